Context: an optimization exercise on an open-source flow, tuned for small area, a short achievable clock period and few clock cycles per item. The choices shown serve that exercise and are no tape-out recipe.
At most, simulation tests tie the RTL to the original design; equivalence was not proved.
Runs are listed by start time; runs that overlapped did not see each other's results, and the first one shown may already differ from the original design.
Some runs may be left out. An edit can pass the tests and still lose a function that they never use.
The RTL of runs 2, 3, 6, 10, 16 and 19 was laid out without a check of its function.
The clock cells of runs 7 to 43 come from the design's own scripts or RTL, not from TritonCTS.
The clock input has no modelled driver; a real chip could not lean on it and would need a root buffer or a full tree.
Power is estimated from default activity; no workload was simulated.

==> design.v <==
    module CLA_8(
        input  wire        Cin,
        input  wire [7:0]  A,
        input  wire [7:0]  B,
        output wire [8:0]  result
    );
        reg [7:0] G, P, S;
        reg [8:0] C;  
        integer i;
        assign result = {C[8], S};
        always @(*) begin
            C[1] = G[0] | (P[0] & C[0]);
            C[2] = G[1] | (P[1] & G[0]) | (P[1] & P[0] & C[0]);
            C[3] = G[2] | (P[2] & G[1]) | (P[2] & P[1] & G[0]) | (P[2] & P[1] & P[0] & C[0]);
            C[4] = G[3] | (P[3] & G[2]) | (P[3] & P[2] & G[1]) | (P[3] & P[2] & P[1] & G[0]) | (P[3] & P[2] & P[1] & P[0] & C[0]);
            C[5] = G[4] | (P[4] & G[3]) | (P[4] & P[3] & G[2]) | (P[4] & P[3] & P[2] & G[1]) | (P[4] & P[3] & P[2] & P[1] & G[0]) | (P[4] & P[3] & P[2] & P[1] & P[0] & C[0]);
            C[6] = G[5] | (P[5] & G[4]) | (P[5] & P[4] & G[3]) | (P[5] & P[4] & P[3] & G[2]) | (P[5] & P[4] & P[3] & P[2] & G[1]) | (P[5] & P[4] & P[3] & P[2] & P[1] & G[0]) | (P[5] & P[4] & P[3] & P[2] & P[1] & P[0] & C[0]);
            C[7] = G[6] | (P[6] & G[5]) | (P[6] & P[5] & G[4]) | (P[6] & P[5] & P[4] & G[3]) | (P[6] & P[5] & P[4] & P[3] & G[2]) | (P[6] & P[5] & P[4] & P[3] & P[2] & G[1]) | (P[6] & P[5] & P[4] & P[3] & P[2] & P[1] & G[0]) | (P[6] & P[5] & P[4] & P[3] & P[2] & P[1] & P[0] & C[0]);
            C[8] = G[7] | (P[7] & G[6]) | (P[7] & P[6] & G[5]) | (P[7] & P[6] & P[5] & G[4]) | (P[7] & P[6] & P[5] & P[4] & G[3]) | (P[7] & P[6] & P[5] & P[4] & P[3] & G[2]) | (P[7] & P[6] & P[5] & P[4] & P[3] & P[2] & G[1]) | (P[7] & P[6] & P[5] & P[4] & P[3] & P[2] & P[1] & G[0]) | (P[7] & P[6] & P[5] & P[4] & P[3] & P[2] & P[1] & P[0] & C[0]);
        end
        always @(*)begin
            C[0] = Cin;
        end
        always @(*) begin
            for (i = 0; i < 8; i = i + 1) begin
                G[i] = A[i] & B[i];
                P[i] = A[i] ^ B[i];
            end
        end
        always @(*) begin
            for (i = 0; i < 8; i = i + 1)begin
                S[i] = P[i] ^ C[i];
            end
        end
    endmodule
module LOD_64 #(
    parameter pDATA_WIDTH    = 64,
    parameter pCOUNTER_WIDTH = 12
)(
    input [(pDATA_WIDTH-1)   :0] A,
    output[(pCOUNTER_WIDTH-1):0] position
);
localparam pSECOND_WIDTH  = pDATA_WIDTH  /2;    
localparam pTHIRD_WIDTH   = pSECOND_WIDTH/2;    
localparam pFOURTH_WIDTH  = pTHIRD_WIDTH /2;    
localparam pFIFTH_WIDTH   = pFOURTH_WIDTH/2;    
localparam pSIXTH_WIDTH   = pFIFTH_WIDTH/2 ;    
wire [5:0]                  data_chk;
wire [(pSECOND_WIDTH-1):0]  part_1;
wire [(pTHIRD_WIDTH-1):0]   part_2;
wire [(pFOURTH_WIDTH-1):0]  part_3;
wire [(pFIFTH_WIDTH-1):0]   part_4;
wire [(pSIXTH_WIDTH-1):0]   part_5;
assign data_chk[5] = |A     [(pDATA_WIDTH-1):pSECOND_WIDTH];   
assign data_chk[4] = |part_1[(pSECOND_WIDTH-1): pTHIRD_WIDTH];
assign data_chk[3] = |part_2[(pTHIRD_WIDTH-1) : pFOURTH_WIDTH];
assign data_chk[2] = |part_3[(pFOURTH_WIDTH-1): pFIFTH_WIDTH ];
assign data_chk[1] = |part_4[(pFIFTH_WIDTH-1) : pSIXTH_WIDTH ];
assign data_chk[0] = |part_5[(pSIXTH_WIDTH-1) ];
assign	part_1	 = (data_chk[5]) ?      A[(pDATA_WIDTH-1):pSECOND_WIDTH]    :      A[(pSECOND_WIDTH-1):0]; 
assign	part_2 	 = (data_chk[4]) ? part_1[(pSECOND_WIDTH-1):pTHIRD_WIDTH]   : part_1[(pTHIRD_WIDTH-1):0];		
assign	part_3 	 = (data_chk[3]) ? part_2[(pTHIRD_WIDTH-1) :pFOURTH_WIDTH]  : part_2[(pFOURTH_WIDTH-1):0];		
assign	part_4 	 = (data_chk[2]) ? part_3[(pFOURTH_WIDTH-1):pFIFTH_WIDTH]   : part_3[(pFIFTH_WIDTH-1 ):0];		
assign  part_5   = (data_chk[1]) ? part_4[(pFIFTH_WIDTH-1 ):pSIXTH_WIDTH]   : part_4[(pSIXTH_WIDTH-1):0];		
assign 	position = (|A) ? {{(pCOUNTER_WIDTH-6){1'b0}}, ~data_chk} : {{(pCOUNTER_WIDTH-8){1'b0}} , 8'd64} ;
endmodule
    module add_11_overflow (
        input [10:0] in_A,
        input [10:0] in_B,
        output[11:0] result
    );
    wire[15:0]      result_expand;
    wire[15:0]      in_A_expand;
    wire[15:0]      in_B_expand;
    wire[7:0]       part_A[0:1];
    wire[7:0]       part_B[0:1];
    wire[8:0]       result_predict_zero[0:1];
    wire[8:0]       result_predict_one [0:1];
    wire            logic_one;
    wire            logic_zero;
    wire[8:0]       r[0:1];            
    assign logic_one   = 1'b1;
    assign logic_zero  = 1'b0;
    assign in_A_expand = {5'd0 ,in_A};
    assign in_B_expand = {5'd0 ,in_B};
    genvar i;
    generate
        for(i=0 ; i<2 ; i=i+1)begin : GEN_PART
            assign part_A[i] = in_A_expand[(8*i+7):(8*i)] ;
            assign part_B[i] = in_B_expand[(8*i+7):(8*i)] ;
        end
    endgenerate
        CLA_8 CLA8_zero(
            .Cin(logic_zero),
            .A( part_A[0] ),
            .B( part_B[0] ),
            .result(result_predict_zero[0])
        );
    genvar j;
    generate
        for(j=1 ; j<2 ; j=j+1)begin : GEN_CLA8
            CLA_8 CLA8_0(
                    .Cin(logic_zero),
                    .A( part_A[j] ),
                    .B( part_B[j] ),
                    .result(result_predict_zero[j])
            );
            CLA_8 CLA8_1(
                    .Cin(logic_one),
                    .A( part_A[j] ),
                    .B( part_B[j] ),
                    .result(result_predict_one[j])
            );
        end
    endgenerate
    assign r[0] = result_predict_zero[0];
    genvar k ;
    generate 
        for(k=1 ; k<2 ; k=k+1)begin : GEN_result
            assign r[k] = (r[k-1][8])? result_predict_one[k] : result_predict_zero[k];
        end
    endgenerate
    assign result_expand    = { r[1][7:0]  , r[0][7:0]  };
    assign result           = result_expand[11:0];
    endmodule
    module add_53_overflow (
        input [52:0] in_A,
        input [52:0] in_B,
        output[53:0] result
    );
    wire[55:0]     result_expand;
    wire[55:0]     in_A_expand;
    wire[55:0]     in_B_expand;
    wire[7:0]       part_A[0:6];
    wire[7:0]       part_B[0:6];
    wire[8:0]       result_predict_zero[0:6];
    wire[8:0]       result_predict_one [0:6];
    wire            logic_one;
    wire            logic_zero;
    wire[8:0]       r[0:6];            
    assign logic_one   = 1'b1;
    assign logic_zero  = 1'b0;
    assign in_A_expand = {3'd0 ,in_A};
    assign in_B_expand = {3'd0 ,in_B};
    genvar i;
    generate
        for(i=0 ; i<7 ; i=i+1)begin : GEN_PART
            assign part_A[i] = in_A_expand[(8*i+7):(8*i)] ;
            assign part_B[i] = in_B_expand[(8*i+7):(8*i)] ;
        end
    endgenerate
        CLA_8 CLA8_zero(
            .Cin(logic_zero),
            .A( part_A[0] ),
            .B( part_B[0] ),
            .result(result_predict_zero[0])
        );
    genvar j;
    generate
        for(j=1 ; j<7 ; j=j+1)begin : GEN_CLA8
            CLA_8 CLA8_0(
                    .Cin(logic_zero),
                    .A( part_A[j] ),
                    .B( part_B[j] ),
                    .result(result_predict_zero[j])
            );
            CLA_8 CLA8_1(
                    .Cin(logic_one),
                    .A( part_A[j] ),
                    .B( part_B[j] ),
                    .result(result_predict_one[j])
            );
        end
    endgenerate
    assign r[0] = result_predict_zero[0];
    genvar k ;
    generate 
        for(k=1 ; k<7 ; k=k+1)begin : GEN_result
            assign r[k] = (r[k-1][8])? result_predict_one[k] : result_predict_zero[k];
        end
    endgenerate
    assign result_expand    = { r[6][7:0], r[5][7:0]  , r[4][7:0]  , r[3][7:0]  , r[2][7:0], r[1][7:0]  , r[0][7:0]  };
    assign result           = result_expand[53:0];
    endmodule
    module add_58 (
        input [57:0] in_A,
        input [57:0] in_B,
        output[57:0] result
    );
    wire[63:0]     result_expand;
    wire[63:0]     in_A_expand;
    wire[63:0]     in_B_expand;
    wire[7:0]       part_A[0:7];
    wire[7:0]       part_B[0:7];
    wire[8:0]       result_predict_zero[0:7];
    wire[8:0]       result_predict_one [0:7];
    wire            logic_one;
    wire            logic_zero;
    wire[8:0]       r[0:7];            
    assign logic_one   = 1'b1;
    assign logic_zero  = 1'b0;
    assign in_A_expand = {6'd0 ,in_A};
    assign in_B_expand = {6'd0 ,in_B};
    genvar i;
    generate
        for(i=0 ; i<8 ; i=i+1)begin : GEN_PART
            assign part_A[i] = in_A_expand[(8*i+7):(8*i)] ;
            assign part_B[i] = in_B_expand[(8*i+7):(8*i)] ;
        end
    endgenerate
        CLA_8 CLA8_zero(
            .Cin(logic_zero),
            .A( part_A[0] ),
            .B( part_B[0] ),
            .result(result_predict_zero[0])
        );
    genvar j;
    generate
        for(j=1 ; j<8 ; j=j+1)begin : GEN_CLA8
            CLA_8 CLA8_0(
                    .Cin(logic_zero),
                    .A( part_A[j] ),
                    .B( part_B[j] ),
                    .result(result_predict_zero[j])
            );
            CLA_8 CLA8_1(
                    .Cin(logic_one),
                    .A( part_A[j] ),
                    .B( part_B[j] ),
                    .result(result_predict_one[j])
            );
        end
    endgenerate
    assign r[0] = result_predict_zero[0];
    genvar k ;
    generate 
        for(k=1 ; k<8 ; k=k+1)begin : GEN_result
            assign r[k] = (r[k-1][8])? result_predict_one[k] : result_predict_zero[k];
        end
    endgenerate
    assign result_expand    = {r[7][7:0] ,  r[6][7:0], r[5][7:0]  , r[4][7:0]  , r[3][7:0]  , r[2][7:0], r[1][7:0]  , r[0][7:0]  };
    assign result           = result_expand[57:0];
    endmodule
    module sub_12 (
        input [11:0] in_A,
        input [11:0] in_B,
        output[11:0] result
    );
    wire[11:0]      in_B_inv     ;
    wire[15:0]      result_expand;
    wire[15:0]      in_A_expand;
    wire[15:0]      in_B_expand;
    wire[7:0]       part_A[0:1];
    wire[7:0]       part_B[0:1];
    wire[8:0]       result_predict_zero[0:1];
    wire[8:0]       result_predict_one [0:1];
    wire            logic_one;
    wire            logic_zero;
    wire[8:0]       r[0:1];            
    assign in_B_inv    = ~in_B ;
    assign logic_one   = 1'b1;
    assign logic_zero  = 1'b0;
    assign in_A_expand = {4'd0 ,in_A};
    assign in_B_expand = {4'd0 ,in_B_inv};
    genvar i;
    generate
        for(i=0 ; i<2 ; i=i+1)begin : GEN_PART
            assign part_A[i] = in_A_expand[(8*i+7):(8*i)] ;
            assign part_B[i] = in_B_expand[(8*i+7):(8*i)] ;
        end
    endgenerate
        CLA_8 CLA8_zero(
            .Cin(logic_one),
            .A( part_A[0] ),
            .B( part_B[0] ),
            .result(result_predict_zero[0])
        );
    genvar j;
    generate
        for(j=1 ; j<2 ; j=j+1)begin : GEN_CLA8
            CLA_8 CLA8_0(
                    .Cin(logic_zero),
                    .A( part_A[j] ),
                    .B( part_B[j] ),
                    .result(result_predict_zero[j])
            );
            CLA_8 CLA8_1(
                    .Cin(logic_one),
                    .A( part_A[j] ),
                    .B( part_B[j] ),
                    .result(result_predict_one[j])
            );
        end
    endgenerate
    assign r[0] = result_predict_zero[0];
    genvar k ;
    generate 
        for(k=1 ; k<2 ; k=k+1)begin : GEN_result
            assign r[k] = (r[k-1][8])? result_predict_one[k] : result_predict_zero[k];
        end
    endgenerate
    assign result_expand    = { r[1][7:0]  , r[0][7:0]  };
    assign result           = result_expand[11:0];
    endmodule
    module sub_58 (
        input [57:0] in_A,
        input [57:0] in_B,
        output[57:0] result
    );
    wire[57:0]      in_B_inv ;
    wire[63:0]      result_expand;
    wire[63:0]      in_A_expand;
    wire[63:0]      in_B_expand;
    wire[7:0]       part_A[0:7];
    wire[7:0]       part_B[0:7];
    wire[8:0]       result_predict_zero[0:7];
    wire[8:0]       result_predict_one [0:7];
    wire            logic_one;
    wire            logic_zero;
    wire[8:0]       r[0:7];            
    assign in_B_inv    = ~in_B ;
    assign logic_one   = 1'b1;
    assign logic_zero  = 1'b0;
    assign in_A_expand = {6'd0 ,in_A};
    assign in_B_expand = {6'd0 ,in_B_inv};
    genvar i;
    generate
        for(i=0 ; i<8 ; i=i+1)begin : GEN_PART
            assign part_A[i] = in_A_expand[(8*i+7):(8*i)] ;
            assign part_B[i] = in_B_expand[(8*i+7):(8*i)] ;
        end
    endgenerate
        CLA_8 CLA8_zero(
            .Cin(logic_one),
            .A( part_A[0] ),
            .B( part_B[0] ),
            .result(result_predict_zero[0])
        );
    genvar j;
    generate
        for(j=1 ; j<8 ; j=j+1)begin : GEN_CLA8
            CLA_8 CLA8_0(
                    .Cin(logic_zero),
                    .A( part_A[j] ),
                    .B( part_B[j] ),
                    .result(result_predict_zero[j])
            );
            CLA_8 CLA8_1(
                    .Cin(logic_one),
                    .A( part_A[j] ),
                    .B( part_B[j] ),
                    .result(result_predict_one[j])
            );
        end
    endgenerate
    assign r[0] = result_predict_zero[0];
    genvar k ;
    generate 
        for(k=1 ; k<8 ; k=k+1)begin : GEN_result
            assign r[k] = (r[k-1][8])? result_predict_one[k] : result_predict_zero[k];
        end
    endgenerate
    assign result_expand    = {r[7][7:0] ,  r[6][7:0], r[5][7:0]  , r[4][7:0]  , r[3][7:0]  , r[2][7:0], r[1][7:0]  , r[0][7:0]  };
    assign result           = result_expand[57:0];
    endmodule
module fp_add#(
    parameter pDATA_WIDTH = 64,
    parameter pEXP_WIDTH  = 11, 
    parameter pFRAC_WIDTH = 52
)
(
    in_A,
    in_B,
    clk,
    rst_n,
    in_valid,
    result,
    out_valid
);
input  [(pDATA_WIDTH-1):0]          in_A ;
input  [(pDATA_WIDTH-1):0]          in_B ;
input                               clk  ;
input                               rst_n ;
input                               in_valid ;
output [(pDATA_WIDTH-1):0]          result;
output                              out_valid ;   
localparam pLOD_WIDTH   = 64;
localparam postive   = 0;
localparam negative  = 1;
localparam posA_posB = 2'b00;
localparam negA_negB = 2'b11;
localparam negA_posB = 2'b10;
localparam posA_negB = 2'b01;
localparam ADD       = 1;
localparam SUB       = 0;
localparam A_ADD_B   = 2'b00;
localparam A_SUB_B   = 2'b01;
localparam B_SUB_A   = 2'b10;
wire[(pFRAC_WIDTH)  :0]             frac_a        ;
wire[(pFRAC_WIDTH)  :0]             frac_b        ;
wire[(pEXP_WIDTH-1) :0]             exp_a         ;
wire[(pEXP_WIDTH-1) :0]             exp_b         ;
wire[(pEXP_WIDTH)   :0]             exp_A         ;
wire[(pEXP_WIDTH)   :0]             exp_B         ;
wire[(pEXP_WIDTH)   :0]             exp_diff_ab   ;
wire[(pEXP_WIDTH)   :0]             exp_diff_ba   ;
wire[(pEXP_WIDTH-1) :0]             pip1_exp_nxt  ;
wire[(pEXP_WIDTH-1) :0]             pip1_shift_nxt;
wire                                exp_compare   ;
wire                                sign_a;
wire                                sign_b;
wire                                hid_a ;
wire                                hid_b ;
wire                                inf_a ; 
wire                                inf_b ;
wire                                NaN   ;
wire                                mantissa_nonzero_a;
wire                                mantissa_nonzero_b;
reg [(pEXP_WIDTH-1) :0]             pip1_exp    ;     
reg [(pEXP_WIDTH-1) :0]             pip1_shift  ;
reg [(pFRAC_WIDTH)  :0]             pip1_frac_a ;     
reg [(pFRAC_WIDTH)  :0]             pip1_frac_b ;
reg                                 pip1_sign_a ;     
reg                                 pip1_sign_b ;    
reg                                 pip1_inf_a ;
reg                                 pip1_inf_b ;
reg                                 pip1_NaN   ;
reg                                 pip1_exp_compare ;
reg                                 pip1_v; 
wire [(pFRAC_WIDTH*2+1) :0]         frac_a_shifted ;
wire [(pFRAC_WIDTH*2+1) :0]         frac_a_expand  ;
wire [(pFRAC_WIDTH*2+1) :0]         frac_b_shifted ;
wire [(pFRAC_WIDTH*2+1) :0]         frac_b_expand  ;
wire [(pFRAC_WIDTH*2+1) :0]         operand_1    ;
wire [(pFRAC_WIDTH*2+1) :0]         operand_2    ;
wire                                inf          ;
wire [1:0]                          sign_ab      ;
reg  [1:0]                          op           ;
reg                                 pip2_op_nxt  ;
reg                                 sign_predict ;
wire                                operand_1_sticky ;
wire                                operand_2_sticky ;
reg  [(pFRAC_WIDTH)   :0]           pip2_operand_1 ; 
reg  [(pFRAC_WIDTH)   :0]           pip2_operand_2 ;  
reg  [(pEXP_WIDTH-1)  :0]           pip2_exp  ;
reg                                 pip2_NaN  ;       
reg                                 pip2_inf  ;   
reg                                 pip2_sign ;      
reg                                 pip2_op   ;       
reg                                 pip2_sticky1   ;
reg                                 pip2_round1    ;
reg                                 pip2_guard1    ;
reg                                 pip2_sticky2   ;
reg                                 pip2_round2    ;
reg                                 pip2_guard2    ;
reg                                 pip2_v         ;
wire [(pFRAC_WIDTH+5) :0]           operand1 ;
wire [(pFRAC_WIDTH+5) :0]           operand2 ;
wire [(pFRAC_WIDTH+5) :0]           adder_op1 ;
wire [(pFRAC_WIDTH+5) :0]           adder_op2 ;
wire [(pFRAC_WIDTH+5) :0]           op1_add_op2 ;
wire [(pFRAC_WIDTH+5) :0]           op1_sub_op2 ;
wire [(pFRAC_WIDTH+5) :0]           adder_out   ; 
wire [(pFRAC_WIDTH+5) :0]           frac_result ;
wire [(pFRAC_WIDTH+5) :0]           logic_one ;
wire [(pFRAC_WIDTH+5) :0]           op1_sub_op2_abs ;
wire [(pFRAC_WIDTH+5) :0]           op1_sub_op2_inv ;
wire                                sign_result ;
reg  [(pEXP_WIDTH-1)  :0]           pip3_exp  ;
reg  [(pFRAC_WIDTH+4) :0]           pip3_frac ;
reg                                 pip3_NaN  ;
reg                                 pip3_inf  ;
reg                                 pip3_sign ;
reg                                 pip3_v    ;
wire [(pEXP_WIDTH)    :0]           exp_add1 ;
wire [(pEXP_WIDTH)    :0]           exp_add2 ;
wire [(pEXP_WIDTH)    :0]           exp_normal_0 ;
wire [(pFRAC_WIDTH)   :0]           frac     ;
wire [(pFRAC_WIDTH+1) :0]           frac_add ;
wire [(pFRAC_WIDTH+1) :0]           frac_rounded ;
wire [(pEXP_WIDTH-1)  :0]           logic_two ;
wire                                guard_bit  ;
wire                                round_bit  ;
wire                                sticky_bit ;
wire                                lsb        ;
reg                                 pip4_NaN  ;
reg                                 pip4_inf  ;
reg                                 pip4_sign ;
reg  [(pEXP_WIDTH)    :0]           pip4_exp  ;
reg  [(pFRAC_WIDTH)   :0]           pip4_frac ;
reg                                 pip4_v    ;
wire [(pLOD_WIDTH-1):0]             frac_expand  ;
wire [(pEXP_WIDTH  ):0]             shift        ;
wire [(pEXP_WIDTH  ):0]             shift_amount ;
wire [(pEXP_WIDTH  ):0]             exp_normal_1 ;
wire [(pFRAC_WIDTH ):0]             frac_shifted ;
wire [(pEXP_WIDTH-1) :0]            exp_final    ;
reg  [(pFRAC_WIDTH-1):0]            frac_final   ;
reg  [(pEXP_WIDTH-1) :0]            pip5_exp  ;
reg  [(pFRAC_WIDTH-1):0]            pip5_frac ;
reg                                 pip5_sign ;
reg                                 pip5_v    ;
assign NaN    = (in_A[pDATA_WIDTH-1] != in_B[pDATA_WIDTH-1])? ((inf_a & inf_b) | ( ((inf_a & mantissa_nonzero_a) | (inf_b & mantissa_nonzero_b)) )) : ((inf_a & mantissa_nonzero_a) | (inf_b & mantissa_nonzero_b));
assign sign_a = in_A[pDATA_WIDTH-1];
assign sign_b = in_B[pDATA_WIDTH-1];
assign exp_a  = in_A[(pDATA_WIDTH-2) : pFRAC_WIDTH]; 
assign exp_b  = in_B[(pDATA_WIDTH-2) : pFRAC_WIDTH];
assign hid_a  = |exp_a;
assign hid_b  = |exp_b;
assign inf_a  = &(exp_a);
assign inf_b  = &(exp_b);
assign frac_a = (hid_a)?  {hid_a , in_A[(pFRAC_WIDTH-1) : 0] } : {in_A[(pFRAC_WIDTH-1) : 0] , 1'b0};      
assign frac_b = (hid_b)?  {hid_b , in_B[(pFRAC_WIDTH-1) : 0] } : {in_B[(pFRAC_WIDTH-1) : 0] , 1'b0};      
assign mantissa_nonzero_a  = (| (in_A[(pFRAC_WIDTH-1):0]));
assign mantissa_nonzero_b  = (| (in_B[(pFRAC_WIDTH-1):0]));
localparam a_bigger = 1'b1;
localparam b_bigger = 1'b0;
assign exp_A = { 1'b0 , exp_a } ;
assign exp_B = { 1'b0 , exp_b } ; 
sub_12 sub_12_00( .in_A( exp_A ) , .in_B( exp_B ) , .result( exp_diff_ab ));
sub_12 sub_12_01( .in_A( exp_B ) , .in_B( exp_A ) , .result( exp_diff_ba ));
assign pip1_shift_nxt  = ( exp_diff_ba[pEXP_WIDTH] )?   exp_diff_ab[(pEXP_WIDTH-1):0] : exp_diff_ba[(pEXP_WIDTH-1):0] ;
assign pip1_exp_nxt    = ( exp_diff_ba[pEXP_WIDTH] )?   exp_a                         : exp_b    ;
assign exp_compare     = ( exp_diff_ba[pEXP_WIDTH] )?   a_bigger                      : b_bigger ;
always @(posedge clk or negedge rst_n) begin
    if(!rst_n)begin
        pip1_NaN         <= 1'b0 ;
        pip1_inf_a       <= 1'b0 ;
        pip1_inf_b       <= 1'b0 ;
        pip1_sign_a      <= 1'b0 ;
        pip1_sign_b      <= 1'b0 ;
        pip1_frac_a      <= {(pFRAC_WIDTH+1){1'b0}} ;
        pip1_frac_b      <= {(pFRAC_WIDTH+1){1'b0}} ;
        pip1_exp         <= {(pEXP_WIDTH){1'b0}} ;
        pip1_shift       <= {(pEXP_WIDTH){1'b0}} ;
        pip1_exp_compare <= 1'b0 ;
        pip1_v           <= 1'b0;
    end else begin
        pip1_NaN         <= NaN    ;
        pip1_inf_a       <= inf_a  ;
        pip1_inf_b       <= inf_b  ; 
        pip1_sign_a      <= sign_a ;
        pip1_sign_b      <= sign_b ;
        pip1_frac_a      <= frac_a ;
        pip1_frac_b      <= frac_b ;
        pip1_exp         <= pip1_exp_nxt  ;
        pip1_shift       <= pip1_shift_nxt;
        pip1_exp_compare <= exp_compare ;
        pip1_v           <= in_valid;
    end
end
assign sign_ab          = {pip1_sign_a , pip1_sign_b};
assign frac_a_expand    = {pip1_frac_a , {(pFRAC_WIDTH+1){1'b0}}};
assign frac_b_expand    = {pip1_frac_b , {(pFRAC_WIDTH+1){1'b0}}};
assign frac_a_shifted   = (pip1_exp_compare == b_bigger)?  (frac_a_expand >> pip1_shift) : frac_a_expand ; 
assign frac_b_shifted   = (pip1_exp_compare == a_bigger)?  (frac_b_expand >> pip1_shift) : frac_b_expand ;
assign operand_1        = (op == B_SUB_A)?  frac_b_shifted : frac_a_shifted ;
assign operand_2        = (op == B_SUB_A)?  frac_a_shifted : frac_b_shifted ;
assign operand_1_sticky = |(operand_1[(pFRAC_WIDTH-2) : 0]);
assign operand_2_sticky = |(operand_2[(pFRAC_WIDTH-2) : 0]);
assign inf              = pip1_inf_a | pip1_inf_b ;
always @(*) begin
    case(sign_ab)
        posA_posB : op =  A_ADD_B ;
        negA_negB : op =  A_ADD_B ;
        negA_posB : op =  B_SUB_A ;
        posA_negB : op =  A_SUB_B ;
    endcase
end
always @(*) begin
    case(sign_ab)
        posA_posB : sign_predict =  postive ;
        negA_negB : sign_predict =  negative ;
        negA_posB : sign_predict =  (pip1_inf_a)? negative : postive ;
        posA_negB : sign_predict =  (pip1_inf_b)? negative : postive ;
    endcase
end
always @(*) begin
    case(sign_ab)
        posA_posB : pip2_op_nxt =  ADD ;
        negA_negB : pip2_op_nxt =  ADD ;
        negA_posB : pip2_op_nxt =  SUB ;
        posA_negB : pip2_op_nxt =  SUB ;
    endcase
end
always @(posedge clk or negedge rst_n) begin
    if(!rst_n)begin
        pip2_NaN         <= 1'b0 ;
        pip2_inf         <= 1'b0 ;
        pip2_sign        <= 1'b0 ;
        pip2_op          <= 1'b0 ;
        pip2_operand_1   <= {(pFRAC_WIDTH+1){1'b0}} ;
        pip2_operand_2   <= {(pFRAC_WIDTH+1){1'b0}} ;
        pip2_exp         <= {(pEXP_WIDTH){1'b0}} ;
        pip2_guard1      <= 1'b0 ;
        pip2_round1      <= 1'b0 ;
        pip2_sticky1     <= 1'b0 ;
        pip2_guard2      <= 1'b0 ;
        pip2_round2      <= 1'b0 ;
        pip2_sticky2     <= 1'b0 ;
        pip2_v           <= 1'b0 ;
    end else begin
        pip2_NaN         <= pip1_NaN  ;
        pip2_inf         <= inf  ;
        pip2_sign        <= sign_predict ;
        pip2_op          <= pip2_op_nxt  ;
        pip2_operand_1   <= operand_1[(pFRAC_WIDTH*2+1):(pFRAC_WIDTH+1)] ;
        pip2_operand_2   <= operand_2[(pFRAC_WIDTH*2+1):(pFRAC_WIDTH+1)] ;
        pip2_guard1      <= operand_1[pFRAC_WIDTH]   ;
        pip2_round1      <= operand_1[pFRAC_WIDTH-1] ;
        pip2_sticky1     <= operand_1_sticky         ;
        pip2_guard2      <= operand_2[pFRAC_WIDTH]   ;
        pip2_round2      <= operand_2[pFRAC_WIDTH-1] ;
        pip2_sticky2     <= operand_2_sticky         ;
        pip2_exp         <= pip1_exp  ;
        pip2_v           <= pip1_v;
    end
end
assign logic_one       = {{(pFRAC_WIDTH+5){1'b0}} , 1'b1}   ;
assign operand1        = { 2'b00 , pip2_operand_1 , pip2_guard1 , pip2_round1 , pip2_sticky1};
assign operand2        = { 2'b00 , pip2_operand_2 , pip2_guard2 , pip2_round2 , pip2_sticky2};
assign op1_sub_op2_inv = ~op1_sub_op2 ;
assign frac_result     = (pip2_op == ADD)?   op1_add_op2 : ((op1_sub_op2[pFRAC_WIDTH+5])?  op1_sub_op2_abs : op1_sub_op2) ;
assign sign_result     = (pip2_inf )?        pip2_sign   : ((pip2_op == ADD)?   pip2_sign   : ( pip2_sign ^ op1_sub_op2[pFRAC_WIDTH+5] ));
assign adder_op1        = (pip2_op == ADD)?  operand1 : op1_sub_op2_inv ;
assign adder_op2        = (pip2_op == ADD)?  operand2 : logic_one   ;
assign op1_add_op2      = adder_out ;
assign op1_sub_op2_abs  = adder_out ;
add_58 add_58_00 (.in_A( adder_op1       ), .in_B( adder_op2  ), .result( adder_out       ));
sub_58 sub_58_00 (.in_A( operand1        ), .in_B( operand2   ), .result( op1_sub_op2     ));
always @(posedge clk or negedge rst_n) begin
    if(!rst_n)begin
        pip3_NaN         <= 1'b0 ;
        pip3_inf         <= 1'b0 ;
        pip3_sign        <= 1'b0 ;
        pip3_exp         <= {(pEXP_WIDTH){1'b0}} ;
        pip3_frac        <= {(pFRAC_WIDTH+5){1'b0}};
        pip3_v           <= 1'b0 ;
    end else begin
        pip3_NaN         <= pip2_NaN  ;
        pip3_inf         <= pip2_inf  ;
        pip3_sign        <= sign_result ;
        pip3_exp         <= pip2_exp  ;
        pip3_frac        <= frac_result[(pFRAC_WIDTH+4):0] ;
        pip3_v           <= pip2_v;
    end
end
assign logic_two    = { {(pEXP_WIDTH-2){1'b0}}  , 2'b10 } ;
assign exp_normal_0 = ( pip3_frac[pFRAC_WIDTH+4] )? ((frac_rounded[pFRAC_WIDTH+1])?  exp_add2 : exp_add1 ) : ((frac_rounded[pFRAC_WIDTH+1])? exp_add1 : ({1'b0 , pip3_exp }));
assign lsb          = ( pip3_frac[pFRAC_WIDTH+4] )? pip3_frac[4]      : pip3_frac[3] ;
assign guard_bit    = ( pip3_frac[pFRAC_WIDTH+4] )? pip3_frac[3]      : pip3_frac[2] ;
assign round_bit    = ( pip3_frac[pFRAC_WIDTH+4] )? pip3_frac[2]      : pip3_frac[1] ;
assign sticky_bit   = ( pip3_frac[pFRAC_WIDTH+4] )? |(pip3_frac[1:0]) : pip3_frac[0] ;
assign frac         = ( pip3_frac[pFRAC_WIDTH+4] )? pip3_frac[(pFRAC_WIDTH+4):4] : pip3_frac[(pFRAC_WIDTH+3):3];
assign frac_rounded = ( guard_bit && (round_bit | lsb | sticky_bit) )?  frac_add : {1'b0 , frac} ;
add_11_overflow add_11_00( .in_A( pip3_exp ) , .in_B( logic_one[(pEXP_WIDTH-1):0] ) , .result( exp_add1  ));
add_11_overflow add_11_01( .in_A( pip3_exp ) , .in_B( logic_two[(pEXP_WIDTH-1):0] ) , .result( exp_add2  ));
add_53_overflow add_53_02( .in_A( frac )     , .in_B( logic_one[(pFRAC_WIDTH):0]  ) , .result( frac_add ));
always @(posedge clk or negedge rst_n) begin
    if(!rst_n)begin
        pip4_NaN         <= 1'b0 ;
        pip4_inf         <= 1'b0 ;
        pip4_sign        <= 1'b0 ;
        pip4_exp         <= {(pEXP_WIDTH+1){1'b0}} ;
        pip4_frac        <= {(pFRAC_WIDTH+1){1'b0}};
        pip4_v           <= 1'b0 ;
    end else begin
        pip4_NaN         <= pip3_NaN  ;
        pip4_inf         <= pip3_inf  ;
        pip4_sign        <= pip3_sign ;
        pip4_exp         <= exp_normal_0  ;
        pip4_frac        <= (frac_rounded[pFRAC_WIDTH+1])? frac_rounded[(pFRAC_WIDTH+1):1] : frac_rounded [pFRAC_WIDTH:0] ;
        pip4_v           <= pip3_v;
    end
end
localparam EXP_MAX      = 11'd2047 ;
localparam EXP_MIN      = 11'd0    ;
localparam FRAC_ZERO    = 52'd0    ;
localparam FRAC_ONE     = 52'd1    ;
assign frac_expand   = {pip4_frac , {(pLOD_WIDTH-pFRAC_WIDTH-1){1'b0}}};
assign frac_shifted  =  pip4_frac << shift_amount;
assign shift_amount  = (shift > pip4_exp)?      pip4_exp : shift ;
assign exp_normal_1  = ((shift > pip4_exp)||(~(|pip4_frac)))?  {(pEXP_WIDTH+1){1'b0}} : (pip4_exp - shift);  
assign exp_final     = (pip4_inf || pip4_NaN)?  EXP_MAX :(( exp_normal_1[pEXP_WIDTH] )?  EXP_MAX  : exp_normal_1[(pEXP_WIDTH-1) : 0]) ;
always @(*) begin
    if(pip4_NaN)begin
        frac_final = FRAC_ONE ;
    end else if ( pip4_inf )begin
        frac_final = FRAC_ZERO ;
    end else if ( exp_normal_1[pEXP_WIDTH] )begin
        frac_final = FRAC_ZERO ;
    end else if ( &(exp_normal_1[(pEXP_WIDTH-1):0])  )begin
        frac_final = FRAC_ZERO ;
    end else if ( |(exp_normal_1[(pEXP_WIDTH)  :0]) )begin
        frac_final = frac_shifted[(pFRAC_WIDTH-1) :0];
    end else begin
        frac_final = frac_shifted[(pFRAC_WIDTH)   :1];
    end
end            
LOD_64 LOD_02  ( .A(frac_expand) , .position(shift));
wire sign_final ;
always @(posedge clk or negedge rst_n) begin
    if(!rst_n)begin
        pip5_sign        <= 1'b0 ;
        pip5_exp         <= {(pEXP_WIDTH){1'b0}} ;
        pip5_frac        <= {(pFRAC_WIDTH){1'b0}};
        pip5_v           <= 1'b0 ;
    end else begin
        pip5_sign        <= (pip4_NaN)? 1'b0 : pip4_sign  ;
        pip5_exp         <= exp_final  ;
        pip5_frac        <= frac_final ;
        pip5_v           <= pip4_v     ;
    end
end
assign sign_final = ((~(| pip5_exp)) && (~(| pip5_frac)))?  1'b0  : pip5_sign ;
assign out_valid  = pip5_v ;
assign result     = { sign_final , pip5_exp , pip5_frac};
endmodule
==> run.sh <==
#!/bin/bash
# synth_recipe.tcl (not shown) runs the flow's synth.tcl, then flattens the netlist and writes it again
# the make line also repeats each setting of config.mk as NAME=value (left out here)
make -C /OpenROAD-flow-scripts/flow DESIGN_CONFIG=/design/flow/config.mk WORK_HOME=/design/flow/orfs CLKGATE_MAP_FILE= SYNTH_SCRIPT=/design/flow/synth_recipe.tcl finish
==> config.mk <==
export PLATFORM = sky130hd
export DESIGN_NAME = fp_add
export DESIGN_NICKNAME = fp_add
export VERILOG_FILES = /design/flow/design.v
export SDC_FILE = /design/flow/constraint.sdc
export NUM_CORES = 8
export LEC_CHECK = 0
export CAP_MARGIN = 20
export CORE_MARGIN = 2
export CORE_UTILIZATION = 40
export SLEW_MARGIN = 20
==> constraint.sdc <==
create_clock -name core_clock -period 10.0 [get_ports {clk}]
set_input_delay 2.0000 -clock core_clock [delete_from_list [all_inputs] [get_ports {clk}]]
set_output_delay 2.0000 -clock core_clock [all_outputs]
set_load 0.01 [all_outputs]
==> results of run 1 <==
[critical path, cell delays in order (launching register included)]
cell and delay [ns]:
dfrtp_1 0.44, nor4_1 0.45, nand4_1 0.33, o41ai_1 0.54, nand3_1 0.35, nand2_1 0.22, o31a_1 0.16, o21ai_1 0.11
a211oi_4 0.30, ha_1 0.24, inv_1 0.06, fa_1 0.39, a21o_1 0.19, a21oi_1 0.22, o21ba_2 0.17, o21ai_1 0.18
nor3_2 0.20, buf_4 0.25, nor2_1 0.12, a32oi_4 0.23, buf_4 0.60, mux2i_1 0.34, mux2i_1 0.14, mux2i_1 0.49
mux2i_1 0.21, a221oi_1 0.58, o22ai_1 0.16
[state kept, by name, summed over array words and instances (netlist names), 11 cells and up]
register and flops:
pip3_frac 57, pip1_frac_b 53, pip1_exp 11, pip4_exp 12
pip1_frac_a 53, pip2_exp 11, pip3_exp 11, pip2_operand_2 53
pip4_frac 53, pip1_shift 11, pip2_operand_1 53, pip5_exp 11
pip5_frac 52
[metal layers]
metal / wire length (um) / track usage / part of all wire / vias up
met1: 59000 / 0.363 / 0.44 / 16300
met4: 6280 / 0.115 / 0.047 / 0
met5: 0 / 0 / 0 / -
met3: 7650 / 0.0346 / 0.057 / 241
met2: 60500 / 0.418 / 0.45 / 1181
li1: - / - / - / 16000
[final timing paths]
path,slack (ns),depth (start not counted),end,start
worst max-delay path,2.16,26,pip5_frac[34]$_DFF_PN0_,pip4_frac[7]$_DFF_PN0_
worst min-delay path,0.34,0,pip3_exp[1]$_DFF_PN0_,pip2_exp[1]$_DFF_PN0_
worst max register to register,2.16,26,pip5_frac[34]$_DFF_PN0_,pip4_frac[7]$_DFF_PN0_
worst min register to register,0.34,0,pip3_exp[1]$_DFF_PN0_,pip2_exp[1]$_DFF_PN0_
max in group asynchronous,6.54,3,pip3_frac[56]$_DFF_PN0_,rst_n
min in group asynchronous,1.36,1,pip5_frac[12]$_DFF_PN0_,rst_n
[through the flow]
step                      setup WS, ns   util
after floorplan                   3.73      -
after global placement            2.52  0.433
after detailed placement          2.47  0.433
after CTS                         2.46  0.453
after global routing              1.86  0.453
final                             2.16  0.453
[power by group]
group	switching [W]	total (W)	internal, W
clock network	0.000863	0.00208	0.00122
registers	0.000644	0.00304	0.00240
logic	0.00399	0.00669	0.00270
total	0.00550	0.0118	0.00632
[logic make-up after synthesis]
family,Yosys count,share of synthesized area
DFF,469,0.303
and+or+nand+nor,1442,0.174
muxes,672,0.213
adders and majority gates,174,0.0570
xor gates and xnor gates,164,0.0371
AOI/OAI and AO/OA,1008,0.169
buffers and inverters,445,0.0463
[synth_stat cells (8+ instances only)]
| cell type | count |
|---|---|
| inv_1 | 168 |
| buf_1 | 57 |
| o211ai_1 | 21 |
| xor2_1 | 53 |
| o22ai_1 | 34 |
| dfrtp_1 | 469 |
| o21bai_1 | 18 |
| buf_2 | 21 |
| a21boi_0 | 10 |
| o2bb2ai_1 | 25 |
| mux2_2 | 218 |
| nor3_1 | 135 |
| nand2_1 | 497 |
| a22o_1 | 24 |
| a21o_1 | 56 |
| nor2b_1 | 32 |
| nor4b_1 | 8 |
| or2_2 | 20 |
| nand3_1 | 85 |
| o21a_1 | 33 |
| a211oi_1 | 35 |
| nor4_1 | 61 |
| a21oi_1 | 305 |
| mux4_2 | 97 |
| a31oi_1 | 27 |
| buf_4 | 15 |
| a221oi_1 | 13 |
| ha_1 | 170 |
| o31ai_1 | 12 |
| clkbuf_1 | 174 |
| o221ai_1 | 10 |
| or3_1 | 23 |
| o22a_1 | 9 |
| nand4_1 | 46 |
| a22oi_1 | 57 |
| nand2b_1 | 27 |
| xnor2_1 | 111 |
| nor2_1 | 362 |
| and3_1 | 22 |
| o21ai_0 | 210 |
| and2_1 | 84 |
| mux2i_1 | 354 |
[cell type report]
cell class	count	area share
antenna	1	0.0000574
clock buffer	68	0.0340
clock inverter	32	0.00907
inverter	173	0.0149
multi-input combinational	3460	0.579
sequential	469	0.270
tap	1276	0.0366
timing repair buffer	258	0.0560
==> results.txt, run 1 <==
* Full die area at 99200 um^2
* FF+latch area at 11800 um^2
* Nets at 4721
* Sequential element share of the synthesized area at 0.303
* Worst Max-Slew Pin Slew at 1.05 ns
* Synth Cell Area at 38700 um^2
* Slew HR at 0.291
* Hpwl dp at 105000 um
* # Max-Cap Violations at 0
* Period minus WS final at 7.84 ns
* Most frequent cells in the layout: 497 x nand2_1, 461 x dfrtp_1, 361 x nor2_1, 354 x mux2i_1, 304 x a21oi_1
* Initial Utilization at 0.402
* Footprint of the multi-input gates at 25300 um^2
* Non-filler instance count after layout at 5737
* CTS Sinks at 469
* Final hold violations at 0
* Worst IR Drop VDD at 0.000150 V
* Via/cell ratio at 5.87
* Largest net degree at the start of global routing at 158
* DP Cell Count at 5636
* FP Rows at 114
* Top post-synthesis cells by area: dfrtp_1 30%, mux2i_1 9.2%, mux2_2 6.3%
* Fraction of registers with async set/reset at 1.00
* Number of flops mapped to enable cells by yosys at 0
* Cts repair resizes at 0
* Final Setup Violations at 0
* Clock transition at path regs at 0.07 ns
* Post-DRT Antenna Nets at 0
* Ys Warns at 7
* Max Clock Freq at 128 MHz
* Core area at 96300 um^2
* Yosys top cell area share at 0.303
* GRT Resource Usage Total at 0.265
* Layout cells sized above 1 at 0.125
* Die H at 315 um
* Vias post-DR at 33700
* CTS max path bufs at 3
* Total Power at 0.0118 W
* Cts bufs inserted at 54
* Global-route wire length before repair at 202000 um
* Largest area contributor in the netlist: dfrtp_1
* RSZ-0062 raised after global routing: false
* Fillers at 9397
* CTS tree: yes
* Area added between synthesis and finish at 12.7%
* Crit start category: register
* Most common cell after layout, fill and taps aside: nand2_1
* Arr. time, crit path at 8.36 ns
* DR iter-0 viols at 3159
* First-pass DRT Iterations at 8
* Hold_buf cts at 0
* Synth Area per Inst at 8.85 um^2
* Pwr Density at 271 nW/um^2
* Die X-Extent at 315 um
* Worst-path maximum fanout at 46
* P_leak at 18.6 nW
* HP Class: register to register
* Syn nets at 4679
* I/O Buffers at 195
* Number of global-route vias before repair at 32400
* Skew-Pair Late Insertion Delay at 0.66 ns
* Gpl congestion at 1.03
* Initial antenna violation count at 0
* WS Path Type: register to register
* Dominant synthesized flop cell: dfrtp_1
* Final instance area at 43600 um^2
* Grt ovf at 0
* Final Cycle Share at 0.784
* I/O Pins at 196
* H-tree levels at 2
* Syn Inst Count at 4374
* Avg WL per Cell at 23.3 um
* Placed Instance Area at 41700 um^2
* #FFs+latches synth at 469
* Status: finished clean
* Max-slew violations at 0
* CP endpoint kind: register
* Post-synthesis cell type count at 101
* Post-CTS setup buffer count at 0
* Critical Path RT at 10.52 ns
* Routed WL at 133000 um
* Clock skew at 0.0240 ns
* Root buf cell: clkbuf_16
* Hold_ws at 0.342 ns
* Sum Neg Setup Slack at 0 ns
* Drt drc at 0
Testbench counts, summed over its fixed seeds: cycles 80,040, items 80,000.
==> inputs of run 2 (changes only) <==
==> design.v (replaced) <==
module fp_add (
    input  [63:0] in_A,
    input  [63:0] in_B,
    input         clk,
    input         rst_n,
    input         in_valid,
    output [63:0] result,
    output        out_valid
);
reg v0, v1, v2, v3, v4;
always @(posedge clk or negedge rst_n) begin
    if (!rst_n) begin
        v0 <= 1'b0; v1 <= 1'b0; v2 <= 1'b0; v3 <= 1'b0; v4 <= 1'b0;
    end else begin
        v0 <= in_valid; v1 <= v0; v2 <= v1; v3 <= v2; v4 <= v3;
    end
end
assign out_valid = v4;
reg [63:0] a0, b0;
always @(posedge clk) begin
    a0 <= in_A;
    b0 <= in_B;
end
wire        sA = a0[63], sB = b0[63];
wire [10:0] eA = a0[62:52], eB = b0[62:52];
wire [51:0] mA = a0[51:0],  mB = b0[51:0];
wire        hA = |eA, hB = |eB;
wire [52:0] fA = hA ? {1'b1, mA} : {mA, 1'b0};
wire [52:0] fB = hB ? {1'b1, mB} : {mB, 1'b0};
wire        infA = &eA, infB = &eB;
wire        nanA = infA & (|mA), nanB = infB & (|mB);
wire        nan1_n = nanA | nanB | (infA & infB & (sA ^ sB));
wire        inf1_n = infA | infB;
wire        a_big = a0[62:0] > b0[62:0];
wire [11:0] dAB = {1'b0, eA} - {1'b0, eB};
wire [11:0] dBA = {1'b0, eB} - {1'b0, eA};
wire [10:0] s   = dAB[11] ? dBA[10:0] : dAB[10:0];    
wire [10:0] eBig = a_big ? eA : eB;
wire [52:0] fBig = a_big ? fA : fB;
wire [52:0] fSm  = a_big ? fB : fA;
wire        sgn  = a_big ? sA : sB;
wire        s_big = |s[10:6];
wire [54:0] w0 = {fSm, 2'b00};
wire [54:0] w1 = s[0] ? {1'b0,  w0[54:1]}  : w0;
wire [54:0] w2 = s[1] ? {2'b0,  w1[54:2]}  : w1;
wire [54:0] w3 = s[2] ? {4'b0,  w2[54:4]}  : w2;
wire [54:0] w4 = s[3] ? {8'b0,  w3[54:8]}  : w3;
wire [54:0] w5 = s[4] ? {16'b0, w4[54:16]} : w4;
wire [54:0] w6 = s[5] ? {32'b0, w5[54:32]} : w5;
wire [54:0] ysh = s_big ? 55'd0 : w6;
reg  [52:0] band;
integer k;
always @(*) begin
    for (k = 0; k < 53; k = k + 1)
        band[k] = ({1'b0, s} >= k + 3) && ({1'b0, s} <= k + 53);
end
wire        stk = |(fSm & band);
reg  [52:0] X1;
reg  [54:0] Y1;
reg         st1;
reg  [10:0] E1;
reg         sgn1, sub1, inf1, nan1;
always @(posedge clk) begin
    X1   <= fBig;
    Y1   <= ysh;
    st1  <= stk;
    E1   <= eBig;
    sgn1 <= sgn;
    sub1 <= sA ^ sB;
    inf1 <= inf1_n;
    nan1 <= nan1_n;
end
wire [55:0] opX = {X1, 3'b000};
wire [55:0] opY = {Y1, st1};
wire [56:0] F   = sub1 ? ({1'b0, opX} - {1'b0, opY}) : ({1'b0, opX} + {1'b0, opY});
reg  [56:0] F2;
reg  [10:0] E2;
reg         sgn2, inf2, nan2;
always @(posedge clk) begin
    F2   <= F;
    E2   <= E1;
    sgn2 <= sgn1;
    inf2 <= inf1;
    nan2 <= nan1;
end
wire        hi   = F2[56];
wire [52:0] frac = hi ? F2[56:4] : F2[55:3];
wire        gb   = hi ? F2[3] : F2[2];
wire        rb   = hi ? F2[2] : F2[1];
wire        sb   = hi ? (F2[1] | F2[0]) : F2[0];
wire        rnd  = gb & (rb | frac[0] | sb);
wire [53:0] fr   = {1'b0, frac} + {53'd0, rnd};
wire [11:0] exp0 = {1'b0, E2} + {11'd0, hi} + {11'd0, fr[53]};
wire [52:0] f4   = {fr[53] | fr[52], fr[51:0]};
reg  [52:0] f3;
reg  [11:0] x3;
reg         sgn3, inf3, nan3;
always @(posedge clk) begin
    f3   <= f4;
    x3   <= exp0;
    sgn3 <= sgn2;
    inf3 <= inf2;
    nan3 <= nan2;
end
reg  [53:0] mark;
always @(*) begin
    for (k = 0; k < 54; k = k + 1)
        mark[k] = (x3 == 53 - k);
end
wire [63:0] lz_in = {({1'b0, f3} | mark), 10'h3ff};
wire [31:0] l1v; wire [31:0] l1c;
wire [15:0] l2v; wire [31:0] l2c;
wire [7:0]  l3v; wire [23:0] l3c;
wire [3:0]  l4v; wire [15:0] l4c;
wire [1:0]  l5v; wire [9:0]  l5c;
wire [5:0]  t;
genvar g;
generate
    for (g = 0; g < 32; g = g + 1) begin : L1
        assign l1v[g] = lz_in[2*g+1] | lz_in[2*g];
        assign l1c[g] = ~lz_in[2*g+1];
    end
    for (g = 0; g < 16; g = g + 1) begin : L2
        assign l2v[g] = l1v[2*g+1] | l1v[2*g];
        assign l2c[2*g+1:2*g] = l1v[2*g+1] ? {1'b0, l1c[2*g+1]} : {1'b1, l1c[2*g]};
    end
    for (g = 0; g < 8; g = g + 1) begin : L3
        assign l3v[g] = l2v[2*g+1] | l2v[2*g];
        assign l3c[3*g+2:3*g] = l2v[2*g+1] ? {1'b0, l2c[4*g+3:4*g+2]} : {1'b1, l2c[4*g+1:4*g]};
    end
    for (g = 0; g < 4; g = g + 1) begin : L4
        assign l4v[g] = l3v[2*g+1] | l3v[2*g];
        assign l4c[4*g+3:4*g] = l3v[2*g+1] ? {1'b0, l3c[6*g+5:6*g+3]} : {1'b1, l3c[6*g+2:6*g]};
    end
    for (g = 0; g < 2; g = g + 1) begin : L5
        assign l5v[g] = l4v[2*g+1] | l4v[2*g];
        assign l5c[5*g+4:5*g] = l4v[2*g+1] ? {1'b0, l4c[8*g+7:8*g+4]} : {1'b1, l4c[8*g+3:8*g]};
    end
endgenerate
assign t = l5v[1] ? {1'b0, l5c[9:5]} : {1'b1, l5c[4:0]};
wire [53:0] p0 = {1'b0, f3};
wire [53:0] p1 = t[5] ? {p0[21:0], 32'd0} : p0;
wire [53:0] p2 = t[4] ? {p1[37:0], 16'd0} : p1;
wire [53:0] p3 = t[3] ? {p2[45:0], 8'd0}  : p2;
wire [53:0] p4 = t[2] ? {p3[49:0], 4'd0}  : p3;
wire [53:0] p5 = t[1] ? {p4[51:0], 2'd0}  : p4;
wire [53:0] p6 = t[0] ? {p5[52:0], 1'd0}  : p5;
wire        normal = p6[53];
wire [11:0] exp1   = normal ? (x3 + 12'd1 - {6'd0, t}) : 12'd0;
wire        ovf    = exp1[11] | (&exp1[10:0]);
wire [51:0] fout   = p6[52:1];
wire        zero   = ~normal & ~(|fout);
reg  [63:0] res;
always @(posedge clk) begin
    if (nan3)
        res <= {1'b0, 11'h7ff, 52'd1};
    else if (inf3 | ovf)
        res <= {sgn3, 11'h7ff, 52'd0};
    else
        res <= {sgn3 & ~zero, exp1[10:0], fout};
end
assign result = res;
endmodule
==> run 2 against run 1 <==
Compared with the run above: critical path type unchanged; largest cell class unchanged; power down 33%; still clean on timing, DRC and antenna; clock power decreased by 6%; largest power group unchanged; sequential share of layout area fell by 2.3 points; highest routed layer is now met5; clock-buffer cell count shrank 5; first-iteration DRC count down 1.5%; critical path depth grew 3.
==> results.txt, run 2 <==
* Status: finished clean
* Slew HR at 0.159 (-0.132)
* R2R Setup Slk at 2.28 ns (+0.12 ns)
* Top post-synthesis cells by area: dfxtp_1 28%, mux2i_1 9.0%, ha_1 7.7%
* Avg WL per Cell at 24.3 um (+4.5%)
* RSZ-0062 raised after global routing: false
* Non-filler instance count after layout at 5312 (-7.4%)
* CP max-delay cell: or4_1
* CP top delay family: simple AND/OR/NAND/NOR gates
* Cts repair resizes at 0 (unchanged)
* Final Cycle Share at 0.772 (-0.0119)
* Post-DRT Antenna Nets at 0 (unchanged)
* Post-synthesis cell type count at 92 (-8.9%)
* CTS max path bufs at 3 (unchanged)
* Clock transition at path regs at 0.06 ns (about the same)
* Hpwl dp at 102000 um (-2.8%)
* Final hold violations at 0 (unchanged)
* Die X-Extent at 291 um (-7.5%)
* Fillers at 8168 (-13%)
* Final Setup Violations at 0 (unchanged)
* Nets at 4538 (-3.9%)
* Syn Inst Count at 4157 (-5.0%)
* Crit start category: register
* Hold_buf cts at 0 (unchanged)
* Full die area at 84900 um^2 (-14%)
* Largest net degree at the start of global routing at 104 (-34%)
* Die H at 291 um (-7.5%)
* CTS Sinks at 460 (-1.9%)
* Worst-path maximum fanout at 31 (-33%)
* Ys Warns at 1 (-6)
* Pwr Density at 210 nW/um^2 (-22%)
* M2 GR Usage at 0.473 (+0.0554)
* HP Class: register to register
* Initial antenna violation count at 5 (+5)
* Vias post-DR at 32200 (-4.3%)
* # Max-Cap Violations at 0 (unchanged)
* Total Power at 0.00789 W (-33%)
* Syn nets at 4496 (-3.9%)
* Number of global-route vias before repair at 30300 (-6.5%)
* Initial Utilization at 0.403 (+0.00158)
* Cts bufs inserted at 52 (-3.7%)
* Yosys top cell area share at 0.276 (-0.0275)
* P_leak at 15.4 nW (-17%)
* Root buf cell: clkbuf_16
* Worst Path Buf+Inv at 5 (+2)
* Worst Max-Slew Pin Slew at 1.25 ns (+0.197 ns)
* Grt met3 use at 0.0402 (+0.00564)
* H-tree levels at 2 (unchanged)
* Skew-Pair Late Insertion Delay at 0.62 ns (-0.04 ns)
* Grt ovf at 0 (unchanged)
* Synth Cell Area at 33000 um^2 (-15%)
* First-pass DRT Iterations at 6 (-2)
* Synth Area per Inst at 7.94 um^2 (-10%)
* Largest regs: a0: 64 flops, b0: 64 flops, res: 64 flops
* I/O Pins at 196 (unchanged)
* Layout cells sized above 1 at 0.0667 (-0.0579)
* WS Path Type: register to register
* Met1 Use GR at 0.378 (+0.0153)
* Sum Neg Setup Slack at 0 ns (unchanged)
* Via/cell ratio at 6.07 (+3.3%)
* CP endpoint kind: register
* Core area at 81800 um^2 (-15%)
* Routed WL at 129000 um (-3.3%)
* Dominant synthesized flop cell: dfxtp_1
* Max-slew violations at 0 (unchanged)
* Gpl congestion at 1.02 (-0.43%)
* GRT Resource Usage Total at 0.292 (+0.0271)
* Count leader, synth: dfxtp_1
* Clock skew at 0.0220 ns (-0.00201 ns)
* Arr. time, crit path at 8.23 ns (-0.13 ns)
* Post-CTS setup buffer count at 0 (unchanged)
* FP Rows at 105 (-7.9%)
* Critical Path RT at 10.51 ns (about the same)
* I/O Buffers at 195 (unchanged)
* Period minus WS final at 7.72 ns (-0.119 ns)
* Most common cell after layout, fill and taps aside: dfxtp_1
* CTS tree: yes
* Worst stage delay on the critical path at 0.57 ns (-0.03 ns)
* Number of flops mapped to enable cells by yosys at 0 (unchanged)
* Synth top cells by count: 455 x dfxtp_1, 419 x nor2_1, 372 x nand2_1
* #FFs+latches synth at 460 (-1.9%)
* Largest area contributor in the netlist: dfxtp_1
* Area added between synthesis and finish at 13.6%
* DR iter-0 viols at 3112 (-1.5%)
* Max Clock Freq at 130 MHz (+1.5%)
* Fraction of registers with async set/reset at 0.0109 (-0.989)
* Drt drc at 0 (unchanged)
* Sequential element share of the synthesized area at 0.280 (-0.0237)
* DP Cell Count at 5215 (-7.5%)
* Worst IR Drop VDD at 0.000126 V (-16%)
* Most frequent cells in the layout: 453 x dfxtp_1, 417 x nor2_1, 371 x nand2_1, 355 x a21oi_1, 297 x mux2i_1
* Global-route wire length before repair at 191000 um (-5.3%)
* Busiest grt layer: met2
run 2: routing by layer:
metal	up-vias	wire length, um
li1	15200	-
met1	15400	54600
met2	1389	58600
met3	319	8720
met4	2	7140
met5	-	11
run 2: cell type report:
type                       instances  area, um^2  area share
multi-input combinational       3211       22000       0.586
antenna                            2        5.00    0.000133
clock buffer                      63        1430      0.0382
sequential                       460        9240       0.246
inverter                         225         847      0.0226
clock inverter                    32         325     0.00867
tap                             1070        1340      0.0357
timing repair buffer             249        2360      0.0628
run 2: per-stage QoR:
stage / util / setup WS [ns] / area [um^2] / hold slack [ns]
finish: 0.458 / 2.28 / 37500 / 0.327
global placement: 0.437 / 2.46 / 35700 / 0.312
CTS: 0.458 / 2.32 / 37500 / 0.326
detailed placement: 0.437 / 2.35 / 35700 / 0.313
floorplan: - / 3.19 / 33000 / 0.310
global route: 0.458 / 1.67 / 37500 / 0.328
run 2: path summary, 6_finish.rpt:
path | startpoint | endpoint | cells past startpoint
max | x3[6]$_DFF_P_ | res[13]$_SDFF_PP0_ | 29
min | E1[7]$_DFF_P_ | E2[7]$_DFF_P_ | 0
max reg2reg | x3[6]$_DFF_P_ | res[13]$_SDFF_PP0_ | 29
min reg2reg | E1[7]$_DFF_P_ | E2[7]$_DFF_P_ | 0
max in group asynchronous | rst_n | v2$_DFF_PN0_ | 1
min in group asynchronous | rst_n | v0$_DFF_PN0_ | 1
run 2: kinds of logic (layout without fill, tap and decap cells):
kind of cell    count (synthesis)  count (layout)  synth area share
other cells                     0               2                 0
fa+ha+maj                     208             208            0.0800
simple gates                 1302            1302             0.185
mux                           378             378             0.127
compound gates               1169            1169             0.229
flops                         460             460             0.280
xor+xnor                      154             154            0.0408
buf+inv                       486             569            0.0590
run 2: power breakdown:
group / total (W) / internal [W] / leakage (nW) / switching [W]
combinational: 0.00334 / 0.00128 / 10.7 / 0.00205
clock: 0.00195 / 0.00113 / 0.860 / 0.000816
sequential: 0.00261 / 0.00218 / 3.87 / 0.000425
==> inputs of run 3 (changes only) <==
--- a/config.mk
+++ b/config.mk
@@ -7,2 +7,3 @@
 export LEC_CHECK = 0
+export ABC_CLOCK_PERIOD_IN_PS = 3000
 export CAP_MARGIN = 20
@@ -10,2 +11,3 @@
 export CORE_UTILIZATION = 40
+export SETUP_SLACK_MARGIN = 5
 export SLEW_MARGIN = 20
==> run 3 against run 2 <==
Compared with the run above: power increased by 5.4%; synthesized cell count did not move; critical path type unchanged; critical path depth fell by 1; routed wire length increased by 2.8%; clock skew is 0.0039 ns lower; core utilization grew 3.1 points; register-to-register slack improved by 1.8 ns; non-clock buffer count up 99; final area rose by 6.8%; worst setup slack better by 1.8 ns; critical endpoint is now res[12]$_SDFF_PP0_.
==> results.txt, run 3 <==
* Worst Max-Slew Pin Slew at 1.00 ns (-0.247 ns)
* Final instance area at 40100 um^2 (+6.8%)
* Area added between synthesis and finish at 21.3%
* Final Worst Setup Slack at 4.08 ns (+1.80 ns)
* Synth top cells by count: 455 x dfxtp_1, 419 x nor2_1, 372 x nand2_1
* Syn nets at 4496 (unchanged)
* Die H at 291 um (unchanged)
* GRT Resource Usage Total at 0.296 (+0.00383)
* Sequential element share of the synthesized area at 0.280 (unchanged)
* Non-filler instance count after layout at 5420 (+2.0%)
* Yosys top cell area share at 0.276 (unchanged)
* Final Cycle Share at 0.592 (-0.180)
* Via/cell ratio at 6.10 (+0.51%)
* Synth Cell Area at 33000 um^2 (unchanged)
* Final hold violations at 0 (unchanged)
* Status: finished clean
* #FFs+latches synth at 460 (unchanged)
* HP Class: register to register
* Pre-CTS WS at 2.52 ns (+0.169 ns)
* Most common cell after layout, fill and taps aside: dfxtp_1
* CTS tree: yes
* CP max-delay cell: or4_4
* FP Rows at 105 (unchanged)
* CTS Sinks at 460 (unchanged)
* Grt ovf at 0 (unchanged)
* Most frequent cells in the layout: 438 x dfxtp_1, 388 x nor2_1, 362 x nand2_1, 342 x a21oi_1, 275 x mux2i_1
* Cts bufs inserted at 51 (-1.9%)
* Gpl congestion at 1.04 (+1.5%)
* R2R Setup Slk at 4.08 ns (+1.80 ns)
* Final Setup Violations at 0 (unchanged)
* Syn Inst Count at 4157 (unchanged)
* Initial Utilization at 0.403 (unchanged)
* Max-slew violations at 0 (unchanged)
* Core area at 81800 um^2 (unchanged)
* Routed WL at 133000 um (+2.8%)
* Hold_ws at 0.326 ns (-0.000224 ns)
* Full die area at 84900 um^2 (unchanged)
* Drt drc at 0 (unchanged)
* Worst-path maximum fanout at 8 (-74%)
* Combinational share of power at 0.452 (+0.029)
* Period minus WS final at 5.92 ns (-1.80 ns)
* Post-synthesis cell type count at 92 (unchanged)
* Fraction of registers with async set/reset at 0.0109 (unchanged)
* Slew HR at 0.315 (+0.155)
* Number of flops mapped to enable cells by yosys at 0 (unchanged)
* Ys Warns at 1 (unchanged)
* Clk pwr share at 0.236 (-0.011)
* RSZ-0062 raised after global routing: true
* Largest area contributor in the netlist: dfxtp_1
* Switching Share at 0.417 (about the same)
* Clock transition at path regs at 0.06 ns (about the same)
* CTS max path bufs at 3 (unchanged)
* Worst IR Drop VDD at 0.000142 V (+13%)
* Max Clock Freq at 169 MHz (+30%)
* # Max-Cap Violations at 0 (unchanged)
* Synth Area per Inst at 7.94 um^2 (unchanged)
* DR iter-0 viols at 3446 (+11%)
* Dominant synthesized flop cell: dfxtp_1
* Sum Neg Setup Slack at 0 ns (unchanged)
* Layout cells sized above 1 at 0.138 (+0.0715)
* Skew-Pair Late Insertion Delay at 0.62 ns (about the same)
* Fillers at 7952 (-2.6%)
* I/O Pins at 196 (unchanged)
* Pint at 0.00485 W (+5.3%)
* Arr. time, crit path at 6.39 ns (-1.84 ns)
* Critical Path RT at 10.47 ns (-0.04 ns)
* DP Cell Count at 5214 (-0.019%)
* Post-DRT Antenna Nets at 0 (unchanged)
* Global-route wire length before repair at 194000 um (+1.6%)
* Crit start category: register
* Root buf cell: clkbuf_16
* Avg WL per Cell at 24.5 um (+0.79%)
* Placed Instance Area at 36000 um^2 (+0.64%)
* Hold Crit Depth at 0 (unchanged)
* Hpwl dp at 99300 um (-3.0%)
* Largest regs: a0: 64 flops, b0: 64 flops, res: 64 flops
* Top post-synthesis cells by area: dfxtp_1 28%, mux2i_1 9.0%, ha_1 7.7%
* WS Path Type: register to register
* H-tree levels at 2 (unchanged)
* Nets at 4647 (+2.4%)
* Pwr Density at 208 nW/um^2 (-1.3%)
* Vias post-DR at 33100 (+2.5%)
* Clock skew at 0.0180 ns (-0.00390 ns)
* Switching power total at 0.00347 W (+5.5%)
* Die X-Extent at 291 um (unchanged)
* Worst stage delay on the critical path at 0.55 ns (-0.02 ns)
* Worst r2r path cells at 28 (-3.4%)
* I/O Buffers at 195 (unchanged)
* Number of global-route vias before repair at 30900 (+1.9%)
* Sequential Power Share at 0.312 (-0.019)
* Largest net degree at the start of global routing at 74 (-29%)
* First-pass DRT Iterations at 6 (unchanged)
* Count leader, synth: dfxtp_1
* CP endpoint kind: register
* Initial antenna violation count at 4 (-1)
* P_leak at 16.3 nW (+5.5%)
[run 3: logic make-up after synthesis]
group	share of synthesized area
simple gates	0.185
fa+ha+maj	0.0800
mux	0.127
compound gates	0.229
flops	0.280
xor+xnor	0.0408
buf+inv	0.0590
[run 3: layout make-up]
cell class	count	area, um^2	area share
Timing Repair inverter	4	32.5	0.000812
Timing Repair Buffer	348	3470	0.0865
Multi-Input combinational cell	3218	23300	0.581
Clock buffer	68	1440	0.0359
Inverter	225	902	0.0225
Clock inverter	25	317	0.00790
Antenna cell	2	5.00	0.000125
Tap cell	1070	1340	0.0334
Sequential cell	460	9270	0.231
[run 3: power by group through the flow]
stage               Sequential (W)  Combinational [W]  Clock [W]
floorplan                  0.00247            0.00216          0
global placement           0.00261            0.00330          0
detailed placement         0.00261            0.00328          0
CTS                        0.00258            0.00351    0.00201
global route               0.00263            0.00396    0.00208
finish                     0.00260            0.00376    0.00196
[run 3: routing by layer]
layer	vias up	wire [um]	GRT usage
li1	15400	-	-
met1	15600	54600	0.379
met2	1636	59800	0.479
met3	400	10400	0.0458
met4	2	7930	0.153
met5	-	13	0
[run 3: what timing repair did]
| action | 4_1_cts | 5_1_grt |
|---|---|---|
| setup buffers | 63 | 29 |
| pin swaps | 57 | 40 |
| endpoints found under the setup margin | 136 | 122 |
| hold buffers | 0 | 0 |
| gates cloned | 13 | 6 |
| gates resized for setup | 197 | 121 |
[run 3: critical path, delay by kind of cell (launching register included)]
family	cells	cell delay, ns
compound gates	11	2.06
simple gates	6	1.78
buf+inv	6	0.64
xor+xnor	1	0.09
flops	1	0.34
fa+ha+maj	4	0.82
[run 3: path summary, 6_finish.rpt]
kind / startpoint / end
max in group asynchronous: rst_n / v4$_DFF_PN0_
min in group asynchronous: rst_n / v3$_DFF_PN0_
hold reg to reg: E1[1]$_DFF_P_ / E2[1]$_DFF_P_
hold / removal: E1[1]$_DFF_P_ / E2[1]$_DFF_P_
setup / recovery: x3[6]$_DFF_P_ / res[12]$_SDFF_PP0_
setup reg to reg: x3[6]$_DFF_P_ / res[12]$_SDFF_PP0_
[run 3: per-stage QoR]
step	util	power, W
after floorplan	-	0.00462
after global placement	0.440	0.00590
after detailed placement	0.440	0.00589
after CTS	0.479	0.00811
after global routing	0.489	0.00867
final	0.490	0.00832
==> inputs of run 4 (changes only) <==
==> design.v (replaced) <==
module fp_add (
    input  [63:0] in_A,
    input  [63:0] in_B,
    input         clk,
    input         rst_n,
    input         in_valid,
    output [63:0] result,
    output        out_valid
);
integer k;
reg [6:0] v;
always @(posedge clk or negedge rst_n) begin
    if (!rst_n) v <= 7'd0;
    else        v <= {v[5:0], in_valid};
end
assign out_valid = v[6];
wire hA_i = |in_A[62:52], hB_i = |in_B[62:52];
reg [63:0] a0, b0;
reg        hA, hB;
always @(posedge clk) begin
    a0 <= {in_A[63:53], in_A[52] | ~hA_i, in_A[51:0]};
    b0 <= {in_B[63:53], in_B[52] | ~hB_i, in_B[51:0]};
    hA <= hA_i;
    hB <= hB_i;
end
wire        sA = a0[63], sB = b0[63];
wire [10:0] eA = a0[62:52], eB = b0[62:52];
wire [51:0] mA = a0[51:0],  mB = b0[51:0];
wire [52:0] fA = {hA, mA};
wire [52:0] fB = {hB, mB};
wire        infA = &eA, infB = &eB;
wire        nanA = infA & (|mA), nanB = infB & (|mB);
wire [11:0] dAB  = {1'b0, eA} - {1'b0, eB};
wire [11:0] dBA  = {1'b0, eB} - {1'b0, eA};
wire        a_ge = ~dAB[11];                        
wire [6:0]  s7   = a_ge ? dAB[6:0] : dBA[6:0];    
wire        o64  = a_ge ? (|dAB[10:6]) : (|dBA[10:6]);
wire        o128 = a_ge ? (|dAB[10:7]) : (|dBA[10:7]);
wire        sub  = sA ^ sB;
reg  [52:0] fBig1, fSm1;
reg  [6:0]  sc1;
reg         o64_1, o128_1;
reg  [10:0] E1;
reg         sgn1, sub1, inf1, nan1;
always @(posedge clk) begin
    fBig1 <= a_ge ? fA : fB;
    fSm1  <= a_ge ? (fB ^ {53{sub}}) : (fA ^ {53{sub}});
    sc1   <= s7;
    o64_1 <= o64;
    o128_1 <= o128;
    E1    <= a_ge ? eA : eB;
    sgn1  <= a_ge ? sA : sB;
    sub1  <= sub;
    inf1  <= infA | infB;
    nan1  <= nanA | nanB | (infA & infB & (sA ^ sB));
end
wire [54:0] w0 = o64_1 ? {55{sub1}} : {fSm1, {2{sub1}}};
wire [54:0] w1 = sc1[5] ? {{32{sub1}}, w0[54:32]} : w0;
wire [54:0] w2 = sc1[4] ? {{16{sub1}}, w1[54:16]} : w1;
wire [54:0] w3 = sc1[3] ? {{8{sub1}},  w2[54:8]}  : w2;
wire [54:0] w4 = sc1[2] ? {{4{sub1}},  w3[54:4]}  : w3;
wire [54:0] w5 = sc1[1] ? {{2{sub1}},  w4[54:2]}  : w4;
wire [54:0] w6 = sc1[0] ? {sub1,       w5[54:1]}  : w5;
reg  [52:0] band;
always @(*) begin
    for (k = 0; k < 53; k = k + 1)
        band[k] = (sc1 >= k + 3) && ({1'b0, sc1} <= k + 53);
end
reg  [52:0] X2;
reg  [54:0] Y2;
reg         st2;
reg  [10:0] E2;
reg         sgn2, sub2, inf2, nan2;
always @(posedge clk) begin
    X2   <= fBig1;
    Y2   <= w6;
    st2  <= ~o128_1 & (|((fSm1 ^ {53{sub1}}) & band));
    E2   <= E1;
    sgn2 <= sgn1;
    sub2 <= sub1;
    inf2 <= inf1;
    nan2 <= nan1;
end
wire [55:0] opX = {X2, 3'b000};
wire [55:0] opY = {Y2, st2 ^ sub2};    
wire [56:0] F   = {1'b0, opX} + {sub2, opY} + {56'd0, sub2};
reg  [56:0] F3;
reg  [10:0] E3;
reg         sgn3, sub3, inf3, nan3;
always @(posedge clk) begin
    F3   <= F;
    E3   <= E2;
    sgn3 <= sgn2;
    sub3 <= sub2;
    inf3 <= inf2;
    nan3 <= nan2;
end
wire        neg  = sub3 & F3[56];
wire        hi   = ~sub3 & F3[56];
wire [52:0] frac = neg ? ~F3[55:3] : hi ? F3[56:4] : F3[55:3];
wire        gb   = hi ? F3[3] : F3[2];
wire        rb   = hi ? F3[2] : F3[1];
wire        sb   = hi ? (F3[1] | F3[0]) : F3[0];
wire        rnd  = neg | (gb & (rb | frac[0] | sb));
wire [53:0] fr   = {1'b0, frac} + {53'd0, rnd};
wire        ones = neg ? ~(|F3[55:3]) : hi ? (&F3[56:4]) : (&F3[55:3]);
wire        fr53 = rnd & ones;
wire [11:0] E3p0 = {1'b0, E3};
wire [11:0] E3p1 = {1'b0, E3} + 12'd1;
wire [11:0] E3p2 = {1'b0, E3} + 12'd2;
wire [11:0] exp0 = (hi & fr53) ? E3p2 : (hi | fr53) ? E3p1 : E3p0;
reg  [52:0] f4;
reg  [11:0] x4;
reg         sgn4, inf4, nan4;
always @(posedge clk) begin
    f4   <= {fr53 | fr[52], fr[51:0]};
    x4   <= exp0;
    sgn4 <= sgn3 ^ neg;
    inf4 <= inf3;
    nan4 <= nan3;
end
reg  [53:0] mark;
always @(*) begin
    for (k = 0; k < 54; k = k + 1)
        mark[k] = (x4 == 53 - k);
end
wire [63:0] lz_in = {({1'b0, f4} | mark), 10'h3ff};
wire [31:0] l1v; wire [31:0] l1c;
wire [15:0] l2v; wire [31:0] l2c;
wire [7:0]  l3v; wire [23:0] l3c;
wire [3:0]  l4v; wire [15:0] l4c;
wire [1:0]  l5v; wire [9:0]  l5c;
wire [5:0]  t;
genvar g;
generate
    for (g = 0; g < 32; g = g + 1) begin : L1
        assign l1v[g] = lz_in[2*g+1] | lz_in[2*g];
        assign l1c[g] = ~lz_in[2*g+1];
    end
    for (g = 0; g < 16; g = g + 1) begin : L2
        assign l2v[g] = l1v[2*g+1] | l1v[2*g];
        assign l2c[2*g+1:2*g] = l1v[2*g+1] ? {1'b0, l1c[2*g+1]} : {1'b1, l1c[2*g]};
    end
    for (g = 0; g < 8; g = g + 1) begin : L3
        assign l3v[g] = l2v[2*g+1] | l2v[2*g];
        assign l3c[3*g+2:3*g] = l2v[2*g+1] ? {1'b0, l2c[4*g+3:4*g+2]} : {1'b1, l2c[4*g+1:4*g]};
    end
    for (g = 0; g < 4; g = g + 1) begin : L4
        assign l4v[g] = l3v[2*g+1] | l3v[2*g];
        assign l4c[4*g+3:4*g] = l3v[2*g+1] ? {1'b0, l3c[6*g+5:6*g+3]} : {1'b1, l3c[6*g+2:6*g]};
    end
    for (g = 0; g < 2; g = g + 1) begin : L5
        assign l5v[g] = l4v[2*g+1] | l4v[2*g];
        assign l5c[5*g+4:5*g] = l4v[2*g+1] ? {1'b0, l4c[8*g+7:8*g+4]} : {1'b1, l4c[8*g+3:8*g]};
    end
endgenerate
assign t = l5v[1] ? {1'b0, l5c[9:5]} : {1'b1, l5c[4:0]};
wire ovf  = ((x4 == 12'd2047) & f4[52]) |
            ((x4 == 12'd2048) & (|f4[52:51])) |
            ((x4 == 12'd2049) & (|f4[52:50]));
wire zero = ~(|f4);
wire [11:0] x4p1   = x4 + 12'd1;
reg  [53:0] p5;
reg  [5:0]  t5;
reg  [11:0] x5;           
reg         sgn5, big5, nan5;
always @(posedge clk) begin
    p5   <= t[5] ? {f4[21:0], 32'd0} : {1'b0, f4};
    t5   <= t;
    x5   <= x4p1;
    sgn5 <= sgn4 & ~nan4 & (inf4 | ~zero);
    big5 <= inf4 | ovf;
    nan5 <= nan4;
end
wire [53:0] p6 = t5[4] ? {p5[37:0], 16'd0} : p5;
wire [53:0] p7 = t5[3] ? {p6[45:0], 8'd0}  : p6;
wire [53:0] p8 = t5[2] ? {p7[49:0], 4'd0}  : p7;
wire [53:0] p9 = t5[1] ? {p8[51:0], 2'd0}  : p8;
wire [53:0] pa = t5[0] ? {p9[52:0], 1'd0}  : p9;
wire        normal = pa[53];
wire [11:0] e1     = x5 - {6'd0, t5};
reg  [63:0] res;
always @(posedge clk) begin
    if (nan5)
        res <= {1'b0, 11'h7ff, 52'd1};
    else if (big5)
        res <= {sgn5, 11'h7ff, 52'd0};
    else
        res <= {sgn5, normal ? e1[10:0] : 11'd0, pa[52:1]};
end
assign result = res;
endmodule
--- a/config.mk
+++ b/config.mk
@@ -7,3 +7,2 @@
 export LEC_CHECK = 0
-export ABC_CLOCK_PERIOD_IN_PS = 3000
 export CAP_MARGIN = 20
==> run 4 against run 3 <==
Compared with the run above: power is 54% higher; largest cell class unchanged; clock power rose by 47%; combinational power up 41%; clock-buffer cell count is 27 higher; still clean; register-to-register slack improved by 1.2 ns.
==> results.txt, run 4 <==
* Sequential element share of the synthesized area at 0.393 (+0.113)
* Nets at 4233 (-8.9%)
* Number of global-route vias before repair at 27600 (-11%)
* Cts repair resizes at 0 (-100%)
* Final Cycle Share at 0.475 (-0.117)
* Final Setup Violations at 0 (unchanged)
* Synth Area per Inst at 8.57 um^2 (+7.8%)
* Synth Cell Area at 34200 um^2 (+3.6%)
* Slew HR at 0.300 (-0.0146)
* Sum Neg Setup Slack at 0 ns (unchanged)
* Gpl congestion at 0.977 (-6.1%)
* Vias post-DR at 28800 (-13%)
* Hpwl dp at 82100 um (-17%)
* Via/cell ratio at 5.53 (-9.4%)
* Largest area contributor in the netlist: dfxtp_1
* Skew-Pair Late Insertion Delay at 0.64 ns (+0.02 ns)
* Arr. time, crit path at 5.26 ns (-1.13 ns)
* Syn Inst Count at 3992 (-4.0%)
* H-tree levels at 3 (+1)
* Grt ovf at 0 (unchanged)
* Post-synthesis cell type count at 97 (+5.4%)
* Area added between synthesis and finish at 15.1%
* P_leak at 16.0 nW (-1.8%)
* Most common cell after layout, fill and taps aside: dfxtp_1
* Cts bufs inserted at 75 (+47%)
* #FFs+latches synth at 669 (+45%)
* Status: finished clean
* Largest net degree at the start of global routing at 103 (+39%)
* Period minus WS final at 4.75 ns (-1.17 ns)
* Worst Max-Slew Pin Slew at 1.05 ns (+0.0439 ns)
* CTS tree: yes
* Final instance area at 39300 um^2 (-1.8%)
* Ys Warns at 1 (unchanged)
* Pwr Density at 326 nW/um^2 (+57%)
* # Max-Cap Violations at 0 (unchanged)
* RSZ-0062 raised after global routing: false
* Synth top cells by count: 662 x dfxtp_1, 423 x nand2_1, 341 x nor2_1
* Worst-path maximum fanout at 95 (+87)
* Full die area at 87800 um^2 (+3.5%)
* I/O Pins at 196 (unchanged)
* Count leader, synth: dfxtp_1
* Clock skew at 0.0283 ns (+0.0102 ns)
* Post-CTS setup buffer count at 0 (-100%)
* Clock transition at path regs at 0.06 ns (about the same)
* CTS Sinks at 669 (+45%)
* CP endpoint kind: register
* Placed Instance Area at 36700 um^2 (+2.1%)
* FF+latch area at 13400 um^2 (+45%)
* Yosys top cell area share at 0.388 (+0.112)
* Max-slew violations at 0 (unchanged)
* Max Clock Freq at 211 MHz (+25%)
* Largest regs: a0: 64 flops, b0: 64 flops, res: 64 flops
* CTS max path bufs at 3 (unchanged)
* HP Class: register to register
* Core area at 84900 um^2 (+3.7%)
* Avg WL per Cell at 20.7 um (-15%)
* WS Path Type: register to register
* Most frequent cells in the layout: 650 x dfxtp_1, 423 x nand2_1, 341 x nor2_1, 340 x a21oi_1, 265 x mux2i_1
* Die X-Extent at 296 um (+1.7%)
* I/O Buffers at 195 (unchanged)
* Footprint of the multi-input gates at 19300 um^2 (-17%)
* Crit start category: register
* Syn nets at 4216 (-6.2%)
* Final hold violations at 0 (unchanged)
* Top post-synthesis cells by area: dfxtp_1 39%, mux2i_1 7.8%, a21oi_1 5.0%
* First-pass DRT Iterations at 6 (unchanged)
* Critical Path RT at 10.51 ns (+0.04 ns)
* Initial Utilization at 0.403 (-0.000538)
* Layout cells sized above 1 at 0.0848 (-0.0534)
* FP Rows at 107 (+1.9%)
* Dominant synthesized flop cell: dfxtp_1
* Diodes inserted at 0 (-2)
* DR iter-0 viols at 2250 (-35%)
* Util after Layout at 0.464 (-0.0259)
* Drt drc at 0 (unchanged)
* Root buf cell: clkbuf_16
* Number of flops mapped to enable cells by yosys at 0 (unchanged)
* Post-DRT Antenna Nets at 0 (unchanged)
* Initial antenna violation count at 1 (-3)
* Fraction of registers with async set/reset at 0.0105 (-0.000406)
* Worst IR Drop VDD at 0.000154 V (+8.4%)
* Global-route wire length before repair at 163000 um (-16%)
* Hold_buf cts at 0 (unchanged)
* Die H at 296 um (+1.7%)
* Fillers at 8365 (+5.2%)
* GRT Resource Usage Total at 0.240 (-0.0553)
* Routed WL at 108000 um (-19%)
==> run 4: changes by cell type in the layout (fill, tap and decap cells not counted), sizes merged, moves of 31 or more <==
| cell | before | now |
|---|---|---|
| dfxtp | 455 | 662 |
| inv | 235 | 116 |
| buf | 146 | 29 |
| ha | 203 | 90 |
| nor2 | 420 | 341 |
| mux2 | 53 | 108 |
| nand2 | 372 | 423 |
| xnor2 | 104 | 149 |
| mux2i | 297 | 265 |
| a31oi | 75 | 44 |
==> run 4: layout make-up <==
| type | count | area share |
|---|---|---|
| multi-input cells | 2931 | 0.489 |
| flip-flops and latches | 669 | 0.342 |
| repair buffers | 224 | 0.0551 |
| clock buffers | 95 | 0.0522 |
| well taps | 1144 | 0.0364 |
| clock inverters | 40 | 0.0147 |
| inverters | 108 | 0.0103 |
==> run 4: worst max-delay path: stages, from the launching register on <==
cell and delay, ns:
dfxtp_4 0.64, buf_4 0.74, nand2b_1 0.29, o21ai_0 0.10, a211o_1 0.34, nand2_1 0.09
ha_1 0.18, inv_1 0.08, a2111oi_4 0.40, nand4_2 0.51, nor4_4 0.57, nand2b_1 0.15
or3_1 0.34, xor2_1 0.14
==> run 4: logic make-up (layout without fill, tap and decap cells) <==
kind of cell,after synthesis,count (layout),share of synthesized area
compound gates,982,982,0.176
xor+xnor,227,227,0.0581
fa+ha+maj,93,93,0.0347
buf+inv,392,467,0.0451
flops,669,669,0.393
mux,381,381,0.118
simple gates,1248,1248,0.175
==> run 4: layer usage <==
metal  wire, um  global-route usage  up-vias
met4       6310               0.132        0
met1      45100               0.295    13400
met2      51000               0.405      985
met3       5460              0.0342      275
met5          0                   0        -
li1           -                   -    14100
==> run 4: power by group <==
part	internal (W)	switching, W	leakage (nW)
Sequential	0.00350	0.00112	5.66
Clock	0.00174	0.00115	1.27
Combinational	0.00229	0.00300	9.05
==> run 4: path summary, 6_finish.rpt <==
| check | start | to | slack, ns | cells after the start |
|---|---|---|---|---|
| hold reg to reg | fBig1[5]$_DFF_P_ | X2[5]$_DFF_P_ | 0.33 | 0 |
| setup / recovery | sub3$_DFF_P_ | f4[51]$_DFF_P_ | 5.25 | 13 |
| hold / removal | fBig1[5]$_DFF_P_ | X2[5]$_DFF_P_ | 0.33 | 0 |
| min in group asynchronous | rst_n | v[6]$_DFF_PN0_ | 1.64 | 1 |
| setup reg to reg | sub3$_DFF_P_ | f4[51]$_DFF_P_ | 5.25 | 13 |
| max in group asynchronous | rst_n | v[1]$_DFF_PN0_ | 8.14 | 1 |
==> run 4: stage by stage <==
| stage | instances | setup WS, ns | power, W | hold slack (ns) |
|---|---|---|---|---|
| 2_1_floorplan | 3992 | 5.59 | 0.00806 | 0.310 |
| 3_3_place_gp | 5076 | 5.52 | 0.00988 | 0.310 |
| 3_5_place_dp | 5076 | 5.40 | 0.00988 | 0.312 |
| 4_1_cts | 5211 | 5.38 | 0.0128 | 0.326 |
| 5_1_grt | 5211 | 5.00 | 0.0136 | 0.328 |
| 6_report | 5211 | 5.25 | 0.0128 | 0.326 |
Testbench counts for the RTL of run 4, summed over its fixed seeds: cycles 80,056, items 80,000.
==> inputs of run 5 (changes only) <==
==> flow/run.sh (new file) <==
#!/bin/bash
set -euo pipefail
bash standard.sh synth > synth.log 2>&1
for step in floorplan place cts grt route finish; do
  bash standard.sh SETUP_SLACK_MARGIN=7 $step > $step.log 2>&1
done
==> standard.sh (new file) <==
#!/bin/bash
# synth_recipe.tcl (not shown) runs the flow's synth.tcl, then flattens the netlist and writes it again
# the make line also repeats each setting of config.mk as NAME=value (left out here)
make -C /OpenROAD-flow-scripts/flow DESIGN_CONFIG=/design/flow/config.mk WORK_HOME=/design/flow/orfs CLKGATE_MAP_FILE= SYNTH_SCRIPT=/design/flow/synth_recipe.tcl "${@:-finish}"
--- a/config.mk
+++ b/config.mk
@@ -9,4 +9,3 @@
 export CORE_MARGIN = 2
-export CORE_UTILIZATION = 40
-export SETUP_SLACK_MARGIN = 5
+export CORE_UTILIZATION = 55
 export SLEW_MARGIN = 20
removed: run.sh
==> run 5 against run 4 <==
Compared with the run above: combinational power up 12%; sequential share of layout area fell by 0.81 points; sequential power grew 1%; power grew 3.7%; largest cell class unchanged; sequential cell count unchanged; worst setup slack improved by 1.6 ns; critical endpoint is now f4[52]$_DFF_P_; critical path type unchanged.
==> results.txt, run 5 <==
* Status: finished clean
* Arr. time, crit path at 3.65 ns (-1.61 ns)
* Switching power total at 0.00570 W (+7.9%)
* Gpl congestion at 1.00 (+2.5%)
* Post-synthesis cell type count at 97 (unchanged)
* Hold Crit Depth at 0 (unchanged)
* HP Class: register to register
* Largest regs: a0: 64 flops, b0: 64 flops, res: 64 flops
* Final hold violations at 0 (unchanged)
* Drt drc at 0 (unchanged)
* Post-DRT Antenna Nets at 0 (unchanged)
* CTS Sinks at 669 (unchanged)
* I/O Buffers at 195 (unchanged)
* DP Cell Count at 4767 (-6.1%)
* Largest net degree at the start of global routing at 78 (-24%)
* Via/cell ratio at 6.21 (+12%)
* Synth Cell Area at 34200 um^2 (unchanged)
* Number of global-route vias before repair at 29700 (+7.7%)
* Clock transition at path regs at 0.07 ns (about the same)
* Synth top cells by count: 662 x dfxtp_1, 423 x nand2_1, 341 x nor2_1
* Fraction of registers with async set/reset at 0.0105 (unchanged)
* Most common cell after layout, fill and taps aside: dfxtp_1
* RSZ-0062 raised after global routing: true
* Nets at 4326 (+2.2%)
* Worst Max-Slew Pin Slew at 0.969 ns (-0.0763 ns)
* Crit-path cells: buf_6 -> buf_4 -> nor2_1 -> a21oi_1 -> mux2_2 -> ha_4 -> inv_4 -> a221oi_4 -> nand4_4 -> nor4b_4 -> and4_4 -> nand4_1 -> xnor2_1 -> nand2_1
* Final Worst Setup Slack at 6.88 ns (+1.62 ns)
* Largest area contributor in the netlist: dfxtp_1
* WS Path Type: register to register
* Combinational share of power at 0.447 (+0.034)
* GRT Resource Usage Total at 0.345 (+0.105)
* Yosys top cell area share at 0.388 (unchanged)
* Final Cycle Share at 0.312 (-0.162)
* Clk pwr share at 0.200 (-0.026)
* Full die area at 64200 um^2 (-27%)
* Switching Share at 0.429 (+0.0166)
* Syn nets at 4216 (unchanged)
* Worst r2r path cells at 14 (+1)
* Hpwl dp at 83100 um (+1.1%)
* Worst IR Drop VDD at 0.000159 V (+3.0%)
* Non-filler instance count after layout at 4996 (-4.1%)
* Count leader, synth: dfxtp_1
* First-pass DRT Iterations at 8 (+2)
* Synth Area per Inst at 8.57 um^2 (unchanged)
* Top post-synthesis cells by area: dfxtp_1 39%, mux2i_1 7.8%, a21oi_1 5.0%
* Pwr Density at 328 nW/um^2 (+0.75%)
* Slew HR at 0.348 (+0.0475)
* # Max-Cap Violations at 0 (unchanged)
* FP Rows at 91 (-15%)
* Final Setup Violations at 0 (unchanged)
* Routed WL at 116000 um (+7.4%)
* Total Power at 0.0133 W (+3.7%)
* Sequential element share of the synthesized area at 0.393 (unchanged)
* H-tree levels at 3 (unchanged)
* Pre-CTS WS at 5.82 ns (+0.427 ns)
* Sum Neg Setup Slack at 0 ns (unchanged)
* Crit start category: register
* CTS tree: yes
* Core area at 61600 um^2 (-27%)
* Skew-Pair Late Insertion Delay at 0.64 ns (about the same)
* I/O Pins at 196 (unchanged)
* Root buf cell: clkbuf_16
* Critical Path RT at 10.53 ns (+0.02 ns)
* #FFs+latches synth at 669 (unchanged)
* Initial antenna violation count at 2 (+1)
* Vias post-DR at 31100 (+7.8%)
* Area added between synthesis and finish at 18.4%
* Number of flops mapped to enable cells by yosys at 0 (unchanged)
* Avg WL per Cell at 23.2 um (+12%)
* Sequential Power Share at 0.353 (-0.008)
* Ys Warns at 1 (unchanged)
* P_leak at 16.8 nW (+5.1%)
* DR iter-0 viols at 3176 (+41%)
* Cts bufs inserted at 70 (-6.7%)
* CP max-delay cell: dfxtp_4
* CTS max path bufs at 3 (unchanged)
* Syn Inst Count at 3992 (unchanged)
* Worst stage delay on the critical path at 0.41 ns (-0.33 ns)
* Layout cells sized above 1 at 0.154 (+0.0696)
* Period minus WS final at 3.12 ns (-1.62 ns)
* Pint at 0.00759 W (+0.78%)
* Global-route wire length before repair at 173000 um (+5.8%)
* CP endpoint kind: register
* Most frequent cells in the layout: 606 x dfxtp_1, 415 x nand2_1, 333 x a21oi_1, 331 x nor2_1, 265 x mux2i_1
* Max-slew violations at 0 (unchanged)
* Initial Utilization at 0.555 (+0.152)
* Worst-path maximum fanout at 6 (-94%)
* Dominant synthesized flop cell: dfxtp_1
* Max Clock Freq at 320 MHz (+52%)
* Grt ovf at 0 (unchanged)
* Die H at 253 um (-15%)
* Clock skew at 0.0263 ns (-0.00193 ns)
* Die X-Extent at 253 um (-15%)
## run 5: cell types whose count changed in the layout (fill, tap and decap cells not counted), sizes merged, moves of 5 or more
cell and delta:
inv -7, bufinv -6, clkinv +9, clkdlybuf4s50 -65, clkbuf +5, buf +147
bufbuf +5
## run 5: per-layer routing
metal | part of all wire | vias up | track usage
met4 | 0.056 | 0 | 0.176
met2 | 0.47 | 1645 | 0.581
met1 | 0.40 | 14700 | 0.429
li1 | - | 14300 | -
met3 | 0.075 | 378 | 0.0523
met5 | 0 | - | 0
## run 5: logic make-up (layout without fill, tap and decap cells)
kind of cell / Yosys count / count (layout) / synth area share
AO/OA/AOI/OAI: 982 / 982 / 0.176
multiplexers: 381 / 381 / 0.118
buffers and inverters: 392 / 556 / 0.0451
other: 0 / 1 / 0
flip-flops: 669 / 669 / 0.393
XOR/XNOR: 227 / 227 / 0.0581
AND/OR/NAND/NOR: 1248 / 1250 / 0.175
adder cells (fa/ha/maj): 93 / 93 / 0.0347
## run 5: power by group through the flow
| stage | registers (W) | clock network (W) | logic [W] |
|---|---|---|---|
| floorplan | 0.00396 | 0 | 0.00414 |
| global placement | 0.00466 | 0 | 0.00521 |
| detailed placement | 0.00467 | 0 | 0.00528 |
| CTS | 0.00460 | 0.00268 | 0.00557 |
| global route | 0.00472 | 0.00279 | 0.00643 |
| finish | 0.00469 | 0.00265 | 0.00594 |
## run 5: stage by stage
| step | hold WS [ns] | util | instance area (um^2) |
|---|---|---|---|
| floorplan | 0.310 | - | 34400 |
| global placement | 0.310 | 0.591 | 36400 |
| detailed placement | 0.312 | 0.591 | 36400 |
| CTS | 0.322 | 0.642 | 39600 |
| global route | 0.327 | 0.657 | 40500 |
| finish | 0.320 | 0.658 | 40500 |
## run 5: what timing repair did
action | 4_1_cts | 5_1_grt
setup endpoints to repair | 357 | 274
gates resized for setup | 406 | 124
hold buffers | 0 | 0
pin swaps | 25 | 33
setup buffers | 41 | 46
cloned | 6 | 7
## run 5: critical path: cells and delay by family, from the launching register on
kind	cells	cell delay (ns)
AND/OR/NAND/NOR	6	1.14
AO/OA/AOI/OAI	2	0.57
flip-flops	1	0.41
buffers and inverters	3	0.29
multiplexers	1	0.25
XOR/XNOR	1	0.23
adder cells (fa/ha/maj)	1	0.15
## run 5: worst paths after layout
path	startpoint	end	slack (ns)
max	sub3$_DFF_P_	f4[52]$_DFF_P_	6.88
min	E1[0]$_DFF_P_	E2[0]$_DFF_P_	0.32
max reg2reg	sub3$_DFF_P_	f4[52]$_DFF_P_	6.88
min reg2reg	E1[0]$_DFF_P_	E2[0]$_DFF_P_	0.32
max in group asynchronous	rst_n	v[2]$_DFF_PN0_	8.14
min in group asynchronous	rst_n	v[5]$_DFF_PN0_	1.64
## run 5: cell type report
type	instances	area [um^2]
fill	4978	21100
multi-input combinational	2933	19900
sequential	669	13500
timing repair buffer	319	3250
clock buffer	92	1960
tap	837	1050
inverter	108	438
clock inverter	36	417
timing repair inverter	1	5.00
antenna	1	2.50
==> inputs of run 6 (changes only) <==
--- a/design.v
+++ b/design.v
@@ -63,7 +63,8 @@
 wire [54:0] w6 = sc1[0] ? {sub1,       w5[54:1]}  : w5;
-reg  [52:0] band;
+reg  [106:0] ge;
 always @(*) begin
-    for (k = 0; k < 53; k = k + 1)
-        band[k] = (sc1 >= k + 3) && ({1'b0, sc1} <= k + 53);
-end
+    for (k = 0; k < 107; k = k + 1)
+        ge[k] = (sc1 >= k);
+end
+wire [52:0] band = ge[55:3] & ~ge[106:54];
 reg  [52:0] X2;
@@ -97,12 +98,30 @@
 end
-wire        neg  = sub3 & F3[56];
-wire        hi   = ~sub3 & F3[56];
-wire [52:0] frac = neg ? ~F3[55:3] : hi ? F3[56:4] : F3[55:3];
-wire        gb   = hi ? F3[3] : F3[2];
-wire        rb   = hi ? F3[2] : F3[1];
-wire        sb   = hi ? (F3[1] | F3[0]) : F3[0];
-wire        rnd  = neg | (gb & (rb | frac[0] | sb));
-wire [53:0] fr   = {1'b0, frac} + {53'd0, rnd};
-wire        ones = neg ? ~(|F3[55:3]) : hi ? (&F3[56:4]) : (&F3[55:3]);
-wire        fr53 = rnd & ones;
+wire        neg    = sub3 & F3[56];
+wire        hi     = ~sub3 & F3[56];
+wire        rnd_hi = F3[3] & (F3[2] | F3[4] | F3[1] | F3[0]);
+wire        rnd_lo = F3[2] & (F3[1] | F3[3] | F3[0]);
+wire [53:0] xr     = F3[56:3] ^ {54{neg}};
+wire        inc0   = neg | (~hi & rnd_lo);
+wire        inc1   = hi & rnd_hi;
+wire        cin1   = inc1 | (inc0 & xr[0]);      
+wire [52:0] pfx [0:6];
+assign pfx[0] = xr[53:1];
+genvar l, j;
+generate
+    for (l = 0; l < 6; l = l + 1) begin : PAL
+        for (j = 0; j < 53; j = j + 1) begin : PAB
+            if ((j >> l) & 1) begin : C
+                assign pfx[l+1][j] = pfx[l][j] & pfx[l][((j >> l) << l) - 1];
+            end else begin : N
+                assign pfx[l+1][j] = pfx[l][j];
+            end
+        end
+    end
+endgenerate
+wire [54:0] R    = {cin1 & pfx[6][52],
+                    xr[53:2] ^ ({52{cin1}} & pfx[6][51:0]),
+                    xr[1] ^ cin1,
+                    xr[0] ^ inc0};
+wire [52:0] frac = hi ? R[53:1] : R[52:0];
+wire        fr53 = hi ? R[54] : R[53];           
 wire [11:0] E3p0 = {1'b0, E3};
@@ -115,3 +134,3 @@
 always @(posedge clk) begin
-    f4   <= {fr53 | fr[52], fr[51:0]};
+    f4   <= {fr53 | frac[52], frac[51:0]};
     x4   <= exp0;
==> run 6 against run 5 <==
Compared with the run above: final area grew 0.17%; area after synthesis shrank 3.4%; critical path depth shrank 1; via count shrank 4.0%; sequential cell count is the same; core utilization grew 2.7 points; largest power group unchanged; global-route usage shrank 0.34 points; clock power grew 3%; die area shrank 3.3%; worst hold slack lost 0.010 ns.
==> results.txt, run 6 <==
* Status: finished clean
* M2 GR Usage at 0.563 (-0.0184)
* Ys Warns at 1 (unchanged)
* Synth Area per Inst at 8.86 um^2 (+3.5%)
* Initial Utilization at 0.558 (+0.00265)
* Sum Neg Setup Slack at 0 ns (unchanged)
* Pwr Density at 309 nW/um^2 (-5.8%)
* Vias post-DR at 29800 (-4.0%)
* #FFs+latches synth at 669 (unchanged)
* Slew HR at 0.336 (-0.0113)
* Full die area at 62100 um^2 (-3.3%)
* Fillers at 4590 (-7.8%)
* P_leak at 16.4 nW (-2.5%)
* Grt met3 use at 0.0618 (+0.00943)
* Die H at 249 um (-1.7%)
* Crit start category: register
* Hold Crit Depth at 0 (unchanged)
* Number of flops mapped to enable cells by yosys at 0 (unchanged)
* Worst r2r path cells at 13 (-1)
* GRT Resource Usage Total at 0.342 (-0.00344)
* Routed WL at 114000 um (-2.1%)
* DR iter-0 viols at 2767 (-13%)
* Worst Max-Slew Pin Slew at 0.989 ns (+0.0198 ns)
* CP endpoint kind: register
* Count leader, synth: dfxtp_1
* Final Worst Setup Slack at 6.79 ns (-0.0834 ns)
* Dominant synthesized flop cell: dfxtp_1
* Max Clock Freq at 312 MHz (-2.6%)
* R2R Setup Slk at 6.79 ns (-0.08 ns)
* Final hold violations at 0 (unchanged)
* Util after Layout at 0.685 (+0.0273)
* Arr. time, crit path at 3.70 ns (+0.05 ns)
* Via/cell ratio at 6.31 (+1.5%)
* I/O Buffers at 195 (unchanged)
* FF+latch area at 13500 um^2 (about the same)
* Avg WL per Cell at 24.0 um (+3.4%)
* I/O Pins at 196 (unchanged)
* Cts bufs inserted at 69 (-1.4%)
* Hold_ws at 0.310 ns (-0.0100 ns)
* Yosys top cell area share at 0.401 (+0.0135)
* Met1 Use GR at 0.432 (+0.00298)
* Initial antenna violation count at 10 (+8)
* Number of global-route vias before repair at 28300 (-4.7%)
* Fraction of registers with async set/reset at 0.0105 (unchanged)
* # Max-Cap Violations at 0 (unchanged)
* Busiest grt layer: met2
* Core area at 59200 um^2 (-3.8%)
* Most common cell after layout, fill and taps aside: dfxtp_1
* Worst IR Drop VDD at 0.000189 V (+19%)
* Clock transition at path regs at 0.06 ns (about the same)
* Nets at 4121 (-4.7%)
* Hpwl dp at 78700 um (-5.3%)
* CTS tree: yes
* WS Path Type: register to register
* HP Class: register to register
* H-tree levels at 3 (unchanged)
* Footprint of the multi-input gates at 19500 um^2 (-2.0%)
* Worst Hold End: inf3$_DFF_P_
* Max-slew violations at 0 (unchanged)
* Period minus WS final at 3.21 ns (+0.0834 ns)
* Layout cells sized above 1 at 0.191 (+0.0369)
* Hold path startpoint: inf2$_DFF_P_
* Top post-synthesis cells by area: dfxtp_1 40%, mux2i_1 6.9%, a21oi_1 4.5%
* CTS max path bufs at 3 (unchanged)
* Pre-CTS WS at 5.10 ns (-0.721 ns)
* Synth top cells by count: 662 x dfxtp_1, 377 x nor2_1, 295 x a21oi_1
* Worst R2R Start: sub3$_DFF_P_
* Most frequent cells in the layout: 608 x dfxtp_1, 359 x nor2_1, 278 x a21oi_1, 262 x nand2_1, 225 x mux2i_1
* Final Setup Violations at 0 (unchanged)
* Grt ovf at 0 (unchanged)
* Largest area contributor in the netlist: dfxtp_1
* Sequential element share of the synthesized area at 0.406 (+0.0137)
* Non-filler instance count after layout at 4728 (-5.4%)
* Skew-Pair Late Insertion Delay at 0.63 ns (about the same)
* Area added between synthesis and finish at 22.8%
* Post-synthesis cell type count at 92 (-5.2%)
* Syn nets at 3952 (-6.3%)
* Gpl congestion at 1.03 (+3.0%)
* First-pass DRT Iterations at 6 (-2)
* FP Rows at 89 (-2.2%)
* Global-route wire length before repair at 166000 um (-3.7%)
* RSZ-0062 raised after global routing: true
* Final Cycle Share at 0.321 (+0.00834)
* Root buf cell: clkbuf_16
* Clock skew at 0.0317 ns (+0.00538 ns)
* Largest net degree at the start of global routing at 85 (+9.0%)
* Worst-path maximum fanout at 20 (+14)
* Post-DRT Antenna Nets at 0 (unchanged)
* Syn Inst Count at 3728 (-6.6%)
* Largest regs: a0: 64 flops, b0: 64 flops, res: 64 flops
* Die X-Extent at 249 um (-1.7%)
* Synth Cell Area at 33000 um^2 (-3.4%)
* DP Cell Count at 4478 (-6.1%)
* Worst r2r dst: f4[41]$_DFF_P_
* Drt drc at 0 (unchanged)
* CTS Sinks at 669 (unchanged)
* Critical Path RT at 10.49 ns (-0.04 ns)
run 6: per-layer routing:
layer  wire length [um]  share of wire  up-vias
li1                   -              -    13700
met1              45300           0.40    14200
met2              52800           0.47     1481
met3               9240          0.081      415
met4               6190          0.055        4
met5                 27        0.00024        -
run 6: worst max-delay path, cell delays in order (launching register included):
cell and delay [ns]:
dfxtp_4 0.37, buf_12 0.15, and2_4 0.22, buf_8 0.19
nor3_1 0.49, o2111ai_4 0.24, nor4_4 0.29, buf_4 0.20
buf_8 0.13, buf_12 0.10, nand2_8 0.06, and3_4 0.22
a2111oi_4 0.33, a21oi_1 0.08
run 6: cell families (layout without fill, tap and decap cells):
| family | after synthesis | count (layout) | synth area share |
|---|---|---|---|
| simple gates | 1036 | 1036 | 0.145 |
| flops | 669 | 669 | 0.406 |
| xor+xnor | 218 | 218 | 0.0578 |
| mux | 375 | 375 | 0.126 |
| fa+ha+maj | 95 | 95 | 0.0365 |
| other cells | 0 | 4 | 0 |
| buf+inv | 354 | 577 | 0.0414 |
| compound gates | 981 | 981 | 0.187 |
run 6: metrics by stage:
stage                     cell area (um^2)  power, W
after CTS                            39100    0.0121
final                                40600    0.0125
after global placement               35300   0.00897
after detailed placement             35300   0.00903
after floorplan                      33100   0.00744
after global routing                 40600    0.0131
run 6: layout make-up:
class	instances	area share
clock inverter	33	0.0112
multi-input combinational	2705	0.480
antenna	4	0.000247
timing repair buffer	355	0.0932
tap	773	0.0238
inverter	97	0.00934
clock buffer	92	0.0489
sequential	669	0.333
run 6: where the power goes:
group          switching, W  internal, W
Clock               0.00109      0.00164
Sequential         0.000965      0.00349
Combinational       0.00299      0.00237
run 6: worst max path at each step:
stage,slack (ns),startpoint,depth (start not counted),to
2_1_floorplan,6.97,sub3$_DFF_P_,15,f4[16]$_DFF_P_
3_3_place_gp,5.28,F3[56]$_DFF_P_,11,x4[9]$_DFF_P_
3_5_place_dp,5.10,F3[56]$_DFF_P_,11,x4[9]$_DFF_P_
4_1_cts,6.86,v[6]$_DFF_PN0_,1,out_valid
5_1_grt,6.62,sub3$_DFF_P_,13,f4[47]$_DFF_P_
6_report,6.79,sub3$_DFF_P_,13,f4[41]$_DFF_P_
run 6: repair_timing:
action	4_1_cts	5_1_grt
setup endpoints to repair	325	259
gates resized for setup	473	202
setup buffers	42	61
pin swaps	32	66
hold buffers	0	0
cloned	13	5
==> inputs of run 7 (changes only) <==
--- a/design.v
+++ b/design.v
@@ -63,8 +63,7 @@
 wire [54:0] w6 = sc1[0] ? {sub1,       w5[54:1]}  : w5;
-reg  [106:0] ge;
+reg  [52:0] band;
 always @(*) begin
-    for (k = 0; k < 107; k = k + 1)
-        ge[k] = (sc1 >= k);
+    for (k = 0; k < 53; k = k + 1)
+        band[k] = (sc1 >= k + 3) && ({1'b0, sc1} <= k + 53);
 end
-wire [52:0] band = ge[55:3] & ~ge[106:54];
 reg  [52:0] X2;
@@ -98,30 +97,12 @@
 end
-wire        neg    = sub3 & F3[56];
-wire        hi     = ~sub3 & F3[56];
-wire        rnd_hi = F3[3] & (F3[2] | F3[4] | F3[1] | F3[0]);
-wire        rnd_lo = F3[2] & (F3[1] | F3[3] | F3[0]);
-wire [53:0] xr     = F3[56:3] ^ {54{neg}};
-wire        inc0   = neg | (~hi & rnd_lo);
-wire        inc1   = hi & rnd_hi;
-wire        cin1   = inc1 | (inc0 & xr[0]);      
-wire [52:0] pfx [0:6];
-assign pfx[0] = xr[53:1];
-genvar l, j;
-generate
-    for (l = 0; l < 6; l = l + 1) begin : PAL
-        for (j = 0; j < 53; j = j + 1) begin : PAB
-            if ((j >> l) & 1) begin : C
-                assign pfx[l+1][j] = pfx[l][j] & pfx[l][((j >> l) << l) - 1];
-            end else begin : N
-                assign pfx[l+1][j] = pfx[l][j];
-            end
-        end
-    end
-endgenerate
-wire [54:0] R    = {cin1 & pfx[6][52],
-                    xr[53:2] ^ ({52{cin1}} & pfx[6][51:0]),
-                    xr[1] ^ cin1,
-                    xr[0] ^ inc0};
-wire [52:0] frac = hi ? R[53:1] : R[52:0];
-wire        fr53 = hi ? R[54] : R[53];           
+wire        neg  = sub3 & F3[56];
+wire        hi   = ~sub3 & F3[56];
+wire [52:0] frac = neg ? ~F3[55:3] : hi ? F3[56:4] : F3[55:3];
+wire        gb   = hi ? F3[3] : F3[2];
+wire        rb   = hi ? F3[2] : F3[1];
+wire        sb   = hi ? (F3[1] | F3[0]) : F3[0];
+wire        rnd  = neg | (gb & (rb | frac[0] | sb));
+wire [53:0] fr   = {1'b0, frac} + {53'd0, rnd};
+wire        ones = neg ? ~(|F3[55:3]) : hi ? (&F3[56:4]) : (&F3[55:3]);
+wire        fr53 = rnd & ones;
 wire [11:0] E3p0 = {1'b0, E3};
@@ -134,3 +115,3 @@
 always @(posedge clk) begin
-    f4   <= {fr53 | frac[52], frac[51:0]};
+    f4   <= {fr53 | fr[52], fr[51:0]};
     x4   <= exp0;
==> flow/run.sh (replaced) <==
#!/bin/bash
set -euo pipefail
TREE=$PWD/flow/cts_tree.tcl
PORTS="BUFFER_PORTS_ARGS=-inputs -outputs -buffer_cell sky130_fd_sc_hd__buf_1"
bash standard.sh synth > synth.log 2>&1
bash standard.sh SETUP_SLACK_MARGIN=7 floorplan > floorplan.log 2>&1
bash standard.sh SETUP_SLACK_MARGIN=7 "$PORTS" place > place.log 2>&1
bash standard.sh SETUP_SLACK_MARGIN=7 PRE_CTS_TCL=$TREE cts > cts.log 2>&1
for step in grt route finish; do
  bash standard.sh SETUP_SLACK_MARGIN=7 $step > $step.log 2>&1
done
==> flow/cts_tree.tcl (new file) <==
# Sourced by ORFS's cts.tcl (PRE_CTS_TCL) in place of TritonCTS: builds a
# two-level clock tree. Root buffers on the clock port each drive a group
# of leaf buffers; each leaf buffer sits at the centre of a k-means cluster
# of flip-flops and drives them. All flip-flops see the same two buffer
# stages; the tree only shortens the clock's insertion delay.
proc my_clock_tree { {nleaf 20} {nroot 4} {bufname sky130_fd_sc_hd__clkbuf_16} } {
  set db [ord::get_db]
  set block [ord::get_db_block]
  set master [$db findMaster $bufname]
  set clk_net [$block findNet clk]
  set sinks {}
  foreach it [$clk_net getITerms] {
    set inst [$it getInst]
    set bb [$inst getBBox]
    lappend sinks [list $it [expr {([$bb xMin] + [$bb xMax]) / 2.0}] [expr {([$bb yMin] + [$bb yMax]) / 2.0}]]
  }
  set n [llength $sinks]
  # k-means: seed with sinks spread by sorted order
  set sorted [lsort -real -index 1 $sinks]
  set cx {}; set cy {}
  for {set k 0} {$k < $nleaf} {incr k} {
    set s [lindex $sorted [expr {int(($k + 0.5) * $n / $nleaf)}]]
    lappend cx [lindex $s 1]; lappend cy [lindex $s 2]
  }
  for {set iter 0} {$iter < 30} {incr iter} {
    set sx [lrepeat $nleaf 0.0]; set sy [lrepeat $nleaf 0.0]; set cnt [lrepeat $nleaf 0]
    set assign {}
    foreach s $sinks {
      set x [lindex $s 1]; set y [lindex $s 2]
      set best 0; set bd 1e30
      for {set k 0} {$k < $nleaf} {incr k} {
        set d [expr {abs($x - [lindex $cx $k]) + abs($y - [lindex $cy $k])}]
        if {$d < $bd} { set bd $d; set best $k }
      }
      lappend assign $best
      lset sx $best [expr {[lindex $sx $best] + $x}]
      lset sy $best [expr {[lindex $sy $best] + $y}]
      lset cnt $best [expr {[lindex $cnt $best] + 1}]
    }
    for {set k 0} {$k < $nleaf} {incr k} {
      if {[lindex $cnt $k] > 0} {
        lset cx $k [expr {[lindex $sx $k] / [lindex $cnt $k]}]
        lset cy $k [expr {[lindex $sy $k] / [lindex $cnt $k]}]
      }
    }
  }
  # roots: k-means of leaf centres into nroot groups
  set leaves {}
  for {set k 0} {$k < $nleaf} {incr k} { lappend leaves [list $k [lindex $cx $k] [lindex $cy $k]] }
  set lsorted [lsort -real -index 1 $leaves]
  set rx {}; set ry {}
  for {set r 0} {$r < $nroot} {incr r} {
    set s [lindex $lsorted [expr {int(($r + 0.5) * $nleaf / $nroot)}]]
    lappend rx [lindex $s 1]; lappend ry [lindex $s 2]
  }
  set rassign [lrepeat $nleaf 0]
  for {set iter 0} {$iter < 20} {incr iter} {
    set sx [lrepeat $nroot 0.0]; set sy [lrepeat $nroot 0.0]; set cnt [lrepeat $nroot 0]
    for {set k 0} {$k < $nleaf} {incr k} {
      set x [lindex $cx $k]; set y [lindex $cy $k]
      set best 0; set bd 1e30
      for {set r 0} {$r < $nroot} {incr r} {
        set d [expr {abs($x - [lindex $rx $r]) + abs($y - [lindex $ry $r])}]
        if {$d < $bd} { set bd $d; set best $r }
      }
      lset rassign $k $best
      lset sx $best [expr {[lindex $sx $best] + $x}]
      lset sy $best [expr {[lindex $sy $best] + $y}]
      lset cnt $best [expr {[lindex $cnt $best] + 1}]
    }
    for {set r 0} {$r < $nroot} {incr r} {
      if {[lindex $cnt $r] > 0} {
        lset rx $r [expr {[lindex $sx $r] / [lindex $cnt $r]}]
        lset ry $r [expr {[lindex $sy $r] / [lindex $cnt $r]}]
      }
    }
  }
  set w [$master getWidth]; set h [$master getHeight]
  # root buffers
  set rnets {}
  for {set r 0} {$r < $nroot} {incr r} {
    set inst [odb::dbInst_create $block $master "clkroot_$r"]
    set net [odb::dbNet_create $block "clkroot_net_$r"]
    $net setSigType CLOCK
    [$inst findITerm A] connect $clk_net
    [$inst findITerm X] connect $net
    $inst setLocation [expr {int([lindex $rx $r] - $w / 2)}] [expr {int([lindex $ry $r] - $h / 2)}]
    $inst setPlacementStatus PLACED
    lappend rnets $net
  }
  # leaf buffers
  set lnets {}
  for {set k 0} {$k < $nleaf} {incr k} {
    set inst [odb::dbInst_create $block $master "clkleaf_$k"]
    set net [odb::dbNet_create $block "clkleaf_net_$k"]
    $net setSigType CLOCK
    [$inst findITerm A] connect [lindex $rnets [lindex $rassign $k]]
    [$inst findITerm X] connect $net
    $inst setLocation [expr {int([lindex $cx $k] - $w / 2)}] [expr {int([lindex $cy $k] - $h / 2)}]
    $inst setPlacementStatus PLACED
    lappend lnets $net
  }
  set i 0
  foreach s $sinks {
    set it [lindex $s 0]
    $it disconnect
    $it connect [lindex $lnets [lindex $assign $i]]
    incr i
  }
  $clk_net setSigType CLOCK
  puts "my_clock_tree: $n sinks, $nleaf leaves, $nroot roots"
}

rename clock_tree_synthesis tritoncts_clock_tree_synthesis
proc clock_tree_synthesis { args } {
  my_clock_tree 40 4
}
==> run 7 against run 6 <==
Compared with the run above: worst setup slack lost 0.0030 ns; maximum frequency is essentially flat; still clean on timing, DRC and antenna; power shrank 3.8%; critical path type unchanged.
==> results.txt, run 7 <==
* Arr. time, crit path at 3.53 ns (-0.17 ns)
* Worst-path maximum fanout at 35 (+75%)
* Number of global-route vias before repair at 28200 (-0.45%)
* I/O Pins at 196 (unchanged)
* P_leak at 15.5 nW (-5.6%)
* Most common cell after layout, fill and taps aside: dfxtp_1
* Yosys top cell area share at 0.388 (-0.0135)
* GRT Resource Usage Total at 0.331 (-0.0112)
* Clock skew at 0.136 ns (+0.104 ns)
* Die H at 253 um (+1.7%)
* Area added between synthesis and finish at 11.4%
* First-pass DRT Iterations at 10 (+4)
* Util after Layout at 0.618 (-0.0664)
* CP max-delay cell: dfxtp_4
* HP Class: register to register
* Synth Area per Inst at 8.57 um^2 (-3.4%)
* Grt ovf at 0 (unchanged)
* #FFs+latches synth at 669 (unchanged)
* Hold_ws at 0.207 ns (-0.103 ns)
* Drt drc at 0 (unchanged)
* Worst stage delay on the critical path at 0.42 ns (-0.07 ns)
* Die X-Extent at 253 um (+1.7%)
* Period minus WS final at 3.21 ns (+0.00300 ns)
* Skew-Pair Late Insertion Delay at 0.46 ns (-0.17 ns)
* Synth top cells by count: 662 x dfxtp_1, 423 x nand2_1, 341 x nor2_1
* Routed WL at 112000 um (-1.3%)
* Non-filler instance count after layout at 4891 (+3.4%)
* Top post-synthesis cells by area: dfxtp_1 39%, mux2i_1 7.8%, a21oi_1 5.0%
* Worst Max-Slew Pin Slew at 0.905 ns (-0.0844 ns)
* Count leader, synth: dfxtp_1
* Cell mode on critical path: buf_4
* Sequential element share of the synthesized area at 0.393 (-0.0137)
* Largest area contributor in the netlist: dfxtp_1
* Largest regs: a0: 64 flops, b0: 64 flops, res: 64 flops
* Avg WL per Cell at 22.9 um (-4.6%)
* WS Path Type: register to register
* Core area at 61600 um^2 (+4.0%)
* Via/cell ratio at 6.21 (-1.5%)
* Sum Neg Setup Slack at 0 ns (unchanged)
* Syn nets at 4216 (+6.7%)
* DR iter-0 viols at 3638 (+31%)
* Full die area at 64200 um^2 (+3.4%)
* Crit-path cells: buf_4 -> buf_4 -> buf_8 -> buf_16 -> o21ai_2 -> a221oi_4 -> nand4_4 -> nor4b_4 -> buf_4 -> nand4b_4 -> or3b_4 -> nor3_4 -> xnor2_1
* DP Cell Count at 4765 (+6.4%)
* Final Cycle Share at 0.321 (about the same)
* Post-DRT Antenna Nets at 0 (unchanged)
* Fraction of registers with async set/reset at 0.0105 (unchanged)
* CP endpoint kind: register
* Pwr Density at 317 nW/um^2 (+2.4%)
* Synth Cell Area at 34200 um^2 (+3.5%)
* Hold_buf cts at 0 (unchanged)
* RSZ-0062 raised after global routing: true
* Most frequent cells in the layout: 634 x dfxtp_1, 414 x nand2_1, 330 x nor2_1, 330 x a21oi_1, 265 x mux2i_1
* Hpwl dp at 81600 um (+3.8%)
* Gpl congestion at 1.05 (+1.6%)
* Global-route wire length before repair at 167000 um (+0.21%)
* Nets at 4280 (+3.9%)
* Initial Utilization at 0.555 (-0.00265)
* FP Rows at 91 (+2.2%)
* Dominant synthesized flop cell: dfxtp_1
* Ys Warns at 1 (unchanged)
* Worst IR Drop VDD at 0.000186 V (-1.8%)
* Slew HR at 0.397 (+0.0604)
* Largest net degree at the start of global routing at 80 (-5.9%)
* Critical Path RT at 10.32 ns (-0.17 ns)
* Diodes inserted at 0 (-4)
* Post-synthesis cell type count at 97 (+5.4%)
* Initial antenna violation count at 4 (-6)
* Number of flops mapped to enable cells by yosys at 0 (unchanged)
* Syn Inst Count at 3992 (+7.1%)
* Layout cells sized above 1 at 0.115 (-0.0766)
* Max-slew violations at 0 (unchanged)
* Final hold violations at 0 (unchanged)
* Clock transition at path regs at 0.10 ns (+0.04 ns)
* # Max-Cap Violations at 0 (unchanged)
* Max Clock Freq at 312 MHz (about the same)
* I/O Buffers at 195 (unchanged)
* Status: finished clean
* Vias post-DR at 30400 (+1.9%)
* Crit start category: register
* Final Setup Violations at 0 (unchanged)
* Total Power at 0.0121 W (-3.8%)
-- run 7: cell count changes after synthesis, sizes merged, moves of 18 or more --
cell and delta:
a21oi +46, nand4 +21, a211oi -20, mux2 -18
mux2i +37, buf +35, nor2 -36, nand2 +147
nand3 +24
-- run 7: path summary, 6_finish.rpt --
check,from,to,slack [ns],depth (start not counted)
worst max register to register,F3[56]$_DFF_P_,f4[50]$_DFF_P_,6.79,13
worst min-delay path,E1[7]$_DFF_P_,E2[7]$_DFF_P_,0.21,0
worst min register to register,E1[7]$_DFF_P_,E2[7]$_DFF_P_,0.21,0
worst max-delay path,F3[56]$_DFF_P_,f4[50]$_DFF_P_,6.79,13
min in group asynchronous,rst_n,v[0]$_DFF_PN0_,1.42,1
max in group asynchronous,rst_n,v[5]$_DFF_PN0_,8.26,1
-- run 7: critical path, delay by kind of cell, from the launching register on --
family / cells / cell delay, ns
AO/OA/AOI/OAI: 2 / 0.46
XOR/XNOR: 1 / 0.14
AND/OR/NAND/NOR: 5 / 0.99
buffers and inverters: 5 / 1.11
flip-flops: 1 / 0.42
-- run 7: final cells by class --
cell class                      instances  area (um^2)
Buffer                                 44         1100
Multi-Input combinational cell       2931        19900
Fill cell                            5399        23500
Timing Repair inverter                  2         13.8
Timing Repair Buffer                  300         2120
Inverter                              108          445
Tap cell                              837         1050
Sequential cell                       669        13500
-- run 7: what timing repair did --
action / CTS / global route
gates cloned: 9 / 5
endpoints found under the setup margin: 280 / 155
buffers inserted: 44 / 24
pin swaps: 19 / 37
gates resized for setup: 106 / 128
-- run 7: metrics by stage --
stage	setup slack [ns]	area, um^2
after floorplan	6.34	34400
after global placement	5.48	35100
after detailed placement	5.38	35100
after CTS	6.81	37300
after global routing	6.69	38100
final	6.79	38100
-- run 7: kinds of logic (layout without fill, tap and decap cells) --
| kind of cell | Yosys count | after routing | synth area share |
|---|---|---|---|
| buffers and inverters | 392 | 454 | 0.0451 |
| adders and majority gates | 93 | 93 | 0.0347 |
| muxes | 381 | 381 | 0.118 |
| and+or+nand+nor | 1248 | 1248 | 0.175 |
| AOI/OAI and AO/OA | 982 | 982 | 0.176 |
| xor gates and xnor gates | 227 | 227 | 0.0581 |
| DFF | 669 | 669 | 0.393 |
-- run 7: metal layers --
| layer | track usage | wire, um | up-vias |
|---|---|---|---|
| met1 | 0.443 | 46500 | 14300 |
| li1 | - | - | 14200 |
| met3 | 0.0435 | 8950 | 369 |
| met5 | 0 | 0 | - |
| met2 | 0.529 | 49900 | 1551 |
| met4 | 0.154 | 6730 | 0 |
-- run 7: power by group --
part           total, W  internal [W]  switching, W
Sequential      0.00471       0.00351       0.00120
Clock           0.00158      0.000775      0.000802
Combinational   0.00578       0.00245       0.00333
Testbench counts for the RTL of run 7, summed over its fixed seeds: cycles 80,056, items 80,000.
==> inputs of run 8 (changes only) <==
--- a/design.v
+++ b/design.v
@@ -89,4 +89,7 @@
 reg         sgn3, sub3, inf3, nan3;
+reg         neg3, hi3;     
 always @(posedge clk) begin
     F3   <= F;
+    neg3 <= sub2 & F[56];
+    hi3  <= ~sub2 & F[56];
     E3   <= E2;
@@ -97,4 +100,4 @@
 end
-wire        neg  = sub3 & F3[56];
-wire        hi   = ~sub3 & F3[56];
+wire        neg  = neg3;
+wire        hi   = hi3;
 wire [52:0] frac = neg ? ~F3[55:3] : hi ? F3[56:4] : F3[55:3];
--- a/flow/run.sh
+++ b/flow/run.sh
@@ -4,3 +4,3 @@
 PORTS="BUFFER_PORTS_ARGS=-inputs -outputs -buffer_cell sky130_fd_sc_hd__buf_1"
-bash standard.sh synth > synth.log 2>&1
+MY_ABC_SCRIPT=$PWD/flow/map.abc bash standard.sh SYNTH_SCRIPT=$PWD/flow/my_synth.tcl synth > synth.log 2>&1
 bash standard.sh SETUP_SLACK_MARGIN=7 floorplan > floorplan.log 2>&1
==> flow/map.abc (new file) <==
strash
dch
map -D 2500
topo
stime -c
buffer -c
upsize -c -D 2500
dnsize -c -D 2500
==> flow/my_synth.tcl (new file) <==
# synth_recipe.tcl (the standard synthesis script) with one change: the
# final ABC technology mapping uses flow/map.abc, a delay-targeted mapping
# (map -D 2500) with buffering and sizing, instead of ORFS's abc_speed
# script. Registers, their names and cell types are untouched: ABC maps only
# the logic between them.
proc synth {args} { yosys synth -nofsm -noshare {*}$args }
proc abc {args} {
  set i [lsearch -exact $args -script]
  if {$i >= 0} { lset args [expr {$i + 1}] $::env(MY_ABC_SCRIPT) }
  yosys abc {*}$args
}
source $::env(SCRIPTS_DIR)/synth.tcl
# left out here: clear keep_hierarchy, flatten, clean up, hide names made inside functions, write 1_2_yosys.v
==> run 8 against run 7 <==
Compared with the run above: sequential cell count up 1; clock skew down 0.042 ns; via count up 0.47%; final cell count up 9.3%; critical path depth up 9; routed wire length down 6.3%; synthesized cell count up 10%; first-iteration DRC count down 24%; sequential power down about 10%; maximum frequency down 8.9%; die area down 4.1%; core utilization up 1.1 points.
==> results.txt, run 8 <==
* Fillers at 5414 (+0.28%)
* Sequential Power Share at 0.370 (-0.020)
* DR iter-0 viols at 2770 (-24%)
* Hpwl dp at 79500 um (-2.7%)
* Final Setup Violations at 0 (unchanged)
* Sequential element share of the synthesized area at 0.410 (+0.0177)
* Worst Path Buf+Inv at 8 (+3)
* Final hold violations at 0 (unchanged)
* Yosys top cell area share at 0.405 (+0.0175)
* Arr. time, crit path at 3.83 ns (+0.30 ns)
* Count leader, synth: nand2_1
* Initial Utilization at 0.556 (+0.00114)
* Worst Max-Slew Pin Slew at 0.911 ns (+0.00574 ns)
* Drt drc at 0 (unchanged)
* Clock skew at 0.0936 ns (-0.0424 ns)
* Hold_ws at 0.316 ns (+0.110 ns)
* DP Cell Count at 5189 (+8.9%)
* Ys Warns at 1 (unchanged)
* Number of flops mapped to enable cells by yosys at 0 (unchanged)
* Footprint of the multi-input gates at 17300 um^2 (-13%)
* Diodes inserted at 0 (unchanged)
* Core area at 58900 um^2 (-4.4%)
* Layout cells sized above 1 at 0.0793 (-0.0354)
* Status: finished clean
* Full die area at 61600 um^2 (-4.1%)
* First-pass DRT Iterations at 8 (-2)
* Final Cycle Share at 0.352 (+0.0313)
* Crit-path cells: buf_12 -> clkinvlp_4 -> buf_4 -> buf_12 -> nor2_1 -> o31ai_4 -> ha_4 -> ha_4 -> inv_4 -> nor2_4 -> nand2_4 -> nor3_4 -> nand3_2 -> nor2_4 -> inv_2 -> nor2_4 -> nand4_1 -> buf_6 -> nor4_4 -> buf_4 -> nand2_2 -> xor2_1
* HP Class: register to register
* Via/cell ratio at 5.71 (-8.1%)
* GRT Resource Usage Total at 0.322 (-0.00841)
* Gpl congestion at 1.01 (-3.7%)
* Number of global-route vias before repair at 27700 (-2.0%)
* Worst IR Drop VDD at 0.000211 V (+14%)
* Top post-synthesis cells by area: dfxtp_1 41%, o21ai_0 9.8%, nand2_1 9.3%
* Switching Share at 0.458 (+0.0166)
* Most common cell after layout, fill and taps aside: nand2_1
* Non-filler instance count after layout at 5348 (+9.3%)
* Largest net degree at the start of global routing at 73 (-8.8%)
* Grt ovf at 0 (unchanged)
* Post-DRT Antenna Nets at 0 (unchanged)
* Clk pwr share at 0.137 (+0.006)
* Slew HR at 0.393 (-0.00383)
* Post-synthesis cell type count at 59 (-39%)
* Period minus WS final at 3.52 ns (+0.313 ns)
* Switching power total at 0.00525 W (-1.5%)
* Sum Neg Setup Slack at 0 ns (unchanged)
* I/O Pins at 196 (unchanged)
* Synth top cells by count: 808 x nand2_1, 663 x dfxtp_1, 644 x o21ai_0
* Die H at 248 um (-2.1%)
* WS Path Type: register to register
* CP top delay family: simple AND/OR/NAND/NOR gates
* Max-slew violations at 0 (unchanged)
* Critical Path RT at 10.31 ns (about the same)
* Most frequent cells in the layout: 801 x nand2_1, 647 x dfxtp_1, 623 x o21ai_0, 480 x inv_1, 296 x nor2_1
* #FFs+latches synth at 670 (+0.15%)
* I/O Buffers at 195 (unchanged)
* Crit start category: register
* Max Clock Freq at 284 MHz (-8.9%)
* Syn nets at 4625 (+9.7%)
* Vias post-DR at 30500 (+0.47%)
* # Max-Cap Violations at 0 (unchanged)
* CP endpoint kind: register
* P_leak at 15.9 nW (+3.1%)
* Fraction of registers with async set/reset at 0.0104 (-0.0000156)
* Avg WL per Cell at 19.6 um (-14%)
* Area added between synthesis and finish at 13.1%
* Largest regs: a0: 64 flops, b0: 64 flops, res: 64 flops
* Worst stage delay on the critical path at 0.35 ns (-0.07 ns)
* Pint at 0.00621 W (-7.8%)
* Routed WL at 105000 um (-6.3%)
* Skew-Pair Late Insertion Delay at 0.43 ns (-0.03 ns)
* Global-route wire length before repair at 155000 um (-6.8%)
* Syn Inst Count at 4399 (+10%)
* Largest area contributor in the netlist: dfxtp_1
* Dominant synthesized flop cell: dfxtp_1
* Initial antenna violation count at 1 (-3)
* FF+latch area at 13500 um^2 (about the same)
* RSZ-0062 raised after global routing: true
* Hold_buf cts at 0 (unchanged)
* Cell mode on critical path: nor2_4
* Die X-Extent at 248 um (-2.1%)
* Nets at 4803 (+12%)
* Clock transition at path regs at 0.09 ns (about the same)
* CP max-delay cell: dfxtp_2
* Synth Cell Area at 32800 um^2 (-4.2%)
* Combinational share of power at 0.492 (+0.013)
* Worst-path maximum fanout at 10 (-71%)
* Synth Area per Inst at 7.45 um^2 (-13%)
* Pwr Density at 309 nW/um^2 (-2.4%)
* FP Rows at 89 (-2.2%)
## run 8: area by class of cell
| cell class | count | area share |
|---|---|---|
| multi-input combinational | 3017 | 0.467 |
| inverter | 502 | 0.0524 |
| timing repair buffer | 339 | 0.0611 |
| timing repair inverter | 3 | 0.000608 |
| tap | 773 | 0.0261 |
| buffer | 44 | 0.0297 |
| sequential | 670 | 0.363 |
## run 8: layer usage
metal,track usage,wire [um],vias up
met2,0.563,50000,1255
met4,0.135,5890,0
met5,0,0,-
met3,0.0300,6150,308
met1,0.407,43000,14000
li1,-,-,15000
## run 8: logic make-up (layout without fill, tap and decap cells)
group,count (synthesis),after routing,share of synthesized area
xor+xnor,242,242,0.0647
mux,62,62,0.0190
compound gates,1151,1152,0.196
buf+inv,714,888,0.0830
fa+ha+maj,95,95,0.0370
simple gates,1465,1466,0.190
flops,670,670,0.410
## run 8: worst paths after layout
check,slack (ns),endpoint,from,cells past startpoint
max,6.48,f4[40]$_DFF_P_,hi3$_DFF_P_,22
min,0.32,X2[46]$_DFF_P_,fBig1[46]$_DFF_P_,0
max reg2reg,6.48,f4[40]$_DFF_P_,hi3$_DFF_P_,22
min reg2reg,0.32,X2[46]$_DFF_P_,fBig1[46]$_DFF_P_,0
max in group asynchronous,8.25,v[0]$_DFF_PN0_,rst_n,1
min in group asynchronous,1.47,v[1]$_DFF_PN0_,rst_n,1
## run 8: what timing repair did
action	CTS	global route
gates cloned	10	5
setup endpoints to repair	280	248
pin swaps	28	36
gates resized for setup	111	141
setup buffers	56	44
## run 8: per-stage QoR
step                power [W]  setup slack (ns)  area (um^2)   util
floorplan             0.00769              6.63        32900      -
global placement      0.00938              5.65        34000  0.577
detailed placement    0.00938              5.57        34000  0.577
CTS                    0.0109              6.67        36200  0.614
global route           0.0122              6.27        37100  0.629
finish                 0.0115              6.48        37100  0.629
## run 8: power by group through the flow
| stage | logic [W] | clock network [W] | registers [W] |
|---|---|---|---|
| 6_report | 0.00564 | 0.00157 | 0.00424 |
| 4_1_cts | 0.00533 | 0.00129 | 0.00428 |
| 2_1_floorplan | 0.00373 | 0 | 0.00395 |
| 3_5_place_dp | 0.00513 | 0 | 0.00426 |
| 3_3_place_gp | 0.00512 | 0 | 0.00425 |
| 5_1_grt | 0.00626 | 0.00169 | 0.00430 |
Testbench counts for the RTL of run 8, summed over its fixed seeds: cycles 80,056, items 80,000.
==> inputs of run 9 (changes only) <==
--- a/flow/run.sh
+++ b/flow/run.sh
@@ -4,3 +4,3 @@
 PORTS="BUFFER_PORTS_ARGS=-inputs -outputs -buffer_cell sky130_fd_sc_hd__buf_1"
-MY_ABC_SCRIPT=$PWD/flow/map.abc bash standard.sh SYNTH_SCRIPT=$PWD/flow/my_synth.tcl synth > synth.log 2>&1
+bash standard.sh synth > synth.log 2>&1
 bash standard.sh SETUP_SLACK_MARGIN=7 floorplan > floorplan.log 2>&1
removed: flow/map.abc
removed: flow/my_synth.tcl
==> run 9 against run 8 <==
Compared with the run above: first-iteration DRC count is 11% higher; critical path depth is 14 lower; sequential share of layout area is 0.36 points lower; combinational power is 4.6% lower; final area is 1.1% higher; global-route usage is 1.5 points higher; die area is 3.9% higher; worst hold slack worse by 0.028 ns; sequential power is 6.6% higher; highest routed layer is now met5; routed wire length is 8.0% higher; clock power hardly changed; clock skew is 0.00086 ns higher.
==> results.txt, run 9 <==
* Status: finished clean
* Post-synthesis cell type count at 94 (+59%)
* RSZ-0062 raised after global routing: true
* Area added between synthesis and finish at 9.99%
* First-pass DRT Iterations at 6 (-2)
* Initial antenna violation count at 5 (+4)
* Hold_ws at 0.288 ns (-0.0282 ns)
* Critical Path RT at 10.30 ns (about the same)
* Number of global-route vias before repair at 28300 (+2.3%)
* Crit start category: register
* Routed WL at 113000 um (+8.0%)
* Ys Warns at 1 (unchanged)
* Synth Cell Area at 34100 um^2 (+3.9%)
* Switching power total at 0.00497 W (-5.3%)
* Max Clock Freq at 333 MHz (+17%)
* FP Rows at 91 (+2.2%)
* Worst stage delay on the critical path at 0.57 ns (+0.22 ns)
* Via/cell ratio at 6.37 (+12%)
* Dominant synthesized flop cell: dfxtp_1
* Number of flops mapped to enable cells by yosys at 0 (unchanged)
* HP Class: register to register
* Core area at 61500 um^2 (+4.4%)
* I/O Buffers at 195 (unchanged)
* Die H at 253 um (+1.9%)
* Syn Inst Count at 3806 (-13%)
* Clk pwr share at 0.137 (about the same)
* Combinational share of power at 0.469 (-0.023)
* GRT Resource Usage Total at 0.337 (+0.0147)
* #FFs+latches synth at 670 (unchanged)
* Largest net degree at the start of global routing at 71 (-2.7%)
* Initial Utilization at 0.554 (-0.00241)
* Avg WL per Cell at 24.3 um (+24%)
* Clock transition at path regs at 0.11 ns (+0.02 ns)
* Most common cell after layout, fill and taps aside: dfxtp_1
* Final Setup Violations at 0 (unchanged)
* Worst-path maximum fanout at 13 (+3)
* Util after Layout at 0.609 (-0.0200)
* Arr. time, crit path at 3.31 ns (-0.52 ns)
* Hpwl dp at 84900 um (+6.9%)
* Sequential element share of the synthesized area at 0.395 (-0.0155)
* Sequential Power Share at 0.394 (+0.024)
* Gpl congestion at 1.01 (+0.44%)
* Final hold violations at 0 (unchanged)
* Fraction of registers with async set/reset at 0.0104 (unchanged)
* Period minus WS final at 3.01 ns (-0.517 ns)
* Full die area at 63900 um^2 (+3.9%)
* FF+latch area at 13500 um^2 (about the same)
* Grt ovf at 0 (unchanged)
* Layout cells sized above 1 at 0.113 (+0.0341)
* Syn nets at 4032 (-13%)
* Top post-synthesis cells by area: dfxtp_1 39%, mux2i_1 8.0%, mux2_2 4.7%
* R2R Setup Slk at 6.99 ns (+0.52 ns)
* Vias post-DR at 29700 (-2.8%)
* Largest area contributor in the netlist: dfxtp_1
* Pwr Density at 307 nW/um^2 (-0.85%)
* Worst IR Drop VDD at 0.000168 V (-20%)
* Max-slew violations at 0 (unchanged)
* CP endpoint kind: register
* Synth top cells by count: 663 x dfxtp_1, 311 x nor2_1, 281 x nand2_1
* Global-route wire length before repair at 169000 um (+8.7%)
* Fillers at 5342 (-1.3%)
* Footprint of the multi-input gates at 19700 um^2 (+14%)
* # Max-Cap Violations at 0 (unchanged)
* Post-DRT Antenna Nets at 0 (unchanged)
* Slew HR at 0.354 (-0.0389)
* Switching Share at 0.433 (-0.0253)
* Largest regs: a0: 64 flops, b0: 64 flops, res: 64 flops
* CP max-delay cell: dfxtp_1
* Pint at 0.00651 W (+4.9%)
* Final Cycle Share at 0.301 (-0.0517)
* Sum Neg Setup Slack at 0 ns (unchanged)
* Clock skew at 0.0945 ns (+0.000858 ns)
* P_leak at 14.9 nW (-6.4%)
* Worst Max-Slew Pin Slew at 0.969 ns (+0.0584 ns)
* Skew-Pair Late Insertion Delay at 0.42 ns (about the same)
* I/O Pins at 196 (unchanged)
* Synth Area per Inst at 8.95 um^2 (+20%)
* Die X-Extent at 253 um (+1.9%)
* Count leader, synth: dfxtp_1
* WS Path Type: register to register
* Yosys top cell area share at 0.390 (-0.0153)
* Crit-path cells: nand4_1 -> nor4_1 -> o211ai_1 -> o31ai_4 -> buf_4 -> nand3_1 -> a211oi_1 -> xor2_1
* Drt drc at 0 (unchanged)
* DR iter-0 viols at 3080 (+11%)
* Most frequent cells in the layout: 645 x dfxtp_1, 299 x nor2_1, 280 x nand2_1, 270 x mux2i_1, 258 x a21oi_1
* Nets at 4098 (-15%)
run 9: final timing paths:
| path | startpoint | end | depth (start not counted) |
|---|---|---|---|
| worst max-delay path | F3[32]$_DFF_P_ | x4[8]$_DFF_P_ | 8 |
| worst min register to register | sgn1$_DFF_P_ | sgn2$_DFF_P_ | 0 |
| max in group asynchronous | rst_n | v[2]$_DFF_PN0_ | 1 |
| worst min-delay path | sgn1$_DFF_P_ | sgn2$_DFF_P_ | 0 |
| worst max register to register | F3[32]$_DFF_P_ | x4[8]$_DFF_P_ | 8 |
| min in group asynchronous | rst_n | v[3]$_DFF_PN0_ | 1 |
run 9: per-stage QoR:
step	worst slack, ns	power [W]	std cells	cell area [um^2]
4_1_cts	6.90	0.0109	4624	36700
2_1_floorplan	6.61	0.00784	3806	34200
3_5_place_dp	6.13	0.00949	4564	35100
6_report	6.99	0.0115	4662	37500
5_1_grt	6.88	0.0121	4660	37500
3_3_place_gp	6.27	0.00941	4564	35100
run 9: worst max-delay path, delay by kind of cell, from the launching register on:
family | cells | cell delay, ns
AOI/OAI and AO/OA | 3 | 1.02
xor gates and xnor gates | 1 | 0.22
buffers and inverters | 1 | 0.25
DFF | 1 | 0.57
and+or+nand+nor | 3 | 0.81
run 9: per-layer routing:
| metal | part of all wire | track usage |
|---|---|---|
| met1 | 0.40 | 0.432 |
| met2 | 0.46 | 0.554 |
| met3 | 0.074 | 0.0413 |
| met4 | 0.064 | 0.181 |
| met5 | 0.000088 | 0 |
run 9: timing repair:
item	4_1_cts	5_1_grt
hold buffers	0	0
setup buffers	12	31
pin swaps	5	18
endpoints found under the hold margin	0	0
setup endpoints to repair	257	224
gates cloned	4	5
resized for setup	79	79
run 9: cells by family after synthesis:
family,Yosys count,share of synthesized area
AO/OA/AOI/OAI,930,0.174
XOR/XNOR,205,0.0527
adder cells (fa/ha/maj),96,0.0359
buffers and inverters,376,0.0435
flip-flops,670,0.395
multiplexers,438,0.143
AND/OR/NAND/NOR,1091,0.156
run 9: power groups by stage:
| stage | combinational [W] | clock, W | sequential, W |
|---|---|---|---|
| floorplan | 0.00388 | 0 | 0.00396 |
| global placement | 0.00491 | 0 | 0.00450 |
| detailed placement | 0.00497 | 0 | 0.00451 |
| CTS | 0.00512 | 0.00129 | 0.00452 |
| global route | 0.00585 | 0.00170 | 0.00455 |
| finish | 0.00538 | 0.00158 | 0.00452 |
run 9: final cells by class:
| cell class | instances | area share |
|---|---|---|
| inverters | 118 | 0.0127 |
| multi-input cells | 2761 | 0.526 |
| well taps | 790 | 0.0264 |
| diodes | 2 | 0.000134 |
| plain buffers | 44 | 0.0294 |
| flip-flops and latches | 670 | 0.360 |
| repair buffers | 277 | 0.0457 |
==> inputs of run 10 (changes only) <==
--- a/design.v
+++ b/design.v
@@ -46,3 +46,3 @@
     fBig1 <= a_ge ? fA : fB;
-    fSm1  <= a_ge ? (fB ^ {53{sub}}) : (fA ^ {53{sub}});
+    fSm1  <= a_ge ? fB : fA;
     sc1   <= s7;
@@ -56,14 +56,15 @@
 end
-wire [54:0] w0 = o64_1 ? {55{sub1}} : {fSm1, {2{sub1}}};
-wire [54:0] w1 = sc1[5] ? {{32{sub1}}, w0[54:32]} : w0;
-wire [54:0] w2 = sc1[4] ? {{16{sub1}}, w1[54:16]} : w1;
-wire [54:0] w3 = sc1[3] ? {{8{sub1}},  w2[54:8]}  : w2;
-wire [54:0] w4 = sc1[2] ? {{4{sub1}},  w3[54:4]}  : w3;
-wire [54:0] w5 = sc1[1] ? {{2{sub1}},  w4[54:2]}  : w4;
-wire [54:0] w6 = sc1[0] ? {sub1,       w5[54:1]}  : w5;
-reg  [52:0] band;
+wire [54:0] w0 = o64_1 ? 55'd0 : {fSm1, 2'b00};
+wire [54:0] w1 = sc1[5] ? {32'd0, w0[54:32]} : w0;
+wire [54:0] w2 = sc1[4] ? {16'd0, w1[54:16]} : w1;
+wire [54:0] w3 = sc1[3] ? {8'd0,  w2[54:8]}  : w2;
+wire [54:0] w4 = sc1[2] ? {4'd0,  w3[54:4]}  : w3;
+wire [54:0] w5 = sc1[1] ? {2'd0,  w4[54:2]}  : w4;
+wire [54:0] w6 = sc1[0] ? {1'd0,  w5[54:1]}  : w5;
+reg  [106:0] ge;
 always @(*) begin
-    for (k = 0; k < 53; k = k + 1)
-        band[k] = (sc1 >= k + 3) && ({1'b0, sc1} <= k + 53);
+    for (k = 0; k < 107; k = k + 1)
+        ge[k] = (sc1 >= k);
 end
+wire [52:0] band = ge[55:3] & ~ge[106:54];
 reg  [52:0] X2;
@@ -76,3 +77,3 @@
     Y2   <= w6;
-    st2  <= ~o128_1 & (|((fSm1 ^ {53{sub1}}) & band));
+    st2  <= ~o128_1 & (|(fSm1 & band));
     E2   <= E1;
@@ -84,4 +85,4 @@
 wire [55:0] opX = {X2, 3'b000};
-wire [55:0] opY = {Y2, st2 ^ sub2};    
-wire [56:0] F   = {1'b0, opX} + {sub2, opY} + {56'd0, sub2};
+wire [55:0] opY = {Y2, st2};
+wire [56:0] F   = {1'b0, opX} + ({1'b0, opY} ^ {57{sub2}}) + {56'd0, sub2};
 reg  [56:0] F3;
==> run 10 against run 9 <==
Compared with the run above: die area shrank 2.4%; routed wire length grew 0.29%; critical path type unchanged; global-route usage grew 0.15 points; power shrank 4.1%; sequential power shrank 2%; worst setup slack lost 0.35 ns; clock skew grew 0.064 ns; maximum frequency shrank 10%; sequential cell count is the same; final cell count grew 4.0%.
==> results.txt, run 10 <==
* Status: finished clean
* I/O Pins at 196 (unchanged)
* Pwr Density at 289 nW/um^2 (-5.6%)
* Vias post-DR at 30300 (+2.0%)
* RSZ-0062 raised after global routing: true
* Skew-Pair Late Insertion Delay at 0.47 ns (+0.05 ns)
* Max Clock Freq at 298 MHz (-10%)
* Worst IR Drop VDD at 0.000206 V (+22%)
* Slew HR at 0.281 (-0.0729)
* Footprint of the multi-input gates at 19700 um^2 (about the same)
* Post-synthesis cell type count at 115 (+22%)
* P_leak at 15.6 nW (+4.6%)
* Post-DRT Antenna Nets at 0 (unchanged)
* Number of flops mapped to enable cells by yosys at 0 (unchanged)
* Hold_ws at 0.247 ns (-0.0409 ns)
* Crit start category: register
* Via/cell ratio at 6.25 (-1.9%)
* Final Setup Violations at 0 (unchanged)
* Number of global-route vias before repair at 28100 (-0.74%)
* Clock transition at path regs at 0.10 ns (about the same)
* Sequential element share of the synthesized area at 0.405 (+0.00983)
* HP Class: register to register
* Final Cycle Share at 0.335 (+0.0346)
* Drt drc at 0 (unchanged)
* Largest regs: a0: 64 flops, b0: 64 flops, res: 64 flops
* Sum Neg Setup Slack at 0 ns (unchanged)
* Routed WL at 114000 um (+0.29%)
* WS Path Type: register to register
* Ys Warns at 1 (unchanged)
* Util after Layout at 0.634 (+0.0245)
* Max-slew violations at 0 (unchanged)
* Most frequent cells in the layout: 647 x dfxtp_1, 600 x nand2_1, 342 x nor2_1, 239 x mux2i_1, 225 x a21oi_1
* DR iter-0 viols at 2888 (-6.2%)
* FP Rows at 90 (-1.1%)
* FF+latch area at 13500 um^2 (about the same)
* Final Worst Setup Slack at 6.65 ns (-0.346 ns)
* Total Power at 0.0110 W (-4.1%)
* CP endpoint kind: register
* Avg WL per Cell at 23.5 um (-3.5%)
* Full die area at 62400 um^2 (-2.4%)
* Critical Path RT at 10.29 ns (about the same)
* Synth Area per Inst at 8.44 um^2 (-5.7%)
* Final hold violations at 0 (unchanged)
* Fraction of registers with async set/reset at 0.0104 (unchanged)
* Hold_buf cts at 0 (unchanged)
* Grt ovf at 0 (unchanged)
* Most common cell after layout, fill and taps aside: dfxtp_1
* GRT Resource Usage Total at 0.338 (+0.00152)
* #FFs+latches synth at 670 (unchanged)
* Diodes inserted at 0 (-2)
* Worst Max-Slew Pin Slew at 1.08 ns (+0.108 ns)
* Syn Inst Count at 3936 (+3.4%)
* Count leader, synth: dfxtp_1
* First-pass DRT Iterations at 6 (unchanged)
* Yosys top cell area share at 0.399 (+0.00970)
* Top post-synthesis cells by area: dfxtp_1 40%, mux2i_1 7.2%, nand2_1 6.9%
* Worst-path maximum fanout at 7 (-6)
* Largest net degree at the start of global routing at 108 (+52%)
* Global-route wire length before repair at 166000 um (-1.6%)
* Area added between synthesis and finish at 14.5%
* Initial Utilization at 0.554 (about the same)
* Clock skew at 0.159 ns (+0.0641 ns)
* Fillers at 4998 (-6.4%)
* # Max-Cap Violations at 0 (unchanged)
* Initial antenna violation count at 8 (+3)
* Hpwl dp at 82400 um (-3.0%)
* Dominant synthesized flop cell: dfxtp_1
* Arr. time, crit path at 3.65 ns (+0.34 ns)
* Die H at 250 um (-1.2%)
* Synth Cell Area at 33200 um^2 (-2.4%)
* Pre-CTS WS at 5.90 ns (-0.229 ns)
* Die X-Extent at 250 um (-1.2%)
* Gpl congestion at 1.00 (-0.90%)
* I/O Buffers at 195 (unchanged)
* Core area at 60000 um^2 (-2.4%)
* Nets at 4293 (+4.8%)
* Layout cells sized above 1 at 0.127 (+0.0135)
* Largest area contributor in the netlist: dfxtp_1
* Syn nets at 4162 (+3.2%)
* Synth top cells by count: 663 x dfxtp_1, 609 x nand2_1, 360 x nor2_1
* Period minus WS final at 3.35 ns (+0.346 ns)
run 10: cells by family (layout without fill, tap and decap cells):
| group | Yosys count | in the layout | synth area share |
|---|---|---|---|
| adder cells (fa/ha/maj) | 97 | 97 | 0.0371 |
| buffers and inverters | 342 | 470 | 0.0427 |
| flip-flops | 670 | 670 | 0.405 |
| AO/OA/AOI/OAI | 885 | 886 | 0.171 |
| XOR/XNOR | 188 | 188 | 0.0496 |
| AND/OR/NAND/NOR | 1467 | 1467 | 0.205 |
| multiplexers | 287 | 287 | 0.0904 |
run 10: metrics by stage:
step | cells | area, um^2
final | 4847 | 38000
after detailed placement | 4675 | 34100
after CTS | 4779 | 36600
after floorplan | 3936 | 33400
after global placement | 4675 | 34100
after global routing | 4847 | 38000
run 10: repair_timing:
action                                  CTS  global route
endpoints found under the setup margin  273           127
resized for setup                       171           168
buffers inserted                         50            64
pin swaps                                34            84
cloned                                   10             3
run 10: cell type report:
cell class              count  share of cell area
well taps                 782              0.0257
multi-input cells        2925               0.518
repair inverters            1            0.000132
repair buffers            350              0.0649
inverters                  75             0.00816
flip-flops and latches    670               0.355
plain buffers              44              0.0289
run 10: worst max-delay path, cell delays in order (launching register included):
cell and delay, ns:
dfxtp_4 0.49, buf_12 0.19, xor2_1 0.31, ha_4 0.29
a21oi_2 0.18, nand2_1 0.11, o311ai_2 0.27, o211ai_1 0.19
a221oi_2 0.36, a31oi_2 0.20, a31o_4 0.28, ha_4 0.26
inv_2 0.03
run 10: report_power, final:
part	internal [W]	total (W)	switching, W
combinational	0.00210	0.00501	0.00291
clock	0.000775	0.00158	0.000800
sequential	0.00340	0.00443	0.00102
run 10: worst paths after layout:
kind | cells after the start | slack [ns] | endpoint | from
setup / recovery | 12 | 6.65 | F3[56]$_DFF_P_ | sub2$_DFF_P_
hold / removal | 0 | 0.25 | X2[48]$_DFF_P_ | fBig1[48]$_DFF_P_
setup reg to reg | 12 | 6.65 | F3[56]$_DFF_P_ | sub2$_DFF_P_
hold reg to reg | 0 | 0.25 | X2[48]$_DFF_P_ | fBig1[48]$_DFF_P_
max in group asynchronous | 1 | 8.26 | v[6]$_DFF_PN0_ | rst_n
min in group asynchronous | 1 | 1.45 | v[4]$_DFF_PN0_ | rst_n
run 10: per-layer routing:
layer	GRT usage	wire length (um)	vias to the layer above
met2	0.570	53300	1447
li1	-	-	14000
met1	0.443	46500	14500
met5	0	27	-
met4	0.128	5650	4
met3	0.0426	8250	322
==> inputs of run 11 (changes only) <==
--- a/design.v
+++ b/design.v
@@ -46,3 +46,3 @@
     fBig1 <= a_ge ? fA : fB;
-    fSm1  <= a_ge ? fB : fA;
+    fSm1  <= a_ge ? (fB ^ {53{sub}}) : (fA ^ {53{sub}});
     sc1   <= s7;
@@ -56,15 +56,14 @@
 end
-wire [54:0] w0 = o64_1 ? 55'd0 : {fSm1, 2'b00};
-wire [54:0] w1 = sc1[5] ? {32'd0, w0[54:32]} : w0;
-wire [54:0] w2 = sc1[4] ? {16'd0, w1[54:16]} : w1;
-wire [54:0] w3 = sc1[3] ? {8'd0,  w2[54:8]}  : w2;
-wire [54:0] w4 = sc1[2] ? {4'd0,  w3[54:4]}  : w3;
-wire [54:0] w5 = sc1[1] ? {2'd0,  w4[54:2]}  : w4;
-wire [54:0] w6 = sc1[0] ? {1'd0,  w5[54:1]}  : w5;
-reg  [106:0] ge;
+wire [54:0] w0 = o64_1 ? {55{sub1}} : {fSm1, {2{sub1}}};
+wire [54:0] w1 = sc1[5] ? {{32{sub1}}, w0[54:32]} : w0;
+wire [54:0] w2 = sc1[4] ? {{16{sub1}}, w1[54:16]} : w1;
+wire [54:0] w3 = sc1[3] ? {{8{sub1}},  w2[54:8]}  : w2;
+wire [54:0] w4 = sc1[2] ? {{4{sub1}},  w3[54:4]}  : w3;
+wire [54:0] w5 = sc1[1] ? {{2{sub1}},  w4[54:2]}  : w4;
+wire [54:0] w6 = sc1[0] ? {sub1,       w5[54:1]}  : w5;
+reg  [52:0] band;
 always @(*) begin
-    for (k = 0; k < 107; k = k + 1)
-        ge[k] = (sc1 >= k);
+    for (k = 0; k < 53; k = k + 1)
+        band[k] = (sc1 >= k + 3) && ({1'b0, sc1} <= k + 53);
 end
-wire [52:0] band = ge[55:3] & ~ge[106:54];
 reg  [52:0] X2;
@@ -77,3 +76,3 @@
     Y2   <= w6;
-    st2  <= ~o128_1 & (|(fSm1 & band));
+    st2  <= ~o128_1 & (|((fSm1 ^ {53{sub1}}) & band));
     E2   <= E1;
@@ -85,4 +84,4 @@
 wire [55:0] opX = {X2, 3'b000};
-wire [55:0] opY = {Y2, st2};
-wire [56:0] F   = {1'b0, opX} + ({1'b0, opY} ^ {57{sub2}}) + {56'd0, sub2};
+wire [55:0] opY = {Y2, st2 ^ sub2};    
+wire [56:0] F   = {1'b0, opX} + {sub2, opY} + {56'd0, sub2};
 reg  [56:0] F3;
==> flow/run.sh (replaced) <==
#!/bin/bash
set -euo pipefail
TREE=$PWD/flow/cts_tree.tcl
PORTS="BUFFER_PORTS_ARGS=-inputs -outputs -buffer_cell sky130_fd_sc_hd__buf_1"
bash standard.sh synth > synth.log 2>&1
bash standard.sh SETUP_SLACK_MARGIN=7.2 floorplan > floorplan.log 2>&1
bash standard.sh SETUP_SLACK_MARGIN=7.2 "$PORTS" place > place.log 2>&1
bash standard.sh SETUP_SLACK_MARGIN=7.2 PRE_CTS_TCL=$TREE cts > cts.log 2>&1
for step in grt route finish; do
  bash standard.sh SETUP_SLACK_MARGIN=7.2 $step > $step.log 2>&1
done
==> run 11 against run 10 <==
Compared with the run above: die area is 2.4% higher; sequential cell count stayed put; via count is 0.53% higher; clock skew is 0.0036 ns higher; first-iteration DRC count is 24% higher; synthesized cell count is 3.3% lower; area after synthesis is 2.5% higher; highest routed layer unchanged.
==> results.txt, run 11 <==
* Status: finished clean
* CP max-delay cell: dfxtp_4
* Syn nets at 4032 (-3.1%)
* DP Cell Count at 4566 (-2.3%)
* Worst Max-Slew Pin Slew at 1.02 ns (-0.0615 ns)
* Fraction of the mapped netlist area in compound gates at 0.174 (+0.00323)
* R2R Setup Slk at 7.05 ns (+0.40 ns)
* Final Cycle Share at 0.295 (-0.0401)
* Total Power at 0.0121 W (+10%)
* Post-synthesis mux area share at 0.143 (+0.0524)
* Top post-synthesis cells by area: dfxtp_1 39%, mux2i_1 8.0%, mux2_2 4.7%
* Gpl congestion at 1.01 (about the same)
* WS Path Type: register to register
* Post-Synth XOR/XNOR Area at 0.0527 (+0.00317)
* Critical Path RT at 10.30 ns (about the same)
* Yosys top cell area share at 0.390 (-0.00970)
* I/O Pins at 196 (unchanged)
* P_leak at 15.7 nW (+0.71%)
* Worst IR Drop VDD at 0.000252 V (+23%)
* Hold_buf cts at 0 (unchanged)
* Largest family of logic cells by synthesized area: compound AO/OA/AOI/OAI gates
* RSZ-0062 raised after global routing: true
* Initial antenna violation count at 2 (-6)
* Synth Area in Adders at 0.0359 (-0.00123)
* Most frequent cells in the layout: 592 x dfxtp_1, 294 x nor2_1, 271 x nand2_1, 258 x mux2i_1, 256 x a21oi_1
* Dominant synthesized flop cell: dfxtp_1
* Syn Inst Count at 3806 (-3.3%)
* Count leader, synth: dfxtp_1
* Number of global-route vias before repair at 28400 (+1.1%)
* Ys Warns at 1 (unchanged)
* Nets at 4152 (-3.3%)
* Sequential element share of the synthesized area at 0.395 (-0.00983)
* CP endpoint kind: register
* #FFs+latches synth at 670 (unchanged)
* Global-route wire length before repair at 173000 um (+4.1%)
* Area added between synthesis and finish at 15.3%
* Worst-path maximum fanout at 8 (+1)
* Most common cell after layout, fill and taps aside: dfxtp_1
* # Max-Cap Violations at 0 (unchanged)
* Via/cell ratio at 6.46 (+3.3%)
* Initial Utilization at 0.554 (about the same)
* Largest regs: a0: 64 flops, b0: 64 flops, res: 64 flops
* Pre-CTS WS at 6.00 ns (+0.0988 ns)
* Number of flops mapped to enable cells by yosys at 0 (unchanged)
* Post-synthesis cell type count at 94 (-18%)
* Max Clock Freq at 339 MHz (+14%)
* Layout cells sized above 1 at 0.179 (+0.0517)
* DR iter-0 viols at 3585 (+24%)
* Max-slew violations at 0 (unchanged)
* Hpwl dp at 85100 um (+3.3%)
* Core area at 61500 um^2 (+2.4%)
* Vias post-DR at 30400 (+0.53%)
* Skew-Pair Late Insertion Delay at 0.49 ns (+0.02 ns)
* CP top delay family: simple AND/OR/NAND/NOR gates
* Full die area at 63900 um^2 (+2.4%)
* Largest area contributor in the netlist: dfxtp_1
* Sum Neg Setup Slack at 0 ns (unchanged)
* Worst stage delay on the critical path at 0.54 ns (+0.05 ns)
* Avg WL per Cell at 25.3 um (+8.0%)
* HP Class: register to register
* Footprint of the multi-input gates at 20300 um^2 (+3.3%)
* Slew HR at 0.323 (+0.0418)
* First-pass DRT Iterations at 10 (+4)
* I/O Buffers at 195 (unchanged)
* Synth top cells by count: 663 x dfxtp_1, 311 x nor2_1, 281 x nand2_1
* Die H at 253 um (+1.2%)
* Largest net degree at the start of global routing at 69 (-36%)
* FP Rows at 91 (+1.1%)
* Period minus WS final at 2.95 ns (-0.401 ns)
* Final Setup Violations at 0 (unchanged)
* Grt ovf at 0 (unchanged)
* Crit-path cells: clkbuf_16 -> a211oi_2 -> a21oi_2 -> ha_4 -> o211ai_1 -> nor4_4 -> nand2_2 -> or4_4 -> buf_12 -> nor3b_4 -> xor2_1
* FF+latch area at 13600 um^2 (+0.53%)
* Crit start category: register
* GRT Resource Usage Total at 0.347 (+0.00847)
* Arr. time, crit path at 3.25 ns (-0.40 ns)
* Fraction of registers with async set/reset at 0.0104 (unchanged)
* Clock transition at path regs at 0.11 ns (about the same)
* Pwr Density at 308 nW/um^2 (+6.5%)
* Util after Layout at 0.639 (+0.00502)
* Simple-gate share of the synthesized area at 0.156 (-0.0486)
* Clock skew at 0.162 ns (+0.00356 ns)
* Final hold violations at 0 (unchanged)
* Drt drc at 0 (unchanged)
* Non-filler instance count after layout at 4715 (-2.7%)
* Fillers at 5080 (+1.6%)
* Synth Cell Area at 34100 um^2 (+2.5%)
* Worst Path Buf+Inv at 2 (unchanged)
* Final Worst Setup Slack at 7.05 ns (+0.401 ns)
* Die X-Extent at 253 um (+1.2%)
* Post-DRT Antenna Nets at 0 (unchanged)
* Routed WL at 119000 um (+5.0%)
* Synth Area per Inst at 8.95 um^2 (+6.0%)
run 11: cell count changes after synthesis, moves of 17 or more:
cell and delta:
mux2_2 +102, mux4_2 +19, nor2_1 -49, xor2_1 -44
xnor2_1 +61, inv_1 +38, a21oi_1 +17, o21ai_0 +23
nor3_1 +19, mux2i_1 +33, nand2_1 -328, buf_2 -22
run 11: final timing paths:
path,start,to,cells after the start
max,hi3$_DFF_P_,f4[47]$_DFF_P_,11
min,fBig1[37]$_DFF_P_,X2[37]$_DFF_P_,0
max reg2reg,hi3$_DFF_P_,f4[47]$_DFF_P_,11
min reg2reg,fBig1[37]$_DFF_P_,X2[37]$_DFF_P_,0
max in group asynchronous,rst_n,v[4]$_DFF_PN0_,1
min in group asynchronous,rst_n,v[1]$_DFF_PN0_,1
run 11: routing by layer:
metal | wire [um] | vias to the layer above | GRT usage
met5 | 18 | - | 0
met4 | 6820 | 2 | 0.154
met3 | 8490 | 368 | 0.0328
met2 | 56100 | 1623 | 0.578
met1 | 48000 | 14600 | 0.457
li1 | - | 13800 | -
run 11: power breakdown:
part / switching (W) / internal [W]
Sequential: 0.00111 / 0.00350
Combinational: 0.00332 / 0.00261
Clock: 0.000804 / 0.000774
run 11: logic make-up (layout without fill, tap and decap cells):
| logic type | count (synthesis) | in the layout |
|---|---|---|
| xor+xnor | 205 | 205 |
| other cells | 0 | 1 |
| simple gates | 1091 | 1092 |
| fa+ha+maj | 96 | 96 |
| flops | 670 | 670 |
| buf+inv | 376 | 493 |
| mux | 438 | 438 |
| compound gates | 930 | 930 |
run 11: repair_timing:
| action | 4_1_cts | 5_1_grt |
|---|---|---|
| gates resized for setup | 166 | 387 |
| pin swaps | 34 | 64 |
| buffers inserted | 38 | 45 |
| cloned | 12 | 9 |
| setup endpoints to repair | 286 | 280 |
run 11: final cells by class:
type                       count  area share
sequential                   670       0.345
timing repair buffer         331      0.0710
antenna                        1   0.0000637
tap                          790      0.0252
multi-input combinational   2761       0.518
inverter                     118      0.0124
buffer                        44      0.0280
run 11: stage by stage:
step	hold WS [ns]	instance area, um^2
3_5_place_dp	0.312	35100
5_1_grt	0.279	39300
6_report	0.306	39300
4_1_cts	0.312	37600
2_1_floorplan	0.310	34200
3_3_place_gp	0.311	35100
Testbench counts for the RTL of run 11, summed over its fixed seeds: cycles 80,056, items 80,000.
==> inputs of run 12 (changes only) <==
==> flow/run.sh (replaced) <==
#!/bin/bash
set -euo pipefail
TREE=$PWD/flow/cts_tree.tcl
PORTS="BUFFER_PORTS_ARGS=-inputs -outputs -buffer_cell sky130_fd_sc_hd__buf_1"
bash standard.sh synth > synth.log 2>&1
bash standard.sh SETUP_SLACK_MARGIN=6.8 floorplan > floorplan.log 2>&1
bash standard.sh SETUP_SLACK_MARGIN=6.8 "$PORTS" place > place.log 2>&1
bash standard.sh SETUP_SLACK_MARGIN=6.8 PRE_CTS_TCL=$TREE cts > cts.log 2>&1
for step in grt route finish; do
  bash standard.sh SETUP_SLACK_MARGIN=6.8 $step > $step.log 2>&1
done
==> run 12 against run 11 <==
Compared with the run above: clock skew shrank 0.082 ns; largest power group unchanged; critical path type unchanged; register-to-register slack got worse by 0.36 ns; clock power about the same; highest routed layer unchanged; final cell count fell by 1.7%.
==> results.txt, run 12 <==
* Cell mode on critical path: buf_4
* Synth top cells by count: 663 x dfxtp_1, 311 x nor2_1, 281 x nand2_1
* Die X-Extent at 253 um (unchanged)
* Hpwl dp at 84700 um (-0.42%)
* Die H at 253 um (unchanged)
* Pre-CTS WS at 5.76 ns (-0.242 ns)
* Crit start category: register
* Routed WL at 112000 um (-6.3%)
* Clk pwr share at 0.140 (+0.010)
* Most common cell after layout, fill and taps aside: dfxtp_1
* Most frequent cells in the layout: 650 x dfxtp_1, 303 x nor2_1, 280 x nand2_1, 272 x mux2i_1, 263 x a21oi_1
* Top post-synthesis cells by area: dfxtp_1 39%, mux2i_1 8.0%, mux2_2 4.7%
* Arr. time, crit path at 3.50 ns (+0.25 ns)
* P_leak at 14.7 nW (-6.5%)
* Core area at 61500 um^2 (unchanged)
* I/O Buffers at 195 (unchanged)
* Fraction of registers with async set/reset at 0.0104 (unchanged)
* Sequential Power Share at 0.399 (+0.019)
* Synth Area per Inst at 8.95 um^2 (unchanged)
* Global-route wire length before repair at 166000 um (-3.6%)
* Crit-path cells: buf_4 -> buf_4 -> nor3_1 -> nand2_1 -> a21oi_1 -> o22ai_1 -> a32oi_1 -> nand4_1 -> a211oi_1 -> a41oi_1
* Slew HR at 0.304 (-0.0193)
* Dominant synthesized flop cell: dfxtp_1
* First-pass DRT Iterations at 8 (-2)
* Period minus WS final at 3.31 ns (+0.356 ns)
* Via/cell ratio at 6.30 (-2.4%)
* R2R Setup Slk at 6.69 ns (-0.36 ns)
* Hold Crit Depth at 0 (unchanged)
* Worst stage delay on the critical path at 0.88 ns (+0.34 ns)
* Max Clock Freq at 302 MHz (-11%)
* Switching Share at 0.433 (+0.00183)
* Skew-Pair Late Insertion Delay at 0.43 ns (-0.06 ns)
* Gpl congestion at 0.979 (-2.6%)
* FP Rows at 91 (unchanged)
* Worst Max-Slew Pin Slew at 1.04 ns (+0.0210 ns)
* Worst r2r dst: st2$_DFF_P_
* Yosys top cell area share at 0.390 (unchanged)
* Largest net degree at the start of global routing at 71 (+2.9%)
* Full die area at 63900 um^2 (unchanged)
* Fillers at 5318 (+4.7%)
* Number of global-route vias before repair at 27600 (-2.9%)
* Switching power total at 0.00489 W (-6.4%)
* HP Class: register to register
* I/O Pins at 196 (unchanged)
* Max-slew violations at 0 (unchanged)
* RSZ-0062 raised after global routing: true
* # Max-Cap Violations at 0 (unchanged)
* CP endpoint kind: register
* Sequential element share of the synthesized area at 0.395 (unchanged)
* Sum Neg Setup Slack at 0 ns (unchanged)
* Layout cells sized above 1 at 0.0970 (-0.0817)
* Post-synthesis cell type count at 94 (unchanged)
* Status: finished clean
* Worst Hold End: E2[2]$_DFF_P_
* Syn Inst Count at 3806 (unchanged)
* Post-DRT Antenna Nets at 0 (unchanged)
* Worst IR Drop VDD at 0.000189 V (-25%)
* Final Cycle Share at 0.331 (+0.0356)
* Final hold violations at 0 (unchanged)
* Hold_buf cts at 0 (unchanged)
* Critical Path RT at 10.20 ns (-0.10 ns)
* Pwr Density at 306 nW/um^2 (-0.63%)
* WS Path Type: register to register
* Worst-path maximum fanout at 35 (+27)
* Clock skew at 0.0800 ns (-0.0821 ns)
* Clock transition at path regs at 0.11 ns (about the same)
* Hold path startpoint: E1[2]$_DFF_P_
* Number of flops mapped to enable cells by yosys at 0 (unchanged)
* Initial antenna violation count at 7 (+5)
* Area added between synthesis and finish at 8.17%
* Syn nets at 4032 (unchanged)
* Initial Utilization at 0.554 (unchanged)
* Combinational share of power at 0.461 (-0.028)
* Worst r2r path cells at 10 (-1)
* Diodes inserted at 0 (-1)
* Drt drc at 0 (unchanged)
* Largest area contributor in the netlist: dfxtp_1
* Worst R2R Start: sc1[2]$_DFF_P_
* #FFs+latches synth at 670 (unchanged)
* Pint at 0.00640 W (-7.1%)
* DR iter-0 viols at 2774 (-23%)
* Largest regs: a0: 64 flops, b0: 64 flops, res: 64 flops
* Final Setup Violations at 0 (unchanged)
* GRT Resource Usage Total at 0.334 (-0.0130)
* Ys Warns at 1 (unchanged)
* Grt ovf at 0 (unchanged)
* CP max-delay cell: nor3_1
* Vias post-DR at 29200 (-4.1%)
* Nets at 4074 (-1.9%)
* Avg WL per Cell at 24.1 um (-4.7%)
* Hold_ws at 0.303 ns (-0.00297 ns)
* Final Worst Setup Slack at 6.69 ns (-0.356 ns)
* Synth Cell Area at 34100 um^2 (unchanged)
* Count leader, synth: dfxtp_1
==> run 12: cell types whose count changed in the layout (fill, tap and decap cells not counted), moves of 11 or more <==
cell and delta:
buf_1 +65, buf_12 -11, buf_2 -32, buf_4 -46
buf_6 -33, dfxtp_1 +58, dfxtp_2 -52, ha_1 +25
ha_4 -17, mux2i_1 +14, mux2i_2 -13
==> run 12: worst max-delay path by stage <==
stage                              start             end  slack [ns]
after floorplan              hi3$_DFF_P_  f4[51]$_DFF_P_        6.61
after global placement    sc1[4]$_DFF_P_     st2$_DFF_P_        5.81
after detailed placement  sc1[4]$_DFF_P_     st2$_DFF_P_        5.76
after global routing      sc1[4]$_DFF_P_  Y2[45]$_DFF_P_        6.75
after CTS                 sc1[3]$_DFF_P_     st2$_DFF_P_        6.71
final                     sc1[2]$_DFF_P_     st2$_DFF_P_        6.69
==> run 12: through the flow <==
stage          cells  area, um^2  power (W)   util
6_report        4636       36800     0.0113  0.599
2_1_floorplan   3806       34200    0.00784      -
4_1_cts         4616       36400     0.0109  0.592
3_5_place_dp    4564       35000    0.00948  0.570
5_1_grt         4636       36800     0.0119  0.599
3_3_place_gp    4564       35000    0.00942  0.570
==> run 12: layer usage <==
| layer | routed length (um) | up-vias | global-route usage |
|---|---|---|---|
| li1 | - | 13600 | - |
| met1 | 46600 | 14000 | 0.445 |
| met2 | 52800 | 1281 | 0.560 |
| met3 | 7480 | 256 | 0.0309 |
| met4 | 5010 | 2 | 0.129 |
| met5 | 13 | - | 0 |
==> run 12: kinds of logic (layout without fill, tap and decap cells) <==
group / Yosys count / after routing / synth area share
DFF: 670 / 670 / 0.395
adders and majority gates: 96 / 96 / 0.0359
buffers and inverters: 376 / 414 / 0.0435
xor gates and xnor gates: 205 / 205 / 0.0527
AOI/OAI and AO/OA: 930 / 930 / 0.174
muxes: 438 / 438 / 0.143
and+or+nand+nor: 1091 / 1093 / 0.156
==> run 12: cell type report <==
| class | instances | area (um^2) | area share |
|---|---|---|---|
| Multi-Input combinational cell | 2762 | 19400 | 0.528 |
| Sequential cell | 670 | 13500 | 0.366 |
| Tap cell | 790 | 988 | 0.0268 |
| Timing Repair Buffer | 252 | 1360 | 0.0370 |
| Buffer | 44 | 1100 | 0.0299 |
| Inverter | 118 | 467 | 0.0127 |
==> run 12: power by group through the flow <==
stage	Clock (W)	Sequential, W	Combinational (W)
after detailed placement	0	0.00453	0.00495
after CTS	0.00129	0.00453	0.00504
after global routing	0.00171	0.00454	0.00566
final	0.00158	0.00450	0.00520
after floorplan	0	0.00396	0.00388
after global placement	0	0.00453	0.00489
==> run 12: critical path, delay by kind of cell (launching register included) <==
kind                   cells  cell delay, ns
AND/OR/NAND/NOR            3            1.23
buffers and inverters      2            0.51
flip-flops                 1            0.31
AO/OA/AOI/OAI              5            1.03
==> run 12: repair_timing <==
| action | 4_1_cts | 5_1_grt |
|---|---|---|
| resized for setup | 34 | 60 |
| cloned | 2 | 2 |
| pin swaps | 1 | 6 |
| endpoints found under the setup margin | 195 | 170 |
| buffers inserted | 6 | 18 |
| endpoints found under the hold margin | 0 | 0 |
==> inputs of run 13 (changes only) <==
==> flow/run.sh (replaced) <==
#!/bin/bash
set -euo pipefail
TREE=$PWD/flow/cts_tree.tcl
PORTS="BUFFER_PORTS_ARGS=-inputs -outputs -buffer_cell sky130_fd_sc_hd__buf_1"
bash standard.sh synth > synth.log 2>&1
bash standard.sh SETUP_SLACK_MARGIN=7 floorplan > floorplan.log 2>&1
bash standard.sh SETUP_SLACK_MARGIN=7 "$PORTS" place > place.log 2>&1
bash standard.sh SETUP_SLACK_MARGIN=7 PRE_CTS_TCL=$TREE cts > cts.log 2>&1
for step in grt route finish; do
  bash standard.sh SETUP_SLACK_MARGIN=7 $step > $step.log 2>&1
done
--- a/config.mk
+++ b/config.mk
@@ -9,3 +9,3 @@
 export CORE_MARGIN = 2
-export CORE_UTILIZATION = 55
+export CORE_UTILIZATION = 65
 export SLEW_MARGIN = 20
==> run 13 against run 12 <==
Compared with the run above: largest cell class unchanged; die area is 15% lower; critical path depth down 3; maximum frequency rose by 8.1%; clock power about the same; register-to-register slack improved by 0.25 ns; combinational power grew 7.3%.
==> results.txt, run 13 <==
* Placed Instance Area at 34900 um^2 (-0.42%)
* Critical Path RT at 10.39 ns (+0.19 ns)
* Most common cell after layout, fill and taps aside: dfxtp_1
* FP Rows at 83 (-8.8%)
* Arr. time, crit path at 3.45 ns (-0.05 ns)
* RSZ-0062 raised after global routing: true
* Worst r2r dst: t5[0]$_DFF_P_
* CP endpoint kind: register
* First-pass DRT Iterations at 8 (unchanged)
* Max Clock Freq at 327 MHz (+8.1%)
* Period minus WS final at 3.06 ns (-0.248 ns)
* Area added between synthesis and finish at 9.91%
* P_leak at 14.9 nW (+1.5%)
* Final instance area at 37400 um^2 (+1.6%)
* Slew HR at 0.341 (+0.0375)
* Worst IR Drop VDD at 0.000208 V (+10%)
* Full die area at 54200 um^2 (-15%)
* Synth Area per Inst at 8.95 um^2 (unchanged)
* Final hold violations at 0 (unchanged)
* Number of global-route vias before repair at 29100 (+5.5%)
* Hold Crit Depth at 0 (unchanged)
* Post-synthesis cell type count at 94 (unchanged)
* Gpl congestion at 1.07 (+8.9%)
* Top post-synthesis cells by area: dfxtp_1 39%, mux2i_1 8.0%, mux2_2 4.7%
* Hold_ws at 0.299 ns (-0.00463 ns)
* Drt drc at 0 (unchanged)
* Count leader, synth: dfxtp_1
* Fraction of registers with async set/reset at 0.0104 (unchanged)
* Post-DRT Antenna Nets at 0 (unchanged)
* Largest net degree at the start of global routing at 69 (-2.8%)
* Initial antenna violation count at 7 (unchanged)
* Largest regs: a0: 64 flops, b0: 64 flops, res: 64 flops
* Total Power at 0.0117 W (+3.5%)
* Yosys top cell area share at 0.390 (unchanged)
* R2R Setup Slk at 6.94 ns (+0.25 ns)
* Global-route wire length before repair at 170000 um (+1.9%)
* Most frequent cells in the layout: 643 x dfxtp_1, 299 x nor2_1, 279 x nand2_1, 264 x mux2i_1, 257 x a21oi_1
* Worst-path maximum fanout at 13 (-63%)
* Syn nets at 4032 (unchanged)
* Core area at 51500 um^2 (-16%)
* Worst R2R Start: x4[3]$_DFF_P_
* I/O Pins at 196 (unchanged)
* Skew-Pair Late Insertion Delay at 0.47 ns (+0.04 ns)
* Sum Neg Setup Slack at 0 ns (unchanged)
* Worst Hold End: p5[31]$_SDFF_PP0_
* I/O Buffers at 195 (unchanged)
* Syn Inst Count at 3806 (unchanged)
* Max-slew violations at 0 (unchanged)
* Via/cell ratio at 6.81 (+8.1%)
* Crit start category: register
* Clock transition at path regs at 0.10 ns (about the same)
* Clock skew at 0.125 ns (+0.0449 ns)
* GRT Resource Usage Total at 0.400 (+0.0658)
* Ys Warns at 1 (unchanged)
* Die X-Extent at 233 um (-7.9%)
* Final Cycle Share at 0.306 (-0.0248)
* Layout cells sized above 1 at 0.119 (+0.0216)
* Nets at 4098 (+0.59%)
* Grt ovf at 0 (unchanged)
* Synth Cell Area at 34100 um^2 (unchanged)
* Routed WL at 117000 um (+4.1%)
* Status: finished clean
* DR iter-0 viols at 3707 (+34%)
* Worst Max-Slew Pin Slew at 0.988 ns (-0.0483 ns)
* # Max-Cap Violations at 0 (unchanged)
* WS Path Type: register to register
* Hpwl dp at 82900 um (-2.2%)
* Synth top cells by count: 663 x dfxtp_1, 311 x nor2_1, 281 x nand2_1
* Initial Utilization at 0.661 (+0.107)
* Fillers at 3561 (-33%)
* Diodes inserted at 0 (unchanged)
* Final Setup Violations at 0 (unchanged)
* Vias post-DR at 31000 (+6.1%)
* HP Class: register to register
* Dominant synthesized flop cell: dfxtp_1
* Worst r2r path cells at 7 (-3)
* Avg WL per Cell at 25.6 um (+6.1%)
* Die H at 233 um (-7.9%)
* Sequential element share of the synthesized area at 0.395 (unchanged)
* Number of flops mapped to enable cells by yosys at 0 (unchanged)
* #FFs+latches synth at 670 (unchanged)
* Hold path startpoint: f4[31]$_DFF_P_
* Largest area contributor in the netlist: dfxtp_1
* Pwr Density at 312 nW/um^2 (+1.9%)
## run 13: changes by cell type in the layout (fill, tap and decap cells not counted), moves of 7 or more
cell,change
dfxtp_1,-7
mux2i_1,-8
mux2i_2,+7
ha_1,-11
ha_2,+9
## run 13: cells by family after synthesis
| group | share of synthesized area |
|---|---|
| and+or+nand+nor | 0.156 |
| AOI/OAI and AO/OA | 0.174 |
| DFF | 0.395 |
| muxes | 0.143 |
| buffers and inverters | 0.0435 |
| xor gates and xnor gates | 0.0527 |
| adders and majority gates | 0.0359 |
## run 13: worst max-delay path: stages (launching register included)
cell and delay [ns]:
dfxtp_1 0.51, nor2_1 0.56, nand2_1 0.16, nor4_1 0.57, a211oi_1 0.19, a2111oi_1 0.60, o22ai_1 0.18, a211oi_1 0.24
## run 13: layout make-up
type,instances,area [um^2],area share
Buffer,44,1100,0.0294
Inverter,118,472,0.0126
Multi-Input combinational cell,2762,19700,0.527
Sequential cell,670,13500,0.360
Tap cell,680,851,0.0227
Timing Repair Buffer,276,1810,0.0482
## run 13: per-stage QoR
stage	util	std cells	worst slack, ns
floorplan	-	3806	6.61
global placement	0.678	4450	6.15
detailed placement	0.678	4450	5.96
CTS	0.711	4510	6.87
global route	0.727	4550	6.88
finish	0.727	4550	6.94
## run 13: power by group
group / total [W] / leakage, nW / switching [W] / internal [W]
Sequential: 0.00452 / 5.67 / 0.00104 / 0.00348
Clock: 0.00159 / 0.542 / 0.000812 / 0.000777
Combinational: 0.00558 / 8.69 / 0.00330 / 0.00228
## run 13: how the worst max path moves through the flow
| stage | startpoint | endpoint | slack [ns] | cells after the start |
|---|---|---|---|---|
| 6_report | x4[3]$_DFF_P_ | t5[0]$_DFF_P_ | 6.94 | 7 |
| 2_1_floorplan | hi3$_DFF_P_ | f4[51]$_DFF_P_ | 6.61 | 18 |
| 3_3_place_gp | sc1[4]$_DFF_P_ | st2$_DFF_P_ | 6.15 | 8 |
| 3_5_place_dp | hi3$_DFF_P_ | f4[46]$_DFF_P_ | 5.96 | 12 |
| 5_1_grt | a0[53]$_DFF_P_ | fSm1[24]$_DFF_P_ | 6.88 | 11 |
| 4_1_cts | hi3$_DFF_P_ | f4[46]$_DFF_P_ | 6.87 | 12 |
## run 13: metal layers
metal / vias up / routed length, um / global-route usage / share of wire
met5: - / 57 / 0 / 0.00049
met4: 8 / 8550 / 0.211 / 0.073
met3: 560 / 11400 / 0.0602 / 0.098
met2: 2177 / 53100 / 0.663 / 0.46
met1: 14500 / 43400 / 0.503 / 0.37
li1: 13700 / - / - / -
## run 13: repair_timing
item	in CTS	in global routing
cloned	5	11
endpoints found under the setup margin	266	240
buffers inserted	11	29
pin swaps	7	19
endpoints found under the hold margin	0	0
hold buffers	0	0
resized for setup	88	99
==> inputs of run 14 (changes only) <==
--- a/config.mk
+++ b/config.mk
@@ -9,3 +9,3 @@
 export CORE_MARGIN = 2
-export CORE_UTILIZATION = 65
+export CORE_UTILIZATION = 60
 export SLEW_MARGIN = 20
==> run 14 against run 13 <==
Compared with the run above: still clean on timing, DRC and antenna; sequential cell count is the same; routed wire length shrank 5.7%; final cell count grew 1.7%; critical path depth grew 6; worst setup slack gained 0.090 ns; die area grew 8.2%; worst hold slack gained 0.012 ns; highest routed layer unchanged.
==> results.txt, run 14 <==
* Largest area contributor in the netlist: dfxtp_1
* Layout cells sized above 1 at 0.118 (-0.00109)
* Core area at 56300 um^2 (+9.3%)
* Post-Synth XOR/XNOR Area at 0.0527 (unchanged)
* Final Worst Setup Slack at 7.03 ns (+0.0896 ns)
* Worst R2R Start: hi3$_DFF_P_
* Hold Crit Depth at 0 (unchanged)
* Drt drc at 0 (unchanged)
* HP Class: register to register
* Count leader, synth: dfxtp_1
* Full die area at 58700 um^2 (+8.2%)
* DP Cell Count at 4528 (+1.8%)
* Worst IR Drop VDD at 0.000241 V (+16%)
* Critical path origin: hi3$_DFF_P_
* FP Rows at 87 (+4.8%)
* Critical Path RT at 10.32 ns (-0.07 ns)
* Pre-CTS WS at 5.86 ns (-0.0949 ns)
* Routed WL at 110000 um (-5.7%)
* Final hold violations at 0 (unchanged)
* Syn Inst Count at 3806 (unchanged)
* Clock skew at 0.0870 ns (-0.0379 ns)
* Worst Hold End: X2[36]$_DFF_P_
* R2R Setup Slk at 7.03 ns (+0.09 ns)
* Max-slew violations at 0 (unchanged)
* Non-filler instance count after layout at 4629 (+1.7%)
* Arr. time, crit path at 3.29 ns (-0.16 ns)
* WS Path Type: register to register
* Area added between synthesis and finish at 10.3%
* Largest net degree at the start of global routing at 71 (+2.9%)
* Grt ovf at 0 (unchanged)
* Initial Utilization at 0.605 (-0.0560)
* Largest regs: a0: 64 flops, b0: 64 flops, res: 64 flops
* Fillers at 4499 (+26%)
* Dominant synthesized flop cell: dfxtp_1
* Pwr Density at 307 nW/um^2 (-1.7%)
* Synth Area in Adders at 0.0359 (unchanged)
* Nets at 4100 (+0.049%)
* CP endpoint kind: register
* RSZ-0062 raised after global routing: true
* Global-route wire length before repair at 164000 um (-3.3%)
* Via/cell ratio at 6.48 (-4.9%)
* Crit start category: register
* First-pass DRT Iterations at 8 (unchanged)
* Die H at 242 um (+4.0%)
* Hold_ws at 0.311 ns (+0.0120 ns)
* Most common cell after layout, fill and taps aside: dfxtp_1
* Worst-path maximum fanout at 19 (+6)
* Fraction of registers with async set/reset at 0.0104 (unchanged)
* I/O Pins at 196 (unchanged)
* #FFs+latches synth at 670 (unchanged)
* Skew-Pair Late Insertion Delay at 0.44 ns (-0.03 ns)
* Slew HR at 0.349 (+0.00776)
* I/O Buffers at 195 (unchanged)
* Post-DRT Antenna Nets at 0 (unchanged)
* Avg WL per Cell at 23.8 um (-7.3%)
* Worst r2r path cells at 13 (+6)
* Die X-Extent at 242 um (+4.0%)
* GRT Resource Usage Total at 0.350 (-0.0497)
* Post-synthesis cell type count at 94 (unchanged)
* Most frequent cells in the layout: 644 x dfxtp_1, 296 x nor2_1, 278 x nand2_1, 270 x mux2i_1, 262 x a21oi_1
* Status: finished clean
* Clock transition at path regs at 0.08 ns (-0.02 ns)
* Sum Neg Setup Slack at 0 ns (unchanged)
* Yosys top cell area share at 0.390 (unchanged)
* Max Clock Freq at 337 MHz (+3.0%)
* Final Cycle Share at 0.297 (-0.00896)
* Synth Cell Area at 34100 um^2 (unchanged)
* Hold_buf cts at 0 (unchanged)
* Worst r2r dst: f4[47]$_DFF_P_
* Largest family of logic cells by synthesized area: compound AO/OA/AOI/OAI gates
* Final Setup Violations at 0 (unchanged)
* Post-synthesis mux area share at 0.143 (unchanged)
* Hpwl dp at 81200 um (-2.1%)
* Initial antenna violation count at 4 (-3)
* # Max-Cap Violations at 0 (unchanged)
* Simple-gate share of the synthesized area at 0.156 (unchanged)
* Synth Area per Inst at 8.95 um^2 (unchanged)
* Total Power at 0.0115 W (-1.4%)
* Top post-synthesis cells by area: dfxtp_1 39%, mux2i_1 8.0%, mux2_2 4.7%
* Fraction of the mapped netlist area in compound gates at 0.174 (unchanged)
* Sequential element share of the synthesized area at 0.395 (unchanged)
* P_leak at 14.9 nW (about the same)
* Syn nets at 4032 (unchanged)
* DR iter-0 viols at 2952 (-20%)
* Vias post-DR at 30000 (-3.3%)
* Ys Warns at 1 (unchanged)
* Hold path startpoint: fBig1[36]$_DFF_P_
* Number of flops mapped to enable cells by yosys at 0 (unchanged)
* Gpl congestion at 1.06 (-0.31%)
* Synth top cells by count: 663 x dfxtp_1, 311 x nor2_1, 281 x nand2_1
* Period minus WS final at 2.97 ns (-0.0896 ns)
* Worst Max-Slew Pin Slew at 0.977 ns (-0.0116 ns)
* Number of global-route vias before repair at 27800 (-4.5%)
-- run 14: cell types whose count changed in the layout (fill, tap and decap cells not counted), moves of 3 or more --
cell     previous run  this run
buf_6               9         5
mux2i_2             8         0
nor2_1            299       296
buf_4              43        54
a21oi_1           257       262
ha_4                2         5
buf_8               6         2
mux2i_1           264       270
a21oi_2             8         3
buf_12              6         9
-- run 14: power by group --
group / total [W] / switching, W / internal (W)
Sequential: 0.00452 / 0.00104 / 0.00348
Combinational: 0.00543 / 0.00316 / 0.00227
Clock: 0.00157 / 0.000794 / 0.000777
Total: 0.0115 / 0.00499 / 0.00653
-- run 14: area by class of cell --
| cell class | instances | area (um^2) | share of cell area |
|---|---|---|---|
| inverter | 118 | 488 | 0.0130 |
| timing repair buffer | 279 | 1780 | 0.0473 |
| multi-input combinational | 2761 | 19800 | 0.526 |
| sequential | 670 | 13500 | 0.359 |
| tap | 756 | 946 | 0.0252 |
| antenna | 1 | 2.50 | 0.0000666 |
| buffer | 44 | 1100 | 0.0293 |
-- run 14: through the flow --
stage | utilization | instance area (um^2)
2_1_floorplan | - | 34200
3_3_place_gp | 0.622 | 35000
3_5_place_dp | 0.622 | 35000
4_1_cts | 0.652 | 36700
5_1_grt | 0.667 | 37500
6_report | 0.667 | 37500
-- run 14: how the worst max path moves through the flow --
| stage | end | slack, ns | cells after the start |
|---|---|---|---|
| 2_1_floorplan | f4[51]$_DFF_P_ | 6.61 | 18 |
| 3_3_place_gp | f4[21]$_DFF_P_ | 5.95 | 9 |
| 3_5_place_dp | f4[46]$_DFF_P_ | 5.86 | 11 |
| 4_1_cts | f4[46]$_DFF_P_ | 6.93 | 12 |
| 5_1_grt | f4[49]$_DFF_P_ | 6.97 | 13 |
| 6_report | f4[47]$_DFF_P_ | 7.03 | 13 |
-- run 14: cells by family after synthesis --
logic type / after synthesis
xor gates and xnor gates: 205
buffers and inverters: 376
AOI/OAI and AO/OA: 930
adders and majority gates: 96
DFF: 670
and+or+nand+nor: 1091
muxes: 438
-- run 14: worst max-delay path: stages, from the launching register on --
cell,delay [ns]
dfxtp_4,0.41
buf_16,0.20
nor2_2,0.13
o22ai_2,0.10
nand2_1,0.10
ha_2,0.21
o211ai_1,0.11
buf_4,0.19
nor4_4,0.30
nand2_2,0.10
or4_4,0.54
buf_4,0.18
nor3b_2,0.19
xor2_1,0.15
-- run 14: repair_timing --
action,4_1_cts,5_1_grt
resized for setup,86,105
setup endpoints to repair,265,223
setup buffers,9,36
pin swaps,4,31
gates cloned,5,6
-- run 14: layer usage --
metal | global-route usage | up-vias | routed length, um
met5 | 0 | - | 13
met4 | 0.178 | 2 | 7240
met3 | 0.0413 | 422 | 8730
met2 | 0.570 | 1676 | 50000
met1 | 0.459 | 14200 | 44000
li1 | - | 13700 | -
==> inputs of run 15 (changes only) <==
==> flow/cts_tree.tcl (replaced) <==
# Sourced by ORFS's cts.tcl (PRE_CTS_TCL) in place of TritonCTS: builds a
# two-level clock tree. Four root buffers on the clock port each drive a
# group of leaf buffers; each leaf buffer sits at the centre of a cluster of
# flip-flops (k-means, then no cluster above 20 flip-flops) and drives them.
# All flip-flops see the same two buffer stages; the tree only shortens the
# clock's insertion delay.
proc kmeans_assign { pts cx cy } {
  set assign {}
  set nk [llength $cx]
  foreach p $pts {
    set x [lindex $p 1]; set y [lindex $p 2]
    set best 0; set bd 1e30
    for {set k 0} {$k < $nk} {incr k} {
      set d [expr {abs($x - [lindex $cx $k]) + abs($y - [lindex $cy $k])}]
      if {$d < $bd} { set bd $d; set best $k }
    }
    lappend assign $best
  }
  return $assign
}
proc my_clock_tree { nleaf nroot cap small } {
  set db [ord::get_db]
  set block [ord::get_db_block]
  set m16 [$db findMaster sky130_fd_sc_hd__clkbuf_16]
  set m8 [$db findMaster sky130_fd_sc_hd__clkbuf_8]
  set clk_net [$block findNet clk]
  set sinks {}
  foreach it [$clk_net getITerms] {
    set bb [[$it getInst] getBBox]
    lappend sinks [list $it [expr {([$bb xMin] + [$bb xMax]) / 2.0}] [expr {([$bb yMin] + [$bb yMax]) / 2.0}]]
  }
  set n [llength $sinks]
  set sorted [lsort -real -index 1 $sinks]
  set cx {}; set cy {}
  for {set k 0} {$k < $nleaf} {incr k} {
    set s [lindex $sorted [expr {int(($k + 0.5) * $n / $nleaf)}]]
    lappend cx [lindex $s 1]; lappend cy [lindex $s 2]
  }
  for {set iter 0} {$iter < 40} {incr iter} {
    set assign [kmeans_assign $sinks $cx $cy]
    set sx [lrepeat $nleaf 0.0]; set sy [lrepeat $nleaf 0.0]; set cnt [lrepeat $nleaf 0]
    foreach s $sinks a $assign {
      lset sx $a [expr {[lindex $sx $a] + [lindex $s 1]}]
      lset sy $a [expr {[lindex $sy $a] + [lindex $s 2]}]
      lset cnt $a [expr {[lindex $cnt $a] + 1}]
    }
    for {set k 0} {$k < $nleaf} {incr k} {
      if {[lindex $cnt $k] > 0} {
        lset cx $k [expr {[lindex $sx $k] / [lindex $cnt $k]}]
        lset cy $k [expr {[lindex $sy $k] / [lindex $cnt $k]}]
      }
    }
  }
  # capacity: move the farthest members of an over-full cluster to the
  # nearest cluster with room
  set assign [kmeans_assign $sinks $cx $cy]
  set cnt [lrepeat $nleaf 0]
  foreach a $assign { lset cnt $a [expr {[lindex $cnt $a] + 1}] }
  for {set k 0} {$k < $nleaf} {incr k} {
    if {[lindex $cnt $k] <= $cap} { continue }
    set mem {}
    set i 0
    foreach s $sinks a $assign {
      if {$a == $k} {
        lappend mem [list $i [expr {abs([lindex $s 1] - [lindex $cx $k]) + abs([lindex $s 2] - [lindex $cy $k])}]]
      }
      incr i
    }
    set mem [lsort -real -decreasing -index 1 $mem]
    foreach m $mem {
      if {[lindex $cnt $k] <= $cap} { break }
      set i [lindex $m 0]
      set s [lindex $sinks $i]
      set best -1; set bd 1e30
      for {set j 0} {$j < $nleaf} {incr j} {
        if {$j == $k || [lindex $cnt $j] >= $cap} { continue }
        set d [expr {abs([lindex $s 1] - [lindex $cx $j]) + abs([lindex $s 2] - [lindex $cy $j])}]
        if {$d < $bd} { set bd $d; set best $j }
      }
      if {$best < 0} { break }
      lset assign $i $best
      lset cnt $k [expr {[lindex $cnt $k] - 1}]
      lset cnt $best [expr {[lindex $cnt $best] + 1}]
    }
  }
  # leaf centres from the final members
  set sx [lrepeat $nleaf 0.0]; set sy [lrepeat $nleaf 0.0]
  foreach s $sinks a $assign {
    lset sx $a [expr {[lindex $sx $a] + [lindex $s 1]}]
    lset sy $a [expr {[lindex $sy $a] + [lindex $s 2]}]
  }
  for {set k 0} {$k < $nleaf} {incr k} {
    if {[lindex $cnt $k] > 0} {
      lset cx $k [expr {[lindex $sx $k] / [lindex $cnt $k]}]
      lset cy $k [expr {[lindex $sy $k] / [lindex $cnt $k]}]
    }
  }
  # roots: k-means of the leaf centres
  set leaves {}
  for {set k 0} {$k < $nleaf} {incr k} { lappend leaves [list $k [lindex $cx $k] [lindex $cy $k]] }
  set lsorted [lsort -real -index 1 $leaves]
  set rx {}; set ry {}
  for {set r 0} {$r < $nroot} {incr r} {
    set s [lindex $lsorted [expr {int(($r + 0.5) * $nleaf / $nroot)}]]
    lappend rx [lindex $s 1]; lappend ry [lindex $s 2]
  }
  for {set iter 0} {$iter < 20} {incr iter} {
    set rassign [kmeans_assign $leaves $rx $ry]
    set sx [lrepeat $nroot 0.0]; set sy [lrepeat $nroot 0.0]; set rc [lrepeat $nroot 0]
    foreach l $leaves a $rassign {
      lset sx $a [expr {[lindex $sx $a] + [lindex $l 1]}]
      lset sy $a [expr {[lindex $sy $a] + [lindex $l 2]}]
      lset rc $a [expr {[lindex $rc $a] + 1}]
    }
    for {set r 0} {$r < $nroot} {incr r} {
      if {[lindex $rc $r] > 0} {
        lset rx $r [expr {[lindex $sx $r] / [lindex $rc $r]}]
        lset ry $r [expr {[lindex $sy $r] / [lindex $rc $r]}]
      }
    }
  }
  set rassign [kmeans_assign $leaves $rx $ry]
  set rnets {}
  for {set r 0} {$r < $nroot} {incr r} {
    set inst [odb::dbInst_create $block $m16 "clkroot_$r"]
    set net [odb::dbNet_create $block "clkroot_net_$r"]
    $net setSigType CLOCK
    [$inst findITerm A] connect $clk_net
    [$inst findITerm X] connect $net
    $inst setLocation [expr {int([lindex $rx $r] - [$m16 getWidth] / 2)}] [expr {int([lindex $ry $r] - [$m16 getHeight] / 2)}]
    $inst setPlacementStatus PLACED
    lappend rnets $net
  }
  set lnets {}
  for {set k 0} {$k < $nleaf} {incr k} {
    set m [expr {[lindex $cnt $k] <= $small ? $m8 : $m16}]
    set inst [odb::dbInst_create $block $m "clkleaf_$k"]
    set net [odb::dbNet_create $block "clkleaf_net_$k"]
    $net setSigType CLOCK
    [$inst findITerm A] connect [lindex $rnets [lindex $rassign $k]]
    [$inst findITerm X] connect $net
    $inst setLocation [expr {int([lindex $cx $k] - [$m getWidth] / 2)}] [expr {int([lindex $cy $k] - [$m getHeight] / 2)}]
    $inst setPlacementStatus PLACED
    lappend lnets $net
  }
  foreach s $sinks a $assign {
    set it [lindex $s 0]
    $it disconnect
    $it connect [lindex $lnets $a]
  }
  $clk_net setSigType CLOCK
  puts "my_clock_tree: $n sinks, $nleaf leaves (sizes [lsort -integer $cnt]), $nroot roots"
}

rename clock_tree_synthesis tritoncts_clock_tree_synthesis
proc clock_tree_synthesis { args } {
  my_clock_tree 40 4 20 0
}
==> run 15 against run 14 <==
Compared with the run above: still clean; worst setup slack worse by 0.064 ns; maximum frequency down 2.1%; routed wire length up 1.5%; worst hold slack worse by 0.059 ns; synthesized cell count unchanged; final area up 0.32%; power up 0.75%; core utilization up 0.21 points; final cell count up 0.19%; area after synthesis unchanged; critical endpoint unchanged; combinational power about the same.
==> results.txt, run 15 <==
* Post-synthesis cell type count at 94 (unchanged)
* Critical Path RT at 10.34 ns (+0.02 ns)
* Top post-synthesis cells by area: dfxtp_1 39%, mux2i_1 8.0%, mux2_2 4.7%
* Routed WL at 112000 um (+1.5%)
* Arr. time, crit path at 3.37 ns (+0.08 ns)
* Sum Neg Setup Slack at 0 ns (unchanged)
* Post-DRT Antenna Nets at 0 (unchanged)
* Max Clock Freq at 330 MHz (-2.1%)
* Number of global-route vias before repair at 27900 (+0.36%)
* Worst IR Drop VDD at 0.000283 V (+17%)
* Count leader, synth: dfxtp_1
* CP endpoint kind: register
* # Max-Cap Violations at 0 (unchanged)
* #FFs+latches synth at 670 (unchanged)
* WS Path Type: register to register
* FP Rows at 87 (unchanged)
* Synth Cell Area at 34100 um^2 (unchanged)
* Synth Area per Inst at 8.95 um^2 (unchanged)
* Placed Instance Area at 35000 um^2 (unchanged)
* Vias post-DR at 30000 (+0.14%)
* Hold path startpoint: fBig1[3]$_DFF_P_
* Hpwl dp at 81200 um (unchanged)
* R2R Setup Slk at 6.97 ns (-0.06 ns)
* RSZ-0062 raised after global routing: true
* Slew HR at 0.347 (-0.00215)
* Period minus WS final at 3.03 ns (+0.0638 ns)
* First-pass DRT Iterations at 6 (-2)
* Syn nets at 4032 (unchanged)
* Final instance area at 37700 um^2 (+0.32%)
* Skew-Pair Late Insertion Delay at 0.45 ns (about the same)
* Initial Utilization at 0.605 (unchanged)
* Gpl congestion at 1.06 (unchanged)
* Die X-Extent at 242 um (unchanged)
* Drt drc at 0 (unchanged)
* Largest net degree at the start of global routing at 71 (unchanged)
* Grt ovf at 0 (unchanged)
* Clock transition at path regs at 0.10 ns (+0.02 ns)
* Synth top cells by count: 663 x dfxtp_1, 311 x nor2_1, 281 x nand2_1
* Status: finished clean
* HP Class: register to register
* Largest regs: a0: 64 flops, b0: 64 flops, res: 64 flops
* Largest area contributor in the netlist: dfxtp_1
* Most frequent cells in the layout: 639 x dfxtp_1, 296 x nor2_1, 276 x nand2_1, 267 x mux2i_1, 262 x a21oi_1
* Util after Layout at 0.669 (+0.00213)
* Core area at 56300 um^2 (unchanged)
* Avg WL per Cell at 24.1 um (+1.3%)
* Final hold violations at 0 (unchanged)
* Yosys top cell area share at 0.390 (unchanged)
* Worst R2R Start: hi3$_DFF_P_
* P_leak at 15.0 nW (+0.34%)
* Ys Warns at 1 (unchanged)
* Fraction of registers with async set/reset at 0.0104 (unchanged)
* Global-route wire length before repair at 166000 um (+1.1%)
* Sequential element share of the synthesized area at 0.395 (unchanged)
* Pwr Density at 308 nW/um^2 (+0.43%)
* Most common cell after layout, fill and taps aside: dfxtp_1
* Final Setup Violations at 0 (unchanged)
* Dominant synthesized flop cell: dfxtp_1
* GRT Resource Usage Total at 0.355 (+0.00558)
* Hold_buf cts at 0 (unchanged)
* Final Cycle Share at 0.303 (+0.00638)
* Full die area at 58700 um^2 (unchanged)
* Initial antenna violation count at 3 (-1)
* Number of flops mapped to enable cells by yosys at 0 (unchanged)
* Nets at 4108 (+0.20%)
* Critical path origin: hi3$_DFF_P_
* I/O Pins at 196 (unchanged)
* Worst Max-Slew Pin Slew at 0.972 ns (-0.00426 ns)
* Clock skew at 0.125 ns (+0.0381 ns)
* Die H at 242 um (unchanged)
* Area added between synthesis and finish at 10.6%
* Layout cells sized above 1 at 0.121 (+0.00337)
* Worst-path maximum fanout at 10 (-9)
* Via/cell ratio at 6.47 (about the same)
* I/O Buffers at 195 (unchanged)
* Max-slew violations at 0 (unchanged)
* Crit start category: register
* DR iter-0 viols at 2927 (-0.85%)
* Syn Inst Count at 3806 (unchanged)
-- run 15: area by class of cell --
cell class	count	area (um^2)
plain buffers	44	1100
fillers	4494	18600
inverters	118	482
flip-flops and latches	670	13500
diodes	2	5.00
well taps	756	946
multi-input cells	2761	19800
repair buffers	287	1860
-- run 15: layer usage --
metal  up-vias  global-route usage  part of all wire  wire length, um
li1      13700                   -                 -                -
met1     14200               0.462              0.40            44500
met2      1664               0.585              0.46            51300
met3       390              0.0403             0.079             8860
met4         2               0.183             0.062             6910
met5         -                   0           0.00012               13
-- run 15: kinds of logic (layout without fill, tap and decap cells) --
logic type                 count (synthesis)  in the layout  synth area share
muxes                                    438            438             0.143
adders and majority gates                 96             96            0.0359
xor gates and xnor gates                 205            205            0.0527
buffers and inverters                    376            449            0.0435
DFF                                      670            670             0.395
other                                      0              2                 0
AOI/OAI and AO/OA                        930            930             0.174
and+or+nand+nor                         1091           1092             0.156
-- run 15: critical path, stage by stage (launching register included) --
cell,delay [ns]
dfxtp_4,0.42
buf_16,0.17
buf_8,0.17
mux2i_1,0.10
o22ai_2,0.26
o211ai_1,0.14
buf_4,0.19
nor4_4,0.35
nand2_2,0.10
or4_4,0.54
buf_4,0.18
nor3b_2,0.19
xor2_1,0.15
-- run 15: path summary, 6_finish.rpt --
check | cells past startpoint | end
setup / recovery | 12 | f4[47]$_DFF_P_
hold / removal | 0 | X2[3]$_DFF_P_
setup reg to reg | 12 | f4[47]$_DFF_P_
hold reg to reg | 0 | X2[3]$_DFF_P_
max in group asynchronous | 1 | v[2]$_DFF_PN0_
min in group asynchronous | 1 | v[0]$_DFF_PN0_
-- run 15: repair_timing --
action,CTS,global route
gates cloned,5,5
gates resized for setup,86,120
pin swaps,4,28
setup endpoints to repair,265,219
buffers inserted,9,45
-- run 15: per-stage QoR --
step,hold slack (ns),setup slack [ns],cells,total power (W)
after floorplan,0.310,6.61,3806,0.00784
after global placement,0.311,5.95,4528,0.00935
after detailed placement,0.312,5.86,4528,0.00944
after CTS,0.312,6.93,4586,0.0109
after global routing,0.241,6.93,4637,0.0122
final,0.251,6.97,4638,0.0116
-- run 15: power by group --
part / switching [W] / total (W) / internal [W]
registers: 0.00105 / 0.00453 / 0.00348
logic: 0.00316 / 0.00544 / 0.00228
clock network: 0.000859 / 0.00164 / 0.000778
total: 0.00506 / 0.0116 / 0.00654
==> inputs of run 16 (changes only) <==
--- a/design.v
+++ b/design.v
@@ -46,3 +46,3 @@
     fBig1 <= a_ge ? fA : fB;
-    fSm1  <= a_ge ? (fB ^ {53{sub}}) : (fA ^ {53{sub}});
+    fSm1  <= a_ge ? fB : fA;
     sc1   <= s7;
@@ -56,3 +56,3 @@
 end
-wire [54:0] w0 = o64_1 ? {55{sub1}} : {fSm1, {2{sub1}}};
+wire [54:0] w0 = o64_1 ? {55{sub1}} : ({fSm1, 2'b00} ^ {55{sub1}});
 wire [54:0] w1 = sc1[5] ? {{32{sub1}}, w0[54:32]} : w0;
@@ -76,3 +76,3 @@
     Y2   <= w6;
-    st2  <= ~o128_1 & (|((fSm1 ^ {53{sub1}}) & band));
+    st2  <= ~o128_1 & (|(fSm1 & band));
     E2   <= E1;
==> run 16 against run 15 <==
Compared with the run above: highest routed layer is now met4; critical endpoint is now F3[56]$_DFF_P_; register-to-register slack barely moved; first-iteration DRC count decreased by 4.9%; largest cell class unchanged; worst setup slack better by 0.0082 ns; clock power about the same; synthesized cell count is 2.2% lower; sequential share of layout area shrank 0.056 points; maximum frequency increased by 0.27%; area after synthesis is essentially flat; sequential power decreased by 3%; critical path depth rose by 1; worst hold slack lost 0.021 ns; global-route usage down 1.0 points.
==> results.txt, run 16 <==
* Dominant synthesized flop cell: dfxtp_1
* Post-synthesis mux area share at 0.157 (+0.0138)
* Max-slew violations at 0 (unchanged)
* Area added between synthesis and finish at 10.9%
* Switching Share at 0.431 (-0.00574)
* Synth top cells by count: 663 x dfxtp_1, 320 x nor2_1, 279 x mux2i_1
* Die H at 242 um (about the same)
* Syn Inst Count at 3721 (-2.2%)
* Skew-Pair Late Insertion Delay at 0.52 ns (+0.07 ns)
* I/O Pins at 196 (unchanged)
* DP Cell Count at 4439 (-2.0%)
* WS Path Type: register to register
* Total Power at 0.0116 W (+0.12%)
* Clock transition at path regs at 0.10 ns (about the same)
* Pre-CTS WS at 6.00 ns (+0.136 ns)
* Layout cells sized above 1 at 0.149 (+0.0278)
* Via/cell ratio at 6.37 (-1.5%)
* Simple-gate share of the synthesized area at 0.155 (-0.00125)
* Final instance area at 37700 um^2 (+0.19%)
* Worst IR Drop VDD at 0.000230 V (-19%)
* Largest net degree at the start of global routing at 68 (-4.2%)
* Pwr Density at 308 nW/um^2 (about the same)
* Gpl congestion at 1.06 (+0.11%)
* Largest area contributor in the netlist: dfxtp_1
* Yosys top cell area share at 0.390 (about the same)
* Final hold violations at 0 (unchanged)
* Hpwl dp at 78700 um (-3.0%)
* Sum Neg Setup Slack at 0 ns (unchanged)
* Max Clock Freq at 331 MHz (+0.27%)
* # Max-Cap Violations at 0 (unchanged)
* RSZ-0062 raised after global routing: true
* Core area at 56300 um^2 (unchanged)
* Worst-path maximum fanout at 4 (-6)
* Period minus WS final at 3.02 ns (-0.00817 ns)
* Syn nets at 3947 (-2.1%)
* Fraction of registers with async set/reset at 0.0104 (unchanged)
* Final Worst Setup Slack at 6.98 ns (+0.00817 ns)
* Worst Max-Slew Pin Slew at 1.10 ns (+0.125 ns)
* Status: finished clean
* First-pass DRT Iterations at 6 (unchanged)
* Final Cycle Share at 0.302 (-0.000817)
* Synth Cell Area at 34000 um^2 (about the same)
* P_leak at 14.9 nW (-0.28%)
* Count leader, synth: dfxtp_1
* Avg WL per Cell at 24.0 um (about the same)
* Global-route wire length before repair at 161000 um (-3.1%)
* Clk pwr share at 0.141 (about the same)
* CP endpoint kind: register
* Sequential Power Share at 0.379 (-0.012)
* GRT Resource Usage Total at 0.345 (-0.0100)
* Synth Area in Adders at 0.0356 (-0.000261)
* Vias post-DR at 29000 (-3.3%)
* Placed Instance Area at 34900 um^2 (-0.39%)
* Pint at 0.00662 W (+1.1%)
* Number of global-route vias before repair at 27600 (-0.94%)
* Arr. time, crit path at 3.27 ns (-0.10 ns)
* Clock skew at 0.209 ns (+0.0836 ns)
* Full die area at 58600 um^2 (about the same)
* Post-synthesis cell type count at 112 (+19%)
* Critical Path RT at 10.25 ns (-0.09 ns)
* Post-DRT Antenna Nets at 0 (unchanged)
* Nets at 4027 (-2.0%)
* Slew HR at 0.262 (-0.0851)
* Sequential element share of the synthesized area at 0.395 (about the same)
* #FFs+latches synth at 670 (unchanged)
* DR iter-0 viols at 2783 (-4.9%)
* Non-filler instance count after layout at 4556 (-1.8%)
* Combinational share of power at 0.479 (+0.011)
* Top post-synthesis cells by area: dfxtp_1 39%, mux2i_1 8.2%, mux2_2 6.6%
* Switching power total at 0.00500 W (-1.2%)
* Routed WL at 110000 um (-1.8%)
* Largest regs: a0: 64 flops, b0: 64 flops, res: 64 flops
* Grt ovf at 0 (unchanged)
* Synth Area per Inst at 9.14 um^2 (+2.2%)
* I/O Buffers at 195 (unchanged)
* Number of flops mapped to enable cells by yosys at 0 (unchanged)
* Initial antenna violation count at 6 (+3)
* Initial Utilization at 0.605 (about the same)
* Fraction of the mapped netlist area in compound gates at 0.167 (-0.00771)
* Most common cell after layout, fill and taps aside: dfxtp_1
* Die X-Extent at 242 um (about the same)
* Most frequent cells in the layout: 640 x dfxtp_1, 310 x nor2_1, 278 x mux2i_1, 263 x nand2_1, 216 x a21oi_1
* Largest family of logic cells by synthesized area: compound AO/OA/AOI/OAI gates
* FP Rows at 87 (unchanged)
* Post-Synth XOR/XNOR Area at 0.0492 (-0.00356)
* Ys Warns at 1 (unchanged)
* Crit start category: register
* Drt drc at 0 (unchanged)
* HP Class: register to register
* Final Setup Violations at 0 (unchanged)
[run 16: worst paths after layout]
check                             startpoint              to  slack (ns)  cells after the start
max reg2reg                     sub2$_DFF_P_  F3[56]$_DFF_P_        6.98                     13
max                             sub2$_DFF_P_  F3[56]$_DFF_P_        6.98                     13
min reg2reg                fBig1[25]$_DFF_P_  X2[25]$_DFF_P_        0.23                      0
min                        fBig1[25]$_DFF_P_  X2[25]$_DFF_P_        0.23                      0
min in group asynchronous              rst_n  v[0]$_DFF_PN0_        1.37                      1
max in group asynchronous              rst_n  v[4]$_DFF_PN0_        8.39                      1
[run 16: cell type report]
cell class | instances | area [um^2]
multi-input cells | 2712 | 19900
fillers | 4624 | 18500
flip-flops and latches | 670 | 13500
repair buffers | 293 | 1920
plain buffers | 44 | 1100
well taps | 756 | 946
inverters | 78 | 320
repair inverters | 2 | 12.5
diodes | 1 | 2.50
[run 16: power groups by stage]
stage	logic [W]	clock network (W)	registers, W
detailed placement	0.00493	0	0.00441
global placement	0.00486	0	0.00439
global route	0.00601	0.00175	0.00445
floorplan	0.00392	0	0.00391
finish	0.00557	0.00164	0.00441
CTS	0.00513	0.00129	0.00441
[run 16: cells by family after synthesis]
| kind of cell | Yosys count |
|---|---|
| DFF | 670 |
| xor gates and xnor gates | 191 |
| buffers and inverters | 339 |
| and+or+nand+nor | 1062 |
| adders and majority gates | 95 |
| AOI/OAI and AO/OA | 872 |
| muxes | 492 |
[run 16: layer usage]
| layer | GRT usage | part of all wire | wire [um] | up-vias |
|---|---|---|---|---|
| li1 | - | - | - | 13500 |
| met1 | 0.414 | 0.38 | 42000 | 13700 |
| met5 | 0 | 0 | 0 | - |
| met4 | 0.212 | 0.078 | 8530 | 0 |
| met3 | 0.0305 | 0.061 | 6690 | 412 |
| met2 | 0.602 | 0.48 | 52300 | 1419 |
[run 16: repair_timing]
item,in CTS,in global routing
cloned,4,8
resized for setup,81,155
pin swaps,10,38
hold buffers,0,0
setup endpoints to repair,221,213
buffers inserted,19,41
[run 16: through the flow]
step	util	hold slack [ns]
floorplan	-	0.310
global placement	0.620	0.311
detailed placement	0.620	0.312
CTS	0.650	0.312
global route	0.671	0.207
finish	0.671	0.230
[run 16: worst max-delay path, stage by stage, from the launching register on]
cell	delay, ns
dfxtp_4	0.38
ha_4	0.18
ha_4	0.17
a31oi_4	0.17
a221oi_2	0.08
buf_4	0.17
a41o_4	0.24
o311ai_4	0.37
a41o_1	0.25
o21a_1	0.15
o21ai_2	0.09
a21o_1	0.18
ha_1	0.27
inv_1	0.03
==> inputs of run 17 (changes only) <==
--- a/design.v
+++ b/design.v
@@ -46,3 +46,3 @@
     fBig1 <= a_ge ? fA : fB;
-    fSm1  <= a_ge ? fB : fA;
+    fSm1  <= a_ge ? (fB ^ {53{sub}}) : (fA ^ {53{sub}});
     sc1   <= s7;
@@ -56,3 +56,3 @@
 end
-wire [54:0] w0 = o64_1 ? {55{sub1}} : ({fSm1, 2'b00} ^ {55{sub1}});
+wire [54:0] w0 = o64_1 ? {55{sub1}} : {fSm1, {2{sub1}}};
 wire [54:0] w1 = sc1[5] ? {{32{sub1}}, w0[54:32]} : w0;
@@ -76,3 +76,3 @@
     Y2   <= w6;
-    st2  <= ~o128_1 & (|(fSm1 & band));
+    st2  <= ~o128_1 & (|((fSm1 ^ {53{sub1}}) & band));
     E2   <= E1;
==> flow/run.sh (replaced) <==
#!/bin/bash
set -euo pipefail
TREE=$PWD/flow/cts_tree.tcl
PORTS="BUFFER_PORTS_ARGS=-inputs -outputs -buffer_cell sky130_fd_sc_hd__buf_1"
bash standard.sh synth > synth.log 2>&1
bash standard.sh SETUP_SLACK_MARGIN=7.1 floorplan > floorplan.log 2>&1
bash standard.sh SETUP_SLACK_MARGIN=7.1 "$PORTS" place > place.log 2>&1
bash standard.sh SETUP_SLACK_MARGIN=7.1 PRE_CTS_TCL=$TREE cts > cts.log 2>&1
for step in grt route finish; do
  bash standard.sh SETUP_SLACK_MARGIN=7.1 $step > $step.log 2>&1
done
==> flow/cts_tree.tcl: back to that of run 7 <==
==> run 17 against run 16 <==
Compared with the run above: clock skew is 0.13 ns lower; final area is 0.99% higher; combinational power hardly changed; area after synthesis hardly changed; largest power group unchanged.
==> results.txt, run 17 <==
* Final Worst Setup Slack at 7.10 ns (+0.123 ns)
* Routed WL at 115000 um (+5.0%)
* RSZ-0062 raised after global routing: true
* Sum Neg Setup Slack at 0 ns (unchanged)
* Final Cycle Share at 0.290 (-0.0123)
* Max-slew violations at 0 (unchanged)
* I/O Buffers at 195 (unchanged)
* Final hold violations at 0 (unchanged)
* Most common cell after layout, fill and taps aside: dfxtp_1
* Non-filler instance count after layout at 4641 (+1.9%)
* DP Cell Count at 4529 (+2.0%)
* Largest regs: a0: 64 flops, b0: 64 flops, res: 64 flops
* CP max-delay cell: dfxtp_1
* Yosys top cell area share at 0.390 (about the same)
* Full die area at 58700 um^2 (about the same)
* Pwr Density at 307 nW/um^2 (-0.23%)
* Crit start category: register
* HP Class: register to register
* Largest area contributor in the netlist: dfxtp_1
* Syn nets at 4032 (+2.2%)
* Clock transition at path regs at 0.08 ns (-0.02 ns)
* Drt drc at 0 (unchanged)
* Sequential element share of the synthesized area at 0.395 (about the same)
* Die X-Extent at 242 um (about the same)
* Max Clock Freq at 345 MHz (+4.2%)
* Clock skew at 0.0807 ns (-0.128 ns)
* Worst-path maximum fanout at 1 (-3)
* Critical Path RT at 8.00 ns (-2.25 ns)
* Worst stage delay on the critical path at 0.35 ns (-0.03 ns)
* FP Rows at 87 (unchanged)
* #FFs+latches synth at 670 (unchanged)
* # Max-Cap Violations at 0 (unchanged)
* Post-synthesis cell type count at 94 (-16%)
* Via/cell ratio at 6.54 (+2.6%)
* Fraction of registers with async set/reset at 0.0104 (unchanged)
* Layout cells sized above 1 at 0.138 (-0.0107)
* Area added between synthesis and finish at 11.9%
* Avg WL per Cell at 24.8 um (+3.1%)
* GRT Resource Usage Total at 0.363 (+0.0177)
* Skew-Pair Late Insertion Delay at 0.41 ns (-0.11 ns)
* Worst Max-Slew Pin Slew at 0.980 ns (-0.117 ns)
* I/O Pins at 196 (unchanged)
* Core area at 56300 um^2 (unchanged)
* Status: finished clean
* Initial Utilization at 0.605 (about the same)
* Hold_ws at 0.311 ns (+0.0808 ns)
* Number of global-route vias before repair at 28600 (+3.4%)
* Largest net degree at the start of global routing at 71 (+4.4%)
* WS Path Type: register to output pin
* Synth Cell Area at 34100 um^2 (about the same)
* Final Setup Violations at 0 (unchanged)
* Syn Inst Count at 3806 (+2.3%)
* Worst Path Buf+Inv at 1 (-1)
* P_leak at 15.1 nW (+1.4%)
* Initial antenna violation count at 3 (-3)
* Gpl congestion at 1.02 (-4.3%)
* Post-DRT Antenna Nets at 0 (unchanged)
* Number of flops mapped to enable cells by yosys at 0 (unchanged)
* Synth Area per Inst at 8.95 um^2 (-2.1%)
* Final instance area at 38100 um^2 (+0.99%)
* Placed Instance Area at 35000 um^2 (+0.41%)
* Ys Warns at 1 (unchanged)
* Synth top cells by count: 663 x dfxtp_1, 311 x nor2_1, 281 x nand2_1
* Nets at 4112 (+2.1%)
* CP top delay family: flip-flops
* First-pass DRT Iterations at 7 (+1)
* Count leader, synth: dfxtp_1
* Grt ovf at 0 (unchanged)
* DR iter-0 viols at 3036 (+9.1%)
* CP endpoint kind: output pin
* Pre-CTS WS at 5.87 ns (-0.123 ns)
* Slew HR at 0.347 (+0.0850)
* Top post-synthesis cells by area: dfxtp_1 39%, mux2i_1 8.0%, mux2_2 4.7%
* Arr. time, crit path at 0.90 ns (-2.37 ns)
* Worst IR Drop VDD at 0.000213 V (-7.2%)
* Die H at 242 um (about the same)
* Crit-path cells: clkbuf_2
* Dominant synthesized flop cell: dfxtp_1
* Hpwl dp at 82900 um (+5.3%)
* Most frequent cells in the layout: 633 x dfxtp_1, 297 x nor2_1, 275 x nand2_1, 259 x a21oi_1, 259 x mux2i_1
* Period minus WS final at 2.90 ns (-0.123 ns)
* Global-route wire length before repair at 169000 um (+5.0%)
* Vias post-DR at 30400 (+4.5%)
-- run 17: changes by cell type after synthesis, sizes merged, moves of 19 or more --
cell    change
mux2       -59
buf        -48
clkbuf     +45
inv        +38
a21oi      +31
nor2b      +30
xnor2      +28
o21ai      +25
and3       -19
-- run 17: timing repair --
action | in CTS | in global routing
resized for setup | 122 | 165
hold buffers | 0 | 0
pin swaps | 14 | 30
setup endpoints to repair | 274 | 228
gates cloned | 10 | 5
buffers inserted | 21 | 31
-- run 17: path summary, 6_finish.rpt --
path | from | to | slack [ns] | depth (start not counted)
max | res[52]$_SDFF_PP1_ | result[52] | 7.10 | 1
min | E1[4]$_DFF_P_ | E2[4]$_DFF_P_ | 0.31 | 0
max reg2reg | X2[4]$_DFF_P_ | F3[56]$_DFF_P_ | 7.12 | 10
min reg2reg | E1[4]$_DFF_P_ | E2[4]$_DFF_P_ | 0.31 | 0
max in group asynchronous | rst_n | v[1]$_DFF_PN0_ | 8.32 | 1
min in group asynchronous | rst_n | v[2]$_DFF_PN0_ | 1.44 | 1
-- run 17: where the power goes --
group / total, W / internal (W) / switching, W
Combinational: 0.00556 / 0.00236 / 0.00320
Sequential: 0.00456 / 0.00349 / 0.00107
Clock: 0.00158 / 0.000776 / 0.000807
Total: 0.0117 / 0.00663 / 0.00508
-- run 17: kinds of logic after synthesis --
group | synth area share
and+or+nand+nor | 0.156
AOI/OAI and AO/OA | 0.174
DFF | 0.395
muxes | 0.143
buffers and inverters | 0.0435
xor gates and xnor gates | 0.0527
adders and majority gates | 0.0359
-- run 17: layout make-up --
class / count / area [um^2]
antenna: 1 / 2.50
buffer: 44 / 1100
fill: 4361 / 18200
inverter: 118 / 470
multi-input combinational: 2761 / 20000
sequential: 670 / 13500
tap: 756 / 946
timing repair buffer: 291 / 2060
-- run 17: layer usage --
| layer | GRT usage | part of all wire |
|---|---|---|
| met5 | 0 | 0 |
| met2 | 0.597 | 0.46 |
| met1 | 0.462 | 0.39 |
| met4 | 0.196 | 0.066 |
| met3 | 0.0521 | 0.081 |
-- run 17: through the flow --
stage	total power, W	utilization
final	0.0117	0.677
after global routing	0.0123	0.677
after CTS	0.0110	0.659
after detailed placement	0.00947	0.622
after global placement	0.00937	0.622
after floorplan	0.00784	-
Testbench counts for the RTL of run 17, summed over its fixed seeds: cycles 80,056, items 80,000.
==> inputs of run 18 (changes only) <==
--- a/config.mk
+++ b/config.mk
@@ -10,2 +10,3 @@
 export CORE_UTILIZATION = 60
+export PLACE_DENSITY = 0.7
 export SLEW_MARGIN = 20
==> run 18 against run 17 <==
Compared with the run above: worst hold slack got worse by 0.078 ns; clock power about the same; still clean; final cell count increased by 0.71%; register-to-register slack worse by 0.04 ns; critical path depth unchanged; critical endpoint is now out_valid.
==> results.txt, run 18 <==
* CP max-delay cell: dfrtp_1
* Synth Area in Adders at 0.0359 (unchanged)
* Sequential Power Share at 0.387 (-0.003)
* Worst r2r path cells at 12 (+2)
* Final Worst Setup Slack at 7.07 ns (-0.0266 ns)
* Busiest grt layer: met2
* Fraction of the mapped netlist area in compound gates at 0.174 (unchanged)
* Initial antenna violation count at 1 (-2)
* I/O Pins at 196 (unchanged)
* Post-Synth XOR/XNOR Area at 0.0527 (unchanged)
* Hpwl dp at 83800 um (+1.1%)
* # Max-Cap Violations at 0 (unchanged)
* Full die area at 58700 um^2 (unchanged)
* Synth Area per Inst at 8.95 um^2 (unchanged)
* WS Path Type: register to output pin
* Diodes inserted at 0 (-1)
* Met1 Use GR at 0.471 (+0.00885)
* Synth Cell Area at 34100 um^2 (unchanged)
* Fraction of registers with async set/reset at 0.0104 (unchanged)
* Period minus WS final at 2.93 ns (+0.0266 ns)
* Die X-Extent at 242 um (unchanged)
* HP Class: register to register
* Area added between synthesis and finish at 12.8%
* GRT Resource Usage Total at 0.368 (+0.00453)
* Sequential element share of the synthesized area at 0.395 (unchanged)
* Worst-path maximum fanout at 1 (unchanged)
* Total Power at 0.0118 W (+0.52%)
* Post-synthesis mux area share at 0.143 (unchanged)
* DP Cell Count at 4532 (+0.066%)
* Dominant synthesized flop cell: dfxtp_1
* Switching Share at 0.435 (+0.00158)
* Pre-CTS WS at 5.95 ns (+0.0757 ns)
* Drt drc at 0 (unchanged)
* Die H at 242 um (unchanged)
* Synth top cells by count: 663 x dfxtp_1, 311 x nor2_1, 281 x nand2_1
* Gpl congestion at 1.02 (+0.31%)
* Largest area contributor in the netlist: dfxtp_1
* Arr. time, crit path at 0.93 ns (+0.03 ns)
* Post-synthesis cell type count at 94 (unchanged)
* Critical path origin: v[6]$_DFF_PN0_
* Worst r2r dst: f4[51]$_DFF_P_
* Clock skew at 0.130 ns (+0.0492 ns)
* Switching power total at 0.00513 W (+0.88%)
* Worst Path Buf+Inv at 1 (unchanged)
* Non-filler instance count after layout at 4674 (+0.71%)
* P_leak at 15.3 nW (+1.4%)
* Skew-Pair Late Insertion Delay at 0.46 ns (+0.05 ns)
* RSZ-0062 raised after global routing: true
* I/O Buffers at 195 (unchanged)
* Layout cells sized above 1 at 0.148 (+0.00978)
* Pwr Density at 306 nW/um^2 (-0.31%)
* R2R Setup Slk at 7.08 ns (-0.04 ns)
* Nets at 4146 (+0.83%)
* Critical Path RT at 8.00 ns (about the same)
* Syn nets at 4032 (unchanged)
* Via/cell ratio at 6.53 (-0.15%)
* Simple-gate share of the synthesized area at 0.156 (unchanged)
* Clock transition at path regs at 0.09 ns (about the same)
* Core area at 56300 um^2 (unchanged)
* Ys Warns at 1 (unchanged)
* Slew HR at 0.344 (-0.00273)
* Syn Inst Count at 3806 (unchanged)
* Final Cycle Share at 0.293 (+0.00266)
* Pint at 0.00664 W (+0.24%)
* Vias post-DR at 30500 (+0.56%)
* DR iter-0 viols at 3150 (+3.8%)
* Worst IR Drop VDD at 0.000240 V (+13%)
* Count leader, synth: dfxtp_1
* Yosys top cell area share at 0.390 (unchanged)
* Hold Crit Depth at 0 (unchanged)
* Avg WL per Cell at 25.0 um (+1.0%)
* Max Clock Freq at 341 MHz (-0.91%)
* Hold path startpoint: fBig1[24]$_DFF_P_
* Max-slew violations at 0 (unchanged)
* Grt met3 use at 0.0489 (-0.00321)
* Largest regs: a0: 64 flops, b0: 64 flops, res: 64 flops
* Crit-path cells: clkbuf_2
* Final Setup Violations at 0 (unchanged)
* Util after Layout at 0.683 (+0.00563)
* Worst Hold End: X2[24]$_DFF_P_
* Crit start category: register
* Hold_buf cts at 0 (unchanged)
* First-pass DRT Iterations at 6 (-1)
* Grt ovf at 0 (unchanged)
* CP endpoint kind: output pin
* Worst stage delay on the critical path at 0.36 ns (about the same)
* Most common cell after layout, fill and taps aside: dfxtp_1
* FP Rows at 87 (unchanged)
* Initial Utilization at 0.605 (unchanged)
* Final hold violations at 0 (unchanged)
* Number of global-route vias before repair at 29000 (+1.6%)
* Status: finished clean
* Post-DRT Antenna Nets at 0 (unchanged)
* Largest net degree at the start of global routing at 67 (-5.6%)
* Worst Max-Slew Pin Slew at 0.984 ns (+0.00409 ns)
* Largest family of logic cells by synthesized area: compound AO/OA/AOI/OAI gates
* Worst R2R Start: hi3$_DFF_P_
* Top post-synthesis cells by area: dfxtp_1 39%, mux2i_1 8.0%, mux2_2 4.7%
* Global-route wire length before repair at 171000 um (+1.3%)
* M2 GR Usage at 0.607 (+0.00972)
* Sum Neg Setup Slack at 0 ns (unchanged)
* Clk pwr share at 0.135 (about the same)
* #FFs+latches synth at 670 (unchanged)
* Number of flops mapped to enable cells by yosys at 0 (unchanged)
* Routed WL at 117000 um (+1.8%)
* CP top delay family: flip-flops
* Most frequent cells in the layout: 627 x dfxtp_1, 299 x nor2_1, 276 x nand2_1, 260 x mux2i_1, 256 x a21oi_1
* Combinational share of power at 0.478 (+0.003)
==> run 18: worst max path at each step <==
stage	to	slack [ns]	cells after the start
6_report	out_valid	7.07	1
5_1_grt	t5[0]$_DFF_P_	6.95	8
4_1_cts	F3[56]$_DFF_P_	7.05	10
3_5_place_dp	t5[1]$_DFF_P_	5.95	12
3_3_place_gp	t5[1]$_DFF_P_	6.10	12
2_1_floorplan	f4[51]$_DFF_P_	6.61	18
==> run 18: area by class of cell <==
cell class | count | area (um^2)
well taps | 756 | 946
inverters | 118 | 468
plain buffers | 44 | 1100
flip-flops and latches | 670 | 13500
multi-input cells | 2762 | 20000
repair buffers | 324 | 2360
fillers | 4230 | 17800
==> run 18: what timing repair did <==
item | in CTS | in global routing
setup endpoints to repair | 281 | 237
endpoints found under the hold margin | 0 | 0
resized for setup | 136 | 167
pin swaps | 17 | 33
gates cloned | 9 | 6
setup buffers | 30 | 53
==> run 18: cells by family (layout without fill, tap and decap cells) <==
| family | count (synthesis) | in the layout |
|---|---|---|
| AO/OA/AOI/OAI | 930 | 930 |
| XOR/XNOR | 205 | 205 |
| adder cells (fa/ha/maj) | 96 | 96 |
| buffers and inverters | 376 | 486 |
| flip-flops | 670 | 670 |
| multiplexers | 438 | 438 |
| AND/OR/NAND/NOR | 1091 | 1093 |
==> run 18: power by group through the flow <==
stage	registers, W	clock network, W	logic (W)
floorplan	0.00396	0	0.00388
global placement	0.00449	0	0.00483
detailed placement	0.00451	0	0.00494
CTS	0.00452	0.00129	0.00519
global route	0.00456	0.00170	0.00605
finish	0.00455	0.00159	0.00563
==> run 18: layer usage <==
layer  vias up  routed length, um
li1      13800                  -
met1     14500              46000
met2      1809              54300
met3       388               9680
met4         0               7050
met5         -                  0
==> run 18: stage by stage <==
stage | hold slack (ns) | cell area, um^2
final | 0.233 | 38400
after global routing | 0.219 | 38400
after CTS | 0.312 | 37200
after detailed placement | 0.312 | 35000
after global placement | 0.312 | 35000
after floorplan | 0.310 | 34200
==> inputs of run 19 (changes only) <==
--- a/design.v
+++ b/design.v
@@ -107,3 +107,17 @@
 wire        rnd  = neg | (gb & (rb | frac[0] | sb));
-wire [53:0] fr   = {1'b0, frac} + {53'd0, rnd};
+wire [52:0] pfx [0:6];
+assign pfx[0] = frac;
+genvar pl, pj;
+generate
+    for (pl = 0; pl < 6; pl = pl + 1) begin : PAL
+        for (pj = 0; pj < 53; pj = pj + 1) begin : PAB
+            if ((pj >> pl) & 1) begin : C
+                assign pfx[pl+1][pj] = pfx[pl][pj] & pfx[pl][((pj >> pl) << pl) - 1];
+            end else begin : N
+                assign pfx[pl+1][pj] = pfx[pl][pj];
+            end
+        end
+    end
+endgenerate
+wire [53:0] fr   = {rnd & pfx[6][52], frac ^ {{52{rnd}} & pfx[6][51:0], rnd}};
 wire        ones = neg ? ~(|F3[55:3]) : hi ? (&F3[56:4]) : (&F3[55:3]);
--- a/flow/run.sh
+++ b/flow/run.sh
@@ -4,3 +4,3 @@
 PORTS="BUFFER_PORTS_ARGS=-inputs -outputs -buffer_cell sky130_fd_sc_hd__buf_1"
-bash standard.sh synth > synth.log 2>&1
+MY_ABC_SCRIPT=$PWD/flow/map.abc bash standard.sh SYNTH_SCRIPT=$PWD/flow/my_synth.tcl synth > synth.log 2>&1
 bash standard.sh SETUP_SLACK_MARGIN=7.1 floorplan > floorplan.log 2>&1
==> flow/map.abc (new file) <==
strash
dch
map -D 2100
topo
stime -c
buffer -c
upsize -c -D 2100
dnsize -c -D 2100
==> flow/my_synth.tcl (new file) <==
# synth_recipe.tcl (the standard synthesis script) with one change: the
# final ABC technology mapping uses flow/map.abc, a delay-targeted mapping
# (map -D 2100) with buffering and sizing, instead of ORFS's abc_speed
# script. Registers, their names and cell types are untouched: ABC maps only
# the logic between them.
proc synth {args} { yosys synth -nofsm -noshare {*}$args }
proc abc {args} {
  set i [lsearch -exact $args -script]
  if {$i >= 0} { lset args [expr {$i + 1}] $::env(MY_ABC_SCRIPT) }
  yosys abc {*}$args
}
source $::env(SCRIPTS_DIR)/synth.tcl
# left out here: clear keep_hierarchy, flatten, clean up, hide names made inside functions, write 1_2_yosys.v
--- a/config.mk
+++ b/config.mk
@@ -10,3 +10,2 @@
 export CORE_UTILIZATION = 60
-export PLACE_DENSITY = 0.7
 export SLEW_MARGIN = 20
==> run 19 against run 18 <==
Compared with the run above: still clean; combinational power up 6.0%; power barely moved; area after synthesis fell by 3.4%; critical path depth is 19 higher.
==> results.txt, run 19 <==
* Status: finished clean
* Most common cell after layout, fill and taps aside: nand2_1
* Post-DRT Antenna Nets at 0 (unchanged)
* FP Rows at 85 (-2.3%)
* Worst Path Buf+Inv at 3 (+2)
* Avg WL per Cell at 20.3 um (-19%)
* Non-filler instance count after layout at 5304 (+13%)
* Simple-gate share of the synthesized area at 0.201 (+0.0446)
* Initial antenna violation count at 1 (unchanged)
* Dominant synthesized flop cell: dfxtp_1
* Initial Utilization at 0.609 (+0.00377)
* FF+latch area at 13500 um^2 (about the same)
* Final hold violations at 0 (unchanged)
* Die H at 238 um (-1.7%)
* Most frequent cells in the layout: 828 x nand2_1, 639 x dfxtp_1, 584 x o21ai_0, 451 x inv_1, 323 x nor2_1
* Placed Instance Area at 33800 um^2 (-3.4%)
* Number of global-route vias before repair at 29600 (+1.9%)
* Max-slew violations at 0 (unchanged)
* HP Class: register to register
* WP depth at 20 (+19)
* Pint at 0.00641 W (-3.5%)
* R2R Setup Slk at 6.87 ns (-0.21 ns)
* Arr. time, crit path at 3.38 ns (+2.45 ns)
* Final Cycle Share at 0.313 (+0.0197)
* RSZ-0062 raised after global routing: true
* Worst stage delay on the critical path at 0.38 ns (+0.02 ns)
* Switching Share at 0.456 (+0.0202)
* Sequential Power Share at 0.361 (-0.026)
* Skew-Pair Late Insertion Delay at 0.48 ns (+0.02 ns)
* P_leak at 16.0 nW (+4.3%)
* Synth Area per Inst at 7.41 um^2 (-17%)
* Cell mode on critical path: nor2_4
* Count leader, synth: nand2_1
* Period minus WS final at 3.13 ns (+0.197 ns)
* Number of flops mapped to enable cells by yosys at 0 (unchanged)
* Critical Path RT at 10.26 ns (+2.26 ns)
* Fraction of the mapped netlist area in compound gates at 0.197 (+0.0233)
* CP max-delay cell: dfxtp_4
* Fillers at 4532 (+7.1%)
* CP endpoint: f4[47]$_DFF_P_
* Drt drc at 0 (unchanged)
* Synth top cells by count: 832 x nand2_1, 663 x dfxtp_1, 605 x o21ai_0
* Clock skew at 0.160 ns (+0.0304 ns)
* Die X-Extent at 238 um (-1.7%)
* Crit start category: register
* # Max-Cap Violations at 0 (unchanged)
* Hpwl dp at 78500 um (-6.4%)
* Via/cell ratio at 5.99 (-8.3%)
* Pwr Density at 315 nW/um^2 (+3.0%)
* Largest area contributor in the netlist: dfxtp_1
* Clk pwr share at 0.133 (-0.002)
* CP endpoint kind: register
* Global-route wire length before repair at 160000 um (-6.1%)
* DR iter-0 viols at 3364 (+6.8%)
* Critical path origin: hi3$_DFF_P_
* Largest net degree at the start of global routing at 120 (+79%)
* I/O Pins at 196 (unchanged)
* Hold_buf cts at 0 (unchanged)
* Grt ovf at 0 (unchanged)
* Switching power total at 0.00537 W (+4.7%)
* Clock transition at path regs at 0.09 ns (about the same)
* Crit-path cells: buf_4 -> bufbuf_16 -> nand2_1 -> o211ai_1 -> o21ai_2 -> nand3_2 -> nor2_4 -> nand4_4 -> nor2_8 -> nand2_4 -> nor2_4 -> inv_2 -> nor3_4 -> nand2_4 -> nor2_4 -> nand3_2 -> nor2_4 -> nand2_2 -> nor2_4 -> xnor2_1
* WS Path Type: register to register
* #FFs+latches synth at 670 (unchanged)
* Largest family of logic cells by synthesized area: simple AND/OR/NAND/NOR gates
* Area added between synthesis and finish at 13.5%
* Total Power at 0.0118 W (about the same)
* Nets at 4834 (+17%)
* Top post-synthesis cells by area: dfxtp_1 40%, nand2_1 9.5%, o21ai_0 9.2%
* Worst r2r path cells at 20 (+8)
* Hold Crit Depth at 0 (unchanged)
* Worst r2r dst: f4[47]$_DFF_P_
* Routed WL at 108000 um (-8.1%)
* Gpl congestion at 1.06 (+3.9%)
* Sequential element share of the synthesized area at 0.409 (+0.0139)
* CP top delay family: simple AND/OR/NAND/NOR gates
* Fraction of registers with async set/reset at 0.0104 (unchanged)
* Yosys top cell area share at 0.403 (+0.0137)
* First-pass DRT Iterations at 7 (+1)
* Syn Inst Count at 4437 (+17%)
* Worst IR Drop VDD at 0.000212 V (-12%)
* Worst R2R Start: hi3$_DFF_P_
* Largest regs: a0: 64 flops, b0: 64 flops, res: 64 flops
* Post-synthesis cell type count at 69 (-27%)
* Slew HR at 0.337 (-0.00697)
* Core area at 54000 um^2 (-4.0%)
* Worst-path maximum fanout at 25 (+24)
* Worst Max-Slew Pin Slew at 0.987 ns (+0.00286 ns)
* Post-Synth XOR/XNOR Area at 0.0578 (+0.00505)
* Combinational share of power at 0.507 (+0.029)
* I/O Buffers at 195 (unchanged)
* Max Clock Freq at 320 MHz (-6.3%)
* Synth Cell Area at 32900 um^2 (-3.4%)
* Syn nets at 4662 (+16%)
* Synth Area in Adders at 0.0364 (+0.000578)
* Sum Neg Setup Slack at 0 ns (unchanged)
* Layout cells sized above 1 at 0.0920 (-0.0557)
* Full die area at 56700 um^2 (-3.3%)
* Footprint of the multi-input gates at 17500 um^2 (-13%)
* GRT Resource Usage Total at 0.358 (-0.0100)
* Final Setup Violations at 0 (unchanged)
* Vias post-DR at 31700 (+4.0%)
* Final instance area at 37300 um^2 (-2.8%)
* Ys Warns at 1 (unchanged)
* Post-synthesis mux area share at 0.0158 (-0.127)
* DP Cell Count at 5147 (+14%)
-- run 19: power groups by stage --
| stage | sequential [W] | combinational [W] | clock (W) |
|---|---|---|---|
| after floorplan | 0.00397 | 0.00377 | 0 |
| final | 0.00425 | 0.00597 | 0.00156 |
| after CTS | 0.00427 | 0.00548 | 0.00129 |
| after detailed placement | 0.00426 | 0.00509 | 0 |
| after global placement | 0.00424 | 0.00506 | 0 |
| after global routing | 0.00430 | 0.00655 | 0.00168 |
-- run 19: per-stage QoR --
step                       util  hold WS, ns  setup slack, ns
after floorplan               -        0.310             7.11
after global placement    0.627        0.310             5.76
after detailed placement  0.627        0.312             5.77
after CTS                 0.669        0.312             6.99
after global routing      0.691        0.329             6.66
final                     0.691        0.322             6.87
-- run 19: area by class of cell --
cell class                 count  area share
antenna                        1   0.0000670
buffer                        44      0.0295
sequential                   670       0.362
inverter                     483      0.0498
tap                          696      0.0233
timing repair buffer         336      0.0660
timing repair inverter         2    0.000335
multi-input combinational   3072       0.469
-- run 19: kinds of logic (layout without fill, tap and decap cells) --
logic type | Yosys count | after routing
multiplexers | 52 | 52
XOR/XNOR | 217 | 217
AND/OR/NAND/NOR | 1552 | 1553
AO/OA/AOI/OAI | 1156 | 1156
flip-flops | 670 | 670
other | 0 | 1
adder cells (fa/ha/maj) | 94 | 94
buffers and inverters | 696 | 865
-- run 19: how the worst min path moves through the flow --
stage                      to  slack [ns]         startpoint
2_1_floorplan   E2[0]$_DFF_P_        0.31      E1[0]$_DFF_P_
3_3_place_gp   X2[13]$_DFF_P_        0.31  fBig1[13]$_DFF_P_
3_5_place_dp   X2[16]$_DFF_P_        0.31  fBig1[16]$_DFF_P_
4_1_cts         X2[1]$_DFF_P_        0.31   fBig1[1]$_DFF_P_
5_1_grt        X2[31]$_DFF_P_        0.33  fBig1[31]$_DFF_P_
6_report       X2[31]$_DFF_P_        0.32  fBig1[31]$_DFF_P_
-- run 19: worst reg2reg max path, stage by stage, from the launching register on --
cell and delay (ns):
dfxtp_4 0.38, buf_4 0.17, bufbuf_16 0.30, nand2_1 0.09
o211ai_1 0.12, o21ai_2 0.11, nand3_2 0.16, nor2_4 0.14
nand4_4 0.12, nor2_8 0.17, nand2_4 0.07, nor2_4 0.11
inv_2 0.06, nor3_4 0.17, nand2_4 0.11, nor2_4 0.14
nand3_2 0.10, nor2_4 0.17, nand2_2 0.09, nor2_4 0.10
xnor2_1 0.06
-- run 19: metal layers --
| metal | GRT usage | vias up | part of all wire |
|---|---|---|---|
| li1 | - | 15100 | - |
| met5 | 0 | - | 0 |
| met2 | 0.620 | 1489 | 0.48 |
| met1 | 0.417 | 14700 | 0.37 |
| met3 | 0.0415 | 461 | 0.066 |
| met4 | 0.239 | 0 | 0.080 |
-- run 19: timing repair --
item	CTS	global route
endpoints found under the hold margin	0	0
buffers inserted	47	48
endpoints found under the setup margin	297	246
cloned	13	4
pin swaps	25	54
gates resized for setup	121	216
==> inputs of run 20 (changes only) <==
--- a/design.v
+++ b/design.v
@@ -32,4 +32,31 @@
 wire        nanA = infA & (|mA), nanB = infB & (|mB);
-wire [11:0] dAB  = {1'b0, eA} - {1'b0, eB};
-wire [11:0] dBA  = {1'b0, eB} - {1'b0, eA};
+wire [11:0] dAB, dBA;
+genvar sg, sl, si;
+generate
+    for (sg = 0; sg < 2; sg = sg + 1) begin : SUBS
+        wire [10:0] u = sg ? eB : eA;
+        wire [10:0] w = sg ? ~eA : ~eB;
+        wire [11:0] sG [0:4];
+        wire [11:0] sP [0:4];
+        assign sG[0] = {u & w, 1'b1};
+        assign sP[0] = {u ^ w, 1'b0};
+        for (sl = 0; sl < 4; sl = sl + 1) begin : LV
+            for (si = 0; si < 12; si = si + 1) begin : B
+                if (si >= (1 << sl)) begin : C
+                    assign sG[sl+1][si] = sG[sl][si] | (sP[sl][si] & sG[sl][si - (1 << sl)]);
+                    assign sP[sl+1][si] = sP[sl][si] & sP[sl][si - (1 << sl)];
+                end else begin : N
+                    assign sG[sl+1][si] = sG[sl][si];
+                    assign sP[sl+1][si] = sP[sl][si];
+                end
+            end
+        end
+        wire [11:0] r = {~sG[4][11], sP[0][11:1] ^ sG[4][10:0]};
+        if (sg == 0) begin : AB
+            assign dAB = r;
+        end else begin : BA
+            assign dBA = r;
+        end
+    end
+endgenerate
 wire        a_ge = ~dAB[11];                        
@@ -85,3 +112,23 @@
 wire [55:0] opY = {Y2, st2 ^ sub2};    
-wire [56:0] F   = {1'b0, opX} + {sub2, opY} + {56'd0, sub2};
+wire [56:0] ag = {opX & opY, sub2};
+wire [56:0] ap = {opX ^ opY, 1'b0};
+wire [56:0] aG [0:6];
+wire [56:0] aP [0:6];
+assign aG[0] = ag;
+assign aP[0] = ap;
+genvar al, ai;
+generate
+    for (al = 0; al < 6; al = al + 1) begin : ADL
+        for (ai = 0; ai < 57; ai = ai + 1) begin : ADB
+            if ((ai >> al) & 1) begin : C
+                assign aG[al+1][ai] = aG[al][ai] | (aP[al][ai] & aG[al][((ai >> al) << al) - 1]);
+                assign aP[al+1][ai] = aP[al][ai] & aP[al][((ai >> al) << al) - 1];
+            end else begin : N
+                assign aG[al+1][ai] = aG[al][ai];
+                assign aP[al+1][ai] = aP[al][ai];
+            end
+        end
+    end
+endgenerate
+wire [56:0] F   = {sub2 ^ aG[6][56], ap[56:1] ^ aG[6][55:0]};
 reg  [56:0] F3;
==> run 20 against run 19 <==
Compared with the run above: power down 6.9%; clock skew down 0.070 ns; critical path depth down 19; register-to-register slack better by 0.21 ns; critical path type is now register to output pin; sequential cell count unchanged; routed wire length down 11%.
==> results.txt, run 20 <==
* Status: finished clean
* Synth top cells by count: 771 x nand2_1, 663 x dfxtp_1, 556 x o21ai_0
* Final instance area at 35500 um^2 (-5.0%)
* Hold_buf cts at 0 (unchanged)
* Critical Path RT at 8.00 ns (-2.26 ns)
* Post-synthesis cell type count at 63 (-8.7%)
* Drt drc at 0 (unchanged)
* Nets at 4534 (-6.2%)
* Via/cell ratio at 5.72 (-4.4%)
* Largest regs: a0: 64 flops, b0: 64 flops, res: 64 flops
* Syn nets at 4393 (-5.8%)
* Crit-path cells: clkbuf_2
* Worst IR Drop VDD at 0.000212 V (+0.11%)
* I/O Buffers at 195 (unchanged)
* Number of flops mapped to enable cells by yosys at 0 (unchanged)
* Die X-Extent at 233 um (-2.0%)
* Largest net degree at the start of global routing at 145 (+21%)
* # Max-Cap Violations at 0 (unchanged)
* Clock transition at path regs at 0.12 ns (+0.03 ns)
* Top post-synthesis cells by area: dfxtp_1 42%, nand2_1 9.2%, o21ai_0 8.8%
* DP Cell Count at 4876 (-5.3%)
* Largest area contributor in the netlist: dfxtp_1
* Switching power total at 0.00478 W (-11%)
* Hold Crit Depth at 0 (unchanged)
* Initial antenna violation count at 1 (unchanged)
* CP top delay family: flip-flops
* Synth Area per Inst at 7.58 um^2 (+2.3%)
* P_leak at 15.4 nW (-3.5%)
* Yosys top cell area share at 0.420 (+0.0168)
* GRT Resource Usage Total at 0.331 (-0.0270)
* Area added between synthesis and finish at 12.4%
* Skew-Pair Late Insertion Delay at 0.45 ns (-0.03 ns)
* Final Setup Violations at 0 (unchanged)
* Util after Layout at 0.678 (-0.0132)
* Fillers at 4559 (+0.60%)
* Clk pwr share at 0.143 (+0.010)
* Arr. time, crit path at 0.95 ns (-2.43 ns)
* Combinational share of power at 0.476 (-0.031)
* Footprint of the multi-input gates at 16200 um^2 (-7.6%)
* Max-slew violations at 0 (unchanged)
* Core area at 52300 um^2 (-3.1%)
* Vias post-DR at 28600 (-10%)
* I/O Pins at 196 (unchanged)
* Most common cell after layout, fill and taps aside: nand2_1
* Max Clock Freq at 339 MHz (+5.8%)
* Count leader, synth: nand2_1
* Worst Max-Slew Pin Slew at 0.965 ns (-0.0219 ns)
* Synth Cell Area at 31600 um^2 (-4.0%)
* Grt ovf at 0 (unchanged)
* Gpl congestion at 1.05 (-1.5%)
* Number of global-route vias before repair at 26200 (-12%)
* FF+latch area at 13500 um^2 (about the same)
* Sequential Power Share at 0.381 (+0.020)
* #FFs+latches synth at 670 (unchanged)
* WS Path Type: register to output pin
* Final hold violations at 0 (unchanged)
* Initial Utilization at 0.603 (-0.00550)
* DR iter-0 viols at 2847 (-15%)
* Worst-path maximum fanout at 1 (-96%)
* Ys Warns at 1 (unchanged)
* RSZ-0062 raised after global routing: true
* Worst r2r dst: F3[56]$_DFF_P_
* Syn Inst Count at 4164 (-6.2%)
* Non-filler instance count after layout at 4992 (-5.9%)
* Worst R2R Start: X2[21]$_DFF_P_
* Worst stage delay on the critical path at 0.37 ns (about the same)
* FP Rows at 84 (-1.2%)
* CP max-delay cell: dfrtp_1
* R2R Setup Slk at 7.08 ns (+0.21 ns)
* Period minus WS final at 2.95 ns (-0.172 ns)
* Sequential element share of the synthesized area at 0.426 (+0.0170)
* CP endpoint kind: output pin
* Routed WL at 95300 um (-11%)
* Global-route wire length before repair at 142000 um (-12%)
* Final Cycle Share at 0.295 (-0.0172)
* Fraction of registers with async set/reset at 0.0104 (unchanged)
* Most frequent cells in the layout: 762 x nand2_1, 635 x dfxtp_1, 547 x o21ai_0, 429 x inv_1, 282 x nor2_1
* Slew HR at 0.356 (+0.0190)
* Worst Hold End: X2[49]$_DFF_P_
* First-pass DRT Iterations at 7 (unchanged)
* Pwr Density at 309 nW/um^2 (-2.0%)
* Switching Share at 0.436 (-0.0195)
* Placed Instance Area at 32600 um^2 (-3.7%)
* Worst r2r path cells at 20 (unchanged)
* Avg WL per Cell at 19.1 um (-5.9%)
* Full die area at 54500 um^2 (-3.9%)
* Crit start category: register
* Dominant synthesized flop cell: dfxtp_1
* Hold path startpoint: fBig1[49]$_DFF_P_
* Die H at 233 um (-2.0%)
* Post-DRT Antenna Nets at 0 (unchanged)
* Sum Neg Setup Slack at 0 ns (unchanged)
* Clock skew at 0.0902 ns (-0.0701 ns)
* Pint at 0.00618 W (-3.5%)
* HP Class: register to register
* Hpwl dp at 70000 um (-11%)
* Layout cells sized above 1 at 0.0927 (+0.000692)
* Worst Path Buf+Inv at 1 (-2)
run 20: power by group through the flow:
stage | Combinational (W) | Sequential, W | Clock (W)
floorplan | 0.00343 | 0.00396 | 0
global placement | 0.00461 | 0.00417 | 0
detailed placement | 0.00463 | 0.00418 | 0
CTS | 0.00482 | 0.00419 | 0.00129
global route | 0.00582 | 0.00424 | 0.00169
finish | 0.00522 | 0.00418 | 0.00157
run 20: area by class of cell:
| type | instances | area share |
|---|---|---|
| flip-flops and latches | 670 | 0.380 |
| repair inverters | 3 | 0.000458 |
| diodes | 1 | 0.0000705 |
| well taps | 688 | 0.0243 |
| plain buffers | 44 | 0.0310 |
| repair buffers | 293 | 0.0565 |
| inverters | 465 | 0.0512 |
| multi-input cells | 2828 | 0.456 |
run 20: kinds of logic (layout without fill, tap and decap cells):
family                   count (synthesis)  in the layout  synth area share
AO/OA/AOI/OAI                         1083           1083             0.192
XOR/XNOR                               211            211            0.0585
adder cells (fa/ha/maj)                 98             98            0.0405
buffers and inverters                  671            805            0.0823
flip-flops                             670            670             0.426
multiplexers                            53             53            0.0168
other                                    0              1                 0
AND/OR/NAND/NOR                       1378           1383             0.184
run 20: worst max-delay path by stage:
stage                        start          endpoint  cells past startpoint
floorplan           X2[21]$_DFF_P_    F3[32]$_DFF_P_                     16
global placement    a0[53]$_DFF_P_  fSm1[48]$_DFF_P_                      9
detailed placement  a0[53]$_DFF_P_  fSm1[48]$_DFF_P_                      9
CTS                 Y2[23]$_DFF_P_    F3[56]$_DFF_P_                     20
global route        X2[21]$_DFF_P_    F3[56]$_DFF_P_                     20
finish              v[6]$_DFF_PN0_         out_valid                      1
run 20: what timing repair did:
action / CTS / global route
buffers inserted: 25 / 27
endpoints found under the setup margin: 291 / 304
gates resized for setup: 77 / 280
gates cloned: 10 / 9
pin swaps: 8 / 45
run 20: metal layers:
metal	GRT usage	vias to the layer above	wire [um]
met5	0	-	0
met4	0.175	0	6210
met3	0.0376	316	5590
met2	0.569	1102	45400
met1	0.406	13100	38100
li1	-	14100	-
run 20: through the flow:
stage / setup WS [ns] / hold WS [ns] / power, W
finish: 7.05 / 0.297 / 0.0110
global route: 6.87 / 0.303 / 0.0118
CTS: 7.05 / 0.312 / 0.0103
detailed placement: 6.24 / 0.312 / 0.00881
global placement: 6.31 / 0.311 / 0.00878
floorplan: 7.25 / 0.310 / 0.00739
Testbench counts for the RTL of run 20, summed over its fixed seeds: cycles 80,056, items 80,000.
==> inputs of run 21 (changes only) <==
==> flow/map.abc (replaced) <==
strash
dch
map -D 2300
topo
stime -c
buffer -c
upsize -c -D 2300
dnsize -c -D 2300
--- a/flow/my_synth.tcl
+++ b/flow/my_synth.tcl
@@ -2,3 +2,3 @@
 # final ABC technology mapping uses flow/map.abc, a delay-targeted mapping
-# (map -D 2100) with buffering and sizing, instead of ORFS's abc_speed
+# (map -D 2300) with buffering and sizing, instead of ORFS's abc_speed
 # script. Registers, their names and cell types are untouched: ABC maps only
==> run 21 against run 20 <==
Compared with the run above: synthesized cell count about the same; critical endpoint is now f4[52]$_DFF_P_; critical path type is now register to register; worst setup slack improved by 0.042 ns; largest cell class unchanged; maximum frequency grew 1.5%; global-route usage up 0.11 points; first-iteration DRC count fell by 1.0%; final area rose by 0.74%; worst hold slack better by 0.0037 ns; clock skew is 0.031 ns lower.
==> results.txt, run 21 <==
* Status: finished clean
* # Max-Cap Violations at 0 (unchanged)
* Final hold violations at 0 (unchanged)
* Full die area at 54400 um^2 (-0.15%)
* Synth top cells by count: 766 x nand2_1, 663 x dfxtp_1, 573 x o21ai_0
* Layout cells sized above 1 at 0.0965 (+0.00380)
* Worst-path maximum fanout at 21 (+20)
* Largest net degree at the start of global routing at 82 (-43%)
* Hpwl dp at 70400 um (+0.52%)
* Avg WL per Cell at 18.9 um (-0.78%)
* Post-synthesis mux area share at 0.0171 (+0.000344)
* Synth Area per Inst at 7.57 um^2 (-0.23%)
* Core area at 52200 um^2 (-0.20%)
* Worst IR Drop VDD at 0.000176 V (-17%)
* Clock transition at path regs at 0.10 ns (-0.02 ns)
* FF+latch area at 13500 um^2 (unchanged)
* Max Clock Freq at 344 MHz (+1.5%)
* Most common cell after layout, fill and taps aside: nand2_1
* Number of global-route vias before repair at 26300 (+0.47%)
* Gpl congestion at 1.04 (-0.47%)
* Final Cycle Share at 0.291 (-0.00423)
* Top post-synthesis cells by area: dfxtp_1 42%, nand2_1 9.1%, o21ai_0 9.1%
* Arr. time, crit path at 3.26 ns (+2.31 ns)
* I/O Buffers at 195 (unchanged)
* DP Cell Count at 4878 (+0.041%)
* Vias post-DR at 28800 (+0.83%)
* Final Setup Violations at 0 (unchanged)
* Area added between synthesis and finish at 13.4%
* Critical path origin: neg3$_DFF_P_
* Synth Area in Adders at 0.0406 (+0.0000643)
* Initial antenna violation count at 4 (+3)
* Hold path startpoint: fBig1[41]$_DFF_P_
* Post-DRT Antenna Nets at 0 (unchanged)
* Clock skew at 0.0590 ns (-0.0312 ns)
* Pwr Density at 306 nW/um^2 (-1.1%)
* Sum Neg Setup Slack at 0 ns (unchanged)
* WS Path Type: register to register
* Worst R2R Start: neg3$_DFF_P_
* Skew-Pair Late Insertion Delay at 0.40 ns (-0.05 ns)
* Slew HR at 0.365 (+0.00901)
* Dominant synthesized flop cell: dfxtp_1
* Simple-gate share of the synthesized area at 0.184 (-0.000382)
* Ys Warns at 1 (unchanged)
* #FFs+latches synth at 670 (unchanged)
* Fillers at 4334 (-4.9%)
* Largest area contributor in the netlist: dfxtp_1
* Total Power at 0.0109 W (-0.41%)
* Max-slew violations at 0 (unchanged)
* HP Class: register to register
* Die X-Extent at 233 um (about the same)
* P_leak at 15.5 nW (+0.54%)
* Critical Path RT at 10.35 ns (+2.35 ns)
* I/O Pins at 196 (unchanged)
* Fraction of the mapped netlist area in compound gates at 0.192 (+0.000265)
* CP endpoint kind: register
* Footprint of the multi-input gates at 16200 um^2 (+0.12%)
* Post-Synth XOR/XNOR Area at 0.0575 (-0.00102)
* Worst r2r path cells at 19 (-5.0%)
* Nets at 4572 (+0.84%)
* Fraction of registers with async set/reset at 0.0104 (unchanged)
* Hold_buf cts at 0 (unchanged)
* Routed WL at 95200 um (about the same)
* Count leader, synth: nand2_1
* GRT Resource Usage Total at 0.332 (+0.00110)
* Syn Inst Count at 4167 (+0.072%)
* Global-route wire length before repair at 142000 um (about the same)
* Period minus WS final at 2.91 ns (-0.0423 ns)
* Via/cell ratio at 5.73 (about the same)
* Die H at 233 um (about the same)
* Drt drc at 0 (unchanged)
* Worst Max-Slew Pin Slew at 0.953 ns (-0.0125 ns)
* Largest regs: a0: 64 flops, b0: 64 flops, res: 64 flops
* Largest family of logic cells by synthesized area: compound AO/OA/AOI/OAI gates
* Initial Utilization at 0.604 (about the same)
* Post-synthesis cell type count at 63 (unchanged)
* Number of flops mapped to enable cells by yosys at 0 (unchanged)
* Syn nets at 4396 (+0.068%)
* Grt ovf at 0 (unchanged)
* Hold Crit Depth at 0 (unchanged)
* FP Rows at 84 (unchanged)
* RSZ-0062 raised after global routing: true
* Synth Cell Area at 31500 um^2 (-0.16%)
* Non-filler instance count after layout at 5030 (+0.76%)
* Most frequent cells in the layout: 759 x nand2_1, 643 x dfxtp_1, 556 x o21ai_0, 436 x inv_1, 275 x nor2_1
* First-pass DRT Iterations at 8 (+1)
* Hold_ws at 0.301 ns (+0.00366 ns)
* Crit start category: register
* DR iter-0 viols at 2818 (-1.0%)
* Yosys top cell area share at 0.421 (+0.000667)
* Sequential element share of the synthesized area at 0.426 (+0.000676)
[run 21: cell types whose count changed after synthesis, moves of 5 or more]
cell / change
nor2_1: +16
o21ai_0: +17
nor2_2: -6
nand2_1: -5
inv_1: +10
inv_2: -6
o21ai_1: -21
[run 21: repair_timing]
item | in CTS | in global routing
hold endpoints to repair | 0 | 0
setup endpoints to repair | 249 | 252
gates resized for setup | 108 | 210
pin swaps | 23 | 39
setup buffers | 42 | 51
gates cloned | 10 | 4
[run 21: worst paths after layout]
path,end,slack (ns)
max,f4[52]$_DFF_P_,7.09
max reg2reg,f4[52]$_DFF_P_,7.09
min in group asynchronous,v[0]$_DFF_PN0_,1.48
min reg2reg,X2[41]$_DFF_P_,0.30
min,X2[41]$_DFF_P_,0.30
max in group asynchronous,v[5]$_DFF_PN0_,8.23
[run 21: area by class of cell]
cell class / instances / area share
multi-input cells: 2825 / 0.454
plain buffers: 44 / 0.0308
flip-flops and latches: 670 / 0.377
repair buffers: 331 / 0.0625
repair inverters: 3 / 0.000665
inverters: 468 / 0.0510
diodes: 1 / 0.0000700
well taps: 688 / 0.0241
[run 21: logic make-up (layout without fill, tap and decap cells)]
logic type | after synthesis | after routing
buf+inv | 674 | 846
compound gates | 1081 | 1081
fa+ha+maj | 98 | 98
other cells | 0 | 1
flops | 670 | 670
mux | 54 | 54
xor+xnor | 207 | 207
simple gates | 1383 | 1385
[run 21: critical path: stages, from the launching register on]
cell and delay, ns:
dfxtp_4 0.41, clkinv_8 0.11, buf_16 0.18, o21ai_4 0.18, nand2_2 0.09, inv_2 0.05
nand3_1 0.08, nand3b_1 0.23, nor3_2 0.24, nand3_2 0.12, nor2_4 0.14, inv_2 0.08
nor2_4 0.15, nand2_4 0.08, nor2_4 0.13, and3_4 0.20, nand2_4 0.06, nor3_4 0.16
nand2_1 0.08, o211ai_1 0.08
[run 21: per-stage QoR]
stage                     cell area, um^2  utilization  setup slack [ns]
after floorplan                     31500            -              7.25
after global placement              32600        0.624              6.06
after detailed placement            32600        0.624              6.00
after CTS                           34600        0.662              7.02
after global routing                35700        0.684              6.87
final                               35700        0.684              7.09
[run 21: report_power, final]
part | internal, W | switching (W) | leakage, nW
Clock | 0.000777 | 0.000786 | 0.542
Combinational | 0.00185 | 0.00334 | 9.31
Sequential | 0.00353 | 0.000645 | 5.67
Total | 0.00615 | 0.00477 | 15.5
[run 21: per-layer routing]
layer  GRT usage  vias to the layer above  wire, um
met5           0                        -        15
met4       0.202                        2      6600
met3      0.0396                      336      5630
met2       0.565                     1141     45200
met1       0.401                    13200     37800
li1            -                    14200         -
==> inputs of run 22 (changes only) <==
==> flow/map.abc (replaced) <==
strash
dch
map -D 1900
topo
stime -c
buffer -c
upsize -c -D 1900
dnsize -c -D 1900
--- a/flow/my_synth.tcl
+++ b/flow/my_synth.tcl
@@ -2,3 +2,3 @@
 # final ABC technology mapping uses flow/map.abc, a delay-targeted mapping
-# (map -D 2300) with buffering and sizing, instead of ORFS's abc_speed
+# (map -D 1900) with buffering and sizing, instead of ORFS's abc_speed
 # script. Registers, their names and cell types are untouched: ABC maps only
==> run 22 against run 21 <==
Compared with the run above: die area rose by 0.16%; worst setup slack improved by 0.016 ns; sequential power barely moved; first-iteration DRC count fell by 9.7%; maximum frequency rose by 0.56%; power rose by 0.36%; critical path depth fell by 18; synthesized cell count barely moved; sequential share of layout area rose by 0.20 points; final area fell by 0.52%; final cell count fell by 0.58%; worst hold slack improved by 0.0062 ns; critical endpoint is now result[61]; largest cell class unchanged; largest power group unchanged.
==> results.txt, run 22 <==
* Final Cycle Share at 0.289 (-0.00163)
* Arr. time, crit path at 0.89 ns (-2.37 ns)
* Pre-CTS WS at 6.06 ns (+0.0674 ns)
* Count leader, synth: nand2_1
* #FFs+latches synth at 670 (unchanged)
* Crit start category: register
* Ys Warns at 1 (unchanged)
* GRT Resource Usage Total at 0.330 (-0.00148)
* Period minus WS final at 2.89 ns (-0.0163 ns)
* Most frequent cells in the layout: 766 x nand2_1, 641 x dfxtp_1, 555 x o21ai_0, 419 x inv_1, 280 x nor2_1
* Pwr Density at 308 nW/um^2 (+0.89%)
* Full die area at 54500 um^2 (+0.16%)
* Largest net degree at the start of global routing at 66 (-20%)
* Grt ovf at 0 (unchanged)
* Status: finished clean
* Worst r2r dst: F3[56]$_DFF_P_
* Synth Area per Inst at 7.59 um^2 (+0.26%)
* Worst Path Buf+Inv at 1 (-3)
* Area added between synthesis and finish at 12.6%
* Clock transition at path regs at 0.11 ns (about the same)
* Post-synthesis cell type count at 62 (-1.6%)
* Initial antenna violation count at 1 (-3)
* Worst R2R Start: X2[13]$_DFF_P_
* Sum Neg Setup Slack at 0 ns (unchanged)
* Core area at 52300 um^2 (+0.20%)
* Vias post-DR at 28600 (-0.66%)
* HP Class: register to register
* Global-route wire length before repair at 141000 um (-0.16%)
* Drt drc at 0 (unchanged)
* I/O Pins at 196 (unchanged)
* Hpwl dp at 69700 um (-0.93%)
* Top post-synthesis cells by area: dfxtp_1 42%, nand2_1 9.2%, o21ai_0 9.0%
* Die X-Extent at 233 um (about the same)
* Clock skew at 0.0973 ns (+0.0383 ns)
* CP max-delay cell: dfxtp_1
* Skew-Pair Late Insertion Delay at 0.43 ns (+0.03 ns)
* Critical Path RT at 8.00 ns (-2.35 ns)
* R2R Setup Slk at 7.15 ns (+0.06 ns)
* Hold path startpoint: fBig1[21]$_DFF_P_
* Routed WL at 95800 um (+0.56%)
* Worst Max-Slew Pin Slew at 0.997 ns (+0.0440 ns)
* Synth top cells by count: 777 x nand2_1, 663 x dfxtp_1, 566 x o21ai_0
* Synth Cell Area at 31600 um^2 (+0.16%)
* Final Setup Violations at 0 (unchanged)
* Via/cell ratio at 5.72 (about the same)
* P_leak at 15.3 nW (-1.1%)
* First-pass DRT Iterations at 6 (-2)
* Final Worst Setup Slack at 7.11 ns (+0.0163 ns)
* Post-DRT Antenna Nets at 0 (unchanged)
* Avg WL per Cell at 19.1 um (+1.1%)
* Fraction of registers with async set/reset at 0.0104 (unchanged)
* WS Path Type: register to output pin
* Worst stage delay on the critical path at 0.33 ns (-0.08 ns)
* Dominant synthesized flop cell: dfxtp_1
* Die H at 233 um (about the same)
* Worst IR Drop VDD at 0.000174 V (-0.86%)
* Max-slew violations at 0 (unchanged)
* Initial Utilization at 0.603 (about the same)
* Syn Inst Count at 4163 (-0.096%)
* Largest regs: a0: 64 flops, b0: 64 flops, res: 64 flops
* Slew HR at 0.331 (-0.0345)
* Max Clock Freq at 345 MHz (+0.56%)
* Diodes inserted at 0 (-1)
* # Max-Cap Violations at 0 (unchanged)
* CP top delay family: flip-flops
* Final hold violations at 0 (unchanged)
* Layout cells sized above 1 at 0.0872 (-0.00934)
* DR iter-0 viols at 2546 (-9.7%)
* Crit-path cells: buf_2
* Worst r2r path cells at 20 (+1)
* Nets at 4544 (-0.61%)
* Yosys top cell area share at 0.420 (-0.000684)
* Number of global-route vias before repair at 26300 (+0.0038%)
* Largest area contributor in the netlist: dfxtp_1
* Gpl congestion at 1.03 (-0.71%)
* Most common cell after layout, fill and taps aside: nand2_1
* Syn nets at 4392 (-0.091%)
* I/O Buffers at 195 (unchanged)
* Worst-path maximum fanout at 1 (-95%)
* FP Rows at 84 (unchanged)
* CP endpoint kind: output pin
* RSZ-0062 raised after global routing: true
* Sequential element share of the synthesized area at 0.426 (-0.000693)
* Number of flops mapped to enable cells by yosys at 0 (unchanged)
* Worst Hold End: X2[21]$_DFF_P_
* Hold Crit Depth at 0 (unchanged)
run 22: cell types whose count changed after synthesis, sizes merged, moves of 2 or more:
cell and delta:
nand2 +9, o211ai +3, nor2 -12, or2 +2
a21oi -6, clkbuf -6, inv -11, o21ai +5
nand3 +6, xor2 +3, nand4 +2, xnor2 +2
buf +7
run 22: final cells by class:
cell class                 instances  area, um^2
fill                            4536       16800
multi-input combinational       2830       16200
sequential                       670       13500
timing repair buffer             307        2070
inverter                         458        1790
buffer                            44        1100
tap                              688         861
timing repair inverter             4        26.3
run 22: worst max-delay path by stage:
stage | startpoint | endpoint | slack [ns] | cells past startpoint
global placement | sc1[4]$_DFF_P_ | st2$_DFF_P_ | 6.18 | 12
floorplan | a0[53]$_DFF_P_ | fSm1[52]$_DFF_P_ | 7.44 | 11
finish | res[61]$_SDFF_PP1_ | result[61] | 7.11 | 1
global route | X2[20]$_DFF_P_ | neg3$_DFF_P_ | 6.96 | 22
detailed placement | a0[53]$_DFF_P_ | fSm1[51]$_DFF_P_ | 6.06 | 10
CTS | a0[53]$_DFF_P_ | o64_1$_DFF_P_ | 7.11 | 11
run 22: per-layer routing:
| metal | wire (um) | up-vias | track usage |
|---|---|---|---|
| met5 | 0 | - | 0 |
| met4 | 6720 | 0 | 0.189 |
| met3 | 5820 | 340 | 0.0374 |
| met2 | 45500 | 1119 | 0.572 |
| met1 | 37700 | 13000 | 0.397 |
| li1 | - | 14100 | - |
run 22: repair_timing:
| item | 4_1_cts | 5_1_grt |
|---|---|---|
| pin swaps | 3 | 40 |
| gates resized for setup | 64 | 231 |
| hold buffers | 0 | 0 |
| endpoints found under the setup margin | 274 | 289 |
| gates cloned | 10 | 9 |
| setup buffers | 20 | 44 |
run 22: cells by family after synthesis:
kind of cell | after synthesis | share of synthesized area
multiplexers | 53 | 0.0168
XOR/XNOR | 212 | 0.0588
flip-flops | 670 | 0.426
adder cells (fa/ha/maj) | 98 | 0.0405
buffers and inverters | 665 | 0.0815
AO/OA/AOI/OAI | 1078 | 0.191
AND/OR/NAND/NOR | 1387 | 0.185
run 22: where the power goes:
part           internal [W]  switching [W]
clock              0.000776       0.000790
combinational       0.00187        0.00334
sequential          0.00353       0.000663
total               0.00617        0.00479
run 22: stage by stage:
stage	hold slack [ns]	total power [W]	instances	util	instance area (um^2)
finish	0.307	0.0110	5001	0.679	35600
global route	0.313	0.0118	5001	0.679	35600
CTS	0.312	0.0103	4948	0.655	34300
detailed placement	0.312	0.00881	4874	0.623	32600
global placement	0.310	0.00876	4874	0.623	32600
floorplan	0.310	0.00739	4163	-	31600
==> inputs of run 23 (changes only) <==
==> flow/run.sh (replaced) <==
#!/bin/bash
set -euo pipefail
TREE=$PWD/flow/cts_tree.tcl
PORTS="BUFFER_PORTS_ARGS=-inputs -outputs -buffer_cell sky130_fd_sc_hd__buf_1"
MY_ABC_SCRIPT=$PWD/flow/map.abc bash standard.sh SYNTH_SCRIPT=$PWD/flow/my_synth.tcl synth > synth.log 2>&1
bash standard.sh SETUP_SLACK_MARGIN=7.25 floorplan > floorplan.log 2>&1
bash standard.sh SETUP_SLACK_MARGIN=7.25 "$PORTS" place > place.log 2>&1
bash standard.sh SETUP_SLACK_MARGIN=7.25 PRE_CTS_TCL=$TREE cts > cts.log 2>&1
for step in grt route finish; do
  bash standard.sh SETUP_SLACK_MARGIN=7.25 $step > $step.log 2>&1
done
==> run 23 against run 22 <==
Compared with the run above: synthesized cell count did not move; register-to-register slack improved by 0.05 ns; routed wire length rose by 3.1%; maximum frequency barely moved; sequential power rose by 1%; combinational power rose by 6.7%; sequential cell count did not move; first-iteration DRC count rose by 12%; area after synthesis did not move; via count rose by 2.1%; critical path depth did not move; core utilization rose by 2.4 points; largest cell class unchanged.
==> results.txt, run 23 <==
* CP endpoint kind: output pin
* CP max-delay cell: dfxtp_1
* Status: finished clean
* Pre-CTS WS at 6.06 ns (unchanged)
* Hpwl dp at 69700 um (unchanged)
* Layout cells sized above 1 at 0.133 (+0.0459)
* Hold_buf cts at 0 (unchanged)
* Worst Path Buf+Inv at 1 (unchanged)
* Most frequent cells in the layout: 765 x nand2_1, 604 x dfxtp_1, 540 x o21ai_0, 403 x inv_1, 266 x nor2_1
* Vias post-DR at 29200 (+2.1%)
* #FFs+latches synth at 670 (unchanged)
* Initial antenna violation count at 2 (+1)
* DR iter-0 viols at 2844 (+12%)
* Drt drc at 0 (unchanged)
* Synth Cell Area at 31600 um^2 (unchanged)
* Max Clock Freq at 346 MHz (about the same)
* Number of global-route vias before repair at 26700 (+1.6%)
* Initial Utilization at 0.603 (unchanged)
* Crit-path cells: buf_2
* Count leader, synth: nand2_1
* Final Setup Violations at 0 (unchanged)
* Hold_ws at 0.315 ns (+0.00805 ns)
* R2R Setup Slk at 7.20 ns (+0.05 ns)
* Sequential element share of the synthesized area at 0.426 (unchanged)
* Crit start category: register
* Avg WL per Cell at 19.6 um (+2.1%)
* Nets at 4589 (+0.99%)
* WS Path Type: register to output pin
* I/O Pins at 196 (unchanged)
* Max-slew violations at 0 (unchanged)
* Hold Crit Depth at 0 (unchanged)
* Worst r2r dst: neg3$_DFF_P_
* Sum Neg Setup Slack at 0 ns (unchanged)
* CP top delay family: flip-flops
* Diodes inserted at 0 (unchanged)
* Global-route wire length before repair at 144000 um (+1.5%)
* First-pass DRT Iterations at 8 (+2)
* Skew-Pair Late Insertion Delay at 0.43 ns (about the same)
* Yosys top cell area share at 0.420 (unchanged)
* Die X-Extent at 233 um (unchanged)
* Clock transition at path regs at 0.11 ns (about the same)
* Syn Inst Count at 4163 (unchanged)
* Gpl congestion at 1.03 (unchanged)
* Worst-path maximum fanout at 1 (unchanged)
* Arr. time, crit path at 0.89 ns (about the same)
* Synth Area per Inst at 7.59 um^2 (unchanged)
* Largest area contributor in the netlist: dfxtp_1
* Via/cell ratio at 5.79 (+1.2%)
* Total Power at 0.0114 W (+3.6%)
* Post-DRT Antenna Nets at 0 (unchanged)
* Most common cell after layout, fill and taps aside: nand2_1
* I/O Buffers at 195 (unchanged)
* Placed Instance Area at 32600 um^2 (unchanged)
* HP Class: register to register
* RSZ-0062 raised after global routing: true
* Die H at 233 um (unchanged)
* Worst R2R Start: X2[21]$_DFF_P_
* Syn nets at 4392 (unchanged)
* Grt ovf at 0 (unchanged)
* Number of flops mapped to enable cells by yosys at 0 (unchanged)
* Final hold violations at 0 (unchanged)
* Hold path startpoint: fBig1[21]$_DFF_P_
* Clock skew at 0.103 ns (+0.00547 ns)
* Fraction of registers with async set/reset at 0.0104 (unchanged)
* Largest net degree at the start of global routing at 66 (unchanged)
* Dominant synthesized flop cell: dfxtp_1
* Ys Warns at 1 (unchanged)
* Slew HR at 0.336 (+0.00558)
* Period minus WS final at 2.89 ns (-0.00206 ns)
* Worst IR Drop VDD at 0.000203 V (+17%)
* Largest regs: a0: 64 flops, b0: 64 flops, res: 64 flops
* Critical Path RT at 8.00 ns (about the same)
* GRT Resource Usage Total at 0.335 (+0.00517)
* P_leak at 15.9 nW (+3.5%)
* Final Worst Setup Slack at 7.11 ns (+0.00206 ns)
* Final Cycle Share at 0.289 (about the same)
* Area added between synthesis and finish at 16.5%
* Routed WL at 98700 um (+3.1%)
* FP Rows at 84 (unchanged)
* Worst Hold End: X2[21]$_DFF_P_
* Worst Max-Slew Pin Slew at 0.988 ns (-0.00831 ns)
* WP depth at 1 (unchanged)
* Full die area at 54500 um^2 (unchanged)
* Synth top cells by count: 777 x nand2_1, 663 x dfxtp_1, 566 x o21ai_0
* Core area at 52300 um^2 (unchanged)
* Top post-synthesis cells by area: dfxtp_1 42%, nand2_1 9.2%, o21ai_0 9.0%
* Pwr Density at 308 nW/um^2 (about the same)
* Worst r2r path cells at 22 (+10%)
* Final instance area at 36800 um^2 (+3.5%)
* Post-synthesis cell type count at 62 (unchanged)
* # Max-Cap Violations at 0 (unchanged)
* Worst stage delay on the critical path at 0.32 ns (about the same)
-- run 23: changes by cell type in the layout (fill, tap and decap cells not counted), sizes merged --
| cell | delta |
|---|---|
| clkbuf | +9 |
| inv | -2 |
| clkinvlp | +2 |
| buf | +34 |
| nand3 | +1 |
| bufinv | +1 |
-- run 23: per-stage QoR --
step | instances | utilization
global route | 5046 | 0.703
detailed placement | 4874 | 0.623
finish | 5046 | 0.703
global placement | 4874 | 0.623
CTS | 4968 | 0.664
floorplan | 4163 | -
-- run 23: how the worst max path moves through the flow --
stage | start | to
6_report | res[56]$_SDFF_PP1_ | result[56]
5_1_grt | X2[21]$_DFF_P_ | neg3$_DFF_P_
4_1_cts | a0[59]$_DFF_P_ | fSm1[22]$_DFF_P_
3_5_place_dp | a0[53]$_DFF_P_ | fSm1[51]$_DFF_P_
3_3_place_gp | sc1[4]$_DFF_P_ | st2$_DFF_P_
2_1_floorplan | a0[53]$_DFF_P_ | fSm1[52]$_DFF_P_
-- run 23: final cells by class --
class,instances,area [um^2]
tap,688,861
inverter,458,1800
buffer,44,1100
timing repair buffer,350,2910
timing repair inverter,5,31.3
sequential,670,13500
multi-input combinational,2831,16500
fill,4303,15500
-- run 23: where the power goes --
group | total (W) | switching [W] | internal [W]
clock network | 0.00157 | 0.000791 | 0.000777
registers | 0.00423 | 0.000688 | 0.00354
logic | 0.00555 | 0.00346 | 0.00210
-- run 23: routing by layer --
| metal | GRT usage | vias up | share of wire |
|---|---|---|---|
| met4 | 0.202 | 2 | 0.075 |
| met1 | 0.397 | 13400 | 0.38 |
| met5 | 0 | - | 0.00011 |
| met2 | 0.580 | 1259 | 0.47 |
| met3 | 0.0447 | 400 | 0.066 |
| li1 | - | 14200 | - |
-- run 23: what timing repair did --
item                                    CTS  global route
endpoints found under the setup margin  333           353
gates cloned                             13            17
pin swaps                                24            55
gates resized for setup                 130           449
buffers inserted                         37            61
-- run 23: cell families after synthesis --
family / count (synthesis) / share of synthesized area
muxes: 53 / 0.0168
and+or+nand+nor: 1387 / 0.185
AOI/OAI and AO/OA: 1078 / 0.191
DFF: 670 / 0.426
buffers and inverters: 665 / 0.0815
adders and majority gates: 98 / 0.0405
xor gates and xnor gates: 212 / 0.0588
==> inputs of run 24 (changes only) <==
==> flow/run.sh (replaced) <==
#!/bin/bash
set -euo pipefail
TREE=$PWD/flow/cts_tree.tcl
PORTS="BUFFER_PORTS_ARGS=-inputs -outputs -buffer_cell sky130_fd_sc_hd__buf_1"
MY_ABC_SCRIPT=$PWD/flow/map.abc bash standard.sh SYNTH_SCRIPT=$PWD/flow/my_synth.tcl synth > synth.log 2>&1
bash standard.sh SETUP_SLACK_MARGIN=7.1 SKIP_GATE_CLONING=1 floorplan > floorplan.log 2>&1
bash standard.sh SETUP_SLACK_MARGIN=7.1 SKIP_GATE_CLONING=1 "$PORTS" place > place.log 2>&1
bash standard.sh SETUP_SLACK_MARGIN=7.1 SKIP_GATE_CLONING=1 PRE_CTS_TCL=$TREE cts > cts.log 2>&1
for step in grt route finish; do
  bash standard.sh SETUP_SLACK_MARGIN=7.1 SKIP_GATE_CLONING=1 $step > $step.log 2>&1
done
==> run 24 against run 23 <==
Compared with the run above: register-to-register slack got worse by 0.04 ns; sequential share of layout area is 1.2 points higher; final cell count shrank 0.91%; maximum frequency shrank 0.70%; largest power group unchanged; highest routed layer is now met4.
==> results.txt, run 24 <==
* Status: finished clean
* Fillers at 4512 (+4.9%)
* Crit start category: register
* DR iter-0 viols at 2662 (-6.4%)
* Global-route wire length before repair at 141000 um (-2.1%)
* Initial Utilization at 0.603 (unchanged)
* Critical path origin: res[55]$_SDFF_PP1_
* Layout cells sized above 1 at 0.0893 (-0.0438)
* Top post-synthesis cells by area: dfxtp_1 42%, nand2_1 9.2%, o21ai_0 9.0%
* Area added between synthesis and finish at 12.4%
* Critical Path RT at 8.00 ns (about the same)
* Pwr Density at 309 nW/um^2 (about the same)
* Skew-Pair Late Insertion Delay at 0.43 ns (about the same)
* Largest area contributor in the netlist: dfxtp_1
* Max-slew violations at 0 (unchanged)
* R2R Setup Slk at 7.16 ns (-0.04 ns)
* CP endpoint: result[55]
* Sequential element share of the synthesized area at 0.426 (unchanged)
* Crit-path cells: clkbuf_2
* Vias post-DR at 28500 (-2.5%)
* Clock transition at path regs at 0.11 ns (about the same)
* Clock skew at 0.0988 ns (-0.00403 ns)
* # Max-Cap Violations at 0 (unchanged)
* Util after Layout at 0.678 (-0.0249)
* Worst IR Drop VDD at 0.000207 V (+1.9%)
* Dominant synthesized flop cell: dfxtp_1
* Avg WL per Cell at 19.0 um (-3.0%)
* Via/cell ratio at 5.70 (-1.6%)
* CP max-delay cell: dfxtp_1
* Number of global-route vias before repair at 26300 (-1.7%)
* Worst Max-Slew Pin Slew at 1.01 ns (+0.0248 ns)
* Worst stage delay on the critical path at 0.35 ns (+0.03 ns)
* Hold_buf cts at 0 (unchanged)
* Total Power at 0.0110 W (-3.5%)
* Hpwl dp at 69700 um (unchanged)
* Most frequent cells in the layout: 766 x nand2_1, 646 x dfxtp_1, 550 x o21ai_0, 418 x inv_1, 277 x nor2_1
* Arr. time, crit path at 0.91 ns (+0.02 ns)
* Largest net degree at the start of global routing at 65 (-1.5%)
* Core area at 52300 um^2 (unchanged)
* Final Setup Violations at 0 (unchanged)
* FP Rows at 84 (unchanged)
* Number of flops mapped to enable cells by yosys at 0 (unchanged)
* I/O Pins at 196 (unchanged)
* Syn Inst Count at 4163 (unchanged)
* Worst R2R Start: sc1[4]$_DFF_P_
* WS Path Type: register to output pin
* Grt ovf at 0 (unchanged)
* Die H at 233 um (unchanged)
* Drt drc at 0 (unchanged)
* CP top delay family: flip-flops
* Max Clock Freq at 343 MHz (-0.70%)
* Hold path startpoint: fBig1[21]$_DFF_P_
* Worst r2r path cells at 13 (-41%)
* Gpl congestion at 1.03 (unchanged)
* Sum Neg Setup Slack at 0 ns (unchanged)
* Synth Cell Area at 31600 um^2 (unchanged)
* Final Cycle Share at 0.291 (+0.00203)
* Routed WL at 94800 um (-3.9%)
* HP Class: register to register
* Synth top cells by count: 777 x nand2_1, 663 x dfxtp_1, 566 x o21ai_0
* Fraction of registers with async set/reset at 0.0104 (unchanged)
* Largest regs: a0: 64 flops, b0: 64 flops, res: 64 flops
* Hold_ws at 0.312 ns (-0.00315 ns)
* Worst r2r dst: st2$_DFF_P_
* #FFs+latches synth at 670 (unchanged)
* First-pass DRT Iterations at 8 (unchanged)
* Ys Warns at 1 (unchanged)
* Post-DRT Antenna Nets at 0 (unchanged)
* Worst Path Buf+Inv at 1 (unchanged)
* Yosys top cell area share at 0.420 (unchanged)
* GRT Resource Usage Total at 0.328 (-0.00731)
* Count leader, synth: nand2_1
* CP endpoint kind: output pin
* Slew HR at 0.319 (-0.0167)
* Full die area at 54500 um^2 (unchanged)
* P_leak at 15.3 nW (-3.6%)
* Synth Area per Inst at 7.59 um^2 (unchanged)
* Final hold violations at 0 (unchanged)
* Most common cell after layout, fill and taps aside: nand2_1
* Nets at 4543 (-1.0%)
* Initial antenna violation count at 1 (-1)
* I/O Buffers at 195 (unchanged)
* Post-synthesis cell type count at 62 (unchanged)
* RSZ-0062 raised after global routing: true
* Syn nets at 4392 (unchanged)
* Die X-Extent at 233 um (unchanged)
* Worst-path maximum fanout at 1 (unchanged)
* WP depth at 1 (unchanged)
* Period minus WS final at 2.91 ns (+0.0203 ns)
* Diodes inserted at 0 (unchanged)
run 24: cell count changes in the layout (fill, tap and decap cells not counted), moves of 15 or more:
cell     change
buf_1       +50
dfxtp_2     -37
inv_1       +15
buf_4       -26
buf_6       -17
dfxtp_1     +42
buf_2       -27
run 24: stage by stage:
| step | area (um^2) | setup WS, ns | instances |
|---|---|---|---|
| global placement | 32600 | 6.18 | 4874 |
| global route | 35500 | 6.96 | 5000 |
| CTS | 34200 | 7.10 | 4948 |
| floorplan | 31600 | 7.44 | 4163 |
| detailed placement | 32600 | 6.06 | 4874 |
| finish | 35500 | 7.09 | 5000 |
run 24: repair_timing:
item	4_1_cts	5_1_grt
resized for setup	64	232
pin swaps	3	40
setup buffers	30	52
setup endpoints to repair	274	266
run 24: layer usage:
metal	global-route usage	vias to the layer above	wire length (um)
met3	0.0371	327	5760
met1	0.394	13000	37400
met5	0	-	0
met4	0.183	0	6270
li1	-	14100	-
met2	0.571	1092	45400
run 24: kinds of logic after synthesis:
kind of cell               count (synthesis)  share of synthesized area
adders and majority gates                 98                     0.0405
xor gates and xnor gates                 212                     0.0588
AOI/OAI and AO/OA                       1078                      0.191
muxes                                     53                     0.0168
DFF                                      670                      0.426
and+or+nand+nor                         1387                      0.185
buffers and inverters                    665                     0.0815
run 24: how the worst min path moves through the flow:
stage / endpoint / depth (start not counted)
global route: X2[21]$_DFF_P_ / 0
CTS: X2[16]$_DFF_P_ / 0
global placement: X2[12]$_DFF_P_ / 0
detailed placement: X2[16]$_DFF_P_ / 0
floorplan: E2[0]$_DFF_P_ / 0
finish: X2[21]$_DFF_P_ / 0
run 24: area by class of cell:
class / instances / area [um^2] / share of cell area
tap: 688 / 861 / 0.0243
buffer: 44 / 1100 / 0.0310
multi-input combinational: 2828 / 16200 / 0.457
inverter: 458 / 1770 / 0.0499
timing repair buffer: 312 / 2040 / 0.0575
sequential: 670 / 13500 / 0.380
run 24: power by group:
part | switching (W) | leakage, nW | internal, W
logic | 0.00335 | 9.10 | 0.00186
clock network | 0.000788 | 0.542 | 0.000776
registers | 0.000661 | 5.67 | 0.00353
total | 0.00479 | 15.3 | 0.00616
==> inputs of run 25 (changes only) <==
==> flow/run.sh (replaced) <==
#!/bin/bash
set -euo pipefail
TREE=$PWD/flow/cts_tree.tcl
PORTS="BUFFER_PORTS_ARGS=-inputs -outputs -buffer_cell sky130_fd_sc_hd__buf_1"
MY_ABC_SCRIPT=$PWD/flow/map.abc bash standard.sh SYNTH_SCRIPT=$PWD/flow/my_synth.tcl synth > synth.log 2>&1
bash standard.sh SETUP_SLACK_MARGIN=7.1 floorplan > floorplan.log 2>&1
bash standard.sh SETUP_SLACK_MARGIN=7.1 "$PORTS" place > place.log 2>&1
bash standard.sh SETUP_SLACK_MARGIN=7.1 PRE_CTS_TCL=$TREE POST_CTS_TCL=$PWD/flow/post_cts.tcl cts > cts.log 2>&1
for step in grt route finish; do
  bash standard.sh SETUP_SLACK_MARGIN=7.1 $step > $step.log 2>&1
done
==> flow/area_recovery.tcl (new file) <==
# Area recovery: give each cell the smallest drive strength of its kind
# that keeps the worst setup slack at or above a target and keeps the
# slew and capacitance limits with margin (register and clock-buffer types
# are kept; only the drive strength changes).
proc dn_ok { target smin cmin } {
  if {[worst_slack -max] < $target} { return 0 }
  if {[sta::max_slew_check_slack_limit] < $smin} { return 0 }
  if {[sta::max_capacitance_check_slack_limit] < $cmin} { return 0 }
  return 1
}
proc downsize_pass { target smin cmin } {
  set n 0
  foreach inst [get_cells *] {
    set lc [get_lib_cells -of_objects $inst]
    if {$lc eq ""} { continue }
    if {[catch {set name [get_name $lc]}]} { continue }
    if {![regexp {^(sky130_fd_sc_hd__[a-z0-9]+)_([0-9]+)$} $name -> base drv]} { continue }
    if {[string match "*clkbuf*" $base] || [string match "*clkinv*" $base] || [string match "*lpflow*" $base]} { continue }
    foreach d {0 1 2 3 4 6 8 12} {
      if {$d >= $drv} { break }
      set cand [get_lib_cells -quiet ${base}_$d]
      if {$cand eq ""} { continue }
      replace_cell $inst $cand
      if {[dn_ok $target $smin $cmin]} { incr n; break }
      replace_cell $inst $lc
    }
  }
  return $n
}
proc area_recovery { margin } {
  set wns [worst_slack -max]
  set target [expr {$wns < $margin ? $wns : $margin}]
  set s0 [sta::max_slew_check_slack_limit]
  set c0 [sta::max_capacitance_check_slack_limit]
  set smin [expr {$s0 < 0.2 ? $s0 : 0.2}]
  set cmin [expr {$c0 < 0.2 ? $c0 : 0.2}]
  set a0 [rsz::design_area]
  set total 0
  for {set pass 0} {$pass < 3} {incr pass} {
    set n [downsize_pass $target $smin $cmin]
    incr total $n
    if {$n == 0} { break }
  }
  puts [format "area_recovery: target slack %.3f (slew %.3f cap %.3f), %d cells downsized, area %.1f -> %.1f um2, worst slack %.3f" $target $smin $cmin $total [expr {$a0 * 1e12}] [expr {[rsz::design_area] * 1e12}] [worst_slack -max]]
}
==> flow/post_cts.tcl (new file) <==
# POST_CTS_TCL: area recovery after CTS's timing repair (flow/area_recovery.tcl),
# keeping the worst setup slack at the repair's target, then re-legalise.
source [file dirname [info script]]/area_recovery.tcl
estimate_parasitics -placement
area_recovery $::env(SETUP_SLACK_MARGIN)
detailed_placement
==> run 25 against run 24 <==
Compared with the run above: highest routed layer unchanged; via count is 1.3% higher; first-iteration DRC count is 2.0% lower; sequential share of layout area down 0.067 points; core utilization increased by 0.18 points; clock skew up 0.0018 ns; still clean; critical endpoint is now f4[52]$_DFF_P_; area after synthesis unchanged.
==> results.txt, run 25 <==
* Status: finished clean
* Via/cell ratio at 5.75 (+0.91%)
* #FFs+latches synth at 670 (unchanged)
* Final Worst Setup Slack at 7.08 ns (-0.00726 ns)
* RSZ-0062 raised after global routing: true
* Syn nets at 4392 (unchanged)
* Largest area contributor in the netlist: dfxtp_1
* Combinational share of power at 0.475 (about the same)
* Core area at 52300 um^2 (unchanged)
* Worst-path maximum fanout at 7 (+6)
* Largest net degree at the start of global routing at 66 (+1.5%)
* Drt drc at 0 (unchanged)
* Ys Warns at 1 (unchanged)
* Synth top cells by count: 777 x nand2_1, 663 x dfxtp_1, 566 x o21ai_0
* Diodes inserted at 0 (unchanged)
* Synth Cell Area at 31600 um^2 (unchanged)
* Slew HR at 0.321 (+0.00205)
* Syn Inst Count at 4163 (unchanged)
* Pwr Density at 308 nW/um^2 (-0.19%)
* Worst r2r path cells at 20 (+7)
* Yosys top cell area share at 0.420 (unchanged)
* Placed Instance Area at 32600 um^2 (unchanged)
* Sum Neg Setup Slack at 0 ns (unchanged)
* HP Class: register to register
* CP endpoint: f4[52]$_DFF_P_
* Hpwl dp at 69700 um (unchanged)
* Non-filler instance count after layout at 5018 (+0.36%)
* DR iter-0 viols at 2609 (-2.0%)
* Die X-Extent at 233 um (unchanged)
* Routed WL at 96400 um (+1.6%)
* Worst IR Drop VDD at 0.000177 V (-15%)
* Clk pwr share at 0.143 (about the same)
* Sequential element share of the synthesized area at 0.426 (unchanged)
* First-pass DRT Iterations at 7 (-1)
* Count leader, synth: nand2_1
* Final hold violations at 0 (unchanged)
* Pint at 0.00616 W (about the same)
* Top post-synthesis cells by area: dfxtp_1 42%, nand2_1 9.2%, o21ai_0 9.0%
* Post-DRT Antenna Nets at 0 (unchanged)
* R2R Setup Slk at 7.08 ns (-0.08 ns)
* I/O Buffers at 195 (unchanged)
* Number of flops mapped to enable cells by yosys at 0 (unchanged)
* Synth Area in Adders at 0.0405 (unchanged)
* Avg WL per Cell at 19.2 um (+1.3%)
* Max-slew violations at 0 (unchanged)
* Initial antenna violation count at 1 (unchanged)
* GRT Resource Usage Total at 0.330 (+0.00223)
* Crit start category: register
* P_leak at 15.4 nW (+0.27%)
* Largest family of logic cells by synthesized area: compound AO/OA/AOI/OAI gates
* Die H at 233 um (unchanged)
* Worst R2R Start: neg3$_DFF_P_
* Most common cell after layout, fill and taps aside: nand2_1
* WS Path Type: register to register
* Simple-gate share of the synthesized area at 0.185 (unchanged)
* Vias post-DR at 28900 (+1.3%)
* Clock skew at 0.101 ns (+0.00182 ns)
* Sequential Power Share at 0.382 (about the same)
* Nets at 4561 (+0.40%)
* DP Cell Count at 4874 (unchanged)
* Post-Synth XOR/XNOR Area at 0.0588 (unchanged)
* FP Rows at 84 (unchanged)
* Post-synthesis mux area share at 0.0168 (unchanged)
* Switching Share at 0.438 (about the same)
* Fraction of registers with async set/reset at 0.0104 (unchanged)
* Grt ovf at 0 (unchanged)
* Final Setup Violations at 0 (unchanged)
* Post-synthesis cell type count at 62 (unchanged)
* Pre-CTS WS at 6.06 ns (unchanged)
* I/O Pins at 196 (unchanged)
* Final instance area at 35600 um^2 (+0.26%)
* Full die area at 54500 um^2 (unchanged)
* Layout cells sized above 1 at 0.0829 (-0.00638)
* # Max-Cap Violations at 0 (unchanged)
* CP endpoint kind: register
* Max Clock Freq at 342 MHz (-0.25%)
* Fraction of the mapped netlist area in compound gates at 0.191 (unchanged)
* Area added between synthesis and finish at 12.7%
* Final Cycle Share at 0.292 (+0.000726)
* Period minus WS final at 2.92 ns (+0.00726 ns)
* Arr. time, crit path at 3.26 ns (+2.35 ns)
* Gpl congestion at 1.03 (unchanged)
* Most frequent cells in the layout: 766 x nand2_1, 639 x dfxtp_1, 568 x o21ai_0, 424 x inv_1, 283 x nor2_1
* Critical path origin: neg3$_DFF_P_
* Worst r2r dst: f4[52]$_DFF_P_
* Switching power total at 0.00480 W (+0.16%)
* Synth Area per Inst at 7.59 um^2 (unchanged)
* Number of global-route vias before repair at 26300 (+0.34%)
* Dominant synthesized flop cell: dfxtp_1
* Global-route wire length before repair at 141000 um (+0.58%)
* Initial Utilization at 0.603 (unchanged)
* Clock transition at path regs at 0.09 ns (-0.02 ns)
* Largest regs: a0: 64 flops, b0: 64 flops, res: 64 flops
* Critical Path RT at 10.34 ns (+2.34 ns)
* Skew-Pair Late Insertion Delay at 0.43 ns (about the same)
* Worst Max-Slew Pin Slew at 1.01 ns (-0.00306 ns)
==> run 25: per-layer routing <==
layer,part of all wire,up-vias,global-route usage
li1,-,14100,-
met1,0.39,13200,0.397
met2,0.47,1182,0.573
met3,0.062,374,0.0375
met4,0.072,0,0.189
met5,0,-,0
==> run 25: how the worst min path moves through the flow <==
stage	slack [ns]	cells after the start	start	to
after floorplan	0.31	0	E1[0]$_DFF_P_	E2[0]$_DFF_P_
after global placement	0.31	0	fBig1[12]$_DFF_P_	X2[12]$_DFF_P_
after detailed placement	0.31	0	fBig1[16]$_DFF_P_	X2[16]$_DFF_P_
after global routing	0.31	0	fBig1[21]$_DFF_P_	X2[21]$_DFF_P_
final	0.31	0	fBig1[14]$_DFF_P_	X2[14]$_DFF_P_
==> run 25: kinds of logic after synthesis <==
family,Yosys count
AO/OA/AOI/OAI,1078
buffers and inverters,665
adder cells (fa/ha/maj),98
AND/OR/NAND/NOR,1387
XOR/XNOR,212
flip-flops,670
multiplexers,53
==> run 25: final cells by class <==
cell class	count	area [um^2]
well taps	688	861
repair inverters	4	26.3
multi-input cells	2830	16200
plain buffers	44	1100
fillers	4524	16800
repair buffers	324	2140
inverters	458	1770
flip-flops and latches	670	13500
==> run 25: per-stage QoR <==
step | hold slack [ns] | power [W] | util
2_1_floorplan | 0.310 | 0.00739 | -
3_3_place_gp | 0.310 | 0.00876 | 0.623
3_5_place_dp | 0.312 | 0.00881 | 0.623
5_1_grt | 0.312 | 0.0118 | 0.680
6_report | 0.308 | 0.0110 | 0.680
==> run 25: power groups by stage <==
stage	Sequential, W	Clock, W	Combinational [W]
after global placement	0.00418	0	0.00458
after global routing	0.00424	0.00168	0.00583
after floorplan	0.00396	0	0.00343
after detailed placement	0.00419	0	0.00462
final	0.00419	0.00156	0.00521
==> run 25: critical path, cell delays in order (launching register included) <==
cell        delay [ns]
dfxtp_2           0.34
buf_6             0.15
clkinvlp_4        0.15
buf_12            0.17
buf_12            0.14
o21ai_4           0.15
nand2_1           0.08
nor2_2            0.12
nand2_1           0.08
nor3_2            0.12
inv_1             0.08
nor3_2            0.18
nand3_2           0.11
nor2_4            0.18
inv_4             0.09
nor2_4            0.12
nand2_2           0.07
or2_4             0.25
nor2_4            0.11
nand2_1           0.06
o211ai_1          0.08
==> inputs of run 26 (changes only) <==
--- a/flow/run.sh
+++ b/flow/run.sh
@@ -8,3 +8,4 @@
 bash standard.sh SETUP_SLACK_MARGIN=7.1 PRE_CTS_TCL=$TREE POST_CTS_TCL=$PWD/flow/post_cts.tcl cts > cts.log 2>&1
-for step in grt route finish; do
+bash standard.sh SETUP_SLACK_MARGIN=7.1 POST_GLOBAL_ROUTE_TCL=$PWD/flow/post_grt.tcl grt > grt.log 2>&1
+for step in route finish; do
   bash standard.sh SETUP_SLACK_MARGIN=7.1 $step > $step.log 2>&1
==> flow/post_grt.tcl (new file) <==
# POST_GLOBAL_ROUTE_TCL: area recovery after global routing's timing repair
# (flow/area_recovery.tcl), with global-routing parasitics.
source [file dirname [info script]]/area_recovery.tcl
estimate_parasitics -global_routing
area_recovery $::env(SETUP_SLACK_MARGIN)
==> run 26 against run 25 <==
Compared with the run above: still clean; clock power about the same; core utilization decreased by 2.7 points; routed wire length about the same; critical path depth decreased by 3; die area unchanged; global-route usage unchanged; final cell count unchanged; sequential share of layout area increased by 1.4 points; critical path type unchanged; largest cell class unchanged; highest routed layer unchanged.
==> results.txt, run 26 <==
* Status: finished clean
* Die X-Extent at 233 um (unchanged)
* # Max-Cap Violations at 0 (unchanged)
* Via/cell ratio at 5.75 (about the same)
* HP Class: register to register
* Yosys top cell area share at 0.420 (unchanged)
* Hpwl dp at 69700 um (unchanged)
* Synth Cell Area at 31600 um^2 (unchanged)
* Diodes inserted at 0 (unchanged)
* Count leader, synth: nand2_1
* Worst R2R Start: x4[10]$_DFF_P_
* Post-synthesis cell type count at 62 (unchanged)
* GRT Resource Usage Total at 0.330 (unchanged)
* Max-slew violations at 0 (unchanged)
* Largest regs: a0: 64 flops, b0: 64 flops, res: 64 flops
* Area added between synthesis and finish at 8.24%
* Critical path origin: x4[10]$_DFF_P_
* Max Clock Freq at 262 MHz (-23%)
* Non-filler instance count after layout at 5018 (unchanged)
* Fillers at 4806 (+6.2%)
* Post-DRT Antenna Nets at 0 (unchanged)
* Critical Path RT at 10.28 ns (-0.06 ns)
* Crit start category: register
* First-pass DRT Iterations at 8 (+1)
* Switching power total at 0.00465 W (-3.2%)
* Full die area at 54500 um^2 (unchanged)
* #FFs+latches synth at 670 (unchanged)
* Ys Warns at 1 (unchanged)
* I/O Pins at 196 (unchanged)
* Hold path startpoint: fBig1[14]$_DFF_P_
* Number of global-route vias before repair at 26300 (unchanged)
* Switching Share at 0.439 (+0.00142)
* Worst stage delay on the critical path at 0.62 ns (+0.28 ns)
* Cell mode on critical path: inv_1
* DR iter-0 viols at 2533 (-2.9%)
* Clock transition at path regs at 0.11 ns (+0.02 ns)
* Most common cell after layout, fill and taps aside: nand2_1
* Sequential element share of the synthesized area at 0.426 (unchanged)
* Skew-Pair Late Insertion Delay at 0.43 ns (about the same)
* Sum Neg Setup Slack at 0 ns (unchanged)
* Nets at 4561 (unchanged)
* Sequential Power Share at 0.393 (+0.011)
* Total Power at 0.0106 W (-3.6%)
* Most frequent cells in the layout: 777 x nand2_1, 663 x dfxtp_1, 603 x o21ai_0, 443 x inv_1, 314 x nor2_1
* Final hold violations at 0 (unchanged)
* Initial antenna violation count at 1 (unchanged)
* Syn nets at 4392 (unchanged)
* Synth top cells by count: 777 x nand2_1, 663 x dfxtp_1, 566 x o21ai_0
* Layout cells sized above 1 at 0.0279 (-0.0550)
* Slew HR at 0.350 (+0.0282)
* Pwr Density at 309 nW/um^2 (+0.39%)
* CP endpoint kind: register
* Footprint of the multi-input gates at 15500 um^2 (-4.6%)
* I/O Buffers at 195 (unchanged)
* Largest net degree at the start of global routing at 66 (unchanged)
* Final Cycle Share at 0.381 (+0.0894)
* Combinational share of power at 0.459 (-0.016)
* Routed WL at 96500 um (about the same)
* Top post-synthesis cells by area: dfxtp_1 42%, nand2_1 9.2%, o21ai_0 9.0%
* Pint at 0.00593 W (-3.8%)
* Crit-path cells: nor4_1 -> inv_1 -> nor4_1 -> a21boi_0 -> inv_1 -> nor2_1 -> nand3_1 -> nor2_1 -> clkinv_1 -> nor3_1 -> nand2_1 -> inv_1 -> nand3_1 -> buf_2 -> inv_2 -> nand2_1 -> o21ai_0
* FP Rows at 84 (unchanged)
* Hold_ws at 0.314 ns (+0.00605 ns)
* Clk pwr share at 0.148 (+0.005)
* Die H at 233 um (unchanged)
* Avg WL per Cell at 19.2 um (about the same)
* Period minus WS final at 3.81 ns (+0.894 ns)
* Grt ovf at 0 (unchanged)
* Gpl congestion at 1.03 (unchanged)
* Number of flops mapped to enable cells by yosys at 0 (unchanged)
* P_leak at 14.8 nW (-3.4%)
* Fraction of registers with async set/reset at 0.0104 (unchanged)
* Worst-path maximum fanout at 13 (+6)
* Global-route wire length before repair at 141000 um (unchanged)
* Drt drc at 0 (unchanged)
* Largest area contributor in the netlist: dfxtp_1
* Clock skew at 0.101 ns (+0.000212 ns)
* Dominant synthesized flop cell: dfxtp_1
* Initial Utilization at 0.603 (unchanged)
* Worst IR Drop VDD at 0.000176 V (-0.36%)
* Worst Max-Slew Pin Slew at 0.976 ns (-0.0345 ns)
* Final Setup Violations at 0 (unchanged)
* Arr. time, crit path at 4.10 ns (+0.84 ns)
* FF+latch area at 13400 um^2 (-0.32%)
* Core area at 52300 um^2 (unchanged)
* R2R Setup Slk at 6.19 ns (-0.89 ns)
* DP Cell Count at 4874 (unchanged)
* Vias post-DR at 28900 (+0.014%)
* WS Path Type: register to register
* Syn Inst Count at 4163 (unchanged)
* Synth Area per Inst at 7.59 um^2 (unchanged)
* CP max-delay cell: nor4_1
run 26: cell count changes in the layout (fill, tap and decap cells not counted), moves of 14 or more:
cell     before  now
buf_1       193  272
buf_4        58   15
o21ai_0     568  603
nor2_1      283  314
dfxtp_1     639  663
buf_6        23    3
o21ai_1      22    2
dfxtp_2      19    0
inv_1       424  443
nor2_4       19    0
a21oi_1     229  243
run 26: final cells by class:
type,instances,area share
buffer,44,0.0322
inverter,458,0.0513
multi-input combinational,2830,0.452
sequential,670,0.393
tap,688,0.0252
timing repair buffer,324,0.0453
timing repair inverter,4,0.000622
run 26: per-stage QoR:
stage | cell area, um^2 | utilization | setup WS (ns)
after floorplan | 31600 | - | 7.44
after global placement | 32600 | 0.623 | 6.18
after detailed placement | 32600 | 0.623 | 6.06
final | 34200 | 0.653 | 6.19
run 26: worst max-delay path, delay by kind of cell, from the launching register on:
kind | cells | cell delay [ns]
buffers and inverters | 6 | 1.21
AND/OR/NAND/NOR | 9 | 1.77
AO/OA/AOI/OAI | 2 | 0.30
flip-flops | 1 | 0.35
run 26: power groups by stage:
stage                     logic, W  clock network (W)  registers (W)
after detailed placement   0.00462                  0        0.00419
after global placement     0.00458                  0        0.00418
after floorplan            0.00343                  0        0.00396
final                      0.00486            0.00157        0.00415
run 26: cells by family after synthesis:
kind of cell	share of synthesized area
xor gates and xnor gates	0.0588
DFF	0.426
muxes	0.0168
buffers and inverters	0.0815
adders and majority gates	0.0405
and+or+nand+nor	0.185
AOI/OAI and AO/OA	0.191
run 26: final timing paths:
kind | end | cells after the start
worst max-delay path | t5[1]$_DFF_P_ | 17
worst min-delay path | X2[14]$_DFF_P_ | 0
worst max register to register | t5[1]$_DFF_P_ | 17
worst min register to register | X2[14]$_DFF_P_ | 0
max in group asynchronous | v[2]$_DFF_PN0_ | 1
min in group asynchronous | v[5]$_DFF_PN0_ | 1
run 26: per-layer routing:
metal | vias up | share of wire | global-route usage
li1 | 14100 | - | -
met1 | 13200 | 0.39 | 0.397
met2 | 1200 | 0.47 | 0.573
met3 | 383 | 0.063 | 0.0375
met4 | 0 | 0.074 | 0.189
met5 | - | 0 | 0
==> inputs of run 27 (changes only) <==
--- a/flow/run.sh
+++ b/flow/run.sh
@@ -7,3 +7,3 @@
 bash standard.sh SETUP_SLACK_MARGIN=7.1 "$PORTS" place > place.log 2>&1
-bash standard.sh SETUP_SLACK_MARGIN=7.1 PRE_CTS_TCL=$TREE POST_CTS_TCL=$PWD/flow/post_cts.tcl cts > cts.log 2>&1
+bash standard.sh SETUP_SLACK_MARGIN=7.1 PRE_CTS_TCL=$TREE cts > cts.log 2>&1
 bash standard.sh SETUP_SLACK_MARGIN=7.1 POST_GLOBAL_ROUTE_TCL=$PWD/flow/post_grt.tcl grt > grt.log 2>&1
==> flow/area_recovery.tcl (replaced) <==
# Area recovery: give each cell the smallest drive strength of its kind
# that keeps the worst setup slack at or above a target plus a guard, keeps
# the slew and capacitance limits with margin, and keeps the cell's own
# output transition below a bound (register and clock-buffer types are
# kept; only the drive strength changes).
proc dn_out_slew { inst } {
  set s 0
  foreach pin [get_pins -of_objects $inst -filter "direction==output"] {
    foreach p {slew_max_rise slew_max_fall} {
      set v [get_property $pin $p]
      if {$v > $s} { set s $v }
    }
  }
  return $s
}
proc dn_ok { inst target smin cmin smax } {
  if {[worst_slack -max] < $target} { return 0 }
  if {[dn_out_slew $inst] > $smax} { return 0 }
  if {[sta::max_slew_check_slack_limit] < $smin} { return 0 }
  if {[sta::max_capacitance_check_slack_limit] < $cmin} { return 0 }
  return 1
}
proc downsize_pass { target smin cmin smax } {
  set n 0
  foreach inst [get_cells *] {
    set lc [get_lib_cells -of_objects $inst]
    if {$lc eq ""} { continue }
    if {[catch {set name [get_name $lc]}]} { continue }
    if {![regexp {^(sky130_fd_sc_hd__[a-z0-9]+)_([0-9]+)$} $name -> base drv]} { continue }
    if {[string match "*clkbuf*" $base] || [string match "*clkinv*" $base] || [string match "*lpflow*" $base]} { continue }
    foreach d {0 1 2 3 4 6 8 12} {
      if {$d >= $drv} { break }
      set cand [get_lib_cells -quiet ${base}_$d]
      if {$cand eq ""} { continue }
      replace_cell $inst $cand
      if {[dn_ok $inst $target $smin $cmin $smax]} { incr n; break }
      replace_cell $inst $lc
    }
  }
  return $n
}
proc area_recovery { margin guard smax } {
  set wns [worst_slack -max]
  set target [expr {($wns < $margin ? $wns : $margin) + $guard}]
  set s0 [sta::max_slew_check_slack_limit]
  set c0 [sta::max_capacitance_check_slack_limit]
  set smin [expr {$s0 < 0.2 ? $s0 : 0.2}]
  set cmin [expr {$c0 < 0.2 ? $c0 : 0.2}]
  set a0 [rsz::design_area]
  set total 0
  for {set pass 0} {$pass < 3} {incr pass} {
    set n [downsize_pass $target $smin $cmin $smax]
    incr total $n
    if {$n == 0} { break }
  }
  puts [format "area_recovery: target slack %.3f (slew %.3f cap %.3f out %.2f), %d cells downsized, area %.1f -> %.1f um2, worst slack %.3f" $target $smin $cmin $smax $total [expr {$a0 * 1e12}] [expr {[rsz::design_area] * 1e12}] [worst_slack -max]]
}
==> flow/post_grt.tcl (replaced) <==
# POST_GLOBAL_ROUTE_TCL: area recovery after global routing's timing repair
# (flow/area_recovery.tcl), with global-routing parasitics: keep the worst
# setup slack 0.08 ns above the repair's result and every downsized cell's
# output transition under 0.3 ns.
source [file dirname [info script]]/area_recovery.tcl
estimate_parasitics -global_routing
area_recovery $::env(SETUP_SLACK_MARGIN) 0.08 0.3
removed: flow/post_cts.tcl
==> run 27 against run 26 <==
Compared with the run above: final cell count decreased by 0.34%; worst hold slack improved by 0.0012 ns; register-to-register slack improved by 0.22 ns; combinational power increased by 0.8%; via count decreased by 1.0%; global-route usage about the same; final area increased by 0.61%; worst setup slack improved by 0.22 ns; maximum frequency increased by 6.1%; first-iteration DRC count increased by 3.6%; largest power group unchanged.
==> results.txt, run 27 <==
* Status: finished clean
* Drt drc at 0 (unchanged)
* Cts repair resizes at 64
* Largest net degree at the start of global routing at 66 (unchanged)
* Number of global-route vias before repair at 26300 (-0.17%)
* Syn nets at 4392 (unchanged)
* Clock transition at path regs at 0.08 ns (-0.03 ns)
* R2R Setup Slk at 6.41 ns (+0.22 ns)
* Post-synthesis cell type count at 62 (unchanged)
* Fillers at 4780 (-0.54%)
* Max Clock Freq at 278 MHz (+6.1%)
* Final hold violations at 0 (unchanged)
* FF+latch area at 13500 um^2 (about the same)
* Ys Warns at 1 (unchanged)
* Hold Crit Depth at 0 (unchanged)
* Arr. time, crit path at 3.94 ns (-0.16 ns)
* WS Path Type: register to register
* Sum Neg Setup Slack at 0 ns (unchanged)
* Pre-CTS WS at 6.06 ns (unchanged)
* #FFs+latches synth at 670 (unchanged)
* Vias post-DR at 28600 (-1.0%)
* Via/cell ratio at 5.71 (-0.67%)
* Most common cell after layout, fill and taps aside: nand2_1
* Max-slew violations at 0 (unchanged)
* Area added between synthesis and finish at 8.91%
* I/O Buffers at 195 (unchanged)
* Yosys top cell area share at 0.420 (unchanged)
* Global-route wire length before repair at 141000 um (about the same)
* Initial antenna violation count at 1 (unchanged)
* Dominant synthesized flop cell: dfxtp_1
* Worst r2r dst: f4[52]$_DFF_P_
* Worst r2r path cells at 19 (+2)
* Synth top cells by count: 777 x nand2_1, 663 x dfxtp_1, 566 x o21ai_0
* DR iter-0 viols at 2625 (+3.6%)
* Gpl congestion at 1.03 (unchanged)
* Nets at 4544 (-0.37%)
* Grt ovf at 0 (unchanged)
* P_leak at 14.9 nW (+0.23%)
* # Max-Cap Violations at 0 (unchanged)
* Period minus WS final at 3.59 ns (-0.220 ns)
* CP endpoint kind: register
* First-pass DRT Iterations at 6 (-2)
* Non-filler instance count after layout at 5001 (-0.34%)
* Syn Inst Count at 4163 (unchanged)
* Worst IR Drop VDD at 0.000173 V (-1.6%)
* Final Cycle Share at 0.359 (-0.0220)
* Footprint of the multi-input gates at 15600 um^2 (+1.2%)
* Sequential element share of the synthesized area at 0.426 (unchanged)
* FP Rows at 84 (unchanged)
* Crit start category: register
* Fraction of registers with async set/reset at 0.0104 (unchanged)
* Synth Cell Area at 31600 um^2 (unchanged)
* Synth Area per Inst at 7.59 um^2 (unchanged)
* Full die area at 54500 um^2 (unchanged)
* Largest area contributor in the netlist: dfxtp_1
* Final Setup Violations at 0 (unchanged)
* Hold_ws at 0.315 ns (+0.00121 ns)
* Clock skew at 0.0990 ns (-0.00182 ns)
* Number of flops mapped to enable cells by yosys at 0 (unchanged)
* Worst R2R Start: neg3$_DFF_P_
* Hpwl dp at 69700 um (unchanged)
* Die X-Extent at 233 um (unchanged)
* Hold path startpoint: fBig1[9]$_DFF_P_
* Top post-synthesis cells by area: dfxtp_1 42%, nand2_1 9.2%, o21ai_0 9.0%
* I/O Pins at 196 (unchanged)
* Post-CTS setup buffer count at 20
* HP Class: register to register
* DP Cell Count at 4874 (unchanged)
* Most frequent cells in the layout: 776 x nand2_1, 660 x dfxtp_1, 581 x o21ai_0, 440 x inv_1, 304 x nor2_1
* Skew-Pair Late Insertion Delay at 0.43 ns (about the same)
* Hold_buf cts at 0
* Critical Path RT at 10.34 ns (+0.06 ns)
* Post-DRT Antenna Nets at 0 (unchanged)
* Core area at 52300 um^2 (unchanged)
* Slew HR at 0.344 (-0.00541)
* Avg WL per Cell at 19.1 um (-0.55%)
* Largest regs: a0: 64 flops, b0: 64 flops, res: 64 flops
* Pwr Density at 309 nW/um^2 (-0.16%)
* Worst-path maximum fanout at 25 (+12)
* Worst Hold End: X2[9]$_DFF_P_
* Die H at 233 um (unchanged)
* Diodes inserted at 0 (unchanged)
* Count leader, synth: nand2_1
* Worst Max-Slew Pin Slew at 0.984 ns (+0.00812 ns)
* Final Worst Setup Slack at 6.41 ns (+0.220 ns)
* Util after Layout at 0.657 (+0.00402)
* Initial Utilization at 0.603 (unchanged)
* Layout cells sized above 1 at 0.0373 (+0.00938)
* GRT Resource Usage Total at 0.330 (about the same)
* Routed WL at 95600 um (-0.89%)
-- run 27: per-stage QoR --
stage | area (um^2) | total power [W]
global placement | 32600 | 0.00876
floorplan | 31600 | 0.00739
finish | 34400 | 0.0106
detailed placement | 32600 | 0.00881
CTS | 34300 | 0.0103
-- run 27: worst max-delay path by stage --
stage              startpoint               end  slack, ns  cells past startpoint
2_1_floorplan  a0[53]$_DFF_P_  fSm1[52]$_DFF_P_       7.44                     11
3_3_place_gp   sc1[4]$_DFF_P_       st2$_DFF_P_       6.18                     12
3_5_place_dp   a0[53]$_DFF_P_  fSm1[51]$_DFF_P_       6.06                     10
4_1_cts        a0[53]$_DFF_P_     o64_1$_DFF_P_       7.11                     11
6_report         neg3$_DFF_P_    f4[52]$_DFF_P_       6.41                     19
-- run 27: kinds of logic (layout without fill, tap and decap cells) --
group / after synthesis / after routing / synth area share
AOI/OAI and AO/OA: 1078 / 1078 / 0.191
muxes: 53 / 53 / 0.0168
xor gates and xnor gates: 212 / 212 / 0.0588
buffers and inverters: 665 / 813 / 0.0815
and+or+nand+nor: 1387 / 1389 / 0.185
adders and majority gates: 98 / 98 / 0.0405
DFF: 670 / 670 / 0.426
-- run 27: area by class of cell --
type	count	area share
repair buffers	307	0.0451
repair inverters	4	0.000618
plain buffers	44	0.0320
well taps	688	0.0250
multi-input cells	2830	0.455
flip-flops and latches	670	0.391
inverters	458	0.0515
-- run 27: routing by layer --
layer,GRT usage,up-vias,wire [um]
met4,0.189,0,6810
met5,0,-,0
met2,0.572,1114,45400
met1,0.397,13000,37400
li1,-,14100,-
met3,0.0374,351,6050
-- run 27: power by group --
group,total (W),internal (W),switching (W)
Sequential,0.00416,0.00352,0.000638
Combinational,0.00490,0.00166,0.00324
Clock,0.00157,0.000777,0.000791
-- run 27: critical path, cell delays in order (launching register included) --
cell and delay (ns):
dfxtp_1 0.38, buf_2 0.28, clkinv_8 0.13, buf_4 0.25, o21ai_0 0.32, nand2_1 0.09, nor2_1 0.17, nand2_1 0.08
nor3_1 0.16, inv_1 0.08, nor3_1 0.18, nand3_1 0.10, nor2_1 0.27, inv_1 0.20, nor2_2 0.18, nand2_1 0.10
or2_0 0.25, nor2_1 0.16, nand2_1 0.07, o211ai_1 0.08
==> inputs of run 28 (changes only) <==
==> flow/area_recovery.tcl (replaced) <==
# Area recovery after timing repair: give each cell (register and
# clock-buffer types kept, only the drive strength changes) the smallest
# drive strength of its kind that keeps the worst setup slack at or above
# a target, keeps the slew and capacitance limits with margin, and keeps
# the cell's own output transition under a bound. Parasitics are
# re-estimated after every swap, since a swapped cell's nets lose theirs.
proc ar_out_slew { inst } {
  set s 0
  foreach pin [get_pins -of_objects $inst -filter "direction==output"] {
    foreach p {slew_max_rise slew_max_fall} {
      set v [get_property $pin $p]
      if {$v > $s} { set s $v }
    }
  }
  return $s
}
proc ar_out_slack { inst } {
  set s 1e9
  foreach pin [get_pins -of_objects $inst -filter "direction==output"] {
    set v [get_property $pin slack_max]
    if {$v < $s} { set s $v }
  }
  return $s
}
proc ar_ok { inst target smin cmin smax } {
  estimate_parasitics $::ar_mode
  if {[worst_slack -max] < $target} { return 0 }
  if {[ar_out_slew $inst] > $smax} { return 0 }
  if {[sta::max_slew_check_slack_limit] < $smin} { return 0 }
  if {[sta::max_capacitance_check_slack_limit] < $cmin} { return 0 }
  return 1
}
proc ar_pass { target smin cmin smax } {
  set n 0
  foreach inst [get_cells *] {
    set lc [get_lib_cells -of_objects $inst]
    if {$lc eq ""} { continue }
    if {[catch {set name [get_name $lc]}]} { continue }
    if {![regexp {^(sky130_fd_sc_hd__[a-z0-9]+)_([0-9]+)$} $name -> base drv]} { continue }
    if {[string match "*clkbuf*" $base] || [string match "*clkinv*" $base] || [string match "*lpflow*" $base]} { continue }
    if {[ar_out_slack $inst] < $target + 0.02} { continue }
    # smaller drive strengths of the same cell, largest first
    set cands {}
    foreach d {12 8 6 4 3 2 1 0} {
      if {$d >= $drv} { continue }
      set c [get_lib_cells -quiet ${base}_$d]
      if {$c ne ""} { lappend cands $c }
    }
    set best $lc
    foreach c $cands {
      replace_cell $inst $c
      if {[ar_ok $inst $target $smin $cmin $smax]} { set best $c } else { break }
    }
    if {$best ne $lc} { incr n }
    replace_cell $inst $best
  }
  estimate_parasitics $::ar_mode
  return $n
}
proc area_recovery { mode margin guard smax } {
  set ::ar_mode $mode
  estimate_parasitics $mode
  set wns [worst_slack -max]
  set target [expr {($wns < $margin ? $wns : $margin) + $guard}]
  set s0 [sta::max_slew_check_slack_limit]
  set c0 [sta::max_capacitance_check_slack_limit]
  set smin [expr {$s0 < 0.2 ? $s0 : 0.2}]
  set cmin [expr {$c0 < 0.2 ? $c0 : 0.2}]
  set a0 [rsz::design_area]
  set total 0
  for {set pass 0} {$pass < 2} {incr pass} {
    set n [ar_pass $target $smin $cmin $smax]
    incr total $n
    if {$n == 0} { break }
  }
  puts [format "area_recovery: target slack %.3f (slew %.3f cap %.3f out %.2f), %d cells downsized, area %.1f -> %.1f um2, worst slack %.3f" $target $smin $cmin $smax $total [expr {$a0 * 1e12}] [expr {[rsz::design_area] * 1e12}] [worst_slack -max]]
}
==> flow/post_grt.tcl (replaced) <==
# POST_GLOBAL_ROUTE_TCL: area recovery after global routing's timing repair
# (flow/area_recovery.tcl), with global-routing parasitics: the worst setup
# slack may not drop below what the repair reached (or its target), and no
# downsized cell's output transition may exceed 0.5 ns.
source [file dirname [info script]]/area_recovery.tcl
area_recovery -global_routing $::env(SETUP_SLACK_MARGIN) 0.0 0.5
==> run 28 against run 27 <==
Compared with the run above: clock power barely moved; final cell count did not move; final area rose by 1.2%; routed wire length rose by 0.12%; critical path depth fell by 18; die area did not move; global-route usage did not move.
==> results.txt, run 28 <==
* Status: finished clean
* Pint at 0.00601 W (+0.87%)
* Syn nets at 4392 (unchanged)
* Top post-synthesis cells by area: dfxtp_1 42%, nand2_1 9.2%, o21ai_0 9.0%
* Clk pwr share at 0.146 (-0.002)
* Skew-Pair Late Insertion Delay at 0.43 ns (about the same)
* Fraction of registers with async set/reset at 0.0104 (unchanged)
* Initial Utilization at 0.603 (unchanged)
* Diodes inserted at 0 (unchanged)
* Ys Warns at 1 (unchanged)
* Synth Area per Inst at 7.59 um^2 (unchanged)
* Post-synthesis cell type count at 62 (unchanged)
* Area added between synthesis and finish at 10.2%
* Layout cells sized above 1 at 0.0536 (+0.0162)
* Gpl congestion at 1.03 (unchanged)
* Die X-Extent at 233 um (unchanged)
* Count leader, synth: nand2_1
* Pwr Density at 308 nW/um^2 (-0.25%)
* Hold Crit Depth at 0 (unchanged)
* Avg WL per Cell at 19.1 um (+0.12%)
* Final instance area at 34800 um^2 (+1.2%)
* Number of global-route vias before repair at 26300 (unchanged)
* Worst IR Drop VDD at 0.000173 V (about the same)
* Placed Instance Area at 32600 um^2 (unchanged)
* Worst stage delay on the critical path at 0.33 ns (-0.05 ns)
* Slew HR at 0.338 (-0.00579)
* Synth Cell Area at 31600 um^2 (unchanged)
* Yosys top cell area share at 0.420 (unchanged)
* Final hold violations at 0 (unchanged)
* Drt drc at 0 (unchanged)
* Largest area contributor in the netlist: dfxtp_1
* Crit-path cells: buf_1
* Crit start category: register
* Synth top cells by count: 777 x nand2_1, 663 x dfxtp_1, 566 x o21ai_0
* WS Path Type: register to output pin
* Busiest grt layer: met2
* Hold_ws at 0.310 ns (-0.00526 ns)
* GRT Resource Usage Total at 0.330 (unchanged)
* FP Rows at 84 (unchanged)
* Arr. time, crit path at 0.94 ns (-3.00 ns)
* Clock transition at path regs at 0.11 ns (+0.03 ns)
* Pre-CTS WS at 6.06 ns (unchanged)
* CP top delay family: flip-flops
* Cts repair resizes at 64 (unchanged)
* Largest regs: a0: 64 flops, b0: 64 flops, res: 64 flops
* Initial antenna violation count at 1 (unchanged)
* Final Cycle Share at 0.294 (-0.0649)
* Combinational share of power at 0.466 (+0.005)
* Most frequent cells in the layout: 770 x nand2_1, 651 x dfxtp_1, 582 x o21ai_0, 431 x inv_1, 291 x nor2_1
* Max-slew violations at 0 (unchanged)
* Hold_buf cts at 0 (unchanged)
* Post-DRT Antenna Nets at 0 (unchanged)
* Dominant synthesized flop cell: dfxtp_1
* FF+latch area at 13500 um^2 (+0.12%)
* Post-CTS setup buffer count at 20 (unchanged)
* Grt ovf at 0 (unchanged)
* Final Setup Violations at 0 (unchanged)
* Hpwl dp at 69700 um (unchanged)
* Die H at 233 um (unchanged)
* Max Clock Freq at 340 MHz (+22%)
* Worst Max-Slew Pin Slew at 0.992 ns (+0.00869 ns)
* Nets at 4544 (unchanged)
* Util after Layout at 0.665 (+0.00767)
* Switching Share at 0.439 (about the same)
* Sum Neg Setup Slack at 0 ns (unchanged)
* # Max-Cap Violations at 0 (unchanged)
* Worst Path Buf+Inv at 1 (-4)
* Via/cell ratio at 5.73 (+0.32%)
* Full die area at 54500 um^2 (unchanged)
* Syn Inst Count at 4163 (unchanged)
* Switching power total at 0.00471 W (+0.96%)
* Fillers at 4702 (-1.6%)
* CP max-delay cell: dfxtp_1
* First-pass DRT Iterations at 6 (unchanged)
* Final Worst Setup Slack at 7.06 ns (+0.649 ns)
* Core area at 52300 um^2 (unchanged)
* Grt met3 use at 0.0374 (unchanged)
* Sequential element share of the synthesized area at 0.426 (unchanged)
* Footprint of the multi-input gates at 15900 um^2 (+1.7%)
* Global-route wire length before repair at 141000 um (unchanged)
* P_leak at 15.0 nW (+0.74%)
* Most common cell after layout, fill and taps aside: nand2_1
* Period minus WS final at 2.94 ns (-0.649 ns)
* Routed WL at 95700 um (+0.12%)
* Clock skew at 0.0986 ns (-0.000310 ns)
* HP Class: register to register
* Critical Path RT at 8.00 ns (-2.34 ns)
* Largest net degree at the start of global routing at 66 (unchanged)
* I/O Buffers at 195 (unchanged)
* WP depth at 1 (-18)
* Worst-path maximum fanout at 1 (-96%)
* #FFs+latches synth at 670 (unchanged)
* Sequential Power Share at 0.389 (-0.003)
* M2 GR Usage at 0.572 (unchanged)
* CP endpoint kind: output pin
* Met1 Use GR at 0.397 (unchanged)
* Vias post-DR at 28700 (+0.32%)
* Worst r2r path cells at 14 (-5)
* DR iter-0 viols at 2463 (-6.2%)
* I/O Pins at 196 (unchanged)
* Number of flops mapped to enable cells by yosys at 0 (unchanged)
## run 28: area by class of cell
class | count | area share
plain buffers | 44 | 0.0316
inverters | 458 | 0.0512
multi-input cells | 2830 | 0.457
flip-flops and latches | 670 | 0.387
well taps | 688 | 0.0247
repair buffers | 307 | 0.0475
repair inverters | 4 | 0.000683
## run 28: final timing paths
| path | start | endpoint | slack (ns) |
|---|---|---|---|
| hold reg to reg | fBig1[21]$_DFF_P_ | X2[21]$_DFF_P_ | 0.31 |
| setup / recovery | res[60]$_SDFF_PP1_ | result[60] | 7.06 |
| max in group asynchronous | rst_n | v[2]$_DFF_PN0_ | 8.16 |
| min in group asynchronous | rst_n | v[5]$_DFF_PN0_ | 1.52 |
| hold / removal | fBig1[21]$_DFF_P_ | X2[21]$_DFF_P_ | 0.31 |
| setup reg to reg | sc1[4]$_DFF_P_ | st2$_DFF_P_ | 7.07 |
## run 28: metrics by stage
step | std cells | power, W
2_1_floorplan | 4163 | 0.00739
3_3_place_gp | 4874 | 0.00876
3_5_place_dp | 4874 | 0.00881
4_1_cts | 4948 | 0.0103
6_report | 5001 | 0.0107
## run 28: kinds of logic (layout without fill, tap and decap cells)
family,after synthesis,count (layout),share of synthesized area
AO/OA/AOI/OAI,1078,1078,0.191
AND/OR/NAND/NOR,1387,1389,0.185
adder cells (fa/ha/maj),98,98,0.0405
multiplexers,53,53,0.0168
flip-flops,670,670,0.426
buffers and inverters,665,813,0.0815
XOR/XNOR,212,212,0.0588
## run 28: power by group through the flow
stage / registers [W] / clock network, W / logic (W)
after floorplan: 0.00396 / 0 / 0.00343
after global placement: 0.00418 / 0 / 0.00458
after detailed placement: 0.00419 / 0 / 0.00462
after CTS: 0.00420 / 0.00129 / 0.00478
final: 0.00417 / 0.00156 / 0.00499
## run 28: routing by layer
| layer | wire [um] | vias to the layer above |
|---|---|---|
| met3 | 5830 | 356 |
| li1 | - | 14100 |
| met5 | 0 | - |
| met2 | 45300 | 1143 |
| met1 | 37700 | 13100 |
| met4 | 6800 | 0 |
==> inputs of run 29 (changes only) <==
--- a/flow/area_recovery.tcl
+++ b/flow/area_recovery.tcl
@@ -2,4 +2,5 @@
 # clock-buffer types kept, only the drive strength changes) the smallest
-# drive strength of its kind that keeps the worst setup slack at or above
-# a target, keeps the slew and capacitance limits with margin, and keeps
+# drive strength of its kind that keeps the worst setup slack where it was
+# (or at the repair's target), keeps every path through the cell a guard
+# above that, keeps the slew and capacitance limits with margin, and keeps
 # the cell's own output transition under a bound. Parasitics are
@@ -24,5 +25,6 @@
 }
-proc ar_ok { inst target smin cmin smax } {
+proc ar_ok { inst floor target smin cmin smax } {
   estimate_parasitics $::ar_mode
-  if {[worst_slack -max] < $target} { return 0 }
+  if {[worst_slack -max] < $floor} { return 0 }
+  if {[ar_out_slack $inst] < $target} { return 0 }
   if {[ar_out_slew $inst] > $smax} { return 0 }
@@ -32,3 +34,3 @@
 }
-proc ar_pass { target smin cmin smax } {
+proc ar_pass { floor target smin cmin smax } {
   set n 0
@@ -51,3 +53,3 @@
       replace_cell $inst $c
-      if {[ar_ok $inst $target $smin $cmin $smax]} { set best $c } else { break }
+      if {[ar_ok $inst $floor $target $smin $cmin $smax]} { set best $c } else { break }
     }
@@ -63,3 +65,4 @@
   set wns [worst_slack -max]
-  set target [expr {($wns < $margin ? $wns : $margin) + $guard}]
+  set floor [expr {$wns < $margin ? $wns : $margin}]
+  set target [expr {$floor + $guard}]
   set s0 [sta::max_slew_check_slack_limit]
@@ -71,3 +74,3 @@
   for {set pass 0} {$pass < 2} {incr pass} {
-    set n [ar_pass $target $smin $cmin $smax]
+    set n [ar_pass $floor $target $smin $cmin $smax]
     incr total $n
==> flow/post_grt.tcl (replaced) <==
# POST_GLOBAL_ROUTE_TCL: area recovery after global routing's timing repair
# (flow/area_recovery.tcl), with global-routing parasitics: the worst setup
# slack may not drop below what the repair reached (or its target), every
# path through a downsized cell keeps 0.05 ns above that, and no downsized
# cell's output transition may exceed 0.5 ns.
source [file dirname [info script]]/area_recovery.tcl
area_recovery -global_routing $::env(SETUP_SLACK_MARGIN) 0.05 0.5
==> run 29 against run 28 <==
Compared with the run above: still clean; clock power about the same; sequential power about the same; power increased by 0.34%; die area unchanged; final cell count unchanged; core utilization increased by 0.19 points; routed wire length about the same; via count decreased by 0.15%; largest power group unchanged.
==> results.txt, run 29 <==
* CP endpoint kind: output pin
* Ys Warns at 1 (unchanged)
* Crit start category: register
* Full die area at 54500 um^2 (unchanged)
* Sequential Power Share at 0.388 (about the same)
* Synth top cells by count: 777 x nand2_1, 663 x dfxtp_1, 566 x o21ai_0
* Worst r2r dst: st2$_DFF_P_
* Largest family of logic cells by synthesized area: compound AO/OA/AOI/OAI gates
* Via/cell ratio at 5.72 (-0.15%)
* Sum Neg Setup Slack at 0 ns (unchanged)
* # Max-Cap Violations at 0 (unchanged)
* Layout cells sized above 1 at 0.0591 (+0.00556)
* Worst Max-Slew Pin Slew at 0.978 ns (-0.0145 ns)
* Gpl congestion at 1.03 (unchanged)
* Largest area contributor in the netlist: dfxtp_1
* Worst IR Drop VDD at 0.000173 V (-0.10%)
* Fraction of registers with async set/reset at 0.0104 (unchanged)
* Max Clock Freq at 341 MHz (+0.35%)
* HP Class: register to register
* DR iter-0 viols at 2421 (-1.7%)
* Post-CTS setup buffer count at 20 (unchanged)
* Post-Synth XOR/XNOR Area at 0.0588 (unchanged)
* Final Setup Violations at 0 (unchanged)
* Core area at 52300 um^2 (unchanged)
* Post-DRT Antenna Nets at 0 (unchanged)
* Util after Layout at 0.667 (+0.00191)
* Drt drc at 0 (unchanged)
* Vias post-DR at 28600 (-0.15%)
* Area added between synthesis and finish at 10.5%
* Hpwl dp at 69700 um (unchanged)
* Pre-CTS WS at 6.06 ns (unchanged)
* Synth Area per Inst at 7.59 um^2 (unchanged)
* Hold_ws at 0.306 ns (-0.00399 ns)
* Most frequent cells in the layout: 771 x nand2_1, 648 x dfxtp_1, 580 x o21ai_0, 430 x inv_1, 288 x nor2_1
* Worst r2r path cells at 13 (-1)
* Synth Area in Adders at 0.0405 (unchanged)
* Crit-path cells: buf_1
* Post-synthesis mux area share at 0.0168 (unchanged)
* Die H at 233 um (unchanged)
* WP depth at 1 (unchanged)
* Number of global-route vias before repair at 26300 (unchanged)
* CP max-delay cell: dfxtp_1
* Dominant synthesized flop cell: dfxtp_1
* Synth Cell Area at 31600 um^2 (unchanged)
* Switching power total at 0.00473 W (+0.38%)
* Simple-gate share of the synthesized area at 0.185 (unchanged)
* I/O Buffers at 195 (unchanged)
* Placed Instance Area at 32600 um^2 (unchanged)
* Worst R2R Start: sc1[2]$_DFF_P_
* P_leak at 15.0 nW (+0.22%)
* Switching Share at 0.439 (about the same)
* I/O Pins at 196 (unchanged)
* FF+latch area at 13500 um^2 (about the same)
* CP top delay family: flip-flops
* Fillers at 4682 (-0.43%)
* Initial Utilization at 0.603 (unchanged)
* Slew HR at 0.348 (+0.00967)
* Critical path origin: res[61]$_SDFF_PP1_
* Clk pwr share at 0.146 (about the same)
* Status: finished clean
* Footprint of the multi-input gates at 16000 um^2 (+0.43%)
* Pint at 0.00603 W (+0.30%)
* Most common cell after layout, fill and taps aside: nand2_1
* Number of flops mapped to enable cells by yosys at 0 (unchanged)
* Clock skew at 0.0986 ns (-0.0000347 ns)
* Arr. time, crit path at 0.93 ns (about the same)
* Count leader, synth: nand2_1
* Final hold violations at 0 (unchanged)
* Hold_buf cts at 0 (unchanged)
* Worst-path maximum fanout at 1 (unchanged)
* Clock transition at path regs at 0.11 ns (about the same)
* Final instance area at 34900 um^2 (+0.29%)
* Global-route wire length before repair at 141000 um (unchanged)
* Skew-Pair Late Insertion Delay at 0.43 ns (about the same)
* Largest regs: a0: 64 flops, b0: 64 flops, res: 64 flops
* Combinational share of power at 0.467 (about the same)
* Syn Inst Count at 4163 (unchanged)
* Routed WL at 95700 um (about the same)
* R2R Setup Slk at 7.11 ns (+0.04 ns)
* Top post-synthesis cells by area: dfxtp_1 42%, nand2_1 9.2%, o21ai_0 9.0%
* WS Path Type: register to output pin
* Pwr Density at 308 nW/um^2 (about the same)
* Avg WL per Cell at 19.1 um (about the same)
* Initial antenna violation count at 1 (unchanged)
* Grt ovf at 0 (unchanged)
* Nets at 4544 (unchanged)
* Worst stage delay on the critical path at 0.33 ns (about the same)
* GRT Resource Usage Total at 0.330 (unchanged)
* Max-slew violations at 0 (unchanged)
* Yosys top cell area share at 0.420 (unchanged)
* Critical Path RT at 8.00 ns (about the same)
* CP endpoint: result[61]
* Period minus WS final at 2.93 ns (-0.0103 ns)
* Post-synthesis cell type count at 62 (unchanged)
* Diodes inserted at 0 (unchanged)
* Final Worst Setup Slack at 7.07 ns (+0.0103 ns)
* FP Rows at 84 (unchanged)
* Fraction of the mapped netlist area in compound gates at 0.191 (unchanged)
* Die X-Extent at 233 um (unchanged)
* Cts repair resizes at 64 (unchanged)
* First-pass DRT Iterations at 10 (+4)
* Sequential element share of the synthesized area at 0.426 (unchanged)
* Worst Path Buf+Inv at 1 (unchanged)
* Largest net degree at the start of global routing at 66 (unchanged)
* Final Cycle Share at 0.293 (-0.00103)
* Syn nets at 4392 (unchanged)
* #FFs+latches synth at 670 (unchanged)
## run 29: cell counts after synthesis
No cell type changed its count.
## run 29: cell type report
class,count,share of cell area
Buffer,44,0.0316
Inverter,458,0.0511
Multi-Input combinational cell,2830,0.458
Sequential cell,670,0.386
Tap cell,688,0.0247
Timing Repair Buffer,307,0.0479
Timing Repair inverter,4,0.000753
## run 29: cells by family after synthesis
group                    Yosys count
AND/OR/NAND/NOR                 1387
AO/OA/AOI/OAI                   1078
flip-flops                       670
buffers and inverters            665
XOR/XNOR                         212
adder cells (fa/ha/maj)           98
multiplexers                      53
## run 29: worst min path at each step
| stage | cells past startpoint | slack, ns | end | from |
|---|---|---|---|---|
| final | 0 | 0.31 | X2[21]$_DFF_P_ | fBig1[21]$_DFF_P_ |
| after global placement | 0 | 0.31 | X2[12]$_DFF_P_ | fBig1[12]$_DFF_P_ |
| after floorplan | 0 | 0.31 | E2[0]$_DFF_P_ | E1[0]$_DFF_P_ |
| after CTS | 0 | 0.31 | X2[16]$_DFF_P_ | fBig1[16]$_DFF_P_ |
| after detailed placement | 0 | 0.31 | X2[16]$_DFF_P_ | fBig1[16]$_DFF_P_ |
## run 29: metrics by stage
stage	power, W	cells
2_1_floorplan	0.00739	4163
3_3_place_gp	0.00876	4874
3_5_place_dp	0.00881	4874
4_1_cts	0.0103	4948
6_report	0.0108	5001
## run 29: per-layer routing
| metal | vias up | wire (um) | GRT usage |
|---|---|---|---|
| met5 | - | 0 | 0 |
| met4 | 0 | 6630 | 0.189 |
| met3 | 347 | 5960 | 0.0374 |
| met2 | 1126 | 45600 | 0.572 |
| met1 | 13000 | 37500 | 0.397 |
| li1 | 14100 | - | - |
## run 29: power groups by stage
stage | registers [W] | clock network [W] | logic, W
after floorplan | 0.00396 | 0 | 0.00343
after global placement | 0.00418 | 0 | 0.00458
after detailed placement | 0.00419 | 0 | 0.00462
after CTS | 0.00420 | 0.00129 | 0.00478
final | 0.00417 | 0.00157 | 0.00502
==> inputs of run 30 (changes only) <==
--- a/flow/run.sh
+++ b/flow/run.sh
@@ -8,4 +8,3 @@
 bash standard.sh SETUP_SLACK_MARGIN=7.1 PRE_CTS_TCL=$TREE cts > cts.log 2>&1
-bash standard.sh SETUP_SLACK_MARGIN=7.1 POST_GLOBAL_ROUTE_TCL=$PWD/flow/post_grt.tcl grt > grt.log 2>&1
-for step in route finish; do
+for step in grt route finish; do
   bash standard.sh SETUP_SLACK_MARGIN=7.1 $step > $step.log 2>&1
--- a/config.mk
+++ b/config.mk
@@ -9,3 +9,3 @@
 export CORE_MARGIN = 2
-export CORE_UTILIZATION = 60
+export CORE_UTILIZATION = 58
 export SLEW_MARGIN = 20
removed: flow/area_recovery.tcl
removed: flow/post_grt.tcl
==> run 30 against run 29 <==
Compared with the run above: still clean; combinational power up 4%; sequential share of layout area down 0.58 points; routed wire length barely moved; worst hold slack lost 0.023 ns; final cell count shrank 0.12%; via count down 0.62%; area after synthesis unchanged; critical endpoint is now out_valid; synthesized cell count is the same.
==> results.txt, run 30 <==
* Fraction of registers with async set/reset at 0.0104 (unchanged)
* Skew-Pair Late Insertion Delay at 0.45 ns (+0.02 ns)
* Synth Cell Area at 31600 um^2 (unchanged)
* Gpl congestion at 1.01 (-2.5%)
* Switching power total at 0.00480 W (+1.5%)
* Via/cell ratio at 5.69 (-0.50%)
* Crit start category: register
* DR iter-0 viols at 3004 (+24%)
* Critical Path RT at 8.00 ns (about the same)
* Top post-synthesis cells by area: dfxtp_1 42%, nand2_1 9.2%, o21ai_0 9.0%
* Count leader, synth: nand2_1
* Worst-path maximum fanout at 1 (unchanged)
* Post-DRT Antenna Nets at 0 (unchanged)
* #FFs+latches synth at 670 (unchanged)
* Die H at 237 um (+1.7%)
* Ys Warns at 1 (unchanged)
* Combinational share of power at 0.475 (+0.008)
* DP Cell Count at 4878 (+0.082%)
* Pwr Density at 309 nW/um^2 (+0.22%)
* Worst Max-Slew Pin Slew at 0.972 ns (-0.00574 ns)
* First-pass DRT Iterations at 6 (-4)
* Full die area at 56300 um^2 (+3.4%)
* Yosys top cell area share at 0.420 (unchanged)
* Switching Share at 0.437 (-0.00221)
* Hold_ws at 0.283 ns (-0.0229 ns)
* Number of flops mapped to enable cells by yosys at 0 (unchanged)
* Non-filler instance count after layout at 4995 (-0.12%)
* FP Rows at 85 (+1.2%)
* Status: finished clean
* Vias post-DR at 28400 (-0.62%)
* Core area at 53800 um^2 (+2.8%)
* Layout cells sized above 1 at 0.0944 (+0.0353)
* Slew HR at 0.351 (+0.00311)
* Worst Path Buf+Inv at 1 (unchanged)
* Initial antenna violation count at 1 (unchanged)
* Largest area contributor in the netlist: dfxtp_1
* Nets at 4530 (-0.31%)
* Final Setup Violations at 0 (unchanged)
* Util after Layout at 0.660 (-0.00671)
* Die X-Extent at 237 um (+1.7%)
* Worst R2R Start: sc1[4]$_DFF_P_
* Synth Area per Inst at 7.59 um^2 (unchanged)
* GRT Resource Usage Total at 0.322 (-0.00806)
* Dominant synthesized flop cell: dfxtp_1
* Sequential element share of the synthesized area at 0.426 (unchanged)
* Most common cell after layout, fill and taps aside: nand2_1
* Grt ovf at 0 (unchanged)
* I/O Pins at 196 (unchanged)
* Pint at 0.00617 W (+2.4%)
* I/O Buffers at 195 (unchanged)
* RSZ-0062 raised after global routing: true
* Clk pwr share at 0.143 (-0.003)
* HP Class: register to register
* Clock skew at 0.106 ns (+0.00741 ns)
* WS Path Type: register to output pin
* Drt drc at 0 (unchanged)
* Sequential Power Share at 0.382 (-0.006)
* Final hold violations at 0 (unchanged)
* Post-synthesis cell type count at 62 (unchanged)
* Global-route wire length before repair at 144000 um (+1.6%)
* Synth top cells by count: 777 x nand2_1, 663 x dfxtp_1, 566 x o21ai_0
* Final Cycle Share at 0.295 (+0.00105)
* CP endpoint kind: output pin
* Avg WL per Cell at 19.2 um (+0.14%)
* Diodes inserted at 0 (unchanged)
* Number of global-route vias before repair at 26200 (-0.55%)
* Syn nets at 4392 (unchanged)
* CP max-delay cell: dfrtp_1
* Worst IR Drop VDD at 0.000189 V (+9.2%)
* Period minus WS final at 2.95 ns (+0.0105 ns)
* Hold_buf cts at 0 (unchanged)
* Arr. time, crit path at 0.95 ns (+0.02 ns)
* # Max-Cap Violations at 0 (unchanged)
* Placed Instance Area at 32600 um^2 (about the same)
* Hpwl dp at 70900 um (+1.7%)
* Critical path origin: v[6]$_DFF_PN0_
* Final instance area at 35500 um^2 (+1.8%)
* Hold path startpoint: fBig1[29]$_DFF_P_
* Max-slew violations at 0 (unchanged)
* Area added between synthesis and finish at 12.5%
* Initial Utilization at 0.587 (-0.0165)
* Crit-path cells: clkbuf_2
* P_leak at 15.3 nW (+2.2%)
* Worst stage delay on the critical path at 0.37 ns (+0.04 ns)
* Syn Inst Count at 4163 (unchanged)
* Routed WL at 95800 um (about the same)
* Most frequent cells in the layout: 767 x nand2_1, 624 x dfxtp_1, 558 x o21ai_0, 425 x inv_1, 279 x nor2_1
* Largest regs: a0: 64 flops, b0: 64 flops, res: 64 flops
* CP top delay family: flip-flops
* Clock transition at path regs at 0.08 ns (-0.03 ns)
* Sum Neg Setup Slack at 0 ns (unchanged)
* Largest net degree at the start of global routing at 114 (+73%)
* Max Clock Freq at 340 MHz (-0.36%)
==> run 30: final timing paths <==
| path | endpoint | depth (start not counted) | slack, ns |
|---|---|---|---|
| worst max-delay path | out_valid | 1 | 7.05 |
| worst min-delay path | X2[29]$_DFF_P_ | 0 | 0.28 |
| worst max register to register | st2$_DFF_P_ | 11 | 7.22 |
| worst min register to register | X2[29]$_DFF_P_ | 0 | 0.28 |
| max in group asynchronous | v[6]$_DFF_PN0_ | 1 | 8.34 |
| min in group asynchronous | v[4]$_DFF_PN0_ | 1 | 1.41 |
==> run 30: metal layers <==
layer,share of wire,global-route usage,up-vias
met5,0,0,-
met3,0.057,0.0369,278
met1,0.40,0.393,13100
met2,0.48,0.565,1019
met4,0.060,0.159,0
li1,-,-,14100
==> run 30: worst register-to-register path: stages (launching register included) <==
cell       delay, ns
dfxtp_1         0.30
clkbuf_8        0.24
nor2_1          0.44
inv_1           0.38
a21oi_2         0.36
inv_1           0.13
a21oi_1         0.15
a2111oi_0       0.08
nor4_1          0.39
nand3_1         0.15
nor2_1          0.11
nor2_1          0.04
==> run 30: power by group through the flow <==
stage	registers, W	clock network, W	logic, W
after global routing	0.00425	0.00169	0.00582
after detailed placement	0.00419	0	0.00464
after floorplan	0.00396	0	0.00343
after global placement	0.00418	0	0.00461
final	0.00419	0.00157	0.00522
after CTS	0.00420	0.00129	0.00480
==> run 30: repair_timing <==
item,4_1_cts,5_1_grt
buffers inserted,16,38
pin swaps,3,31
setup endpoints to repair,290,293
gates resized for setup,74,273
cloned,9,10
==> run 30: metrics by stage <==
step | total power [W] | setup slack, ns
4_1_cts | 0.0103 | 7.09
3_5_place_dp | 0.00883 | 6.12
6_report | 0.0110 | 7.05
3_3_place_gp | 0.00879 | 6.15
5_1_grt | 0.0118 | 7.02
2_1_floorplan | 0.00739 | 7.44
==> run 30: cell families (layout without fill, tap and decap cells) <==
group | Yosys count | after routing | share of synthesized area
xor gates and xnor gates | 212 | 212 | 0.0588
DFF | 670 | 670 | 0.426
muxes | 53 | 53 | 0.0168
AOI/OAI and AO/OA | 1078 | 1078 | 0.191
and+or+nand+nor | 1387 | 1389 | 0.185
buffers and inverters | 665 | 799 | 0.0815
adders and majority gates | 98 | 98 | 0.0405
==> run 30: area by class of cell <==
type,count,area [um^2]
buffer,44,1100
fill,4777,18300
inverter,458,1790
multi-input combinational,2830,16200
sequential,670,13500
tap,696,871
timing repair buffer,291,1990
timing repair inverter,6,36.3
==> inputs of run 31 (changes only) <==
--- a/config.mk
+++ b/config.mk
@@ -9,3 +9,3 @@
 export CORE_MARGIN = 2
-export CORE_UTILIZATION = 58
+export CORE_UTILIZATION = 63
 export SLEW_MARGIN = 20
==> run 31 against run 30 <==
Compared with the run above: still clean; maximum frequency rose by 1.9%; power decreased by 0.73%; clock power is essentially flat; sequential power hardly changed; critical path type unchanged; largest cell class unchanged; largest power group unchanged.
==> results.txt, run 31 <==
* Status: finished clean
* Fraction of registers with async set/reset at 0.0104 (unchanged)
* Number of flops mapped to enable cells by yosys at 0 (unchanged)
* Pwr Density at 309 nW/um^2 (about the same)
* Slew HR at 0.278 (-0.0732)
* Avg WL per Cell at 18.8 um (-1.7%)
* Number of global-route vias before repair at 26300 (+0.51%)
* Footprint of the multi-input gates at 16100 um^2 (-0.83%)
* Pint at 0.00613 W (-0.67%)
* Skew-Pair Late Insertion Delay at 0.42 ns (-0.03 ns)
* Crit-path cells: clkbuf_2
* Pre-CTS WS at 6.04 ns (-0.0867 ns)
* Area added between synthesis and finish at 11.6%
* Full die area at 51900 um^2 (-7.8%)
* Global-route wire length before repair at 141000 um (-1.6%)
* First-pass DRT Iterations at 7 (+1)
* Initial Utilization at 0.633 (+0.0465)
* Via/cell ratio at 5.78 (+1.5%)
* Period minus WS final at 2.89 ns (-0.0559 ns)
* Post-DRT Antenna Nets at 0 (unchanged)
* Max-slew violations at 0 (unchanged)
* Diodes inserted at 0 (unchanged)
* Final hold violations at 0 (unchanged)
* Largest area contributor in the netlist: dfxtp_1
* Nets at 4528 (-0.044%)
* Top post-synthesis cells by area: dfxtp_1 42%, nand2_1 9.2%, o21ai_0 9.0%
* Layout cells sized above 1 at 0.0861 (-0.00833)
* Final Setup Violations at 0 (unchanged)
* Sequential Power Share at 0.385 (+0.003)
* CP endpoint kind: output pin
* CP top delay family: flip-flops
* Die H at 228 um (-4.0%)
* Core area at 49900 um^2 (-7.3%)
* Initial antenna violation count at 2 (+1)
* Fillers at 4144 (-13%)
* Combinational share of power at 0.471 (-0.004)
* Sequential element share of the synthesized area at 0.426 (unchanged)
* Clock transition at path regs at 0.07 ns (about the same)
* Yosys top cell area share at 0.420 (unchanged)
* Hold_buf cts at 0 (unchanged)
* Max Clock Freq at 346 MHz (+1.9%)
* Crit start category: register
* I/O Pins at 196 (unchanged)
* Vias post-DR at 28700 (+1.0%)
* CP max-delay cell: dfrtp_1
* Largest regs: a0: 64 flops, b0: 64 flops, res: 64 flops
* GRT Resource Usage Total at 0.337 (+0.0145)
* Syn nets at 4392 (unchanged)
* HP Class: register to register
* #FFs+latches synth at 670 (unchanged)
* Switching Share at 0.437 (about the same)
* I/O Buffers at 195 (unchanged)
* DP Cell Count at 4854 (-0.49%)
* Worst Max-Slew Pin Slew at 1.07 ns (+0.101 ns)
* Sum Neg Setup Slack at 0 ns (unchanged)
* RSZ-0062 raised after global routing: true
* Most frequent cells in the layout: 768 x nand2_1, 641 x dfxtp_1, 554 x o21ai_0, 421 x inv_1, 276 x nor2_1
* Switching power total at 0.00476 W (-0.81%)
* Hpwl dp at 69000 um (-2.7%)
* FF+latch area at 13500 um^2 (-0.12%)
* Gpl congestion at 1.05 (+3.8%)
* Worst-path maximum fanout at 1 (unchanged)
* Worst IR Drop VDD at 0.000210 V (+11%)
* Critical Path RT at 8.00 ns (about the same)
* Clk pwr share at 0.144 (about the same)
* Routed WL at 93600 um (-2.2%)
* Grt ovf at 0 (unchanged)
* DR iter-0 viols at 2507 (-17%)
* Synth Area per Inst at 7.59 um^2 (unchanged)
* Die X-Extent at 228 um (-4.0%)
* Worst stage delay on the critical path at 0.36 ns (about the same)
* Arr. time, crit path at 0.89 ns (-0.06 ns)
* Most common cell after layout, fill and taps aside: nand2_1
* Dominant synthesized flop cell: dfxtp_1
* Final Cycle Share at 0.289 (-0.00559)
* Count leader, synth: nand2_1
* Non-filler instance count after layout at 4969 (-0.52%)
* Final Worst Setup Slack at 7.11 ns (+0.0559 ns)
* # Max-Cap Violations at 0 (unchanged)
* Ys Warns at 1 (unchanged)
* P_leak at 15.3 nW (-0.50%)
* Synth top cells by count: 777 x nand2_1, 663 x dfxtp_1, 566 x o21ai_0
* Worst Path Buf+Inv at 1 (unchanged)
* Synth Cell Area at 31600 um^2 (unchanged)
* WS Path Type: register to output pin
* Drt drc at 0 (unchanged)
* Syn Inst Count at 4163 (unchanged)
* Post-synthesis cell type count at 62 (unchanged)
* Clock skew at 0.104 ns (-0.00239 ns)
* Largest net degree at the start of global routing at 132 (+16%)
* FP Rows at 82 (-3.5%)
-- run 31: metrics by stage --
stage | hold WS [ns] | instance area (um^2) | utilization | power [W]
after detailed placement | 0.312 | 32600 | 0.653 | 0.00879
after floorplan | 0.310 | 31600 | - | 0.00739
final | 0.280 | 35300 | 0.707 | 0.0109
after global placement | 0.310 | 32600 | 0.653 | 0.00874
after global routing | 0.290 | 35300 | 0.707 | 0.0116
after CTS | 0.312 | 34200 | 0.686 | 0.0103
-- run 31: path summary, 6_finish.rpt --
check / end / slack (ns) / cells past startpoint / start
max: out_valid / 7.11 / 1 / v[6]$_DFF_PN0_
min: X2[45]$_DFF_P_ / 0.28 / 0 / fBig1[45]$_DFF_P_
max reg2reg: F3[56]$_DFF_P_ / 7.17 / 20 / X2[13]$_DFF_P_
min reg2reg: X2[45]$_DFF_P_ / 0.28 / 0 / fBig1[45]$_DFF_P_
max in group asynchronous: v[6]$_DFF_PN0_ / 8.26 / 1 / rst_n
min in group asynchronous: v[0]$_DFF_PN0_ / 1.47 / 1 / rst_n
-- run 31: area by class of cell --
class | count | share of cell area
inverters | 458 | 0.0508
plain buffers | 44 | 0.0312
repair inverters | 5 | 0.000958
flip-flops and latches | 670 | 0.383
repair buffers | 291 | 0.0540
multi-input cells | 2829 | 0.456
well taps | 672 | 0.0239
-- run 31: kinds of logic after synthesis --
group / share of synthesized area
flip-flops: 0.426
multiplexers: 0.0168
adder cells (fa/ha/maj): 0.0405
buffers and inverters: 0.0815
XOR/XNOR: 0.0588
AO/OA/AOI/OAI: 0.191
AND/OR/NAND/NOR: 0.185
-- run 31: power groups by stage --
stage | clock (W) | combinational (W) | sequential (W)
global placement | 0 | 0.00453 | 0.00420
finish | 0.00157 | 0.00513 | 0.00420
detailed placement | 0 | 0.00458 | 0.00421
global route | 0.00169 | 0.00571 | 0.00425
floorplan | 0 | 0.00343 | 0.00396
CTS | 0.00129 | 0.00474 | 0.00423
-- run 31: routing by layer --
layer,vias up,track usage,share of wire
met2,1164,0.586,0.48
met5,-,0,0.00014
met1,13200,0.412,0.39
met3,318,0.0408,0.067
li1,14100,-,-
met4,2,0.169,0.061
-- run 31: timing repair --
| action | CTS | global route |
|---|---|---|
| gates cloned | 8 | 7 |
| resized for setup | 76 | 212 |
| pin swaps | 5 | 27 |
| endpoints found under the setup margin | 287 | 297 |
| buffers inserted | 17 | 39 |
==> inputs of run 32 (changes only) <==
--- a/config.mk
+++ b/config.mk
@@ -9,3 +9,3 @@
 export CORE_MARGIN = 2
-export CORE_UTILIZATION = 63
+export CORE_UTILIZATION = 66
 export SLEW_MARGIN = 20
==> run 32 against run 31 <==
Compared with the run above: sequential share of layout area shrank 0.18 points; global-route usage rose by 3.3 points; critical path depth is 17 higher; core utilization increased by 3.9 points; critical path type is now register to register; largest cell class unchanged; largest power group unchanged.
==> results.txt, run 32 <==
* Nets at 4542 (+0.31%)
* Switching Share at 0.442 (+0.00519)
* Slew HR at 0.335 (+0.0571)
* Synth Cell Area at 31600 um^2 (unchanged)
* Global-route wire length before repair at 146000 um (+3.4%)
* CP top delay family: compound AO/OA/AOI/OAI gates
* Sequential element share of the synthesized area at 0.426 (unchanged)
* Gpl congestion at 1.07 (+2.0%)
* Worst Max-Slew Pin Slew at 0.997 ns (-0.0757 ns)
* Critical Path RT at 10.29 ns (+2.29 ns)
* Switching power total at 0.00488 W (+2.5%)
* Util after Layout at 0.746 (+0.0394)
* #FFs+latches synth at 670 (unchanged)
* Skew-Pair Late Insertion Delay at 0.43 ns (about the same)
* Number of flops mapped to enable cells by yosys at 0 (unchanged)
* Routed WL at 98600 um (+5.3%)
* Dominant synthesized flop cell: dfxtp_1
* Count leader, synth: nand2_1
* Worst r2r path cells at 18 (-10%)
* Worst-path maximum fanout at 5 (+4)
* Hold_buf cts at 0 (unchanged)
* Total Power at 0.0110 W (+1.3%)
* Syn nets at 4392 (unchanged)
* Clock transition at path regs at 0.09 ns (+0.02 ns)
* Worst Path Buf+Inv at 6 (+5)
* Most frequent cells in the layout: 766 x nand2_1, 642 x dfxtp_1, 549 x o21ai_0, 419 x inv_1, 276 x nor2_1
* First-pass DRT Iterations at 7 (unchanged)
* Largest area contributor in the netlist: dfxtp_1
* Sequential Power Share at 0.381 (-0.004)
* GRT Resource Usage Total at 0.369 (+0.0327)
* Crit-path cells: ha_2 -> a21oi_4 -> nor3_2 -> a211oi_2 -> inv_1 -> nand2_2 -> a21oi_2 -> nor2_1 -> inv_2 -> a21oi_2 -> o21ai_1 -> nor2_2 -> buf_6 -> clkinvlp_4 -> buf_6 -> buf_6 -> a311oi_2 -> xor2_1
* Die H at 223 um (-2.3%)
* Post-synthesis cell type count at 62 (unchanged)
* I/O Pins at 196 (unchanged)
* Avg WL per Cell at 20.0 um (+6.2%)
* CP endpoint kind: register
* DR iter-0 viols at 3245 (+29%)
* Status: finished clean
* DP Cell Count at 4799 (-1.1%)
* Period minus WS final at 2.98 ns (+0.0958 ns)
* # Max-Cap Violations at 0 (unchanged)
* Pwr Density at 312 nW/um^2 (+0.89%)
* Initial antenna violation count at 2 (unchanged)
* Worst IR Drop VDD at 0.000235 V (+12%)
* Grt ovf at 0 (unchanged)
* Most common cell after layout, fill and taps aside: nand2_1
* Hold Crit Depth at 0 (unchanged)
* Hpwl dp at 69600 um (+0.88%)
* Cell mode on critical path: buf_6
* Synth top cells by count: 777 x nand2_1, 663 x dfxtp_1, 566 x o21ai_0
* Final hold violations at 0 (unchanged)
* Synth Area per Inst at 7.59 um^2 (unchanged)
* Arr. time, crit path at 3.27 ns (+2.38 ns)
* Vias post-DR at 29700 (+3.2%)
* Ys Warns at 1 (unchanged)
* Max Clock Freq at 335 MHz (-3.2%)
* Pint at 0.00616 W (+0.41%)
* Via/cell ratio at 6.02 (+4.1%)
* Final Setup Violations at 0 (unchanged)
* I/O Buffers at 195 (unchanged)
* Final instance area at 35400 um^2 (+0.45%)
* Worst stage delay on the critical path at 0.36 ns (about the same)
* Fraction of registers with async set/reset at 0.0104 (unchanged)
* Number of global-route vias before repair at 27300 (+4.0%)
* WP depth at 18 (+17)
* Final Cycle Share at 0.298 (+0.00958)
* Yosys top cell area share at 0.420 (unchanged)
* Clk pwr share at 0.143 (about the same)
* Combinational share of power at 0.477 (+0.006)
* Full die area at 49600 um^2 (-4.5%)
* Drt drc at 0 (unchanged)
* CP max-delay cell: dfxtp_1
* WS Path Type: register to register
* Area added between synthesis and finish at 12.1%
* Diodes inserted at 0 (unchanged)
* Clock skew at 0.0740 ns (-0.0296 ns)
* Max-slew violations at 0 (unchanged)
* Largest regs: a0: 64 flops, b0: 64 flops, res: 64 flops
* Initial Utilization at 0.666 (+0.0323)
* Placed Instance Area at 32500 um^2 (-0.17%)
* RSZ-0062 raised after global routing: true
* Post-DRT Antenna Nets at 0 (unchanged)
* Die X-Extent at 223 um (-2.3%)
* HP Class: register to register
* P_leak at 15.3 nW (about the same)
* Non-filler instance count after layout at 4926 (-0.87%)
* Core area at 47400 um^2 (-4.8%)
* Largest net degree at the start of global routing at 81 (-39%)
* FP Rows at 80 (-2.4%)
* Syn Inst Count at 4163 (unchanged)
* Layout cells sized above 1 at 0.0879 (+0.00181)
* Top post-synthesis cells by area: dfxtp_1 42%, nand2_1 9.2%, o21ai_0 9.0%
* Sum Neg Setup Slack at 0 ns (unchanged)
* Crit start category: register
[run 32: cell types whose count changed in the layout (fill, tap and decap cells not counted), sizes merged]
cell	change
buf	+34
nand3	+2
clkinv	+2
clkbuf	-21
clkinvlp	-4
inv	+1
[run 32: final timing paths]
path / startpoint / to / slack [ns]
setup reg to reg: X2[12]$_DFF_P_ / F3[48]$_DFF_P_ / 7.02
max in group asynchronous: rst_n / v[0]$_DFF_PN0_ / 8.20
hold reg to reg: E1[5]$_DFF_P_ / E2[5]$_DFF_P_ / 0.32
setup / recovery: X2[12]$_DFF_P_ / F3[48]$_DFF_P_ / 7.02
hold / removal: E1[5]$_DFF_P_ / E2[5]$_DFF_P_ / 0.32
min in group asynchronous: rst_n / v[6]$_DFF_PN0_ / 1.49
[run 32: cell type report]
type / instances / area [um^2]
multi-input cells: 2831 / 16200
flip-flops and latches: 670 / 13500
fillers: 3554 / 12000
repair buffers: 304 / 2020
inverters: 458 / 1780
plain buffers: 44 / 1100
well taps: 615 / 769
repair inverters: 4 / 27.5
[run 32: per-stage QoR]
| step | hold WS (ns) | setup WS [ns] |
|---|---|---|
| global placement | 0.311 | 6.19 |
| detailed placement | 0.312 | 6.04 |
| global route | 0.315 | 6.94 |
| floorplan | 0.310 | 7.44 |
| CTS | 0.312 | 7.10 |
| finish | 0.315 | 7.02 |
[run 32: cell families after synthesis]
| group | count (synthesis) | share of synthesized area |
|---|---|---|
| fa+ha+maj | 98 | 0.0405 |
| buf+inv | 665 | 0.0815 |
| flops | 670 | 0.426 |
| simple gates | 1387 | 0.185 |
| compound gates | 1078 | 0.191 |
| mux | 53 | 0.0168 |
| xor+xnor | 212 | 0.0588 |
[run 32: what timing repair did]
action                     in CTS  in global routing
gates resized for setup        80                203
gates cloned                    9                 11
setup endpoints to repair     240                263
pin swaps                       6                 35
buffers inserted               21                 42
[run 32: power groups by stage]
| stage | combinational [W] | clock [W] | sequential (W) |
|---|---|---|---|
| CTS | 0.00479 | 0.00129 | 0.00420 |
| global route | 0.00583 | 0.00167 | 0.00425 |
| finish | 0.00526 | 0.00157 | 0.00420 |
| global placement | 0.00453 | 0 | 0.00417 |
| detailed placement | 0.00459 | 0 | 0.00419 |
| floorplan | 0.00343 | 0 | 0.00396 |
[run 32: routing by layer]
layer,up-vias,GRT usage,routed length [um]
li1,14100,-,-
met1,13600,0.437,36800
met2,1500,0.653,47700
met3,408,0.0365,6780
met4,0,0.215,7370
met5,-,0,0
==> inputs of run 33 (changes only) <==
--- a/flow/cts_tree.tcl
+++ b/flow/cts_tree.tcl
@@ -4,7 +4,11 @@
 # of flip-flops and drives them. All flip-flops see the same two buffer
-# stages; the tree only shortens the clock's insertion delay.
-proc my_clock_tree { {nleaf 20} {nroot 4} {bufname sky130_fd_sc_hd__clkbuf_16} } {
+# stages; the tree only shortens the clock's insertion delay. The roots are
+# buf_16; a leaf is buf_8, or buf_12 when it drives more than 20
+# flip-flops (plain buffers: faster than the clkbuf cells at these loads).
+proc my_clock_tree { {nleaf 20} {nroot 4} } {
   set db [ord::get_db]
   set block [ord::get_db_block]
-  set master [$db findMaster $bufname]
+  set master [$db findMaster sky130_fd_sc_hd__buf_16]
+  set m8 [$db findMaster sky130_fd_sc_hd__buf_8]
+  set m12 [$db findMaster sky130_fd_sc_hd__buf_12]
   set clk_net [$block findNet clk]
@@ -91,5 +95,8 @@
   # leaf buffers
+  set lcnt [lrepeat $nleaf 0]
+  foreach a $assign { lset lcnt $a [expr {[lindex $lcnt $a] + 1}] }
   set lnets {}
   for {set k 0} {$k < $nleaf} {incr k} {
-    set inst [odb::dbInst_create $block $master "clkleaf_$k"]
+    set lm [expr {[lindex $lcnt $k] > 20 ? $m12 : $m8}]
+    set inst [odb::dbInst_create $block $lm "clkleaf_$k"]
     set net [odb::dbNet_create $block "clkleaf_net_$k"]
@@ -98,3 +105,3 @@
     [$inst findITerm X] connect $net
-    $inst setLocation [expr {int([lindex $cx $k] - $w / 2)}] [expr {int([lindex $cy $k] - $h / 2)}]
+    $inst setLocation [expr {int([lindex $cx $k] - [$lm getWidth] / 2)}] [expr {int([lindex $cy $k] - [$lm getHeight] / 2)}]
     $inst setPlacementStatus PLACED
--- a/config.mk
+++ b/config.mk
@@ -9,3 +9,3 @@
 export CORE_MARGIN = 2
-export CORE_UTILIZATION = 66
+export CORE_UTILIZATION = 63
 export SLEW_MARGIN = 20
==> run 33 against run 32 <==
Compared with the run above: still clean on timing, DRC and antenna; global-route usage is 3.4 points lower; routed wire length is 5.6% lower; worst setup slack better by 0.11 ns; maximum frequency is 3.9% higher; clock skew is 0.018 ns higher; sequential share of layout area is 0.77 points higher; power is 3.9% lower; die area is 4.7% higher; final area is 2.0% lower; sequential cell count stayed put; worst hold slack worse by 0.018 ns; critical path depth is 17 lower; critical endpoint is now result[45].
==> results.txt, run 33 <==
* Max-slew violations at 0 (unchanged)
* P_leak at 14.9 nW (-2.2%)
* I/O Buffers at 195 (unchanged)
* Critical Path RT at 8.00 ns (-2.29 ns)
* Synth Area in Adders at 0.0405 (unchanged)
* Initial Utilization at 0.633 (-0.0323)
* Non-filler instance count after layout at 4960 (+0.69%)
* Hold_ws at 0.297 ns (-0.0184 ns)
* Skew-Pair Late Insertion Delay at 0.39 ns (-0.04 ns)
* Number of global-route vias before repair at 26200 (-4.2%)
* Final Cycle Share at 0.287 (-0.0112)
* Initial antenna violation count at 2 (unchanged)
* Arr. time, crit path at 0.87 ns (-2.40 ns)
* Largest net degree at the start of global routing at 132 (+63%)
* Worst r2r dst: F3[56]$_DFF_P_
* Count leader, synth: nand2_1
* Status: finished clean
* Hold Crit Depth at 0 (unchanged)
* Clock skew at 0.0918 ns (+0.0178 ns)
* Hpwl dp at 69000 um (-0.87%)
* Synth top cells by count: 777 x nand2_1, 663 x dfxtp_1, 566 x o21ai_0
* Worst IR Drop VDD at 0.000211 V (-10%)
* Nets at 4519 (-0.51%)
* Yosys top cell area share at 0.420 (unchanged)
* I/O Pins at 196 (unchanged)
* #FFs+latches synth at 670 (unchanged)
* Crit-path cells: buf_1
* Global-route wire length before repair at 141000 um (-3.8%)
* CP top delay family: flip-flops
* Sequential element share of the synthesized area at 0.426 (unchanged)
* Worst Max-Slew Pin Slew at 1.09 ns (+0.0925 ns)
* R2R Setup Slk at 7.13 ns (+0.11 ns)
* Fillers at 4218 (+19%)
* Largest regs: a0: 64 flops, b0: 64 flops, res: 64 flops
* Largest family of logic cells by synthesized area: compound AO/OA/AOI/OAI gates
* Ys Warns at 1 (unchanged)
* Vias post-DR at 28600 (-3.4%)
* Final hold violations at 0 (unchanged)
* Most frequent cells in the layout: 767 x nand2_1, 643 x dfxtp_1, 558 x o21ai_0, 422 x inv_1, 280 x nor2_1
* Top post-synthesis cells by area: dfxtp_1 42%, nand2_1 9.2%, o21ai_0 9.0%
* Via/cell ratio at 5.78 (-4.1%)
* Worst Hold End: X2[45]$_DFF_P_
* Synth Area per Inst at 7.59 um^2 (unchanged)
* HP Class: register to register
* Grt ovf at 0 (unchanged)
* WS Path Type: register to output pin
* RSZ-0062 raised after global routing: true
* Layout cells sized above 1 at 0.0730 (-0.0149)
* Die H at 228 um (+2.3%)
* Worst-path maximum fanout at 1 (-4)
* Core area at 49900 um^2 (+5.1%)
* Worst Path Buf+Inv at 1 (-5)
* Full die area at 51900 um^2 (+4.7%)
* Clock transition at path regs at 0.10 ns (about the same)
* Post-Synth XOR/XNOR Area at 0.0588 (unchanged)
* Simple-gate share of the synthesized area at 0.185 (unchanged)
* Hold_buf cts at 0 (unchanged)
* Period minus WS final at 2.87 ns (-0.112 ns)
* CP endpoint kind: output pin
* # Max-Cap Violations at 0 (unchanged)
* CP max-delay cell: dfxtp_1
* Worst stage delay on the critical path at 0.35 ns (about the same)
* Synth Cell Area at 31600 um^2 (unchanged)
* Post-DRT Antenna Nets at 0 (unchanged)
* First-pass DRT Iterations at 6 (-1)
* Slew HR at 0.267 (-0.0684)
* Avg WL per Cell at 18.8 um (-6.2%)
* Diodes inserted at 0 (unchanged)
* Most common cell after layout, fill and taps aside: nand2_1
* Fraction of registers with async set/reset at 0.0104 (unchanged)
* Dominant synthesized flop cell: dfxtp_1
* Sum Neg Setup Slack at 0 ns (unchanged)
* GRT Resource Usage Total at 0.335 (-0.0342)
* Drt drc at 0 (unchanged)
* Final Setup Violations at 0 (unchanged)
* Die X-Extent at 228 um (+2.3%)
* Area added between synthesis and finish at 9.92%
* Worst r2r path cells at 20 (+2)
* Post-synthesis mux area share at 0.0168 (unchanged)
* Routed WL at 93100 um (-5.6%)
* Fraction of the mapped netlist area in compound gates at 0.191 (unchanged)
* Number of flops mapped to enable cells by yosys at 0 (unchanged)
* Pwr Density at 306 nW/um^2 (-1.9%)
* Largest area contributor in the netlist: dfxtp_1
* Hold path startpoint: fBig1[45]$_DFF_P_
* Gpl congestion at 1.05 (-1.9%)
* Crit start category: register
* Max Clock Freq at 348 MHz (+3.9%)
* FP Rows at 82 (+2.5%)
* Worst R2R Start: X2[13]$_DFF_P_
* Syn Inst Count at 4163 (unchanged)
* Syn nets at 4392 (unchanged)
* DP Cell Count at 4854 (+1.1%)
* DR iter-0 viols at 2509 (-23%)
* Post-synthesis cell type count at 62 (unchanged)
[run 33: cell types whose count changed in the layout (fill, tap and decap cells not counted), sizes merged]
cell	before	now
buf	282	313
clkbuf	65	12
clkinv	5	4
clkinvlp	10	11
inv	447	448
nand3	109	107
[run 33: worst max path at each step]
stage / startpoint / endpoint / slack (ns) / cells past startpoint
6_report: res[45]$_SDFF_PP0_ / result[45] / 7.13 / 1
5_1_grt: a0[58]$_DFF_P_ / o64_1$_DFF_P_ / 7.00 / 14
4_1_cts: hi3$_DFF_P_ / f4[52]$_DFF_P_ / 7.11 / 17
3_5_place_dp: a0[53]$_DFF_P_ / fSm1[34]$_DFF_P_ / 6.04 / 10
3_3_place_gp: sc1[4]$_DFF_P_ / st2$_DFF_P_ / 6.06 / 12
2_1_floorplan: a0[53]$_DFF_P_ / fSm1[52]$_DFF_P_ / 7.44 / 11
[run 33: cells by family after synthesis]
kind of cell               Yosys count
and+or+nand+nor                   1387
AOI/OAI and AO/OA                 1078
DFF                                670
buffers and inverters              665
xor gates and xnor gates           212
adders and majority gates           98
muxes                               53
[run 33: power by group]
| part | switching [W] | leakage [nW] | internal [W] |
|---|---|---|---|
| registers | 0.000666 | 5.67 | 0.00353 |
| clock network | 0.000792 | 0.363 | 0.000560 |
| logic | 0.00328 | 8.91 | 0.00179 |
[run 33: layout make-up]
class,instances,area (um^2),area share
Buffer,44,751,0.0216
Inverter,458,1780,0.0511
Multi-Input combinational cell,2829,16000,0.462
Sequential cell,670,13500,0.389
Tap cell,672,841,0.0242
Timing Repair Buffer,282,1790,0.0516
Timing Repair inverter,5,33.8,0.000973
[run 33: repair_timing]
action | CTS | global route
setup endpoints to repair | 287 | 255
gates resized for setup | 74 | 152
pin swaps | 4 | 30
gates cloned | 7 | 7
buffers inserted | 15 | 33
[run 33: per-layer routing]
metal,wire (um),vias up,GRT usage
li1,-,14100,-
met1,36700,13100,0.411
met2,44200,1198,0.582
met3,6130,325,0.0404
met4,6010,2,0.171
met5,13,-,0
[run 33: metrics by stage]
step	utilization	area, um^2	total power [W]	worst slack [ns]
2_1_floorplan	-	31600	0.00739	7.44
3_3_place_gp	0.653	32600	0.00874	6.06
3_5_place_dp	0.653	32600	0.00879	6.04
4_1_cts	0.678	33800	0.0100	7.11
5_1_grt	0.696	34700	0.0114	7.00
6_report	0.696	34700	0.0106	7.13
==> inputs of run 34 (changes only) <==
==> flow/run.sh (replaced) <==
#!/bin/bash
set -euo pipefail
TREE=$PWD/flow/cts_tree.tcl
PORTS="BUFFER_PORTS_ARGS=-inputs -outputs -buffer_cell sky130_fd_sc_hd__buf_1"
MY_ABC_SCRIPT=$PWD/flow/map.abc bash standard.sh SYNTH_SCRIPT=$PWD/flow/my_synth.tcl synth > synth.log 2>&1
bash standard.sh SETUP_SLACK_MARGIN=7.15 floorplan > floorplan.log 2>&1
bash standard.sh SETUP_SLACK_MARGIN=7.15 "$PORTS" place > place.log 2>&1
bash standard.sh SETUP_SLACK_MARGIN=7.15 PRE_CTS_TCL=$TREE cts > cts.log 2>&1
for step in grt route finish; do
  bash standard.sh SETUP_SLACK_MARGIN=7.15 $step > $step.log 2>&1
done
--- a/flow/cts_tree.tcl
+++ b/flow/cts_tree.tcl
@@ -1,8 +1 @@
-# Sourced by ORFS's cts.tcl (PRE_CTS_TCL) in place of TritonCTS: builds a
-# two-level clock tree. Root buffers on the clock port each drive a group
-# of leaf buffers; each leaf buffer sits at the centre of a k-means cluster
-# of flip-flops and drives them. All flip-flops see the same two buffer
-# stages; the tree only shortens the clock's insertion delay. The roots are
-# buf_16; a leaf is buf_8, or buf_12 when it drives more than 20
-# flip-flops (plain buffers: faster than the clkbuf cells at these loads).
 proc my_clock_tree { {nleaf 20} {nroot 4} } {
@@ -117,2 +110,29 @@
   $clk_net setSigType CLOCK
+  set_propagated_clock [all_clocks]
+  # leaf sizing for the flip-flop clock transition
+  set order [list sky130_fd_sc_hd__buf_8 sky130_fd_sc_hd__buf_12 sky130_fd_sc_hd__buf_16]
+  for {set pass 0} {$pass < 3} {incr pass} {
+    estimate_parasitics -placement
+    set changed 0
+    for {set k 0} {$k < $nleaf} {incr k} {
+      set inst [$block findInst "clkleaf_$k"]
+      set worst 0
+      foreach it [[lindex $lnets $k] getITerms] {
+        if {[$it getIoType] eq "INPUT"} {
+          set pin [get_pins [[$it getInst] getName]/[[$it getMTerm] getName]]
+          foreach p {slew_max_rise slew_max_fall} {
+            set v [get_property $pin $p]
+            if {$v > $worst} { set worst $v }
+          }
+        }
+      }
+      set cur [[$inst getMaster] getName]
+      set i [lsearch -exact $order $cur]
+      if {$worst > 0.090 && $i >= 0 && $i < 2} {
+        $inst swapMaster [$db findMaster [lindex $order [expr {$i + 1}]]]
+        set changed 1
+      }
+    }
+    if {!$changed} { break }
+  }
   puts "my_clock_tree: $n sinks, $nleaf leaves, $nroot roots"
@@ -122,3 +142,3 @@
 proc clock_tree_synthesis { args } {
-  my_clock_tree 40 4
+  my_clock_tree 48 4
 }
==> run 34 against run 33 <==
Compared with the run above: still clean on timing, DRC and antenna; sequential power about the same; register-to-register slack better by 0.07 ns; clock power up 9%; critical path depth unchanged; first-iteration DRC count up 8.2%; via count up 0.62%; core utilization up 1.1 points; final area up 1.6%; sequential share of layout area down 0.61 points; routed wire length up 1.0%; maximum frequency up 1.2%; critical endpoint is now out_valid; largest cell class unchanged.
==> results.txt, run 34 <==
* Worst-path maximum fanout at 1 (unchanged)
* M2 GR Usage at 0.586 (+0.00419)
* Yosys top cell area share at 0.420 (unchanged)
* Die X-Extent at 228 um (unchanged)
* Synth Area per Inst at 7.59 um^2 (unchanged)
* Nets at 4547 (+0.62%)
* Full die area at 51900 um^2 (unchanged)
* Busiest grt layer: met2
* Most common cell after layout, fill and taps aside: nand2_1
* Switching power total at 0.00479 W (+1.2%)
* Combinational share of power at 0.476 (about the same)
* Final instance area at 35300 um^2 (+1.6%)
* Gpl congestion at 1.05 (unchanged)
* Worst Path Buf+Inv at 1 (unchanged)
* Sequential element share of the synthesized area at 0.426 (unchanged)
* Syn Inst Count at 4163 (unchanged)
* Number of global-route vias before repair at 26400 (+1.0%)
* Met1 Use GR at 0.413 (+0.00197)
* I/O Pins at 196 (unchanged)
* Fraction of the mapped netlist area in compound gates at 0.191 (unchanged)
* FF+latch area at 13500 um^2 (about the same)
* First-pass DRT Iterations at 7 (+1)
* Largest family of logic cells by synthesized area: compound AO/OA/AOI/OAI gates
* Synth top cells by count: 777 x nand2_1, 663 x dfxtp_1, 566 x o21ai_0
* Layout cells sized above 1 at 0.0945 (+0.0215)
* # Max-Cap Violations at 0 (unchanged)
* Critical Path RT at 8.00 ns (about the same)
* Dominant synthesized flop cell: dfxtp_1
* Routed WL at 94100 um (+1.0%)
* FP Rows at 82 (unchanged)
* Sequential Power Share at 0.388 (-0.007)
* Area added between synthesis and finish at 11.7%
* Grt ovf at 0 (unchanged)
* Drt drc at 0 (unchanged)
* Global-route wire length before repair at 142000 um (+0.86%)
* Arr. time, crit path at 0.84 ns (-0.03 ns)
* Top post-synthesis cells by area: dfxtp_1 42%, nand2_1 9.2%, o21ai_0 9.0%
* Switching Share at 0.442 (-0.00392)
* Placed Instance Area at 32600 um^2 (unchanged)
* I/O Buffers at 195 (unchanged)
* Largest area contributor in the netlist: dfxtp_1
* Worst stage delay on the critical path at 0.36 ns (about the same)
* Count leader, synth: nand2_1
* Period minus WS final at 2.84 ns (-0.0328 ns)
* Max Clock Freq at 352 MHz (+1.2%)
* DR iter-0 viols at 2715 (+8.2%)
* Ys Warns at 1 (unchanged)
* Vias post-DR at 28800 (+0.62%)
* Post-synthesis cell type count at 62 (unchanged)
* CP max-delay cell: dfrtp_1
* Final Cycle Share at 0.284 (-0.00328)
* Initial Utilization at 0.633 (unchanged)
* Crit-path cells: clkbuf_2
* Max-slew violations at 0 (unchanged)
* Diodes inserted at 0 (unchanged)
* Clock skew at 0.0799 ns (-0.0119 ns)
* P_leak at 15.2 nW (+1.8%)
* Grt met3 use at 0.0424 (+0.00200)
* HP Class: register to register
* Most frequent cells in the layout: 765 x nand2_1, 639 x dfxtp_1, 551 x o21ai_0, 415 x inv_1, 273 x nor2_1
* Fillers at 4111 (-2.5%)
* Skew-Pair Late Insertion Delay at 0.39 ns (about the same)
* Fraction of registers with async set/reset at 0.0104 (unchanged)
* Simple-gate share of the synthesized area at 0.185 (unchanged)
* WS Path Type: register to output pin
* RSZ-0062 raised after global routing: true
* Largest regs: a0: 64 flops, b0: 64 flops, res: 64 flops
* Synth Cell Area at 31600 um^2 (unchanged)
* Final hold violations at 0 (unchanged)
* Crit start category: register
* Via/cell ratio at 5.78 (about the same)
* Final Setup Violations at 0 (unchanged)
* Hpwl dp at 69000 um (unchanged)
* Footprint of the multi-input gates at 16200 um^2 (+0.98%)
* Clock transition at path regs at 0.08 ns (-0.02 ns)
* CP endpoint kind: output pin
* Largest net degree at the start of global routing at 67 (-49%)
* Post-DRT Antenna Nets at 0 (unchanged)
* Status: finished clean
* Post-Synth XOR/XNOR Area at 0.0588 (unchanged)
* CP top delay family: flip-flops
* Die H at 228 um (unchanged)
* Worst IR Drop VDD at 0.000200 V (-5.1%)
* Post-synthesis mux area share at 0.0168 (unchanged)
* Slew HR at 0.259 (-0.00794)
* Total Power at 0.0108 W (+2.1%)
* Synth Area in Adders at 0.0405 (unchanged)
* Sum Neg Setup Slack at 0 ns (unchanged)
* GRT Resource Usage Total at 0.338 (+0.00306)
* Number of flops mapped to enable cells by yosys at 0 (unchanged)
* #FFs+latches synth at 670 (unchanged)
* Pint at 0.00604 W (+2.8%)
* Clk pwr share at 0.136 (+0.009)
* Pwr Density at 307 nW/um^2 (+0.47%)
* Worst Max-Slew Pin Slew at 1.10 ns (+0.0118 ns)
* Syn nets at 4392 (unchanged)
* Initial antenna violation count at 2 (unchanged)
* Avg WL per Cell at 18.9 um (+0.45%)
* Core area at 49900 um^2 (unchanged)
==> run 34: kinds of logic after synthesis <==
group	after synthesis
xor+xnor	212
compound gates	1078
flops	670
simple gates	1387
mux	53
buf+inv	665
fa+ha+maj	98
==> run 34: what timing repair did <==
| item | in CTS | in global routing |
|---|---|---|
| hold buffers | 0 | 0 |
| cloned | 10 | 7 |
| endpoints found under the hold margin | 0 | 0 |
| pin swaps | 10 | 28 |
| setup endpoints to repair | 304 | 251 |
| setup buffers | 22 | 43 |
| gates resized for setup | 103 | 205 |
==> run 34: worst paths after layout <==
path | startpoint | end | slack [ns] | depth (start not counted)
min in group asynchronous | rst_n | v[3]$_DFF_PN0_ | 1.51 | 1
worst min-delay path | fBig1[34]$_DFF_P_ | X2[34]$_DFF_P_ | 0.30 | 0
max in group asynchronous | rst_n | v[0]$_DFF_PN0_ | 8.19 | 1
worst max-delay path | v[6]$_DFF_PN0_ | out_valid | 7.16 | 1
worst max register to register | a0[52]$_DFF_P_ | o64_1$_DFF_P_ | 7.20 | 13
worst min register to register | fBig1[34]$_DFF_P_ | X2[34]$_DFF_P_ | 0.30 | 0
==> run 34: power groups by stage <==
stage | combinational, W | sequential, W | clock [W]
after global routing | 0.00575 | 0.00425 | 0.00160
after floorplan | 0.00343 | 0.00396 | 0
after detailed placement | 0.00458 | 0.00421 | 0
final | 0.00516 | 0.00420 | 0.00147
after global placement | 0.00453 | 0.00420 | 0
after CTS | 0.00478 | 0.00416 | 0.00150
==> run 34: per-layer routing <==
layer,wire (um),up-vias
met5,13,-
met4,5900,2
met3,6310,307
met2,44500,1231
met1,37300,13200
li1,-,14100
==> run 34: area by class of cell <==
class,instances,share of cell area
buffer,52,0.0253
inverter,458,0.0510
multi-input combinational,2830,0.459
sequential,670,0.383
tap,672,0.0238
timing repair buffer,301,0.0575
timing repair inverter,5,0.000887
==> run 34: per-stage QoR <==
step / util / std cells / setup WS [ns] / hold slack (ns)
after floorplan: - / 4163 / 7.44 / 0.310
after global placement: 0.653 / 4854 / 6.06 / 0.310
after detailed placement: 0.653 / 4854 / 6.04 / 0.312
after CTS: 0.684 / 4938 / 7.15 / 0.301
after global routing: 0.707 / 4988 / 7.05 / 0.319
final: 0.707 / 4988 / 7.16 / 0.304
==> inputs of run 35 (changes only) <==
--- a/flow/cts_tree.tcl
+++ b/flow/cts_tree.tcl
@@ -1 +1,8 @@
+# Sourced by ORFS's cts.tcl (PRE_CTS_TCL) in place of TritonCTS: builds a
+# two-level clock tree. Root buffers on the clock port each drive a group
+# of leaf buffers; each leaf buffer sits at the centre of a k-means cluster
+# of flip-flops and drives them. All flip-flops see the same two buffer
+# stages; the tree only shortens the clock's insertion delay. The roots are
+# buf_16; a leaf is buf_8, or buf_12 when it drives more than 20
+# flip-flops (plain buffers: faster than the clkbuf cells at these loads).
 proc my_clock_tree { {nleaf 20} {nroot 4} } {
@@ -110,29 +117,2 @@
   $clk_net setSigType CLOCK
-  set_propagated_clock [all_clocks]
-  # leaf sizing for the flip-flop clock transition
-  set order [list sky130_fd_sc_hd__buf_8 sky130_fd_sc_hd__buf_12 sky130_fd_sc_hd__buf_16]
-  for {set pass 0} {$pass < 3} {incr pass} {
-    estimate_parasitics -placement
-    set changed 0
-    for {set k 0} {$k < $nleaf} {incr k} {
-      set inst [$block findInst "clkleaf_$k"]
-      set worst 0
-      foreach it [[lindex $lnets $k] getITerms] {
-        if {[$it getIoType] eq "INPUT"} {
-          set pin [get_pins [[$it getInst] getName]/[[$it getMTerm] getName]]
-          foreach p {slew_max_rise slew_max_fall} {
-            set v [get_property $pin $p]
-            if {$v > $worst} { set worst $v }
-          }
-        }
-      }
-      set cur [[$inst getMaster] getName]
-      set i [lsearch -exact $order $cur]
-      if {$worst > 0.090 && $i >= 0 && $i < 2} {
-        $inst swapMaster [$db findMaster [lindex $order [expr {$i + 1}]]]
-        set changed 1
-      }
-    }
-    if {!$changed} { break }
-  }
   puts "my_clock_tree: $n sinks, $nleaf leaves, $nroot roots"
@@ -142,3 +122,3 @@
 proc clock_tree_synthesis { args } {
-  my_clock_tree 48 4
+  my_clock_tree 40 4
 }
==> run 35 against run 34 <==
Compared with the run above: final area decreased by 0.49%; via count decreased by 0.31%; maximum frequency decreased by 0.22%; still clean on timing, DRC and antenna; sequential cell count unchanged; worst setup slack got worse by 0.0064 ns; highest routed layer unchanged; critical path type unchanged; worst hold slack got worse by 0.011 ns; critical endpoint unchanged; register-to-register slack about the same; core utilization decreased by 0.35 points; synthesized cell count unchanged; clock power decreased by 8%.
==> results.txt, run 35 <==
* I/O Buffers at 195 (unchanged)
* Final Cycle Share at 0.285 (+0.000640)
* Number of flops mapped to enable cells by yosys at 0 (unchanged)
* GRT Resource Usage Total at 0.337 (-0.00157)
* Sum Neg Setup Slack at 0 ns (unchanged)
* Hpwl dp at 69000 um (unchanged)
* Arr. time, crit path at 0.85 ns (about the same)
* Worst r2r path cells at 20 (+7)
* CP endpoint kind: output pin
* Pwr Density at 305 nW/um^2 (-0.74%)
* Number of global-route vias before repair at 26300 (-0.71%)
* Period minus WS final at 2.85 ns (+0.00640 ns)
* Largest net degree at the start of global routing at 132 (+97%)
* Nets at 4531 (-0.35%)
* Initial antenna violation count at 2 (unchanged)
* P_leak at 15.1 nW (-0.34%)
* Worst R2R Start: X2[13]$_DFF_P_
* Layout cells sized above 1 at 0.0972 (+0.00268)
* Diodes inserted at 0 (unchanged)
* Sequential element share of the synthesized area at 0.426 (unchanged)
* Total Power at 0.0107 W (-1.2%)
* Worst Max-Slew Pin Slew at 1.13 ns (+0.0327 ns)
* R2R Setup Slk at 7.20 ns (about the same)
* Clock skew at 0.0882 ns (+0.00826 ns)
* Post-Synth XOR/XNOR Area at 0.0588 (unchanged)
* Area added between synthesis and finish at 11.1%
* Synth Cell Area at 31600 um^2 (unchanged)
* Largest area contributor in the netlist: dfxtp_1
* Die X-Extent at 228 um (unchanged)
* Core area at 49900 um^2 (unchanged)
* Max Clock Freq at 351 MHz (-0.22%)
* Worst r2r dst: F3[56]$_DFF_P_
* I/O Pins at 196 (unchanged)
* Skew-Pair Late Insertion Delay at 0.38 ns (about the same)
* DR top layer: met5
* Initial Utilization at 0.633 (unchanged)
* Critical path origin: v[6]$_DFF_PN0_
* Largest regs: a0: 64 flops, b0: 64 flops, res: 64 flops
* Largest family of logic cells by synthesized area: compound AO/OA/AOI/OAI gates
* Post-synthesis cell type count at 62 (unchanged)
* Most frequent cells in the layout: 764 x nand2_1, 623 x dfxtp_1, 552 x o21ai_0, 414 x inv_1, 271 x nor2_1
* Simple-gate share of the synthesized area at 0.185 (unchanged)
* Most common cell after layout, fill and taps aside: nand2_1
* # Max-Cap Violations at 0 (unchanged)
* CP endpoint: out_valid
* Syn nets at 4392 (unchanged)
* Gpl congestion at 1.05 (unchanged)
* #FFs+latches synth at 670 (unchanged)
* Fraction of the mapped netlist area in compound gates at 0.191 (unchanged)
* Max-slew violations at 0 (unchanged)
* Count leader, synth: nand2_1
* Via/cell ratio at 5.78 (about the same)
* Worst Path Buf+Inv at 1 (unchanged)
* Top post-synthesis cells by area: dfxtp_1 42%, nand2_1 9.2%, o21ai_0 9.0%
* Synth Area in Adders at 0.0405 (unchanged)
* Ys Warns at 1 (unchanged)
* Synth top cells by count: 777 x nand2_1, 663 x dfxtp_1, 566 x o21ai_0
* Critical Path RT at 8.00 ns (about the same)
* Full die area at 51900 um^2 (unchanged)
* Avg WL per Cell at 18.9 um (+0.12%)
* Worst-path maximum fanout at 1 (unchanged)
* Dominant synthesized flop cell: dfxtp_1
* Synth Area per Inst at 7.59 um^2 (unchanged)
* Die H at 228 um (unchanged)
* Met1 WL at 36800 um (-1.4%)
* WS Path Type: register to output pin
* Final Setup Violations at 0 (unchanged)
* Util after Layout at 0.704 (-0.00346)
* Vias post-DR at 28700 (-0.31%)
* HP Class: register to register
* CP max-delay cell: dfrtp_1
* Fraction of registers with async set/reset at 0.0104 (unchanged)
* Crit start category: register
* FP Rows at 82 (unchanged)
* WL met3 at 6370 um (+1.0%)
* WP depth at 1 (unchanged)
* Final hold violations at 0 (unchanged)
* Post-DRT Antenna Nets at 0 (unchanged)
* Drt drc at 0 (unchanged)
* Hold_buf cts at 0 (unchanged)
* Clock transition at path regs at 0.10 ns (+0.02 ns)
* RSZ-0062 raised after global routing: true
* DR iter-0 viols at 2633 (-3.0%)
* Slew HR at 0.237 (-0.0220)
* Worst stage delay on the critical path at 0.37 ns (about the same)
* Grt ovf at 0 (unchanged)
* Status: finished clean
* Met2 Routed Length at 44700 um (+0.39%)
* Hold Crit Depth at 0 (unchanged)
* CP top delay family: flip-flops
* First-pass DRT Iterations at 6 (-1)
* Yosys top cell area share at 0.420 (unchanged)
* Post-synthesis mux area share at 0.0168 (unchanged)
* Crit-path cells: clkbuf_2
* Syn Inst Count at 4163 (unchanged)
* Routed WL at 93900 um (-0.20%)
* Global-route wire length before repair at 141000 um (-0.42%)
* Worst IR Drop VDD at 0.000211 V (+5.2%)
-- run 35: logic make-up (layout without fill, tap and decap cells) --
group | after synthesis | in the layout
simple gates | 1387 | 1388
compound gates | 1078 | 1078
flops | 670 | 670
buf+inv | 665 | 801
xor+xnor | 212 | 212
fa+ha+maj | 98 | 98
mux | 53 | 53
-- run 35: final cells by class --
type / instances / area [um^2]
Buffer: 44 / 751
Tap cell: 672 / 841
Timing Repair Buffer: 294 / 1990
Timing Repair inverter: 5 / 33.8
Multi-Input combinational cell: 2829 / 16200
Fill cell: 4164 / 14800
Inverter: 458 / 1790
Sequential cell: 670 / 13500
-- run 35: per-stage QoR --
step	setup WS, ns	cell area [um^2]	std cells	hold WS (ns)
finish	7.15	35100	4972	0.293
floorplan	7.44	31600	4163	0.310
global route	7.04	35100	4972	0.310
global placement	6.06	32600	4854	0.310
CTS	7.16	33900	4925	0.312
detailed placement	6.04	32600	4854	0.312
-- run 35: worst min path at each step --
stage,from,end
floorplan,E1[0]$_DFF_P_,E2[0]$_DFF_P_
global placement,E2[1]$_DFF_P_,E3[1]$_DFF_P_
detailed placement,E1[5]$_DFF_P_,E2[5]$_DFF_P_
CTS,fBig1[13]$_DFF_P_,X2[13]$_DFF_P_
global route,fBig1[45]$_DFF_P_,X2[45]$_DFF_P_
finish,fBig1[45]$_DFF_P_,X2[45]$_DFF_P_
-- run 35: what timing repair did --
item	in CTS	in global routing
endpoints found under the setup margin	295	314
pin swaps	7	34
gates resized for setup	86	265
cloned	8	8
buffers inserted	19	39
-- run 35: metal layers --
layer  vias up  global-route usage
met1     13100               0.412
met4         2               0.172
met2      1209               0.585
li1      14100                   -
met5         -                   0
met3       310              0.0404
-- run 35: power breakdown --
group	leakage (nW)	switching (W)	internal [W]	total, W
clock	0.363	0.000791	0.000560	0.00135
combinational	9.11	0.00330	0.00184	0.00514
sequential	5.67	0.000674	0.00354	0.00421
==> inputs of run 36 (changes only) <==
==> flow/run.sh (replaced) <==
#!/bin/bash
set -euo pipefail
TREE=$PWD/flow/cts_tree.tcl
PORTS="BUFFER_PORTS_ARGS=-inputs -outputs -buffer_cell sky130_fd_sc_hd__buf_1"
MY_ABC_SCRIPT=$PWD/flow/map.abc bash standard.sh SYNTH_SCRIPT=$PWD/flow/my_synth.tcl synth > synth.log 2>&1
bash standard.sh SETUP_SLACK_MARGIN=7.2 floorplan > floorplan.log 2>&1
bash standard.sh SETUP_SLACK_MARGIN=7.2 "$PORTS" place > place.log 2>&1
bash standard.sh SETUP_SLACK_MARGIN=7.2 PRE_CTS_TCL=$TREE cts > cts.log 2>&1
for step in grt route finish; do
  bash standard.sh SETUP_SLACK_MARGIN=7.2 $step > $step.log 2>&1
done
==> run 36 against run 35 <==
Compared with the run above: power is 2.4% higher; final area increased by 1.9%; synthesized cell count unchanged; global-route usage is 0.22 points higher; sequential cell count unchanged; sequential power barely moved; highest routed layer unchanged; maximum frequency down 0.10%; critical endpoint unchanged; clock skew is 0.0047 ns higher; first-iteration DRC count up 1.8%.
==> results.txt, run 36 <==
* Status: finished clean
* FP Rows at 82 (unchanged)
* Worst IR Drop VDD at 0.000211 V (about the same)
* Fraction of registers with async set/reset at 0.0104 (unchanged)
* Sum Neg Setup Slack at 0 ns (unchanged)
* WS Path Type: register to output pin
* Number of flops mapped to enable cells by yosys at 0 (unchanged)
* Largest net degree at the start of global routing at 132 (unchanged)
* Routed WL at 95900 um (+2.2%)
* Largest area contributor in the netlist: dfxtp_1
* Initial Utilization at 0.633 (unchanged)
* Gpl congestion at 1.05 (unchanged)
* DR iter-0 viols at 2681 (+1.8%)
* Most common cell after layout, fill and taps aside: nand2_1
* Met2 Routed Length at 45600 um (+2.0%)
* Via/cell ratio at 5.82 (+0.68%)
* Worst Max-Slew Pin Slew at 1.09 ns (-0.0493 ns)
* DP Cell Count at 4854 (unchanged)
* Final Cycle Share at 0.285 (+0.000296)
* Post-DRT Antenna Nets at 0 (unchanged)
* Count leader, synth: nand2_1
* Sequential Power Share at 0.388 (-0.005)
* Full die area at 51900 um^2 (unchanged)
* Sequential element share of the synthesized area at 0.426 (unchanged)
* HP Class: register to register
* Synth top cells by count: 777 x nand2_1, 663 x dfxtp_1, 566 x o21ai_0
* Nets at 4553 (+0.49%)
* Vias post-DR at 29100 (+1.1%)
* Top post-synthesis cells by area: dfxtp_1 42%, nand2_1 9.2%, o21ai_0 9.0%
* GRT Resource Usage Total at 0.339 (+0.00218)
* First-pass DRT Iterations at 8 (+2)
* Grt ovf at 0 (unchanged)
* Critical Path RT at 8.00 ns (about the same)
* Synth Area per Inst at 7.59 um^2 (unchanged)
* CP max-delay cell: dfrtp_1
* Clock skew at 0.0929 ns (+0.00470 ns)
* Most frequent cells in the layout: 763 x nand2_1, 604 x dfxtp_1, 550 x o21ai_0, 414 x inv_1, 267 x nor2_1
* Ys Warns at 1 (unchanged)
* Fillers at 4031 (-3.2%)
* Post-synthesis cell type count at 62 (unchanged)
* Met1 WL at 37300 um (+1.3%)
* RSZ-0062 raised after global routing: true
* Final Setup Violations at 0 (unchanged)
* Die H at 228 um (unchanged)
* Core area at 49900 um^2 (unchanged)
* P_leak at 15.4 nW (+1.9%)
* Combinational share of power at 0.489 (+0.009)
* DR top layer: met5
* Clock transition at path regs at 0.10 ns (about the same)
* Yosys top cell area share at 0.420 (unchanged)
* Final hold violations at 0 (unchanged)
* Worst-path maximum fanout at 1 (unchanged)
* Switching power total at 0.00486 W (+2.0%)
* Number of global-route vias before repair at 26400 (+0.58%)
* Largest regs: a0: 64 flops, b0: 64 flops, res: 64 flops
* Max-slew violations at 0 (unchanged)
* Hpwl dp at 69000 um (unchanged)
* # Max-Cap Violations at 0 (unchanged)
* Non-filler instance count after layout at 4994 (+0.44%)
* WL met3 at 6670 um (+4.7%)
* Clk pwr share at 0.124 (-0.002)
* Worst stage delay on the critical path at 0.37 ns (about the same)
* Syn nets at 4392 (unchanged)
* CP top delay family: flip-flops
* I/O Buffers at 195 (unchanged)
* Pwr Density at 306 nW/um^2 (+0.42%)
* Footprint of the multi-input gates at 16300 um^2 (+0.97%)
* Crit start category: register
* Layout cells sized above 1 at 0.115 (+0.0182)
* Arr. time, crit path at 0.85 ns (about the same)
* Die X-Extent at 228 um (unchanged)
* Drt drc at 0 (unchanged)
* I/O Pins at 196 (unchanged)
* Period minus WS final at 2.85 ns (+0.00296 ns)
* Skew-Pair Late Insertion Delay at 0.39 ns (about the same)
* Slew HR at 0.270 (+0.0332)
* Diodes inserted at 0 (unchanged)
* Hold_buf cts at 0 (unchanged)
* Avg WL per Cell at 19.2 um (+1.8%)
* Max Clock Freq at 351 MHz (-0.10%)
* #FFs+latches synth at 670 (unchanged)
* Area added between synthesis and finish at 13.3%
* FF+latch area at 13600 um^2 (+0.23%)
* Dominant synthesized flop cell: dfxtp_1
* Global-route wire length before repair at 142000 um (+0.63%)
* Worst Path Buf+Inv at 1 (unchanged)
* Switching Share at 0.443 (-0.00156)
* Pint at 0.00610 W (+2.6%)
* Synth Cell Area at 31600 um^2 (unchanged)
* Initial antenna violation count at 2 (unchanged)
* Syn Inst Count at 4163 (unchanged)
* Crit-path cells: clkbuf_2
* CP endpoint kind: output pin
[run 36: path summary, 6_finish.rpt]
kind,endpoint,slack (ns),from,cells past startpoint
max,out_valid,7.15,v[6]$_DFF_PN0_,1
min reg2reg,X2[45]$_DFF_P_,0.30,fBig1[45]$_DFF_P_,0
min in group asynchronous,v[4]$_DFF_PN0_,1.51,rst_n,1
min,X2[45]$_DFF_P_,0.30,fBig1[45]$_DFF_P_,0
max reg2reg,F3[56]$_DFF_P_,7.23,X2[13]$_DFF_P_,20
max in group asynchronous,v[6]$_DFF_PN0_,8.23,rst_n,1
[run 36: layout make-up]
cell class,instances,share of cell area
plain buffers,44,0.0210
inverters,458,0.0502
multi-input cells,2829,0.456
flip-flops and latches,670,0.379
well taps,672,0.0235
repair buffers,316,0.0692
repair inverters,5,0.000944
[run 36: worst reg2reg max path, stage by stage (launching register included)]
cell and delay [ns]:
dfxtp_4 0.37, ha_4 0.25, a21oi_2 0.14, nor3_1 0.07, a211oi_2 0.17, inv_1 0.10, nand2_1 0.07, a21oi_1 0.06
nor2_1 0.08, inv_1 0.07, a21oi_1 0.12, o21ai_1 0.09, nor2_1 0.12, buf_6 0.15, clkinvlp_4 0.16, nand2_2 0.11
nand2_2 0.06, nand4_1 0.09, nand2_2 0.10, ha_4 0.27, inv_2 0.02
[run 36: stage by stage]
stage | hold WS (ns) | cell area [um^2] | power [W] | util | setup WS, ns
detailed placement | 0.312 | 32600 | 0.00879 | 0.653 | 6.04
finish | 0.296 | 35800 | 0.0110 | 0.717 | 7.15
global placement | 0.310 | 32600 | 0.00874 | 0.653 | 6.06
CTS | 0.312 | 34100 | 0.0101 | 0.684 | 7.20
global route | 0.312 | 35800 | 0.0117 | 0.717 | 7.08
floorplan | 0.310 | 31600 | 0.00739 | - | 7.44
[run 36: logic make-up (layout without fill, tap and decap cells)]
kind of cell	Yosys count	count (layout)	share of synthesized area
xor gates and xnor gates	212	212	0.0588
buffers and inverters	665	823	0.0815
AOI/OAI and AO/OA	1078	1078	0.191
muxes	53	53	0.0168
adders and majority gates	98	98	0.0405
DFF	670	670	0.426
and+or+nand+nor	1387	1388	0.185
[run 36: power groups by stage]
| stage | clock network (W) | registers (W) | logic [W] |
|---|---|---|---|
| 2_1_floorplan | 0 | 0.00396 | 0.00343 |
| 3_3_place_gp | 0 | 0.00420 | 0.00453 |
| 3_5_place_dp | 0 | 0.00421 | 0.00458 |
| 4_1_cts | 0.00108 | 0.00422 | 0.00479 |
| 5_1_grt | 0.00147 | 0.00430 | 0.00594 |
| 6_report | 0.00135 | 0.00424 | 0.00535 |
[run 36: repair_timing]
action / in CTS / in global routing
gates cloned: 10 / 12
pin swaps: 15 / 53
endpoints found under the setup margin: 308 / 330
setup buffers: 26 / 48
gates resized for setup: 109 / 385
[run 36: layer usage]
metal  up-vias  global-route usage
met1     13300               0.413
met3       348              0.0414
met5         -                   0
met4         2               0.175
li1      14100                   -
met2      1304               0.589
==> inputs of run 37 (changes only) <==
==> flow/run.sh (replaced) <==
#!/bin/bash
set -euo pipefail
TREE=$PWD/flow/cts_tree.tcl
PORTS="BUFFER_PORTS_ARGS=-inputs -outputs -buffer_cell sky130_fd_sc_hd__buf_1"
MY_ABC_SCRIPT=$PWD/flow/map.abc bash standard.sh SYNTH_SCRIPT=$PWD/flow/my_synth.tcl synth > synth.log 2>&1
bash standard.sh SETUP_SLACK_MARGIN=7.25 floorplan > floorplan.log 2>&1
bash standard.sh SETUP_SLACK_MARGIN=7.25 "$PORTS" place > place.log 2>&1
bash standard.sh SETUP_SLACK_MARGIN=7.25 PRE_CTS_TCL=$TREE cts > cts.log 2>&1
for step in grt route finish; do
  bash standard.sh SETUP_SLACK_MARGIN=7.25 $step > $step.log 2>&1
done
==> run 37 against run 36 <==
Compared with the run above: clock skew shrank 0.0015 ns; clock power is essentially flat; maximum frequency is essentially flat; synthesized cell count is the same; worst setup slack is essentially flat; first-iteration DRC count grew 3.5%; core utilization grew 0.56 points; worst hold slack lost 0.0093 ns; critical endpoint unchanged; routed wire length grew 1.7%; still clean; critical path type unchanged.
==> results.txt, run 37 <==
* FP Rows at 82 (unchanged)
* Hold path startpoint: fBig1[45]$_DFF_P_
* Syn nets at 4392 (unchanged)
* Final Cycle Share at 0.285 (about the same)
* Core area at 49900 um^2 (unchanged)
* Critical Path RT at 8.00 ns (about the same)
* Clock transition at path regs at 0.10 ns (about the same)
* Pre-CTS WS at 6.04 ns (unchanged)
* Combinational share of power at 0.493 (+0.004)
* Number of global-route vias before repair at 26400 (+0.14%)
* Worst IR Drop VDD at 0.000210 V (-0.51%)
* Switching Share at 0.444 (+0.00107)
* Worst Hold End: X2[45]$_DFF_P_
* Skew-Pair Late Insertion Delay at 0.39 ns (about the same)
* DR iter-0 viols at 2774 (+3.5%)
* Period minus WS final at 2.85 ns (-0.000470 ns)
* Count leader, synth: nand2_1
* Worst-path maximum fanout at 1 (unchanged)
* Status: finished clean
* Arr. time, crit path at 0.85 ns (about the same)
* WL met3 at 7180 um (+7.6%)
* # Max-Cap Violations at 0 (unchanged)
* Largest net degree at the start of global routing at 132 (unchanged)
* Die H at 228 um (unchanged)
* Hpwl dp at 69000 um (unchanged)
* Worst r2r path cells at 17 (-15%)
* Synth top cells by count: 777 x nand2_1, 663 x dfxtp_1, 566 x o21ai_0
* Number of flops mapped to enable cells by yosys at 0 (unchanged)
* Worst R2R Start: X2[29]$_DFF_P_
* Fillers at 3999 (-0.79%)
* Largest regs: a0: 64 flops, b0: 64 flops, res: 64 flops
* Pwr Density at 307 nW/um^2 (+0.19%)
* Post-synthesis cell type count at 62 (unchanged)
* Synth Cell Area at 31600 um^2 (unchanged)
* Hold Crit Depth at 0 (unchanged)
* Diodes inserted at 0 (unchanged)
* Drt drc at 0 (unchanged)
* Worst r2r dst: F3[56]$_DFF_P_
* Worst Path Buf+Inv at 1 (unchanged)
* Ys Warns at 1 (unchanged)
* Hold_buf cts at 0 (unchanged)
* Initial Utilization at 0.633 (unchanged)
* P_leak at 15.5 nW (+0.58%)
* Routed WL at 97600 um (+1.7%)
* Syn Inst Count at 4163 (unchanged)
* GRT Resource Usage Total at 0.341 (+0.00222)
* Final instance area at 36100 um^2 (+0.78%)
* Crit start category: register
* Fraction of registers with async set/reset at 0.0104 (unchanged)
* Gpl congestion at 1.05 (unchanged)
* #FFs+latches synth at 670 (unchanged)
* Layout cells sized above 1 at 0.122 (+0.00695)
* Area added between synthesis and finish at 14.2%
* Via/cell ratio at 5.86 (+0.76%)
* Avg WL per Cell at 19.5 um (+1.6%)
* Synth Area per Inst at 7.59 um^2 (unchanged)
* Nets at 4561 (+0.18%)
* Full die area at 51900 um^2 (unchanged)
* Met2 Routed Length at 46200 um (+1.3%)
* Max Clock Freq at 351 MHz (about the same)
* WS Path Type: register to output pin
* Initial antenna violation count at 1 (-1)
* Post-DRT Antenna Nets at 0 (unchanged)
* DR top layer: met4
* Util after Layout at 0.723 (+0.00557)
* Global-route wire length before repair at 143000 um (+0.60%)
* HP Class: register to register
* Vias post-DR at 29300 (+0.92%)
* I/O Buffers at 195 (unchanged)
* Worst Max-Slew Pin Slew at 1.06 ns (-0.0244 ns)
* RSZ-0062 raised after global routing: true
* Clock skew at 0.0914 ns (-0.00152 ns)
* Sequential Power Share at 0.384 (-0.004)
* Sum Neg Setup Slack at 0 ns (unchanged)
* R2R Setup Slk at 7.21 ns (-0.02 ns)
* Final Setup Violations at 0 (unchanged)
* Met1 WL at 37500 um (+0.69%)
* Crit-path cells: clkbuf_2
* Dominant synthesized flop cell: dfxtp_1
* Die X-Extent at 228 um (unchanged)
* CP max-delay cell: dfrtp_1
* Clk pwr share at 0.122 (-0.002)
* Largest area contributor in the netlist: dfxtp_1
* Top post-synthesis cells by area: dfxtp_1 42%, nand2_1 9.2%, o21ai_0 9.0%
* First-pass DRT Iterations at 6 (-2)
* Placed Instance Area at 32600 um^2 (unchanged)
* Slew HR at 0.286 (+0.0164)
* Yosys top cell area share at 0.420 (unchanged)
* Max-slew violations at 0 (unchanged)
* Worst stage delay on the critical path at 0.37 ns (about the same)
* Sequential element share of the synthesized area at 0.426 (unchanged)
* Grt ovf at 0 (unchanged)
* Most frequent cells in the layout: 763 x nand2_1, 602 x dfxtp_1, 545 x o21ai_0, 411 x inv_1, 265 x nor2_1
* Final Worst Setup Slack at 7.15 ns (+0.000470 ns)
* Final hold violations at 0 (unchanged)
* CP endpoint kind: output pin
* Switching power total at 0.00492 W (+1.2%)
* Pint at 0.00614 W (+0.78%)
* Most common cell after layout, fill and taps aside: nand2_1
* CP top delay family: flip-flops
* I/O Pins at 196 (unchanged)
==> run 37: area by class of cell <==
class / count / area (um^2) / share of cell area
Inverter: 458 / 1800 / 0.0500
Tap cell: 672 / 841 / 0.0233
Buffer: 44 / 751 / 0.0208
Timing Repair inverter: 5 / 33.8 / 0.000937
Sequential cell: 670 / 13600 / 0.376
Multi-Input combinational cell: 2829 / 16500 / 0.457
Timing Repair Buffer: 324 / 2610 / 0.0725
==> run 37: per-layer routing <==
metal  track usage  up-vias
met3        0.0400      384
li1              -    14100
met4         0.171        0
met5             0        -
met1         0.417    13400
met2         0.596     1424
==> run 37: repair_timing <==
action,CTS,global route
cloned,10,15
resized for setup,146,402
setup buffers,32,47
setup endpoints to repair,323,345
pin swaps,22,60
==> run 37: metrics by stage <==
stage	total power [W]	hold slack [ns]	instances
6_report	0.0111	0.287	5002
5_1_grt	0.0118	0.310	5002
4_1_cts	0.0101	0.312	4940
3_5_place_dp	0.00879	0.312	4854
3_3_place_gp	0.00874	0.310	4854
2_1_floorplan	0.00739	0.310	4163
==> run 37: cells by family (layout without fill, tap and decap cells) <==
kind of cell               Yosys count  count (layout)  synth area share
DFF                                670             670             0.426
xor gates and xnor gates           212             212            0.0588
adders and majority gates           98              98            0.0405
muxes                               53              53            0.0168
AOI/OAI and AO/OA                 1078            1078             0.191
buffers and inverters              665             831            0.0815
and+or+nand+nor                   1387            1388             0.185
==> run 37: worst max path at each step <==
stage | endpoint | slack, ns | cells past startpoint | from
detailed placement | fSm1[34]$_DFF_P_ | 6.04 | 10 | a0[53]$_DFF_P_
CTS | x4[6]$_DFF_P_ | 7.20 | 12 | hi3$_DFF_P_
floorplan | fSm1[52]$_DFF_P_ | 7.44 | 11 | a0[53]$_DFF_P_
global route | F3[56]$_DFF_P_ | 7.05 | 17 | X2[29]$_DFF_P_
finish | out_valid | 7.15 | 1 | v[6]$_DFF_PN0_
global placement | st2$_DFF_P_ | 6.06 | 12 | sc1[4]$_DFF_P_
==> run 37: power by group through the flow <==
| stage | sequential (W) | clock, W | combinational, W |
|---|---|---|---|
| 3_3_place_gp | 0.00420 | 0 | 0.00453 |
| 2_1_floorplan | 0.00396 | 0 | 0.00343 |
| 3_5_place_dp | 0.00421 | 0 | 0.00458 |
| 6_report | 0.00425 | 0.00135 | 0.00545 |
| 5_1_grt | 0.00431 | 0.00147 | 0.00603 |
| 4_1_cts | 0.00423 | 0.00108 | 0.00483 |
==> inputs of run 38 (changes only) <==
==> flow/run.sh (replaced) <==
#!/bin/bash
set -euo pipefail
TREE=$PWD/flow/cts_tree.tcl
PORTS="BUFFER_PORTS_ARGS=-inputs -outputs -buffer_cell sky130_fd_sc_hd__buf_1"
MY_ABC_SCRIPT=$PWD/flow/map.abc bash standard.sh SYNTH_SCRIPT=$PWD/flow/my_synth.tcl synth > synth.log 2>&1
bash standard.sh SETUP_SLACK_MARGIN=7.15 floorplan > floorplan.log 2>&1
bash standard.sh SETUP_SLACK_MARGIN=7.15 "$PORTS" place > place.log 2>&1
bash standard.sh SETUP_SLACK_MARGIN=7.15 PRE_CTS_TCL=$TREE cts > cts.log 2>&1
for step in grt route finish; do
  bash standard.sh SETUP_SLACK_MARGIN=7.15 $step > $step.log 2>&1
done
--- a/config.mk
+++ b/config.mk
@@ -7,5 +7,5 @@
 export LEC_CHECK = 0
-export CAP_MARGIN = 20
+export CAP_MARGIN = 5
 export CORE_MARGIN = 2
 export CORE_UTILIZATION = 63
-export SLEW_MARGIN = 20
+export SLEW_MARGIN = 5
==> run 38 against run 37 <==
Compared with the run above: final area fell by 2.6%; area after synthesis did not move; register-to-register slack barely moved; sequential power fell by 0.9%; worst hold slack improved by 0.0058 ns; sequential share of layout area rose by 0.93 points; power fell by 3.2%; core utilization fell by 1.9 points; critical path depth did not move; largest power group unchanged.
==> results.txt, run 38 <==
* Status: finished clean
* Most frequent cells in the layout: 764 x nand2_1, 623 x dfxtp_1, 552 x o21ai_0, 414 x inv_1, 271 x nor2_1
* DR iter-0 viols at 2633 (-5.1%)
* Sum Neg Setup Slack at 0 ns (unchanged)
* Layout cells sized above 1 at 0.0972 (-0.0252)
* Nets at 4531 (-0.66%)
* Pre-CTS WS at 6.04 ns (unchanged)
* Count leader, synth: nand2_1
* FF+latch area at 13500 um^2 (-0.25%)
* Number of global-route vias before repair at 26300 (-0.71%)
* Synth Cell Area at 31600 um^2 (unchanged)
* CP top delay family: flip-flops
* Worst-path maximum fanout at 1 (unchanged)
* Final Worst Setup Slack at 7.15 ns (+0.00249 ns)
* Arr. time, crit path at 0.85 ns (about the same)
* Die H at 228 um (unchanged)
* Hold_ws at 0.293 ns (+0.00581 ns)
* Clock skew at 0.0882 ns (-0.00318 ns)
* Non-filler instance count after layout at 4972 (-0.60%)
* Footprint of the multi-input gates at 16200 um^2 (-1.7%)
* Routed WL at 93900 um (-3.8%)
* Largest regs: a0: 64 flops, b0: 64 flops, res: 64 flops
* Fillers at 4164 (+4.1%)
* Post-synthesis cell type count at 62 (unchanged)
* Die X-Extent at 228 um (unchanged)
* Top post-synthesis cells by area: dfxtp_1 42%, nand2_1 9.2%, o21ai_0 9.0%
* Via/cell ratio at 5.78 (-1.4%)
* # Max-Cap Violations at 0 (unchanged)
* I/O Buffers at 195 (unchanged)
* GRT Resource Usage Total at 0.337 (-0.00441)
* Avg WL per Cell at 18.9 um (-3.2%)
* Skew-Pair Late Insertion Delay at 0.38 ns (about the same)
* Global-route wire length before repair at 141000 um (-1.2%)
* Final hold violations at 0 (unchanged)
* Period minus WS final at 2.85 ns (-0.00249 ns)
* RSZ-0062 raised after global routing: true
* Util after Layout at 0.704 (-0.0191)
* CP max-delay cell: dfrtp_1
* Ys Warns at 1 (unchanged)
* Max-slew violations at 0 (unchanged)
* Number of flops mapped to enable cells by yosys at 0 (unchanged)
* Max Clock Freq at 351 MHz (about the same)
* Syn Inst Count at 4163 (unchanged)
* Full die area at 51900 um^2 (unchanged)
* Core area at 49900 um^2 (unchanged)
* Initial antenna violation count at 2 (+1)
* Worst stage delay on the critical path at 0.37 ns (about the same)
* WS Path Type: register to output pin
* Hold_buf cts at 0 (unchanged)
* Crit-path cells: clkbuf_2
* Worst Max-Slew Pin Slew at 1.13 ns (+0.0737 ns)
* Initial Utilization at 0.633 (unchanged)
* CP endpoint kind: output pin
* I/O Pins at 196 (unchanged)
* Synth Area per Inst at 7.59 um^2 (unchanged)
* Worst Path Buf+Inv at 1 (unchanged)
* HP Class: register to register
* Largest area contributor in the netlist: dfxtp_1
* Dominant synthesized flop cell: dfxtp_1
* Final Cycle Share at 0.285 (about the same)
* Crit start category: register
* Slew HR at 0.237 (-0.0496)
* Critical Path RT at 8.00 ns (about the same)
* Vias post-DR at 28700 (-2.0%)
* Synth top cells by count: 777 x nand2_1, 663 x dfxtp_1, 566 x o21ai_0
* Drt drc at 0 (unchanged)
* Syn nets at 4392 (unchanged)
* Hpwl dp at 69000 um (unchanged)
* Final Setup Violations at 0 (unchanged)
* Fraction of registers with async set/reset at 0.0104 (unchanged)
* Pwr Density at 305 nW/um^2 (-0.61%)
* Grt ovf at 0 (unchanged)
* DP Cell Count at 4854 (unchanged)
* Clock transition at path regs at 0.10 ns (about the same)
* Diodes inserted at 0 (unchanged)
* FP Rows at 82 (unchanged)
* P_leak at 15.1 nW (-2.5%)
* Post-DRT Antenna Nets at 0 (unchanged)
* Area added between synthesis and finish at 11.1%
* Sequential element share of the synthesized area at 0.426 (unchanged)
* Yosys top cell area share at 0.420 (unchanged)
* Gpl congestion at 1.05 (unchanged)
* Largest net degree at the start of global routing at 132 (unchanged)
* Worst IR Drop VDD at 0.000211 V (+0.55%)
* First-pass DRT Iterations at 6 (unchanged)
* Most common cell after layout, fill and taps aside: nand2_1
* #FFs+latches synth at 670 (unchanged)
-- run 38: cell counts after synthesis --
No cell type changed its count.
-- run 38: final timing paths --
path,from,end,slack [ns],cells past startpoint
setup / recovery,v[6]$_DFF_PN0_,out_valid,7.15,1
hold / removal,fBig1[45]$_DFF_P_,X2[45]$_DFF_P_,0.29,0
setup reg to reg,X2[13]$_DFF_P_,F3[56]$_DFF_P_,7.20,20
hold reg to reg,fBig1[45]$_DFF_P_,X2[45]$_DFF_P_,0.29,0
max in group asynchronous,rst_n,v[6]$_DFF_PN0_,8.22,1
min in group asynchronous,rst_n,v[4]$_DFF_PN0_,1.51,1
-- run 38: cell families (layout without fill, tap and decap cells) --
group | count (synthesis) | count (layout) | synth area share
AOI/OAI and AO/OA | 1078 | 1078 | 0.191
xor gates and xnor gates | 212 | 212 | 0.0588
adders and majority gates | 98 | 98 | 0.0405
buffers and inverters | 665 | 801 | 0.0815
DFF | 670 | 670 | 0.426
muxes | 53 | 53 | 0.0168
and+or+nand+nor | 1387 | 1388 | 0.185
-- run 38: per-stage QoR --
stage          area, um^2  total power [W]
4_1_cts             33900           0.0101
5_1_grt             35100           0.0115
2_1_floorplan       31600          0.00739
6_report            35100           0.0107
3_5_place_dp        32600          0.00879
3_3_place_gp        32600          0.00874
-- run 38: timing repair --
action	CTS	global route
setup buffers	19	39
setup endpoints to repair	295	314
cloned	8	8
resized for setup	86	265
pin swaps	7	34
-- run 38: power by group --
part	leakage, nW	switching (W)	internal (W)
Clock	0.363	0.000791	0.000560
Sequential	5.67	0.000674	0.00354
Combinational	9.11	0.00330	0.00184
Total	15.1	0.00476	0.00594
-- run 38: per-layer routing --
metal | global-route usage | share of wire | vias up
met5 | 0 | 0.00014 | -
met3 | 0.0404 | 0.068 | 310
met4 | 0.172 | 0.064 | 2
met1 | 0.412 | 0.39 | 13100
met2 | 0.585 | 0.48 | 1209
li1 | - | - | 14100
-- run 38: cell type report --
type / instances / share of cell area
sequential: 670 / 0.385
multi-input combinational: 2829 / 0.461
timing repair inverter: 5 / 0.000962
buffer: 44 / 0.0214
timing repair buffer: 294 / 0.0568
tap: 672 / 0.0240
inverter: 458 / 0.0509
==> inputs of run 39 (changes only) <==
--- a/flow/cts_tree.tcl
+++ b/flow/cts_tree.tcl
@@ -1,8 +1 @@
-# Sourced by ORFS's cts.tcl (PRE_CTS_TCL) in place of TritonCTS: builds a
-# two-level clock tree. Root buffers on the clock port each drive a group
-# of leaf buffers; each leaf buffer sits at the centre of a k-means cluster
-# of flip-flops and drives them. All flip-flops see the same two buffer
-# stages; the tree only shortens the clock's insertion delay. The roots are
-# buf_16; a leaf is buf_8, or buf_12 when it drives more than 20
-# flip-flops (plain buffers: faster than the clkbuf cells at these loads).
 proc my_clock_tree { {nleaf 20} {nroot 4} } {
@@ -117,2 +110,29 @@
   $clk_net setSigType CLOCK
+  set_propagated_clock [all_clocks]
+  # leaf sizing for the flip-flop clock transition
+  set order [list sky130_fd_sc_hd__buf_8 sky130_fd_sc_hd__buf_12 sky130_fd_sc_hd__buf_16]
+  for {set pass 0} {$pass < 3} {incr pass} {
+    estimate_parasitics -placement
+    set changed 0
+    for {set k 0} {$k < $nleaf} {incr k} {
+      set inst [$block findInst "clkleaf_$k"]
+      set worst 0
+      foreach it [[lindex $lnets $k] getITerms] {
+        if {[$it getIoType] eq "INPUT"} {
+          set pin [get_pins [[$it getInst] getName]/[[$it getMTerm] getName]]
+          foreach p {slew_max_rise slew_max_fall} {
+            set v [get_property $pin $p]
+            if {$v > $worst} { set worst $v }
+          }
+        }
+      }
+      set cur [[$inst getMaster] getName]
+      set i [lsearch -exact $order $cur]
+      if {$worst > 0.090 && $i >= 0 && $i < 2} {
+        $inst swapMaster [$db findMaster [lindex $order [expr {$i + 1}]]]
+        set changed 1
+      }
+    }
+    if {!$changed} { break }
+  }
   puts "my_clock_tree: $n sinks, $nleaf leaves, $nroot roots"
@@ -122,3 +142,3 @@
 proc clock_tree_synthesis { args } {
-  my_clock_tree 40 4
+  my_clock_tree 48 4
 }
==> flow/map.abc (replaced) <==
strash
dch
map -D 1800
topo
stime -c
buffer -c
upsize -c -D 1800
dnsize -c -D 1800
--- a/flow/my_synth.tcl
+++ b/flow/my_synth.tcl
@@ -2,3 +2,3 @@
 # final ABC technology mapping uses flow/map.abc, a delay-targeted mapping
-# (map -D 1900) with buffering and sizing, instead of ORFS's abc_speed
+# (map -D 1800) with buffering and sizing, instead of ORFS's abc_speed
 # script. Registers, their names and cell types are untouched: ABC maps only
--- a/config.mk
+++ b/config.mk
@@ -7,5 +7,5 @@
 export LEC_CHECK = 0
-export CAP_MARGIN = 5
+export CAP_MARGIN = 20
 export CORE_MARGIN = 2
 export CORE_UTILIZATION = 63
-export SLEW_MARGIN = 5
+export SLEW_MARGIN = 20
==> run 39 against run 38 <==
Compared with the run above: core utilization rose by 1.4 points; first-iteration DRC count rose by 10%; register-to-register slack got worse by 0.07 ns; critical endpoint unchanged.
==> results.txt, run 39 <==
* Post-synthesis cell type count at 63 (+1.6%)
* Post-DRT Antenna Nets at 0 (unchanged)
* Die X-Extent at 228 um (-0.11%)
* Worst Path Buf+Inv at 1 (unchanged)
* Synth top cells by count: 770 x nand2_1, 663 x dfxtp_1, 555 x o21ai_0
* Grt ovf at 0 (unchanged)
* Status: finished clean
* Final Setup Violations at 0 (unchanged)
* Pwr Density at 309 nW/um^2 (+1.4%)
* Synth Area per Inst at 7.58 um^2 (about the same)
* P_leak at 15.3 nW (+1.0%)
* Final hold violations at 0 (unchanged)
* Most frequent cells in the layout: 751 x nand2_1, 624 x dfxtp_1, 542 x o21ai_0, 413 x inv_1, 279 x nor2_1
* Number of global-route vias before repair at 27200 (+3.5%)
* Most common cell after layout, fill and taps aside: nand2_1
* Max-slew violations at 0 (unchanged)
* Skew-Pair Late Insertion Delay at 0.38 ns (about the same)
* #FFs+latches synth at 670 (unchanged)
* Largest net degree at the start of global routing at 80 (-39%)
* DP Cell Count at 4841 (-0.27%)
* Yosys top cell area share at 0.421 (+0.000918)
* Syn nets at 4385 (-0.16%)
* Worst R2R Start: neg3$_DFF_P_
* I/O Pins at 196 (unchanged)
* Largest regs: a0: 64 flops, b0: 64 flops, res: 64 flops
* Routed WL at 97300 um (+3.7%)
* Avg WL per Cell at 19.6 um (+3.8%)
* CP endpoint kind: output pin
* Full die area at 51800 um^2 (-0.21%)
* HP Class: register to register
* Crit start category: register
* Ys Warns at 1 (unchanged)
* Crit-path cells: clkbuf_2
* Max Clock Freq at 348 MHz (-0.90%)
* Synth Cell Area at 31500 um^2 (-0.22%)
* Hpwl dp at 70600 um (+2.3%)
* Busiest grt layer: met2
* Syn Inst Count at 4156 (-0.17%)
* Critical Path RT at 8.00 ns (about the same)
* Clock transition at path regs at 0.07 ns (-0.03 ns)
* Core area at 49200 um^2 (-1.4%)
* Top post-synthesis cells by area: dfxtp_1 42%, nand2_1 9.2%, o21ai_0 8.8%
* Sequential element share of the synthesized area at 0.427 (+0.000930)
* Arr. time, crit path at 0.87 ns (+0.02 ns)
* Worst IR Drop VDD at 0.000189 V (-11%)
* Largest area contributor in the netlist: dfxtp_1
* Drt drc at 0 (unchanged)
* GRT Resource Usage Total at 0.358 (+0.0210)
* Count leader, synth: nand2_1
* I/O Buffers at 195 (unchanged)
* Grt met3 use at 0.0492 (+0.00886)
* # Max-Cap Violations at 0 (unchanged)
* Period minus WS final at 2.87 ns (+0.0258 ns)
* First-pass DRT Iterations at 9 (+3)
* Initial antenna violation count at 3 (+1)
* FP Rows at 81 (-1.2%)
* Worst-path maximum fanout at 1 (unchanged)
* Dominant synthesized flop cell: dfxtp_1
* Gpl congestion at 1.03 (-1.8%)
* DR iter-0 viols at 2907 (+10%)
* Number of flops mapped to enable cells by yosys at 0 (unchanged)
* Non-filler instance count after layout at 4964 (-0.16%)
* Fraction of registers with async set/reset at 0.0104 (unchanged)
* M2 GR Usage at 0.615 (+0.0300)
* Final Cycle Share at 0.287 (+0.00258)
* Sum Neg Setup Slack at 0 ns (unchanged)
* Die H at 228 um (-0.11%)
* CP max-delay cell: dfrtp_1
* Hold_buf cts at 0 (unchanged)
* CP top delay family: flip-flops
* WS Path Type: register to output pin
* Layout cells sized above 1 at 0.100 (+0.00305)
* Area added between synthesis and finish at 12.0%
* Critical path origin: v[6]$_DFF_PN0_
* Clock skew at 0.0823 ns (-0.00592 ns)
* Global-route wire length before repair at 145000 um (+2.9%)
* Via/cell ratio at 5.88 (+1.7%)
* Hold path startpoint: v[2]$_DFF_PN0_
* Worst stage delay on the critical path at 0.37 ns (about the same)
* Vias post-DR at 29200 (+1.5%)
* Nets at 4530 (-0.022%)
* Met1 Use GR at 0.428 (+0.0160)
* Slew HR at 0.346 (+0.109)
* Worst Max-Slew Pin Slew at 0.982 ns (-0.153 ns)
* RSZ-0062 raised after global routing: true
* Initial Utilization at 0.641 (+0.00774)
[run 39: logic make-up after synthesis]
kind of cell             Yosys count  synth area share
AND/OR/NAND/NOR                 1380             0.185
AO/OA/AOI/OAI                   1079             0.191
flip-flops                       670             0.427
buffers and inverters            664            0.0807
XOR/XNOR                         210            0.0584
adder cells (fa/ha/maj)           98            0.0406
multiplexers                      55            0.0175
[run 39: report_power, final]
part	internal (W)	switching (W)	total, W
clock	0.000651	0.000809	0.00146
sequential	0.00353	0.000656	0.00419
combinational	0.00187	0.00340	0.00527
[run 39: worst paths after layout]
| check | slack, ns | to | cells past startpoint |
|---|---|---|---|
| setup / recovery | 7.13 | out_valid | 1 |
| setup reg to reg | 7.13 | f4[36]$_DFF_P_ | 13 |
| min in group asynchronous | 1.53 | v[5]$_DFF_PN0_ | 1 |
| hold / removal | 0.28 | v[3]$_DFF_PN0_ | 0 |
| max in group asynchronous | 8.12 | v[0]$_DFF_PN0_ | 1 |
| hold reg to reg | 0.28 | v[3]$_DFF_PN0_ | 0 |
[run 39: stage by stage]
stage | cell area, um^2 | setup WS (ns) | util | total power, W | hold WS (ns)
finish | 35300 | 7.13 | 0.718 | 0.0109 | 0.284
global route | 35300 | 7.02 | 0.718 | 0.0117 | 0.284
CTS | 34300 | 7.10 | 0.697 | 0.0105 | 0.276
detailed placement | 32500 | 5.98 | 0.662 | 0.00882 | 0.312
global placement | 32500 | 6.16 | 0.662 | 0.00875 | 0.310
floorplan | 31500 | 7.40 | - | 0.00739 | 0.310
[run 39: metal layers]
metal  vias up  wire length, um  part of all wire
met5         -               15           0.00015
met1     13400            37500              0.39
li1      14100                -                 -
met4         2             6640             0.068
met2      1384            46300              0.48
met3       347             6860             0.071
[run 39: cell type report]
| class | count | area (um^2) |
|---|---|---|
| Antenna cell | 1 | 2.50 |
| Buffer | 52 | 883 |
| Fill cell | 3877 | 13800 |
| Inverter | 456 | 1780 |
| Multi-Input combinational cell | 2824 | 16300 |
| Sequential cell | 670 | 13500 |
| Tap cell | 664 | 831 |
| Timing Repair Buffer | 294 | 2020 |
| Timing Repair inverter | 3 | 20.0 |
[run 39: repair_timing]
action,in CTS,in global routing
gates resized for setup,127,218
pin swaps,10,41
gates cloned,12,4
setup buffers,20,34
setup endpoints to repair,369,281
==> inputs of run 40 (changes only) <==
==> flow/map.abc (replaced) <==
strash
dch
map -D 2000
topo
stime -c
buffer -c
upsize -c -D 2000
dnsize -c -D 2000
--- a/flow/my_synth.tcl
+++ b/flow/my_synth.tcl
@@ -2,3 +2,3 @@
 # final ABC technology mapping uses flow/map.abc, a delay-targeted mapping
-# (map -D 1800) with buffering and sizing, instead of ORFS's abc_speed
+# (map -D 2000) with buffering and sizing, instead of ORFS's abc_speed
 # script. Registers, their names and cell types are untouched: ABC maps only
==> run 40 against run 39 <==
Compared with the run above: worst hold slack gained 0.020 ns; die area up 0.14%; core utilization is 0.68 points lower; register-to-register slack got worse by 0.11 ns; critical path type is now register to register.
==> results.txt, run 40 <==
* CP endpoint kind: register
* Die H at 228 um (about the same)
* Worst Max-Slew Pin Slew at 0.979 ns (-0.00246 ns)
* # Max-Cap Violations at 0 (unchanged)
* Worst IR Drop VDD at 0.000180 V (-4.4%)
* Clock transition at path regs at 0.09 ns (+0.02 ns)
* DR iter-0 viols at 2608 (-10%)
* Syn Inst Count at 4160 (+0.096%)
* Layout cells sized above 1 at 0.0969 (-0.00335)
* Count leader, synth: nand2_1
* Area added between synthesis and finish at 12.2%
* Largest area contributor in the netlist: dfxtp_1
* Sequential Power Share at 0.383 (about the same)
* HP Class: register to register
* Clock skew at 0.0766 ns (-0.00569 ns)
* Via/cell ratio at 5.85 (-0.48%)
* Slew HR at 0.347 (+0.00164)
* Avg WL per Cell at 19.4 um (-0.88%)
* Drt drc at 0 (unchanged)
* Core area at 49800 um^2 (+1.2%)
* Largest net degree at the start of global routing at 67 (-16%)
* Global-route wire length before repair at 144000 um (-0.73%)
* GRT Resource Usage Total at 0.346 (-0.0113)
* Final Cycle Share at 0.298 (+0.0108)
* I/O Buffers at 195 (unchanged)
* Post-DRT Antenna Nets at 0 (unchanged)
* Initial Utilization at 0.634 (-0.00694)
* RSZ-0062 raised after global routing: true
* Most frequent cells in the layout: 758 x nand2_1, 628 x dfxtp_1, 554 x o21ai_0, 431 x inv_1, 273 x nor2_1
* Post-synthesis cell type count at 60 (-4.8%)
* Fraction of registers with async set/reset at 0.0104 (unchanged)
* Diodes inserted at 0 (-1)
* Synth Cell Area at 31600 um^2 (+0.14%)
* Initial antenna violation count at 2 (-1)
* Hpwl dp at 71000 um (+0.58%)
* Gpl congestion at 1.03 (+0.47%)
* Status: finished clean
* Combinational share of power at 0.482 (about the same)
* Clk pwr share at 0.135 (about the same)
* Number of global-route vias before repair at 26800 (-1.5%)
* Grt ovf at 0 (unchanged)
* Max-slew violations at 0 (unchanged)
* Critical Path RT at 10.27 ns (+2.27 ns)
* Sum Neg Setup Slack at 0 ns (unchanged)
* Most common cell after layout, fill and taps aside: nand2_1
* Worst-path maximum fanout at 3 (+2)
* Full die area at 51900 um^2 (+0.14%)
* #FFs+latches synth at 670 (unchanged)
* Max Clock Freq at 336 MHz (-3.6%)
* Die X-Extent at 228 um (about the same)
* Switching power total at 0.00489 W (+0.54%)
* Yosys top cell area share at 0.421 (-0.000584)
* Arr. time, crit path at 3.25 ns (+2.38 ns)
* Top post-synthesis cells by area: dfxtp_1 42%, nand2_1 9.2%, o21ai_0 9.1%
* Pre-CTS WS at 6.04 ns (+0.0580 ns)
* Final Setup Violations at 0 (unchanged)
* P_leak at 15.4 nW (+0.59%)
* I/O Pins at 196 (unchanged)
* Synth top cells by count: 770 x nand2_1, 663 x dfxtp_1, 576 x o21ai_0
* Synth Area per Inst at 7.59 um^2 (about the same)
* Sequential element share of the synthesized area at 0.426 (-0.000592)
* Ys Warns at 1 (unchanged)
* Vias post-DR at 29100 (-0.26%)
* Nets at 4534 (+0.088%)
* Period minus WS final at 2.98 ns (+0.108 ns)
* WS Path Type: register to register
* Final Worst Setup Slack at 7.02 ns (-0.108 ns)
* Pint at 0.00609 W (+0.59%)
* Pwr Density at 310 nW/um^2 (+0.29%)
* Skew-Pair Late Insertion Delay at 0.39 ns (about the same)
* Syn nets at 4389 (+0.091%)
* Number of flops mapped to enable cells by yosys at 0 (unchanged)
* Switching Share at 0.445 (about the same)
* Dominant synthesized flop cell: dfxtp_1
* Largest regs: a0: 64 flops, b0: 64 flops, res: 64 flops
* FP Rows at 82 (+1.2%)
* Crit start category: register
* Routed WL at 96700 um (-0.66%)
* First-pass DRT Iterations at 8 (-1)
* Final hold violations at 0 (unchanged)
-- run 40: power by group through the flow --
stage | clock, W | combinational (W) | sequential, W
2_1_floorplan | 0 | 0.00342 | 0.00396
3_3_place_gp | 0 | 0.00455 | 0.00417
3_5_place_dp | 0 | 0.00462 | 0.00419
4_1_cts | 0.00150 | 0.00488 | 0.00415
5_1_grt | 0.00160 | 0.00584 | 0.00425
6_report | 0.00148 | 0.00529 | 0.00421
-- run 40: worst paths after layout --
kind / from / end / slack [ns] / cells after the start
min in group asynchronous: rst_n / v[5]$_DFF_PN0_ / 1.49 / 1
hold reg to reg: E1[10]$_DFF_P_ / E2[10]$_DFF_P_ / 0.30 / 0
setup reg to reg: Y2[23]$_DFF_P_ / F3[47]$_DFF_P_ / 7.02 / 20
hold / removal: E1[10]$_DFF_P_ / E2[10]$_DFF_P_ / 0.30 / 0
max in group asynchronous: rst_n / v[6]$_DFF_PN0_ / 8.24 / 1
setup / recovery: Y2[23]$_DFF_P_ / F3[47]$_DFF_P_ / 7.02 / 20
-- run 40: layout make-up --
class                   instances  area (um^2)
flip-flops and latches        670        13500
multi-input cells            2823        16300
well taps                     672          841
fillers                      3965        14400
repair buffers                294         2060
repair inverters                1         5.00
plain buffers                  52          896
inverters                     463         1810
-- run 40: metrics by stage --
stage | util | instances | hold slack [ns] | total power, W | area (um^2)
floorplan | - | 4160 | 0.310 | 0.00738 | 31600
global placement | 0.655 | 4856 | 0.311 | 0.00872 | 32600
detailed placement | 0.655 | 4856 | 0.312 | 0.00881 | 32600
CTS | 0.691 | 4941 | 0.310 | 0.0105 | 34400
global route | 0.711 | 4975 | 0.321 | 0.0117 | 35400
finish | 0.711 | 4975 | 0.304 | 0.0110 | 35400
-- run 40: per-layer routing --
| layer | global-route usage | routed length [um] | share of wire |
|---|---|---|---|
| met1 | 0.409 | 37300 | 0.39 |
| met2 | 0.614 | 46500 | 0.48 |
| met3 | 0.0348 | 5880 | 0.061 |
| met4 | 0.199 | 6940 | 0.072 |
| met5 | 0 | 0 | 0 |
-- run 40: cell families after synthesis --
kind of cell               synth area share
and+or+nand+nor                       0.184
AOI/OAI and AO/OA                     0.192
DFF                                   0.426
buffers and inverters                0.0814
xor gates and xnor gates             0.0588
adders and majority gates            0.0405
muxes                                0.0168
-- run 40: critical path, cell delays in order (launching register included) --
cell and delay [ns]:
dfxtp_2 0.33, ha_4 0.24, a21oi_2 0.16, inv_1 0.07, a21oi_2 0.15, inv_1 0.06, a21oi_2 0.16, inv_1 0.08
a311oi_2 0.27, nor2_1 0.10, a211oi_2 0.15, inv_1 0.08, nor2_2 0.14, buf_6 0.14, clkinvlp_4 0.14, nand2_2 0.09
nand2_2 0.06, buf_4 0.14, buf_6 0.10, buf_4 0.13, xor2_1 0.13
-- run 40: repair_timing --
action	4_1_cts	5_1_grt
hold buffers	0	0
pin swaps	13	48
cloned	10	5
setup endpoints to repair	328	290
buffers inserted	23	29
resized for setup	133	226
==> inputs of run 41 (changes only) <==
--- a/flow/cts_tree.tcl
+++ b/flow/cts_tree.tcl
@@ -1 +1,9 @@
+# Sourced by ORFS's cts.tcl (PRE_CTS_TCL) in place of TritonCTS: builds a
+# two-level clock tree. Four root buffers on the clock port each drive a
+# quarter of the leaf buffers (split by position); each leaf buffer sits at
+# the centre of a k-means cluster
+# of flip-flops and drives them. All flip-flops see the same two buffer
+# stages; the tree only shortens the clock's insertion delay. The roots are
+# buf_16; a leaf is buf_8, or buf_12 when it drives more than 20
+# flip-flops (plain buffers: faster than the clkbuf cells at these loads).
 proc my_clock_tree { {nleaf 20} {nroot 4} } {
@@ -47,27 +55,18 @@
   set lsorted [lsort -real -index 1 $leaves]
+  # roots: split the leaves at the median x, then each half at its median
+  # y, into four equal groups; each root sits at its group's centre
+  set rassign [lrepeat $nleaf 0]
+  set byx [lsort -real -index 1 $leaves]
+  set half [expr {$nleaf / 2}]
+  set groups [list [lrange $byx 0 [expr {$half - 1}]] [lrange $byx $half end]]
+  set r 0
   set rx {}; set ry {}
-  for {set r 0} {$r < $nroot} {incr r} {
-    set s [lindex $lsorted [expr {int(($r + 0.5) * $nleaf / $nroot)}]]
-    lappend rx [lindex $s 1]; lappend ry [lindex $s 2]
-  }
-  set rassign [lrepeat $nleaf 0]
-  for {set iter 0} {$iter < 20} {incr iter} {
-    set sx [lrepeat $nroot 0.0]; set sy [lrepeat $nroot 0.0]; set cnt [lrepeat $nroot 0]
-    for {set k 0} {$k < $nleaf} {incr k} {
-      set x [lindex $cx $k]; set y [lindex $cy $k]
-      set best 0; set bd 1e30
-      for {set r 0} {$r < $nroot} {incr r} {
-        set d [expr {abs($x - [lindex $rx $r]) + abs($y - [lindex $ry $r])}]
-        if {$d < $bd} { set bd $d; set best $r }
-      }
-      lset rassign $k $best
-      lset sx $best [expr {[lindex $sx $best] + $x}]
-      lset sy $best [expr {[lindex $sy $best] + $y}]
-      lset cnt $best [expr {[lindex $cnt $best] + 1}]
-    }
-    for {set r 0} {$r < $nroot} {incr r} {
-      if {[lindex $cnt $r] > 0} {
-        lset rx $r [expr {[lindex $sx $r] / [lindex $cnt $r]}]
-        lset ry $r [expr {[lindex $sy $r] / [lindex $cnt $r]}]
-      }
+  foreach grp $groups {
+    set byy [lsort -real -index 2 $grp]
+    set hh [expr {[llength $byy] / 2}]
+    foreach sub [list [lrange $byy 0 [expr {$hh - 1}]] [lrange $byy $hh end]] {
+      set sx 0.0; set sy 0.0
+      foreach l $sub { lset rassign [lindex $l 0] $r; set sx [expr {$sx + [lindex $l 1]}]; set sy [expr {$sy + [lindex $l 2]}] }
+      lappend rx [expr {$sx / [llength $sub]}]; lappend ry [expr {$sy / [llength $sub]}]
+      incr r
     }
@@ -110,29 +109,2 @@
   $clk_net setSigType CLOCK
-  set_propagated_clock [all_clocks]
-  # leaf sizing for the flip-flop clock transition
-  set order [list sky130_fd_sc_hd__buf_8 sky130_fd_sc_hd__buf_12 sky130_fd_sc_hd__buf_16]
-  for {set pass 0} {$pass < 3} {incr pass} {
-    estimate_parasitics -placement
-    set changed 0
-    for {set k 0} {$k < $nleaf} {incr k} {
-      set inst [$block findInst "clkleaf_$k"]
-      set worst 0
-      foreach it [[lindex $lnets $k] getITerms] {
-        if {[$it getIoType] eq "INPUT"} {
-          set pin [get_pins [[$it getInst] getName]/[[$it getMTerm] getName]]
-          foreach p {slew_max_rise slew_max_fall} {
-            set v [get_property $pin $p]
-            if {$v > $worst} { set worst $v }
-          }
-        }
-      }
-      set cur [[$inst getMaster] getName]
-      set i [lsearch -exact $order $cur]
-      if {$worst > 0.090 && $i >= 0 && $i < 2} {
-        $inst swapMaster [$db findMaster [lindex $order [expr {$i + 1}]]]
-        set changed 1
-      }
-    }
-    if {!$changed} { break }
-  }
   puts "my_clock_tree: $n sinks, $nleaf leaves, $nroot roots"
@@ -142,3 +114,3 @@
 proc clock_tree_synthesis { args } {
-  my_clock_tree 48 4
+  my_clock_tree 40 4
 }
==> flow/map.abc (replaced) <==
strash
dch
map -D 1900
topo
stime -c
buffer -c
upsize -c -D 1900
dnsize -c -D 1900
--- a/flow/my_synth.tcl
+++ b/flow/my_synth.tcl
@@ -2,3 +2,3 @@
 # final ABC technology mapping uses flow/map.abc, a delay-targeted mapping
-# (map -D 2000) with buffering and sizing, instead of ORFS's abc_speed
+# (map -D 1900) with buffering and sizing, instead of ORFS's abc_speed
 # script. Registers, their names and cell types are untouched: ABC maps only
==> run 41 against run 40 <==
Compared with the run above: still clean on timing, DRC and antenna; routed wire length decreased by 3.7%; sequential cell count unchanged; synthesized cell count about the same; first-iteration DRC count decreased by 4.4%; power decreased by 3.0%; clock power decreased by 9%; core utilization decreased by 1.2 points; clock skew decreased by 0.0017 ns; maximum frequency increased by 5.0%; die area about the same; sequential share of layout area increased by 0.60 points; global-route usage decreased by 0.94 points; highest routed layer is now met5.
==> results.txt, run 41 <==
* Most frequent cells in the layout: 765 x nand2_1, 634 x dfxtp_1, 549 x o21ai_0, 418 x inv_1, 272 x nor2_1
* Post-synthesis cell type count at 62 (+3.3%)
* Period minus WS final at 2.84 ns (-0.142 ns)
* GRT Resource Usage Total at 0.337 (-0.00936)
* Full die area at 51900 um^2 (about the same)
* Initial Utilization at 0.633 (-0.000803)
* Hold_buf cts at 0 (unchanged)
* Worst IR Drop VDD at 0.000187 V (+3.6%)
* Final Worst Setup Slack at 7.16 ns (+0.142 ns)
* Worst stage delay on the critical path at 0.37 ns (+0.04 ns)
* Max Clock Freq at 352 MHz (+5.0%)
* FP Rows at 82 (unchanged)
* Syn nets at 4392 (+0.068%)
* Number of global-route vias before repair at 26300 (-1.9%)
* CP top delay family: flip-flops
* Sequential element share of the synthesized area at 0.426 (about the same)
* Grt ovf at 0 (unchanged)
* First-pass DRT Iterations at 6 (-2)
* Nets at 4511 (-0.51%)
* Pint at 0.00590 W (-3.1%)
* Slew HR at 0.269 (-0.0786)
* Switching Share at 0.446 (+0.000446)
* FF+latch area at 13500 um^2 (about the same)
* Max-slew violations at 0 (unchanged)
* Clock transition at path regs at 0.10 ns (about the same)
* Largest area contributor in the netlist: dfxtp_1
* RSZ-0062 raised after global routing: true
* Post-DRT Antenna Nets at 0 (unchanged)
* Worst Path Buf+Inv at 1 (-8)
* Largest regs: a0: 64 flops, b0: 64 flops, res: 64 flops
* Total Power at 0.0106 W (-3.0%)
* Drt drc at 0 (unchanged)
* Arr. time, crit path at 0.84 ns (-2.41 ns)
* Clock skew at 0.0749 ns (-0.00170 ns)
* Number of flops mapped to enable cells by yosys at 0 (unchanged)
* Placed Instance Area at 32600 um^2 (about the same)
* Largest net degree at the start of global routing at 132 (+97%)
* Synth top cells by count: 777 x nand2_1, 663 x dfxtp_1, 566 x o21ai_0
* Synth Area per Inst at 7.59 um^2 (about the same)
* WS Path Type: register to output pin
* Diodes inserted at 0 (unchanged)
* Fraction of registers with async set/reset at 0.0104 (unchanged)
* Final instance area at 34900 um^2 (-1.5%)
* Syn Inst Count at 4163 (+0.072%)
* Final Cycle Share at 0.284 (-0.0142)
* Gpl congestion at 1.05 (+1.4%)
* Count leader, synth: nand2_1
* Clk pwr share at 0.127 (-0.008)
* Worst r2r path cells at 20 (unchanged)
* Die X-Extent at 228 um (about the same)
* Worst Max-Slew Pin Slew at 1.09 ns (+0.108 ns)
* Sequential Power Share at 0.395 (+0.012)
* Sum Neg Setup Slack at 0 ns (unchanged)
* Switching power total at 0.00475 W (-2.9%)
* DR iter-0 viols at 2493 (-4.4%)
* Die H at 228 um (about the same)
* Worst-path maximum fanout at 1 (-2)
* Crit-path cells: clkbuf_2
* Pwr Density at 305 nW/um^2 (-1.5%)
* Dominant synthesized flop cell: dfxtp_1
* Vias post-DR at 28600 (-1.6%)
* Crit start category: register
* Critical Path RT at 8.00 ns (-2.27 ns)
* Avg WL per Cell at 18.8 um (-3.2%)
* Initial antenna violation count at 2 (unchanged)
* Core area at 49900 um^2 (+0.21%)
* HP Class: register to register
* I/O Buffers at 195 (unchanged)
* Final Setup Violations at 0 (unchanged)
* Hpwl dp at 69000 um (-2.8%)
* Top post-synthesis cells by area: dfxtp_1 42%, nand2_1 9.2%, o21ai_0 9.0%
* CP endpoint kind: output pin
* Yosys top cell area share at 0.420 (about the same)
* #FFs+latches synth at 670 (unchanged)
* Combinational share of power at 0.478 (-0.004)
* Via/cell ratio at 5.78 (-1.1%)
* Layout cells sized above 1 at 0.0879 (-0.00906)
* Footprint of the multi-input gates at 16200 um^2 (-0.72%)
* # Max-Cap Violations at 0 (unchanged)
* Skew-Pair Late Insertion Delay at 0.37 ns (-0.02 ns)
* WP depth at 1 (-95%)
* I/O Pins at 196 (unchanged)
* Area added between synthesis and finish at 10.4%
* P_leak at 15.0 nW (-2.5%)
* Status: finished clean
* Synth Cell Area at 31600 um^2 (about the same)
* Ys Warns at 1 (unchanged)
* Final hold violations at 0 (unchanged)
* Routed WL at 93100 um (-3.7%)
* Fillers at 4185 (+5.5%)
* CP max-delay cell: dfrtp_1
* Global-route wire length before repair at 141000 um (-2.0%)
* Hold Crit Depth at 0 (unchanged)
* Pre-CTS WS at 6.04 ns (-0.00295 ns)
* Most common cell after layout, fill and taps aside: nand2_1
## run 41: changes by cell type after synthesis, sizes merged, moves of 3 or more
cell,change
clkbuf,-10
a21oi,-3
nor2,+3
nand3,+4
nand2,+5
inv,-6
buf,+11
## run 41: area by class of cell
class / instances / share of cell area
Timing Repair Buffer: 274 / 0.0512
Tap cell: 672 / 0.0241
Inverter: 458 / 0.0511
Multi-Input combinational cell: 2829 / 0.464
Buffer: 44 / 0.0215
Sequential cell: 670 / 0.388
Timing Repair inverter: 5 / 0.000969
## run 41: power by group through the flow
stage | Clock, W | Combinational [W] | Sequential [W]
global placement | 0 | 0.00453 | 0.00420
finish | 0.00135 | 0.00509 | 0.00420
floorplan | 0 | 0.00343 | 0.00396
detailed placement | 0 | 0.00458 | 0.00421
CTS | 0.00108 | 0.00475 | 0.00422
global route | 0.00148 | 0.00568 | 0.00426
## run 41: path summary, 6_finish.rpt
check | from | to | slack [ns]
hold reg to reg | E1[9]$_DFF_P_ | E2[9]$_DFF_P_ | 0.31
hold / removal | E1[9]$_DFF_P_ | E2[9]$_DFF_P_ | 0.31
max in group asynchronous | rst_n | v[6]$_DFF_PN0_ | 8.21
setup reg to reg | X2[13]$_DFF_P_ | F3[56]$_DFF_P_ | 7.21
min in group asynchronous | rst_n | v[4]$_DFF_PN0_ | 1.52
setup / recovery | v[6]$_DFF_PN0_ | out_valid | 7.16
## run 41: stage by stage
step / hold slack, ns / cells / util
floorplan: 0.310 / 4163 / -
global placement: 0.310 / 4854 / 0.653
detailed placement: 0.312 / 4854 / 0.653
CTS: 0.312 / 4925 / 0.680
global route: 0.316 / 4952 / 0.699
finish: 0.314 / 4952 / 0.699
## run 41: timing repair
action / in CTS / in global routing
gates cloned: 8 / 6
pin swaps: 9 / 31
setup buffers: 19 / 21
gates resized for setup: 90 / 228
endpoints found under the setup margin: 295 / 281
## run 41: cell families after synthesis
kind of cell             synth area share
adder cells (fa/ha/maj)            0.0405
AND/OR/NAND/NOR                     0.185
flip-flops                          0.426
XOR/XNOR                           0.0588
buffers and inverters              0.0815
AO/OA/AOI/OAI                       0.191
multiplexers                       0.0168
## run 41: metal layers
| metal | up-vias | part of all wire | track usage |
|---|---|---|---|
| li1 | 14000 | - | - |
| met5 | - | 0.00014 | 0 |
| met4 | 2 | 0.065 | 0.171 |
| met3 | 321 | 0.063 | 0.0368 |
| met2 | 1159 | 0.47 | 0.589 |
| met1 | 13100 | 0.40 | 0.413 |
==> inputs of run 42 (changes only) <==
--- a/flow/cts_tree.tcl
+++ b/flow/cts_tree.tcl
@@ -114,3 +114,3 @@
 proc clock_tree_synthesis { args } {
-  my_clock_tree 40 4
+  my_clock_tree 36 4
 }
==> run 42 against run 41 <==
Compared with the run above: clock power about the same; critical path depth increased by 17; register-to-register slack got worse by 0.03 ns; synthesized cell count unchanged; global-route usage decreased by 0.15 points; combinational power about the same; clock skew decreased by 0.020 ns; routed wire length decreased by 0.13%; via count increased by 0.31%; worst hold slack improved by 0.00069 ns; area after synthesis unchanged; sequential share of layout area about the same.
==> results.txt, run 42 <==
* Status: finished clean
* Crit start category: register
* Post-DRT Antenna Nets at 0 (unchanged)
* Grt ovf at 0 (unchanged)
* Critical Path RT at 10.23 ns (+2.23 ns)
* DR iter-0 viols at 2580 (+3.5%)
* Vias post-DR at 28700 (+0.31%)
* Gpl congestion at 1.05 (unchanged)
* Die H at 228 um (unchanged)
* DR top layer: met5
* Fraction of registers with async set/reset at 0.0104 (unchanged)
* GRT Resource Usage Total at 0.336 (-0.00147)
* Fillers at 4222 (+0.88%)
* CP endpoint kind: register
* Syn Inst Count at 4163 (unchanged)
* Diodes inserted at 0 (unchanged)
* Via/cell ratio at 5.79 (+0.15%)
* Nets at 4519 (+0.18%)
* Pre-CTS WS at 6.04 ns (unchanged)
* Worst r2r dst: F3[56]$_DFF_P_
* Period minus WS final at 2.82 ns (-0.0151 ns)
* Largest net degree at the start of global routing at 132 (unchanged)
* Skew-Pair Late Insertion Delay at 0.35 ns (-0.02 ns)
* Largest area contributor in the netlist: dfxtp_1
* Worst R2R Start: X2[21]$_DFF_P_
* Worst r2r path cells at 18 (-10%)
* Post-synthesis cell type count at 62 (unchanged)
* Area added between synthesis and finish at 10.5% (about the same)
* Initial antenna violation count at 2 (unchanged)
* Full die area at 51900 um^2 (unchanged)
* Worst Hold End: X2[1]$_DFF_P_
* Hold path startpoint: fBig1[1]$_DFF_P_
* #FFs+latches synth at 670 (unchanged)
* Layout cells sized above 1 at 0.0858 (-0.00203)
* Final hold violations at 0 (unchanged)
* R2R Setup Slk at 7.18 ns (-0.03 ns)
* Die X-Extent at 228 um (unchanged)
* Synth Area per Inst at 7.59 um^2 (unchanged)
* # Max-Cap Violations at 0 (unchanged)
* Max Clock Freq at 354 MHz (+0.54%)
* First-pass DRT Iterations at 6 (unchanged)
* Most frequent cells in the layout: 764 x nand2_1, 637 x dfxtp_1, 551 x o21ai_0, 419 x inv_1, 272 x nor2_1
* RSZ-0062 raised after global routing: true
* Largest regs: a0: 64 flops, b0: 64 flops, res: 64 flops
* Synth top cells by count: 777 x nand2_1, 663 x dfxtp_1, 566 x o21ai_0
* Core area at 49900 um^2 (unchanged)
* Count leader, synth: nand2_1
* Dominant synthesized flop cell: dfxtp_1
* Drt drc at 0 (unchanged)
* Synth Cell Area at 31600 um^2 (unchanged)
* WS Path Type: register to register
* Final Worst Setup Slack at 7.18 ns (+0.0151 ns)
* Clock skew at 0.0548 ns (-0.0201 ns)
* Final Cycle Share at 0.282 (-0.00151)
* Avg WL per Cell at 18.7 um (-0.29%)
* Met1 WL at 36700 um (-1.0%)
* Routed WL at 93000 um (-0.13%)
* Arr. time, crit path at 3.05 ns (+2.21 ns)
* Initial Utilization at 0.633 (unchanged)
* Final Setup Violations at 0 (unchanged)
* Worst IR Drop VDD at 0.000194 V (+3.7%)
* Clock transition at path regs at 0.10 ns (about the same)
* FP Rows at 82 (unchanged)
* I/O Pins at 196 (unchanged)
* Max-slew violations at 0 (unchanged)
* Util after Layout at 0.700 (about the same)
* Global-route wire length before repair at 141000 um (-0.43%)
* P_leak at 15.0 nW (about the same)
* Ys Warns at 1 (unchanged)
* HP Class: register to register
* Most common cell after layout, fill and taps aside: nand2_1
* WL met3 at 6190 um (+5.8%)
* Yosys top cell area share at 0.420 (unchanged)
* Worst Max-Slew Pin Slew at 1.10 ns (+0.0168 ns)
* Hold Crit Depth at 0 (unchanged)
* Top post-synthesis cells by area: dfxtp_1 42%, nand2_1 9.2%, o21ai_0 9.0%
* Syn nets at 4392 (unchanged)
* Pwr Density at 304 nW/um^2 (-0.41%)
* Slew HR at 0.257 (-0.0113)
* Sum Neg Setup Slack at 0 ns (unchanged)
* Hpwl dp at 69000 um (unchanged)
* Sequential element share of the synthesized area at 0.426 (unchanged)
* I/O Buffers at 195 (unchanged)
* Met2 Routed Length at 43800 um (-0.57%)
* Critical path origin: X2[21]$_DFF_P_
* Number of global-route vias before repair at 26200 (-0.21%)
* Worst-path maximum fanout at 3 (+2)
* Number of flops mapped to enable cells by yosys at 0 (unchanged)
==> run 42: logic make-up (layout without fill, tap and decap cells) <==
| group | Yosys count | in the layout | synth area share |
|---|---|---|---|
| xor+xnor | 212 | 212 | 0.0588 |
| mux | 53 | 53 | 0.0168 |
| simple gates | 1387 | 1388 | 0.185 |
| buf+inv | 665 | 789 | 0.0815 |
| flops | 670 | 670 | 0.426 |
| compound gates | 1078 | 1078 | 0.191 |
| fa+ha+maj | 98 | 98 | 0.0405 |
==> run 42: cell type report <==
class | instances | area (um^2) | share of cell area
Timing Repair inverter | 5 | 33.8 | 0.000968
Inverter | 458 | 1780 | 0.0511
Timing Repair Buffer | 286 | 1830 | 0.0524
Tap cell | 672 | 841 | 0.0241
Sequential cell | 670 | 13500 | 0.387
Multi-Input combinational cell | 2829 | 16200 | 0.464
Buffer | 40 | 711 | 0.0204
==> run 42: how the worst max path moves through the flow <==
stage / to / slack (ns)
after floorplan: fSm1[52]$_DFF_P_ / 7.44
after global placement: st2$_DFF_P_ / 6.06
after detailed placement: fSm1[34]$_DFF_P_ / 6.04
after CTS: F3[32]$_DFF_P_ / 7.16
after global routing: x4[9]$_DFF_P_ / 6.97
final: F3[56]$_DFF_P_ / 7.18
==> run 42: power by group <==
part / internal, W / leakage (nW) / switching (W) / total, W
Sequential: 0.00353 / 5.67 / 0.000668 / 0.00420
Clock: 0.000538 / 0.342 / 0.000777 / 0.00132
Combinational: 0.00181 / 8.99 / 0.00329 / 0.00510
==> run 42: metrics by stage <==
stage	total power (W)	instances	hold slack, ns	instance area (um^2)
final	0.0106	4960	0.315	34900
after global routing	0.0114	4960	0.321	34900
after CTS	0.0100	4921	0.312	33900
after detailed placement	0.00879	4854	0.312	32600
after global placement	0.00874	4854	0.310	32600
after floorplan	0.00739	4163	0.310	31600
==> run 42: layer usage <==
layer  track usage  up-vias
li1              -    14000
met1         0.412    13100
met2         0.583     1247
met3        0.0369      327
met4         0.173        2
met5             0        -
==> run 42: repair_timing <==
| item | CTS | global route |
|---|---|---|
| pin swaps | 7 | 35 |
| cloned | 8 | 6 |
| setup buffers | 19 | 33 |
| hold buffers | 0 | 0 |
| endpoints found under the setup margin | 296 | 268 |
| gates resized for setup | 88 | 205 |
==> run 42: worst max-delay path, cell delays in order (launching register included) <==
cell,delay [ns]
dfxtp_4,0.37
ha_4,0.22
a21oi_2,0.15
inv_1,0.07
a21oi_2,0.16
inv_1,0.07
a21oi_2,0.14
inv_2,0.06
a311oi_2,0.28
o21ai_1,0.12
nor2_1,0.12
buf_6,0.15
clkinvlp_4,0.14
nand2_2,0.10
nand2_2,0.06
nand4_1,0.09
nand2_2,0.10
ha_4,0.28
inv_2,0.02
==> inputs of run 43 (changes only) <==
--- a/flow/cts_tree.tcl
+++ b/flow/cts_tree.tcl
@@ -114,3 +114,3 @@
 proc clock_tree_synthesis { args } {
-  my_clock_tree 36 4
+  my_clock_tree 38 4
 }
==> run 43 against run 42 <==
Compared with the run above: still clean; register-to-register slack worse by 0.02 ns; largest cell class unchanged; combinational power up 1%; maximum frequency fell by 1.6%; final cell count shrank 0.16%; final area rose by 0.32%; largest power group unchanged; core utilization rose by 0.22 points; critical path depth shrank 17; highest routed layer unchanged; worst setup slack got worse by 0.045 ns; sequential share of layout area barely moved; global-route usage grew 0.23 points; die area unchanged; worst hold slack better by 0.0044 ns.
==> results.txt, run 43 <==
* Fillers at 4153 (-1.6%)
* Synth top cells by count: 777 x nand2_1, 663 x dfxtp_1, 566 x o21ai_0
* Clock transition at path regs at 0.12 ns (+0.02 ns)
* Clock skew at 0.0808 ns (+0.0261 ns)
* Placed Instance Area at 32600 um^2 (unchanged)
* Layout cells sized above 1 at 0.0951 (+0.00927)
* Area added between synthesis and finish at 10.8%
* Die X-Extent at 228 um (unchanged)
* Dominant synthesized flop cell: dfxtp_1
* Gpl congestion at 1.05 (unchanged)
* P_leak at 15.1 nW (+0.56%)
* Crit start category: register
* Max Clock Freq at 349 MHz (-1.6%)
* Period minus WS final at 2.87 ns (+0.0450 ns)
* Skew-Pair Late Insertion Delay at 0.37 ns (+0.02 ns)
* Post-DRT Antenna Nets at 0 (unchanged)
* Diodes inserted at 0 (unchanged)
* Sequential element share of the synthesized area at 0.426 (unchanged)
* Post-synthesis cell type count at 62 (unchanged)
* I/O Buffers at 195 (unchanged)
* Final hold violations at 0 (unchanged)
* Pwr Density at 306 nW/um^2 (+0.78%)
* Initial antenna violation count at 2 (unchanged)
* Die H at 228 um (unchanged)
* Final Setup Violations at 0 (unchanged)
* Hold_ws at 0.319 ns (+0.00439 ns)
* Via/cell ratio at 5.80 (+0.19%)
* Worst-path maximum fanout at 1 (-2)
* Most common cell after layout, fill and taps aside: nand2_1
* Top post-synthesis cells by area: dfxtp_1 42%, nand2_1 9.2%, o21ai_0 9.0%
* Largest regs: a0: 64 flops, b0: 64 flops, res: 64 flops
* GRT Resource Usage Total at 0.338 (+0.00226)
* Critical Path RT at 8.00 ns (-2.23 ns)
* Worst Path Buf+Inv at 1 (-5)
* Sum Neg Setup Slack at 0 ns (unchanged)
* Worst Max-Slew Pin Slew at 1.14 ns (+0.0321 ns)
* Grt met3 use at 0.0408 (+0.00388)
* Ys Warns at 1 (unchanged)
* Largest net degree at the start of global routing at 67 (-49%)
* Hpwl dp at 69000 um (unchanged)
* CP endpoint kind: output pin
* Crit-path cells: clkbuf_2
* Synth Area per Inst at 7.59 um^2 (unchanged)
* Yosys top cell area share at 0.420 (unchanged)
* Number of global-route vias before repair at 26300 (+0.56%)
* First-pass DRT Iterations at 6 (unchanged)
* Full die area at 51900 um^2 (unchanged)
* Nets at 4511 (-0.18%)
* Arr. time, crit path at 0.87 ns (-2.18 ns)
* Slew HR at 0.236 (-0.0216)
* Grt ovf at 0 (unchanged)
* Initial Utilization at 0.633 (unchanged)
* Avg WL per Cell at 18.9 um (+0.77%)
* Most frequent cells in the layout: 766 x nand2_1, 611 x dfxtp_1, 553 x o21ai_0, 422 x inv_1, 272 x nor2_1
* Fraction of registers with async set/reset at 0.0104 (unchanged)
* Critical path origin: v[6]$_DFF_PN0_
* RSZ-0062 raised after global routing: true
* Routed WL at 93500 um (+0.61%)
* Core area at 49900 um^2 (unchanged)
* CP top delay family: flip-flops
* Met1 Use GR at 0.412 (-0.000610)
* HP Class: register to register
* Busiest grt layer: met2
* Worst stage delay on the critical path at 0.38 ns (about the same)
* Synth Cell Area at 31600 um^2 (unchanged)
* # Max-Cap Violations at 0 (unchanged)
* Drt drc at 0 (unchanged)
* M2 GR Usage at 0.585 (+0.00191)
* Final Worst Setup Slack at 7.13 ns (-0.0450 ns)
* Global-route wire length before repair at 141000 um (+0.49%)
* Worst R2R Start: X2[5]$_DFF_P_
* CP max-delay cell: dfrtp_1
* FP Rows at 82 (unchanged)
* Syn Inst Count at 4163 (unchanged)
* DR iter-0 viols at 2586 (+0.23%)
* Final instance area at 35000 um^2 (+0.32%)
* Vias post-DR at 28700 (+0.028%)
* Worst IR Drop VDD at 0.000180 V (-7.0%)
* #FFs+latches synth at 670 (unchanged)
* I/O Pins at 196 (unchanged)
* Count leader, synth: nand2_1
* Syn nets at 4392 (unchanged)
* Final Cycle Share at 0.287 (+0.00450)
* WS Path Type: register to output pin
* Largest area contributor in the netlist: dfxtp_1
* Max-slew violations at 0 (unchanged)
* Number of flops mapped to enable cells by yosys at 0 (unchanged)
* Pre-CTS WS at 6.04 ns (unchanged)
* Status: finished clean
* Hold path startpoint: fBig1[14]$_DFF_P_
[run 43: repair_timing]
| action | CTS | global route |
|---|---|---|
| buffers inserted | 22 | 19 |
| cloned | 9 | 6 |
| hold buffers | 0 | 0 |
| gates resized for setup | 87 | 286 |
| setup endpoints to repair | 299 | 262 |
| pin swaps | 7 | 30 |
[run 43: stage by stage]
| step | cells | utilization | power (W) |
|---|---|---|---|
| after floorplan | 4163 | - | 0.00739 |
| after global routing | 4952 | 0.702 | 0.0115 |
| after global placement | 4854 | 0.653 | 0.00874 |
| after CTS | 4927 | 0.680 | 0.0101 |
| after detailed placement | 4854 | 0.653 | 0.00879 |
| final | 4952 | 0.702 | 0.0107 |
[run 43: kinds of logic (layout without fill, tap and decap cells)]
| kind of cell | count (synthesis) | after routing | synth area share |
|---|---|---|---|
| muxes | 53 | 53 | 0.0168 |
| and+or+nand+nor | 1387 | 1388 | 0.185 |
| DFF | 670 | 670 | 0.426 |
| AOI/OAI and AO/OA | 1078 | 1078 | 0.191 |
| adders and majority gates | 98 | 98 | 0.0405 |
| buffers and inverters | 665 | 781 | 0.0815 |
| xor gates and xnor gates | 212 | 212 | 0.0588 |
[run 43: path summary, 6_finish.rpt]
check                      cells past startpoint             end  slack [ns]
hold reg to reg                                0  X2[14]$_DFF_P_        0.32
max in group asynchronous                      1  v[4]$_DFF_PN0_        8.23
hold / removal                                 0  X2[14]$_DFF_P_        0.32
setup reg to reg                              17  F3[56]$_DFF_P_        7.16
min in group asynchronous                      1  v[3]$_DFF_PN0_        1.50
setup / recovery                               1       out_valid        7.13
[run 43: final cells by class]
type	instances	area, um^2	share of cell area
repair inverters	5	31.3	0.000894
multi-input cells	2829	16200	0.462
flip-flops and latches	670	13500	0.387
repair buffers	276	1900	0.0544
inverters	458	1770	0.0506
plain buffers	42	731	0.0209
well taps	672	841	0.0240
[run 43: where the power goes]
group | switching (W) | internal (W)
combinational | 0.00330 | 0.00187
clock | 0.000781 | 0.000548
sequential | 0.000682 | 0.00354
total | 0.00477 | 0.00596
[run 43: layer usage]
metal,part of all wire,vias to the layer above
li1,-,14000
met1,0.39,13100
met2,0.47,1194
met3,0.067,340
met4,0.067,2
met5,0.00014,-

[static timing again, ports no longer ideal]
No port has a modelled driver above. Below, the same layouts with a new extraction and two added sets of constraints. Step 1 assumes that a clkbuf_16 drives the clock port and a buf_2 every other input. Step 2 adds t to the input delays and takes it off the output delays; t is the mean of the earliest and latest rising clock arrival at the registers after step 1. Input paths then give back, and output paths get back, about the clock's delay inside the block. a / b / c = no drivers / after step 1 / after step 2; a / b = the first two.
run | t (ns) | setup WS [ns] | worst slew at a driven data input, ns | cell pins on the clock port's net
run 1 | 0.721 | 2.160 / 2.160 / 2.160 | 0.06 | 1
run 2 | 0.687 | 2.279 / 2.279 / 2.279 | 0.05 | 1
run 3 | 0.689 | 4.081 / 4.081 / 4.081 | 0.05 | 1
run 4 | 0.693 | 5.252 / 5.252 / 5.252 | 0.06 | 1
run 5 | 0.690 | 6.876 / 6.845 / 6.780 | 0.06 | 1
run 6 | 0.679 | 6.793 / 6.793 / 6.793 | 0.06 | 1
run 7 | 0.522 | 6.790 / 6.790 / 6.790 | 0.04 | 4
run 8 | 0.515 | 6.477 / 6.477 / 6.477 | 0.05 | 4
run 9 | 0.517 | 6.994 / 6.904 / 6.993 | 0.04 | 4
run 10 | 0.541 | 6.648 / 6.648 / 6.648 | 0.05 | 4
run 11 | 0.537 | 7.049 / 6.940 / 7.049 | 0.05 | 4
run 12 | 0.518 | 6.693 / 6.693 / 6.693 | 0.05 | 4
run 13 | 0.552 | 6.941 / 6.873 / 6.941 | 0.06 | 4
run 14 | 0.520 | 7.031 / 6.919 / 7.031 | 0.09 | 4
run 15 | 0.513 | 6.967 / 6.910 / 6.967 | 0.09 | 4
run 16 | 0.544 | 6.975 / 6.865 / 6.975 | 0.04 | 4
run 17 | 0.516 | 7.098 / 6.966 / 7.115 | 0.06 | 4
run 18 | 0.533 | 7.072 / 6.931 / 7.082 | 0.05 | 4
run 19 | 0.528 | 6.875 / 6.874 / 6.874 | 0.06 | 4
run 20 | 0.531 | 7.047 / 6.912 / 7.082 | 0.06 | 4
run 21 | 0.522 | 7.089 / 6.984 / 7.089 | 0.05 | 4
run 22 | 0.523 | 7.105 / 6.966 / 7.150 | 0.05 | 4
run 23 | 0.518 | 7.107 / 6.974 / 7.196 | 0.05 | 4
run 24 | 0.521 | 7.087 / 6.949 / 7.159 | 0.05 | 4
run 25 | 0.522 | 7.080 / 6.968 / 7.080 | 0.05 | 4
run 26 | 0.523 | 6.186 / 6.186 / 6.186 | 0.05 | 4
run 27 | 0.521 | 6.406 / 6.406 / 6.406 | 0.05 | 4
run 28 | 0.524 | 7.055 / 6.915 / 7.066 | 0.05 | 4
run 29 | 0.524 | 7.065 / 6.926 / 7.111 | 0.05 | 4
run 30 | 0.546 | 7.055 / 6.906 / 7.203 | 0.06 | 4
run 31 | 0.518 | 7.111 / 6.975 / 7.169 | 0.05 | 4
run 32 | 0.525 | 7.015 / 6.975 / 7.015 | 0.06 | 4
run 33 | 0.483 | 7.127 / 6.976 / 7.132 | 0.05 | 4
run 34 | 0.492 | 7.160 / 7.014 / 7.198 | 0.05 | 4
run 35 | 0.482 | 7.154 / 7.002 / 7.199 | 0.05 | 4
run 36 | 0.486 | 7.151 / 6.998 / 7.230 | 0.05 | 4
run 37 | 0.487 | 7.151 / 6.996 / 7.210 | 0.05 | 4
run 38 | 0.482 | 7.154 / 7.002 / 7.199 | 0.05 | 4
run 39 | 0.491 | 7.128 / 6.979 / 7.132 | 0.06 | 4
run 40 | 0.493 | 7.020 / 7.000 / 7.020 | 0.06 | 4
run 41 | 0.489 | 7.163 / 7.011 / 7.170 | 0.05 | 4
run 42 | 0.468 | 7.178 / 7.031 / 7.178 | 0.05 | 4
run 43 | 0.480 | 7.133 / 6.984 / 7.157 | 0.06 | 4
After both steps every run listed still meets setup and hold. For run 5, which loses most, drivers alone change the setup slack by -0.031 ns; drivers and shift together by -0.096 ns.
